From an optimization exercise on the open Yosys and OpenROAD flow, aimed at small area; shortcuts taken in it are not production practice. Only simulation tests tie the RTL to the original design; equivalence was not proved. Runs are listed by start time; runs that overlapped did not see each other's results, and the first one shown may already differ from the original design. Not every run is shown, and edits may drop behaviour that the tests do not exercise. Power figures rest on the tool's default switching activity, not on a simulated workload.

[design/flow/run.sh]
#!/bin/bash
# synth_recipe.tcl (not shown) runs the flow's synth.tcl, then flattens the netlist and writes it again
# the make line also repeats each setting of config.mk as NAME=value (left out here)
make -C /OpenROAD-flow-scripts/flow DESIGN_CONFIG=/design/flow/config.mk WORK_HOME=/design/flow/orfs CLKGATE_MAP_FILE= SYNTH_SCRIPT=/design/flow/synth_recipe.tcl finish
[design/flow/config.mk]
export PLATFORM = sky130hd
export DESIGN_NAME = game
export DESIGN_NICKNAME = game
export VERILOG_FILES = /design/flow/design.v
export SDC_FILE = /design/flow/constraint.sdc
export NUM_CORES = 4
export LEC_CHECK = 0
export CAP_MARGIN = 40
export CORE_MARGIN = 2
export CORE_UTILIZATION = 35
export SLEW_MARGIN = 20
[design/flow/constraint.sdc]
create_clock -name core_clock -period 10.0 [get_ports {clk}]
set_input_delay 2.0000 -clock core_clock [delete_from_list [all_inputs] [get_ports {clk}]]
set_output_delay 2.0000 -clock core_clock [all_outputs]
set_load 0.01 [all_outputs]
[design/flow/design.v]
`timescale 1ns / 1ps
module game(
	input clk,
	input move_en,  
	input load,  
	input [3:0] load_stage,  
	input [9:0] load_x, load_y,
	input load_grav, load_ckpt,
	input bright,
	input rst,
	input up, input down, input left, input right,
	input [9:0] hCount, vCount,
	output reg [11:0] rgb,
	output [9:0] char_x, char_y,  
	output [3:0] level  
	);
	wire main_charac;
	reg checkpointFlag;
	reg[11:0] background;
	reg gravity;
	parameter DOWN = 0;
	parameter UP   = 1;
	reg[8:0] stage;
	parameter LVL1 = 9'b000000001; 
	parameter LVL2 = 9'b000000010; 
	parameter LVL3 = 9'b000000100; 
	parameter LVL4 = 9'b000001000; 
	parameter LVL5 = 9'b000010000; 
	parameter LVL6 = 9'b000100000; 
	parameter LVL7 = 9'b001000000; 
	parameter LVL8 = 9'b010000000; 
	parameter WIN  = 9'b100000000;
	reg [9:0] xPos, yPos;
	assign char_x = xPos;
	assign char_y = yPos;
	assign level = {stage[8], stage[7] | stage[6] | stage[5] | stage[4],
	                stage[7] | stage[6] | stage[3] | stage[2],
	                stage[7] | stage[5] | stage[3] | stage[1]};
	wire [9:0] pos_bottom_left_x, pos_bottom_right_x;
	wire [9:0] pos_bottom_y;
	wire [9:0] pos_top_left_x, pos_top_right_x;
	wire [9:0] pos_top_y;
	wire [9:0] pos_right_x;
	wire [9:0] pos_right_bottom_y, pos_right_top_y;
	wire [9:0] pos_left_x;
	wire [9:0] pos_left_bottom_y, pos_left_top_y;
	assign main_charac = (vCount>=(yPos-5) && vCount<=(yPos+5) && hCount>=(xPos-5) && hCount<=(xPos+5)) ? 1 : 0;
	assign pos_bottom_left_x = xPos - 5;
	assign pos_bottom_right_x = xPos + 5;
	assign pos_bottom_y = yPos + 7;
	assign pos_top_left_x = xPos - 5;
	assign pos_top_right_x = xPos + 5;
	assign pos_top_y = yPos - 7;
	assign pos_right_x = xPos + 7;
	assign pos_right_bottom_y = yPos + 5;
	assign pos_right_top_y = yPos - 5;
	assign pos_left_x = xPos - 7;
	assign pos_left_bottom_y = yPos + 5;
	assign pos_left_top_y = yPos - 5;
	wire lvl1Block1;  
	wire lvl1Block2;  
	wire lvl1Block3;  
	wire lvl1Block4;  
	wire lvl1Block5;  
	wire lvl1Block6;  
	wire safelevel1;  
	wire lvl1Lava;
	wire lvl1_To_lvl2;
	assign lvl1Block1 = ((hCount >= 10'd144) && (hCount <= 10'd400)) && ((vCount >= 10'd259) && (vCount <= 10'd515)) ? 1 : 0;
	assign lvl1Block2 = ((hCount >= 10'd144) && (hCount <= 10'd208)) && ((vCount >= 10'd35) && (vCount <= 10'd258)) ? 1 : 0;
	assign lvl1Block3 = ((hCount >= 10'd209) && (hCount <= 10'd784)) && ((vCount >= 10'd35) && (vCount <= 10'd115)) ? 1 : 0;
	assign lvl1Block4 = ((hCount >= 10'd639) && (hCount <= 10'd784)) && ((vCount >= 10'd116) && (vCount <= 10'd163)) ? 1 : 0;
	assign lvl1Block5 = ((hCount >= 10'd703) && (hCount <= 10'd784)) && ((vCount >= 10'd227) && (vCount <= 10'd427)) ? 1 : 0;
	assign lvl1Block6 = ((hCount >= 10'd561) && (hCount <= 10'd784)) && ((vCount >= 10'd387) && (vCount <= 10'd515)) ? 1 : 0;
	assign lvl1Lava = ((hCount >= 10'd401) && (hCount <= 10'd560)) && ((vCount >= 10'd387) && (vCount <= 10'd515)) ? 1 : 0;
	assign lvl1_To_lvl2 = ((hCount >= 10'd767) && (hCount <= 10'd784)) && ((vCount >= 10'd164) && (vCount <= 10'd226)) ? 1 : 0;
	assign safelevel1 = lvl1Block1 || lvl1Block2 || lvl1Block3 || lvl1Block4 || lvl1Block5 || lvl1Block6;
	assign lvl1Block1_col_down1 = ((pos_bottom_left_x >= 10'd144) && (pos_bottom_left_x <= 10'd400)) && ((pos_bottom_y >= 10'd259) && (pos_bottom_y <= 10'd515)) ? 1 : 0;
	assign lvl1Block1_col_down2 = ((pos_bottom_right_x >= 10'd144) && (pos_bottom_right_x <= 10'd400)) && ((pos_bottom_y >= 10'd259) && (pos_bottom_y <= 10'd515)) ? 1 : 0;
	assign lvl1Block5_col_down1 = ((pos_bottom_left_x >= 10'd703) && (pos_bottom_left_x <= 10'd784)) && ((pos_bottom_y >= 10'd227) && (pos_bottom_y <= 10'd427)) ? 1 : 0;
	assign lvl1Block5_col_down2 = ((pos_bottom_right_x >= 10'd703) && (pos_bottom_right_x <= 10'd784)) && ((pos_bottom_y >= 10'd227) && (pos_bottom_y <= 10'd427)) ? 1 : 0;
	assign lvl1Block6_col_down1 = ((pos_bottom_left_x >= 10'd561) && (pos_bottom_left_x <= 10'd784)) && ((pos_bottom_y >= 10'd387) && (pos_bottom_y <= 10'd515)) ? 1 : 0;
	assign lvl1Block6_col_down2 = ((pos_bottom_right_x >= 10'd561) && (pos_bottom_right_x <= 10'd784)) && ((pos_bottom_y >= 10'd387) && (pos_bottom_y <= 10'd515)) ? 1 : 0;
	assign lvl1_col_down = lvl1Block1_col_down1 || lvl1Block1_col_down2 || lvl1Block5_col_down1 || lvl1Block5_col_down2 || lvl1Block6_col_down1 || lvl1Block6_col_down2;
	assign lvl1Block1_col_left1 = ((pos_left_x >= 10'd144) && (pos_left_x <= 10'd400)) && ((pos_left_bottom_y >= 10'd259) && (pos_left_bottom_y <= 10'd515)) ? 1 : 0;
	assign lvl1Block1_col_left2 = ((pos_left_x >= 10'd144) && (pos_left_x <= 10'd400)) && ((pos_left_top_y >= 10'd259) && (pos_left_top_y <= 10'd515)) ? 1 : 0;
	assign lvl1Block2_col_left1 = ((pos_left_x >= 10'd144) && (pos_left_x <= 10'd208)) && ((pos_left_bottom_y >= 10'd35) && (pos_left_bottom_y <= 10'd258)) ? 1 : 0;
	assign lvl1Block2_col_left2 = ((pos_left_x >= 10'd144) && (pos_left_x <= 10'd208)) && ((pos_left_top_y >= 10'd35) && (pos_left_top_y <= 10'd258)) ? 1 : 0;
	assign lvl1_col_left = lvl1Block1_col_left1 || lvl1Block1_col_left2 || lvl1Block2_col_left1 || lvl1Block2_col_left2;
	assign lvl1Block3_col_up1 = ((pos_top_left_x >= 10'd209) && (pos_top_left_x <= 10'd784)) && ((pos_top_y >= 10'd35) && (pos_top_y <= 10'd115)) ? 1 : 0;
	assign lvl1Block3_col_up2 = ((pos_top_right_x >= 10'd209) && (pos_top_right_x <= 10'd784)) && ((pos_top_y >= 10'd35) && (pos_top_y <= 10'd115)) ? 1 : 0;
	assign lvl1Block4_col_up1 = ((pos_top_left_x >= 10'd639) && (pos_top_left_x <= 10'd784)) && ((pos_top_y >= 10'd116) && (pos_top_y <= 10'd163)) ? 1 : 0;
	assign lvl1Block4_col_up2 = ((pos_top_right_x >= 10'd639) && (pos_top_right_x <= 10'd784)) && ((pos_top_y >= 10'd116) && (pos_top_y <= 10'd163)) ? 1 : 0;
	assign lvl1_col_up = lvl1Block3_col_up1 || lvl1Block3_col_up2 || lvl1Block4_col_up1 || lvl1Block4_col_up2;
	assign lvl1Block4_col_right1 = ((pos_right_x >= 10'd639) && (pos_right_x <= 10'd784)) && ((pos_right_bottom_y >= 10'd116) && (pos_right_bottom_y <= 10'd163)) ? 1 : 0;
	assign lvl1Block4_col_right2 = ((pos_right_x >= 10'd639) && (pos_right_x <= 10'd784)) && ((pos_right_top_y >= 10'd116) && (pos_right_top_y <= 10'd163)) ? 1 : 0;
	assign lvl1Block5_col_right1 = ((pos_right_x >= 10'd703) && (pos_right_x <= 10'd784)) && ((pos_right_bottom_y >= 10'd227) && (pos_right_bottom_y <= 10'd427)) ? 1 : 0;
	assign lvl1Block5_col_right2 = ((pos_right_x >= 10'd703) && (pos_right_x <= 10'd784)) && ((pos_right_top_y >= 10'd227) && (pos_right_top_y <= 10'd427)) ? 1 : 0;
	assign lvl1_col_right = lvl1Block4_col_right1 || lvl1Block4_col_right2 || lvl1Block5_col_right1 || lvl1Block5_col_right2;
	assign lvl1Lava_col = ((xPos >= 10'd401) && (xPos <= 10'd560)) && ((yPos >= 10'd387) && (yPos <= 10'd515)) ? 1 : 0;
	assign lvl1_To_lvl2_col = ((xPos >= 10'd767) && (xPos <= 10'd784)) && ((yPos >= 10'd164) && (yPos <= 10'd226)) ? 1 : 0;
    wire lvl2Block1;  
    wire lvl2Block2;  
    wire lvl2Block3;  
    wire lvl2Block4;  
    wire lvl2Block5;  
    wire lvl2Block6;  
	wire safelvl2;
    wire lvl2Lava;
    wire lvl2_To_lvl1;
    wire lvl2_To_lvl3;
    wire lvl2_To_lvl7;
    wire lvl2_To_lvl8;
    assign lvl2Block1 = ((hCount >= 10'd144) && (hCount <= 10'd400)) && ((vCount >= 10'd227) && (vCount <= 10'd515));
    assign lvl2Block2 = ((hCount >= 10'd144) && (hCount <= 10'd336)) && ((vCount >= 10'd35) && (vCount <= 10'd163)) ? 1 : 0;
    assign lvl2Block3 = ((hCount >= 10'd593) && (hCount <= 10'd656)) && ((vCount >= 10'd35) && (vCount <= 10'd163)) ? 1 : 0;
    assign lvl2Block4 = ((hCount >= 10'd529) && (hCount <= 10'd656)) && ((vCount >= 10'd227) && (vCount <= 10'd515)) ? 1 : 0;
    assign lvl2Block5 = ((hCount >= 10'd655) && (hCount <= 10'd784)) && ((vCount >= 10'd386) && (vCount <= 10'd515)) ? 1 : 0;
    assign lvl2Block6 = ((hCount >= 10'd719) && (hCount <= 10'd784)) && ((vCount >= 10'd35) && (vCount <= 10'd323)) ? 1 : 0;
	assign safelevel2 = lvl2Block1 || lvl2Block2 || lvl2Block3 || lvl2Block4 || lvl2Block5 || lvl2Block6;
    assign lvl2Lava = ((hCount >= 10'd337) && (hCount <= 10'd592)) && ((vCount >= 10'd35) && (vCount <= 10'd67)) ? 1 : 0;
    assign lvl2_To_lvl1 = ((hCount >= 10'd144) && (hCount <= 10'd160)) && ((vCount >= 10'd164) && (vCount <= 10'd226)) ? 1 : 0;
    assign lvl2_To_lvl3 = ((hCount >= 10'd401) && (hCount <= 10'd528)) && ((vCount >= 10'd499) && (vCount <= 10'd515)) ? 1 : 0;
    assign lvl2_To_lvl7 = ((hCount >= 10'd767) && (hCount <= 10'd784)) && ((vCount >= 10'd324) && (vCount <= 10'd387)) ? 1 : 0;
    assign lvl2_To_lvl8 = ((hCount >= 10'd657) && (hCount <= 10'd720)) && ((vCount >= 10'd35) && (vCount <= 10'd51)) ? 1 : 0;
	assign lvl2Block1_col_down1 = ((pos_bottom_left_x >= 10'd144) && (pos_bottom_left_x <= 10'd400)) && ((pos_bottom_y >= 10'd227) && (pos_bottom_y <= 10'd515)) ? 1 : 0;
	assign lvl2Block1_col_down2 = ((pos_bottom_right_x >= 10'd144) && (pos_bottom_right_x <= 10'd400)) && ((pos_bottom_y >= 10'd227) && (pos_bottom_y <= 10'd515)) ? 1 : 0;
	assign lvl2Block4_col_down1 = ((pos_bottom_left_x >= 10'd529) && (pos_bottom_left_x <= 10'd656)) && ((pos_bottom_y >= 10'd227) && (pos_bottom_y <= 10'd515)) ? 1 : 0;
	assign lvl2Block4_col_down2 = ((pos_bottom_right_x >= 10'd529) && (pos_bottom_right_x <= 10'd656)) && ((pos_bottom_y >= 10'd227) && (pos_bottom_y <= 10'd515)) ? 1 : 0;
	assign lvl2Block5_col_down1 = ((pos_bottom_left_x >= 10'd655) && (pos_bottom_left_x <= 10'd784)) && ((pos_bottom_y >= 10'd386) && (pos_bottom_y <= 10'd515)) ? 1 : 0;
	assign lvl2Block5_col_down2 = ((pos_bottom_right_x >= 10'd655) && (pos_bottom_right_x <= 10'd784)) && ((pos_bottom_y >= 10'd386) && (pos_bottom_y <= 10'd515)) ? 1 : 0;
	assign lvl2_col_down = lvl2Block1_col_down1 || lvl2Block1_col_down2 || lvl2Block4_col_down1 || lvl2Block4_col_down2 || lvl2Block5_col_down1 || lvl2Block5_col_down2;
	assign lvl2Block1_col_left1 = ((pos_left_x >= 10'd144) && (pos_left_x <= 10'd400)) && ((pos_left_bottom_y >= 10'd227) && (pos_left_bottom_y <= 10'd515)) ? 1 : 0;
	assign lvl2Block1_col_left2 = ((pos_left_x >= 10'd144) && (pos_left_x <= 10'd400)) && ((pos_left_top_y >= 10'd227) && (pos_left_top_y <= 10'd515)) ? 1 : 0;
	assign lvl2Block2_col_left1 = ((pos_left_x >= 10'd144) && (pos_left_x <= 10'd336)) && ((pos_left_bottom_y >= 10'd35) && (pos_left_bottom_y <= 10'd163)) ? 1 : 0;
	assign lvl2Block2_col_left2 = ((pos_left_x >= 10'd144) && (pos_left_x <= 10'd336)) && ((pos_left_top_y >= 10'd35) && (pos_left_top_y <= 10'd163)) ? 1 : 0;
	assign lvl2Block3_col_left1 = ((pos_left_x >= 10'd593) && (pos_left_x <= 10'd656)) && ((pos_left_bottom_y >= 10'd35) && (pos_left_bottom_y <= 10'd163)) ? 1 : 0;
	assign lvl2Block3_col_left2 = ((pos_left_x >= 10'd593) && (pos_left_x <= 10'd656)) && ((pos_left_top_y >= 10'd35) && (pos_left_top_y <= 10'd163)) ? 1 : 0;
	assign lvl2Block4_col_left1 = ((pos_left_x >= 10'd529) && (pos_left_x <= 10'd656)) && ((pos_left_bottom_y >= 10'd227) && (pos_left_bottom_y <= 10'd515)) ? 1 : 0;
	assign lvl2Block4_col_left2 = ((pos_left_x >= 10'd529) && (pos_left_x <= 10'd656)) && ((pos_left_top_y >= 10'd227) && (pos_left_top_y <= 10'd515)) ? 1 : 0;
	assign lvl2_col_left = lvl2Block1_col_left1 || lvl2Block1_col_left2 || lvl2Block2_col_left1 || lvl2Block2_col_left2 || lvl2Block3_col_left1 || lvl2Block3_col_left2 || lvl2Block4_col_left1 || lvl2Block4_col_left2;
	assign lvl2Block2_col_up1 = ((pos_top_left_x >= 10'd144) && (pos_top_left_x <= 10'd336)) && ((pos_top_y >= 10'd35) && (pos_top_y <= 10'd163)) ? 1 : 0;
	assign lvl2Block2_col_up2 = ((pos_top_right_x >= 10'd144) && (pos_top_right_x <= 10'd336)) && ((pos_top_y >= 10'd35) && (pos_top_y <= 10'd163)) ? 1 : 0;
	assign lvl2Block3_col_up1 = ((pos_top_left_x >= 10'd593) && (pos_top_left_x <= 10'd656)) && ((pos_top_y >= 10'd35) && (pos_top_y <= 10'd163)) ? 1 : 0;
	assign lvl2Block3_col_up2 = ((pos_top_right_x >= 10'd593) && (pos_top_right_x <= 10'd656)) && ((pos_top_y >= 10'd35) && (pos_top_y <= 10'd163)) ? 1 : 0;
	assign lvl2Block6_col_up1 = ((pos_top_left_x >= 10'd719) && (pos_top_left_x <= 10'd784)) && ((pos_top_y >= 10'd35) && (pos_top_y <= 10'd323)) ? 1 : 0;
	assign lvl2Block6_col_up2 = ((pos_top_right_x >= 10'd719) && (pos_top_right_x <= 10'd784)) && ((pos_top_y >= 10'd35) && (pos_top_y <= 10'd323)) ? 1 : 0;
	assign lvl2_col_up = lvl2Block2_col_up1 || lvl2Block2_col_up2 || lvl2Block3_col_up1 || lvl2Block3_col_up2 || lvl2Block6_col_up1 || lvl2Block6_col_up2;
	assign lvl2Block3_col_right1 = ((pos_right_x >= 10'd593) && (pos_right_x <= 10'd656)) && ((pos_right_bottom_y >= 10'd35) && (pos_right_bottom_y <= 10'd163)) ? 1 : 0;
	assign lvl2Block3_col_right2 = ((pos_right_x >= 10'd593) && (pos_right_x <= 10'd656)) && ((pos_right_top_y >= 10'd35) && (pos_right_top_y <= 10'd163)) ? 1 : 0;
	assign lvl2Block4_col_right1 = ((pos_right_x >= 10'd529) && (pos_right_x <= 10'd656)) && ((pos_right_bottom_y >= 10'd227) && (pos_right_bottom_y <= 10'd515)) ? 1 : 0;
	assign lvl2Block4_col_right2 = ((pos_right_x >= 10'd529) && (pos_right_x <= 10'd656)) && ((pos_right_top_y >= 10'd227) && (pos_right_top_y <= 10'd515)) ? 1 : 0;
	assign lvl2Block6_col_right1 = ((pos_right_x >= 10'd719) && (pos_right_x <= 10'd784)) && ((pos_right_bottom_y >= 10'd35) && (pos_right_bottom_y <= 10'd323)) ? 1 : 0;
	assign lvl2Block6_col_right2 = ((pos_right_x >= 10'd719) && (pos_right_x <= 10'd784)) && ((pos_right_top_y >= 10'd35) && (pos_right_top_y <= 10'd323)) ? 1 : 0;
	assign lvl2_col_right = lvl2Block3_col_right1 || lvl2Block3_col_right2 || lvl2Block4_col_right1 || lvl2Block4_col_right2 || lvl2Block6_col_right1 || lvl2Block6_col_right2;
	assign lvl2Lava_col = ((xPos >= 10'd337) && (xPos <= 10'd592)) && ((yPos >= 10'd35) && (yPos <= 10'd67)) ? 1 : 0;
	assign lvl2_To_lvl1_col = ((xPos >= 10'd144) && (xPos <= 10'd160)) && ((yPos >= 10'd164) && (yPos <= 10'd226)) ? 1 : 0;
	assign lvl2_To_lvl3_col = ((xPos >= 10'd401) && (xPos <= 10'd528)) && ((yPos >= 10'd499) && (yPos <= 10'd515)) ? 1 : 0;
	assign lvl2_To_lvl7_col = ((xPos >= 10'd767) && (xPos <= 10'd784)) && ((yPos >= 10'd324) && (yPos <= 10'd387)) ? 1 : 0;
	assign lvl2_To_lvl8_col = ((xPos >= 10'd657) && (xPos <= 10'd720)) && ((yPos >= 10'd35) && (yPos <= 10'd51)) ? 1 : 0;
    wire lvl3Block1;  
    wire lvl3Block2;  
	wire safelevel3;
    wire lvl3Lava;
    wire lvl3_To_lvl2;
    wire lvl3_To_lvl4;
    assign lvl3Block1 = ((hCount >= 10'd144) && (hCount <= 10'd400)) && ((vCount >= 10'd35) && (vCount <= 10'd515)) ? 1 : 0;
    assign lvl3Block2 = ((hCount >= 10'd529) && (hCount <= 10'd784)) && ((vCount >= 10'd35) && (vCount <= 10'd515)) ? 1 : 0;
	assign safelevel3 = lvl3Block1 || lvl3Block2;
    assign lvl3Lava = ((hCount >= 10'd448) && (hCount <= 10'd480)) && ((vCount >= 10'd355) && (vCount <= 10'd467)) ? 1 : 0;
    assign lvl3_To_lvl2 = ((hCount >= 10'd401) && (hCount <= 10'd528)) && ((vCount >= 10'd35) && (vCount <= 10'd51)) ? 1 : 0;
    assign lvl3_To_lvl4 = ((hCount >= 10'd401) && (hCount <= 10'd528)) && ((vCount >= 10'd499) && (vCount <= 10'd515)) ? 1 : 0;
	assign lvl3Block1_col_left1 = ((pos_left_x >= 10'd144) && (pos_left_x <= 10'd400)) && ((pos_left_bottom_y >= 10'd35) && (pos_left_bottom_y <= 10'd515)) ? 1 : 0;
	assign lvl3Block1_col_left2 = ((pos_left_x >= 10'd144) && (pos_left_x <= 10'd400)) && ((pos_left_top_y >= 10'd35) && (pos_left_top_y <= 10'd515)) ? 1 : 0;
	assign lvl3_col_left = lvl3Block1_col_left1 || lvl3Block1_col_left2;
	assign lvl3Block2_col_right1 = ((pos_right_x >= 10'd529) && (pos_right_x <= 10'd784)) && ((pos_right_bottom_y >= 10'd35) && (pos_right_bottom_y <= 10'd515)) ? 1 : 0;
	assign lvl3Block2_col_right2 = ((pos_right_x >= 10'd529) && (pos_right_x <= 10'd784)) && ((pos_right_top_y >= 10'd35) && (pos_right_top_y <= 10'd515)) ? 1 : 0;
	assign lvl3_col_right = lvl3Block2_col_right1 || lvl3Block2_col_right2;
	assign lvl3Lava_col = ((xPos >= 10'd448) && (xPos <= 10'd480)) && ((yPos >= 10'd355) && (yPos <= 10'd467)) ? 1 : 0;
	assign lvl3_To_lvl2_col = ((xPos >= 10'd401) && (xPos <= 10'd528)) && ((yPos >= 10'd35) && (yPos <= 10'd51)) ? 1 : 0;
	assign lvl3_To_lvl4_col = ((xPos >= 10'd401) && (xPos <= 10'd528)) && ((yPos >= 10'd499) && (yPos <= 10'd515)) ? 1 : 0;
    wire lvl4Block1;  
    wire lvl4Block2;  
    wire lvl4Block3;  
    wire lvl4Block4;  
    wire lvl4Block5;  
    wire lvl4Block6;  
	wire safelevel4;
    wire lvl4Lava1;
    wire lvl4Lava2;
    wire lvl4Lava3;
    wire lvl4Lava4;
	wire lvl4Lava;
    wire lvl4_To_lvl3;
    wire lvl4_To_lvl5;
    assign lvl4Block1 = ((hCount >= 10'd272) && (hCount <= 10'd784)) && ((vCount >= 10'd164) && (vCount <= 10'd275)) ? 1 : 0;
    assign lvl4Block2 = ((hCount >= 10'd144) && (hCount <= 10'd400)) && ((vCount >= 10'd35) && (vCount <= 10'd99)) ? 1 : 0;
    assign lvl4Block3 = ((hCount >= 10'd144) && (hCount <= 10'd208)) && ((vCount >= 10'd100) && (vCount <= 10'd515)) ? 1 : 0;
    assign lvl4Block4 = ((hCount >= 10'd209) && (hCount <= 10'd784)) && ((vCount >= 10'd451) && (vCount <= 10'd515)) ? 1 : 0;
    assign lvl4Block5 = ((hCount >= 10'd529) && (hCount <= 10'd784)) && ((vCount >= 10'd35) && (vCount <= 10'd163)) ? 1 : 0;
    assign lvl4Block6 = ((hCount >= 10'd719) && (hCount <= 10'd784)) && ((vCount >= 10'd276) && (vCount <= 10'd387)) ? 1 : 0;
	assign safelevel4 = lvl4Block1 || lvl4Block2 || lvl4Block3 || lvl4Block4 || lvl4Block5 || lvl4Block6;
    assign lvl4Lava1 = ((hCount >= 10'd288) && (hCount <= 10'd384)) && ((vCount >= 10'd434) && (vCount <= 10'd450)) ? 1 : 0;
    assign lvl4Lava2 = ((hCount >= 10'd400) && (hCount <= 10'd496)) && ((vCount >= 10'd276) && (vCount <= 10'd291)) ? 1 : 0;
    assign lvl4Lava3 = ((hCount >= 10'd512) && (hCount <= 10'd608)) && ((vCount >= 10'd434) && (vCount <= 10'd450)) ? 1 : 0;
    assign lvl4Lava4 = ((hCount >= 10'd624) && (hCount <= 10'd718)) && ((vCount >= 10'd276) && (vCount <= 10'd291)) ? 1 : 0;
	assign lvl4Lava = lvl4Lava1 || lvl4Lava2 || lvl4Lava3 || lvl4Lava4;
    assign lvl4_To_lvl3 = ((hCount >= 10'd401) && (hCount <= 10'd528)) && ((vCount >= 10'd35) && (vCount <= 10'd51)) ? 1 : 0;
    assign lvl4_To_lvl5 = ((hCount >= 10'd768) && (hCount <= 10'd784)) && ((vCount >= 10'd388) && (vCount <= 10'd450)) ? 1 : 0;
	assign lvl4Block1_col_down1 = ((pos_bottom_left_x >= 10'd272) && (pos_bottom_left_x <= 10'd784)) && ((pos_bottom_y >= 10'd164) && (pos_bottom_y <= 10'd275)) ? 1 : 0;
	assign lvl4Block1_col_down2 = ((pos_bottom_right_x >= 10'd272) && (pos_bottom_right_x <= 10'd784)) && ((pos_bottom_y >= 10'd164) && (pos_bottom_y <= 10'd275)) ? 1 : 0;
	assign lvl4Block4_col_down1 = ((pos_bottom_left_x >= 10'd209) && (pos_bottom_left_x <= 10'd784)) && ((pos_bottom_y >= 10'd451) && (pos_bottom_y <= 10'd515)) ? 1 : 0;
	assign lvl4Block4_col_down2 = ((pos_bottom_right_x >= 10'd209) && (pos_bottom_right_x <= 10'd784)) && ((pos_bottom_y >= 10'd451) && (pos_bottom_y <= 10'd515)) ? 1 : 0;
	assign lvl4_col_down = lvl4Block1_col_down1 || lvl4Block1_col_down2 || lvl4Block4_col_down1 || lvl4Block4_col_down2;
	assign lvl4Block2_col_left1 = ((pos_left_x >= 10'd144) && (pos_left_x <= 10'd400)) && ((pos_left_bottom_y >= 10'd35) && (pos_left_bottom_y <= 10'd99)) ? 1 : 0;
	assign lvl4Block2_col_left2 = ((pos_left_x >= 10'd144) && (pos_left_x <= 10'd400)) && ((pos_left_top_y >= 10'd35) && (pos_left_top_y <= 10'd99)) ? 1 : 0;
	assign lvl4Block3_col_left1 = ((pos_left_x >= 10'd144) && (pos_left_x <= 10'd208)) && ((pos_left_bottom_y >= 10'd100) && (pos_left_bottom_y <= 10'd515)) ? 1 : 0;
	assign lvl4Block3_col_left2 = ((pos_left_x >= 10'd144) && (pos_left_x <= 10'd208)) && ((pos_left_top_y >= 10'd100) && (pos_left_top_y <= 10'd515)) ? 1 : 0;
	assign lvl4_col_left = lvl4Block2_col_left1 || lvl4Block2_col_left2 || lvl4Block3_col_left1 || lvl4Block3_col_left2;
    assign lvl4Block1_col_up1 = ((pos_top_left_x >= 10'd272) && (pos_top_left_x <= 10'd784)) && ((pos_top_y >= 10'd164) && (pos_top_y <= 10'd275)) ? 1 : 0;
    assign lvl4Block1_col_up2 = ((pos_top_right_x >= 10'd272) && (pos_top_right_x <= 10'd784)) && ((pos_top_y >= 10'd164) && (pos_top_y <= 10'd275)) ? 1 : 0;
	assign lvl4Block2_col_up1 = ((pos_top_left_x >= 10'd144) && (pos_top_left_x <= 10'd400)) && ((pos_top_y >= 10'd35) && (pos_top_y <= 10'd99)) ? 1 : 0;
	assign lvl4Block2_col_up2 = ((pos_top_right_x >= 10'd144) && (pos_top_right_x <= 10'd400)) && ((pos_top_y >= 10'd35) && (pos_top_y <= 10'd99)) ? 1 : 0;
	assign lvl4Block6_col_up1 = ((pos_top_left_x >= 10'd719) && (pos_top_left_x <= 10'd784)) && ((pos_top_y >= 10'd276) && (pos_top_y <= 10'd387)) ? 1 : 0;
	assign lvl4Block6_col_up2 = ((pos_top_right_x >= 10'd719) && (pos_top_right_x <= 10'd784)) && ((pos_top_y >= 10'd276) && (pos_top_y <= 10'd387)) ? 1 : 0;
	assign lvl4_col_up = lvl4Block1_col_up1 || lvl4Block1_col_up2 || lvl4Block2_col_up1 || lvl4Block2_col_up2 || lvl4Block6_col_up1 || lvl4Block6_col_up2;
	assign lvl4Block1_col_right1 = ((pos_right_x >= 10'd272) && (pos_right_x <= 10'd784)) && ((pos_right_bottom_y >= 10'd164) && (pos_right_bottom_y <= 10'd275)) ? 1 : 0;
	assign lvl4Block1_col_right2 = ((pos_right_x >= 10'd272) && (pos_right_x <= 10'd784)) && ((pos_right_top_y >= 10'd164) && (pos_right_top_y <= 10'd275)) ? 1 : 0;
	assign lvl4Block5_col_right1 = ((pos_right_x >= 10'd529) && (pos_right_x <= 10'd784)) && ((pos_right_bottom_y >= 10'd35) && (pos_right_bottom_y <= 10'd163)) ? 1 : 0;
	assign lvl4Block5_col_right2 = ((pos_right_x >= 10'd529) && (pos_right_x <= 10'd784)) && ((pos_right_top_y >= 10'd35) && (pos_right_top_y <= 10'd163)) ? 1 : 0;
	assign lvl4Block6_col_right1 = ((pos_right_x >= 10'd719) && (pos_right_x <= 10'd784)) && ((pos_right_bottom_y >= 10'd276) && (pos_right_bottom_y <= 10'd387)) ? 1 : 0;
	assign lvl4Block6_col_right2 = ((pos_right_x >= 10'd719) && (pos_right_x <= 10'd784)) && ((pos_right_top_y >= 10'd276) && (pos_right_top_y <= 10'd387)) ? 1 : 0;
	assign lvl4_col_right = lvl4Block1_col_right1 || lvl4Block1_col_right2 || lvl4Block5_col_right1 || lvl4Block5_col_right2 || lvl4Block6_col_right1 || lvl4Block6_col_right2;
	assign lvl4Lava1_col = ((xPos >= 10'd288) && (xPos <= 10'd384)) && ((yPos >= 10'd434) && (yPos <= 10'd450)) ? 1 : 0;
    assign lvl4Lava2_col = ((xPos >= 10'd400) && (xPos <= 10'd496)) && ((yPos >= 10'd276) && (yPos <= 10'd291)) ? 1 : 0;
    assign lvl4Lava3_col = ((xPos >= 10'd512) && (xPos <= 10'd608)) && ((yPos >= 10'd434) && (yPos <= 10'd450)) ? 1 : 0;
    assign lvl4Lava4_col = ((xPos >= 10'd624) && (xPos <= 10'd718)) && ((yPos >= 10'd276) && (yPos <= 10'd291)) ? 1 : 0;
	assign lvl4Lava_col = lvl4Lava1_col || lvl4Lava2_col || lvl4Lava3_col || lvl4Lava4_col;
	assign lvl4_To_lvl3_col = ((xPos >= 10'd401) && (xPos <= 10'd528)) && ((yPos >= 10'd35) && (yPos <= 10'd51)) ? 1 : 0;
    assign lvl4_To_lvl5_col = ((xPos >= 10'd768) && (xPos <= 10'd784)) && ((yPos >= 10'd388) && (yPos <= 10'd450)) ? 1 : 0;
    wire lvl5Block1;  
    wire lvl5Block2;  
    wire lvl5Block3;  
    wire lvl5Block4;  
    wire lvl5Block5;  
    wire lvl5Block6;  
    wire lvl5Block7;  
    wire lvl5Block8;  
	wire safelevel5;
    wire lvl5Lava1;
    wire lvl5Lava2;
    wire lvl5Lava3;
    wire lvl5Lava4;
	wire lvl5Lava;
    wire lvl5_To_lvl4;
    wire lvl5_To_lvl6;
    wire checkpointLoc;
    assign lvl5Block1 = ((hCount >= 10'd144) && (hCount <= 10'd336)) && ((vCount >= 10'd35) && (vCount <= 10'd386)) ? 1 : 0;
    assign lvl5Block2 = ((hCount >= 10'd337) && (hCount <= 10'd400)) && ((vCount >= 10'd35) && (vCount <= 10'd354)) ? 1 : 0;
    assign lvl5Block3 = ((hCount >= 10'd401) && (hCount <= 10'd464)) && ((vCount >= 10'd35) && (vCount <= 10'd322)) ? 1 : 0;
    assign lvl5Block4 = ((hCount >= 10'd465) && (hCount <= 10'd528)) && ((vCount >= 10'd35) && (vCount <= 10'd290)) ? 1 : 0;
    assign lvl5Block5 = ((hCount >= 10'd529) && (hCount <= 10'd656)) && ((vCount >= 10'd35) && (vCount <= 10'd258)) ? 1 : 0;
    assign lvl5Block6 = ((hCount >= 10'd721) && (hCount <= 10'd784)) && ((vCount >= 10'd35) && (vCount <= 10'd450)) ? 1 : 0;
    assign lvl5Block7 = ((hCount >= 10'd592) && (hCount <= 10'd720)) && ((vCount >= 10'd323) && (vCount <= 10'd450)) ? 1 : 0;
    assign lvl5Block8 = ((hCount >= 10'd144) && (hCount <= 10'd784)) && ((vCount >= 10'd451) && (vCount <= 10'd515)) ? 1 : 0;
	assign safelevel5 = lvl5Block1 || lvl5Block2 || lvl5Block3 || lvl5Block4 || lvl5Block5 || lvl5Block6 || lvl5Block7 || lvl5Block8;
    assign lvl5Lava1 = ((hCount >= 10'd337) && (hCount <= 10'd400)) && ((vCount >= 10'd434) && (vCount <= 10'd450)) ? 1 : 0;
    assign lvl5Lava2 = ((hCount >= 10'd401) && (hCount <= 10'd464)) && ((vCount >= 10'd418) && (vCount <= 10'd450)) ? 1 : 0;
    assign lvl5Lava3 = ((hCount >= 10'd465) && (hCount <= 10'd528)) && ((vCount >= 10'd402) && (vCount <= 10'd450)) ? 1 : 0;
    assign lvl5Lava4 = ((hCount >= 10'd529) && (hCount <= 10'd591)) && ((vCount >= 10'd386) && (vCount <= 10'd450)) ? 1 : 0;
	assign lvl5Lava = lvl5Lava1 || lvl5Lava2 || lvl5Lava3 || lvl5Lava4;
    assign lvl5_To_lvl4 = ((hCount >= 10'd144) && (hCount <= 10'd160)) && ((vCount >= 10'd387) && (vCount <= 10'd450)) ? 1 : 0;
    assign lvl5_To_lvl6 = ((hCount >= 10'd657) && (hCount <= 10'd720)) && ((vCount >= 10'd35) && (vCount <= 10'd51)) ? 1 : 0;
    assign checkpointLoc = ((hCount >= 10'd687) && (hCount <= 10'd703)) && ((vCount >= 10'd307) && (vCount <= 10'd322)) ? 1 : 0;
	assign lvl5Block7_col_down1 = ((pos_bottom_left_x >= 10'd592) && (pos_bottom_left_x <= 10'd720)) && ((pos_bottom_y >= 10'd323) && (pos_bottom_y <= 10'd450)) ? 1 : 0;
	assign lvl5Block7_col_down2 = ((pos_bottom_right_x >= 10'd592) && (pos_bottom_right_x <= 10'd720)) && ((pos_bottom_y >= 10'd323) && (pos_bottom_y <= 10'd450)) ? 1 : 0;
	assign lvl5Block8_col_down1 = ((pos_bottom_left_x >= 10'd144) && (pos_bottom_left_x <= 10'd784)) && ((pos_bottom_y >= 10'd451) && (pos_bottom_y <= 10'd515)) ? 1 : 0;
	assign lvl5Block8_col_down2 = ((pos_bottom_right_x >= 10'd144) && (pos_bottom_right_x <= 10'd784)) && ((pos_bottom_y >= 10'd451) && (pos_bottom_y <= 10'd515)) ? 1 : 0;
	assign lvl5_col_down = lvl5Block7_col_down1 || lvl5Block7_col_down2 || lvl5Block8_col_down1 || lvl5Block8_col_down2;
	assign lvl5Block1_col_left1 = ((pos_left_x >= 10'd144) && (pos_left_x <= 10'd336)) && ((pos_left_bottom_y >= 10'd35) && (pos_left_bottom_y <= 10'd386)) ? 1 : 0;
	assign lvl5Block1_col_left2 = ((pos_left_x >= 10'd144) && (pos_left_x <= 10'd336)) && ((pos_left_top_y >= 10'd35) && (pos_left_top_y <= 10'd386)) ? 1 : 0;
    assign lvl5Block2_col_left1 = ((pos_left_x >= 10'd337) && (pos_left_x <= 10'd400)) && ((pos_left_bottom_y >= 10'd35) && (pos_left_bottom_y <= 10'd354)) ? 1 : 0;
    assign lvl5Block2_col_left2 = ((pos_left_x >= 10'd337) && (pos_left_x <= 10'd400)) && ((pos_left_top_y >= 10'd35) && (pos_left_top_y <= 10'd354)) ? 1 : 0;
	assign lvl5Block3_col_left1 = ((pos_left_x >= 10'd401) && (pos_left_x <= 10'd464)) && ((pos_left_bottom_y >= 10'd35) && (pos_left_bottom_y <= 10'd322)) ? 1 : 0;
	assign lvl5Block3_col_left2 = ((pos_left_x >= 10'd401) && (pos_left_x <= 10'd464)) && ((pos_left_top_y >= 10'd35) && (pos_left_top_y <= 10'd322)) ? 1 : 0;
	assign lvl5Block4_col_left1 = ((pos_left_x >= 10'd465) && (pos_left_x <= 10'd528)) && ((pos_left_bottom_y >= 10'd35) && (pos_left_bottom_y <= 10'd290)) ? 1 : 0;
	assign lvl5Block4_col_left2 = ((pos_left_x >= 10'd465) && (pos_left_x <= 10'd528)) && ((pos_left_top_y >= 10'd35) && (pos_left_top_y <= 10'd290)) ? 1 : 0;
	assign lvl5Block5_col_left1 = ((pos_left_x >= 10'd529) && (pos_left_x <= 10'd656)) && ((pos_left_bottom_y >= 10'd35) && (pos_left_bottom_y <= 10'd258)) ? 1 : 0;
	assign lvl5Block5_col_left2 = ((pos_left_x >= 10'd529) && (pos_left_x <= 10'd656)) && ((pos_left_top_y >= 10'd35) && (pos_left_top_y <= 10'd258)) ? 1 : 0;
	assign lvl5_col_left = lvl5Block1_col_left1 || lvl5Block1_col_left2 || lvl5Block2_col_left1 || lvl5Block2_col_left2 || lvl5Block3_col_left1 || lvl5Block3_col_left2 || lvl5Block4_col_left1 || lvl5Block4_col_left2 || lvl5Block5_col_left1 || lvl5Block5_col_left2;
    assign lvl5Block1_col_up1 = ((pos_top_left_x >= 10'd144) && (pos_top_left_x <= 10'd336)) && ((pos_top_y >= 10'd35) && (pos_top_y <= 10'd386)) ? 1 : 0;
	assign lvl5Block1_col_up2 = ((pos_top_right_x >= 10'd144) && (pos_top_right_x <= 10'd336)) && ((pos_top_y >= 10'd35) && (pos_top_y <= 10'd386)) ? 1 : 0;
    assign lvl5Block2_col_up1 = ((pos_top_left_x >= 10'd337) && (pos_top_left_x <= 10'd400)) && ((pos_top_y >= 10'd35) && (pos_top_y <= 10'd354)) ? 1 : 0;
    assign lvl5Block2_col_up2 = ((pos_top_right_x >= 10'd337) && (pos_top_right_x <= 10'd400)) && ((pos_top_y >= 10'd35) && (pos_top_y <= 10'd354)) ? 1 : 0;
	assign lvl5Block3_col_up1 = ((pos_top_left_x >= 10'd401) && (pos_top_left_x <= 10'd464)) && ((pos_top_y >= 10'd35) && (pos_top_y <= 10'd322)) ? 1 : 0;
	assign lvl5Block3_col_up2 = ((pos_top_right_x >= 10'd401) && (pos_top_right_x <= 10'd464)) && ((pos_top_y >= 10'd35) && (pos_top_y <= 10'd322)) ? 1 : 0;
	assign lvl5Block4_col_up1 = ((pos_top_left_x >= 10'd465) && (pos_top_left_x <= 10'd528)) && ((pos_top_y >= 10'd35) && (pos_top_y <= 10'd290)) ? 1 : 0;
	assign lvl5Block4_col_up2 = ((pos_top_right_x >= 10'd465) && (pos_top_right_x <= 10'd528)) && ((pos_top_y >= 10'd35) && (pos_top_y <= 10'd290)) ? 1 : 0;
	assign lvl5Block5_col_up1 = ((pos_top_left_x >= 10'd529) && (pos_top_left_x <= 10'd656)) && ((pos_top_y >= 10'd35) && (pos_top_y <= 10'd258)) ? 1 : 0;
	assign lvl5Block5_col_up2 = ((pos_top_right_x >= 10'd529) && (pos_top_right_x <= 10'd656)) && ((pos_top_y >= 10'd35) && (pos_top_y <= 10'd258)) ? 1 : 0;
	assign lvl5_col_up = lvl5Block1_col_up1 || lvl5Block1_col_up2 || lvl5Block2_col_up1 || lvl5Block2_col_up2 || lvl5Block3_col_up1 || lvl5Block3_col_up2 || lvl5Block4_col_up1 || lvl5Block4_col_up2 || lvl5Block5_col_up1 || lvl5Block5_col_up1;
	assign lvl5Block6_col_right1 = ((pos_right_x >= 10'd721) && (pos_right_x <= 10'd784)) && ((pos_right_bottom_y >= 10'd35) && (pos_right_bottom_y <= 10'd450)) ? 1 : 0;
	assign lvl5Block6_col_right2 = ((pos_right_x >= 10'd721) && (pos_right_x <= 10'd784)) && ((pos_right_top_y >= 10'd35) && (pos_right_top_y <= 10'd450)) ? 1 : 0;
	assign lvl5Block7_col_right1 = ((pos_right_x >= 10'd592) && (pos_right_x <= 10'd720)) && ((pos_right_bottom_y >= 10'd323) && (pos_right_bottom_y <= 10'd450)) ? 1 : 0;
	assign lvl5Block7_col_right2 = ((pos_right_x >= 10'd592) && (pos_right_x <= 10'd720)) && ((pos_right_top_y >= 10'd323) && (pos_right_top_y <= 10'd450)) ? 1 : 0;
	assign lvl5_col_right = lvl5Block6_col_right1 || lvl5Block6_col_right2 || lvl5Block7_col_right1 || lvl5Block7_col_right2;
    assign lvl5Lava1_col = ((xPos >= 10'd337) && (xPos <= 10'd400)) && ((yPos >= 10'd434) && (yPos <= 10'd450)) ? 1 : 0;
    assign lvl5Lava2_col = ((xPos >= 10'd401) && (xPos <= 10'd464)) && ((yPos >= 10'd418) && (yPos <= 10'd450)) ? 1 : 0;
    assign lvl5Lava3_col = ((xPos >= 10'd465) && (xPos <= 10'd528)) && ((yPos >= 10'd402) && (yPos <= 10'd450)) ? 1 : 0;
    assign lvl5Lava4_col = ((xPos >= 10'd529) && (xPos <= 10'd591)) && ((yPos >= 10'd386) && (yPos <= 10'd450)) ? 1 : 0;
	assign lvl5Lava_col = lvl5Lava1_col || lvl5Lava2_col || lvl5Lava3_col || lvl5Lava4_col;
	assign lvl5_To_lvl4_col = ((xPos >= 10'd144) && (xPos <= 10'd160)) && ((yPos >= 10'd387) && (yPos <= 10'd450)) ? 1 : 0;
    assign lvl5_To_lvl6_col = ((xPos >= 10'd657) && (xPos <= 10'd720)) && ((yPos >= 10'd35) && (yPos <= 10'd51)) ? 1 : 0;
	assign checkpointLoc_col = ((xPos >= 10'd687) && (xPos <= 10'd703)) && ((yPos >= 10'd307) && (yPos <= 10'd322)) ? 1 : 0;
    wire lvl6Block1;  
    wire lvl6Block2;  
    wire lvl6Block3;  
    wire lvl6Block4;  
    wire lvl6Block5;  
    wire lvl6Block6;  
    wire lvl6Block7;  
    wire lvl6Block8;  
	wire safelevel6;
    wire lvl6Lava1;
    wire lvl6Lava2;
    wire lvl6Lava3;
    wire lvl6Lava4;
	wire lvl6Lava;
    wire lvl6_To_lvl5;
    wire lvl6_To_lvl7;
    assign lvl6Block1 = ((hCount >= 10'd384) && (hCount <= 10'd576)) && ((vCount >= 10'd147) && (vCount <= 10'd163)) ? 1 : 0;
    assign lvl6Block2 = ((hCount >= 10'd272) && (hCount <= 10'd400)) && ((vCount >= 10'd324) && (vCount <= 10'd355)) ? 1 : 0;
    assign lvl6Block3 = ((hCount >= 10'd528) && (hCount <= 10'd656)) && ((vCount >= 10'd419) && (vCount <= 10'd450)) ? 1 : 0;
    assign lvl6Block4 = ((hCount >= 10'd209) && (hCount <= 10'd656)) && ((vCount >= 10'd451) && (vCount <= 10'd515)) ? 1 : 0;
    assign lvl6Block5 = ((hCount >= 10'd144) && (hCount <= 10'd208)) && ((vCount >= 10'd35) && (vCount <= 10'd515)) ? 1 : 0;
    assign lvl6Block6 = ((hCount >= 10'd209) && (hCount <= 10'd656)) && ((vCount >= 10'd35) && (vCount <= 10'd99)) ? 1 : 0;
    assign lvl6Block7 = ((hCount >= 10'd719) && (hCount <= 10'd784)) && ((vCount >= 10'd35) && (vCount <= 10'd515)) ? 1 : 0;
    assign lvl6Block8 = ((hCount >= 10'd272) && (hCount <= 10'd718)) && ((vCount >= 10'd227) && (vCount <= 10'd323)) ? 1 : 0;
	assign safelevel6 = lvl6Block1 || lvl6Block2 || lvl6Block3 || lvl6Block4 || lvl6Block5 || lvl6Block6 || lvl6Block7 || lvl6Block8;
    assign lvl6Lava1 = ((hCount >= 10'd528) && (hCount <= 10'd656)) && ((vCount >= 10'd402) && (vCount <= 10'd418)) ? 1 : 0;
    assign lvl6Lava2 = ((hCount >= 10'd272) && (hCount <= 10'd400)) && ((vCount >= 10'd356) && (vCount <= 10'd371)) ? 1 : 0;
    assign lvl6Lava3 = ((hCount >= 10'd432) && (hCount <= 10'd528)) && ((vCount >= 10'd211) && (vCount <= 10'd226)) ? 1 : 0;
    assign lvl6Lava4 = ((hCount >= 10'd336) && (hCount <= 10'd624)) && ((vCount >= 10'd100) && (vCount <= 10'd115)) ? 1 : 0;
	assign lvl6Lava = lvl6Lava1 || lvl6Lava2 || lvl6Lava3 || lvl6Lava4;
    assign lvl6_To_lvl5 = ((hCount >= 10'd657) && (hCount <= 10'd718)) && ((vCount >= 10'd499) && (vCount <= 10'd515)) ? 1 : 0;
    assign lvl6_To_lvl7 = ((hCount >= 10'd657) && (hCount <= 10'd718)) && ((vCount >= 10'd35) && (vCount <= 10'd51)) ? 1 : 0;
	assign lvl6Block1_col_down1 = ((pos_bottom_left_x >= 10'd384) && (pos_bottom_left_x <= 10'd576)) && ((pos_bottom_y >= 10'd147) && (pos_bottom_y <= 10'd163)) ? 1 : 0;
	assign lvl6Block1_col_down2 = ((pos_bottom_right_x >= 10'd384) && (pos_bottom_right_x <= 10'd576)) && ((pos_bottom_y >= 10'd147) && (pos_bottom_y <= 10'd163)) ? 1 : 0;
	assign lvl6Block4_col_down1 = ((pos_bottom_left_x >= 10'd209) && (pos_bottom_left_x <= 10'd656)) && ((pos_bottom_y >= 10'd451) && (pos_bottom_y <= 10'd515)) ? 1 : 0;
	assign lvl6Block4_col_down2 = ((pos_bottom_right_x >= 10'd209) && (pos_bottom_right_x <= 10'd656)) && ((pos_bottom_y >= 10'd451) && (pos_bottom_y <= 10'd515)) ? 1 : 0;
	assign lvl6Block8_col_down1 = ((pos_bottom_left_x >= 10'd272) && (pos_bottom_left_x <= 10'd718)) && ((pos_bottom_y >= 10'd227) && (pos_bottom_y <= 10'd323)) ? 1 : 0;
	assign lvl6Block8_col_down2 = ((pos_bottom_right_x >= 10'd272) && (pos_bottom_right_x <= 10'd718)) && ((pos_bottom_y >= 10'd227) && (pos_bottom_y <= 10'd323)) ? 1 : 0;
	assign lvl6_col_down = lvl6Block1_col_down1 || lvl6Block1_col_down2 || lvl6Block4_col_down1 || lvl6Block4_col_down2 || lvl6Block8_col_down1 || lvl6Block8_col_down2;
	assign lvl6Block1_col_left1 = ((pos_left_x >= 10'd384) && (pos_left_x <= 10'd576)) && ((pos_left_bottom_y >= 10'd147) && (pos_left_bottom_y <= 10'd163)) ? 1 : 0;
	assign lvl6Block1_col_left2 = ((pos_left_x >= 10'd384) && (pos_left_x <= 10'd576)) && ((pos_left_top_y >= 10'd147) && (pos_left_top_y <= 10'd163)) ? 1 : 0;
	assign lvl6Block2_col_left1 = ((pos_left_x >= 10'd272) && (pos_left_x <= 10'd400)) && ((pos_left_bottom_y >= 10'd324) && (pos_left_bottom_y <= 10'd355)) ? 1 : 0;
	assign lvl6Block2_col_left2 = ((pos_left_x >= 10'd272) && (pos_left_x <= 10'd400)) && ((pos_left_top_y >= 10'd324) && (pos_left_top_y <= 10'd355)) ? 1 : 0;
	assign lvl6Block3_col_left1 = ((pos_left_x >= 10'd528) && (pos_left_x <= 10'd656)) && ((pos_left_bottom_y >= 10'd419) && (pos_left_bottom_y <= 10'd450)) ? 1 : 0;
	assign lvl6Block3_col_left2 = ((pos_left_x >= 10'd528) && (pos_left_x <= 10'd656)) && ((pos_left_top_y >= 10'd419) && (pos_left_top_y <= 10'd450)) ? 1 : 0;
	assign lvl6Block4_col_left1 = ((pos_left_x >= 10'd209) && (pos_left_x <= 10'd656)) && ((pos_left_bottom_y >= 10'd451) && (pos_left_bottom_y <= 10'd515)) ? 1 : 0;
	assign lvl6Block4_col_left2 = ((pos_left_x >= 10'd209) && (pos_left_x <= 10'd656)) && ((pos_left_top_y >= 10'd451) && (pos_left_top_y <= 10'd515)) ? 1 : 0;
	assign lvl6Block5_col_left1 = ((pos_left_x >= 10'd144) && (pos_left_x <= 10'd208)) && ((pos_left_bottom_y >= 10'd35) && (pos_left_bottom_y <= 10'd515)) ? 1 : 0;
	assign lvl6Block5_col_left2 = ((pos_left_x >= 10'd144) && (pos_left_x <= 10'd208)) && ((pos_left_top_y >= 10'd35) && (pos_left_top_y <= 10'd515)) ? 1 : 0;
	assign lvl6Block6_col_left1 = ((pos_left_x >= 10'd209) && (pos_left_x <= 10'd656)) && ((pos_left_bottom_y >= 10'd35) && (pos_left_bottom_y <= 10'd99)) ? 1 : 0;
	assign lvl6Block6_col_left2 = ((pos_left_x >= 10'd209) && (pos_left_x <= 10'd656)) && ((pos_left_top_y >= 10'd35) && (pos_left_top_y <= 10'd99)) ? 1 : 0;
	assign lvl6_col_left = lvl6Block1_col_left1 || lvl6Block1_col_left2 || lvl6Block2_col_left1 || lvl6Block2_col_left2 || lvl6Block3_col_left1 || lvl6Block3_col_left2 || lvl6Block4_col_left1 || lvl6Block4_col_left2 || lvl6Block5_col_left1 || lvl6Block5_col_left2 || lvl6Block6_col_left1 || lvl6Block6_col_left2;
	assign lvl6Block1_col_up1 = ((pos_top_left_x >= 10'd384) && (pos_top_left_x <= 10'd576)) && ((pos_top_y >= 10'd147) && (pos_top_y <= 10'd163)) ? 1 : 0;
	assign lvl6Block1_col_up2 = ((pos_top_right_x >= 10'd384) && (pos_top_right_x <= 10'd576)) && ((pos_top_y >= 10'd147) && (pos_top_y <= 10'd163)) ? 1 : 0;
	assign lvl6Block6_col_up1 = ((pos_top_left_x >= 10'd209) && (pos_top_left_x <= 10'd656)) && ((pos_top_y >= 10'd35) && (pos_top_y <= 10'd99)) ? 1 : 0;
	assign lvl6Block6_col_up2 = ((pos_top_right_x >= 10'd209) && (pos_top_right_x <= 10'd656)) && ((pos_top_y >= 10'd35) && (pos_top_y <= 10'd99)) ? 1 : 0;
	assign lvl6Block8_col_up1 = ((pos_top_left_x >= 10'd272) && (pos_top_left_x <= 10'd718)) && ((pos_top_y >= 10'd227) && (pos_top_y <= 10'd323)) ? 1 : 0;
	assign lvl6Block8_col_up2 = ((pos_top_right_x >= 10'd272) && (pos_top_right_x <= 10'd718)) && ((pos_top_y >= 10'd227) && (pos_top_y <= 10'd323)) ? 1 : 0;
	assign lvl6_col_up = lvl6Block1_col_up1 || lvl6Block1_col_up2 || lvl6Block6_col_up1 || lvl6Block6_col_up2 || lvl6Block8_col_up1 || lvl6Block8_col_up2;
	assign lvl6Block1_col_right1 = ((pos_right_x >= 10'd384) && (pos_right_x <= 10'd576)) && ((pos_right_bottom_y >= 10'd147) && (pos_right_bottom_y <= 10'd163)) ? 1 : 0;
	assign lvl6Block1_col_right2 = ((pos_right_x >= 10'd384) && (pos_right_x <= 10'd576)) && ((pos_right_top_y >= 10'd147) && (pos_right_top_y <= 10'd163)) ? 1 : 0;
	assign lvl6Block2_col_right1 = ((pos_right_x >= 10'd272) && (pos_right_x <= 10'd400)) && ((pos_right_bottom_y >= 10'd324) && (pos_right_bottom_y <= 10'd355)) ? 1 : 0;
	assign lvl6Block2_col_right2 = ((pos_right_x >= 10'd272) && (pos_right_x <= 10'd400)) && ((pos_right_top_y >= 10'd324) && (pos_right_top_y <= 10'd355)) ? 1 : 0;
	assign lvl6Block3_col_right1 = ((pos_right_x >= 10'd528) && (pos_right_x <= 10'd656)) && ((pos_right_bottom_y >= 10'd419) && (pos_right_bottom_y <= 10'd450)) ? 1 : 0;
	assign lvl6Block3_col_right2 = ((pos_right_x >= 10'd528) && (pos_right_x <= 10'd656)) && ((pos_right_top_y >= 10'd419) && (pos_right_top_y <= 10'd450)) ? 1 : 0;
	assign lvl6Block7_col_right1 = ((pos_right_x >= 10'd719) && (pos_right_x <= 10'd784)) && ((pos_right_bottom_y >= 10'd35) && (pos_right_bottom_y <= 10'd515)) ? 1 : 0;
	assign lvl6Block7_col_right2 = ((pos_right_x >= 10'd719) && (pos_right_x <= 10'd784)) && ((pos_right_top_y >= 10'd35) && (pos_right_top_y <= 10'd515)) ? 1 : 0;
	assign lvl6Block8_col_right1 = ((pos_right_x >= 10'd272) && (pos_right_x <= 10'd718)) && ((pos_right_bottom_y >= 10'd227) && (pos_right_bottom_y <= 10'd323)) ? 1 : 0;
	assign lvl6Block8_col_right2 = ((pos_right_x >= 10'd272) && (pos_right_x <= 10'd718)) && ((pos_right_top_y >= 10'd227) && (pos_right_top_y <= 10'd323)) ? 1 : 0;
	assign lvl6_col_right = lvl6Block1_col_right1 || lvl6Block1_col_right2 || lvl6Block2_col_right1 || lvl6Block2_col_right2 || lvl6Block3_col_right1 || lvl6Block3_col_right2 || lvl6Block7_col_right1 || lvl6Block7_col_right2 || lvl6Block8_col_right1 || lvl6Block8_col_right2;
	assign lvl6Lava1_col = ((xPos >= 10'd528) && (xPos <= 10'd656)) && ((yPos >= 10'd402) && (yPos <= 10'd418)) ? 1 : 0;
    assign lvl6Lava2_col = ((xPos >= 10'd272) && (xPos <= 10'd400)) && ((yPos >= 10'd356) && (yPos <= 10'd371)) ? 1 : 0;
    assign lvl6Lava3_col = ((xPos >= 10'd432) && (xPos <= 10'd528)) && ((yPos >= 10'd211) && (yPos <= 10'd226)) ? 1 : 0;
    assign lvl6Lava4_col = ((xPos >= 10'd336) && (xPos <= 10'd624)) && ((yPos >= 10'd100) && (yPos <= 10'd115)) ? 1 : 0;
	assign lvl6Lava_col = lvl6Lava1_col || lvl6Lava2_col || lvl6Lava3_col || lvl6Lava4_col;
	assign lvl6_To_lvl5_col = ((xPos >= 10'd657) && (xPos <= 10'd718)) && ((yPos >= 10'd499) && (yPos <= 10'd515)) ? 1 : 0;
	assign lvl6_To_lvl7_col = ((xPos >= 10'd657) && (xPos <= 10'd718)) && ((yPos >= 10'd35) && (yPos <= 10'd51)) ? 1 : 0;
    wire lvl7Block1;  
    wire lvl7Block2;  
    wire lvl7Block3;  
    wire lvl7Block4;  
    wire lvl7Block5;  
    wire lvl7Block6;  
    wire lvl7Block7;  
    wire lvl7Block8;  
    wire lvl7Block9;  
	wire safelevel7;
    wire lvl7Lava1;
    wire lvl7Lava2;
    wire lvl7Lava3;
    wire lvl7Lava4;
	wire lvl7Lava;
    wire lvl7_To_lvl6;
    wire lvl7_To_lvl2;
    assign lvl7Block1 = ((hCount >= 10'd608) && (hCount <= 10'd720)) && ((vCount >= 10'd275) && (vCount <= 10'd339)) ? 1 : 0;
    assign lvl7Block2 = ((hCount >= 10'd432) && (hCount <= 10'd544)) && ((vCount >= 10'd244) && (vCount <= 10'd259)) ? 1 : 0;
    assign lvl7Block3 = ((hCount >= 10'd481) && (hCount <= 10'd496)) && ((vCount >= 10'd100) && (vCount <= 10'd243)) ? 1 : 0;
    assign lvl7Block4 = ((hCount >= 10'd144) && (hCount <= 10'd208)) && ((vCount >= 10'd386) && (vCount <= 10'd450)) ? 1 : 0;
    assign lvl7Block5 = ((hCount >= 10'd241) && (hCount <= 10'd368)) && ((vCount >= 10'd100) && (vCount <= 10'd163)) ? 1 : 0;
    assign lvl7Block6 = ((hCount >= 10'd144) && (hCount <= 10'd176)) && ((vCount >= 10'd100) && (vCount <= 10'd323)) ? 1 : 0;
    assign lvl7Block7 = ((hCount >= 10'd144) && (hCount <= 10'd720)) && ((vCount >= 10'd35) && (vCount <= 10'd99)) ? 1 : 0;
    assign lvl7Block8 = ((hCount >= 10'd721) && (hCount <= 10'd784)) && ((vCount >= 10'd35) && (vCount <= 10'd515)) ? 1 : 0;
    assign lvl7Block9 = ((hCount >= 10'd144) && (hCount <= 10'd656)) && ((vCount >= 10'd451) && (vCount <= 10'd515)) ? 1 : 0;
	assign safelevel7 = lvl7Block1 || lvl7Block2 || lvl7Block3 || lvl7Block4 || lvl7Block5 || lvl7Block6 || lvl7Block7 || lvl7Block8 || lvl7Block9;
    assign lvl7Lava1 = ((hCount >= 10'd209) && (hCount <= 10'd656)) && ((vCount >= 10'd418) && (vCount <= 10'd450)) ? 1 : 0;
    assign lvl7Lava2 = ((hCount >= 10'd177) && (hCount <= 10'd240)) && ((vCount >= 10'd100) && (vCount <= 10'd131)) ? 1 : 0;
    assign lvl7Lava3 = ((hCount >= 10'd369) && (hCount <= 10'd480)) && ((vCount >= 10'd100) && (vCount <= 10'd131)) ? 1 : 0;
    assign lvl7Lava4 = ((hCount >= 10'd497) && (hCount <= 10'd720)) && ((vCount >= 10'd100) && (vCount <= 10'd131)) ? 1 : 0;
	assign lvl7Lava = lvl7Lava1 || lvl7Lava2 || lvl7Lava3 || lvl7Lava4;
    assign lvl7_To_lvl6 = ((hCount >= 10'd657) && (hCount <= 10'd720)) && ((vCount >= 10'd499) && (vCount <= 10'd515)) ? 1 : 0;
    assign lvl7_To_lvl2 = ((hCount >= 10'd144) && (hCount <= 10'd160)) && ((vCount >= 10'd323) && (vCount <= 10'd385)) ? 1 : 0;
	assign lvl7Block1_col_down1 = ((pos_bottom_left_x >= 10'd608) && (pos_bottom_left_x <= 10'd720)) && ((pos_bottom_y >= 10'd275) && (pos_bottom_y <= 10'd339)) ? 1 : 0;
	assign lvl7Block1_col_down2 = ((pos_bottom_right_x >= 10'd608) && (pos_bottom_right_x <= 10'd720)) && ((pos_bottom_y >= 10'd275) && (pos_bottom_y <= 10'd339)) ? 1 : 0;
	assign lvl7Block2_col_down1 = ((pos_bottom_left_x >= 10'd432) && (pos_bottom_left_x <= 10'd544)) && ((pos_bottom_y >= 10'd244) && (pos_bottom_y <= 10'd259)) ? 1 : 0;
	assign lvl7Block2_col_down2 = ((pos_bottom_right_x >= 10'd432) && (pos_bottom_right_x <= 10'd544)) && ((pos_bottom_y >= 10'd244) && (pos_bottom_y <= 10'd259)) ? 1 : 0;
	assign lvl7Block4_col_down1 = ((pos_bottom_left_x >= 10'd144) && (pos_bottom_left_x <= 10'd208)) && ((pos_bottom_y >= 10'd386) && (pos_bottom_y <= 10'd450)) ? 1 : 0;
	assign lvl7Block4_col_down2 = ((pos_bottom_right_x >= 10'd144) && (pos_bottom_right_x <= 10'd208)) && ((pos_bottom_y >= 10'd386) && (pos_bottom_y <= 10'd450)) ? 1 : 0;
	assign lvl7Block9_col_down1 = ((pos_bottom_left_x >= 10'd144) && (pos_bottom_left_x <= 10'd656)) && ((pos_bottom_y >= 10'd451) && (pos_bottom_y <= 10'd515)) ? 1 : 0;
	assign lvl7Block9_col_down2 = ((pos_bottom_right_x >= 10'd144) && (pos_bottom_right_x <= 10'd656)) && ((pos_bottom_y >= 10'd451) && (pos_bottom_y <= 10'd515)) ? 1 : 0;
	assign lvl7_col_down = lvl7Block1_col_down1 || lvl7Block1_col_down2 || lvl7Block2_col_down1 || lvl7Block2_col_down2 ||lvl7Block4_col_down1 || lvl7Block4_col_down2 || lvl7Block9_col_down1 || lvl7Block9_col_down2;
	assign lvl7Block2_col_left1 = ((pos_left_x >= 10'd432) && (pos_left_x <= 10'd544)) && ((pos_left_bottom_y >= 10'd244) && (pos_left_bottom_y <= 10'd259)) ? 1 : 0;
	assign lvl7Block2_col_left2 = ((pos_left_x >= 10'd432) && (pos_left_x <= 10'd544)) && ((pos_left_top_y >= 10'd244) && (pos_left_top_y <= 10'd259)) ? 1 : 0;
	assign lvl7Block3_col_left1 = ((pos_left_x >= 10'd481) && (pos_left_x <= 10'd496)) && ((pos_left_bottom_y >= 10'd100) && (pos_left_bottom_y <= 10'd243)) ? 1 : 0;
	assign lvl7Block3_col_left2 = ((pos_left_x >= 10'd481) && (pos_left_x <= 10'd496)) && ((pos_left_top_y >= 10'd100) && (pos_left_top_y <= 10'd243)) ? 1 : 0;
	assign lvl7Block4_col_left1 = ((pos_left_x >= 10'd481) && (pos_left_x <= 10'd496)) && ((pos_left_bottom_y >= 10'd100) && (pos_left_bottom_y <= 10'd243)) ? 1 : 0;
	assign lvl7Block4_col_left2 = ((pos_left_x >= 10'd481) && (pos_left_x <= 10'd496)) && ((pos_left_top_y >= 10'd100) && (pos_left_top_y <= 10'd243)) ? 1 : 0;
	assign lvl7Block5_col_left1 = ((pos_left_x >= 10'd144) && (pos_left_x <= 10'd208)) && ((pos_left_bottom_y >= 10'd386) && (pos_left_bottom_y <= 10'd450)) ? 1 : 0;
	assign lvl7Block5_col_left2 = ((pos_left_x >= 10'd144) && (pos_left_x <= 10'd208)) && ((pos_left_top_y >= 10'd386) && (pos_left_top_y <= 10'd450)) ? 1 : 0;
	assign lvl7Block6_col_left1 = ((pos_left_x >= 10'd144) && (pos_left_x <= 10'd176)) && ((pos_left_bottom_y >= 10'd100) && (pos_left_bottom_y <= 10'd323)) ? 1 : 0;
	assign lvl7Block6_col_left2 = ((pos_left_x >= 10'd144) && (pos_left_x <= 10'd176)) && ((pos_left_top_y >= 10'd100) && (pos_left_top_y <= 10'd323)) ? 1 : 0;
	assign lvl7Block9_col_left1 = ((pos_left_x >= 10'd241) && (pos_left_x <= 10'd368)) && ((pos_left_bottom_y >= 10'd100) && (pos_left_bottom_y <= 10'd163)) ? 1 : 0;
	assign lvl7Block9_col_left2 = ((pos_left_x >= 10'd241) && (pos_left_x <= 10'd368)) && ((pos_left_top_y >= 10'd100) && (pos_left_top_y <= 10'd163)) ? 1 : 0;
	assign lvl7_col_left = lvl7Block2_col_left1 || lvl7Block2_col_left2 || lvl7Block3_col_left1 || lvl7Block3_col_left2|| lvl7Block4_col_left1 || lvl7Block6_col_left1 || lvl7Block6_col_left2 || lvl7Block4_col_left2 || lvl7Block5_col_left1 || lvl7Block5_col_left2|| lvl7Block9_col_left1 || lvl7Block9_col_left2;
    assign lvl7Block1_col_up1 = ((pos_top_left_x >= 10'd608) && (pos_top_left_x <= 10'd720)) && ((pos_top_y >= 10'd275) && (pos_top_y <= 10'd339)) ? 1 : 0;
    assign lvl7Block1_col_up2 = ((pos_top_right_x >= 10'd608) && (pos_top_right_x <= 10'd720)) && ((pos_top_y >= 10'd275) && (pos_top_y <= 10'd339)) ? 1 : 0;
	assign lvl7Block2_col_up1 = ((pos_top_left_x >= 10'd432) && (pos_top_left_x <= 10'd544)) && ((pos_top_y >= 10'd244) && (pos_top_y <= 10'd259)) ? 1 : 0;
	assign lvl7Block2_col_up2 = ((pos_top_right_x >= 10'd432) && (pos_top_right_x <= 10'd544)) && ((pos_top_y >= 10'd244) && (pos_top_y <= 10'd259)) ? 1 : 0;
	assign lvl7Block5_col_up1 = ((pos_top_left_x >= 10'd241) && (pos_top_left_x <= 10'd368)) && ((pos_top_y >= 10'd100) && (pos_top_y <= 10'd163)) ? 1 : 0;
	assign lvl7Block5_col_up2 = ((pos_top_right_x >= 10'd241) && (pos_top_right_x <= 10'd368)) && ((pos_top_y >= 10'd100) && (pos_top_y <= 10'd163)) ? 1 : 0;
	assign lvl7Block6_col_up1 = ((pos_top_left_x >= 10'd144) && (pos_top_left_x <= 10'd176)) && ((pos_top_y >= 10'd100) && (pos_top_y <= 10'd323)) ? 1 : 0;
	assign lvl7Block6_col_up2 = ((pos_top_right_x >= 10'd144) && (pos_top_right_x <= 10'd176)) && ((pos_top_y >= 10'd100) && (pos_top_y <= 10'd323)) ? 1 : 0;
	assign lvl7Block7_col_up1 = ((pos_top_left_x >= 10'd144) && (pos_top_left_x <= 10'd720)) && ((pos_top_y >= 10'd35) && (pos_top_y <= 10'd99)) ? 1 : 0;
	assign lvl7Block7_col_up2 = ((pos_top_right_x >= 10'd144) && (pos_top_right_x <= 10'd720)) && ((pos_top_y >= 10'd35) && (pos_top_y <= 10'd99)) ? 1 : 0;
	assign lvl7_col_up = lvl7Block1_col_up1 || lvl7Block1_col_up2 || lvl7Block2_col_up1 || lvl7Block2_col_up2 || lvl7Block5_col_up1 || lvl7Block5_col_up2 || lvl7Block6_col_up1 || lvl7Block6_col_up2 || lvl7Block7_col_up1 || lvl7Block7_col_up2;
	assign lvl7Block1_col_right1 = ((pos_right_x >= 10'd608) && (pos_right_x <= 10'd720)) && ((pos_right_bottom_y >= 10'd275) && (pos_right_bottom_y <= 10'd339)) ? 1 : 0;
	assign lvl7Block1_col_right2 = ((pos_right_x >= 10'd608) && (pos_right_x <= 10'd720)) && ((pos_right_top_y >= 10'd275) && (pos_right_top_y <= 10'd339)) ? 1 : 0;
	assign lvl7Block2_col_right1 = ((pos_right_x >= 10'd432) && (pos_right_x <= 10'd544)) && ((pos_right_bottom_y >= 10'd244) && (pos_right_bottom_y <= 10'd259)) ? 1 : 0;
	assign lvl7Block2_col_right2 = ((pos_right_x >= 10'd432) && (pos_right_x <= 10'd544)) && ((pos_right_top_y >= 10'd244) && (pos_right_top_y <= 10'd259)) ? 1 : 0;
	assign lvl7Block3_col_right1 = ((pos_right_x >= 10'd481) && (pos_right_x <= 10'd496)) && ((pos_right_bottom_y >= 10'd100) && (pos_right_bottom_y <= 10'd243)) ? 1 : 0;
	assign lvl7Block3_col_right2 = ((pos_right_x >= 10'd481) && (pos_right_x <= 10'd496)) && ((pos_right_top_y >= 10'd100) && (pos_right_top_y <= 10'd243)) ? 1 : 0;
	assign lvl7Block5_col_right1 = ((pos_right_x >= 10'd241) && (pos_right_x <= 10'd368)) && ((pos_right_bottom_y >= 10'd100) && (pos_right_bottom_y <= 10'd163)) ? 1 : 0;
	assign lvl7Block5_col_right2 = ((pos_right_x >= 10'd241) && (pos_right_x <= 10'd368)) && ((pos_right_top_y >= 10'd100) && (pos_right_top_y <= 10'd163)) ? 1 : 0;
	assign lvl7Block8_col_right1 = ((pos_right_x >= 10'd721) && (pos_right_x <= 10'd784)) && ((pos_right_bottom_y >= 10'd35) && (pos_right_bottom_y <= 10'd515)) ? 1 : 0;
	assign lvl7Block8_col_right2 = ((pos_right_x >= 10'd721) && (pos_right_x <= 10'd784)) && ((pos_right_top_y >= 10'd35) && (pos_right_top_y <= 10'd515)) ? 1 : 0;
	assign lvl7_col_right = lvl7Block1_col_right1 || lvl7Block1_col_right2 || lvl7Block2_col_right1 || lvl7Block2_col_right2 || lvl7Block3_col_right1 || lvl7Block3_col_right2|| lvl7Block5_col_right1 || lvl7Block5_col_right2 || lvl7Block8_col_right1 || lvl7Block8_col_right2; 
    assign lvl7Lava1_col = ((xPos >= 10'd209) && (xPos <= 10'd656)) && ((yPos >= 10'd418) && (yPos <= 10'd450)) ? 1 : 0;
    assign lvl7Lava2_col = ((xPos >= 10'd177) && (xPos <= 10'd240)) && ((yPos >= 10'd100) && (yPos <= 10'd131)) ? 1 : 0;
    assign lvl7Lava3_col = ((xPos >= 10'd369) && (xPos <= 10'd480)) && ((yPos >= 10'd100) && (yPos <= 10'd131)) ? 1 : 0;
    assign lvl7Lava4_col = ((xPos >= 10'd497) && (xPos <= 10'd720)) && ((yPos >= 10'd100) && (yPos <= 10'd131)) ? 1 : 0;
	assign lvl7Lava_col = lvl7Lava1_col || lvl7Lava2_col || lvl7Lava3_col || lvl7Lava4_col;
	assign lvl7_To_lvl6_col = ((xPos >= 10'd657) && (xPos <= 10'd720)) && ((yPos >= 10'd499) && (yPos <= 10'd515)) ? 1 : 0;
	assign lvl7_To_lvl2_col = ((xPos >= 10'd144) && (xPos <= 10'd160)) && ((yPos >= 10'd323) && (yPos <= 10'd385)) ? 1 : 0;
    wire lvl8Block1;  
    wire lvl8Block2;  
    wire lvl8Block3;  
    wire lvl8Block4;  
    wire lvl8Block5;  
    wire lvl8Block6;  
    wire lvl8Block7;  
    wire lvl8Block8;
    wire lvl8Block9;
    wire lvl8Block10;
    wire lvl8Block11;
    wire lvl8Block12;
    wire lvl8Block13;  
    wire lvl8Block14;
    wire lvl8Block15;
    wire lvl8Block16;
    wire lvl8Block17;
    wire lvl8Block18;
    wire lvl8Block19;  
    wire lvl8Block20;
    wire lvl8Block21;
    wire lvl8Block22;
    wire lvl8Block23;
    wire lvl8Block24;
    wire lvl8Block25;
    wire lvl8Block26;
    wire lvl8Block27;
    wire lvl8Block28;
    wire lvl8Block29;
    wire lvl8Block30;
    wire lvl8Block31;
    wire lvl8Block32;
    wire lvl8Block33;
	wire safelvl8;
    wire lvl8Lava1;  
    wire lvl8Lava2;
    wire lvl8Lava3;
    wire lvl8Lava4;
    wire lvl8Lava5;
    wire lvl8Lava6;
    wire lvl8Lava7;
    wire lvl8Lava8;  
    wire lvl8Lava9;
    wire lvl8Lava10;
    wire lvl8Lava11;
    wire lvl8Lava12;
    wire lvl8Lava13;
    wire lvl8Lava14;
    wire lvl8Lava15;  
    wire lvl8Lava16;
    wire lvl8Lava17;
    wire lvl8Lava18;
    wire lvl8Lava19;
    wire lvl8Lava20;
    wire lvl8Lava21;
    wire lvl8Lava22;
    wire lvl8Lava23;
    wire lvl8Lava24;
    wire lvl8Lava25;
    wire lvl8Lava26;
    wire lvl8Lava27;
    wire lvl8Lava28;
    wire lvl8Lava29;
    wire lvl8Lava30;
    wire lvl8Lava31;
	wire lvl8Lava;
    wire lvl8_To_lvl2;
    wire victoryZone;
	wire winText;
    assign lvl8Block1 = ((hCount >= 10'd209) && (hCount <= 10'd272)) && ((vCount >= 10'd35) && (vCount <= 10'd323)) ? 1 : 0;
    assign lvl8Block2 = ((hCount >= 10'd144) && (hCount <= 10'd208)) && ((vCount >= 10'd35) && (vCount <= 10'd387)) ? 1 : 0;
    assign lvl8Block3 = ((hCount >= 10'd273) && (hCount <= 10'd624)) && ((vCount >= 10'd35) && (vCount <= 10'd179)) ? 1 : 0;
    assign lvl8Block4 = ((hCount >= 10'd625) && (hCount <= 10'd720)) && ((vCount >= 10'd35) && (vCount <= 10'd323)) ? 1 : 0;
    assign lvl8Block5 = ((hCount >= 10'd721) && (hCount <= 10'd784)) && ((vCount >= 10'd35) && (vCount <= 10'd515)) ? 1 : 0;
    assign lvl8Block6 = ((hCount >= 10'd144) && (hCount <= 10'd656)) && ((vCount >= 10'd387) && (vCount <= 10'd515)) ? 1 : 0;
    assign lvl8Block7 = ((hCount >= 10'd273) && (hCount <= 10'd288)) && ((vCount >= 10'd180) && (vCount <= 10'd275)) ? 1 : 0;  
    assign lvl8Block8 = ((hCount >= 10'd289) && (hCount <= 10'd304)) && ((vCount >= 10'd180) && (vCount <= 10'd259)) ? 1 : 0;
    assign lvl8Block9 = ((hCount >= 10'd305) && (hCount <= 10'd320)) && ((vCount >= 10'd180) && (vCount <= 10'd243)) ? 1 : 0;
    assign lvl8Block10 = ((hCount >= 10'd321) && (hCount <= 10'd336)) && ((vCount >= 10'd180) && (vCount <= 10'd227)) ? 1 : 0;
    assign lvl8Block11 = ((hCount >= 10'd337) && (hCount <= 10'd352)) && ((vCount >= 10'd180) && (vCount <= 10'd211)) ? 1 : 0;
    assign lvl8Block12 = ((hCount >= 10'd353) && (hCount <= 10'd368)) && ((vCount >= 10'd180) && (vCount <= 10'd195)) ? 1 : 0;
    assign lvl8Block13 = ((hCount >= 10'd529) && (hCount <= 10'd544)) && ((vCount >= 10'd180) && (vCount <= 10'd195)) ? 1 : 0;  
    assign lvl8Block14 = ((hCount >= 10'd545) && (hCount <= 10'd560)) && ((vCount >= 10'd180) && (vCount <= 10'd211)) ? 1 : 0;
    assign lvl8Block15 = ((hCount >= 10'd561) && (hCount <= 10'd576)) && ((vCount >= 10'd180) && (vCount <= 10'd227)) ? 1 : 0;
    assign lvl8Block16 = ((hCount >= 10'd577) && (hCount <= 10'd592)) && ((vCount >= 10'd180) && (vCount <= 10'd243)) ? 1 : 0;
    assign lvl8Block17 = ((hCount >= 10'd593) && (hCount <= 10'd608)) && ((vCount >= 10'd180) && (vCount <= 10'd259)) ? 1 : 0;
    assign lvl8Block18 = ((hCount >= 10'd609) && (hCount <= 10'd719)) && ((vCount >= 10'd180) && (vCount <= 10'd275)) ? 1 : 0;
    assign lvl8Block19 = ((hCount >= 10'd321) && (hCount <= 10'd336)) && ((vCount >= 10'd370) && (vCount <= 10'd386)) ? 1 : 0;  
    assign lvl8Block20 = ((hCount >= 10'd337) && (hCount <= 10'd352)) && ((vCount >= 10'd354) && (vCount <= 10'd386)) ? 1 : 0;
    assign lvl8Block21 = ((hCount >= 10'd353) && (hCount <= 10'd368)) && ((vCount >= 10'd338) && (vCount <= 10'd386)) ? 1 : 0;
    assign lvl8Block22 = ((hCount >= 10'd369) && (hCount <= 10'd384)) && ((vCount >= 10'd322) && (vCount <= 10'd386)) ? 1 : 0;
    assign lvl8Block23 = ((hCount >= 10'd385) && (hCount <= 10'd400)) && ((vCount >= 10'd306) && (vCount <= 10'd386)) ? 1 : 0;
    assign lvl8Block24 = ((hCount >= 10'd401) && (hCount <= 10'd416)) && ((vCount >= 10'd290) && (vCount <= 10'd386)) ? 1 : 0;
    assign lvl8Block25 = ((hCount >= 10'd417) && (hCount <= 10'd432)) && ((vCount >= 10'd274) && (vCount <= 10'd386)) ? 1 : 0;
    assign lvl8Block26 = ((hCount >= 10'd433) && (hCount <= 10'd464)) && ((vCount >= 10'd258) && (vCount <= 10'd386)) ? 1 : 0;  
    assign lvl8Block27 = ((hCount >= 10'd465) && (hCount <= 10'd480)) && ((vCount >= 10'd274) && (vCount <= 10'd386)) ? 1 : 0;
    assign lvl8Block28 = ((hCount >= 10'd481) && (hCount <= 10'd496)) && ((vCount >= 10'd290) && (vCount <= 10'd386)) ? 1 : 0;
    assign lvl8Block29 = ((hCount >= 10'd497) && (hCount <= 10'd512)) && ((vCount >= 10'd306) && (vCount <= 10'd386)) ? 1 : 0;
    assign lvl8Block30 = ((hCount >= 10'd513) && (hCount <= 10'd528)) && ((vCount >= 10'd322) && (vCount <= 10'd386)) ? 1 : 0;
    assign lvl8Block31 = ((hCount >= 10'd529) && (hCount <= 10'd544)) && ((vCount >= 10'd338) && (vCount <= 10'd386)) ? 1 : 0;
    assign lvl8Block32 = ((hCount >= 10'd545) && (hCount <= 10'd560)) && ((vCount >= 10'd354) && (vCount <= 10'd386)) ? 1 : 0;
    assign lvl8Block33 = ((hCount >= 10'd561) && (hCount <= 10'd576)) && ((vCount >= 10'd370) && (vCount <= 10'd386)) ? 1 : 0;
	assign safelevel8 = lvl8Block1 || lvl8Block2 || lvl8Block3 || lvl8Block4 || lvl8Block5 || lvl8Block6 || lvl8Block7 || lvl8Block8 || lvl8Block9 || lvl8Block10 || lvl8Block11 || lvl8Block12 || lvl8Block13 || lvl8Block14 || lvl8Block15 || lvl8Block16 || lvl8Block17 || lvl8Block18 || lvl8Block19 || lvl8Block20 || lvl8Block21 || lvl8Block22 || lvl8Block23 || lvl8Block24 || lvl8Block25 || lvl8Block26 || lvl8Block27 || lvl8Block28 || lvl8Block29 || lvl8Block30 || lvl8Block31 || lvl8Block32 || lvl8Block33;
    assign lvl8Lava1 = ((hCount >= 10'd273) && (hCount <= 10'd288)) && ((vCount >= 10'd276) && (vCount <= 10'd291)) ? 1 : 0;  
    assign lvl8Lava2 = ((hCount >= 10'd289) && (hCount <= 10'd304)) && ((vCount >= 10'd260) && (vCount <= 10'd275)) ? 1 : 0;
    assign lvl8Lava3 = ((hCount >= 10'd305) && (hCount <= 10'd320)) && ((vCount >= 10'd244) && (vCount <= 10'd259)) ? 1 : 0;
    assign lvl8Lava4 = ((hCount >= 10'd321) && (hCount <= 10'd336)) && ((vCount >= 10'd228) && (vCount <= 10'd243)) ? 1 : 0;
    assign lvl8Lava5 = ((hCount >= 10'd337) && (hCount <= 10'd352)) && ((vCount >= 10'd212) && (vCount <= 10'd227)) ? 1 : 0;
    assign lvl8Lava6 = ((hCount >= 10'd353) && (hCount <= 10'd368)) && ((vCount >= 10'd196) && (vCount <= 10'd211)) ? 1 : 0;
    assign lvl8Lava7 = ((hCount >= 10'd369) && (hCount <= 10'd384)) && ((vCount >= 10'd180) && (vCount <= 10'd195)) ? 1 : 0;
    assign lvl8Lava8 = ((hCount >= 10'd513) && (hCount <= 10'd528)) && ((vCount >= 10'd180) && (vCount <= 10'd195)) ? 1 : 0;  
    assign lvl8Lava9 = ((hCount >= 10'd529) && (hCount <= 10'd544)) && ((vCount >= 10'd196) && (vCount <= 10'd211)) ? 1 : 0;
    assign lvl8Lava10 = ((hCount >= 10'd545) && (hCount <= 10'd560)) && ((vCount >= 10'd212) && (vCount <= 10'd227)) ? 1 : 0;
    assign lvl8Lava11 = ((hCount >= 10'd561) && (hCount <= 10'd576)) && ((vCount >= 10'd228) && (vCount <= 10'd243)) ? 1 : 0;
    assign lvl8Lava12 = ((hCount >= 10'd577) && (hCount <= 10'd592)) && ((vCount >= 10'd244) && (vCount <= 10'd259)) ? 1 : 0;
    assign lvl8Lava13 = ((hCount >= 10'd593) && (hCount <= 10'd608)) && ((vCount >= 10'd260) && (vCount <= 10'd275)) ? 1 : 0;
    assign lvl8Lava14 = ((hCount >= 10'd609) && (hCount <= 10'd719)) && ((vCount >= 10'd276) && (vCount <= 10'd291)) ? 1 : 0;
    assign lvl8Lava15 = ((hCount >= 10'd305) && (hCount <= 10'd320)) && ((vCount >= 10'd370) && (vCount <= 10'd386)) ? 1 : 0;  
    assign lvl8Lava16 = ((hCount >= 10'd321) && (hCount <= 10'd336)) && ((vCount >= 10'd354) && (vCount <= 10'd369)) ? 1 : 0;
    assign lvl8Lava17 = ((hCount >= 10'd337) && (hCount <= 10'd352)) && ((vCount >= 10'd338) && (vCount <= 10'd353)) ? 1 : 0;
    assign lvl8Lava18 = ((hCount >= 10'd353) && (hCount <= 10'd368)) && ((vCount >= 10'd322) && (vCount <= 10'd337)) ? 1 : 0;
    assign lvl8Lava19 = ((hCount >= 10'd369) && (hCount <= 10'd384)) && ((vCount >= 10'd306) && (vCount <= 10'd321)) ? 1 : 0;
    assign lvl8Lava20 = ((hCount >= 10'd385) && (hCount <= 10'd400)) && ((vCount >= 10'd290) && (vCount <= 10'd305)) ? 1 : 0;
    assign lvl8Lava21 = ((hCount >= 10'd401) && (hCount <= 10'd416)) && ((vCount >= 10'd274) && (vCount <= 10'd289)) ? 1 : 0;
    assign lvl8Lava22 = ((hCount >= 10'd417) && (hCount <= 10'd432)) && ((vCount >= 10'd258) && (vCount <= 10'd273)) ? 1 : 0;
    assign lvl8Lava23 = ((hCount >= 10'd433) && (hCount <= 10'd464)) && ((vCount >= 10'd242) && (vCount <= 10'd257)) ? 1 : 0;  
    assign lvl8Lava24 = ((hCount >= 10'd465) && (hCount <= 10'd480)) && ((vCount >= 10'd258) && (vCount <= 10'd273)) ? 1 : 0;
    assign lvl8Lava25 = ((hCount >= 10'd481) && (hCount <= 10'd496)) && ((vCount >= 10'd274) && (vCount <= 10'd289)) ? 1 : 0;
    assign lvl8Lava26 = ((hCount >= 10'd497) && (hCount <= 10'd512)) && ((vCount >= 10'd290) && (vCount <= 10'd305)) ? 1 : 0;
    assign lvl8Lava27 = ((hCount >= 10'd513) && (hCount <= 10'd528)) && ((vCount >= 10'd306) && (vCount <= 10'd321)) ? 1 : 0;
    assign lvl8Lava28 = ((hCount >= 10'd529) && (hCount <= 10'd544)) && ((vCount >= 10'd322) && (vCount <= 10'd337)) ? 1 : 0;
    assign lvl8Lava29 = ((hCount >= 10'd545) && (hCount <= 10'd560)) && ((vCount >= 10'd338) && (vCount <= 10'd353)) ? 1 : 0;
    assign lvl8Lava30 = ((hCount >= 10'd561) && (hCount <= 10'd576)) && ((vCount >= 10'd354) && (vCount <= 10'd369)) ? 1 : 0;
    assign lvl8Lava31 = ((hCount >= 10'd577) && (hCount <= 10'd592)) && ((vCount >= 10'd370) && (vCount <= 10'd386)) ? 1 : 0;
	assign lvl8Lava = lvl8Lava1 || lvl8Lava2 || lvl8Lava3 || lvl8Lava4 || lvl8Lava5 || lvl8Lava6 || lvl8Lava7 || lvl8Lava8 || lvl8Lava9 || lvl8Lava10 || lvl8Lava11 || lvl8Lava12 || lvl8Lava13 || lvl8Lava14 || lvl8Lava15 || lvl8Lava16 || lvl8Lava17 || lvl8Lava18 || lvl8Lava19 || lvl8Lava20 || lvl8Lava21 || lvl8Lava22 || lvl8Lava23 || lvl8Lava24 || lvl8Lava25 || lvl8Lava26 || lvl8Lava27 || lvl8Lava28 || lvl8Lava29 || lvl8Lava30 || lvl8Lava31;
    assign lvl8_To_lvl2 = ((hCount >= 10'd657) && (hCount <= 10'd720)) && ((vCount >= 10'd499) && (vCount <= 10'd515)) ? 1 : 0;
    assign victoryZone = ((hCount >= 10'd224) && (hCount <= 10'd239)) && ((vCount >= 10'd371) && (vCount <= 10'd386)) ? 1 : 0;
	assign winTextBlock1 = ((hCount >= 10'd144) && (hCount <= 10'd208)) && ((vCount >= 10'd259) && (vCount <= 10'd291)) ? 1 : 0;  
	assign winTextBlock2 = ((hCount >= 10'd704) && (hCount <= 10'd784)) && ((vCount >= 10'd259) && (vCount <= 10'd291)) ? 1 : 0;
	assign winTextBlock3 = ((hCount >= 10'd304) && (hCount <= 10'd608)) && ((vCount >= 10'd115) && (vCount <= 10'd131)) ? 1 : 0;
	assign winTextBlock4 = ((hCount >= 10'd304) && (hCount <= 10'd608)) && ((vCount >= 10'd419) && (vCount <= 10'd435)) ? 1 : 0;
	assign winTextBlock5 = ((hCount >= 10'd208) && (hCount <= 10'd224)) && ((vCount >= 10'd195) && (vCount <= 10'd355)) ? 1 : 0;  
	assign winTextBlock6 = ((hCount >= 10'd225) && (hCount <= 10'd240)) && ((vCount >= 10'd179) && (vCount <= 10'd371)) ? 1 : 0;
	assign winTextBlock7 = ((hCount >= 10'd241) && (hCount <= 10'd256)) && ((vCount >= 10'd163) && (vCount <= 10'd387)) ? 1 : 0;
	assign winTextBlock8 = ((hCount >= 10'd257) && (hCount <= 10'd272)) && ((vCount >= 10'd147) && (vCount <= 10'd403)) ? 1 : 0;
	assign winTextBlock9 = ((hCount >= 10'd273) && (hCount <= 10'd288)) && ((vCount >= 10'd131) && (vCount <= 10'd419)) ? 1 : 0;
	assign winTextBlock10 = ((hCount >= 10'd289) && (hCount <= 10'd303)) && ((vCount >= 10'd115) && (vCount <= 10'd435)) ? 1 : 0;
	assign winTextBlock11 = ((hCount >= 10'd609) && (hCount <= 10'd624)) && ((vCount >= 10'd115) && (vCount <= 10'd435)) ? 1 : 0;  
	assign winTextBlock12 = ((hCount >= 10'd625) && (hCount <= 10'd640)) && ((vCount >= 10'd131) && (vCount <= 10'd419)) ? 1 : 0;
	assign winTextBlock13 = ((hCount >= 10'd641) && (hCount <= 10'd656)) && ((vCount >= 10'd147) && (vCount <= 10'd403)) ? 1 : 0;
	assign winTextBlock14 = ((hCount >= 10'd657) && (hCount <= 10'd672)) && ((vCount >= 10'd163) && (vCount <= 10'd387)) ? 1 : 0;
	assign winTextBlock15 = ((hCount >= 10'd673) && (hCount <= 10'd688)) && ((vCount >= 10'd179) && (vCount <= 10'd371)) ? 1 : 0;
	assign winTextBlock16 = ((hCount >= 10'd689) && (hCount <= 10'd703)) && ((vCount >= 10'd195) && (vCount <= 10'd355)) ? 1 : 0;
	assign winText_Y_block1 = ((hCount >= 10'd320) && (hCount <= 10'd336)) && ((vCount >= 10'd147) && (vCount <= 10'd211)) ? 1 : 0;
	assign winText_Y_block2 = ((hCount >= 10'd337) && (hCount <= 10'd384)) && ((vCount >= 10'd195) && (vCount <= 10'd211)) ? 1 : 0;
	assign winText_Y_block3 = ((hCount >= 10'd385) && (hCount <= 10'd400)) && ((vCount >= 10'd147) && (vCount <= 10'd211)) ? 1 : 0;
	assign winText_Y_block4 = ((hCount >= 10'd352) && (hCount <= 10'd368)) && ((vCount >= 10'd212) && (vCount <= 10'd259)) ? 1 : 0;
	assign winText_O_block1 = ((hCount >= 10'd416) && (hCount <= 10'd432)) && ((vCount >= 10'd147) && (vCount <= 10'd259)) ? 1 : 0;
	assign winText_O_block2 = ((hCount >= 10'd433) && (hCount <= 10'd480)) && ((vCount >= 10'd147) && (vCount <= 10'd162)) ? 1 : 0;
	assign winText_O_block3 = ((hCount >= 10'd433) && (hCount <= 10'd480)) && ((vCount >= 10'd243) && (vCount <= 10'd259)) ? 1 : 0;
	assign winText_O_block4 = ((hCount >= 10'd481) && (hCount <= 10'd496)) && ((vCount >= 10'd147) && (vCount <= 10'd259)) ? 1 : 0;
	assign winText_U_block1 = ((hCount >= 10'd512) && (hCount <= 10'd528)) && ((vCount >= 10'd147) && (vCount <= 10'd259)) ? 1 : 0;
	assign winText_U_block2 = ((hCount >= 10'd529) && (hCount <= 10'd576)) && ((vCount >= 10'd243) && (vCount <= 10'd259)) ? 1 : 0;
	assign winText_U_block3 = ((hCount >= 10'd577) && (hCount <= 10'd592)) && ((vCount >= 10'd147) && (vCount <= 10'd259)) ? 1 : 0;
	assign winText_W_block1 = ((hCount >= 10'd320) && (hCount <= 10'd336)) && ((vCount >= 10'd291) && (vCount <= 10'd403)) ? 1 : 0;
	assign winText_W_block2 = ((hCount >= 10'd337) && (hCount <= 10'd352)) && ((vCount >= 10'd371) && (vCount <= 10'd403)) ? 1 : 0;
	assign winText_W_block3 = ((hCount >= 10'd353) && (hCount <= 10'd368)) && ((vCount >= 10'd355) && (vCount <= 10'd387)) ? 1 : 0;
	assign winText_W_block4 = ((hCount >= 10'd369) && (hCount <= 10'd384)) && ((vCount >= 10'd371) && (vCount <= 10'd403)) ? 1 : 0;
	assign winText_W_block5 = ((hCount >= 10'd385) && (hCount <= 10'd400)) && ((vCount >= 10'd291) && (vCount <= 10'd403)) ? 1 : 0;
	assign winText_I_block1 = ((hCount >= 10'd416) && (hCount <= 10'd496)) && ((vCount >= 10'd291) && (vCount <= 10'd306)) ? 1 : 0;
	assign winText_I_block2 = ((hCount >= 10'd448) && (hCount <= 10'd464)) && ((vCount >= 10'd307) && (vCount <= 10'd386)) ? 1 : 0;
	assign winText_I_block3 = ((hCount >= 10'd416) && (hCount <= 10'd496)) && ((vCount >= 10'd387) && (vCount <= 10'd403)) ? 1 : 0;
	assign winText_N_block1 = ((hCount >= 10'd512) && (hCount <= 10'd528)) && ((vCount >= 10'd291) && (vCount <= 10'd403)) ? 1 : 0;
	assign winText_N_block2 = ((hCount >= 10'd529) && (hCount <= 10'd544)) && ((vCount >= 10'd307) && (vCount <= 10'd323)) ? 1 : 0;
	assign winText_N_block3 = ((hCount >= 10'd545) && (hCount <= 10'd560)) && ((vCount >= 10'd324) && (vCount <= 10'd371)) ? 1 : 0;
	assign winText_N_block4 = ((hCount >= 10'd561) && (hCount <= 10'd576)) && ((vCount >= 10'd372) && (vCount <= 10'd387)) ? 1 : 0;
	assign winText_N_block5 = ((hCount >= 10'd577) && (hCount <= 10'd592)) && ((vCount >= 10'd291) && (vCount <= 10'd403)) ? 1 : 0;
	assign winText = winTextBlock1 || winTextBlock2 || winTextBlock3 || winTextBlock4 || winTextBlock5 || winTextBlock6 || winTextBlock7 || winTextBlock8 || winTextBlock9 || winTextBlock10 || winTextBlock11 || winTextBlock12 || winTextBlock13 || winTextBlock14 || winTextBlock15 || winTextBlock16 || winText_Y_block1 || winText_Y_block2 || winText_Y_block3 || winText_Y_block4 || winText_O_block1 || winText_O_block2 || winText_O_block3 || winText_O_block4 || winText_U_block1 || winText_U_block2 || winText_U_block3 || winText_W_block1 || winText_W_block2 || winText_W_block3 || winText_W_block4 || winText_W_block5 || winText_I_block1 || winText_I_block2 || winText_I_block3 || winText_N_block1 || winText_N_block2 || winText_N_block3 || winText_N_block4 || winText_N_block5;
	assign lvl8Block6_col_down1 = ((pos_bottom_left_x >= 10'd144) && (pos_bottom_left_x <= 10'd656)) && ((pos_bottom_y >= 10'd387) && (pos_bottom_y <= 10'd515)) ? 1 : 0;
	assign lvl8Block6_col_down2 = ((pos_bottom_right_x >= 10'd144) && (pos_bottom_right_x <= 10'd656)) && ((pos_bottom_y >= 10'd387) && (pos_bottom_y <= 10'd515)) ? 1 : 0;
	assign lvl8_col_down = lvl8Block6_col_down1 || lvl8Block6_col_down2;
	assign lvl8Block1_col_left1 = ((pos_left_x >= 10'd209) && (pos_left_x <= 10'd272)) && ((pos_left_bottom_y >= 10'd35) && (pos_left_bottom_y <= 10'd323)) ? 1 : 0;
	assign lvl8Block1_col_left2 = ((pos_left_x >= 10'd209) && (pos_left_x <= 10'd272)) && ((pos_left_top_y >= 10'd35) && (pos_left_top_y <= 10'd323)) ? 1 : 0;
	assign lvl8Block2_col_left1 = ((pos_left_x >= 10'd144) && (pos_left_x <= 10'd208)) && ((pos_left_bottom_y >= 10'd35) && (pos_left_bottom_y <= 10'd387)) ? 1 : 0;
	assign lvl8Block2_col_left2 = ((pos_left_x >= 10'd144) && (pos_left_x <= 10'd208)) && ((pos_left_top_y >= 10'd35) && (pos_left_top_y <= 10'd387)) ? 1 : 0;
	assign lvl8Block6_col_left1 = ((pos_left_x >= 10'd144) && (pos_left_x <= 10'd656)) && ((pos_left_bottom_y >= 10'd387) && (pos_left_bottom_y <= 10'd515)) ? 1 : 0;
	assign lvl8Block6_col_left2 = ((pos_left_x >= 10'd144) && (pos_left_x <= 10'd656)) && ((pos_left_top_y >= 10'd387) && (pos_left_top_y <= 10'd515)) ? 1 : 0;
	assign lvl8_col_left = lvl8Block1_col_left1 || lvl8Block1_col_left2 || lvl8Block2_col_left1 || lvl8Block2_col_left2 || lvl8Block6_col_left1 || lvl8Block6_col_left2;
    assign lvl8Block1_col_up1 = ((pos_top_left_x >= 10'd209) && (pos_top_left_x <= 10'd272)) && ((pos_top_y >= 10'd35) && (pos_top_y <= 10'd323)) ? 1 : 0;
    assign lvl8Block1_col_up2 = ((pos_top_right_x >= 10'd209) && (pos_top_right_x <= 10'd272)) && ((pos_top_y >= 10'd35) && (pos_top_y <= 10'd323)) ? 1 : 0;
	assign lvl8Block3_col_up1 = ((pos_top_left_x >= 10'd273) && (pos_top_left_x <= 10'd624)) && ((pos_top_y >= 10'd35) && (pos_top_y <= 10'd179)) ? 1 : 0;
	assign lvl8Block3_col_up2 = ((pos_top_right_x >= 10'd273) && (pos_top_right_x <= 10'd624)) && ((pos_top_y >= 10'd35) && (pos_top_y <= 10'd179)) ? 1 : 0;
	assign lvl8Block4_col_up1 = ((pos_top_left_x >= 10'd625) && (pos_top_left_x <= 10'd720)) && ((pos_top_y >= 10'd35) && (pos_top_y <= 10'd323)) ? 1 : 0;
	assign lvl8Block4_col_up2 = ((pos_top_right_x >= 10'd625) && (pos_top_right_x <= 10'd720)) && ((pos_top_y >= 10'd35) && (pos_top_y <= 10'd323)) ? 1 : 0;
	assign lvl8_col_up = lvl8Block1_col_up1 || lvl8Block1_col_up2 || lvl8Block3_col_up1 || lvl8Block3_col_up2 || lvl8Block4_col_up1 || lvl8Block4_col_up2;
	assign lvl8Block4_col_right1 = ((pos_right_x >= 10'd625) && (pos_right_x <= 10'd720)) && ((pos_right_bottom_y >= 10'd35) && (pos_right_bottom_y <= 10'd323)) ? 1 : 0;
	assign lvl8Block4_col_right2 = ((pos_right_x >= 10'd625) && (pos_right_x <= 10'd720)) && ((pos_right_top_y >= 10'd35) && (pos_right_top_y <= 10'd323)) ? 1 : 0;
	assign lvl8Block5_col_right1 = ((pos_right_x >= 10'd721) && (pos_right_x <= 10'd784)) && ((pos_right_bottom_y >= 10'd35) && (pos_right_bottom_y <= 10'd515)) ? 1 : 0;
	assign lvl8Block5_col_right2 = ((pos_right_x >= 10'd721) && (pos_right_x <= 10'd784)) && ((pos_right_top_y >= 10'd35) && (pos_right_top_y <= 10'd515)) ? 1 : 0;
	assign lvl8_col_right = lvl8Block4_col_right1 || lvl8Block4_col_right2 || lvl8Block5_col_right1 || lvl8Block5_col_right2; 
	assign lvl8Lava1_col = ((xPos >= 10'd273) && (xPos <= 10'd288)) && ((yPos >= 10'd276) && (yPos <= 10'd291)) ? 1 : 0;  
	assign lvl8Lava2_col = ((xPos >= 10'd289) && (xPos <= 10'd304)) && ((yPos >= 10'd260) && (yPos <= 10'd275)) ? 1 : 0;
	assign lvl8Lava3_col = ((xPos >= 10'd305) && (xPos <= 10'd320)) && ((yPos >= 10'd244) && (yPos <= 10'd259)) ? 1 : 0;
	assign lvl8Lava4_col = ((xPos >= 10'd321) && (xPos <= 10'd336)) && ((yPos >= 10'd228) && (yPos <= 10'd243)) ? 1 : 0;
	assign lvl8Lava5_col = ((xPos >= 10'd337) && (xPos <= 10'd352)) && ((yPos >= 10'd212) && (yPos <= 10'd227)) ? 1 : 0;
	assign lvl8Lava6_col = ((xPos >= 10'd353) && (xPos <= 10'd368)) && ((yPos >= 10'd196) && (yPos <= 10'd211)) ? 1 : 0;
	assign lvl8Lava7_col = ((xPos >= 10'd369) && (xPos <= 10'd384)) && ((yPos >= 10'd180) && (yPos <= 10'd195)) ? 1 : 0;
	assign lvl8Lava8_col = ((xPos >= 10'd513) && (xPos <= 10'd528)) && ((yPos >= 10'd180) && (yPos <= 10'd195)) ? 1 : 0;  
	assign lvl8Lava9_col = ((xPos >= 10'd529) && (xPos <= 10'd544)) && ((yPos >= 10'd196) && (yPos <= 10'd211)) ? 1 : 0;
	assign lvl8Lava10_col = ((xPos >= 10'd545) && (xPos <= 10'd560)) && ((yPos >= 10'd212) && (yPos <= 10'd227)) ? 1 : 0;
	assign lvl8Lava11_col = ((xPos >= 10'd561) && (xPos <= 10'd576)) && ((yPos >= 10'd228) && (yPos <= 10'd243)) ? 1 : 0;
	assign lvl8Lava12_col = ((xPos >= 10'd577) && (xPos <= 10'd592)) && ((yPos >= 10'd244) && (yPos <= 10'd259)) ? 1 : 0;
	assign lvl8Lava13_col = ((xPos >= 10'd593) && (xPos <= 10'd608)) && ((yPos >= 10'd260) && (yPos <= 10'd275)) ? 1 : 0;
	assign lvl8Lava14_col = ((xPos >= 10'd609) && (xPos <= 10'd719)) && ((yPos >= 10'd276) && (yPos <= 10'd291)) ? 1 : 0;
	assign lvl8Lava15_col = ((xPos >= 10'd305) && (xPos <= 10'd320)) && ((yPos >= 10'd370) && (yPos <= 10'd386)) ? 1 : 0;  
	assign lvl8Lava16_col = ((xPos >= 10'd321) && (xPos <= 10'd336)) && ((yPos >= 10'd354) && (yPos <= 10'd369)) ? 1 : 0;
	assign lvl8Lava17_col = ((xPos >= 10'd337) && (xPos <= 10'd352)) && ((yPos >= 10'd338) && (yPos <= 10'd353)) ? 1 : 0;
	assign lvl8Lava18_col = ((xPos >= 10'd353) && (xPos <= 10'd368)) && ((yPos >= 10'd322) && (yPos <= 10'd337)) ? 1 : 0;
	assign lvl8Lava19_col = ((xPos >= 10'd369) && (xPos <= 10'd384)) && ((yPos >= 10'd306) && (yPos <= 10'd321)) ? 1 : 0;
	assign lvl8Lava20_col = ((xPos >= 10'd385) && (xPos <= 10'd400)) && ((yPos >= 10'd290) && (yPos <= 10'd305)) ? 1 : 0;
	assign lvl8Lava21_col = ((xPos >= 10'd401) && (xPos <= 10'd416)) && ((yPos >= 10'd274) && (yPos <= 10'd289)) ? 1 : 0;
	assign lvl8Lava22_col = ((xPos >= 10'd417) && (xPos <= 10'd432)) && ((yPos >= 10'd258) && (yPos <= 10'd273)) ? 1 : 0;
	assign lvl8Lava23_col = ((xPos >= 10'd433) && (xPos <= 10'd464)) && ((yPos >= 10'd242) && (yPos <= 10'd257)) ? 1 : 0;  
	assign lvl8Lava24_col = ((xPos >= 10'd465) && (xPos <= 10'd480)) && ((yPos >= 10'd258) && (yPos <= 10'd273)) ? 1 : 0;
	assign lvl8Lava25_col = ((xPos >= 10'd481) && (xPos <= 10'd496)) && ((yPos >= 10'd274) && (yPos <= 10'd289)) ? 1 : 0;
	assign lvl8Lava26_col = ((xPos >= 10'd497) && (xPos <= 10'd512)) && ((yPos >= 10'd290) && (yPos <= 10'd305)) ? 1 : 0;
	assign lvl8Lava27_col = ((xPos >= 10'd513) && (xPos <= 10'd528)) && ((yPos >= 10'd306) && (yPos <= 10'd321)) ? 1 : 0;
	assign lvl8Lava28_col = ((xPos >= 10'd529) && (xPos <= 10'd544)) && ((yPos >= 10'd322) && (yPos <= 10'd337)) ? 1 : 0;
	assign lvl8Lava29_col = ((xPos >= 10'd545) && (xPos <= 10'd560)) && ((yPos >= 10'd338) && (yPos <= 10'd353)) ? 1 : 0;
	assign lvl8Lava30_col = ((xPos >= 10'd561) && (xPos <= 10'd576)) && ((yPos >= 10'd354) && (yPos <= 10'd369)) ? 1 : 0;
	assign lvl8Lava31_col = ((xPos >= 10'd577) && (xPos <= 10'd592)) && ((yPos >= 10'd370) && (yPos <= 10'd386)) ? 1 : 0;
	assign lvl8Lava_col = lvl8Lava1_col || lvl8Lava2_col || lvl8Lava3_col || lvl8Lava4_col || lvl8Lava5_col || lvl8Lava6_col || lvl8Lava7_col || lvl8Lava8_col || lvl8Lava9_col || lvl8Lava10_col || lvl8Lava11_col || lvl8Lava12_col || lvl8Lava13_col || lvl8Lava14_col || lvl8Lava15_col || lvl8Lava16_col || lvl8Lava17_col || lvl8Lava18_col || lvl8Lava19_col || lvl8Lava20_col || lvl8Lava21_col || lvl8Lava22_col || lvl8Lava23_col || lvl8Lava24_col || lvl8Lava25_col || lvl8Lava26_col || lvl8Lava27_col || lvl8Lava28_col || lvl8Lava29_col || lvl8Lava30_col || lvl8Lava31_col;
	assign lvl8_To_lvl2_col = ((xPos >= 10'd657) && (xPos <= 10'd720)) && ((yPos >= 10'd499) && (yPos <= 10'd515)) ? 1 : 0;
	assign victoryZone_col = ((xPos >= 10'd224) && (xPos <= 10'd239)) && ((yPos >= 10'd371) && (yPos <= 10'd386)) ? 1 : 0;
	parameter RED     = 12'b1111_0000_0000;  
	parameter BLACK   = 12'b0000_0000_0000;  
	parameter GREEN   = 12'b0000_1111_0000;  
	parameter YELLOW  = 12'b1111_1111_0000;  
	parameter ORANGE  = 12'b1111_0111_0000;  
	parameter PURPLE  = 12'b1010_0000_1111;  
	parameter BLUE    = 12'b0000_0000_1111;  
	always@ (*) begin
    	if(~bright)	 
			rgb = BLACK;
		else begin
			rgb = background;  
			if (stage == LVL1) begin
				if (safelevel1 == 1)
					rgb = BLUE;
				else if (lvl1Lava == 1)
					rgb = RED;
				else if (lvl1_To_lvl2 == 1)
					rgb = GREEN;
				else
					rgb = background;
			end
			else if (stage == LVL2) begin
				if (safelevel2 == 1)
					rgb = BLUE;
				else if (lvl2Lava == 1)
					rgb = RED;
				else if (lvl2_To_lvl3 || lvl2_To_lvl7 || lvl2_To_lvl8 || lvl2_To_lvl1)
					rgb = GREEN;
				else
					rgb = background;
			end
			else if (stage == LVL3) begin
				if (safelevel3 == 1)
					rgb = BLUE;
				else if (lvl3Lava == 1)
					rgb = RED;
				else if (lvl3_To_lvl2 || lvl3_To_lvl4)
					rgb = GREEN;
				else
					rgb = background;
			end
			else if (stage == LVL4) begin
				if (safelevel4 == 1)
					rgb = BLUE;
				else if (lvl4Lava == 1)
					rgb = RED;
				else if (lvl4_To_lvl3 || lvl4_To_lvl5)
					rgb = GREEN;
				else
					rgb = background;
			end
			else if (stage == LVL5) begin
				if (safelevel5 == 1)
					rgb = BLUE;
				else if (lvl5Lava == 1)
					rgb = RED;
				else if (lvl5_To_lvl4 || lvl5_To_lvl6)
					rgb = GREEN;
				else if (checkpointLoc)
					rgb = PURPLE;
				else
					rgb = background;
			end
			else if (stage == LVL6) begin
				if (safelevel6 == 1)
					rgb = BLUE;
				else if (lvl6Lava == 1)
					rgb = RED;
				else if (lvl6_To_lvl5 || lvl6_To_lvl7)
					rgb = GREEN;
				else
					rgb = background;
			end
			else if (stage == LVL7) begin
				if (safelevel7 == 1)
					rgb = BLUE;
				else if (lvl7Lava == 1)
					rgb = RED;
				else if (lvl7_To_lvl6 || lvl7_To_lvl2)
					rgb = GREEN;
				else
					rgb = background;
			end
			else if (stage == LVL8) begin
				if (safelevel8 == 1)
					rgb = BLUE;
				else if (lvl8Lava == 1)
					rgb = RED;
				else if (lvl8_To_lvl2 == 1)
					rgb = GREEN;
				else if (victoryZone)
					rgb = YELLOW;
				else
					rgb = background;
			end
			else if (stage == WIN)  begin
				if (winText == 1)
					rgb = YELLOW;
				else
					rgb = background;
			end
			if (main_charac == 1)  
				rgb = ORANGE;
		end
	end
	always@(posedge clk, posedge rst) 
     begin
		if(rst) begin
			xPos <= 304;
			yPos <= 220;
			stage <= LVL1;
			gravity <= DOWN;
			background <= BLACK;
			checkpointFlag <= 0;
		end
		else if (load) begin
			xPos <= load_x;
			yPos <= load_y;
			stage <= (load_stage <= 4'd8) ? (9'b1 << load_stage) : LVL1;
			gravity <= load_grav;
			checkpointFlag <= load_ckpt;
		end
		else if (move_en) begin
			if (stage == LVL1) begin
				if(gravity == DOWN && ~lvl1_col_down) begin
					yPos <= yPos + 2;  
				end
				else if (gravity == DOWN && up) begin
					gravity <= UP;
				end
				if (gravity == UP && ~lvl1_col_up) begin
					yPos <= yPos - 2;  
				end
				else if (gravity == UP && up) begin
					gravity <= DOWN;
				end
				if (right && left) begin
					xPos <= xPos;
				end
				else if (right && ~lvl1_col_right) begin
					xPos <= xPos + 2;  
				end
				else if (left && ~lvl1_col_left) begin
					xPos <= xPos - 2;  
				end
				if (lvl1Lava_col) begin
					if (~checkpointFlag) begin  
						xPos <= 304;
						yPos <= 220;
					end
					else begin  
						stage <= LVL5;
						xPos <= 695;
						yPos <= 307;
					end
					gravity <= DOWN;
				end
				if (lvl1_To_lvl2_col) begin
					stage <= LVL2;
					xPos <= 176;
					yPos <= yPos;
				end
			end
			else if (stage == LVL2) begin
				if(gravity == DOWN && ~lvl2_col_down) begin
					yPos <= yPos + 2;  
				end
				else if (gravity == DOWN && up) begin
					gravity <= UP;
				end
				if (gravity == UP && ~lvl2_col_up) begin
					yPos <= yPos - 2;  
				end
				else if (gravity == UP && up) begin
					gravity <= DOWN;
				end
				if (right && left) begin
					xPos <= xPos;
				end
				else if (right && ~lvl2_col_right) begin
					xPos <= xPos + 2;  
				end
				else if (left && ~lvl2_col_left) begin
					xPos <= xPos - 2;  
				end
				if (lvl2Lava_col) begin
					if (~checkpointFlag) begin  
						stage <= LVL1;
						xPos <= 304;
						yPos <= 220;
					end
					else begin  
						stage <= LVL5;
						xPos <= 695;
						yPos <= 307;
					end
					gravity <= DOWN;
				end
				if (lvl2_To_lvl3_col) begin
					stage <= LVL3;
					xPos <= xPos;
					yPos <= 61;
					gravity <= DOWN;
				end
				else if (lvl2_To_lvl8_col) begin
					stage <= LVL8;
					xPos <= xPos;
					yPos <= 489;
					gravity <= UP;
				end
				else if (lvl2_To_lvl1_col) begin
					stage <= LVL1;
					xPos <= 758;
					yPos <= yPos;
				end
				else if (lvl2_To_lvl7_col) begin
					stage <= LVL7;
					xPos <= 170;
					yPos <= yPos;
				end
			end
			else if (stage == LVL3) begin
				if (gravity == DOWN)
					yPos <= yPos + 2;
				else
					yPos <= yPos - 2;
				if (right && left) begin
					xPos <= xPos;
				end
				else if (right && ~lvl3_col_right) begin
					xPos <= xPos + 2;  
				end
				else if (left && ~lvl3_col_left) begin
					xPos <= xPos - 2;  
				end
				if (lvl3Lava_col) begin
					if (~checkpointFlag) begin  
						stage <= LVL1;
						xPos <= 304;
						yPos <= 220;
					end
					else begin  
						stage <= LVL5;
						xPos <= 695;
						yPos <= 307;
					end
					gravity <= DOWN;
				end
				if (lvl3_To_lvl4_col) begin
					stage <= LVL4;
					xPos <= xPos;
					yPos <= 61;
					gravity <= DOWN;
				end
				else if (lvl3_To_lvl2_col) begin
					stage <= LVL2;
					xPos <= xPos;
					yPos <= 489;
					gravity <= UP;
				end
			end
			else if (stage == LVL4) begin
				if(gravity == DOWN && ~lvl4_col_down) begin
					yPos <= yPos + 2;  
				end
				else if (gravity == DOWN && up) begin
					gravity <= UP;
				end
				if (gravity == UP && ~lvl4_col_up) begin
					yPos <= yPos - 2;  
				end
				else if (gravity == UP && up) begin
					gravity <= DOWN;
				end
				if (right && left) begin
					xPos <= xPos;
				end
				else if (right && ~lvl4_col_right) begin
					xPos <= xPos + 2;  
				end
				else if (left && ~lvl4_col_left) begin
					xPos <= xPos - 2;  
				end
				if (lvl4Lava_col) begin
					if (~checkpointFlag) begin  
						stage <= LVL1;
						xPos <= 304;
						yPos <= 220;
					end
					else begin  
						stage <= LVL5;
						xPos <= 695;
						yPos <= 307;
					end
					gravity <= DOWN;
				end
				if (lvl4_To_lvl5_col) begin
					stage <= LVL5;
					xPos <= 170;
					yPos <= yPos;
				end
				else if (lvl4_To_lvl3_col) begin
					stage <= LVL3;
					xPos <= xPos;
					yPos <= 489;
					gravity <= UP;
				end
			end
			else if (stage == LVL5) begin
				if(gravity == DOWN && ~lvl5_col_down) begin
					yPos <= yPos + 2;  
				end
				else if (gravity == DOWN && up) begin
					gravity <= UP;
				end
				if (gravity == UP && ~lvl5_col_up) begin
					yPos <= yPos - 2;  
				end
				else if (gravity == UP && up) begin
					gravity <= DOWN;
				end
				if (right && left) begin
					xPos <= xPos;
				end
				else if (right && ~lvl5_col_right) begin
					xPos <= xPos + 2;  
				end
				else if (left && ~lvl5_col_left) begin
					xPos <= xPos - 2;  
				end
				if (lvl5Lava_col) begin
					if (~checkpointFlag) begin  
						stage <= LVL1;
						xPos <= 304;
						yPos <= 220;
					end
					else begin  
						stage <= LVL5;
						xPos <= 695;
						yPos <= 307;
					end
					gravity <= DOWN;
				end
				if (lvl5_To_lvl6_col) begin
					stage <= LVL6;
					xPos <= xPos;
					yPos <= 489;
					gravity <= UP;
				end
				else if (lvl5_To_lvl4_col) begin
					stage <= LVL4;
					xPos <= 758;
					yPos <= yPos;
				end
				else if (checkpointLoc_col) begin
					checkpointFlag <= 1;
				end
			end
			else if (stage == LVL6) begin
				if(gravity == DOWN && ~lvl6_col_down) begin
					yPos <= yPos + 2;  
				end
				else if (gravity == DOWN && up) begin
					gravity <= UP;
				end
				if (gravity == UP && ~lvl6_col_up) begin
					yPos <= yPos - 2;  
				end
				else if (gravity == UP && up) begin
					gravity <= DOWN;
				end
				if (right && left) begin
					xPos <= xPos;
				end
				else if (right && ~lvl6_col_right) begin
					xPos <= xPos + 2;  
				end
				else if (left && ~lvl6_col_left) begin
					xPos <= xPos - 2;  
				end
				if (lvl6Lava_col) begin
					if (~checkpointFlag) begin  
						stage <= LVL1;
						xPos <= 304;
						yPos <= 220;
					end
					else begin  
						stage <= LVL5;
						xPos <= 695;
						yPos <= 307;
					end
					gravity <= DOWN;
				end
				if (lvl6_To_lvl7_col) begin
					stage <= LVL7;
					xPos <= xPos;
					yPos <= 489;
					gravity <= UP;
				end
				else if (lvl6_To_lvl5_col) begin
					stage <= LVL5;
					xPos <= xPos;
					yPos <= 61;
					gravity <= DOWN;
				end
			end
			else if (stage == LVL7) begin
				if(gravity == DOWN && ~lvl7_col_down) begin
					yPos <= yPos + 2;  
				end
				else if (gravity == DOWN && up) begin
					gravity <= UP;
				end
				if (gravity == UP && ~lvl7_col_up) begin
					yPos <= yPos - 2;  
				end
				else if (gravity == UP && up) begin
					gravity <= DOWN;
				end
				if (right && left) begin
					xPos <= xPos;
				end
				else if (right && ~lvl7_col_right) begin
					xPos <= xPos + 2;  
				end
				else if (left && ~lvl7_col_left) begin
					xPos <= xPos - 2;  
				end
				if (lvl7Lava_col) begin
					if (~checkpointFlag) begin  
						stage <= LVL1;
						xPos <= 304;
						yPos <= 220;
					end
					else begin  
						stage <= LVL5;
						xPos <= 695;
						yPos <= 307;
					end
					gravity <= DOWN;
				end
				if (lvl7_To_lvl2_col) begin
					stage <= LVL2;
					xPos <= 758;
					yPos <= yPos;
				end
				else if (lvl7_To_lvl6_col) begin
					stage <= LVL6;
					xPos <= xPos;
					yPos <= 61;
					gravity <= DOWN;
				end
			end
			else if (stage == LVL8) begin
				if(gravity == DOWN && ~lvl8_col_down) begin
					yPos <= yPos + 2;  
				end
				else if (gravity == DOWN && up) begin
					gravity <= UP;
				end
				if (gravity == UP && ~lvl8_col_up) begin
					yPos <= yPos - 2;  
				end
				else if (gravity == UP && up) begin
					gravity <= DOWN;
				end
				if (right && left) begin
					xPos <= xPos;
				end
				else if (right && ~lvl8_col_right) begin
					xPos <= xPos + 2;  
				end
				else if (left && ~lvl8_col_left) begin
					xPos <= xPos - 2;  
				end
				if (lvl8Lava_col) begin
					if (~checkpointFlag) begin  
						stage <= LVL1;
						xPos <= 304;
						yPos <= 220;
					end
					else begin  
						stage <= LVL5;
						xPos <= 695;
						yPos <= 307;
					end
					gravity <= DOWN;
				end
				if (lvl8_To_lvl2_col) begin
					stage <= LVL2;
					xPos <= xPos;
					yPos <= 61;
				end
				else if (victoryZone_col) begin
					stage <= WIN;
					xPos <= 464;
					yPos <= 275;
				end
			end
			else if (stage == WIN) begin
				if (up && down) 
					yPos <= yPos;
				else if (up && yPos >= 41) 
					yPos <= yPos - 2;
				else if (down && yPos <= 509)
					yPos <= yPos + 2;
				if (right && left)
					xPos <= xPos;
				else if (right && xPos <= 778)
					xPos <= xPos + 2;
				else if (left && xPos >= 150)
					xPos <= xPos - 2;
			end
		end
	end
endmodule
==> results_tabular.tex, run 1 <==
\begin{tabular}{lr}
\hline
Metric & Value \\
\hline
\multicolumn{2}{l}{\textbf{Run status}} \\
\quad Outcome & finished clean \\
\multicolumn{2}{l}{\textbf{Clock network}} \\
\quad Clock-pin transition on the worst setup and hold timing paths & 0.06 ns \\
\quad Clock sink count & 31 \\
\quad Count of H-tree levels built during CTS & 2 \\
\quad Clock tree from TritonCTS & done \\
\quad Number of buffers created by CTS & 5 \\
\quad Buffer count from post-CTS setup fixing & 0 \\
\quad Quantity of hold-fixing buffers added after cts & 0 \\
\quad Clk Tree Root Cell & sky130\_fd\_sc\_hd\_\_clkbuf\_16 \\
\quad Clock Latency Late Sink & 0.32 ns \\
\quad Post-cts sizing count & 0 \\
\quad Maximum clock insertion buffer count & 2 \\
\multicolumn{2}{l}{\textbf{Critical path}} \\
\quad Crit path capture type & output pin \\
\quad Data required time at the worst endpoint & 8.00 ns \\
\quad Worst Path Class, Setup & in2out \\
\quad Delay contributed by the slowest stage of the critical path & 0.81 ns \\
\quad Critical path's top delay family & compound AO/OA/AOI/OAI gates \\
\quad Critical path startpoint category & primary input \\
\quad Number of buffers and inverters on the critical path & 2 \\
\quad Worst r2r path cells & 15 \\
\quad Highest-delay cell along the critical path & sky130\_fd\_sc\_hd\_\_or4\_1 \\
\quad Worst Path Max Fanout & 15 \\
\quad Crit path depth & 14 \\
\quad CP arrival & 6.95 ns \\
\quad Worst path cell trace & clkdlybuf4s50\_1, or4\_1, a21oi\_1, nand2\_1, and3\_1, o21ai\_0, a311oi\_1, nand4\_1, nor4\_1, a21oi\_1, nor3\_1, o41ai\_1, o21a\_1, clkdlybuf4s50\_1 \\
\multicolumn{2}{l}{\textbf{Layout}} \\
\quad Number of filler cells placed in the layout & 6703 \\
\quad Synthesis-to-finish area growth & 9.04\% \\
\quad Area of the multi-input gates & 19000 um2 \\
\quad Most common cell after layout, fill and taps aside & sky130\_fd\_sc\_hd\_\_nand2\_1 \\
\quad Total area of sequential cells & 792 um2 \\
\quad Share of cells above drive strength 1 & 9.11\% \\
\quad Commonest cells after routing, fill and taps aside & sky130\_fd\_sc\_hd\_\_nand2\_1 (352), sky130\_fd\_sc\_hd\_\_nor2\_1 (346), sky130\_fd\_sc\_hd\_\_a21oi\_1 (273) \\
\quad Net count reported at finish & 3494 \\
\multicolumn{2}{l}{\textbf{Placed design}} \\
\quad Global placer's final weighted congestion & 1.10 \\
\quad Port bufs & 90 \\
\quad Detail Placement HPWL & 109000 um \\
\multicolumn{2}{l}{\textbf{Job}} \\
\quad Max-cap check violation count & 0 \\
\multicolumn{2}{l}{\textbf{Synthesis}} \\
\quad Area of the mapped netlist & 21300 um2 \\
\quad Number of distinct library cells after synthesis & 111 \\
\quad Post-Syn Area per Cell & 6.24 um2 \\
\quad Most common flop cell mapped by yosys & sky130\_fd\_sc\_hd\_\_dfrtp\_1 \\
\quad Synth Register Bits & 31 \\
\quad Simple-gate share of the synthesized area & 33.8\% \\
\quad Adder and majority gate portion of the synthesized area & 3.52\% \\
\quad Ys Warns & 334 \\
\quad Fraction of the mapped netlist area in compound gates & 42.4\% \\
\quad Dominant combinational cell family by area after synthesis & compound AO/OA/AOI/OAI gates \\
\quad Fraction of the yosys area taken by sequential cells & 3.69\% \\
\quad Post-synthesis cell count & 3417 \\
\quad Share of synthesized registers carrying an async set or reset & 100\% \\
\quad Xor and xnor area share after synthesis & 4.41\% \\
\quad Post-Syn Nets & 3532 \\
\quad Fraction of synthesized area in multiplexers & 4.72\% \\
\quad EDFF count, synth & 0 \\
\multicolumn{2}{l}{\textbf{Worst hold path}} \\
\quad Cell depth of the worst hold path & 2 \\
\quad Type of the most critical hold path & reg2reg \\
\multicolumn{2}{l}{\textbf{STA}} \\
\quad Count of pins over their slew limit & 0 \\
\quad Max frequency & 112 MHz \\
\quad Hold Vio Cnt, Final & 0 \\
\quad Shortest clock period the worst path allows after layout & 8.95 ns \\
\quad Worst slew slack as a fraction of its limit & 19.1\% \\
\quad Tightest Pin Transition & 1.18 ns \\
\quad Fraction of the cycle the final worst path needs & 89.5\% \\
\quad Fin Clk Skew & 0.0153 ns \\
\quad Sum of negative setup slack & 0 ns \\
\quad Final setup violation count & 0 \\
\quad Worst hold margin & 0.646 ns \\
\quad Unrepaired setup endpoints after global routing & no \\
\multicolumn{2}{l}{\textbf{Route}} \\
\quad Post-DR vias/cell & 7.45 \\
\quad Total Wirelength & 139000 um \\
\quad DRC & 0 \\
\quad Detailed Routing Iterations Pass 1 & 9 \\
\quad DR WL/cell & 33.5 um \\
\quad Via count & 31100 \\
\quad DRC violation total after the first TritonRoute iteration & 5584 \\
\quad Post-DRT Antenna Nets & 0 \\
\multicolumn{2}{l}{\textbf{Global routing}} \\
\quad Wire length of the first global-routing pass & 199000 um \\
\quad Overflow left after global routing & 0 \\
\quad Aggregate global-route resource usage & 42.2\% \\
\quad Vias in the first global route & 28000 \\
\quad Pin count of the biggest net entering global routing & 62 \\
\quad Initial antenna violation count & 2 \\
\multicolumn{2}{l}{\textbf{Floorplanning}} \\
\quad Standard-cell rows & 90 \\
\quad Horizontal extent of the die & 251 um \\
\quad \# IOs & 91 \\
\quad Die Span Y & 251 um \\
\quad Effective utilization at floorplan & 35.3\% \\
\quad Die Outline Area & 62900 um2 \\
\quad Placeable core area & 60400 um2 \\
\multicolumn{2}{l}{\textbf{Pwr}} \\
\quad Leakage dissipation & 7.98 nW \\
\quad Ratio of total power to cell area & 390 nW/um2 \\
\quad Worst VDD drop & 319 uV \\
\hline
\end{tabular}
[through the flow]
| step | setup WS (ns) | area, um2 | std cells | total power (W) | util, % |
|---|---|---|---|---|---|
| 2_1_floorplan | 3.07 | 21300 | 3417 | 0.00559 | - |
| 3_3_place_gp | 1.30 | 22900 | 4123 | 0.00835 | 37.9 |
| 3_5_place_dp | 1.23 | 23000 | 4145 | 0.00835 | 38.1 |
| 4_1_cts | 1.20 | 23200 | 4153 | 0.00858 | 38.4 |
| 5_1_grt | 0.841 | 23200 | 4162 | 0.00941 | 38.5 |
| 6_report | 1.05 | 23300 | 4167 | 0.00907 | 38.5 |
[registers in the layout, summed over array words and instances, names as in the netlist]
signal	flops
gravity	1
yPos	10
checkpointFlag	1
xPos	10
stage	9
[cell families after synthesis]
| kind of cell | after synthesis |
|---|---|
| flops | 31 |
| simple gates | 1436 |
| fa+ha+maj | 60 |
| compound gates | 1324 |
| mux | 97 |
| xor+xnor | 103 |
| buf+inv | 366 |
[worst reg2reg max path: stages, from the launching register on]
cell and delay, ns:
sky130_fd_sc_hd__dfrtp_1 0.38, sky130_fd_sc_hd__inv_1 0.45, sky130_fd_sc_hd__ha_1 0.77, sky130_fd_sc_hd__nand2b_1 0.55, sky130_fd_sc_hd__nand3_1 0.24, sky130_fd_sc_hd__xnor2_2 0.45, sky130_fd_sc_hd__clkinv_1 0.45, sky130_fd_sc_hd__nand3_1 0.26
sky130_fd_sc_hd__nor3_1 0.10, sky130_fd_sc_hd__a22oi_1 0.53, sky130_fd_sc_hd__o2111a_1 0.38, sky130_fd_sc_hd__nand3_1 0.59, sky130_fd_sc_hd__a311oi_1 0.46, sky130_fd_sc_hd__and3_1 0.18, sky130_fd_sc_hd__and3_1 0.54, sky130_fd_sc_hd__mux2i_1 0.41
[cells in the mapped netlist, types with 27 or more instances]
cell                       count  area (um2)
sky130_fd_sc_hd__a32oi_1      29         254
sky130_fd_sc_hd__mux2i_1      69         691
sky130_fd_sc_hd__a22oi_1      27         203
sky130_fd_sc_hd__nand2b_1     53         332
sky130_fd_sc_hd__a21o_1       42         315
sky130_fd_sc_hd__o211ai_1     54         405
sky130_fd_sc_hd__nand2_1     352        1320
sky130_fd_sc_hd__nor4_1       57         357
sky130_fd_sc_hd__nand3_1     160         801
sky130_fd_sc_hd__and3_1       28         175
sky130_fd_sc_hd__a221oi_1     36         315
sky130_fd_sc_hd__xnor2_1      80         701
sky130_fd_sc_hd__o21ai_0     269        1350
sky130_fd_sc_hd__buf_2        71         355
sky130_fd_sc_hd__or2_2        27         169
sky130_fd_sc_hd__inv_1        59         221
sky130_fd_sc_hd__a21oi_1     273        1370
sky130_fd_sc_hd__nor3_1      111         556
sky130_fd_sc_hd__o31ai_1      30         225
sky130_fd_sc_hd__nor2b_1      39         244
sky130_fd_sc_hd__clkbuf_1    155         582
sky130_fd_sc_hd__buf_1        31         116
sky130_fd_sc_hd__buf_4        28         210
sky130_fd_sc_hd__nand4_1      58         363
sky130_fd_sc_hd__o21a_1       33         248
sky130_fd_sc_hd__o22ai_1      45         282
sky130_fd_sc_hd__or3_1        45         282
sky130_fd_sc_hd__nor2_1      346        1300
sky130_fd_sc_hd__a211oi_1     53         398
sky130_fd_sc_hd__and2_1       48         300
sky130_fd_sc_hd__a31oi_1      70         438
sky130_fd_sc_hd__ha_1         60         751
[per-layer routing]
metal  vias to the layer above  routed length (um)  GRT usage [%]
li1                      13100                   -              -
met1                     14600               54600           55.5
met2                      2715               54400           59.8
met5                         -                   0              0
met4                         0               11900           27.2
met3                       619               18600           12.1
[power by group]
part	total, W	leakage (nW)	switching, W	internal [W]
sequential	0.000391	0.351	0.000193	0.000199
clock	0.000202	0.0869	0.0000779	0.000124
combinational	0.00848	7.54	0.00593	0.00254
total	0.00907	7.98	0.00620	0.00287
[area by class of cell]
| class | count | share of cell area, % |
|---|---|---|
| antenna | 5 | 0.0538 |
| multi-input combinational | 3020 | 81.6 |
| clock buffer | 6 | 0.597 |
| clock inverter | 2 | 0.151 |
| tap | 782 | 4.21 |
| inverter | 78 | 1.26 |
| timing repair buffer | 243 | 8.69 |
| sequential | 31 | 3.41 |
[worst paths after layout]
path                                            from                    to  slack [ns]
min in group asynchronous                        rst   xPos[0]$_DFFE_PP0P_        2.11
max in group asynchronous                        rst   yPos[8]$_DFFE_PP0P_        7.50
worst min register to register  stage[8]$_DFFE_PP0P_  stage[8]$_DFFE_PP0P_        0.65
worst max register to register   yPos[0]$_DFFE_PP0P_   xPos[9]$_DFFE_PP0P_        3.12
worst max-delay path                       hCount[2]                rgb[6]        1.05
worst min-delay path            stage[8]$_DFFE_PP0P_  stage[8]$_DFFE_PP0P_        0.65
==> run 2, diff against run 1 <==
==> design/flow/design.v (replaced) <==
`timescale 1ns / 1ps
module game(
	input clk,
	input move_en,
	input load,
	input [3:0] load_stage,
	input [9:0] load_x, load_y,
	input load_grav, load_ckpt,
	input bright,
	input rst,
	input up, input down, input left, input right,
	input [9:0] hCount, vCount,
	output reg [11:0] rgb,
	output [9:0] char_x, char_y,
	output [3:0] level
	);
	reg [9:0] xPos, yPos;
	reg [3:0] stage;  
	reg gravity, checkpointFlag;
	assign char_x = xPos;
	assign char_y = yPos;
	assign level = stage;
	wire s8 = stage[3];
	wire s0 = ~stage[3] & (stage[2:0] == 3'd0);
	wire s1 = stage[2:0] == 3'd1;
	wire s2 = stage[2:0] == 3'd2;
	wire s3 = stage[2:0] == 3'd3;
	wire s4 = stage[2:0] == 3'd4;
	wire s5 = stage[2:0] == 3'd5;
	wire s6 = stage[2:0] == 3'd6;
	wire s7 = stage[2:0] == 3'd7;
	wire ge_h_144 = hCount >= 10'd144;
	wire ge_h_161 = hCount >= 10'd161;
	wire ge_h_177 = hCount >= 10'd177;
	wire ge_h_208 = hCount >= 10'd208;
	wire ge_h_209 = hCount >= 10'd209;
	wire ge_h_224 = hCount >= 10'd224;
	wire ge_h_225 = hCount >= 10'd225;
	wire ge_h_240 = hCount >= 10'd240;
	wire ge_h_241 = hCount >= 10'd241;
	wire ge_h_257 = hCount >= 10'd257;
	wire ge_h_272 = hCount >= 10'd272;
	wire ge_h_273 = hCount >= 10'd273;
	wire ge_h_288 = hCount >= 10'd288;
	wire ge_h_289 = hCount >= 10'd289;
	wire ge_h_304 = hCount >= 10'd304;
	wire ge_h_305 = hCount >= 10'd305;
	wire ge_h_320 = hCount >= 10'd320;
	wire ge_h_321 = hCount >= 10'd321;
	wire ge_h_336 = hCount >= 10'd336;
	wire ge_h_337 = hCount >= 10'd337;
	wire ge_h_352 = hCount >= 10'd352;
	wire ge_h_353 = hCount >= 10'd353;
	wire ge_h_369 = hCount >= 10'd369;
	wire ge_h_384 = hCount >= 10'd384;
	wire ge_h_385 = hCount >= 10'd385;
	wire ge_h_400 = hCount >= 10'd400;
	wire ge_h_401 = hCount >= 10'd401;
	wire ge_h_416 = hCount >= 10'd416;
	wire ge_h_417 = hCount >= 10'd417;
	wire ge_h_432 = hCount >= 10'd432;
	wire ge_h_433 = hCount >= 10'd433;
	wire ge_h_448 = hCount >= 10'd448;
	wire ge_h_465 = hCount >= 10'd465;
	wire ge_h_481 = hCount >= 10'd481;
	wire ge_h_497 = hCount >= 10'd497;
	wire ge_h_512 = hCount >= 10'd512;
	wire ge_h_513 = hCount >= 10'd513;
	wire ge_h_528 = hCount >= 10'd528;
	wire ge_h_529 = hCount >= 10'd529;
	wire ge_h_545 = hCount >= 10'd545;
	wire ge_h_561 = hCount >= 10'd561;
	wire ge_h_577 = hCount >= 10'd577;
	wire ge_h_592 = hCount >= 10'd592;
	wire ge_h_593 = hCount >= 10'd593;
	wire ge_h_608 = hCount >= 10'd608;
	wire ge_h_609 = hCount >= 10'd609;
	wire ge_h_624 = hCount >= 10'd624;
	wire ge_h_625 = hCount >= 10'd625;
	wire ge_h_639 = hCount >= 10'd639;
	wire ge_h_641 = hCount >= 10'd641;
	wire ge_h_657 = hCount >= 10'd657;
	wire ge_h_673 = hCount >= 10'd673;
	wire ge_h_687 = hCount >= 10'd687;
	wire ge_h_689 = hCount >= 10'd689;
	wire ge_h_703 = hCount >= 10'd703;
	wire ge_h_704 = hCount >= 10'd704;
	wire ge_h_719 = hCount >= 10'd719;
	wire ge_h_721 = hCount >= 10'd721;
	wire ge_h_767 = hCount >= 10'd767;
	wire ge_h_768 = hCount >= 10'd768;
	wire ge_h_785 = hCount >= 10'd785;
	wire ge_v_35 = vCount >= 10'd35;
	wire ge_v_52 = vCount >= 10'd52;
	wire ge_v_68 = vCount >= 10'd68;
	wire ge_v_100 = vCount >= 10'd100;
	wire ge_v_115 = vCount >= 10'd115;
	wire ge_v_116 = vCount >= 10'd116;
	wire ge_v_131 = vCount >= 10'd131;
	wire ge_v_132 = vCount >= 10'd132;
	wire ge_v_147 = vCount >= 10'd147;
	wire ge_v_163 = vCount >= 10'd163;
	wire ge_v_164 = vCount >= 10'd164;
	wire ge_v_179 = vCount >= 10'd179;
	wire ge_v_180 = vCount >= 10'd180;
	wire ge_v_195 = vCount >= 10'd195;
	wire ge_v_196 = vCount >= 10'd196;
	wire ge_v_211 = vCount >= 10'd211;
	wire ge_v_212 = vCount >= 10'd212;
	wire ge_v_227 = vCount >= 10'd227;
	wire ge_v_228 = vCount >= 10'd228;
	wire ge_v_242 = vCount >= 10'd242;
	wire ge_v_243 = vCount >= 10'd243;
	wire ge_v_244 = vCount >= 10'd244;
	wire ge_v_258 = vCount >= 10'd258;
	wire ge_v_259 = vCount >= 10'd259;
	wire ge_v_260 = vCount >= 10'd260;
	wire ge_v_274 = vCount >= 10'd274;
	wire ge_v_275 = vCount >= 10'd275;
	wire ge_v_276 = vCount >= 10'd276;
	wire ge_v_290 = vCount >= 10'd290;
	wire ge_v_291 = vCount >= 10'd291;
	wire ge_v_292 = vCount >= 10'd292;
	wire ge_v_306 = vCount >= 10'd306;
	wire ge_v_307 = vCount >= 10'd307;
	wire ge_v_322 = vCount >= 10'd322;
	wire ge_v_323 = vCount >= 10'd323;
	wire ge_v_324 = vCount >= 10'd324;
	wire ge_v_338 = vCount >= 10'd338;
	wire ge_v_340 = vCount >= 10'd340;
	wire ge_v_354 = vCount >= 10'd354;
	wire ge_v_355 = vCount >= 10'd355;
	wire ge_v_356 = vCount >= 10'd356;
	wire ge_v_370 = vCount >= 10'd370;
	wire ge_v_371 = vCount >= 10'd371;
	wire ge_v_372 = vCount >= 10'd372;
	wire ge_v_386 = vCount >= 10'd386;
	wire ge_v_387 = vCount >= 10'd387;
	wire ge_v_388 = vCount >= 10'd388;
	wire ge_v_402 = vCount >= 10'd402;
	wire ge_v_404 = vCount >= 10'd404;
	wire ge_v_418 = vCount >= 10'd418;
	wire ge_v_419 = vCount >= 10'd419;
	wire ge_v_420 = vCount >= 10'd420;
	wire ge_v_434 = vCount >= 10'd434;
	wire ge_v_436 = vCount >= 10'd436;
	wire ge_v_451 = vCount >= 10'd451;
	wire ge_v_468 = vCount >= 10'd468;
	wire ge_v_499 = vCount >= 10'd499;
	wire ge_v_516 = vCount >= 10'd516;
	wire ge_x_139 = xPos >= 10'd139;
	wire ge_x_144 = xPos >= 10'd144;
	wire ge_x_150 = xPos >= 10'd150;
	wire ge_x_151 = xPos >= 10'd151;
	wire ge_x_161 = xPos >= 10'd161;
	wire ge_x_177 = xPos >= 10'd177;
	wire ge_x_182 = xPos >= 10'd182;
	wire ge_x_184 = xPos >= 10'd184;
	wire ge_x_204 = xPos >= 10'd204;
	wire ge_x_209 = xPos >= 10'd209;
	wire ge_x_214 = xPos >= 10'd214;
	wire ge_x_216 = xPos >= 10'd216;
	wire ge_x_224 = xPos >= 10'd224;
	wire ge_x_234 = xPos >= 10'd234;
	wire ge_x_236 = xPos >= 10'd236;
	wire ge_x_240 = xPos >= 10'd240;
	wire ge_x_241 = xPos >= 10'd241;
	wire ge_x_248 = xPos >= 10'd248;
	wire ge_x_265 = xPos >= 10'd265;
	wire ge_x_267 = xPos >= 10'd267;
	wire ge_x_272 = xPos >= 10'd272;
	wire ge_x_273 = xPos >= 10'd273;
	wire ge_x_278 = xPos >= 10'd278;
	wire ge_x_279 = xPos >= 10'd279;
	wire ge_x_280 = xPos >= 10'd280;
	wire ge_x_288 = xPos >= 10'd288;
	wire ge_x_289 = xPos >= 10'd289;
	wire ge_x_305 = xPos >= 10'd305;
	wire ge_x_321 = xPos >= 10'd321;
	wire ge_x_336 = xPos >= 10'd336;
	wire ge_x_337 = xPos >= 10'd337;
	wire ge_x_342 = xPos >= 10'd342;
	wire ge_x_344 = xPos >= 10'd344;
	wire ge_x_353 = xPos >= 10'd353;
	wire ge_x_362 = xPos >= 10'd362;
	wire ge_x_369 = xPos >= 10'd369;
	wire ge_x_374 = xPos >= 10'd374;
	wire ge_x_376 = xPos >= 10'd376;
	wire ge_x_377 = xPos >= 10'd377;
	wire ge_x_379 = xPos >= 10'd379;
	wire ge_x_385 = xPos >= 10'd385;
	wire ge_x_391 = xPos >= 10'd391;
	wire ge_x_394 = xPos >= 10'd394;
	wire ge_x_400 = xPos >= 10'd400;
	wire ge_x_401 = xPos >= 10'd401;
	wire ge_x_406 = xPos >= 10'd406;
	wire ge_x_408 = xPos >= 10'd408;
	wire ge_x_417 = xPos >= 10'd417;
	wire ge_x_425 = xPos >= 10'd425;
	wire ge_x_427 = xPos >= 10'd427;
	wire ge_x_432 = xPos >= 10'd432;
	wire ge_x_433 = xPos >= 10'd433;
	wire ge_x_439 = xPos >= 10'd439;
	wire ge_x_448 = xPos >= 10'd448;
	wire ge_x_465 = xPos >= 10'd465;
	wire ge_x_470 = xPos >= 10'd470;
	wire ge_x_472 = xPos >= 10'd472;
	wire ge_x_474 = xPos >= 10'd474;
	wire ge_x_481 = xPos >= 10'd481;
	wire ge_x_488 = xPos >= 10'd488;
	wire ge_x_490 = xPos >= 10'd490;
	wire ge_x_497 = xPos >= 10'd497;
	wire ge_x_504 = xPos >= 10'd504;
	wire ge_x_512 = xPos >= 10'd512;
	wire ge_x_513 = xPos >= 10'd513;
	wire ge_x_521 = xPos >= 10'd521;
	wire ge_x_522 = xPos >= 10'd522;
	wire ge_x_524 = xPos >= 10'd524;
	wire ge_x_528 = xPos >= 10'd528;
	wire ge_x_529 = xPos >= 10'd529;
	wire ge_x_534 = xPos >= 10'd534;
	wire ge_x_535 = xPos >= 10'd535;
	wire ge_x_536 = xPos >= 10'd536;
	wire ge_x_538 = xPos >= 10'd538;
	wire ge_x_545 = xPos >= 10'd545;
	wire ge_x_550 = xPos >= 10'd550;
	wire ge_x_552 = xPos >= 10'd552;
	wire ge_x_556 = xPos >= 10'd556;
	wire ge_x_561 = xPos >= 10'd561;
	wire ge_x_570 = xPos >= 10'd570;
	wire ge_x_577 = xPos >= 10'd577;
	wire ge_x_582 = xPos >= 10'd582;
	wire ge_x_584 = xPos >= 10'd584;
	wire ge_x_585 = xPos >= 10'd585;
	wire ge_x_586 = xPos >= 10'd586;
	wire ge_x_587 = xPos >= 10'd587;
	wire ge_x_588 = xPos >= 10'd588;
	wire ge_x_592 = xPos >= 10'd592;
	wire ge_x_593 = xPos >= 10'd593;
	wire ge_x_600 = xPos >= 10'd600;
	wire ge_x_601 = xPos >= 10'd601;
	wire ge_x_603 = xPos >= 10'd603;
	wire ge_x_609 = xPos >= 10'd609;
	wire ge_x_618 = xPos >= 10'd618;
	wire ge_x_620 = xPos >= 10'd620;
	wire ge_x_624 = xPos >= 10'd624;
	wire ge_x_625 = xPos >= 10'd625;
	wire ge_x_632 = xPos >= 10'd632;
	wire ge_x_634 = xPos >= 10'd634;
	wire ge_x_650 = xPos >= 10'd650;
	wire ge_x_657 = xPos >= 10'd657;
	wire ge_x_662 = xPos >= 10'd662;
	wire ge_x_664 = xPos >= 10'd664;
	wire ge_x_687 = xPos >= 10'd687;
	wire ge_x_696 = xPos >= 10'd696;
	wire ge_x_698 = xPos >= 10'd698;
	wire ge_x_704 = xPos >= 10'd704;
	wire ge_x_712 = xPos >= 10'd712;
	wire ge_x_714 = xPos >= 10'd714;
	wire ge_x_719 = xPos >= 10'd719;
	wire ge_x_720 = xPos >= 10'd720;
	wire ge_x_721 = xPos >= 10'd721;
	wire ge_x_724 = xPos >= 10'd724;
	wire ge_x_726 = xPos >= 10'd726;
	wire ge_x_767 = xPos >= 10'd767;
	wire ge_x_768 = xPos >= 10'd768;
	wire ge_x_778 = xPos >= 10'd778;
	wire ge_x_779 = xPos >= 10'd779;
	wire ge_x_785 = xPos >= 10'd785;
	wire ge_x_790 = xPos >= 10'd790;
	wire ge_y_30 = yPos >= 10'd30;
	wire ge_y_35 = yPos >= 10'd35;
	wire ge_y_41 = yPos >= 10'd41;
	wire ge_y_42 = yPos >= 10'd42;
	wire ge_y_52 = yPos >= 10'd52;
	wire ge_y_68 = yPos >= 10'd68;
	wire ge_y_95 = yPos >= 10'd95;
	wire ge_y_100 = yPos >= 10'd100;
	wire ge_y_105 = yPos >= 10'd105;
	wire ge_y_107 = yPos >= 10'd107;
	wire ge_y_111 = yPos >= 10'd111;
	wire ge_y_116 = yPos >= 10'd116;
	wire ge_y_123 = yPos >= 10'd123;
	wire ge_y_132 = yPos >= 10'd132;
	wire ge_y_140 = yPos >= 10'd140;
	wire ge_y_142 = yPos >= 10'd142;
	wire ge_y_154 = yPos >= 10'd154;
	wire ge_y_157 = yPos >= 10'd157;
	wire ge_y_159 = yPos >= 10'd159;
	wire ge_y_164 = yPos >= 10'd164;
	wire ge_y_169 = yPos >= 10'd169;
	wire ge_y_171 = yPos >= 10'd171;
	wire ge_y_180 = yPos >= 10'd180;
	wire ge_y_187 = yPos >= 10'd187;
	wire ge_y_196 = yPos >= 10'd196;
	wire ge_y_211 = yPos >= 10'd211;
	wire ge_y_212 = yPos >= 10'd212;
	wire ge_y_220 = yPos >= 10'd220;
	wire ge_y_222 = yPos >= 10'd222;
	wire ge_y_227 = yPos >= 10'd227;
	wire ge_y_228 = yPos >= 10'd228;
	wire ge_y_234 = yPos >= 10'd234;
	wire ge_y_237 = yPos >= 10'd237;
	wire ge_y_239 = yPos >= 10'd239;
	wire ge_y_242 = yPos >= 10'd242;
	wire ge_y_244 = yPos >= 10'd244;
	wire ge_y_251 = yPos >= 10'd251;
	wire ge_y_252 = yPos >= 10'd252;
	wire ge_y_253 = yPos >= 10'd253;
	wire ge_y_254 = yPos >= 10'd254;
	wire ge_y_258 = yPos >= 10'd258;
	wire ge_y_260 = yPos >= 10'd260;
	wire ge_y_264 = yPos >= 10'd264;
	wire ge_y_265 = yPos >= 10'd265;
	wire ge_y_266 = yPos >= 10'd266;
	wire ge_y_267 = yPos >= 10'd267;
	wire ge_y_268 = yPos >= 10'd268;
	wire ge_y_269 = yPos >= 10'd269;
	wire ge_y_270 = yPos >= 10'd270;
	wire ge_y_274 = yPos >= 10'd274;
	wire ge_y_276 = yPos >= 10'd276;
	wire ge_y_281 = yPos >= 10'd281;
	wire ge_y_282 = yPos >= 10'd282;
	wire ge_y_283 = yPos >= 10'd283;
	wire ge_y_290 = yPos >= 10'd290;
	wire ge_y_292 = yPos >= 10'd292;
	wire ge_y_296 = yPos >= 10'd296;
	wire ge_y_298 = yPos >= 10'd298;
	wire ge_y_306 = yPos >= 10'd306;
	wire ge_y_307 = yPos >= 10'd307;
	wire ge_y_316 = yPos >= 10'd316;
	wire ge_y_317 = yPos >= 10'd317;
	wire ge_y_318 = yPos >= 10'd318;
	wire ge_y_319 = yPos >= 10'd319;
	wire ge_y_322 = yPos >= 10'd322;
	wire ge_y_323 = yPos >= 10'd323;
	wire ge_y_324 = yPos >= 10'd324;
	wire ge_y_328 = yPos >= 10'd328;
	wire ge_y_329 = yPos >= 10'd329;
	wire ge_y_330 = yPos >= 10'd330;
	wire ge_y_331 = yPos >= 10'd331;
	wire ge_y_333 = yPos >= 10'd333;
	wire ge_y_338 = yPos >= 10'd338;
	wire ge_y_345 = yPos >= 10'd345;
	wire ge_y_347 = yPos >= 10'd347;
	wire ge_y_354 = yPos >= 10'd354;
	wire ge_y_355 = yPos >= 10'd355;
	wire ge_y_356 = yPos >= 10'd356;
	wire ge_y_360 = yPos >= 10'd360;
	wire ge_y_361 = yPos >= 10'd361;
	wire ge_y_362 = yPos >= 10'd362;
	wire ge_y_370 = yPos >= 10'd370;
	wire ge_y_371 = yPos >= 10'd371;
	wire ge_y_372 = yPos >= 10'd372;
	wire ge_y_379 = yPos >= 10'd379;
	wire ge_y_380 = yPos >= 10'd380;
	wire ge_y_381 = yPos >= 10'd381;
	wire ge_y_382 = yPos >= 10'd382;
	wire ge_y_386 = yPos >= 10'd386;
	wire ge_y_387 = yPos >= 10'd387;
	wire ge_y_388 = yPos >= 10'd388;
	wire ge_y_392 = yPos >= 10'd392;
	wire ge_y_393 = yPos >= 10'd393;
	wire ge_y_394 = yPos >= 10'd394;
	wire ge_y_395 = yPos >= 10'd395;
	wire ge_y_402 = yPos >= 10'd402;
	wire ge_y_414 = yPos >= 10'd414;
	wire ge_y_418 = yPos >= 10'd418;
	wire ge_y_419 = yPos >= 10'd419;
	wire ge_y_433 = yPos >= 10'd433;
	wire ge_y_434 = yPos >= 10'd434;
	wire ge_y_444 = yPos >= 10'd444;
	wire ge_y_446 = yPos >= 10'd446;
	wire ge_y_451 = yPos >= 10'd451;
	wire ge_y_456 = yPos >= 10'd456;
	wire ge_y_468 = yPos >= 10'd468;
	wire ge_y_499 = yPos >= 10'd499;
	wire ge_y_509 = yPos >= 10'd509;
	wire ge_y_510 = yPos >= 10'd510;
	wire ge_y_516 = yPos >= 10'd516;
	wire ge_y_521 = yPos >= 10'd521;
	wire r0 = ge_h_144 & ~ge_h_209 & ge_v_35 & ~ge_v_516;
	wire r1 = ge_h_144 & ~ge_h_785 & ge_v_35 & ~ge_v_116;
	wire r2 = ge_h_144 & ~ge_h_401 & ge_v_259 & ~ge_v_516;
	wire r3 = ge_h_561 & ~ge_h_785 & ge_v_387 & ~ge_v_516;
	wire r4 = ge_h_639 & ~ge_h_785 & ge_v_35 & ~ge_v_164;
	wire r5 = ge_h_703 & ~ge_h_785 & ge_v_227 & ~ge_v_516;
	wire r6 = ge_h_144 & ~ge_h_337 & ge_v_35 & ~ge_v_164;
	wire r7 = ge_h_144 & ~ge_h_401 & ge_v_227 & ~ge_v_516;
	wire r8 = ge_h_529 & ~ge_h_657 & ge_v_227 & ~ge_v_516;
	wire r9 = ge_h_593 & ~ge_h_657 & ge_v_35 & ~ge_v_164;
	wire r10 = ge_h_529 & ~ge_h_785 & ge_v_386 & ~ge_v_516;
	wire r11 = ge_h_719 & ~ge_h_785 & ge_v_35 & ~ge_v_324;
	wire r12 = ge_h_144 & ~ge_h_401 & ge_v_35 & ~ge_v_516;
	wire r13 = ge_h_529 & ~ge_h_785 & ge_v_35 & ~ge_v_516;
	wire r14 = ge_h_144 & ~ge_h_401 & ge_v_35 & ~ge_v_100;
	wire r15 = ge_h_144 & ~ge_h_785 & ge_v_451 & ~ge_v_516;
	wire r16 = ge_h_272 & ~ge_h_785 & ge_v_164 & ~ge_v_276;
	wire r17 = ge_h_529 & ~ge_h_785 & ge_v_35 & ~ge_v_276;
	wire r18 = ge_h_719 & ~ge_h_785 & ge_v_35 & ~ge_v_388;
	wire r19 = ge_h_144 & ~ge_h_465 & ge_v_35 & ~ge_v_323;
	wire r20 = ge_h_144 & ~ge_h_337 & ge_v_35 & ~ge_v_387;
	wire r21 = ge_h_144 & ~ge_h_401 & ge_v_35 & ~ge_v_355;
	wire r22 = ge_h_144 & ~ge_h_657 & ge_v_35 & ~ge_v_259;
	wire r23 = ge_h_144 & ~ge_h_529 & ge_v_35 & ~ge_v_291;
	wire r24 = ge_h_592 & ~ge_h_785 & ge_v_323 & ~ge_v_516;
	wire r25 = ge_h_687 & ~ge_h_704 & ge_v_307 & ~ge_v_516;
	wire r26 = ge_h_721 & ~ge_h_785 & ge_v_35 & ~ge_v_516;
	wire r27 = ge_h_144 & ~ge_h_657 & ge_v_35 & ~ge_v_100;
	wire r28 = ge_h_144 & ~ge_h_657 & ge_v_451 & ~ge_v_516;
	wire r29 = ge_h_272 & ~ge_h_785 & ge_v_227 & ~ge_v_324;
	wire r30 = ge_h_272 & ~ge_h_401 & ge_v_227 & ~ge_v_356;
	wire r31 = ge_h_384 & ~ge_h_577 & ge_v_147 & ~ge_v_164;
	wire r32 = ge_h_528 & ~ge_h_657 & ge_v_419 & ~ge_v_516;
	wire r33 = ge_h_719 & ~ge_h_785 & ge_v_35 & ~ge_v_516;
	wire r34 = ge_h_144 & ~ge_h_785 & ge_v_35 & ~ge_v_100;
	wire r35 = ge_h_144 & ~ge_h_177 & ge_v_35 & ~ge_v_324;
	wire r36 = ge_h_144 & ~ge_h_209 & ge_v_386 & ~ge_v_516;
	wire r37 = ge_h_241 & ~ge_h_369 & ge_v_35 & ~ge_v_164;
	wire r38 = ge_h_432 & ~ge_h_545 & ge_v_244 & ~ge_v_260;
	wire r39 = ge_h_481 & ~ge_h_497 & ge_v_35 & ~ge_v_260;
	wire r40 = ge_h_608 & ~ge_h_785 & ge_v_275 & ~ge_v_340;
	wire r41 = ge_h_144 & ~ge_h_305 & ge_v_35 & ~ge_v_260;
	wire r42 = ge_h_144 & ~ge_h_273 & ge_v_35 & ~ge_v_324;
	wire r43 = ge_h_144 & ~ge_h_657 & ge_v_387 & ~ge_v_516;
	wire r44 = ge_h_144 & ~ge_h_289 & ge_v_35 & ~ge_v_276;
	wire r45 = ge_h_144 & ~ge_h_785 & ge_v_35 & ~ge_v_180;
	wire r46 = ge_h_144 & ~ge_h_337 & ge_v_35 & ~ge_v_228;
	wire r47 = ge_h_144 & ~ge_h_321 & ge_v_35 & ~ge_v_244;
	wire r48 = ge_h_321 & ~ge_h_577 & ge_v_370 & ~ge_v_516;
	wire r49 = ge_h_144 & ~ge_h_353 & ge_v_35 & ~ge_v_212;
	wire r50 = ge_h_337 & ~ge_h_561 & ge_v_354 & ~ge_v_516;
	wire r51 = ge_h_144 & ~ge_h_369 & ge_v_35 & ~ge_v_196;
	wire r52 = ge_h_353 & ~ge_h_545 & ge_v_338 & ~ge_v_516;
	wire r53 = ge_h_369 & ~ge_h_529 & ge_v_322 & ~ge_v_516;
	wire r54 = ge_h_385 & ~ge_h_513 & ge_v_306 & ~ge_v_516;
	wire r55 = ge_h_401 & ~ge_h_497 & ge_v_290 & ~ge_v_516;
	wire r56 = ge_h_417 & ~ge_h_481 & ge_v_274 & ~ge_v_516;
	wire r57 = ge_h_433 & ~ge_h_465 & ge_v_258 & ~ge_v_516;
	wire r58 = ge_h_529 & ~ge_h_785 & ge_v_35 & ~ge_v_196;
	wire r59 = ge_h_545 & ~ge_h_785 & ge_v_35 & ~ge_v_212;
	wire r60 = ge_h_561 & ~ge_h_785 & ge_v_35 & ~ge_v_228;
	wire r61 = ge_h_577 & ~ge_h_785 & ge_v_35 & ~ge_v_244;
	wire r62 = ge_h_593 & ~ge_h_785 & ge_v_35 & ~ge_v_260;
	wire r63 = ge_h_609 & ~ge_h_785 & ge_v_35 & ~ge_v_276;
	wire r64 = ge_h_625 & ~ge_h_785 & ge_v_35 & ~ge_v_324;
	wire r65 = ge_h_401 & ~ge_h_561 & ge_v_387 & ~ge_v_516;
	wire r66 = ge_h_337 & ~ge_h_593 & ge_v_35 & ~ge_v_68;
	wire r67 = ge_h_448 & ~ge_h_481 & ge_v_355 & ~ge_v_468;
	wire r68 = ge_h_288 & ~ge_h_385 & ge_v_434 & ~ge_v_451;
	wire r69 = ge_h_400 & ~ge_h_497 & ge_v_276 & ~ge_v_292;
	wire r70 = ge_h_512 & ~ge_h_609 & ge_v_434 & ~ge_v_451;
	wire r71 = ge_h_624 & ~ge_h_719 & ge_v_276 & ~ge_v_292;
	wire r72 = ge_h_337 & ~ge_h_592 & ge_v_434 & ~ge_v_451;
	wire r73 = ge_h_401 & ~ge_h_592 & ge_v_418 & ~ge_v_451;
	wire r74 = ge_h_465 & ~ge_h_592 & ge_v_402 & ~ge_v_451;
	wire r75 = ge_h_529 & ~ge_h_592 & ge_v_386 & ~ge_v_451;
	wire r76 = ge_h_687 & ~ge_h_704 & ge_v_307 & ~ge_v_323;
	wire r77 = ge_h_272 & ~ge_h_401 & ge_v_356 & ~ge_v_372;
	wire r78 = ge_h_336 & ~ge_h_625 & ge_v_100 & ~ge_v_116;
	wire r79 = ge_h_432 & ~ge_h_529 & ge_v_211 & ~ge_v_227;
	wire r80 = ge_h_528 & ~ge_h_657 & ge_v_402 & ~ge_v_419;
	wire r81 = ge_h_177 & ~ge_h_241 & ge_v_100 & ~ge_v_132;
	wire r82 = ge_h_209 & ~ge_h_657 & ge_v_418 & ~ge_v_451;
	wire r83 = ge_h_369 & ~ge_h_481 & ge_v_100 & ~ge_v_132;
	wire r84 = ge_h_497 & ~ge_h_721 & ge_v_100 & ~ge_v_132;
	wire r85 = ge_h_224 & ~ge_h_240 & ge_v_371 & ~ge_v_387;
	wire r86 = ge_h_273 & ~ge_h_289 & ge_v_276 & ~ge_v_292;
	wire r87 = ge_h_289 & ~ge_h_305 & ge_v_260 & ~ge_v_276;
	wire r88 = ge_h_305 & ~ge_h_321 & ge_v_244 & ~ge_v_260;
	wire r89 = ge_h_305 & ~ge_h_321 & ge_v_370 & ~ge_v_387;
	wire r90 = ge_h_321 & ~ge_h_337 & ge_v_228 & ~ge_v_244;
	wire r91 = ge_h_321 & ~ge_h_337 & ge_v_354 & ~ge_v_370;
	wire r92 = ge_h_337 & ~ge_h_353 & ge_v_212 & ~ge_v_228;
	wire r93 = ge_h_337 & ~ge_h_353 & ge_v_338 & ~ge_v_354;
	wire r94 = ge_h_353 & ~ge_h_369 & ge_v_196 & ~ge_v_212;
	wire r95 = ge_h_353 & ~ge_h_369 & ge_v_322 & ~ge_v_338;
	wire r96 = ge_h_369 & ~ge_h_385 & ge_v_180 & ~ge_v_196;
	wire r97 = ge_h_369 & ~ge_h_385 & ge_v_306 & ~ge_v_322;
	wire r98 = ge_h_385 & ~ge_h_401 & ge_v_290 & ~ge_v_306;
	wire r99 = ge_h_401 & ~ge_h_417 & ge_v_274 & ~ge_v_290;
	wire r100 = ge_h_417 & ~ge_h_433 & ge_v_258 & ~ge_v_274;
	wire r101 = ge_h_433 & ~ge_h_465 & ge_v_242 & ~ge_v_258;
	wire r102 = ge_h_465 & ~ge_h_481 & ge_v_258 & ~ge_v_274;
	wire r103 = ge_h_481 & ~ge_h_497 & ge_v_274 & ~ge_v_290;
	wire r104 = ge_h_497 & ~ge_h_513 & ge_v_290 & ~ge_v_306;
	wire r105 = ge_h_513 & ~ge_h_529 & ge_v_180 & ~ge_v_196;
	wire r106 = ge_h_513 & ~ge_h_529 & ge_v_306 & ~ge_v_322;
	wire r107 = ge_h_529 & ~ge_h_545 & ge_v_196 & ~ge_v_212;
	wire r108 = ge_h_529 & ~ge_h_545 & ge_v_322 & ~ge_v_338;
	wire r109 = ge_h_545 & ~ge_h_561 & ge_v_212 & ~ge_v_228;
	wire r110 = ge_h_545 & ~ge_h_561 & ge_v_338 & ~ge_v_354;
	wire r111 = ge_h_561 & ~ge_h_577 & ge_v_228 & ~ge_v_244;
	wire r112 = ge_h_561 & ~ge_h_577 & ge_v_354 & ~ge_v_370;
	wire r113 = ge_h_577 & ~ge_h_593 & ge_v_244 & ~ge_v_260;
	wire r114 = ge_h_577 & ~ge_h_593 & ge_v_370 & ~ge_v_387;
	wire r115 = ge_h_593 & ~ge_h_609 & ge_v_260 & ~ge_v_276;
	wire r116 = ge_h_609 & ~ge_h_625 & ge_v_276 & ~ge_v_292;
	wire r117 = ge_h_144 & ~ge_h_304 & ge_v_259 & ~ge_v_292;
	wire r118 = ge_h_208 & ~ge_h_304 & ge_v_195 & ~ge_v_356;
	wire r119 = ge_h_225 & ~ge_h_304 & ge_v_179 & ~ge_v_372;
	wire r120 = ge_h_241 & ~ge_h_304 & ge_v_163 & ~ge_v_388;
	wire r121 = ge_h_257 & ~ge_h_304 & ge_v_147 & ~ge_v_404;
	wire r122 = ge_h_273 & ~ge_h_641 & ge_v_131 & ~ge_v_132;
	wire r123 = ge_h_273 & ~ge_h_304 & ge_v_131 & ~ge_v_420;
	wire r124 = ge_h_289 & ~ge_h_625 & ge_v_115 & ~ge_v_132;
	wire r125 = ge_h_289 & ~ge_h_625 & ge_v_419 & ~ge_v_436;
	wire r126 = ge_h_320 & ~ge_h_337 & ge_v_147 & ~ge_v_212;
	wire r127 = ge_h_320 & ~ge_h_337 & ge_v_291 & ~ge_v_404;
	wire r128 = ge_h_320 & ~ge_h_401 & ge_v_195 & ~ge_v_212;
	wire r129 = ge_h_320 & ~ge_h_401 & ge_v_371 & ~ge_v_388;
	wire r130 = ge_h_320 & ~ge_h_353 & ge_v_371 & ~ge_v_404;
	wire r131 = ge_h_352 & ~ge_h_369 & ge_v_195 & ~ge_v_260;
	wire r132 = ge_h_353 & ~ge_h_369 & ge_v_355 & ~ge_v_388;
	wire r133 = ge_h_369 & ~ge_h_401 & ge_v_371 & ~ge_v_404;
	wire r134 = ge_h_385 & ~ge_h_401 & ge_v_147 & ~ge_v_212;
	wire r135 = ge_h_385 & ~ge_h_401 & ge_v_291 & ~ge_v_404;
	wire r136 = ge_h_416 & ~ge_h_433 & ge_v_147 & ~ge_v_260;
	wire r137 = ge_h_416 & ~ge_h_497 & ge_v_291 & ~ge_v_307;
	wire r138 = ge_h_416 & ~ge_h_497 & ge_v_387 & ~ge_v_404;
	wire r139 = ge_h_416 & ~ge_h_497 & ge_v_147 & ~ge_v_163;
	wire r140 = ge_h_416 & ~ge_h_497 & ge_v_243 & ~ge_v_260;
	wire r141 = ge_h_448 & ~ge_h_465 & ge_v_291 & ~ge_v_404;
	wire r142 = ge_h_481 & ~ge_h_497 & ge_v_147 & ~ge_v_260;
	wire r143 = ge_h_512 & ~ge_h_529 & ge_v_147 & ~ge_v_260;
	wire r144 = ge_h_512 & ~ge_h_529 & ge_v_291 & ~ge_v_404;
	wire r145 = ge_h_512 & ~ge_h_593 & ge_v_243 & ~ge_v_260;
	wire r146 = ge_h_512 & ~ge_h_545 & ge_v_307 & ~ge_v_324;
	wire r147 = ge_h_545 & ~ge_h_561 & ge_v_324 & ~ge_v_372;
	wire r148 = ge_h_561 & ~ge_h_593 & ge_v_372 & ~ge_v_388;
	wire r149 = ge_h_577 & ~ge_h_593 & ge_v_147 & ~ge_v_260;
	wire r150 = ge_h_577 & ~ge_h_593 & ge_v_291 & ~ge_v_404;
	wire r151 = ge_h_609 & ~ge_h_641 & ge_v_131 & ~ge_v_420;
	wire r152 = ge_h_609 & ~ge_h_657 & ge_v_147 & ~ge_v_404;
	wire r153 = ge_h_609 & ~ge_h_673 & ge_v_163 & ~ge_v_388;
	wire r154 = ge_h_609 & ~ge_h_689 & ge_v_179 & ~ge_v_372;
	wire r155 = ge_h_609 & ~ge_h_704 & ge_v_195 & ~ge_v_356;
	wire r156 = ge_h_609 & ~ge_h_785 & ge_v_259 & ~ge_v_292;
	wire r157 = ge_h_767 & ~ge_h_785 & ge_v_164 & ~ge_v_227;
	wire r158 = ge_h_144 & ~ge_h_161 & ge_v_164 & ~ge_v_227;
	wire r159 = ge_h_401 & ~ge_h_529 & ge_v_499 & ~ge_v_516;
	wire r160 = ge_h_657 & ~ge_h_719 & ge_v_35 & ~ge_v_52;
	wire r161 = ge_h_767 & ~ge_h_785 & ge_v_324 & ~ge_v_386;
	wire r162 = ge_h_401 & ~ge_h_529 & ge_v_35 & ~ge_v_52;
	wire r163 = ge_h_768 & ~ge_h_785 & ge_v_388 & ~ge_v_451;
	wire r164 = ge_h_144 & ~ge_h_161 & ge_v_387 & ~ge_v_451;
	wire r165 = ge_h_657 & ~ge_h_721 & ge_v_35 & ~ge_v_52;
	wire r166 = ge_h_657 & ~ge_h_719 & ge_v_499 & ~ge_v_516;
	wire r167 = ge_h_144 & ~ge_h_161 & ge_v_324 & ~ge_v_386;
	wire r168 = ge_h_657 & ~ge_h_721 & ge_v_499 & ~ge_v_516;
	wire r169 = ge_x_139 & ~ge_x_406 & ge_y_252 & ~ge_y_509;
	wire r170 = ge_x_556 & ~ge_x_790 & ge_y_380 & ~ge_y_509;
	wire r171 = ge_x_698 & ~ge_x_790 & ge_y_220 & ~ge_y_509;
	wire r172 = ge_x_139 & ~ge_x_406 & ge_y_220 & ~ge_y_509;
	wire r173 = ge_x_524 & ~ge_x_662 & ge_y_220 & ~ge_y_509;
	wire r174 = ge_x_524 & ~ge_x_790 & ge_y_379 & ~ge_y_509;
	wire r175 = ge_x_204 & ~ge_x_790 & ge_y_444 & ~ge_y_509;
	wire r176 = ge_x_267 & ~ge_x_790 & ge_y_157 & ~ge_y_269;
	wire r177 = ge_x_139 & ~ge_x_790 & ge_y_444 & ~ge_y_509;
	wire r178 = ge_x_587 & ~ge_x_726 & ge_y_316 & ~ge_y_509;
	wire r179 = ge_x_204 & ~ge_x_662 & ge_y_444 & ~ge_y_509;
	wire r180 = ge_x_267 & ~ge_x_724 & ge_y_220 & ~ge_y_317;
	wire r181 = ge_x_379 & ~ge_x_582 & ge_y_140 & ~ge_y_157;
	wire r182 = ge_x_139 & ~ge_x_214 & ge_y_379 & ~ge_y_509;
	wire r183 = ge_x_139 & ~ge_x_662 & ge_y_444 & ~ge_y_509;
	wire r184 = ge_x_427 & ~ge_x_550 & ge_y_237 & ~ge_y_253;
	wire r185 = ge_x_603 & ~ge_x_726 & ge_y_268 & ~ge_y_333;
	wire r186 = ge_x_139 & ~ge_x_662 & ge_y_380 & ~ge_y_509;
	wire r187 = ge_y_510;
	wire r188 = ge_x_204 & ~ge_x_790 & ge_y_42 & ~ge_y_123;
	wire r189 = ge_x_634 & ~ge_x_790 & ge_y_42 & ~ge_y_171;
	wire r190 = ge_x_139 & ~ge_x_342 & ge_y_42 & ~ge_y_171;
	wire r191 = ge_x_588 & ~ge_x_662 & ge_y_42 & ~ge_y_171;
	wire r192 = ge_x_714 & ~ge_x_790 & ge_y_42 & ~ge_y_331;
	wire r193 = ge_x_139 & ~ge_x_406 & ge_y_42 & ~ge_y_107;
	wire r194 = ge_x_267 & ~ge_x_790 & ge_y_171 & ~ge_y_283;
	wire r195 = ge_x_714 & ~ge_x_790 & ge_y_171 & ~ge_y_395;
	wire r196 = ge_x_139 & ~ge_x_470 & ge_y_42 & ~ge_y_330;
	wire r197 = ge_x_139 & ~ge_x_342 & ge_y_42 & ~ge_y_394;
	wire r198 = ge_x_139 & ~ge_x_406 & ge_y_42 & ~ge_y_362;
	wire r199 = ge_x_139 & ~ge_x_534 & ge_y_42 & ~ge_y_298;
	wire r200 = ge_x_139 & ~ge_x_662 & ge_y_42 & ~ge_y_266;
	wire r201 = ge_x_204 & ~ge_x_662 & ge_y_42 & ~ge_y_107;
	wire r202 = ge_x_267 & ~ge_x_724 & ge_y_234 & ~ge_y_331;
	wire r203 = ge_x_379 & ~ge_x_582 & ge_y_154 & ~ge_y_171;
	wire r204 = ge_x_139 & ~ge_x_726 & ge_y_42 & ~ge_y_107;
	wire r205 = ge_x_139 & ~ge_x_182 & ge_y_42 & ~ge_y_331;
	wire r206 = ge_x_236 & ~ge_x_374 & ge_y_42 & ~ge_y_171;
	wire r207 = ge_x_427 & ~ge_x_550 & ge_y_251 & ~ge_y_267;
	wire r208 = ge_x_603 & ~ge_x_726 & ge_y_282 & ~ge_y_347;
	wire r209 = ge_x_204 & ~ge_x_726 & ge_y_42 & ~ge_y_187;
	wire r210 = ge_x_204 & ~ge_x_278 & ge_y_42 & ~ge_y_331;
	wire r211 = ge_x_620 & ~ge_x_726 & ge_y_42 & ~ge_y_331;
	wire r212 = ~ge_y_41;
	wire r213 = ge_x_151 & ~ge_x_216 & ge_y_30 & ~ge_y_521;
	wire r214 = ge_x_151 & ~ge_x_408 & ge_y_254 & ~ge_y_521;
	wire r215 = ge_x_151 & ~ge_x_344 & ge_y_30 & ~ge_y_169;
	wire r216 = ge_x_151 & ~ge_x_408 & ge_y_222 & ~ge_y_521;
	wire r217 = ge_x_536 & ~ge_x_664 & ge_y_222 & ~ge_y_521;
	wire r218 = ge_x_600 & ~ge_x_664 & ge_y_30 & ~ge_y_169;
	wire r219 = ge_x_151 & ~ge_x_408 & ge_y_30 & ~ge_y_521;
	wire r220 = ge_x_151 & ~ge_x_408 & ge_y_30 & ~ge_y_105;
	wire r221 = ge_x_151 & ~ge_x_472 & ge_y_30 & ~ge_y_328;
	wire r222 = ge_x_151 & ~ge_x_344 & ge_y_30 & ~ge_y_392;
	wire r223 = ge_x_151 & ~ge_x_408 & ge_y_30 & ~ge_y_360;
	wire r224 = ge_x_151 & ~ge_x_536 & ge_y_30 & ~ge_y_296;
	wire r225 = ge_x_151 & ~ge_x_664 & ge_y_30 & ~ge_y_264;
	wire r226 = ge_x_151 & ~ge_x_664 & ge_y_30 & ~ge_y_105;
	wire r227 = ge_x_151 & ~ge_x_664 & ge_y_446 & ~ge_y_521;
	wire r228 = ge_x_279 & ~ge_x_408 & ge_y_319 & ~ge_y_361;
	wire r229 = ge_x_391 & ~ge_x_584 & ge_y_142 & ~ge_y_169;
	wire r230 = ge_x_535 & ~ge_x_664 & ge_y_414 & ~ge_y_521;
	wire r231 = ge_x_151 & ~ge_x_184 & ge_y_95 & ~ge_y_329;
	wire r232 = ge_x_151 & ~ge_x_216 & ge_y_381 & ~ge_y_456;
	wire r233 = ge_x_248 & ~ge_x_376 & ge_y_95 & ~ge_y_169;
	wire r234 = ge_x_439 & ~ge_x_552 & ge_y_239 & ~ge_y_265;
	wire r235 = ge_x_488 & ~ge_x_504 & ge_y_95 & ~ge_y_265;
	wire r236 = ge_x_151 & ~ge_x_280 & ge_y_30 & ~ge_y_329;
	wire r237 = ge_x_151 & ~ge_x_664 & ge_y_382 & ~ge_y_521;
	wire r238 = ~ge_x_150;
	wire r239 = ge_x_632 & ~ge_x_778 & ge_y_111 & ~ge_y_169;
	wire r240 = ge_x_696 & ~ge_x_778 & ge_y_222 & ~ge_y_433;
	wire r241 = ge_x_522 & ~ge_x_650 & ge_y_222 & ~ge_y_521;
	wire r242 = ge_x_586 & ~ge_x_650 & ge_y_30 & ~ge_y_169;
	wire r243 = ge_x_712 & ~ge_x_778 & ge_y_30 & ~ge_y_329;
	wire r244 = ge_x_522 & ~ge_x_778 & ge_y_30 & ~ge_y_521;
	wire r245 = ge_x_265 & ~ge_x_778 & ge_y_159 & ~ge_y_281;
	wire r246 = ge_x_522 & ~ge_x_778 & ge_y_30 & ~ge_y_281;
	wire r247 = ge_x_712 & ~ge_x_778 & ge_y_30 & ~ge_y_393;
	wire r248 = ge_x_585 & ~ge_x_778 & ge_y_318 & ~ge_y_456;
	wire r249 = ge_x_714 & ~ge_x_778 & ge_y_30 & ~ge_y_456;
	wire r250 = ge_x_265 & ~ge_x_778 & ge_y_222 & ~ge_y_329;
	wire r251 = ge_x_265 & ~ge_x_394 & ge_y_222 & ~ge_y_361;
	wire r252 = ge_x_377 & ~ge_x_570 & ge_y_142 & ~ge_y_169;
	wire r253 = ge_x_521 & ~ge_x_650 & ge_y_414 & ~ge_y_456;
	wire r254 = ge_x_712 & ~ge_x_778 & ge_y_30 & ~ge_y_521;
	wire r255 = ge_x_234 & ~ge_x_362 & ge_y_95 & ~ge_y_169;
	wire r256 = ge_x_425 & ~ge_x_538 & ge_y_239 & ~ge_y_265;
	wire r257 = ge_x_474 & ~ge_x_490 & ge_y_95 & ~ge_y_265;
	wire r258 = ge_x_601 & ~ge_x_778 & ge_y_270 & ~ge_y_345;
	wire r259 = ge_x_714 & ~ge_x_778 & ge_y_30 & ~ge_y_521;
	wire r260 = ge_x_618 & ~ge_x_778 & ge_y_30 & ~ge_y_329;
	wire r261 = ge_x_779;
	wire r262 = ge_x_401 & ~ge_x_561 & ge_y_387 & ~ge_y_516;
	wire r263 = ge_x_337 & ~ge_x_593 & ge_y_35 & ~ge_y_68;
	wire r264 = ge_x_448 & ~ge_x_481 & ge_y_355 & ~ge_y_468;
	wire r265 = ge_x_288 & ~ge_x_385 & ge_y_434 & ~ge_y_451;
	wire r266 = ge_x_400 & ~ge_x_497 & ge_y_276 & ~ge_y_292;
	wire r267 = ge_x_512 & ~ge_x_609 & ge_y_434 & ~ge_y_451;
	wire r268 = ge_x_624 & ~ge_x_719 & ge_y_276 & ~ge_y_292;
	wire r269 = ge_x_337 & ~ge_x_592 & ge_y_434 & ~ge_y_451;
	wire r270 = ge_x_401 & ~ge_x_592 & ge_y_418 & ~ge_y_451;
	wire r271 = ge_x_465 & ~ge_x_592 & ge_y_402 & ~ge_y_451;
	wire r272 = ge_x_529 & ~ge_x_592 & ge_y_386 & ~ge_y_451;
	wire r273 = ge_x_272 & ~ge_x_401 & ge_y_356 & ~ge_y_372;
	wire r274 = ge_x_336 & ~ge_x_625 & ge_y_100 & ~ge_y_116;
	wire r275 = ge_x_432 & ~ge_x_529 & ge_y_211 & ~ge_y_227;
	wire r276 = ge_x_528 & ~ge_x_657 & ge_y_402 & ~ge_y_419;
	wire r277 = ge_x_177 & ~ge_x_241 & ge_y_100 & ~ge_y_132;
	wire r278 = ge_x_209 & ~ge_x_657 & ge_y_418 & ~ge_y_451;
	wire r279 = ge_x_369 & ~ge_x_481 & ge_y_100 & ~ge_y_132;
	wire r280 = ge_x_497 & ~ge_x_721 & ge_y_100 & ~ge_y_132;
	wire r281 = ge_x_273 & ~ge_x_289 & ge_y_276 & ~ge_y_292;
	wire r282 = ge_x_289 & ~ge_x_305 & ge_y_260 & ~ge_y_276;
	wire r283 = ge_x_305 & ~ge_x_321 & ge_y_244 & ~ge_y_260;
	wire r284 = ge_x_305 & ~ge_x_321 & ge_y_370 & ~ge_y_387;
	wire r285 = ge_x_321 & ~ge_x_337 & ge_y_228 & ~ge_y_244;
	wire r286 = ge_x_321 & ~ge_x_337 & ge_y_354 & ~ge_y_370;
	wire r287 = ge_x_337 & ~ge_x_353 & ge_y_212 & ~ge_y_228;
	wire r288 = ge_x_337 & ~ge_x_353 & ge_y_338 & ~ge_y_354;
	wire r289 = ge_x_353 & ~ge_x_369 & ge_y_196 & ~ge_y_212;
	wire r290 = ge_x_353 & ~ge_x_369 & ge_y_322 & ~ge_y_338;
	wire r291 = ge_x_369 & ~ge_x_385 & ge_y_180 & ~ge_y_196;
	wire r292 = ge_x_369 & ~ge_x_385 & ge_y_306 & ~ge_y_322;
	wire r293 = ge_x_385 & ~ge_x_401 & ge_y_290 & ~ge_y_306;
	wire r294 = ge_x_401 & ~ge_x_417 & ge_y_274 & ~ge_y_290;
	wire r295 = ge_x_417 & ~ge_x_433 & ge_y_258 & ~ge_y_274;
	wire r296 = ge_x_433 & ~ge_x_465 & ge_y_242 & ~ge_y_258;
	wire r297 = ge_x_465 & ~ge_x_481 & ge_y_258 & ~ge_y_274;
	wire r298 = ge_x_481 & ~ge_x_497 & ge_y_274 & ~ge_y_290;
	wire r299 = ge_x_497 & ~ge_x_513 & ge_y_290 & ~ge_y_306;
	wire r300 = ge_x_513 & ~ge_x_529 & ge_y_180 & ~ge_y_196;
	wire r301 = ge_x_513 & ~ge_x_529 & ge_y_306 & ~ge_y_322;
	wire r302 = ge_x_529 & ~ge_x_545 & ge_y_196 & ~ge_y_212;
	wire r303 = ge_x_529 & ~ge_x_545 & ge_y_322 & ~ge_y_338;
	wire r304 = ge_x_545 & ~ge_x_561 & ge_y_212 & ~ge_y_228;
	wire r305 = ge_x_545 & ~ge_x_561 & ge_y_338 & ~ge_y_354;
	wire r306 = ge_x_561 & ~ge_x_577 & ge_y_228 & ~ge_y_244;
	wire r307 = ge_x_561 & ~ge_x_577 & ge_y_354 & ~ge_y_370;
	wire r308 = ge_x_577 & ~ge_x_593 & ge_y_244 & ~ge_y_260;
	wire r309 = ge_x_577 & ~ge_x_593 & ge_y_370 & ~ge_y_387;
	wire r310 = ge_x_593 & ~ge_x_609 & ge_y_260 & ~ge_y_276;
	wire r311 = ge_x_609 & ~ge_x_720 & ge_y_276 & ~ge_y_292;
	wire r312 = ge_x_767 & ~ge_x_785 & ge_y_164 & ~ge_y_227;
	wire r313 = ge_x_401 & ~ge_x_529 & ge_y_499 & ~ge_y_516;
	wire r314 = ge_x_657 & ~ge_x_721 & ge_y_35 & ~ge_y_52;
	wire r315 = ge_x_144 & ~ge_x_161 & ge_y_164 & ~ge_y_227;
	wire r316 = ge_x_767 & ~ge_x_785 & ge_y_324 & ~ge_y_388;
	wire r317 = ge_x_401 & ~ge_x_529 & ge_y_35 & ~ge_y_52;
	wire r318 = ge_x_768 & ~ge_x_785 & ge_y_388 & ~ge_y_451;
	wire r319 = ge_x_144 & ~ge_x_161 & ge_y_387 & ~ge_y_451;
	wire r320 = ge_x_687 & ~ge_x_704 & ge_y_307 & ~ge_y_323;
	wire r321 = ge_x_657 & ~ge_x_719 & ge_y_35 & ~ge_y_52;
	wire r322 = ge_x_657 & ~ge_x_719 & ge_y_499 & ~ge_y_516;
	wire r323 = ge_x_144 & ~ge_x_161 & ge_y_323 & ~ge_y_386;
	wire r324 = ge_x_657 & ~ge_x_721 & ge_y_499 & ~ge_y_516;
	wire r325 = ge_x_224 & ~ge_x_240 & ge_y_371 & ~ge_y_387;
	wire mB = ((s0 | s3 | s5 | s7) & r0) | ((s0) & r1) | ((s0) & r2) | ((s0) & r3) | ((s0) & r4) | ((s0) & r5) | ((s1) & r6) | ((s1) & r7) | ((s1) & r8) | ((s1) & r9) | ((s1) & r10) | ((s1) & r11) | ((s2) & r12) | ((s2) & r13) | ((s3) & r14) | ((s3 | s4) & r15) | ((s3) & r16) | ((s3) & r17) | ((s3) & r18) | ((s4) & r19) | ((s4) & r20) | ((s4) & r21) | ((s4) & r22) | ((s4) & r23) | ((s4) & r24) | ((s4) & r25) | ((s4 | s6 | s7) & r26) | ((s5) & r27) | ((s5 | s6) & r28) | ((s5) & r29) | ((s5) & r30) | ((s5) & r31) | ((s5) & r32) | ((s5) & r33) | ((s6) & r34) | ((s6) & r35) | ((s6) & r36) | ((s6) & r37) | ((s6) & r38) | ((s6) & r39) | ((s6) & r40) | ((s7) & r41) | ((s7) & r42) | ((s7) & r43) | ((s7) & r44) | ((s7) & r45) | ((s7) & r46) | ((s7) & r47) | ((s7) & r48) | ((s7) & r49) | ((s7) & r50) | ((s7) & r51) | ((s7) & r52) | ((s7) & r53) | ((s7) & r54) | ((s7) & r55) | ((s7) & r56) | ((s7) & r57) | ((s7) & r58) | ((s7) & r59) | ((s7) & r60) | ((s7) & r61) | ((s7) & r62) | ((s7) & r63) | ((s7) & r64);
	wire mRH = ((s0) & r65) | ((s1) & r66) | ((s2) & r67) | ((s3) & r68) | ((s3) & r69) | ((s3) & r70) | ((s3) & r71) | ((s4) & r72) | ((s4) & r73) | ((s4) & r74) | ((s4) & r75) | ((s4) & r76) | ((s5) & r77) | ((s5) & r78) | ((s5) & r79) | ((s5) & r80) | ((s6) & r81) | ((s6) & r82) | ((s6) & r83) | ((s6) & r84) | ((s7) & r85) | ((s7) & r86) | ((s7) & r87) | ((s7) & r88) | ((s7) & r89) | ((s7) & r90) | ((s7) & r91) | ((s7) & r92) | ((s7) & r93) | ((s7) & r94) | ((s7) & r95) | ((s7) & r96) | ((s7) & r97) | ((s7) & r98) | ((s7) & r99) | ((s7) & r100) | ((s7) & r101) | ((s7) & r102) | ((s7) & r103) | ((s7) & r104) | ((s7) & r105) | ((s7) & r106) | ((s7) & r107) | ((s7) & r108) | ((s7) & r109) | ((s7) & r110) | ((s7) & r111) | ((s7) & r112) | ((s7) & r113) | ((s7) & r114) | ((s7) & r115) | ((s7) & r116) | ((s8) & r117) | ((s8) & r118) | ((s8) & r119) | ((s8) & r120) | ((s8) & r121) | ((s8) & r122) | ((s8) & r123) | ((s8) & r124) | ((s8) & r125) | ((s8) & r126) | ((s8) & r127) | ((s8) & r128) | ((s8) & r129) | ((s8) & r130) | ((s8) & r131) | ((s8) & r132) | ((s8) & r133) | ((s8) & r134) | ((s8) & r135) | ((s8) & r136) | ((s8) & r137) | ((s8) & r138) | ((s8) & r139) | ((s8) & r140) | ((s8) & r141) | ((s8) & r142) | ((s8) & r143) | ((s8) & r144) | ((s8) & r145) | ((s8) & r146) | ((s8) & r147) | ((s8) & r148) | ((s8) & r149) | ((s8) & r150) | ((s8) & r151) | ((s8) & r152) | ((s8) & r153) | ((s8) & r154) | ((s8) & r155) | ((s8) & r156);
	wire mRL = ((s0) & r65) | ((s1) & r66) | ((s2) & r67) | ((s3) & r68) | ((s3) & r69) | ((s3) & r70) | ((s3) & r71) | ((s4) & r72) | ((s4) & r73) | ((s4) & r74) | ((s4) & r75) | ((s5) & r77) | ((s5) & r78) | ((s5) & r79) | ((s5) & r80) | ((s6) & r81) | ((s6) & r82) | ((s6) & r83) | ((s6) & r84) | ((s7) & r85) | ((s7) & r86) | ((s7) & r87) | ((s7) & r88) | ((s7) & r89) | ((s7) & r90) | ((s7) & r91) | ((s7) & r92) | ((s7) & r93) | ((s7) & r94) | ((s7) & r95) | ((s7) & r96) | ((s7) & r97) | ((s7) & r98) | ((s7) & r99) | ((s7) & r100) | ((s7) & r101) | ((s7) & r102) | ((s7) & r103) | ((s7) & r104) | ((s7) & r105) | ((s7) & r106) | ((s7) & r107) | ((s7) & r108) | ((s7) & r109) | ((s7) & r110) | ((s7) & r111) | ((s7) & r112) | ((s7) & r113) | ((s7) & r114) | ((s7) & r115) | ((s7) & r116) | ((s8) & r117) | ((s8) & r118) | ((s8) & r119) | ((s8) & r120) | ((s8) & r121) | ((s8) & r122) | ((s8) & r123) | ((s8) & r124) | ((s8) & r125) | ((s8) & r126) | ((s8) & r127) | ((s8) & r128) | ((s8) & r129) | ((s8) & r130) | ((s8) & r131) | ((s8) & r132) | ((s8) & r133) | ((s8) & r134) | ((s8) & r135) | ((s8) & r136) | ((s8) & r137) | ((s8) & r138) | ((s8) & r139) | ((s8) & r140) | ((s8) & r141) | ((s8) & r142) | ((s8) & r143) | ((s8) & r144) | ((s8) & r145) | ((s8) & r146) | ((s8) & r147) | ((s8) & r148) | ((s8) & r149) | ((s8) & r150) | ((s8) & r151) | ((s8) & r152) | ((s8) & r153) | ((s8) & r154) | ((s8) & r155) | ((s8) & r156);
	wire mG = ((s0) & r157) | ((s1) & r158) | ((s1 | s2) & r159) | ((s1 | s5) & r160) | ((s1) & r161) | ((s2 | s3) & r162) | ((s3) & r163) | ((s4) & r164) | ((s4) & r165) | ((s5) & r166) | ((s6) & r167) | ((s6 | s7) & r168) | ((s7) & r85) | ((s8) & r117) | ((s8) & r118) | ((s8) & r119) | ((s8) & r120) | ((s8) & r121) | ((s8) & r122) | ((s8) & r123) | ((s8) & r124) | ((s8) & r125) | ((s8) & r126) | ((s8) & r127) | ((s8) & r128) | ((s8) & r129) | ((s8) & r130) | ((s8) & r131) | ((s8) & r132) | ((s8) & r133) | ((s8) & r134) | ((s8) & r135) | ((s8) & r136) | ((s8) & r137) | ((s8) & r138) | ((s8) & r139) | ((s8) & r140) | ((s8) & r141) | ((s8) & r142) | ((s8) & r143) | ((s8) & r144) | ((s8) & r145) | ((s8) & r146) | ((s8) & r147) | ((s8) & r148) | ((s8) & r149) | ((s8) & r150) | ((s8) & r151) | ((s8) & r152) | ((s8) & r153) | ((s8) & r154) | ((s8) & r155) | ((s8) & r156);
	wire cD = ((s0) & r169) | ((s0) & r170) | ((s0) & r171) | ((s1) & r172) | ((s1) & r173) | ((s1) & r174) | ((s3) & r175) | ((s3) & r176) | ((s4) & r177) | ((s4) & r178) | ((s5) & r179) | ((s5) & r180) | ((s5) & r181) | ((s6) & r182) | ((s6) & r183) | ((s6) & r184) | ((s6) & r185) | ((s7) & r186) | ((s8) & r187);
	wire cU = ((s0) & r188) | ((s0) & r189) | ((s1) & r190) | ((s1) & r191) | ((s1) & r192) | ((s3) & r193) | ((s3) & r194) | ((s3) & r195) | ((s4) & r196) | ((s4) & r197) | ((s4) & r198) | ((s4) & r199) | ((s4) & r200) | ((s5) & r201) | ((s5) & r202) | ((s5) & r203) | ((s6) & r204) | ((s6) & r205) | ((s6) & r206) | ((s6) & r207) | ((s6) & r208) | ((s7) & r209) | ((s7) & r210) | ((s7) & r211) | ((s8) & r212);
	wire cL = ((s0 | s3 | s5 | s7) & r213) | ((s0) & r214) | ((s1) & r215) | ((s1) & r216) | ((s1) & r217) | ((s1) & r218) | ((s2) & r219) | ((s3) & r220) | ((s4) & r221) | ((s4) & r222) | ((s4) & r223) | ((s4) & r224) | ((s4) & r225) | ((s5) & r226) | ((s5) & r227) | ((s5) & r228) | ((s5) & r229) | ((s5) & r230) | ((s6) & r231) | ((s6) & r232) | ((s6) & r233) | ((s6) & r234) | ((s6) & r235) | ((s7) & r236) | ((s7) & r237) | ((s8) & r238);
	wire cR = ((s0) & r239) | ((s0) & r240) | ((s1) & r241) | ((s1) & r242) | ((s1) & r243) | ((s2) & r244) | ((s3) & r245) | ((s3) & r246) | ((s3) & r247) | ((s4) & r248) | ((s4) & r249) | ((s5) & r250) | ((s5) & r251) | ((s5) & r252) | ((s5) & r253) | ((s5) & r254) | ((s6) & r255) | ((s6) & r256) | ((s6) & r257) | ((s6) & r258) | ((s6 | s7) & r259) | ((s7) & r260) | ((s8) & r261);
	wire lava = ((s0) & r262) | ((s1) & r263) | ((s2) & r264) | ((s3) & r265) | ((s3) & r266) | ((s3) & r267) | ((s3) & r268) | ((s4) & r269) | ((s4) & r270) | ((s4) & r271) | ((s4) & r272) | ((s5) & r273) | ((s5) & r274) | ((s5) & r275) | ((s5) & r276) | ((s6) & r277) | ((s6) & r278) | ((s6) & r279) | ((s6) & r280) | ((s7) & r281) | ((s7) & r282) | ((s7) & r283) | ((s7) & r284) | ((s7) & r285) | ((s7) & r286) | ((s7) & r287) | ((s7) & r288) | ((s7) & r289) | ((s7) & r290) | ((s7) & r291) | ((s7) & r292) | ((s7) & r293) | ((s7) & r294) | ((s7) & r295) | ((s7) & r296) | ((s7) & r297) | ((s7) & r298) | ((s7) & r299) | ((s7) & r300) | ((s7) & r301) | ((s7) & r302) | ((s7) & r303) | ((s7) & r304) | ((s7) & r305) | ((s7) & r306) | ((s7) & r307) | ((s7) & r308) | ((s7) & r309) | ((s7) & r310) | ((s7) & r311);
	wire t12 = ((s0) & r312);
	wire t23 = ((s1) & r313);
	wire t28 = ((s1) & r314);
	wire t21 = ((s1) & r315);
	wire t27 = ((s1) & r316);
	wire t34 = ((s2) & r313);
	wire t32 = ((s2) & r317);
	wire t45 = ((s3) & r318);
	wire t43 = ((s3) & r317);
	wire t56 = ((s4) & r314);
	wire t54 = ((s4) & r319);
	wire ck = ((s4) & r320);
	wire t67 = ((s5) & r321);
	wire t65 = ((s5) & r322);
	wire t72 = ((s6) & r323);
	wire t76 = ((s6) & r324);
	wire t82 = ((s7) & r324);
	wire vic = ((s7) & r325);
	wire [10:0] dh = {1'b0, hCount} - {1'b0, xPos};
	wire [10:0] dv = {1'b0, vCount} - {1'b0, yPos};
	wire inh = xPos >= 10'd5 && (dh[10] ? dh[9:0] >= 10'd1019 : dh[9:0] <= 10'd5);
	wire inv = yPos >= 10'd5 && (dv[10] ? dv[9:0] >= 10'd1019 : dv[9:0] <= 10'd5);
	wire main_charac = inh & inv;
	always @(*) begin
		if (~bright) rgb = 12'h000;
		else if (main_charac) rgb = 12'hF70;
		else rgb = {mRH, mRL, mRH, mRL, mG, mG, mG, mG, mB, mB, mB, mB};
	end
	reg [9:0] nx, ny;
	reg [3:0] nst;
	reg ng, nc;
	wire incY = s8 ? (down & ~up & ~cD) : (~gravity & ~cD);
	wire decY = s8 ? (up & ~down & ~cU) : (gravity & ~cU);
	wire incX = right & ~left & ~cR;
	wire decX = left & ~right & ~cL;
	wire flip = ~s8 & up & (gravity ? cU : cD);
	always @(*) begin
		nx = incX ? xPos + 10'd2 : decX ? xPos - 10'd2 : xPos;
		ny = incY ? yPos + 10'd2 : decY ? yPos - 10'd2 : yPos;
		ng = gravity ^ flip;
		nst = stage;
		nc = checkpointFlag;
		if (lava) begin
			nst = checkpointFlag ? 4'd4 : 4'd0;
			nx = checkpointFlag ? 10'd695 : 10'd304;
			ny = checkpointFlag ? 10'd307 : 10'd220;
			ng = 1'b0;
		end
		if (t12) begin nst = 4'd1; nx = 10'd176; ny = yPos; end
		if (t23) begin nst = 4'd2; nx = xPos; ny = 10'd61; ng = 1'b0; end
		else if (t28) begin nst = 4'd7; nx = xPos; ny = 10'd489; ng = 1'b1; end
		else if (t21) begin nst = 4'd0; nx = 10'd758; ny = yPos; end
		else if (t27) begin nst = 4'd6; nx = 10'd170; ny = yPos; end
		if (t34) begin nst = 4'd3; nx = xPos; ny = 10'd61; ng = 1'b0; end
		else if (t32) begin nst = 4'd1; nx = xPos; ny = 10'd489; ng = 1'b1; end
		if (t45) begin nst = 4'd4; nx = 10'd170; ny = yPos; end
		else if (t43) begin nst = 4'd2; nx = xPos; ny = 10'd489; ng = 1'b1; end
		if (t56) begin nst = 4'd5; nx = xPos; ny = 10'd489; ng = 1'b1; end
		else if (t54) begin nst = 4'd3; nx = 10'd758; ny = yPos; end
		else if (ck) nc = 1'b1;
		if (t67) begin nst = 4'd6; nx = xPos; ny = 10'd489; ng = 1'b1; end
		else if (t65) begin nst = 4'd4; nx = xPos; ny = 10'd61; ng = 1'b0; end
		if (t72) begin nst = 4'd1; nx = 10'd758; ny = yPos; end
		else if (t76) begin nst = 4'd5; nx = xPos; ny = 10'd61; ng = 1'b0; end
		if (t82) begin nst = 4'd1; nx = xPos; ny = 10'd61; end
		else if (vic) begin nst = 4'd8; nx = 10'd464; ny = 10'd275; end
	end
	always @(posedge clk or posedge rst) begin
		if (rst) begin
			xPos <= 10'd304;
			yPos <= 10'd220;
			stage <= 4'd0;
			gravity <= 1'b0;
			checkpointFlag <= 1'b0;
		end else if (load) begin
			xPos <= load_x;
			yPos <= load_y;
			stage <= (load_stage <= 4'd8) ? load_stage : 4'd0;
			gravity <= load_grav;
			checkpointFlag <= load_ckpt;
		end else if (move_en) begin
			xPos <= nx;
			yPos <= ny;
			stage <= nst;
			gravity <= ng;
			checkpointFlag <= nc;
		end
	end
endmodule
==> run 2 against run 1 <==
Effect of this change: total power fell by 51%; cell count fell by 43%; worst setup slack better by 0.23 ns; sequential power down 19%; via count fell by 43%; hold slack lost 0.070 ns; clock power fell by about 40%; combinational power down 53%; global-route usage is 0.57 points lower; register-to-register slack improved by 0.19 ns; synthesized cell count fell by 44%; critical endpoint is now rgb[1]; highest routed layer unchanged.
==> results_tabular.tex, run 2 <==
\begin{tabular}{lr}
\hline
Metric & Value \\
\hline
\multicolumn{2}{l}{\textbf{Layout}} \\
\quad Number of filler cells placed in the layout & 3775 (-44\%) \\
\quad Commonest cells after routing, fill and taps aside & sky130\_fd\_sc\_hd\_\_nand2\_1 (192), sky130\_fd\_sc\_hd\_\_a21oi\_1 (179), sky130\_fd\_sc\_hd\_\_nor2\_1 (159) \\
\quad Filler-free cell count of the finished design & 2360 (-43\%) \\
\quad Inserted Diodes & 0 (-5) \\
\quad Share of cells above drive strength 1 & 9.50\% (+0.39 points) \\
\quad Synthesis-to-finish area growth & 10.5\% \\
\quad Largest registers & xPos: 10 flops, yPos: 10 flops, stage: 4 flops \\
\quad Net count reported at finish & 1999 (-43\%) \\
\quad Area of the multi-input gates & 10500 um2 (-44\%) \\
\quad Layout Cell Area excl Fill & 13500 um2 (-42\%) \\
\quad Most common cell after layout, fill and taps aside & sky130\_fd\_sc\_hd\_\_nand2\_1 \\
\quad Total area of sequential cells & 661 um2 (-17\%) \\
\multicolumn{2}{l}{\textbf{Clock network}} \\
\quad Clock tree from TritonCTS & done \\
\quad Clk Tree Root Cell & sky130\_fd\_sc\_hd\_\_clkbuf\_16 \\
\quad Number of buffers created by CTS & 3 (-2) \\
\quad Quantity of hold-fixing buffers added after cts & 0 (unchanged) \\
\quad Maximum clock insertion buffer count & 2 (unchanged) \\
\quad Post-cts sizing count & 0 (unchanged) \\
\quad Clock sink count & 26 (-16\%) \\
\quad Clock Latency Late Sink & 0.27 ns (-0.05 ns) \\
\quad Buffer count from post-CTS setup fixing & 0 (unchanged) \\
\quad Clock-pin transition on the worst setup and hold timing paths & 0.07 ns (about the same) \\
\quad Count of H-tree levels built during CTS & 1 (-1) \\
\multicolumn{2}{l}{\textbf{Route}} \\
\quad Via count & 17800 (-43\%) \\
\quad DRC violation total after the first TritonRoute iteration & 3529 (-37\%) \\
\quad Total Wirelength & 78800 um (-44\%) \\
\quad Detailed Routing Iterations Pass 1 & 9 (unchanged) \\
\quad DRC & 0 (unchanged) \\
\quad DR WL/cell & 33.4 um (-0.25\%) \\
\quad Post-DR vias/cell & 7.56 (+1.4\%) \\
\quad Post-DRT Antenna Nets & 0 (unchanged) \\
\multicolumn{2}{l}{\textbf{STA}} \\
\quad Max frequency & 115 MHz (+2.7\%) \\
\quad Count of pins over their slew limit & 0 (unchanged) \\
\quad Worst slew slack as a fraction of its limit & 33.2\% (+14 points) \\
\quad Fin Clk Skew & 0.00896 ns (-0.00639 ns) \\
\quad Hold Vio Cnt, Final & 0 (unchanged) \\
\quad Unrepaired setup endpoints after global routing & no \\
\quad Sum of negative setup slack & 0 ns (unchanged) \\
\quad Shortest clock period the worst path allows after layout & 8.72 ns (-0.232 ns) \\
\quad Fraction of the cycle the final worst path needs & 87.2\% (-2.3 points) \\
\quad Worst hold margin & 0.576 ns (-0.0698 ns) \\
\quad Final setup violation count & 0 (unchanged) \\
\quad Tightest Pin Transition & 1.00 ns (-0.182 ns) \\
\multicolumn{2}{l}{\textbf{Placed design}} \\
\quad Detail Placement HPWL & 60700 um (-44\%) \\
\quad Instance area at placement & 13400 um2 (-42\%) \\
\quad Instance count after placement with tap cells included & 2351 (-43\%) \\
\quad Global placer's final weighted congestion & 1.09 (-0.27\%) \\
\quad Port bufs & 90 (unchanged) \\
\multicolumn{2}{l}{\textbf{Global routing}} \\
\quad Aggregate global-route resource usage & 41.6\% (-0.57 points) \\
\quad Vias in the first global route & 16200 (-42\%) \\
\quad Wire length of the first global-routing pass & 113000 um (-43\%) \\
\quad Overflow left after global routing & 0 (unchanged) \\
\quad Pin count of the biggest net entering global routing & 49 (-21\%) \\
\quad Initial antenna violation count & 0 (-2) \\
\multicolumn{2}{l}{\textbf{Run status}} \\
\quad Outcome & finished clean \\
\multicolumn{2}{l}{\textbf{Critical path}} \\
\quad Worst setup path endpoint & rgb[1] \\
\quad Worst r2r path cells & 19 (+4) \\
\quad Data required time at the worst endpoint & 8.00 ns (about the same) \\
\quad Worst setup slack for register-to-register paths & 3.31 ns (+0.19 ns) \\
\quad Crit path capture type & output pin \\
\quad Worst Path Max Fanout & 15 (unchanged) \\
\quad Critical path startpoint category & primary input \\
\quad Endpoint of the lowest-slack register-to-register path & yPos[9]\$\_DFFE\_PP0P\_ \\
\quad CP arrival & 6.72 ns (-0.23 ns) \\
\quad Origin of the worst setup path & vCount[1] \\
\quad Worst Path Class, Setup & in2out \\
\quad Reg-to-reg startpoint & yPos[8]\$\_DFFE\_PP0P\_ \\
\multicolumn{2}{l}{\textbf{Floorplanning}} \\
\quad Die Span Y & 191 um (-24\%) \\
\quad Horizontal extent of the die & 191 um (-24\%) \\
\quad Standard-cell rows & 68 (-24\%) \\
\quad \# IOs & 91 (unchanged) \\
\quad Effective utilization at floorplan & 35.5\% (+0.20 points) \\
\quad Die Outline Area & 36500 um2 (-42\%) \\
\quad Placeable core area & 34500 um2 (-43\%) \\
\multicolumn{2}{l}{\textbf{Synthesis}} \\
\quad Cell taking the most area after synthesis & sky130\_fd\_sc\_hd\_\_a21oi\_1 \\
\quad Area of the mapped netlist & 12200 um2 (-43\%) \\
\quad Fraction of the yosys area taken by sequential cells & 5.40\% (+1.7 points) \\
\quad Post-Syn Area per Cell & 6.44 um2 (+3.1\%) \\
\quad EDFF count, synth & 0 (unchanged) \\
\quad Number of distinct library cells after synthesis & 122 (+9.9\%) \\
\quad Share of synthesized registers carrying an async set or reset & 100\% (unchanged) \\
\quad Most common flop cell mapped by yosys & sky130\_fd\_sc\_hd\_\_dfrtp\_1 \\
\quad Top cells by count, synth & sky130\_fd\_sc\_hd\_\_nand2\_1 (192), sky130\_fd\_sc\_hd\_\_a21oi\_1 (179), sky130\_fd\_sc\_hd\_\_nor2\_1 (159) \\
\quad Synth Register Bits & 26 (-16\%) \\
\quad Ranking of synthesized cells by area & sky130\_fd\_sc\_hd\_\_a21oi\_1 (7.3\%), sky130\_fd\_sc\_hd\_\_o21ai\_0 (6.5\%), sky130\_fd\_sc\_hd\_\_nand2\_1 (5.9\%) \\
\quad Fraction of post-synthesis cell area in the top cell type by area & 7.32\% (+0.91 points) \\
\quad Most common cell in the synthesized netlist & sky130\_fd\_sc\_hd\_\_nand2\_1 \\
\quad Post-Syn Nets & 1995 (-44\%) \\
\quad Post-synthesis cell count & 1902 (-44\%) \\
\quad Ys Warns & 1 (-99.7\%) \\
\multicolumn{2}{l}{\textbf{Pwr}} \\
\quad Total power draw & 0.00445 W (-51\%) \\
\quad Leakage dissipation & 4.55 nW (-43\%) \\
\quad Ratio of total power to cell area & 329 nW/um2 (-16\%) \\
\quad Worst VDD drop & 307 uV (-3.6\%) \\
\multicolumn{2}{l}{\textbf{Worst hold path}} \\
\quad Type of the most critical hold path & reg2reg \\
\multicolumn{2}{l}{\textbf{Job}} \\
\quad Max-cap check violation count & 0 (unchanged) \\
\hline
\end{tabular}
## run 2: changes by cell type after synthesis, moves of 60 or more
cell                       previous run  this run
sky130_fd_sc_hd__a21oi_1            273       179
sky130_fd_sc_hd__clkbuf_1           155        69
sky130_fd_sc_hd__mux2i_1             69         8
sky130_fd_sc_hd__nand2_1            352       192
sky130_fd_sc_hd__nand3_1            160        82
sky130_fd_sc_hd__nor2_1             346       159
sky130_fd_sc_hd__o21ai_0            269       158
sky130_fd_sc_hd__xnor2_1             80        20
## run 2: per-stage QoR
| stage | worst slack (ns) | utilization [%] |
|---|---|---|
| finish | 1.28 | 39.3 |
| global route | 1.10 | 39.3 |
| CTS | 1.47 | 39.1 |
| detailed placement | 1.48 | 38.8 |
| global placement | 1.47 | 38.7 |
| floorplan | 3.31 | - |
## run 2: worst min-delay path by stage
stage	from	to	slack (ns)	cells past startpoint
CTS	checkpointFlag$_DFFE_PP0P_	checkpointFlag$_DFFE_PP0P_	0.60	2
finish	stage[0]$_DFFE_PP0P_	stage[0]$_DFFE_PP0P_	0.58	1
global placement	checkpointFlag$_DFFE_PP0P_	checkpointFlag$_DFFE_PP0P_	0.57	2
detailed placement	yPos[9]$_DFFE_PP0P_	yPos[9]$_DFFE_PP0P_	0.58	2
global route	stage[0]$_DFFE_PP0P_	stage[0]$_DFFE_PP0P_	0.58	1
floorplan	checkpointFlag$_DFFE_PP0P_	checkpointFlag$_DFFE_PP0P_	0.54	2
## run 2: critical path, cell delays in order
cell and delay [ns]:
sky130_fd_sc_hd__clkdlybuf4s50_1 0.75, sky130_fd_sc_hd__a2111oi_0 0.71, sky130_fd_sc_hd__nor2_1 0.29, sky130_fd_sc_hd__nor2_1 0.63, sky130_fd_sc_hd__nor2_1 0.23, sky130_fd_sc_hd__nand3_1 0.19, sky130_fd_sc_hd__o21ai_0 0.15, sky130_fd_sc_hd__a221oi_1 0.31
sky130_fd_sc_hd__o21ai_0 0.13, sky130_fd_sc_hd__a2111oi_0 0.45, sky130_fd_sc_hd__a31oi_1 0.32, sky130_fd_sc_hd__clkdlybuf4s50_1 0.56
## run 2: layout make-up
type	count	area share, %
well taps	455	4.21
clock inverters	1	0.222
repair buffers	162	10.7
flip-flops and latches	26	4.88
multi-input cells	1660	78.0
clock buffers	3	0.555
inverters	53	1.47
## run 2: logic make-up after synthesis
kind of cell / synth area share (%)
mux: 2.19
xor+xnor: 2.15
buf+inv: 8.57
fa+ha+maj: 4.37
simple gates: 35.1
flops: 5.40
compound gates: 42.2
## run 2: power breakdown
part / internal, W / leakage, nW / switching [W] / total [W]
clock network: 0.0000799 / 0.0511 / 0.0000415 / 0.000121
logic: 0.00130 / 4.20 / 0.00271 / 0.00401
registers: 0.000169 / 0.301 / 0.000147 / 0.000316
total: 0.00155 / 4.55 / 0.00290 / 0.00445
## run 2: routing by layer
| layer | global-route usage [%] | vias up | part of all wire, % |
|---|---|---|---|
| li1 | - | 7413 | - |
| met1 | 57.8 | 8528 | 41 |
| met2 | 57.7 | 1618 | 39 |
| met3 | 15.2 | 289 | 16 |
| met4 | 15.7 | 0 | 4.9 |
| met5 | 0 | - | 0 |
==> run 3, diff against run 2 <==
==> design/flow/design.v (replaced) <==
`timescale 1ns / 1ps
module game(
	input clk,
	input move_en,
	input load,
	input [3:0] load_stage,
	input [9:0] load_x, load_y,
	input load_grav, load_ckpt,
	input bright,
	input rst,
	input up, input down, input left, input right,
	input [9:0] hCount, vCount,
	output reg [11:0] rgb,
	output [9:0] char_x, char_y,
	output [3:0] level
	);
	reg [9:0] xPos, yPos;
	reg [3:0] stage;  
	reg gravity, checkpointFlag;
	assign char_x = xPos;
	assign char_y = yPos;
	assign level = stage;
	wire s8 = stage[3];
	wire s0 = ~stage[3] & (stage[2:0] == 3'd0);
	wire s1 = stage[2:0] == 3'd1;
	wire s2 = stage[2:0] == 3'd2;
	wire s3 = stage[2:0] == 3'd3;
	wire s4 = stage[2:0] == 3'd4;
	wire s5 = stage[2:0] == 3'd5;
	wire s6 = stage[2:0] == 3'd6;
	wire s7 = stage[2:0] == 3'd7;
	wire vs = s8 ? up : gravity;
	wire ge_h_144 = hCount >= 10'd144;
	wire ge_h_161 = hCount >= 10'd161;
	wire ge_h_177 = hCount >= 10'd177;
	wire ge_h_208 = hCount >= 10'd208;
	wire ge_h_209 = hCount >= 10'd209;
	wire ge_h_224 = hCount >= 10'd224;
	wire ge_h_225 = hCount >= 10'd225;
	wire ge_h_240 = hCount >= 10'd240;
	wire ge_h_241 = hCount >= 10'd241;
	wire ge_h_257 = hCount >= 10'd257;
	wire ge_h_272 = hCount >= 10'd272;
	wire ge_h_273 = hCount >= 10'd273;
	wire ge_h_288 = hCount >= 10'd288;
	wire ge_h_289 = hCount >= 10'd289;
	wire ge_h_304 = hCount >= 10'd304;
	wire ge_h_305 = hCount >= 10'd305;
	wire ge_h_320 = hCount >= 10'd320;
	wire ge_h_321 = hCount >= 10'd321;
	wire ge_h_336 = hCount >= 10'd336;
	wire ge_h_337 = hCount >= 10'd337;
	wire ge_h_352 = hCount >= 10'd352;
	wire ge_h_353 = hCount >= 10'd353;
	wire ge_h_369 = hCount >= 10'd369;
	wire ge_h_384 = hCount >= 10'd384;
	wire ge_h_385 = hCount >= 10'd385;
	wire ge_h_400 = hCount >= 10'd400;
	wire ge_h_401 = hCount >= 10'd401;
	wire ge_h_416 = hCount >= 10'd416;
	wire ge_h_417 = hCount >= 10'd417;
	wire ge_h_432 = hCount >= 10'd432;
	wire ge_h_433 = hCount >= 10'd433;
	wire ge_h_448 = hCount >= 10'd448;
	wire ge_h_465 = hCount >= 10'd465;
	wire ge_h_481 = hCount >= 10'd481;
	wire ge_h_497 = hCount >= 10'd497;
	wire ge_h_512 = hCount >= 10'd512;
	wire ge_h_513 = hCount >= 10'd513;
	wire ge_h_528 = hCount >= 10'd528;
	wire ge_h_529 = hCount >= 10'd529;
	wire ge_h_545 = hCount >= 10'd545;
	wire ge_h_561 = hCount >= 10'd561;
	wire ge_h_577 = hCount >= 10'd577;
	wire ge_h_592 = hCount >= 10'd592;
	wire ge_h_593 = hCount >= 10'd593;
	wire ge_h_608 = hCount >= 10'd608;
	wire ge_h_609 = hCount >= 10'd609;
	wire ge_h_624 = hCount >= 10'd624;
	wire ge_h_625 = hCount >= 10'd625;
	wire ge_h_639 = hCount >= 10'd639;
	wire ge_h_641 = hCount >= 10'd641;
	wire ge_h_657 = hCount >= 10'd657;
	wire ge_h_673 = hCount >= 10'd673;
	wire ge_h_687 = hCount >= 10'd687;
	wire ge_h_689 = hCount >= 10'd689;
	wire ge_h_703 = hCount >= 10'd703;
	wire ge_h_704 = hCount >= 10'd704;
	wire ge_h_719 = hCount >= 10'd719;
	wire ge_h_721 = hCount >= 10'd721;
	wire ge_h_767 = hCount >= 10'd767;
	wire ge_h_768 = hCount >= 10'd768;
	wire ge_h_785 = hCount >= 10'd785;
	wire ge_v_35 = vCount >= 10'd35;
	wire ge_v_52 = vCount >= 10'd52;
	wire ge_v_68 = vCount >= 10'd68;
	wire ge_v_100 = vCount >= 10'd100;
	wire ge_v_115 = vCount >= 10'd115;
	wire ge_v_116 = vCount >= 10'd116;
	wire ge_v_131 = vCount >= 10'd131;
	wire ge_v_132 = vCount >= 10'd132;
	wire ge_v_147 = vCount >= 10'd147;
	wire ge_v_163 = vCount >= 10'd163;
	wire ge_v_164 = vCount >= 10'd164;
	wire ge_v_179 = vCount >= 10'd179;
	wire ge_v_180 = vCount >= 10'd180;
	wire ge_v_195 = vCount >= 10'd195;
	wire ge_v_196 = vCount >= 10'd196;
	wire ge_v_211 = vCount >= 10'd211;
	wire ge_v_212 = vCount >= 10'd212;
	wire ge_v_227 = vCount >= 10'd227;
	wire ge_v_228 = vCount >= 10'd228;
	wire ge_v_242 = vCount >= 10'd242;
	wire ge_v_243 = vCount >= 10'd243;
	wire ge_v_244 = vCount >= 10'd244;
	wire ge_v_258 = vCount >= 10'd258;
	wire ge_v_259 = vCount >= 10'd259;
	wire ge_v_260 = vCount >= 10'd260;
	wire ge_v_274 = vCount >= 10'd274;
	wire ge_v_275 = vCount >= 10'd275;
	wire ge_v_276 = vCount >= 10'd276;
	wire ge_v_290 = vCount >= 10'd290;
	wire ge_v_291 = vCount >= 10'd291;
	wire ge_v_292 = vCount >= 10'd292;
	wire ge_v_306 = vCount >= 10'd306;
	wire ge_v_307 = vCount >= 10'd307;
	wire ge_v_322 = vCount >= 10'd322;
	wire ge_v_323 = vCount >= 10'd323;
	wire ge_v_324 = vCount >= 10'd324;
	wire ge_v_338 = vCount >= 10'd338;
	wire ge_v_340 = vCount >= 10'd340;
	wire ge_v_354 = vCount >= 10'd354;
	wire ge_v_355 = vCount >= 10'd355;
	wire ge_v_356 = vCount >= 10'd356;
	wire ge_v_370 = vCount >= 10'd370;
	wire ge_v_371 = vCount >= 10'd371;
	wire ge_v_372 = vCount >= 10'd372;
	wire ge_v_386 = vCount >= 10'd386;
	wire ge_v_387 = vCount >= 10'd387;
	wire ge_v_388 = vCount >= 10'd388;
	wire ge_v_402 = vCount >= 10'd402;
	wire ge_v_404 = vCount >= 10'd404;
	wire ge_v_418 = vCount >= 10'd418;
	wire ge_v_419 = vCount >= 10'd419;
	wire ge_v_420 = vCount >= 10'd420;
	wire ge_v_434 = vCount >= 10'd434;
	wire ge_v_436 = vCount >= 10'd436;
	wire ge_v_451 = vCount >= 10'd451;
	wire ge_v_468 = vCount >= 10'd468;
	wire ge_v_499 = vCount >= 10'd499;
	wire ge_v_516 = vCount >= 10'd516;
	wire ge_x_139 = xPos >= 10'd139;
	wire ge_x_144 = xPos >= 10'd144;
	wire ge_x_150 = xPos >= 10'd150;
	wire ge_x_151 = xPos >= 10'd151;
	wire ge_x_161 = xPos >= 10'd161;
	wire ge_x_177 = xPos >= 10'd177;
	wire ge_x_182 = xPos >= 10'd182;
	wire ge_x_184 = xPos >= 10'd184;
	wire ge_x_204 = xPos >= 10'd204;
	wire ge_x_209 = xPos >= 10'd209;
	wire ge_x_214 = xPos >= 10'd214;
	wire ge_x_216 = xPos >= 10'd216;
	wire ge_x_224 = xPos >= 10'd224;
	wire ge_x_234 = xPos >= 10'd234;
	wire ge_x_236 = xPos >= 10'd236;
	wire ge_x_240 = xPos >= 10'd240;
	wire ge_x_241 = xPos >= 10'd241;
	wire ge_x_248 = xPos >= 10'd248;
	wire ge_x_265 = xPos >= 10'd265;
	wire ge_x_267 = xPos >= 10'd267;
	wire ge_x_272 = xPos >= 10'd272;
	wire ge_x_273 = xPos >= 10'd273;
	wire ge_x_278 = xPos >= 10'd278;
	wire ge_x_279 = xPos >= 10'd279;
	wire ge_x_280 = xPos >= 10'd280;
	wire ge_x_288 = xPos >= 10'd288;
	wire ge_x_289 = xPos >= 10'd289;
	wire ge_x_305 = xPos >= 10'd305;
	wire ge_x_321 = xPos >= 10'd321;
	wire ge_x_336 = xPos >= 10'd336;
	wire ge_x_337 = xPos >= 10'd337;
	wire ge_x_342 = xPos >= 10'd342;
	wire ge_x_344 = xPos >= 10'd344;
	wire ge_x_353 = xPos >= 10'd353;
	wire ge_x_362 = xPos >= 10'd362;
	wire ge_x_369 = xPos >= 10'd369;
	wire ge_x_374 = xPos >= 10'd374;
	wire ge_x_376 = xPos >= 10'd376;
	wire ge_x_377 = xPos >= 10'd377;
	wire ge_x_379 = xPos >= 10'd379;
	wire ge_x_385 = xPos >= 10'd385;
	wire ge_x_391 = xPos >= 10'd391;
	wire ge_x_394 = xPos >= 10'd394;
	wire ge_x_400 = xPos >= 10'd400;
	wire ge_x_401 = xPos >= 10'd401;
	wire ge_x_406 = xPos >= 10'd406;
	wire ge_x_408 = xPos >= 10'd408;
	wire ge_x_417 = xPos >= 10'd417;
	wire ge_x_425 = xPos >= 10'd425;
	wire ge_x_427 = xPos >= 10'd427;
	wire ge_x_432 = xPos >= 10'd432;
	wire ge_x_433 = xPos >= 10'd433;
	wire ge_x_439 = xPos >= 10'd439;
	wire ge_x_448 = xPos >= 10'd448;
	wire ge_x_465 = xPos >= 10'd465;
	wire ge_x_470 = xPos >= 10'd470;
	wire ge_x_472 = xPos >= 10'd472;
	wire ge_x_474 = xPos >= 10'd474;
	wire ge_x_481 = xPos >= 10'd481;
	wire ge_x_488 = xPos >= 10'd488;
	wire ge_x_490 = xPos >= 10'd490;
	wire ge_x_497 = xPos >= 10'd497;
	wire ge_x_504 = xPos >= 10'd504;
	wire ge_x_512 = xPos >= 10'd512;
	wire ge_x_513 = xPos >= 10'd513;
	wire ge_x_521 = xPos >= 10'd521;
	wire ge_x_522 = xPos >= 10'd522;
	wire ge_x_524 = xPos >= 10'd524;
	wire ge_x_528 = xPos >= 10'd528;
	wire ge_x_529 = xPos >= 10'd529;
	wire ge_x_534 = xPos >= 10'd534;
	wire ge_x_535 = xPos >= 10'd535;
	wire ge_x_536 = xPos >= 10'd536;
	wire ge_x_538 = xPos >= 10'd538;
	wire ge_x_545 = xPos >= 10'd545;
	wire ge_x_550 = xPos >= 10'd550;
	wire ge_x_552 = xPos >= 10'd552;
	wire ge_x_556 = xPos >= 10'd556;
	wire ge_x_561 = xPos >= 10'd561;
	wire ge_x_570 = xPos >= 10'd570;
	wire ge_x_577 = xPos >= 10'd577;
	wire ge_x_582 = xPos >= 10'd582;
	wire ge_x_584 = xPos >= 10'd584;
	wire ge_x_585 = xPos >= 10'd585;
	wire ge_x_586 = xPos >= 10'd586;
	wire ge_x_587 = xPos >= 10'd587;
	wire ge_x_588 = xPos >= 10'd588;
	wire ge_x_592 = xPos >= 10'd592;
	wire ge_x_593 = xPos >= 10'd593;
	wire ge_x_600 = xPos >= 10'd600;
	wire ge_x_601 = xPos >= 10'd601;
	wire ge_x_603 = xPos >= 10'd603;
	wire ge_x_609 = xPos >= 10'd609;
	wire ge_x_618 = xPos >= 10'd618;
	wire ge_x_620 = xPos >= 10'd620;
	wire ge_x_624 = xPos >= 10'd624;
	wire ge_x_625 = xPos >= 10'd625;
	wire ge_x_632 = xPos >= 10'd632;
	wire ge_x_634 = xPos >= 10'd634;
	wire ge_x_650 = xPos >= 10'd650;
	wire ge_x_657 = xPos >= 10'd657;
	wire ge_x_662 = xPos >= 10'd662;
	wire ge_x_664 = xPos >= 10'd664;
	wire ge_x_687 = xPos >= 10'd687;
	wire ge_x_696 = xPos >= 10'd696;
	wire ge_x_698 = xPos >= 10'd698;
	wire ge_x_704 = xPos >= 10'd704;
	wire ge_x_712 = xPos >= 10'd712;
	wire ge_x_714 = xPos >= 10'd714;
	wire ge_x_719 = xPos >= 10'd719;
	wire ge_x_720 = xPos >= 10'd720;
	wire ge_x_721 = xPos >= 10'd721;
	wire ge_x_724 = xPos >= 10'd724;
	wire ge_x_726 = xPos >= 10'd726;
	wire ge_x_767 = xPos >= 10'd767;
	wire ge_x_768 = xPos >= 10'd768;
	wire ge_x_778 = xPos >= 10'd778;
	wire ge_x_779 = xPos >= 10'd779;
	wire ge_x_785 = xPos >= 10'd785;
	wire ge_x_790 = xPos >= 10'd790;
	wire ge_y_30 = yPos >= 10'd30;
	wire ge_y_35 = yPos >= 10'd35;
	wire ge_y_41 = yPos >= 10'd41;
	wire ge_y_42 = yPos >= 10'd42;
	wire ge_y_52 = yPos >= 10'd52;
	wire ge_y_68 = yPos >= 10'd68;
	wire ge_y_95 = yPos >= 10'd95;
	wire ge_y_100 = yPos >= 10'd100;
	wire ge_y_105 = yPos >= 10'd105;
	wire ge_y_107 = yPos >= 10'd107;
	wire ge_y_111 = yPos >= 10'd111;
	wire ge_y_116 = yPos >= 10'd116;
	wire ge_y_123 = yPos >= 10'd123;
	wire ge_y_132 = yPos >= 10'd132;
	wire ge_y_140 = yPos >= 10'd140;
	wire ge_y_142 = yPos >= 10'd142;
	wire ge_y_154 = yPos >= 10'd154;
	wire ge_y_157 = yPos >= 10'd157;
	wire ge_y_159 = yPos >= 10'd159;
	wire ge_y_164 = yPos >= 10'd164;
	wire ge_y_169 = yPos >= 10'd169;
	wire ge_y_171 = yPos >= 10'd171;
	wire ge_y_180 = yPos >= 10'd180;
	wire ge_y_187 = yPos >= 10'd187;
	wire ge_y_196 = yPos >= 10'd196;
	wire ge_y_211 = yPos >= 10'd211;
	wire ge_y_212 = yPos >= 10'd212;
	wire ge_y_220 = yPos >= 10'd220;
	wire ge_y_222 = yPos >= 10'd222;
	wire ge_y_227 = yPos >= 10'd227;
	wire ge_y_228 = yPos >= 10'd228;
	wire ge_y_234 = yPos >= 10'd234;
	wire ge_y_237 = yPos >= 10'd237;
	wire ge_y_239 = yPos >= 10'd239;
	wire ge_y_242 = yPos >= 10'd242;
	wire ge_y_244 = yPos >= 10'd244;
	wire ge_y_251 = yPos >= 10'd251;
	wire ge_y_252 = yPos >= 10'd252;
	wire ge_y_253 = yPos >= 10'd253;
	wire ge_y_254 = yPos >= 10'd254;
	wire ge_y_258 = yPos >= 10'd258;
	wire ge_y_260 = yPos >= 10'd260;
	wire ge_y_264 = yPos >= 10'd264;
	wire ge_y_265 = yPos >= 10'd265;
	wire ge_y_266 = yPos >= 10'd266;
	wire ge_y_267 = yPos >= 10'd267;
	wire ge_y_268 = yPos >= 10'd268;
	wire ge_y_269 = yPos >= 10'd269;
	wire ge_y_270 = yPos >= 10'd270;
	wire ge_y_274 = yPos >= 10'd274;
	wire ge_y_276 = yPos >= 10'd276;
	wire ge_y_281 = yPos >= 10'd281;
	wire ge_y_282 = yPos >= 10'd282;
	wire ge_y_283 = yPos >= 10'd283;
	wire ge_y_290 = yPos >= 10'd290;
	wire ge_y_292 = yPos >= 10'd292;
	wire ge_y_296 = yPos >= 10'd296;
	wire ge_y_298 = yPos >= 10'd298;
	wire ge_y_306 = yPos >= 10'd306;
	wire ge_y_307 = yPos >= 10'd307;
	wire ge_y_316 = yPos >= 10'd316;
	wire ge_y_317 = yPos >= 10'd317;
	wire ge_y_318 = yPos >= 10'd318;
	wire ge_y_319 = yPos >= 10'd319;
	wire ge_y_322 = yPos >= 10'd322;
	wire ge_y_323 = yPos >= 10'd323;
	wire ge_y_324 = yPos >= 10'd324;
	wire ge_y_328 = yPos >= 10'd328;
	wire ge_y_329 = yPos >= 10'd329;
	wire ge_y_330 = yPos >= 10'd330;
	wire ge_y_331 = yPos >= 10'd331;
	wire ge_y_333 = yPos >= 10'd333;
	wire ge_y_338 = yPos >= 10'd338;
	wire ge_y_345 = yPos >= 10'd345;
	wire ge_y_347 = yPos >= 10'd347;
	wire ge_y_354 = yPos >= 10'd354;
	wire ge_y_355 = yPos >= 10'd355;
	wire ge_y_356 = yPos >= 10'd356;
	wire ge_y_360 = yPos >= 10'd360;
	wire ge_y_361 = yPos >= 10'd361;
	wire ge_y_362 = yPos >= 10'd362;
	wire ge_y_370 = yPos >= 10'd370;
	wire ge_y_371 = yPos >= 10'd371;
	wire ge_y_372 = yPos >= 10'd372;
	wire ge_y_379 = yPos >= 10'd379;
	wire ge_y_380 = yPos >= 10'd380;
	wire ge_y_381 = yPos >= 10'd381;
	wire ge_y_382 = yPos >= 10'd382;
	wire ge_y_386 = yPos >= 10'd386;
	wire ge_y_387 = yPos >= 10'd387;
	wire ge_y_388 = yPos >= 10'd388;
	wire ge_y_392 = yPos >= 10'd392;
	wire ge_y_393 = yPos >= 10'd393;
	wire ge_y_394 = yPos >= 10'd394;
	wire ge_y_395 = yPos >= 10'd395;
	wire ge_y_402 = yPos >= 10'd402;
	wire ge_y_414 = yPos >= 10'd414;
	wire ge_y_418 = yPos >= 10'd418;
	wire ge_y_419 = yPos >= 10'd419;
	wire ge_y_433 = yPos >= 10'd433;
	wire ge_y_434 = yPos >= 10'd434;
	wire ge_y_444 = yPos >= 10'd444;
	wire ge_y_446 = yPos >= 10'd446;
	wire ge_y_451 = yPos >= 10'd451;
	wire ge_y_456 = yPos >= 10'd456;
	wire ge_y_468 = yPos >= 10'd468;
	wire ge_y_499 = yPos >= 10'd499;
	wire ge_y_509 = yPos >= 10'd509;
	wire ge_y_510 = yPos >= 10'd510;
	wire ge_y_516 = yPos >= 10'd516;
	wire ge_y_521 = yPos >= 10'd521;
	wire r0 = ge_h_144 & ~ge_h_209 & ge_v_35 & ~ge_v_516;
	wire r1 = ge_h_144 & ~ge_h_785 & ge_v_35 & ~ge_v_116;
	wire r2 = ge_h_144 & ~ge_h_401 & ge_v_259 & ~ge_v_516;
	wire r3 = ge_h_561 & ~ge_h_785 & ge_v_387 & ~ge_v_516;
	wire r4 = ge_h_639 & ~ge_h_785 & ge_v_35 & ~ge_v_164;
	wire r5 = ge_h_703 & ~ge_h_785 & ge_v_227 & ~ge_v_516;
	wire r6 = ge_h_144 & ~ge_h_337 & ge_v_35 & ~ge_v_164;
	wire r7 = ge_h_144 & ~ge_h_401 & ge_v_227 & ~ge_v_516;
	wire r8 = ge_h_529 & ~ge_h_657 & ge_v_227 & ~ge_v_516;
	wire r9 = ge_h_593 & ~ge_h_657 & ge_v_35 & ~ge_v_164;
	wire r10 = ge_h_529 & ~ge_h_785 & ge_v_386 & ~ge_v_516;
	wire r11 = ge_h_719 & ~ge_h_785 & ge_v_35 & ~ge_v_324;
	wire r12 = ge_h_144 & ~ge_h_401 & ge_v_35 & ~ge_v_516;
	wire r13 = ge_h_529 & ~ge_h_785 & ge_v_35 & ~ge_v_516;
	wire r14 = ge_h_144 & ~ge_h_401 & ge_v_35 & ~ge_v_100;
	wire r15 = ge_h_144 & ~ge_h_785 & ge_v_451 & ~ge_v_516;
	wire r16 = ge_h_272 & ~ge_h_785 & ge_v_164 & ~ge_v_276;
	wire r17 = ge_h_529 & ~ge_h_785 & ge_v_35 & ~ge_v_276;
	wire r18 = ge_h_719 & ~ge_h_785 & ge_v_35 & ~ge_v_388;
	wire r19 = ge_h_144 & ~ge_h_465 & ge_v_35 & ~ge_v_323;
	wire r20 = ge_h_144 & ~ge_h_337 & ge_v_35 & ~ge_v_387;
	wire r21 = ge_h_144 & ~ge_h_401 & ge_v_35 & ~ge_v_355;
	wire r22 = ge_h_144 & ~ge_h_657 & ge_v_35 & ~ge_v_259;
	wire r23 = ge_h_144 & ~ge_h_529 & ge_v_35 & ~ge_v_291;
	wire r24 = ge_h_592 & ~ge_h_785 & ge_v_323 & ~ge_v_516;
	wire r25 = ge_h_721 & ~ge_h_785 & ge_v_35 & ~ge_v_516;
	wire r26 = ge_h_144 & ~ge_h_657 & ge_v_35 & ~ge_v_100;
	wire r27 = ge_h_144 & ~ge_h_657 & ge_v_451 & ~ge_v_516;
	wire r28 = ge_h_272 & ~ge_h_785 & ge_v_227 & ~ge_v_324;
	wire r29 = ge_h_272 & ~ge_h_401 & ge_v_227 & ~ge_v_356;
	wire r30 = ge_h_384 & ~ge_h_577 & ge_v_147 & ~ge_v_164;
	wire r31 = ge_h_528 & ~ge_h_657 & ge_v_419 & ~ge_v_516;
	wire r32 = ge_h_719 & ~ge_h_785 & ge_v_35 & ~ge_v_516;
	wire r33 = ge_h_144 & ~ge_h_785 & ge_v_35 & ~ge_v_100;
	wire r34 = ge_h_144 & ~ge_h_177 & ge_v_35 & ~ge_v_324;
	wire r35 = ge_h_144 & ~ge_h_209 & ge_v_386 & ~ge_v_516;
	wire r36 = ge_h_241 & ~ge_h_369 & ge_v_35 & ~ge_v_164;
	wire r37 = ge_h_432 & ~ge_h_545 & ge_v_244 & ~ge_v_260;
	wire r38 = ge_h_481 & ~ge_h_497 & ge_v_35 & ~ge_v_260;
	wire r39 = ge_h_608 & ~ge_h_785 & ge_v_275 & ~ge_v_340;
	wire r40 = ge_h_144 & ~ge_h_305 & ge_v_35 & ~ge_v_260;
	wire r41 = ge_h_144 & ~ge_h_273 & ge_v_35 & ~ge_v_324;
	wire r42 = ge_h_144 & ~ge_h_657 & ge_v_387 & ~ge_v_516;
	wire r43 = ge_h_144 & ~ge_h_289 & ge_v_35 & ~ge_v_276;
	wire r44 = ge_h_144 & ~ge_h_785 & ge_v_35 & ~ge_v_180;
	wire r45 = ge_h_144 & ~ge_h_337 & ge_v_35 & ~ge_v_228;
	wire r46 = ge_h_144 & ~ge_h_321 & ge_v_35 & ~ge_v_244;
	wire r47 = ge_h_321 & ~ge_h_577 & ge_v_370 & ~ge_v_516;
	wire r48 = ge_h_144 & ~ge_h_353 & ge_v_35 & ~ge_v_212;
	wire r49 = ge_h_337 & ~ge_h_561 & ge_v_354 & ~ge_v_516;
	wire r50 = ge_h_144 & ~ge_h_369 & ge_v_35 & ~ge_v_196;
	wire r51 = ge_h_353 & ~ge_h_545 & ge_v_338 & ~ge_v_516;
	wire r52 = ge_h_369 & ~ge_h_529 & ge_v_322 & ~ge_v_516;
	wire r53 = ge_h_385 & ~ge_h_513 & ge_v_306 & ~ge_v_516;
	wire r54 = ge_h_401 & ~ge_h_497 & ge_v_290 & ~ge_v_516;
	wire r55 = ge_h_417 & ~ge_h_481 & ge_v_274 & ~ge_v_516;
	wire r56 = ge_h_433 & ~ge_h_465 & ge_v_258 & ~ge_v_516;
	wire r57 = ge_h_529 & ~ge_h_785 & ge_v_35 & ~ge_v_196;
	wire r58 = ge_h_545 & ~ge_h_785 & ge_v_35 & ~ge_v_212;
	wire r59 = ge_h_561 & ~ge_h_785 & ge_v_35 & ~ge_v_228;
	wire r60 = ge_h_577 & ~ge_h_785 & ge_v_35 & ~ge_v_244;
	wire r61 = ge_h_593 & ~ge_h_785 & ge_v_35 & ~ge_v_260;
	wire r62 = ge_h_609 & ~ge_h_785 & ge_v_35 & ~ge_v_276;
	wire r63 = ge_h_625 & ~ge_h_785 & ge_v_35 & ~ge_v_324;
	wire r64 = ge_h_144 & ~ge_h_561 & ge_v_387 & ~ge_v_516;
	wire r65 = ge_h_144 & ~ge_h_593 & ge_v_35 & ~ge_v_68;
	wire r66 = ge_h_448 & ~ge_h_481 & ge_v_355 & ~ge_v_468;
	wire r67 = ge_h_288 & ~ge_h_385 & ge_v_434 & ~ge_v_516;
	wire r68 = ge_h_400 & ~ge_h_497 & ge_v_164 & ~ge_v_292;
	wire r69 = ge_h_512 & ~ge_h_609 & ge_v_434 & ~ge_v_516;
	wire r70 = ge_h_624 & ~ge_h_719 & ge_v_35 & ~ge_v_292;
	wire r71 = ge_h_337 & ~ge_h_592 & ge_v_434 & ~ge_v_516;
	wire r72 = ge_h_401 & ~ge_h_592 & ge_v_418 & ~ge_v_516;
	wire r73 = ge_h_465 & ~ge_h_592 & ge_v_402 & ~ge_v_516;
	wire r74 = ge_h_529 & ~ge_h_592 & ge_v_386 & ~ge_v_516;
	wire r75 = ge_h_272 & ~ge_h_401 & ge_v_227 & ~ge_v_372;
	wire r76 = ge_h_336 & ~ge_h_625 & ge_v_35 & ~ge_v_116;
	wire r77 = ge_h_432 & ~ge_h_529 & ge_v_211 & ~ge_v_324;
	wire r78 = ge_h_528 & ~ge_h_657 & ge_v_402 & ~ge_v_516;
	wire r79 = ge_h_144 & ~ge_h_721 & ge_v_35 & ~ge_v_132;
	wire r80 = ge_h_144 & ~ge_h_657 & ge_v_418 & ~ge_v_516;
	wire r81 = ge_h_144 & ~ge_h_289 & ge_v_35 & ~ge_v_292;
	wire r82 = ge_h_144 & ~ge_h_305 & ge_v_35 & ~ge_v_276;
	wire r83 = ge_h_144 & ~ge_h_321 & ge_v_35 & ~ge_v_260;
	wire r84 = ge_h_305 & ~ge_h_593 & ge_v_370 & ~ge_v_516;
	wire r85 = ge_h_144 & ~ge_h_337 & ge_v_35 & ~ge_v_244;
	wire r86 = ge_h_321 & ~ge_h_577 & ge_v_354 & ~ge_v_516;
	wire r87 = ge_h_144 & ~ge_h_353 & ge_v_35 & ~ge_v_228;
	wire r88 = ge_h_337 & ~ge_h_561 & ge_v_338 & ~ge_v_516;
	wire r89 = ge_h_144 & ~ge_h_369 & ge_v_35 & ~ge_v_212;
	wire r90 = ge_h_353 & ~ge_h_545 & ge_v_322 & ~ge_v_516;
	wire r91 = ge_h_144 & ~ge_h_385 & ge_v_35 & ~ge_v_196;
	wire r92 = ge_h_369 & ~ge_h_529 & ge_v_306 & ~ge_v_516;
	wire r93 = ge_h_385 & ~ge_h_513 & ge_v_290 & ~ge_v_516;
	wire r94 = ge_h_401 & ~ge_h_497 & ge_v_274 & ~ge_v_516;
	wire r95 = ge_h_417 & ~ge_h_481 & ge_v_258 & ~ge_v_516;
	wire r96 = ge_h_433 & ~ge_h_465 & ge_v_242 & ~ge_v_516;
	wire r97 = ge_h_513 & ~ge_h_529 & ge_v_35 & ~ge_v_196;
	wire r98 = ge_h_529 & ~ge_h_545 & ge_v_35 & ~ge_v_212;
	wire r99 = ge_h_545 & ~ge_h_561 & ge_v_35 & ~ge_v_228;
	wire r100 = ge_h_561 & ~ge_h_577 & ge_v_35 & ~ge_v_244;
	wire r101 = ge_h_577 & ~ge_h_593 & ge_v_35 & ~ge_v_260;
	wire r102 = ge_h_593 & ~ge_h_609 & ge_v_35 & ~ge_v_276;
	wire r103 = ge_h_609 & ~ge_h_625 & ge_v_35 & ~ge_v_292;
	wire r104 = ge_h_767 & ~ge_h_785 & ge_v_35 & ~ge_v_516;
	wire r105 = ge_h_144 & ~ge_h_161 & ge_v_35 & ~ge_v_516;
	wire r106 = ge_h_144 & ~ge_h_529 & ge_v_499 & ~ge_v_516;
	wire r107 = ge_h_144 & ~ge_h_719 & ge_v_35 & ~ge_v_52;
	wire r108 = ge_h_144 & ~ge_h_529 & ge_v_35 & ~ge_v_52;
	wire r109 = ge_h_768 & ~ge_h_785 & ge_v_35 & ~ge_v_516;
	wire r110 = ge_h_144 & ~ge_h_721 & ge_v_35 & ~ge_v_52;
	wire r111 = ge_h_144 & ~ge_h_719 & ge_v_499 & ~ge_v_516;
	wire r112 = ge_h_144 & ~ge_h_721 & ge_v_499 & ~ge_v_516;
	wire r113 = ge_h_687 & ~ge_h_704 & ge_v_307 & ~ge_v_516;
	wire r114 = ge_h_224 & ~ge_h_240 & ge_v_371 & ~ge_v_516;
	wire r115 = ge_h_144 & ~ge_h_304 & ge_v_259 & ~ge_v_292;
	wire r116 = ge_h_208 & ~ge_h_304 & ge_v_195 & ~ge_v_356;
	wire r117 = ge_h_225 & ~ge_h_304 & ge_v_179 & ~ge_v_372;
	wire r118 = ge_h_241 & ~ge_h_304 & ge_v_163 & ~ge_v_388;
	wire r119 = ge_h_257 & ~ge_h_304 & ge_v_147 & ~ge_v_404;
	wire r120 = ge_h_273 & ~ge_h_641 & ge_v_131 & ~ge_v_132;
	wire r121 = ge_h_273 & ~ge_h_304 & ge_v_131 & ~ge_v_420;
	wire r122 = ge_h_289 & ~ge_h_625 & ge_v_115 & ~ge_v_132;
	wire r123 = ge_h_289 & ~ge_h_625 & ge_v_419 & ~ge_v_436;
	wire r124 = ge_h_320 & ~ge_h_337 & ge_v_147 & ~ge_v_212;
	wire r125 = ge_h_320 & ~ge_h_337 & ge_v_291 & ~ge_v_404;
	wire r126 = ge_h_320 & ~ge_h_401 & ge_v_195 & ~ge_v_212;
	wire r127 = ge_h_320 & ~ge_h_401 & ge_v_371 & ~ge_v_388;
	wire r128 = ge_h_320 & ~ge_h_353 & ge_v_371 & ~ge_v_404;
	wire r129 = ge_h_352 & ~ge_h_369 & ge_v_195 & ~ge_v_260;
	wire r130 = ge_h_353 & ~ge_h_369 & ge_v_355 & ~ge_v_388;
	wire r131 = ge_h_369 & ~ge_h_401 & ge_v_371 & ~ge_v_404;
	wire r132 = ge_h_385 & ~ge_h_401 & ge_v_147 & ~ge_v_212;
	wire r133 = ge_h_385 & ~ge_h_401 & ge_v_291 & ~ge_v_404;
	wire r134 = ge_h_416 & ~ge_h_433 & ge_v_147 & ~ge_v_260;
	wire r135 = ge_h_416 & ~ge_h_497 & ge_v_291 & ~ge_v_307;
	wire r136 = ge_h_416 & ~ge_h_497 & ge_v_387 & ~ge_v_404;
	wire r137 = ge_h_416 & ~ge_h_497 & ge_v_147 & ~ge_v_163;
	wire r138 = ge_h_416 & ~ge_h_497 & ge_v_243 & ~ge_v_260;
	wire r139 = ge_h_448 & ~ge_h_465 & ge_v_291 & ~ge_v_404;
	wire r140 = ge_h_481 & ~ge_h_497 & ge_v_147 & ~ge_v_260;
	wire r141 = ge_h_512 & ~ge_h_529 & ge_v_147 & ~ge_v_260;
	wire r142 = ge_h_512 & ~ge_h_529 & ge_v_291 & ~ge_v_404;
	wire r143 = ge_h_512 & ~ge_h_593 & ge_v_243 & ~ge_v_260;
	wire r144 = ge_h_512 & ~ge_h_545 & ge_v_307 & ~ge_v_324;
	wire r145 = ge_h_545 & ~ge_h_561 & ge_v_324 & ~ge_v_372;
	wire r146 = ge_h_561 & ~ge_h_593 & ge_v_372 & ~ge_v_388;
	wire r147 = ge_h_577 & ~ge_h_593 & ge_v_147 & ~ge_v_260;
	wire r148 = ge_h_577 & ~ge_h_593 & ge_v_291 & ~ge_v_404;
	wire r149 = ge_h_609 & ~ge_h_641 & ge_v_131 & ~ge_v_420;
	wire r150 = ge_h_609 & ~ge_h_657 & ge_v_147 & ~ge_v_404;
	wire r151 = ge_h_609 & ~ge_h_673 & ge_v_163 & ~ge_v_388;
	wire r152 = ge_h_609 & ~ge_h_689 & ge_v_179 & ~ge_v_372;
	wire r153 = ge_h_609 & ~ge_h_704 & ge_v_195 & ~ge_v_356;
	wire r154 = ge_h_609 & ~ge_h_785 & ge_v_259 & ~ge_v_292;
	wire r155 = ge_x_139 & ~ge_x_406 & ge_y_252 & ~ge_y_509;
	wire r156 = ge_x_556 & ~ge_x_790 & ge_y_380 & ~ge_y_509;
	wire r157 = ge_x_698 & ~ge_x_790 & ge_y_220 & ~ge_y_509;
	wire r158 = ge_x_139 & ~ge_x_406 & ge_y_220 & ~ge_y_509;
	wire r159 = ge_x_524 & ~ge_x_662 & ge_y_220 & ~ge_y_509;
	wire r160 = ge_x_524 & ~ge_x_790 & ge_y_379 & ~ge_y_509;
	wire r161 = ge_x_204 & ~ge_x_790 & ge_y_444 & ~ge_y_509;
	wire r162 = ge_x_267 & ~ge_x_790 & ge_y_157 & ~ge_y_269;
	wire r163 = ge_x_139 & ~ge_x_790 & ge_y_444 & ~ge_y_509;
	wire r164 = ge_x_587 & ~ge_x_726 & ge_y_316 & ~ge_y_509;
	wire r165 = ge_x_204 & ~ge_x_662 & ge_y_444 & ~ge_y_509;
	wire r166 = ge_x_267 & ~ge_x_724 & ge_y_220 & ~ge_y_317;
	wire r167 = ge_x_379 & ~ge_x_582 & ge_y_140 & ~ge_y_157;
	wire r168 = ge_x_139 & ~ge_x_214 & ge_y_379 & ~ge_y_509;
	wire r169 = ge_x_139 & ~ge_x_662 & ge_y_444 & ~ge_y_509;
	wire r170 = ge_x_427 & ~ge_x_550 & ge_y_237 & ~ge_y_253;
	wire r171 = ge_x_603 & ~ge_x_726 & ge_y_268 & ~ge_y_333;
	wire r172 = ge_x_139 & ~ge_x_662 & ge_y_380 & ~ge_y_509;
	wire r173 = ge_y_510;
	wire r174 = ge_x_204 & ~ge_x_790 & ge_y_42 & ~ge_y_123;
	wire r175 = ge_x_634 & ~ge_x_790 & ge_y_42 & ~ge_y_171;
	wire r176 = ge_x_139 & ~ge_x_662 & ge_y_42 & ~ge_y_68;
	wire r177 = ge_x_139 & ~ge_x_342 & ge_y_42 & ~ge_y_171;
	wire r178 = ge_x_588 & ~ge_x_662 & ge_y_42 & ~ge_y_171;
	wire r179 = ge_x_714 & ~ge_x_790 & ge_y_42 & ~ge_y_331;
	wire r180 = ge_x_139 & ~ge_x_406 & ge_y_42 & ~ge_y_107;
	wire r181 = ge_x_267 & ~ge_x_790 & ge_y_171 & ~ge_y_283;
	wire r182 = ge_x_714 & ~ge_x_790 & ge_y_171 & ~ge_y_395;
	wire r183 = ge_x_139 & ~ge_x_470 & ge_y_42 & ~ge_y_330;
	wire r184 = ge_x_139 & ~ge_x_342 & ge_y_42 & ~ge_y_394;
	wire r185 = ge_x_139 & ~ge_x_406 & ge_y_42 & ~ge_y_362;
	wire r186 = ge_x_139 & ~ge_x_662 & ge_y_42 & ~ge_y_266;
	wire r187 = ge_x_139 & ~ge_x_534 & ge_y_42 & ~ge_y_298;
	wire r188 = ge_x_204 & ~ge_x_662 & ge_y_42 & ~ge_y_107;
	wire r189 = ge_x_267 & ~ge_x_724 & ge_y_234 & ~ge_y_331;
	wire r190 = ge_x_379 & ~ge_x_582 & ge_y_154 & ~ge_y_171;
	wire r191 = ge_x_139 & ~ge_x_726 & ge_y_42 & ~ge_y_107;
	wire r192 = ge_x_139 & ~ge_x_182 & ge_y_42 & ~ge_y_331;
	wire r193 = ge_x_236 & ~ge_x_374 & ge_y_42 & ~ge_y_171;
	wire r194 = ge_x_427 & ~ge_x_550 & ge_y_251 & ~ge_y_267;
	wire r195 = ge_x_603 & ~ge_x_726 & ge_y_282 & ~ge_y_347;
	wire r196 = ge_x_204 & ~ge_x_726 & ge_y_42 & ~ge_y_187;
	wire r197 = ge_x_204 & ~ge_x_278 & ge_y_42 & ~ge_y_331;
	wire r198 = ge_x_620 & ~ge_x_726 & ge_y_42 & ~ge_y_331;
	wire r199 = ~ge_y_41;
	wire r200 = ge_x_151 & ~ge_x_216 & ge_y_30 & ~ge_y_521;
	wire r201 = ge_x_151 & ~ge_x_408 & ge_y_254 & ~ge_y_521;
	wire r202 = ge_x_151 & ~ge_x_344 & ge_y_30 & ~ge_y_169;
	wire r203 = ge_x_151 & ~ge_x_408 & ge_y_222 & ~ge_y_521;
	wire r204 = ge_x_536 & ~ge_x_664 & ge_y_222 & ~ge_y_521;
	wire r205 = ge_x_600 & ~ge_x_664 & ge_y_30 & ~ge_y_169;
	wire r206 = ge_x_151 & ~ge_x_408 & ge_y_30 & ~ge_y_521;
	wire r207 = ge_x_151 & ~ge_x_408 & ge_y_30 & ~ge_y_105;
	wire r208 = ge_x_151 & ~ge_x_536 & ge_y_30 & ~ge_y_296;
	wire r209 = ge_x_151 & ~ge_x_344 & ge_y_30 & ~ge_y_392;
	wire r210 = ge_x_151 & ~ge_x_408 & ge_y_30 & ~ge_y_360;
	wire r211 = ge_x_151 & ~ge_x_472 & ge_y_30 & ~ge_y_328;
	wire r212 = ge_x_151 & ~ge_x_664 & ge_y_30 & ~ge_y_264;
	wire r213 = ge_x_151 & ~ge_x_664 & ge_y_30 & ~ge_y_105;
	wire r214 = ge_x_151 & ~ge_x_664 & ge_y_446 & ~ge_y_521;
	wire r215 = ge_x_279 & ~ge_x_408 & ge_y_319 & ~ge_y_361;
	wire r216 = ge_x_391 & ~ge_x_584 & ge_y_142 & ~ge_y_169;
	wire r217 = ge_x_535 & ~ge_x_664 & ge_y_414 & ~ge_y_521;
	wire r218 = ge_x_151 & ~ge_x_184 & ge_y_95 & ~ge_y_329;
	wire r219 = ge_x_151 & ~ge_x_216 & ge_y_381 & ~ge_y_456;
	wire r220 = ge_x_248 & ~ge_x_376 & ge_y_95 & ~ge_y_169;
	wire r221 = ge_x_439 & ~ge_x_552 & ge_y_239 & ~ge_y_265;
	wire r222 = ge_x_488 & ~ge_x_504 & ge_y_95 & ~ge_y_265;
	wire r223 = ge_x_151 & ~ge_x_280 & ge_y_30 & ~ge_y_329;
	wire r224 = ge_x_151 & ~ge_x_664 & ge_y_382 & ~ge_y_521;
	wire r225 = ~ge_x_150;
	wire r226 = ge_x_632 & ~ge_x_778 & ge_y_111 & ~ge_y_169;
	wire r227 = ge_x_696 & ~ge_x_778 & ge_y_222 & ~ge_y_433;
	wire r228 = ge_x_522 & ~ge_x_650 & ge_y_222 & ~ge_y_521;
	wire r229 = ge_x_586 & ~ge_x_650 & ge_y_30 & ~ge_y_169;
	wire r230 = ge_x_712 & ~ge_x_778 & ge_y_30 & ~ge_y_329;
	wire r231 = ge_x_522 & ~ge_x_778 & ge_y_30 & ~ge_y_521;
	wire r232 = ge_x_265 & ~ge_x_778 & ge_y_159 & ~ge_y_281;
	wire r233 = ge_x_522 & ~ge_x_778 & ge_y_30 & ~ge_y_281;
	wire r234 = ge_x_712 & ~ge_x_778 & ge_y_30 & ~ge_y_393;
	wire r235 = ge_x_585 & ~ge_x_778 & ge_y_318 & ~ge_y_456;
	wire r236 = ge_x_714 & ~ge_x_778 & ge_y_30 & ~ge_y_456;
	wire r237 = ge_x_265 & ~ge_x_778 & ge_y_222 & ~ge_y_329;
	wire r238 = ge_x_265 & ~ge_x_394 & ge_y_222 & ~ge_y_361;
	wire r239 = ge_x_377 & ~ge_x_570 & ge_y_142 & ~ge_y_169;
	wire r240 = ge_x_521 & ~ge_x_650 & ge_y_414 & ~ge_y_456;
	wire r241 = ge_x_712 & ~ge_x_778 & ge_y_30 & ~ge_y_521;
	wire r242 = ge_x_234 & ~ge_x_362 & ge_y_95 & ~ge_y_169;
	wire r243 = ge_x_425 & ~ge_x_538 & ge_y_239 & ~ge_y_265;
	wire r244 = ge_x_474 & ~ge_x_490 & ge_y_95 & ~ge_y_265;
	wire r245 = ge_x_601 & ~ge_x_778 & ge_y_270 & ~ge_y_345;
	wire r246 = ge_x_714 & ~ge_x_778 & ge_y_30 & ~ge_y_521;
	wire r247 = ge_x_618 & ~ge_x_778 & ge_y_30 & ~ge_y_329;
	wire r248 = ge_x_779;
	wire r249 = ge_x_401 & ~ge_x_561 & ge_y_387 & ~ge_y_516;
	wire r250 = ge_x_337 & ~ge_x_593 & ge_y_35 & ~ge_y_68;
	wire r251 = ge_x_448 & ~ge_x_481 & ge_y_355 & ~ge_y_468;
	wire r252 = ge_x_288 & ~ge_x_385 & ge_y_434 & ~ge_y_451;
	wire r253 = ge_x_400 & ~ge_x_497 & ge_y_276 & ~ge_y_292;
	wire r254 = ge_x_512 & ~ge_x_609 & ge_y_434 & ~ge_y_451;
	wire r255 = ge_x_624 & ~ge_x_719 & ge_y_276 & ~ge_y_292;
	wire r256 = ge_x_337 & ~ge_x_592 & ge_y_434 & ~ge_y_451;
	wire r257 = ge_x_401 & ~ge_x_592 & ge_y_418 & ~ge_y_451;
	wire r258 = ge_x_465 & ~ge_x_592 & ge_y_402 & ~ge_y_451;
	wire r259 = ge_x_529 & ~ge_x_592 & ge_y_386 & ~ge_y_451;
	wire r260 = ge_x_272 & ~ge_x_401 & ge_y_356 & ~ge_y_372;
	wire r261 = ge_x_336 & ~ge_x_625 & ge_y_100 & ~ge_y_116;
	wire r262 = ge_x_432 & ~ge_x_529 & ge_y_211 & ~ge_y_227;
	wire r263 = ge_x_528 & ~ge_x_657 & ge_y_402 & ~ge_y_419;
	wire r264 = ge_x_177 & ~ge_x_241 & ge_y_100 & ~ge_y_132;
	wire r265 = ge_x_209 & ~ge_x_657 & ge_y_418 & ~ge_y_451;
	wire r266 = ge_x_369 & ~ge_x_481 & ge_y_100 & ~ge_y_132;
	wire r267 = ge_x_497 & ~ge_x_721 & ge_y_100 & ~ge_y_132;
	wire r268 = ge_x_273 & ~ge_x_289 & ge_y_276 & ~ge_y_292;
	wire r269 = ge_x_289 & ~ge_x_305 & ge_y_260 & ~ge_y_276;
	wire r270 = ge_x_305 & ~ge_x_321 & ge_y_244 & ~ge_y_260;
	wire r271 = ge_x_305 & ~ge_x_321 & ge_y_370 & ~ge_y_387;
	wire r272 = ge_x_321 & ~ge_x_337 & ge_y_228 & ~ge_y_244;
	wire r273 = ge_x_321 & ~ge_x_337 & ge_y_354 & ~ge_y_370;
	wire r274 = ge_x_337 & ~ge_x_353 & ge_y_212 & ~ge_y_228;
	wire r275 = ge_x_337 & ~ge_x_353 & ge_y_338 & ~ge_y_354;
	wire r276 = ge_x_353 & ~ge_x_369 & ge_y_196 & ~ge_y_212;
	wire r277 = ge_x_353 & ~ge_x_369 & ge_y_322 & ~ge_y_338;
	wire r278 = ge_x_369 & ~ge_x_385 & ge_y_180 & ~ge_y_196;
	wire r279 = ge_x_369 & ~ge_x_385 & ge_y_306 & ~ge_y_322;
	wire r280 = ge_x_385 & ~ge_x_401 & ge_y_290 & ~ge_y_306;
	wire r281 = ge_x_401 & ~ge_x_417 & ge_y_274 & ~ge_y_290;
	wire r282 = ge_x_417 & ~ge_x_433 & ge_y_258 & ~ge_y_274;
	wire r283 = ge_x_433 & ~ge_x_465 & ge_y_242 & ~ge_y_258;
	wire r284 = ge_x_465 & ~ge_x_481 & ge_y_258 & ~ge_y_274;
	wire r285 = ge_x_481 & ~ge_x_497 & ge_y_274 & ~ge_y_290;
	wire r286 = ge_x_497 & ~ge_x_513 & ge_y_290 & ~ge_y_306;
	wire r287 = ge_x_513 & ~ge_x_529 & ge_y_180 & ~ge_y_196;
	wire r288 = ge_x_513 & ~ge_x_529 & ge_y_306 & ~ge_y_322;
	wire r289 = ge_x_529 & ~ge_x_545 & ge_y_196 & ~ge_y_212;
	wire r290 = ge_x_529 & ~ge_x_545 & ge_y_322 & ~ge_y_338;
	wire r291 = ge_x_545 & ~ge_x_561 & ge_y_212 & ~ge_y_228;
	wire r292 = ge_x_545 & ~ge_x_561 & ge_y_338 & ~ge_y_354;
	wire r293 = ge_x_561 & ~ge_x_577 & ge_y_228 & ~ge_y_244;
	wire r294 = ge_x_561 & ~ge_x_577 & ge_y_354 & ~ge_y_370;
	wire r295 = ge_x_577 & ~ge_x_593 & ge_y_244 & ~ge_y_260;
	wire r296 = ge_x_577 & ~ge_x_593 & ge_y_370 & ~ge_y_387;
	wire r297 = ge_x_593 & ~ge_x_609 & ge_y_260 & ~ge_y_276;
	wire r298 = ge_x_609 & ~ge_x_720 & ge_y_276 & ~ge_y_292;
	wire r299 = ge_x_767 & ~ge_x_785 & ge_y_164 & ~ge_y_227;
	wire r300 = ge_x_401 & ~ge_x_529 & ge_y_499 & ~ge_y_516;
	wire r301 = ge_x_657 & ~ge_x_721 & ge_y_35 & ~ge_y_52;
	wire r302 = ge_x_144 & ~ge_x_161 & ge_y_164 & ~ge_y_227;
	wire r303 = ge_x_767 & ~ge_x_785 & ge_y_324 & ~ge_y_388;
	wire r304 = ge_x_401 & ~ge_x_529 & ge_y_35 & ~ge_y_52;
	wire r305 = ge_x_768 & ~ge_x_785 & ge_y_388 & ~ge_y_451;
	wire r306 = ge_x_144 & ~ge_x_161 & ge_y_387 & ~ge_y_451;
	wire r307 = ge_x_687 & ~ge_x_704 & ge_y_307 & ~ge_y_323;
	wire r308 = ge_x_657 & ~ge_x_719 & ge_y_35 & ~ge_y_52;
	wire r309 = ge_x_657 & ~ge_x_719 & ge_y_499 & ~ge_y_516;
	wire r310 = ge_x_144 & ~ge_x_161 & ge_y_323 & ~ge_y_386;
	wire r311 = ge_x_657 & ~ge_x_721 & ge_y_499 & ~ge_y_516;
	wire r312 = ge_x_224 & ~ge_x_240 & ge_y_371 & ~ge_y_387;
	wire dB = ((s0 | s3 | s5 | s7) & r0) | (s0 & r1) | (s0 & r2) | (s0 & r3) | (s0 & r4) | (s0 & r5) | (s1 & r6) | (s1 & r7) | (s1 & r8) | (s1 & r9) | (s1 & r10) | (s1 & r11) | (s2 & r12) | (s2 & r13) | (s3 & r14) | ((s3 | s4) & r15) | (s3 & r16) | (s3 & r17) | (s3 & r18) | (s4 & r19) | (s4 & r20) | (s4 & r21) | (s4 & r22) | (s4 & r23) | (s4 & r24) | ((s4 | s6 | s7) & r25) | (s5 & r26) | ((s5 | s6) & r27) | (s5 & r28) | (s5 & r29) | (s5 & r30) | (s5 & r31) | (s5 & r32) | (s6 & r33) | (s6 & r34) | (s6 & r35) | (s6 & r36) | (s6 & r37) | (s6 & r38) | (s6 & r39) | (s7 & r40) | (s7 & r41) | (s7 & r42) | (s7 & r43) | (s7 & r44) | (s7 & r45) | (s7 & r46) | (s7 & r47) | (s7 & r48) | (s7 & r49) | (s7 & r50) | (s7 & r51) | (s7 & r52) | (s7 & r53) | (s7 & r54) | (s7 & r55) | (s7 & r56) | (s7 & r57) | (s7 & r58) | (s7 & r59) | (s7 & r60) | (s7 & r61) | (s7 & r62) | (s7 & r63);
	wire dR = (s0 & r64) | (s1 & r65) | (s2 & r66) | (s3 & r67) | (s3 & r68) | (s3 & r69) | (s3 & r70) | (s4 & r71) | (s4 & r72) | (s4 & r73) | (s4 & r74) | (s5 & r75) | (s5 & r76) | (s5 & r77) | (s5 & r78) | (s6 & r79) | (s6 & r80) | (s7 & r81) | (s7 & r82) | (s7 & r83) | (s7 & r84) | (s7 & r85) | (s7 & r86) | (s7 & r87) | (s7 & r88) | (s7 & r89) | (s7 & r90) | (s7 & r91) | (s7 & r92) | (s7 & r93) | (s7 & r94) | (s7 & r95) | (s7 & r96) | (s7 & r97) | (s7 & r98) | (s7 & r99) | (s7 & r100) | (s7 & r101) | (s7 & r102) | (s7 & r103);
	wire dG = ((s0 | s1) & r104) | ((s1 | s4 | s6) & r105) | ((s1 | s2) & r106) | ((s1 | s5) & r107) | ((s2 | s3) & r108) | (s3 & r109) | (s4 & r110) | (s5 & r111) | ((s6 | s7) & r112);
	wire dP = (s4 & r113);
	wire dY = (s7 & r114) | (s8 & r115) | (s8 & r116) | (s8 & r117) | (s8 & r118) | (s8 & r119) | (s8 & r120) | (s8 & r121) | (s8 & r122) | (s8 & r123) | (s8 & r124) | (s8 & r125) | (s8 & r126) | (s8 & r127) | (s8 & r128) | (s8 & r129) | (s8 & r130) | (s8 & r131) | (s8 & r132) | (s8 & r133) | (s8 & r134) | (s8 & r135) | (s8 & r136) | (s8 & r137) | (s8 & r138) | (s8 & r139) | (s8 & r140) | (s8 & r141) | (s8 & r142) | (s8 & r143) | (s8 & r144) | (s8 & r145) | (s8 & r146) | (s8 & r147) | (s8 & r148) | (s8 & r149) | (s8 & r150) | (s8 & r151) | (s8 & r152) | (s8 & r153) | (s8 & r154);
	wire cD = (s0 & r155) | (s0 & r156) | (s0 & r157) | (s1 & r158) | (s1 & r159) | (s1 & r160) | (s3 & r161) | (s3 & r162) | (s4 & r163) | (s4 & r164) | (s5 & r165) | (s5 & r166) | (s5 & r167) | (s6 & r168) | (s6 & r169) | (s6 & r170) | (s6 & r171) | (s7 & r172) | (s8 & r173);
	wire cU = (s0 & r174) | (s0 & r175) | (s1 & r176) | (s1 & r177) | (s1 & r178) | (s1 & r179) | (s3 & r180) | (s3 & r181) | (s3 & r182) | (s4 & r183) | (s4 & r184) | (s4 & r185) | (s4 & r186) | (s4 & r187) | (s5 & r188) | (s5 & r189) | (s5 & r190) | (s6 & r191) | (s6 & r192) | (s6 & r193) | (s6 & r194) | (s6 & r195) | (s7 & r196) | (s7 & r197) | (s7 & r198) | (s8 & r199);
	wire cL = ((s0 | s3 | s5 | s7) & r200) | (s0 & r201) | (s1 & r202) | (s1 & r203) | (s1 & r204) | (s1 & r205) | (s2 & r206) | (s3 & r207) | (s4 & r208) | (s4 & r209) | (s4 & r210) | (s4 & r211) | (s4 & r212) | (s5 & r213) | (s5 & r214) | (s5 & r215) | (s5 & r216) | (s5 & r217) | (s6 & r218) | (s6 & r219) | (s6 & r220) | (s6 & r221) | (s6 & r222) | (s7 & r223) | (s7 & r224) | (s8 & r225);
	wire cR = (s0 & r226) | (s0 & r227) | (s1 & r228) | (s1 & r229) | (s1 & r230) | (s2 & r231) | (s3 & r232) | (s3 & r233) | (s3 & r234) | (s4 & r235) | (s4 & r236) | (s5 & r237) | (s5 & r238) | (s5 & r239) | (s5 & r240) | (s5 & r241) | (s6 & r242) | (s6 & r243) | (s6 & r244) | (s6 & r245) | ((s6 | s7) & r246) | (s7 & r247) | (s8 & r248);
	wire lava = (s0 & r249) | (s1 & r250) | (s2 & r251) | (s3 & r252) | (s3 & r253) | (s3 & r254) | (s3 & r255) | (s4 & r256) | (s4 & r257) | (s4 & r258) | (s4 & r259) | (s5 & r260) | (s5 & r261) | (s5 & r262) | (s5 & r263) | (s6 & r264) | (s6 & r265) | (s6 & r266) | (s6 & r267) | (s7 & r268) | (s7 & r269) | (s7 & r270) | (s7 & r271) | (s7 & r272) | (s7 & r273) | (s7 & r274) | (s7 & r275) | (s7 & r276) | (s7 & r277) | (s7 & r278) | (s7 & r279) | (s7 & r280) | (s7 & r281) | (s7 & r282) | (s7 & r283) | (s7 & r284) | (s7 & r285) | (s7 & r286) | (s7 & r287) | (s7 & r288) | (s7 & r289) | (s7 & r290) | (s7 & r291) | (s7 & r292) | (s7 & r293) | (s7 & r294) | (s7 & r295) | (s7 & r296) | (s7 & r297) | (s7 & r298);
	wire t12 = (s0 & r299);
	wire t23 = (s1 & r300);
	wire t28 = (s1 & r301);
	wire t21 = (s1 & r302);
	wire t27 = (s1 & r303);
	wire t34 = (s2 & r300);
	wire t32 = (s2 & r304);
	wire t45 = (s3 & r305);
	wire t43 = (s3 & r304);
	wire t56 = (s4 & r301);
	wire t54 = (s4 & r306);
	wire ck = (s4 & r307);
	wire t67 = (s5 & r308);
	wire t65 = (s5 & r309);
	wire t72 = (s6 & r310);
	wire t76 = (s6 & r311);
	wire t82 = (s7 & r311);
	wire vic = (s7 & r312);
	wire cRd = dR & ~dB;
	wire cGr = dG & ~dB & ~dR;
	wire cPu = dP & ~dB & ~dR & ~dG;
	wire cYe = dY & ~dB & ~dR & ~dG;
	wire mB = dB | cPu;
	wire mRL = cRd | cYe;
	wire mRH = mRL | cPu;
	wire mG = cGr | cYe;
	wire [10:0] chb, cvb;
	wire [9:0] dh, dv;
	assign chb[0] = 1'b1;
	assign cvb[0] = 1'b1;
	genvar j;
	generate for (j = 0; j < 10; j = j + 1) begin : sub
		assign dh[j] = hCount[j] ^ ~xPos[j] ^ chb[j];
		assign chb[j + 1] = (hCount[j] & ~xPos[j]) | (hCount[j] & chb[j]) | (~xPos[j] & chb[j]);
		assign dv[j] = vCount[j] ^ ~yPos[j] ^ cvb[j];
		assign cvb[j + 1] = (vCount[j] & ~yPos[j]) | (vCount[j] & cvb[j]) | (~yPos[j] & cvb[j]);
	end endgenerate
	wire inh = (xPos >= 10'd5) & ((chb[10] & ~|dh[9:3] & (dh[2:0] <= 3'd5)) | (~chb[10] & &dh[9:3] & (dh[2:0] >= 3'd3)));
	wire inv = (yPos >= 10'd5) & ((cvb[10] & ~|dv[9:3] & (dv[2:0] <= 3'd5)) | (~cvb[10] & &dv[9:3] & (dv[2:0] >= 3'd3)));
	wire main_charac = inh & inv;
	always @(*) begin
		if (~bright) rgb = 12'h000;
		else if (main_charac) rgb = 12'hF70;
		else rgb = {mRH, mRL, mRH, mRL, mG, mG, mG, mG, mB, mB, mB, mB};
	end
	wire cV = vs ? cU : cD;
	wire cH = right ? cR : cL;
	wire mvV = ~cV & (~s8 | (up ^ down));
	wire mvH = (right ^ left) & ~cH;
	wire flip = ~s8 & up & cV;
	wire e28 = t28 & ~t23;
	wire e21 = t21 & ~t23 & ~t28;
	wire e27 = t27 & ~t23 & ~t28 & ~t21;
	wire e32 = t32 & ~t34;
	wire e43 = t43 & ~t45;
	wire e54 = t54 & ~t56;
	wire eck = ck & ~t56 & ~t54;
	wire e65 = t65 & ~t67;
	wire e76 = t76 & ~t72;
	wire evic = vic & ~t82;
	wire lv = lava & ~(t12 | t23 | t28 | t21 | t27 | t34 | t32 | t45 | t43 | t56 | t54 | t67 | t65 | t72 | t76 | t82 | vic);
	wire lv0 = lv & ~checkpointFlag, lv1 = lv & checkpointFlag;
	wire x176 = t12;
	wire x758 = e21 | e54 | t72;
	wire x170 = e27 | t45;
	wire x464 = evic;
	wire xhold = t23 | e28 | t34 | e32 | e43 | t56 | t67 | e65 | e76 | t82;
	wire xconst = lv | x176 | x758 | x170 | x464;
	wire [9:0] xc = ({10{lv0}} & 10'd304) | ({10{lv1}} & 10'd695) | ({10{x176}} & 10'd176) |
		({10{x758}} & 10'd758) | ({10{x170}} & 10'd170) | ({10{x464}} & 10'd464);
	wire xstep = mvH & ~xconst & ~xhold;
	wire y61 = t23 | t34 | e65 | e76 | t82;
	wire y489 = e28 | e32 | e43 | t56 | t67;
	wire y275 = evic;
	wire yhold = t12 | e21 | e27 | t45 | e54 | t72;
	wire yconst = lv | y61 | y489 | y275;
	wire [9:0] yc = ({10{lv0}} & 10'd220) | ({10{lv1}} & 10'd307) | ({10{y61}} & 10'd61) |
		({10{y489}} & 10'd489) | ({10{y275}} & 10'd275);
	wire ystep = mvV & ~yconst & ~yhold;
	wire [9:0] xs, ys;
	wire [10:0] xcy, ycy;
	assign xcy[1] = xstep; assign ycy[1] = ystep;
	assign xs[0] = xPos[0]; assign ys[0] = yPos[0];
	genvar i;
	generate for (i = 1; i < 10; i = i + 1) begin : cnt
		assign xs[i] = xPos[i] ^ xcy[i];
		assign xcy[i + 1] = xcy[i] & (xPos[i] ^ ~right);
		assign ys[i] = yPos[i] ^ ycy[i];
		assign ycy[i + 1] = ycy[i] & (yPos[i] ^ vs);
	end endgenerate
	wire [9:0] nx = xconst ? xc : xs;
	wire [9:0] ny = yconst ? yc : ys;
	wire st1 = t12 | e32 | t72 | t82;
	wire st2 = t23 | e43;
	wire st3 = t34 | e54;
	wire st4 = lv1 | t45 | e65;
	wire st5 = t56 | e76;
	wire st6 = e27 | t67;
	wire st7 = e28;
	wire st8 = evic;
	wire st0 = lv0 | e21;
	wire stc = st0 | st1 | st2 | st3 | st4 | st5 | st6 | st7 | st8;
	wire [3:0] nst = stc ? {st8, st4 | st5 | st6 | st7, st2 | st3 | st6 | st7, st1 | st3 | st5 | st7} : stage;
	wire g0 = t23 | t34 | e65 | e76;
	wire g1 = e28 | e32 | e43 | t56 | t67;
	wire ng = g1 | (~g0 & ~lava & (gravity ^ flip));
	wire nc = checkpointFlag | eck;
	always @(posedge clk or posedge rst) begin
		if (rst) begin
			xPos <= 10'd304;
			yPos <= 10'd220;
			stage <= 4'd0;
			gravity <= 1'b0;
			checkpointFlag <= 1'b0;
		end else if (load) begin
			xPos <= load_x;
			yPos <= load_y;
			stage <= (load_stage <= 4'd8) ? load_stage : 4'd0;
			gravity <= load_grav;
			checkpointFlag <= load_ckpt;
		end else if (move_en) begin
			xPos <= nx;
			yPos <= ny;
			stage <= nst;
			gravity <= ng;
			checkpointFlag <= nc;
		end
	end
endmodule
--- a/design/flow/config.mk
+++ b/design/flow/config.mk
@@ -7,2 +7,3 @@
 export LEC_CHECK = 0
+export ABC_AREA = 1
 export CAP_MARGIN = 40
==> run 3 against run 2 <==
Effect of this change: clock skew decreased by 0.0057 ns; via count is 4.7% lower; largest cell class unchanged; hold slack worse by 0.023 ns; critical endpoint is now rgb[7]; cell area shrank 6.8%; sequential share of layout area is 0.36 points higher; non-clock buffer count fell by 33.
==> results_tabular.tex, run 3 <==
\begin{tabular}{lr}
\hline
Metric & Value \\
\hline
\multicolumn{2}{l}{\textbf{Layout}} \\
\quad Commonest cells after routing, fill and taps aside & sky130\_fd\_sc\_hd\_\_nand2\_1 (627), sky130\_fd\_sc\_hd\_\_nor2\_1 (354), sky130\_fd\_sc\_hd\_\_nand3\_1 (246) \\
\quad Number of filler cells placed in the layout & 3665 (-2.9\%) \\
\quad Largest registers & xPos: 10 flops, yPos: 10 flops, stage: 4 flops \\
\quad Most common cell after layout, fill and taps aside & sky130\_fd\_sc\_hd\_\_nand2\_1 \\
\quad Share of cells above drive strength 1 & 7.36\% (-2.1 points) \\
\quad Net count reported at finish & 2373 (+19\%) \\
\quad Inserted Diodes & 0 (unchanged) \\
\quad Final Util & 39.9\% (+0.70 points) \\
\quad Synthesis-to-finish area growth & 12.5\% \\
\multicolumn{2}{l}{\textbf{STA}} \\
\quad Final setup violation count & 0 (unchanged) \\
\quad Tightest Pin Transition & 0.957 ns (-0.0446 ns) \\
\quad Fraction of the cycle the final worst path needs & 98.1\% (+11 points) \\
\quad Count of pins over their slew limit & 0 (unchanged) \\
\quad Shortest clock period the worst path allows after layout & 9.81 ns (+1.09 ns) \\
\quad Fin Clk Skew & 0.00323 ns (-0.00572 ns) \\
\quad Worst slew slack as a fraction of its limit & 35.5\% (+2.3 points) \\
\quad Sum of negative setup slack & 0 ns (unchanged) \\
\quad Max frequency & 102 MHz (-11\%) \\
\quad Hold Vio Cnt, Final & 0 (unchanged) \\
\quad Setup ws final & 0.190 ns (-1.09 ns) \\
\multicolumn{2}{l}{\textbf{Critical path}} \\
\quad Data required time at the worst endpoint & 8.00 ns (about the same) \\
\quad Critical path startpoint category & primary input \\
\quad Most common cell type on the critical path & sky130\_fd\_sc\_hd\_\_fa\_1 \\
\quad Crit path capture type & output pin \\
\quad Highest-delay cell along the critical path & sky130\_fd\_sc\_hd\_\_fa\_1 \\
\quad Worst Path Class, Setup & in2out \\
\quad Worst path cell trace & clkdlybuf4s50\_1, inv\_2, ha\_1, inv\_1, fa\_1, fa\_1, fa\_1, fa\_1, fa\_1, fa\_2, fa\_1, fa\_1, fa\_1, nand3\_1, o41ai\_2, buf\_4, nand4\_1, nand2\_2, nor2\_1, clkdlybuf4s50\_1 \\
\quad Worst Path Max Fanout & 3 (-12) \\
\quad Number of buffers and inverters on the critical path & 5 (+3) \\
\quad Delay contributed by the slowest stage of the critical path & 0.53 ns (-0.22 ns) \\
\quad Critical path's top delay family & adder cells \\
\quad CP arrival & 7.81 ns (+1.09 ns) \\
\multicolumn{2}{l}{\textbf{Clock network}} \\
\quad Clock tree from TritonCTS & done \\
\quad Number of buffers created by CTS & 3 (unchanged) \\
\quad Clock-pin transition on the worst setup and hold timing paths & 0.07 ns (about the same) \\
\quad Buffer count from post-CTS setup fixing & 0 (unchanged) \\
\quad Count of H-tree levels built during CTS & 1 (unchanged) \\
\quad Clk Tree Root Cell & sky130\_fd\_sc\_hd\_\_clkbuf\_16 \\
\quad Maximum clock insertion buffer count & 2 (unchanged) \\
\quad Clock Latency Late Sink & 0.28 ns (about the same) \\
\quad Clock sink count & 26 (unchanged) \\
\multicolumn{2}{l}{\textbf{Placed design}} \\
\quad Worst-case setup slack after placement & -0.129 ns (-1.61 ns) \\
\quad Detail Placement HPWL & 56800 um (-6.5\%) \\
\quad Port bufs & 90 (unchanged) \\
\quad Global placer's final weighted congestion & 1.12 (+2.2\%) \\
\multicolumn{2}{l}{\textbf{Synthesis}} \\
\quad Synth Register Bits & 26 (unchanged) \\
\quad Fraction of post-synthesis cell area in the top cell type by area & 21.0\% (+14 points) \\
\quad Post-Syn Nets & 2310 (+16\%) \\
\quad Most common flop cell mapped by yosys & sky130\_fd\_sc\_hd\_\_dfrtp\_1 \\
\quad Cell taking the most area after synthesis & sky130\_fd\_sc\_hd\_\_nand2\_1 \\
\quad Post-synthesis cell count & 2235 (+18\%) \\
\quad Most common cell in the synthesized netlist & sky130\_fd\_sc\_hd\_\_nand2\_1 \\
\quad EDFF count, synth & 0 (unchanged) \\
\quad Ys Warns & 1 (unchanged) \\
\quad Area of the mapped netlist & 11200 um2 (-8.5\%) \\
\quad Ranking of synthesized cells by area & sky130\_fd\_sc\_hd\_\_nand2\_1 (21\%), sky130\_fd\_sc\_hd\_\_nor2\_1 (12\%), sky130\_fd\_sc\_hd\_\_nand3\_1 (11\%) \\
\quad Fraction of the yosys area taken by sequential cells & 5.90\% (+0.50 points) \\
\quad Number of distinct library cells after synthesis & 62 (-49\%) \\
\quad Post-Syn Area per Cell & 5.01 um2 (-22\%) \\
\quad Top cells by count, synth & sky130\_fd\_sc\_hd\_\_nand2\_1 (628), sky130\_fd\_sc\_hd\_\_nor2\_1 (355), sky130\_fd\_sc\_hd\_\_nand3\_1 (246) \\
\quad Share of synthesized registers carrying an async set or reset & 100\% (unchanged) \\
\multicolumn{2}{l}{\textbf{Pwr}} \\
\quad Clock network fraction of design power & 3.3\% (+0.6 points) \\
\quad Worst VDD drop & 206 uV (-33\%) \\
\quad Ratio of total power to cell area & 251 nW/um2 (-24\%) \\
\quad Leakage dissipation & 6.12 nW (+34\%) \\
\quad Net switching power figure & 0.00221 W (-24\%) \\
\quad Sw Share & 69.8\% (+4.6 points) \\
\quad Seq pwr share & 9.7\% (+2.6 points) \\
\quad Int Pwr & 0.000954 W (-38\%) \\
\quad Combinational Power Share & 87.0\% (-3.2 points) \\
\multicolumn{2}{l}{\textbf{Global routing}} \\
\quad Vias in the first global route & 16300 (+0.25\%) \\
\quad Wire length of the first global-routing pass & 103000 um (-8.6\%) \\
\quad Aggregate global-route resource usage & 41.5\% (-0.11 points) \\
\quad Initial antenna violation count & 0 (unchanged) \\
\quad Overflow left after global routing & 0 (unchanged) \\
\quad Pin count of the biggest net entering global routing & 31 (-37\%) \\
\multicolumn{2}{l}{\textbf{Route}} \\
\quad DRC & 0 (unchanged) \\
\quad DRC violation total after the first TritonRoute iteration & 2617 (-26\%) \\
\quad DR WL/cell & 26.4 um (-21\%) \\
\quad Via count & 17000 (-4.7\%) \\
\quad Detailed Routing Iterations Pass 1 & 6 (-3) \\
\quad Post-DR vias/cell & 6.30 (-17\%) \\
\quad Total Wirelength & 71100 um (-9.7\%) \\
\quad Post-DRT Antenna Nets & 0 (unchanged) \\
\multicolumn{2}{l}{\textbf{Floorplanning}} \\
\quad Horizontal extent of the die & 183 um (-4.3\%) \\
\quad Die Outline Area & 33500 um2 (-8.3\%) \\
\quad Effective utilization at floorplan & 35.5\% (about the same) \\
\quad \# IOs & 91 (unchanged) \\
\quad Standard-cell rows & 65 (-4.4\%) \\
\quad Placeable core area & 31600 um2 (-8.4\%) \\
\quad Die Span Y & 183 um (-4.3\%) \\
\multicolumn{2}{l}{\textbf{Job}} \\
\quad Max-cap check violation count & 0 (unchanged) \\
\multicolumn{2}{l}{\textbf{Worst hold path}} \\
\quad Type of the most critical hold path & reg2reg \\
\multicolumn{2}{l}{\textbf{Run status}} \\
\quad Outcome & finished clean \\
\hline
\end{tabular}
[run 3: power by group through the flow]
| stage | clock network [W] | logic [W] | registers, W |
|---|---|---|---|
| final | 0.000104 | 0.00275 | 0.000308 |
| after floorplan | 0 | 0.00174 | 0.000213 |
| after global placement | 0 | 0.00262 | 0.000298 |
| after global routing | 0.000106 | 0.00292 | 0.000310 |
| after detailed placement | 0 | 0.00262 | 0.000298 |
| after CTS | 0.000105 | 0.00263 | 0.000297 |
[run 3: logic make-up after synthesis]
family / synth area share (%)
adders and majority gates: 3.44
DFF: 5.90
buffers and inverters: 12.6
xor gates and xnor gates: 0.547
and+or+nand+nor: 56.1
AOI/OAI and AO/OA: 21.4
[run 3: repair_timing]
| action | CTS | global route |
|---|---|---|
| resized for setup | 6 | 12 |
| hold buffers | 0 | 0 |
| endpoints found under the setup margin | 11 | 10 |
| cloned | 0 | 0 |
| pin swaps | 1 | 2 |
[run 3: final cells by class]
type	instances	area, um2	area share (%)
clock buffers	4	88.8	0.705
inverters	263	996	7.90
multi-input cells	1875	9160	72.7
flip-flops and latches	26	661	5.24
well taps	402	503	3.99
repair buffers	129	1200	9.50
[run 3: stage by stage]
| stage | instance area [um2] | instances | hold slack [ns] | total power, W |
|---|---|---|---|---|
| 2_1_floorplan | 11200 | 2235 | 0.485 | 0.00195 |
| 3_3_place_gp | 12400 | 2682 | 0.518 | 0.00292 |
| 3_5_place_dp | 12400 | 2687 | 0.531 | 0.00291 |
| 4_1_cts | 12500 | 2691 | 0.550 | 0.00303 |
| 5_1_grt | 12600 | 2699 | 0.561 | 0.00334 |
| 6_report | 12600 | 2699 | 0.553 | 0.00316 |
[run 3: path summary, 6_finish.rpt]
check | start | end | slack [ns] | depth (start not counted)
setup / recovery | vCount[0] | rgb[7] | 0.19 | 20
hold / removal | gravity$_DFFE_PP0P_ | gravity$_DFFE_PP0P_ | 0.55 | 2
setup reg to reg | yPos[9]$_DFFE_PP0P_ | xPos[5]$_DFFE_PP1P_ | 5.15 | 22
hold reg to reg | gravity$_DFFE_PP0P_ | gravity$_DFFE_PP0P_ | 0.55 | 2
max in group asynchronous | rst | yPos[6]$_DFFE_PP1P_ | 7.43 | 3
min in group asynchronous | rst | xPos[2]$_DFFE_PP0P_ | 2.01 | 2
[run 3: per-layer routing]
layer | global-route usage [%] | share of wire [%] | vias to the layer above
li1 | - | - | 7541
met1 | 45.0 | 34 | 7810
met2 | 69.8 | 45 | 1268
met3 | 7.76 | 9.5 | 394
met4 | 36.2 | 11 | 0
met5 | 0 | 0 | -
[run 3: tightest hold or removal path, delay by kind of cell, from the launching register on]
kind / cells / cell delay [ns]
DFF: 1 / 0.39
and+or+nand+nor: 2 / 0.13
==> run 4, diff against run 3 <==
==> design/flow/flow/run.sh (new file) <==
#!/bin/bash
# Standard layout, with the smallest buffer cell used for the port buffers.
set -euo pipefail
bash standard.sh BUFFER_PORTS_ARGS="-buffer_cell sky130_fd_sc_hd__buf_1" finish > standard.log 2>&1
==> design/flow/standard.sh (new file) <==
#!/bin/bash
# synth_recipe.tcl (not shown) runs the flow's synth.tcl, then flattens the netlist and writes it again
# the make line also repeats each setting of config.mk as NAME=value (left out here)
make -C /OpenROAD-flow-scripts/flow DESIGN_CONFIG=/design/flow/config.mk WORK_HOME=/design/flow/orfs CLKGATE_MAP_FILE= SYNTH_SCRIPT=/design/flow/synth_recipe.tcl "${@:-finish}"
removed: design/flow/run.sh
==> run 4 against run 3 <==
Effect of this change: still clean; synthesized cell count is the same; combinational power shrank 2%; die area is the same; routed wire length grew 1.2%; clock skew is essentially flat; sequential cell count is the same; cell count is essentially flat; sequential share of layout area grew 0.27 points; via count grew 0.14%; sequential power is essentially flat; synthesized area is the same; largest power group unchanged.
==> results_tabular.tex, run 4 <==
\begin{tabular}{lr}
\hline
Metric & Value \\
\hline
\multicolumn{2}{l}{\textbf{STA}} \\
\quad Max frequency & 104 MHz (+1.7\%) \\
\quad Unrepaired setup endpoints after global routing & no \\
\quad Worst slew slack as a fraction of its limit & 38.6\% (+3.0 points) \\
\quad Hold Vio Cnt, Final & 0 (unchanged) \\
\quad Fin Clk Skew & 0.00273 ns (-0.000497 ns) \\
\quad Count of pins over their slew limit & 0 (unchanged) \\
\quad Worst hold margin & 0.537 ns (-0.0153 ns) \\
\quad Shortest clock period the worst path allows after layout & 9.65 ns (-0.159 ns) \\
\quad Sum of negative setup slack & 0 ns (unchanged) \\
\quad Tightest Pin Transition & 0.914 ns (-0.0424 ns) \\
\quad Fraction of the cycle the final worst path needs & 96.5\% (-1.6 points) \\
\quad Final setup violation count & 0 (unchanged) \\
\multicolumn{2}{l}{\textbf{Pwr}} \\
\quad Total power draw & 0.00311 W (-1.6\%) \\
\quad Leakage dissipation & 5.71 nW (-6.7\%) \\
\quad Ratio of total power to cell area & 259 nW/um2 (+3.4\%) \\
\quad Worst VDD drop & 209 uV (+1.2\%) \\
\multicolumn{2}{l}{\textbf{Clock network}} \\
\quad Clock Latency Late Sink & 0.27 ns (about the same) \\
\quad Post-cts sizing count & 0 (-6) \\
\quad Buffer count from post-CTS setup fixing & 0 (unchanged) \\
\quad Maximum clock insertion buffer count & 2 (unchanged) \\
\quad Clk Tree Root Cell & sky130\_fd\_sc\_hd\_\_clkbuf\_16 \\
\quad Number of buffers created by CTS & 3 (unchanged) \\
\quad Clock tree from TritonCTS & done \\
\quad Clock sink count & 26 (unchanged) \\
\quad Quantity of hold-fixing buffers added after cts & 0 (unchanged) \\
\quad Count of H-tree levels built during CTS & 1 (unchanged) \\
\quad Clock-pin transition on the worst setup and hold timing paths & 0.07 ns (about the same) \\
\multicolumn{2}{l}{\textbf{Synthesis}} \\
\quad Post-Syn Nets & 2310 (unchanged) \\
\quad EDFF count, synth & 0 (unchanged) \\
\quad Post-synthesis cell count & 2235 (unchanged) \\
\quad Fraction of the yosys area taken by sequential cells & 5.90\% (unchanged) \\
\quad Xor and xnor area share after synthesis & 0.547\% (unchanged) \\
\quad Simple-gate share of the synthesized area & 56.1\% (unchanged) \\
\quad Area of the mapped netlist & 11200 um2 (unchanged) \\
\quad Synth Register Bits & 26 (unchanged) \\
\quad Top cells by count, synth & sky130\_fd\_sc\_hd\_\_nand2\_1 (628), sky130\_fd\_sc\_hd\_\_nor2\_1 (355), sky130\_fd\_sc\_hd\_\_nand3\_1 (246) \\
\quad Ys Warns & 1 (unchanged) \\
\quad Ranking of synthesized cells by area & sky130\_fd\_sc\_hd\_\_nand2\_1 (21\%), sky130\_fd\_sc\_hd\_\_nor2\_1 (12\%), sky130\_fd\_sc\_hd\_\_nand3\_1 (11\%) \\
\quad Fraction of the mapped netlist area in compound gates & 21.4\% (unchanged) \\
\quad Cell taking the most area after synthesis & sky130\_fd\_sc\_hd\_\_nand2\_1 \\
\quad Number of distinct library cells after synthesis & 62 (unchanged) \\
\quad Adder and majority gate portion of the synthesized area & 3.44\% (unchanged) \\
\quad Most common flop cell mapped by yosys & sky130\_fd\_sc\_hd\_\_dfrtp\_1 \\
\quad Fraction of post-synthesis cell area in the top cell type by area & 21.0\% (unchanged) \\
\quad Most common cell in the synthesized netlist & sky130\_fd\_sc\_hd\_\_nand2\_1 \\
\quad Dominant combinational cell family by area after synthesis & simple AND/OR/NAND/NOR gates \\
\quad Post-Syn Area per Cell & 5.01 um2 (unchanged) \\
\quad Fraction of synthesized area in multiplexers & 0\% (unchanged) \\
\quad Share of synthesized registers carrying an async set or reset & 100\% (unchanged) \\
\multicolumn{2}{l}{\textbf{Job}} \\
\quad Max-cap check violation count & 0 (unchanged) \\
\multicolumn{2}{l}{\textbf{Run status}} \\
\quad Outcome & finished clean \\
\multicolumn{2}{l}{\textbf{Critical path}} \\
\quad Data required time at the worst endpoint & 8.00 ns (about the same) \\
\quad Critical path's top delay family & adder cells \\
\quad Highest-delay cell along the critical path & sky130\_fd\_sc\_hd\_\_fa\_1 \\
\quad Crit path capture type & output pin \\
\quad Worst Path Class, Setup & in2out \\
\quad Most common cell type on the critical path & sky130\_fd\_sc\_hd\_\_fa\_1 \\
\quad Worst Path Max Fanout & 4 (+1) \\
\quad CP arrival & 7.65 ns (-0.16 ns) \\
\quad Delay contributed by the slowest stage of the critical path & 0.51 ns (-0.02 ns) \\
\quad Critical path startpoint category & primary input \\
\quad Number of buffers and inverters on the critical path & 5 (unchanged) \\
\quad Worst path cell trace & buf\_1, inv\_1, ha\_1, inv\_1, fa\_1, fa\_1, fa\_1, fa\_1, fa\_1, fa\_1, fa\_1, fa\_1, fa\_1, nand3\_1, o41ai\_1, buf\_4, nand4\_1, a21boi\_0, buf\_1 \\
\multicolumn{2}{l}{\textbf{Global routing}} \\
\quad Wire length of the first global-routing pass & 105000 um (+1.9\%) \\
\quad Vias in the first global route & 16100 (-1.1\%) \\
\quad Overflow left after global routing & 0 (unchanged) \\
\quad Pin count of the biggest net entering global routing & 31 (unchanged) \\
\quad Aggregate global-route resource usage & 42.4\% (+0.89 points) \\
\quad Initial antenna violation count & 1 (+1) \\
\multicolumn{2}{l}{\textbf{Floorplanning}} \\
\quad Die Span Y & 183 um (unchanged) \\
\quad Horizontal extent of the die & 183 um (unchanged) \\
\quad Die Outline Area & 33500 um2 (unchanged) \\
\quad Placeable core area & 31600 um2 (unchanged) \\
\quad Standard-cell rows & 65 (unchanged) \\
\quad \# IOs & 91 (unchanged) \\
\quad Effective utilization at floorplan & 35.5\% (unchanged) \\
\multicolumn{2}{l}{\textbf{Layout}} \\
\quad Layout Cell Area excl Fill & 12000 um2 (-4.8\%) \\
\quad Share of cells above drive strength 1 & 7.02\% (-0.34 points) \\
\quad Net count reported at finish & 2371 (-0.084\%) \\
\quad Number of filler cells placed in the layout & 3799 (+3.7\%) \\
\quad Largest registers & xPos: 10 flops, yPos: 10 flops, stage: 4 flops \\
\quad Commonest cells after routing, fill and taps aside & sky130\_fd\_sc\_hd\_\_nand2\_1 (628), sky130\_fd\_sc\_hd\_\_nor2\_1 (354), sky130\_fd\_sc\_hd\_\_nand3\_1 (246) \\
\quad Inserted Diodes & 0 (unchanged) \\
\quad Most common cell after layout, fill and taps aside & sky130\_fd\_sc\_hd\_\_nand2\_1 \\
\quad Synthesis-to-finish area growth & 7.10\% \\
\multicolumn{2}{l}{\textbf{Route}} \\
\quad DRC & 0 (unchanged) \\
\quad Post-DR vias/cell & 6.32 (+0.21\%) \\
\quad Via count & 17000 (+0.14\%) \\
\quad Detailed Routing Iterations Pass 1 & 8 (+2) \\
\quad DRC violation total after the first TritonRoute iteration & 2427 (-7.3\%) \\
\quad DR WL/cell & 26.7 um (+1.3\%) \\
\quad Total Wirelength & 72000 um (+1.2\%) \\
\quad Post-DRT Antenna Nets & 0 (unchanged) \\
\multicolumn{2}{l}{\textbf{Worst hold path}} \\
\quad Type of the most critical hold path & reg2reg \\
\multicolumn{2}{l}{\textbf{Placed design}} \\
\quad Detail Placement HPWL & 58500 um (+3.0\%) \\
\quad Instance area at placement & 11900 um2 (-4.6\%) \\
\quad Port bufs & 90 (unchanged) \\
\quad Global placer's final weighted congestion & 1.12 (about the same) \\
\hline
\end{tabular}
[run 4: cell counts after synthesis]
No cell type changed its count.
[run 4: cell type report]
cell class | count | area, um2 | area share, %
multi-input combinational | 1875 | 9140 | 76.2
tap | 402 | 503 | 4.19
timing repair buffer | 127 | 612 | 5.10
clock buffer | 4 | 88.8 | 0.740
sequential | 26 | 661 | 5.51
inverter | 263 | 996 | 8.30
[run 4: power breakdown]
| part | switching, W | internal (W) |
|---|---|---|
| Clock | 0.0000402 | 0.0000615 |
| Sequential | 0.000155 | 0.000156 |
| Combinational | 0.00204 | 0.000660 |
[run 4: layer usage]
metal | vias up | global-route usage (%) | routed length (um)
li1 | 7551 | - | -
met5 | - | 0 | 18
met3 | 376 | 7.05 | 6630
met1 | 7848 | 46.8 | 24700
met4 | 2 | 36.7 | 7680
met2 | 1259 | 71.0 | 32900
[run 4: worst min-delay path, delay by kind of cell, from the launching register on]
| kind | cells | cell delay [ns] |
|---|---|---|
| simple gates | 2 | 0.12 |
| flops | 1 | 0.38 |
[run 4: path summary, 6_finish.rpt]
| kind | from | end | slack (ns) | cells past startpoint |
|---|---|---|---|---|
| max | vCount[0] | rgb[4] | 0.35 | 19 |
| min | gravity$_DFFE_PP0P_ | gravity$_DFFE_PP0P_ | 0.54 | 2 |
| max reg2reg | yPos[9]$_DFFE_PP0P_ | xPos[5]$_DFFE_PP1P_ | 4.93 | 22 |
| min reg2reg | gravity$_DFFE_PP0P_ | gravity$_DFFE_PP0P_ | 0.54 | 2 |
| max in group asynchronous | rst | yPos[6]$_DFFE_PP1P_ | 7.80 | 3 |
| min in group asynchronous | rst | xPos[7]$_DFFE_PP0P_ | 1.66 | 2 |
[run 4: kinds of logic (layout without fill, tap and decap cells)]
| family | count (synthesis) | in the layout |
|---|---|---|
| AND/OR/NAND/NOR | 1426 | 1426 |
| XOR/XNOR | 7 | 7 |
| flip-flops | 26 | 26 |
| buffers and inverters | 334 | 394 |
| AO/OA/AOI/OAI | 422 | 422 |
| adder cells (fa/ha/maj) | 20 | 20 |
[run 4: stage by stage]
| step | cells | setup slack [ns] | util (%) |
|---|---|---|---|
| 4_1_cts | 2690 | 0.285 | 37.9 |
| 3_5_place_dp | 2686 | 0.322 | 37.6 |
| 6_report | 2697 | 0.349 | 38.0 |
| 2_1_floorplan | 2235 | 0.977 | - |
| 3_3_place_gp | 2678 | 0.377 | 37.4 |
| 5_1_grt | 2697 | 0.00411 | 38.0 |
==> run 5, diff against run 4 <==
==> design/flow/flow/run.sh (replaced) <==
#!/bin/bash
# Standard synthesis, then an area-oriented re-mapping of the combinational logic only
# (registers, their names and cell types untouched), then the standard layout with the
# smallest buffer cell for the port buffers.
set -euo pipefail
R=orfs/results/${FLOW_PLATFORM}/game/base
L=orfs/logs/${FLOW_PLATFORM}/game/base
LIB=${FLOW_HOME}/platforms/${FLOW_PLATFORM}/lib/sky130_fd_sc_hd__tt_025C_1v80.lib
bash standard.sh synth > standard_synth.log 2>&1
cp $R/1_2_yosys.v standard_1_2_yosys.v
python3 flow/mkcells.py cells_comb.v > mkcells.log 2>&1
DU=$(grep -o -- "-dont_use [^ ]*" $L/1_2_yosys.log | sort -u | tr '\n' ' ')
cat > remap.abc <<'EOA'
strash
dc2
dch -f
map -a
strash
dch -f
amap
EOA
yosys -l remap_yosys.log -p "read_liberty -lib $LIB; \
  read_verilog standard_1_2_yosys.v; hierarchy -top ${FLOW_TOP}; techmap -map cells_comb.v; opt -purge; techmap; opt -fast -purge; \
  abc -liberty $LIB $DU -script remap.abc; opt_clean -purge; \
  hilomap -singleton -hicell sky130_fd_sc_hd__conb_1 HI -locell sky130_fd_sc_hd__conb_1 LO; \
  splitnets; opt_clean -purge; check -assert; stat -liberty $LIB; \
  write_verilog -noattr -noexpr -nohex -nodec remapped.v" > /dev/null 2>&1
cp remapped.v $R/1_2_yosys.v
bash standard.sh BUFFER_PORTS_ARGS="-buffer_cell sky130_fd_sc_hd__buf_1" finish > standard_finish.log 2>&1
==> design/flow/flow/mkcells.py (new file) <==
# Write Verilog models (assign from the liberty 'function') of the combinational sky130hd cells.
import re, sys
lib = open('/OpenROAD-flow-scripts/flow/platforms/sky130hd/lib/sky130_fd_sc_hd__tt_025C_1v80.lib').read()
out = []
for m in re.finditer(r'\n\s*cell\s*\(\s*"?(sky130_fd_sc_hd__\w+)"?\s*\)\s*\{', lib):
    name = m.group(1)
    start = m.end()
    # find the cell body by brace matching
    depth = 1; i = start
    while depth:
        c = lib[i]
        if c == '{': depth += 1
        elif c == '}': depth -= 1
        i += 1
    body = lib[start:i]
    if re.search(r'\b(ff|latch|statetable)\s*\(', body): continue
    pins = []
    for pm in re.finditer(r'\n\s*pin\s*\(\s*"?(\w+)"?\s*\)\s*\{', body):
        s = pm.end(); d = 1; j = s
        while d:
            if body[j] == '{': d += 1
            elif body[j] == '}': d -= 1
            j += 1
        pb = body[s:j]
        dirm = re.search(r'direction\s*:\s*"?(\w+)"?', pb)
        fm = re.search(r'function\s*:\s*"([^"]*)"', pb)
        pins.append((pm.group(1), dirm.group(1) if dirm else None, fm.group(1) if fm else None))
    outs = [p for p in pins if p[1] == 'output']
    ins = [p for p in pins if p[1] == 'input']
    if not outs or any(o[2] is None for o in outs): continue
    def conv(f):
        f = f.replace('!', '~').replace('+', '|').replace('*', '&').replace('^', '^')
        # implicit AND by space between operands
        f = re.sub(r'(\w|\))\s+(?=[\w(~])', r'\1 & ', f)
        return f
    ports = ', '.join(['input ' + p[0] for p in ins] + ['output ' + o[0] for o in outs])
    lines = ['module %s(%s);' % (name, ports)]
    for o in outs: lines.append('  assign %s = %s;' % (o[0], conv(o[2])))
    lines.append('endmodule')
    out.append('\n'.join(lines))
open(sys.argv[1], 'w').write('\n'.join(out) + '\n')
print(len(out), 'cells')
==> run 5 against run 4 <==
Effect of this change: die area fell by 22%; still clean on timing, DRC and antenna; first-iteration DRC count rose by 10%; non-clock buffer count up 1.
==> results_tabular.tex, run 5 <==
\begin{tabular}{lr}
\hline
Metric & Value \\
\hline
\multicolumn{2}{l}{\textbf{Floorplanning}} \\
\quad Horizontal extent of the die & 162 um (-12\%) \\
\quad Standard-cell rows & 57 (-12\%) \\
\quad Die Outline Area & 26100 um2 (-22\%) \\
\quad Placeable core area & 24300 um2 (-23\%) \\
\quad Die Span Y & 162 um (-12\%) \\
\quad Effective utilization at floorplan & 35.7\% (+0.23 points) \\
\quad \# IOs & 91 (unchanged) \\
\multicolumn{2}{l}{\textbf{Pwr}} \\
\quad Combinational Power Share & 85.9\% (-0.8 points) \\
\quad Ratio of total power to cell area & 294 nW/um2 (+13\%) \\
\quad Clock network fraction of design power & 3.2\% (about the same) \\
\quad Seq pwr share & 10.9\% (+0.9 points) \\
\quad Int Pwr & 0.000866 W (-1.3\%) \\
\quad Sw Share & 70.0\% (-1.8 points) \\
\quad Leakage dissipation & 3.03 nW (-47\%) \\
\quad Worst VDD drop & 180 uV (-14\%) \\
\quad Net switching power figure & 0.00202 W (-9.7\%) \\
\multicolumn{2}{l}{\textbf{Clock network}} \\
\quad Clock sink count & 26 (unchanged) \\
\quad Number of buffers created by CTS & 3 (unchanged) \\
\quad Count of H-tree levels built during CTS & 1 (unchanged) \\
\quad Clock-pin transition on the worst setup and hold timing paths & 0.06 ns (about the same) \\
\quad Clock tree from TritonCTS & done \\
\quad Maximum clock insertion buffer count & 2 (unchanged) \\
\quad Quantity of hold-fixing buffers added after cts & 0 (unchanged) \\
\quad Clock Latency Late Sink & 0.27 ns (about the same) \\
\quad Post-cts sizing count & 0 (unchanged) \\
\quad Buffer count from post-CTS setup fixing & 0 (unchanged) \\
\quad Clk Tree Root Cell & sky130\_fd\_sc\_hd\_\_clkbuf\_16 \\
\multicolumn{2}{l}{\textbf{Placed design}} \\
\quad Port bufs & 90 (unchanged) \\
\quad Detail Placement HPWL & 45000 um (-23\%) \\
\quad Global placer's final weighted congestion & 1.16 (+3.8\%) \\
\multicolumn{2}{l}{\textbf{Worst hold path}} \\
\quad Type of the most critical hold path & reg2reg \\
\multicolumn{2}{l}{\textbf{Global routing}} \\
\quad Pin count of the biggest net entering global routing & 25 (-19\%) \\
\quad Wire length of the first global-routing pass & 86400 um (-18\%) \\
\quad Vias in the first global route & 13900 (-14\%) \\
\quad Initial antenna violation count & 1 (unchanged) \\
\quad Aggregate global-route resource usage & 43.5\% (+1.1 points) \\
\quad Overflow left after global routing & 0 (unchanged) \\
\multicolumn{2}{l}{\textbf{Synthesis}} \\
\quad Post-synthesis cell count & 1605 (-28\%) \\
\quad Ys Warns & 1 (unchanged) \\
\quad Area of the mapped netlist & 8690 um2 (-22\%) \\
\quad Post-Syn Nets & 1660 (-28\%) \\
\quad Post-Syn Area per Cell & 5.41 um2 (+8.0\%) \\
\multicolumn{2}{l}{\textbf{Layout}} \\
\quad Final Util & 40.3\% (+2.3 points) \\
\quad Share of cells above drive strength 1 & 2.76\% (-4.3 points) \\
\quad Commonest cells after routing, fill and taps aside & sky130\_fd\_sc\_hd\_\_nor2\_1 (417), sky130\_fd\_sc\_hd\_\_clkinv\_1 (202), sky130\_fd\_sc\_hd\_\_o21ai\_0 (167) \\
\quad Most common cell after layout, fill and taps aside & sky130\_fd\_sc\_hd\_\_nor2\_1 \\
\quad Total area of sequential cells & 661 um2 (unchanged) \\
\quad Area of the multi-input gates & 7270 um2 (-20\%) \\
\quad Net count reported at finish & 1793 (-24\%) \\
\quad Number of filler cells placed in the layout & 2734 (-28\%) \\
\quad Largest registers & xPos: 10 flops, yPos: 10 flops, stage: 4 flops \\
\quad Synthesis-to-finish area growth & 12.9\% \\
\multicolumn{2}{l}{\textbf{Job}} \\
\quad Max-cap check violation count & 0 (unchanged) \\
\multicolumn{2}{l}{\textbf{Critical path}} \\
\quad Critical path startpoint category & primary input \\
\quad Crit path capture type & output pin \\
\quad CP arrival & 6.86 ns (-0.79 ns) \\
\quad Worst Path Max Fanout & 10 (+6) \\
\quad Worst Path Class, Setup & in2out \\
\quad Data required time at the worst endpoint & 8.00 ns (about the same) \\
\multicolumn{2}{l}{\textbf{Route}} \\
\quad Detailed Routing Iterations Pass 1 & 9 (+1) \\
\quad Total Wirelength & 58400 um (-19\%) \\
\quad Via count & 14900 (-13\%) \\
\quad DR WL/cell & 28.3 um (+6.0\%) \\
\quad DRC violation total after the first TritonRoute iteration & 2676 (+10\%) \\
\quad DRC & 0 (unchanged) \\
\quad Post-DR vias/cell & 7.21 (+14\%) \\
\quad Post-DRT Antenna Nets & 0 (unchanged) \\
\multicolumn{2}{l}{\textbf{STA}} \\
\quad Worst hold margin & 0.584 ns (+0.0467 ns) \\
\quad Max frequency & 113 MHz (+8.9\%) \\
\quad Final setup violation count & 0 (unchanged) \\
\quad Worst slew slack as a fraction of its limit & 37.1\% (-1.5 points) \\
\quad Shortest clock period the worst path allows after layout & 8.86 ns (-0.792 ns) \\
\quad Tightest Pin Transition & 0.920 ns (+0.00531 ns) \\
\quad Unrepaired setup endpoints after global routing & no \\
\quad Count of pins over their slew limit & 0 (unchanged) \\
\quad Fraction of the cycle the final worst path needs & 88.6\% (-7.9 points) \\
\quad Fin Clk Skew & 0.00361 ns (+0.000871 ns) \\
\quad Hold Vio Cnt, Final & 0 (unchanged) \\
\quad Sum of negative setup slack & 0 ns (unchanged) \\
\multicolumn{2}{l}{\textbf{Run status}} \\
\quad Outcome & finished clean \\
\hline
\end{tabular}
-- run 5: cell count changes in the layout (fill, tap and decap cells not counted), moves of 34 or more --
| cell | change |
|---|---|
| sky130_fd_sc_hd__nand3_1 | -219 |
| sky130_fd_sc_hd__nand2_1 | -516 |
| sky130_fd_sc_hd__o21ai_1 | -36 |
| sky130_fd_sc_hd__inv_1 | -228 |
| sky130_fd_sc_hd__nor2_1 | +63 |
| sky130_fd_sc_hd__a31oi_1 | +34 |
| sky130_fd_sc_hd__nor3_1 | +37 |
| sky130_fd_sc_hd__clkinv_1 | +197 |
-- run 5: layout make-up --
type                       instances  share of cell area [%]
multi-input combinational       1377                    74.1
inverter                         202                    7.73
sequential                        26                    6.74
timing repair buffer             128                    6.43
tap                              324                    4.13
clock buffer                       4                   0.804
antenna                            1                  0.0255
-- run 5: power by group through the flow --
stage / clock (W) / sequential (W) / combinational [W]
finish: 0.0000911 / 0.000315 / 0.00248
global placement: 0 / 0.000303 / 0.00229
detailed placement: 0 / 0.000305 / 0.00227
global route: 0.0000982 / 0.000318 / 0.00256
floorplan: 0 / 0.000265 / 0.00140
CTS: 0.0000936 / 0.000303 / 0.00228
-- run 5: final timing paths --
check	slack [ns]	cells past startpoint	end	start
worst max-delay path	1.14	22	rgb[11]	vCount[2]
worst min-delay path	0.58	2	gravity$_DFFE_PP0P_	gravity$_DFFE_PP0P_
worst max register to register	1.92	29	yPos[9]$_DFFE_PP0P_	xPos[6]$_DFFE_PP0P_
worst min register to register	0.58	2	gravity$_DFFE_PP0P_	gravity$_DFFE_PP0P_
max in group asynchronous	7.89	3	xPos[8]$_DFFE_PP1P_	rst
min in group asynchronous	1.64	2	yPos[8]$_DFFE_PP0P_	rst
-- run 5: critical path, stage by stage --
cell	delay, ns
sky130_fd_sc_hd__buf_1	0.11
sky130_fd_sc_hd__nor2_1	0.33
sky130_fd_sc_hd__clkinv_1	0.18
sky130_fd_sc_hd__o21ai_0	0.68
sky130_fd_sc_hd__clkinv_1	0.21
sky130_fd_sc_hd__nor3_1	0.39
sky130_fd_sc_hd__nand2_1	0.29
sky130_fd_sc_hd__clkinv_1	0.30
sky130_fd_sc_hd__nor2_1	0.14
sky130_fd_sc_hd__clkinv_1	0.09
sky130_fd_sc_hd__nor2_1	0.05
sky130_fd_sc_hd__o21ai_0	0.18
sky130_fd_sc_hd__o221ai_1	0.14
sky130_fd_sc_hd__nand2_1	0.10
sky130_fd_sc_hd__o31ai_1	0.08
sky130_fd_sc_hd__nor4_1	0.57
sky130_fd_sc_hd__nand2_1	0.15
sky130_fd_sc_hd__a21oi_1	0.16
sky130_fd_sc_hd__nor2_1	0.05
sky130_fd_sc_hd__nor2_1	0.26
sky130_fd_sc_hd__a21o_1	0.21
sky130_fd_sc_hd__buf_1	0.17
-- run 5: stage by stage --
| stage | instance area, um2 | instances | power (W) | worst slack [ns] |
|---|---|---|---|---|
| 5_1_grt | 9800 | 2061 | 0.00298 | 0.786 |
| 3_3_place_gp | 9640 | 2046 | 0.00259 | 0.960 |
| 3_5_place_dp | 9680 | 2050 | 0.00257 | 1.43 |
| 4_1_cts | 9760 | 2054 | 0.00268 | 1.42 |
| 6_report | 9810 | 2062 | 0.00288 | 1.14 |
| 2_1_floorplan | 8690 | 1605 | 0.00167 | 2.81 |
-- run 5: routing by layer --
metal | up-vias | share of wire, % | track usage [%]
met4 | 0 | 12 | 37.1
met3 | 531 | 13 | 12.0
met2 | 1554 | 42 | 68.5
met5 | - | 0 | 0
met1 | 6551 | 33 | 48.7
li1 | 6241 | - | -
==> run 6, diff against run 5 <==
==> design/flow/flow/run.sh (replaced) <==
#!/bin/bash
# Standard synthesis; then the combinational logic alone is re-synthesised for area with ABC
# (&deepsyn from several seeds in parallel, area mapping, smallest result kept). Registers, their
# names and cell types are left exactly as the standard synthesis made them. Then the standard
# layout, with the smallest buffer cell for the port buffers.
set -euo pipefail
R=orfs/results/${FLOW_PLATFORM}/game/base
L=orfs/logs/${FLOW_PLATFORM}/game/base
LIB=${FLOW_HOME}/platforms/${FLOW_PLATFORM}/lib/sky130_fd_sc_hd__tt_025C_1v80.lib
DST=${DEEPSYN_T:-720}
bash standard.sh synth > standard_synth.log 2>&1
cp $R/1_2_yosys.v standard_1_2_yosys.v
python3 flow/mkcells.py cells_comb.v > mkcells.log 2>&1
DU=$(grep -o -- "-dont_use [^ ]*" $L/1_2_yosys.log | sort -u | tr '\n' ' ')
remap() { # $1 = tag, $2 = abc script
  printf '%s\n' "$2" | tr ';' '\n' > remap_$1.abc
  yosys -l remap_$1_yosys.log -p "read_liberty -lib $LIB; \
    read_verilog standard_1_2_yosys.v; hierarchy -top ${FLOW_TOP}; techmap -map cells_comb.v; \
    opt -purge; techmap; opt -fast -purge; \
    abc -liberty $LIB $DU -script remap_$1.abc; opt_clean -purge; \
    hilomap -singleton -hicell sky130_fd_sc_hd__conb_1 HI -locell sky130_fd_sc_hd__conb_1 LO; \
    splitnets; opt_clean -purge; check -assert; tee -o remap_$1.stat stat -liberty $LIB; \
    write_verilog -noattr -noexpr -nohex -nodec remapped_$1.v" > /dev/null 2>&1 || true
}
remap a "strash; dc2; dch -f; map -a; strash; dch -f; amap" &
for S in 1 2 3; do
  remap s$S "strash; &get -n; &deepsyn -T $DST -S $S; &put; dch -f; amap" &
done
wait
best=""; besta=""
for t in a s1 s2 s3; do
  [[ -s remapped_$t.v && -s remap_$t.stat ]] || continue
  a=$(grep -i "chip area" remap_$t.stat | awk '{print $NF}')
  echo "$t $a" >> remap_areas.log
  if [[ -z "$best" ]] || python3 -c "import sys; sys.exit(0 if $a < $besta else 1)"; then best=$t; besta=$a; fi
done
echo "best $best $besta" >> remap_areas.log
cp remapped_$best.v $R/1_2_yosys.v
bash standard.sh BUFFER_PORTS_ARGS="-buffer_cell sky130_fd_sc_hd__buf_1" finish > standard_finish.log 2>&1
--- a/design/flow/config.mk
+++ b/design/flow/config.mk
@@ -8,5 +8,6 @@
 export ABC_AREA = 1
-export CAP_MARGIN = 40
+export CAP_MARGIN = 10
 export CORE_MARGIN = 2
 export CORE_UTILIZATION = 35
-export SLEW_MARGIN = 20
+export CTS_BUF_LIST = sky130_fd_sc_hd__clkbuf_4 sky130_fd_sc_hd__clkbuf_8
+export SLEW_MARGIN = 10
==> run 6 against run 5 <==
Effect of this change: synthesized cell count fell by 12%; fmax fell by 6.0%; critical endpoint is now rgb[6]; cell area fell by 12%; highest routed layer unchanged; worst setup slack got worse by 0.57 ns; sequential power fell by 41%; total power fell by 60%; sequential share of layout area rose by 0.96 points; global-route usage rose by 7.3 points; synthesized area fell by 13%; critical path type unchanged; via count fell by 11%.
==> results_tabular.tex, run 6 <==
\begin{tabular}{lr}
\hline
Metric & Value \\
\hline
\multicolumn{2}{l}{\textbf{Clock network}} \\
\quad Post-cts sizing count & 0 (unchanged) \\
\quad Buffer count from post-CTS setup fixing & 0 (unchanged) \\
\quad Clock Latency Late Sink & 0.30 ns (+0.03 ns) \\
\quad Clock sink count & 26 (unchanged) \\
\quad Number of buffers created by CTS & 3 (unchanged) \\
\quad Clock-pin transition on the worst setup and hold timing paths & 0.11 ns (+0.05 ns) \\
\quad Count of H-tree levels built during CTS & 1 (unchanged) \\
\quad Clk Tree Root Cell & sky130\_fd\_sc\_hd\_\_clkbuf\_8 \\
\quad Quantity of hold-fixing buffers added after cts & 0 (unchanged) \\
\quad Clock tree from TritonCTS & done \\
\quad Maximum clock insertion buffer count & 2 (unchanged) \\
\multicolumn{2}{l}{\textbf{STA}} \\
\quad Sum of negative setup slack & 0 ns (unchanged) \\
\quad Fin Clk Skew & 0.0107 ns (+0.00706 ns) \\
\quad Max frequency & 106 MHz (-6.0\%) \\
\quad Unrepaired setup endpoints after global routing & no \\
\quad Tightest Pin Transition & 1.29 ns (+0.367 ns) \\
\quad Final setup violation count & 0 (unchanged) \\
\quad Count of pins over their slew limit & 0 (unchanged) \\
\quad Fraction of the cycle the final worst path needs & 94.3\% (+5.7 points) \\
\quad Shortest clock period the worst path allows after layout & 9.43 ns (+0.570 ns) \\
\quad Worst slew slack as a fraction of its limit & 12.0\% (-25 points) \\
\quad Hold Vio Cnt, Final & 0 (unchanged) \\
\multicolumn{2}{l}{\textbf{Critical path}} \\
\quad CP arrival & 7.43 ns (+0.57 ns) \\
\quad Critical path startpoint category & primary input \\
\quad Worst r2r path cells & 35 (+21\%) \\
\quad Worst setup slack for register-to-register paths & 2.10 ns (+0.18 ns) \\
\quad Origin of the worst setup path & hCount[3] \\
\quad Data required time at the worst endpoint & 8.00 ns (about the same) \\
\quad Crit path capture type & output pin \\
\quad Worst setup path endpoint & rgb[6] \\
\quad Endpoint of the lowest-slack register-to-register path & xPos[9]\$\_DFFE\_PP0P\_ \\
\quad Reg-to-reg startpoint & yPos[3]\$\_DFFE\_PP1P\_ \\
\quad Worst Path Max Fanout & 6 (-4) \\
\quad Worst Path Class, Setup & in2out \\
\multicolumn{2}{l}{\textbf{Pwr}} \\
\quad Ratio of total power to cell area & 134 nW/um2 (-55\%) \\
\quad Worst VDD drop & 117 uV (-35\%) \\
\quad Total power draw & 0.00115 W (-60\%) \\
\quad Leakage dissipation & 2.72 nW (-10\%) \\
\multicolumn{2}{l}{\textbf{Synthesis}} \\
\quad Post-Syn Nets & 1461 (-12\%) \\
\quad Post-synthesis cell count & 1406 (-12\%) \\
\quad Post-Syn Area per Cell & 5.38 um2 (-0.64\%) \\
\quad Ys Warns & 1 (unchanged) \\
\quad Area of the mapped netlist & 7560 um2 (-13\%) \\
\multicolumn{2}{l}{\textbf{Route}} \\
\quad DR WL/cell & 31.4 um (+11\%) \\
\quad Detailed Routing Iterations Pass 1 & 10 (+1) \\
\quad DRC & 0 (unchanged) \\
\quad Via count & 13300 (-11\%) \\
\quad DRC violation total after the first TritonRoute iteration & 2268 (-15\%) \\
\quad Post-DR vias/cell & 7.34 (+1.7\%) \\
\quad Post-DRT Antenna Nets & 0 (unchanged) \\
\quad Total Wirelength & 56900 um (-2.6\%) \\
\multicolumn{2}{l}{\textbf{Global routing}} \\
\quad Wire length of the first global-routing pass & 84500 um (-2.2\%) \\
\quad Vias in the first global route & 12600 (-9.3\%) \\
\quad Initial antenna violation count & 1 (unchanged) \\
\quad Pin count of the biggest net entering global routing & 27 (+8.0\%) \\
\quad Overflow left after global routing & 0 (unchanged) \\
\quad Aggregate global-route resource usage & 50.8\% (+7.3 points) \\
\multicolumn{2}{l}{\textbf{Placed design}} \\
\quad Detail Placement HPWL & 43300 um (-3.9\%) \\
\quad Global placer's final weighted congestion & 1.23 (+6.0\%) \\
\quad Port bufs & 90 (unchanged) \\
\multicolumn{2}{l}{\textbf{Layout}} \\
\quad Net count reported at finish & 1593 (-11\%) \\
\quad Number of filler cells placed in the layout & 2432 (-11\%) \\
\quad Most common cell after layout, fill and taps aside & sky130\_fd\_sc\_hd\_\_nor2\_1 \\
\quad Largest registers & xPos: 10 flops, yPos: 10 flops, stage: 4 flops \\
\quad Synthesis-to-finish area growth & 13.5\% \\
\quad Share of cells above drive strength 1 & 3.25\% (+0.49 points) \\
\quad Commonest cells after routing, fill and taps aside & sky130\_fd\_sc\_hd\_\_nor2\_1 (399), sky130\_fd\_sc\_hd\_\_clkinv\_1 (194), sky130\_fd\_sc\_hd\_\_o21ai\_0 (134) \\
\multicolumn{2}{l}{\textbf{Run status}} \\
\quad Outcome & finished clean \\
\multicolumn{2}{l}{\textbf{Job}} \\
\quad Max-cap check violation count & 0 (unchanged) \\
\multicolumn{2}{l}{\textbf{Floorplanning}} \\
\quad \# IOs & 91 (unchanged) \\
\quad Placeable core area & 21100 um2 (-13\%) \\
\quad Die Outline Area & 22800 um2 (-13\%) \\
\quad Horizontal extent of the die & 151 um (-6.5\%) \\
\quad Effective utilization at floorplan & 35.9\% (+0.14 points) \\
\quad Standard-cell rows & 53 (-7.0\%) \\
\quad Die Span Y & 151 um (-6.5\%) \\
\multicolumn{2}{l}{\textbf{Worst hold path}} \\
\quad Type of the most critical hold path & reg2reg \\
\hline
\end{tabular}
[run 6: cell count changes in the layout (fill, tap and decap cells not counted), sizes merged, moves of 7 or more]
cell	change
a31oi	-7
o22ai	-21
or3	-20
a211oi	+10
or4	-9
o21ai	-34
nand4	-11
clkinv	-8
or2	-11
a21oi	-41
nor2	-18
nand2	-9
[run 6: cell type report]
class	count	area, um2	area share [%]
multi-input cells	1186	6180	72.0
inverters	194	728	8.48
diodes	1	2.50	0.0291
repair buffers	127	616	7.17
flip-flops and latches	26	661	7.69
well taps	275	344	4.01
clock buffers	4	55.1	0.641
[run 6: worst min path at each step]
stage                                from                         end  slack [ns]  cells past startpoint
3_3_place_gp          gravity$_DFFE_PP0P_         gravity$_DFFE_PP0P_        0.64                      2
3_5_place_dp          yPos[7]$_DFFE_PP1P_         yPos[7]$_DFFE_PP1P_        0.65                      2
6_report              yPos[7]$_DFFE_PP1P_         yPos[7]$_DFFE_PP1P_        0.67                      2
4_1_cts               yPos[7]$_DFFE_PP1P_         yPos[7]$_DFFE_PP1P_        0.67                      2
5_1_grt               yPos[2]$_DFFE_PP1P_         yPos[2]$_DFFE_PP1P_        0.72                      2
2_1_floorplan  checkpointFlag$_DFFE_PP0P_  checkpointFlag$_DFFE_PP0P_        0.55                      2
[run 6: critical path, cell delays in order]
cell,delay [ns]
sky130_fd_sc_hd__buf_1,0.12
sky130_fd_sc_hd__nor4_1,0.53
sky130_fd_sc_hd__nor2_1,0.20
sky130_fd_sc_hd__nor2_1,0.50
sky130_fd_sc_hd__clkinv_1,0.45
sky130_fd_sc_hd__nor2_1,0.40
sky130_fd_sc_hd__o21ai_0,0.15
sky130_fd_sc_hd__or2_0,0.46
sky130_fd_sc_hd__nor2_1,0.19
sky130_fd_sc_hd__nor2_1,0.07
sky130_fd_sc_hd__a211oi_1,1.00
sky130_fd_sc_hd__a31oi_1,0.08
sky130_fd_sc_hd__o22ai_1,0.25
sky130_fd_sc_hd__nor2_1,0.08
sky130_fd_sc_hd__a21oi_1,0.15
sky130_fd_sc_hd__a41o_1,0.14
sky130_fd_sc_hd__a221oi_1,0.06
sky130_fd_sc_hd__nor3_1,0.24
sky130_fd_sc_hd__o21a_1,0.18
sky130_fd_sc_hd__buf_1,0.16
[run 6: through the flow]
| step | cell area [um2] | cells | utilization, % | setup slack (ns) | hold slack, ns |
|---|---|---|---|---|---|
| 2_1_floorplan | 7560 | 1406 | - | 2.83 | 0.545 |
| 6_report | 8590 | 1813 | 40.7 | 0.571 | 0.665 |
| 5_1_grt | 8590 | 1813 | 40.7 | 0.371 | 0.720 |
| 3_5_place_dp | 8520 | 1808 | 40.4 | 0.980 | 0.652 |
| 4_1_cts | 8580 | 1812 | 40.7 | 0.954 | 0.668 |
| 3_3_place_gp | 8520 | 1808 | 40.4 | 0.795 | 0.644 |
[run 6: where the power goes]
| group | leakage (nW) | internal, W | switching (W) | total (W) |
|---|---|---|---|---|
| Combinational | 2.39 | 0.000218 | 0.000665 | 0.000883 |
| Clock | 0.0288 | 0.0000356 | 0.0000414 | 0.0000769 |
| Sequential | 0.294 | 0.000126 | 0.0000610 | 0.000187 |
| Total | 2.72 | 0.000380 | 0.000767 | 0.00115 |
[run 6: metal layers]
layer	wire [um]	up-vias	track usage, %
met2	24300	1407	78.8
li1	-	5403	-
met5	0	-	2.05
met4	7220	0	45.6
met3	7680	515	19.1
met1	17700	5977	53.6
==> run 7, diff against run 6 <==
--- a/design/flow/flow/run.sh
+++ b/design/flow/flow/run.sh
@@ -9,3 +9,3 @@
 LIB=${FLOW_HOME}/platforms/${FLOW_PLATFORM}/lib/sky130_fd_sc_hd__tt_025C_1v80.lib
-DST=${DEEPSYN_T:-720}
+DST=${DEEPSYN_T:-30}
 bash standard.sh synth > standard_synth.log 2>&1
--- a/design/flow/config.mk
+++ b/design/flow/config.mk
@@ -12,2 +12,3 @@
 export CTS_BUF_LIST = sky130_fd_sc_hd__clkbuf_4 sky130_fd_sc_hd__clkbuf_8
+export GPL_TIMING_DRIVEN = 0
 export SLEW_MARGIN = 10
==> run 7 against run 6 <==
Effect of this change: cell area grew 2.7%; critical endpoint is now rgb[2]; sequential cell count unchanged; still clean; register-to-register slack got worse by 0.93 ns; clock-buffer cell count fell by 1; combinational power rose by 33%; largest cell class unchanged; clock power grew 16%.
==> results_tabular.tex, run 7 <==
\begin{tabular}{lr}
\hline
Metric & Value \\
\hline
\multicolumn{2}{l}{\textbf{Run status}} \\
\quad Outcome & finished clean \\
\multicolumn{2}{l}{\textbf{Global routing}} \\
\quad Wire length of the first global-routing pass & 81100 um (-4.0\%) \\
\quad Vias in the first global route & 12300 (-2.3\%) \\
\quad Overflow left after global routing & 0 (unchanged) \\
\quad Pin count of the biggest net entering global routing & 29 (+7.4\%) \\
\quad Initial antenna violation count & 2 (+1) \\
\quad Aggregate global-route resource usage & 45.0\% (-5.8 points) \\
\multicolumn{2}{l}{\textbf{STA}} \\
\quad Shortest clock period the worst path allows after layout & 9.75 ns (+0.323 ns) \\
\quad Tightest Pin Transition & 1.28 ns (-0.00702 ns) \\
\quad Worst slew slack as a fraction of its limit & 14.7\% (+2.7 points) \\
\quad Fraction of the cycle the final worst path needs & 97.5\% (+3.2 points) \\
\quad Sum of negative setup slack & 0 ns (unchanged) \\
\quad Final setup violation count & 0 (unchanged) \\
\quad Setup ws final & 0.248 ns (-0.323 ns) \\
\quad Max frequency & 103 MHz (-3.3\%) \\
\quad Count of pins over their slew limit & 0 (unchanged) \\
\quad Unrepaired setup endpoints after global routing & no \\
\quad Fin Clk Skew & 0.00312 ns (-0.00755 ns) \\
\quad Hold Vio Cnt, Final & 0 (unchanged) \\
\multicolumn{2}{l}{\textbf{Critical path}} \\
\quad Crit path capture type & output pin \\
\quad Critical path startpoint category & primary input \\
\quad CP arrival & 7.75 ns (+0.32 ns) \\
\quad Worst Path Class, Setup & in2out \\
\quad Data required time at the worst endpoint & 8.00 ns (about the same) \\
\quad Origin of the worst setup path & hCount[5] \\
\quad Worst Path Max Fanout & 9 (+3) \\
\quad Worst path cell trace & buf\_1, nor2\_1, clkinv\_1, nor2\_1, clkinv\_1, a21oi\_1, nor2\_1, clkinv\_1, nor2\_1, o21ai\_0, clkinv\_1, o21ai\_0, o221ai\_1, a21oi\_1, o221ai\_1, nor3\_1, o21ai\_0, o21bai\_1, or2\_0, nor4\_1, o21a\_1, buf\_1 \\
\quad Highest-delay cell along the critical path & sky130\_fd\_sc\_hd\_\_a21oi\_1 \\
\quad Reg-to-reg startpoint & xPos[6]\$\_DFFE\_PP0P\_ \\
\quad Critical path's top delay family & compound AO/OA/AOI/OAI gates \\
\quad Number of buffers and inverters on the critical path & 6 (+3) \\
\quad Delay contributed by the slowest stage of the critical path & 1.02 ns (+0.02 ns) \\
\multicolumn{2}{l}{\textbf{Clock network}} \\
\quad Clock-pin transition on the worst setup and hold timing paths & 0.09 ns (-0.02 ns) \\
\quad Clock sink count & 26 (unchanged) \\
\quad Clock Latency Late Sink & 0.28 ns (-0.02 ns) \\
\quad Number of buffers created by CTS & 3 (unchanged) \\
\quad Clk Tree Root Cell & sky130\_fd\_sc\_hd\_\_clkbuf\_8 \\
\quad Quantity of hold-fixing buffers added after cts & 0 (unchanged) \\
\quad Count of H-tree levels built during CTS & 1 (unchanged) \\
\quad Post-cts sizing count & 0 (unchanged) \\
\quad Buffer count from post-CTS setup fixing & 0 (unchanged) \\
\quad Maximum clock insertion buffer count & 2 (unchanged) \\
\quad Clock tree from TritonCTS & done \\
\multicolumn{2}{l}{\textbf{Route}} \\
\quad DR WL/cell & 30.4 um (-3.0\%) \\
\quad DRC violation total after the first TritonRoute iteration & 2337 (+3.0\%) \\
\quad Detailed Routing Iterations Pass 1 & 8 (-2) \\
\quad Post-DRT Antenna Nets & 0 (unchanged) \\
\quad Via count & 13500 (+1.5\%) \\
\quad Post-DR vias/cell & 7.24 (-1.4\%) \\
\quad Total Wirelength & 56800 um (-0.12\%) \\
\quad DRC & 0 (unchanged) \\
\multicolumn{2}{l}{\textbf{Floorplanning}} \\
\quad Placeable core area & 22600 um2 (+7.0\%) \\
\quad Standard-cell rows & 55 (+3.8\%) \\
\quad Effective utilization at floorplan & 35.6\% (-0.25 points) \\
\quad Die Outline Area & 24200 um2 (+6.1\%) \\
\quad \# IOs & 91 (unchanged) \\
\quad Horizontal extent of the die & 156 um (+3.0\%) \\
\quad Die Span Y & 156 um (+3.0\%) \\
\multicolumn{2}{l}{\textbf{Pwr}} \\
\quad Leakage dissipation & 2.73 nW (+0.49\%) \\
\quad Sw Share & 68.2\% (+1.4 points) \\
\quad Net switching power figure & 0.00102 W (+33\%) \\
\quad Total power draw & 0.00150 W (+30\%) \\
\quad Int Pwr & 0.000475 W (+25\%) \\
\quad Clock network fraction of design power & 6.0\% (-0.7 points) \\
\quad Combinational Power Share & 78.0\% (+1.0 points) \\
\quad Seq pwr share & 16.0\% (-0.3 points) \\
\quad Ratio of total power to cell area & 170 nW/um2 (+27\%) \\
\quad Worst VDD drop & 128 uV (+9.8\%) \\
\multicolumn{2}{l}{\textbf{Placed design}} \\
\quad Global placer's final weighted congestion & 1.05 (-15\%) \\
\quad Detail Placement HPWL & 45000 um (+4.0\%) \\
\quad Worst-case setup slack after placement & 0.585 ns (-0.394 ns) \\
\quad Port bufs & 90 (unchanged) \\
\multicolumn{2}{l}{\textbf{Synthesis}} \\
\quad Post-Syn Nets & 1540 (+5.4\%) \\
\quad Post-Syn Area per Cell & 5.41 um2 (+0.63\%) \\
\quad Post-synthesis cell count & 1485 (+5.6\%) \\
\quad Area of the mapped netlist & 8040 um2 (+6.3\%) \\
\quad Ys Warns & 1 (unchanged) \\
\multicolumn{2}{l}{\textbf{Worst hold path}} \\
\quad Type of the most critical hold path & reg2reg \\
\quad Beginning of the worst hold path & checkpointFlag\$\_DFFE\_PP0P\_ \\
\multicolumn{2}{l}{\textbf{Job}} \\
\quad Max-cap check violation count & 0 (unchanged) \\
\multicolumn{2}{l}{\textbf{Layout}} \\
\quad Commonest cells after routing, fill and taps aside & sky130\_fd\_sc\_hd\_\_nor2\_1 (413), sky130\_fd\_sc\_hd\_\_clkinv\_1 (195), sky130\_fd\_sc\_hd\_\_o21ai\_0 (127) \\
\quad Most common cell after layout, fill and taps aside & sky130\_fd\_sc\_hd\_\_nor2\_1 \\
\quad Number of filler cells placed in the layout & 2632 (+8.2\%) \\
\quad Synthesis-to-finish area growth & 9.73\% \\
\quad Share of cells above drive strength 1 & 0.886\% (-2.4 points) \\
\quad Net count reported at finish & 1636 (+2.7\%) \\
\quad Largest registers & xPos: 10 flops, yPos: 10 flops, stage: 4 flops \\
\hline
\end{tabular}
## run 7: metal layers
metal,share of wire [%],global-route usage [%]
met2,40,66.1
met3,15,12.4
met5,0.16,2.48
met4,6.0,20.3
met1,39,61.0
## run 7: layout make-up
type	instances	area, um2	area share [%]
multi-input combinational	1264	6650	75.4
clock buffer	3	41.3	0.468
timing repair buffer	91	345	3.91
clock inverter	1	30.0	0.340
sequential	26	661	7.49
inverter	195	732	8.30
tap	285	357	4.04
antenna	1	2.50	0.0284
## run 7: worst paths after layout
path | end | slack (ns) | depth (start not counted)
setup reg to reg | yPos[9]$_DFFE_PP0P_ | 1.17 | 26
min in group asynchronous | xPos[2]$_DFFE_PP0P_ | 1.77 | 2
max in group asynchronous | stage[0]$_DFFE_PP0P_ | 7.79 | 2
hold reg to reg | checkpointFlag$_DFFE_PP0P_ | 0.58 | 1
setup / recovery | rgb[2] | 0.25 | 22
hold / removal | checkpointFlag$_DFFE_PP0P_ | 0.58 | 1
## run 7: power groups by stage
stage	clock network [W]	registers (W)	logic, W
floorplan	0	0.000189	0.000667
global route	0.0000927	0.000239	0.00121
CTS	0.0000911	0.000232	0.00109
finish	0.0000893	0.000240	0.00117
detailed placement	0	0.000234	0.00108
global placement	0	0.000234	0.00110
## run 7: worst reg2reg max path, cell delays in order (launching register included)
cell and delay [ns]:
sky130_fd_sc_hd__dfrtp_1 0.90, sky130_fd_sc_hd__clkinv_1 0.96, sky130_fd_sc_hd__nand2_1 0.48, sky130_fd_sc_hd__nor2_1 0.26, sky130_fd_sc_hd__nor2_1 0.59, sky130_fd_sc_hd__clkinv_1 0.48, sky130_fd_sc_hd__a21oi_1 0.57, sky130_fd_sc_hd__nor3_1 0.15
sky130_fd_sc_hd__o22ai_1 0.52, sky130_fd_sc_hd__nor2_1 0.10, sky130_fd_sc_hd__a31oi_1 0.20, sky130_fd_sc_hd__nor2_1 0.06, sky130_fd_sc_hd__o41ai_1 0.82, sky130_fd_sc_hd__o211a_1 0.32, sky130_fd_sc_hd__o21a_1 0.15, sky130_fd_sc_hd__o21a_1 0.13
sky130_fd_sc_hd__o221ai_1 0.15, sky130_fd_sc_hd__nor2_1 0.23, sky130_fd_sc_hd__o221ai_1 0.20, sky130_fd_sc_hd__a21oi_1 0.27, sky130_fd_sc_hd__o221ai_1 0.18, sky130_fd_sc_hd__clkinv_1 0.09, sky130_fd_sc_hd__o21ai_0 0.10, sky130_fd_sc_hd__nand2_1 0.10
sky130_fd_sc_hd__o21ai_0 0.15, sky130_fd_sc_hd__a222oi_1 0.42, sky130_fd_sc_hd__clkinv_1 0.11
## run 7: per-stage QoR
stage	util [%]	area (um2)	instances	hold WS, ns
after global placement	38.7	8730	1860	0.537
after floorplan	-	8040	1485	0.522
final	39.1	8820	1866	0.577
after global routing	39.1	8820	1865	0.605
after detailed placement	38.7	8740	1861	0.550
after CTS	39.0	8810	1865	0.572
==> run 8, diff against run 7 <==
--- a/design/flow/config.mk
+++ b/design/flow/config.mk
@@ -8,3 +8,3 @@
 export ABC_AREA = 1
-export CAP_MARGIN = 10
+export CAP_MARGIN = 0
 export CORE_MARGIN = 2
@@ -12,3 +12,2 @@
 export CTS_BUF_LIST = sky130_fd_sc_hd__clkbuf_4 sky130_fd_sc_hd__clkbuf_8
-export GPL_TIMING_DRIVEN = 0
-export SLEW_MARGIN = 10
+export SLEW_MARGIN = 0
==> run 8 against run 7 <==
Effect of this change: global-route usage grew 2.2 points; sequential share of layout area decreased by 0.17 points; combinational power rose by 3%; first-iteration DRC count fell by 14%; highest routed layer unchanged.
==> results_tabular.tex, run 8 <==
\begin{tabular}{lr}
\hline
Metric & Value \\
\hline
\multicolumn{2}{l}{\textbf{STA}} \\
\quad Tightest Pin Transition & 1.33 ns (+0.0542 ns) \\
\quad Sum of negative setup slack & 0 ns (unchanged) \\
\quad Worst slew slack as a fraction of its limit & 10.2\% (-4.6 points) \\
\quad Shortest clock period the worst path allows after layout & 9.23 ns (-0.521 ns) \\
\quad Max frequency & 108 MHz (+5.6\%) \\
\quad Unrepaired setup endpoints after global routing & no \\
\quad Fraction of the cycle the final worst path needs & 92.3\% (-5.2 points) \\
\quad Fin Clk Skew & 0.00690 ns (+0.00377 ns) \\
\quad Hold Vio Cnt, Final & 0 (unchanged) \\
\quad Worst hold margin & 0.571 ns (-0.00583 ns) \\
\quad Final setup violation count & 0 (unchanged) \\
\quad Count of pins over their slew limit & 0 (unchanged) \\
\multicolumn{2}{l}{\textbf{Layout}} \\
\quad Share of cells above drive strength 1 & 2.49\% (+1.6 points) \\
\quad Synthesis-to-finish area growth & 12.2\% \\
\quad Most common cell after layout, fill and taps aside & sky130\_fd\_sc\_hd\_\_nor2\_1 \\
\quad Largest registers & xPos: 10 flops, yPos: 10 flops, stage: 4 flops \\
\quad Layout Cell Area excl Fill & 9020 um2 (+2.3\%) \\
\quad Net count reported at finish & 1663 (+1.7\%) \\
\quad Final Util & 40.0\% (+0.89 points) \\
\quad Commonest cells after routing, fill and taps aside & sky130\_fd\_sc\_hd\_\_nor2\_1 (413), sky130\_fd\_sc\_hd\_\_clkinv\_1 (195), sky130\_fd\_sc\_hd\_\_o21ai\_0 (130) \\
\multicolumn{2}{l}{\textbf{Clock network}} \\
\quad Number of buffers created by CTS & 3 (unchanged) \\
\quad Clk Tree Root Cell & sky130\_fd\_sc\_hd\_\_clkbuf\_8 \\
\quad Quantity of hold-fixing buffers added after cts & 0 (unchanged) \\
\quad Count of H-tree levels built during CTS & 1 (unchanged) \\
\quad Clock-pin transition on the worst setup and hold timing paths & 0.10 ns (about the same) \\
\quad Maximum clock insertion buffer count & 2 (unchanged) \\
\quad Clock Latency Late Sink & 0.30 ns (+0.02 ns) \\
\quad Post-cts sizing count & 0 (unchanged) \\
\quad Clock sink count & 26 (unchanged) \\
\quad Buffer count from post-CTS setup fixing & 0 (unchanged) \\
\quad Clock tree from TritonCTS & done \\
\multicolumn{2}{l}{\textbf{Floorplanning}} \\
\quad Placeable core area & 22600 um2 (unchanged) \\
\quad Die Outline Area & 24200 um2 (unchanged) \\
\quad Horizontal extent of the die & 156 um (unchanged) \\
\quad Effective utilization at floorplan & 35.6\% (unchanged) \\
\quad \# IOs & 91 (unchanged) \\
\quad Die Span Y & 156 um (unchanged) \\
\quad Standard-cell rows & 55 (unchanged) \\
\multicolumn{2}{l}{\textbf{Global routing}} \\
\quad Aggregate global-route resource usage & 47.2\% (+2.2 points) \\
\quad Overflow left after global routing & 0 (unchanged) \\
\quad Initial antenna violation count & 5 (+3) \\
\quad GR Layer Usage met3 & 13.3\% (+0.92 points) \\
\quad Pin count of the biggest net entering global routing & 29 (unchanged) \\
\quad Vias in the first global route & 12900 (+4.5\%) \\
\quad GR Layer Usage met1 & 51.0\% (-10 points) \\
\quad Met2 Track Usage GR & 76.5\% (+10 points) \\
\quad Wire length of the first global-routing pass & 84500 um (+4.1\%) \\
\quad Layer with the highest usage after global routing & met2 \\
\multicolumn{2}{l}{\textbf{Route}} \\
\quad DRC & 0 (unchanged) \\
\quad Post-DRT Antenna Nets & 0 (unchanged) \\
\quad Post-DR vias/cell & 7.25 (+0.21\%) \\
\quad Via count & 13700 (+1.8\%) \\
\quad DRC violation total after the first TritonRoute iteration & 2007 (-14\%) \\
\quad DR WL/cell & 30.9 um (+1.7\%) \\
\quad Detailed Routing Iterations Pass 1 & 8 (unchanged) \\
\quad Total Wirelength & 58600 um (+3.3\%) \\
\multicolumn{2}{l}{\textbf{Job}} \\
\quad Max-cap check violation count & 0 (unchanged) \\
\multicolumn{2}{l}{\textbf{Pwr}} \\
\quad Ratio of total power to cell area & 168 nW/um2 (-0.87\%) \\
\quad Leakage dissipation & 2.86 nW (+4.7\%) \\
\quad Worst VDD drop & 133 uV (+3.6\%) \\
\multicolumn{2}{l}{\textbf{Synthesis}} \\
\quad Area of the mapped netlist & 8040 um2 (unchanged) \\
\quad Post-synthesis cell count & 1485 (unchanged) \\
\quad Ys Warns & 1 (unchanged) \\
\quad Post-Syn Area per Cell & 5.41 um2 (unchanged) \\
\quad Post-Syn Nets & 1540 (unchanged) \\
\multicolumn{2}{l}{\textbf{Placed design}} \\
\quad Instance area at placement & 8940 um2 (+2.3\%) \\
\quad Detail Placement HPWL & 45500 um (+1.2\%) \\
\quad Global placer's final weighted congestion & 1.15 (+9.5\%) \\
\quad Port bufs & 90 (unchanged) \\
\multicolumn{2}{l}{\textbf{Critical path}} \\
\quad Critical path's top delay family & compound AO/OA/AOI/OAI gates \\
\quad Worst path cell trace & buf\_1, clkinv\_1, nor2\_1, nor2\_1, clkinv\_1, o21ai\_0, nand2\_1, clkinv\_1, nand2\_1, o21ai\_0, nor2\_1, a2111oi\_0, o22a\_1, o221a\_1, o21bai\_1, or2\_0, nor4\_1, o21a\_1, buf\_1 \\
\quad Crit path capture type & output pin \\
\quad Delay contributed by the slowest stage of the critical path & 0.56 ns (-0.46 ns) \\
\quad CP arrival & 7.23 ns (-0.52 ns) \\
\quad Worst Path Class, Setup & in2out \\
\quad Data required time at the worst endpoint & 8.00 ns (about the same) \\
\quad Number of buffers and inverters on the critical path & 5 (-1) \\
\quad Highest-delay cell along the critical path & sky130\_fd\_sc\_hd\_\_nor2\_1 \\
\quad Worst Path Max Fanout & 9 (unchanged) \\
\quad Critical path startpoint category & primary input \\
\multicolumn{2}{l}{\textbf{Worst hold path}} \\
\quad Type of the most critical hold path & reg2reg \\
\multicolumn{2}{l}{\textbf{Run status}} \\
\quad Outcome & finished clean \\
\hline
\end{tabular}
==> run 8: cell count changes in the layout (fill, tap and decap cells not counted), sizes merged <==
cell	delta
buf	+27
diode	+2
==> run 8: per-layer routing <==
metal | vias up | wire length (um)
met3 | 441 | 7500
met5 | - | 11
met2 | 1352 | 25600
met1 | 6201 | 18800
met4 | 2 | 6720
li1 | 5743 | -
==> run 8: final timing paths <==
| kind | depth (start not counted) | end | from | slack [ns] |
|---|---|---|---|---|
| worst min-delay path | 1 | checkpointFlag$_DFFE_PP0P_ | checkpointFlag$_DFFE_PP0P_ | 0.57 |
| min in group asynchronous | 2 | xPos[1]$_DFFE_PP0P_ | rst | 1.78 |
| worst max-delay path | 19 | rgb[1] | hCount[8] | 0.77 |
| max in group asynchronous | 2 | checkpointFlag$_DFFE_PP0P_ | rst | 7.76 |
| worst min register to register | 1 | checkpointFlag$_DFFE_PP0P_ | checkpointFlag$_DFFE_PP0P_ | 0.57 |
| worst max register to register | 27 | yPos[9]$_DFFE_PP0P_ | yPos[8]$_DFFE_PP0P_ | 2.28 |
==> run 8: stage by stage <==
stage	setup WS (ns)	total power [W]	std cells
detailed placement	1.14	0.00133	1888
CTS	1.13	0.00142	1892
global route	0.500	0.00157	1892
finish	0.769	0.00152	1895
floorplan	2.52	0.000857	1485
global placement	1.04	0.00134	1888
==> run 8: power breakdown <==
group	internal [W]	total, W	leakage (nW)	switching [W]
Clock	0.0000538	0.0000942	0.0357	0.0000403
Combinational	0.000310	0.00121	2.53	0.000904
Sequential	0.000131	0.000209	0.296	0.0000782
==> run 8: area by class of cell <==
class / count / area, um2
Fill cell: 2609 / 13500
Multi-Input combinational cell: 1264 / 6650
Inverter: 195 / 732
Sequential cell: 26 / 661
Timing Repair Buffer: 118 / 548
Tap cell: 285 / 357
Clock buffer: 3 / 41.3
Clock inverter: 1 / 30.0
Antenna cell: 3 / 7.51
==> run 8: worst reg2reg max path, stage by stage (launching register included) <==
cell,delay [ns]
sky130_fd_sc_hd__dfrtp_1,0.66
sky130_fd_sc_hd__clkinv_1,0.39
sky130_fd_sc_hd__nor2_1,0.26
sky130_fd_sc_hd__nor2_1,0.21
sky130_fd_sc_hd__clkinv_1,0.28
sky130_fd_sc_hd__nor2_1,0.59
sky130_fd_sc_hd__clkinv_1,0.49
sky130_fd_sc_hd__o21ai_0,0.73
sky130_fd_sc_hd__a211oi_1,0.20
sky130_fd_sc_hd__a21oi_1,0.17
sky130_fd_sc_hd__o221ai_1,0.15
sky130_fd_sc_hd__nor2_1,0.25
sky130_fd_sc_hd__nor2_1,0.07
sky130_fd_sc_hd__o41ai_1,0.69
sky130_fd_sc_hd__o211a_1,0.33
sky130_fd_sc_hd__o21a_1,0.17
sky130_fd_sc_hd__o21a_1,0.15
sky130_fd_sc_hd__o221ai_1,0.16
sky130_fd_sc_hd__nor2_1,0.23
sky130_fd_sc_hd__o221ai_1,0.21
sky130_fd_sc_hd__a21oi_1,0.24
sky130_fd_sc_hd__o221ai_1,0.19
sky130_fd_sc_hd__clkinv_1,0.09
sky130_fd_sc_hd__o21ai_0,0.10
sky130_fd_sc_hd__nand2_1,0.11
sky130_fd_sc_hd__o21ai_0,0.10
sky130_fd_sc_hd__a222oi_1,0.29
sky130_fd_sc_hd__clkinv_1,0.12
==> run 9, diff against run 8 <==
--- a/design/flow/flow/run.sh
+++ b/design/flow/flow/run.sh
@@ -9,3 +9,3 @@
 LIB=${FLOW_HOME}/platforms/${FLOW_PLATFORM}/lib/sky130_fd_sc_hd__tt_025C_1v80.lib
-DST=${DEEPSYN_T:-30}
+DST=${DEEPSYN_T:-900}
 bash standard.sh synth > standard_synth.log 2>&1
@@ -25,3 +25,3 @@
 remap a "strash; dc2; dch -f; map -a; strash; dch -f; amap" &
-for S in 1 2 3; do
+for S in 1 2 3 4; do
   remap s$S "strash; &get -n; &deepsyn -T $DST -S $S; &put; dch -f; amap" &
@@ -30,3 +30,3 @@
 best=""; besta=""
-for t in a s1 s2 s3; do
+for t in a s1 s2 s3 s4; do
   [[ -s remapped_$t.v && -s remap_$t.stat ]] || continue
--- a/design/flow/config.mk
+++ b/design/flow/config.mk
@@ -8,3 +8,3 @@
 export ABC_AREA = 1
-export CAP_MARGIN = 0
+export CAP_MARGIN = 10
 export CORE_MARGIN = 2
@@ -12,2 +12,4 @@
 export CTS_BUF_LIST = sky130_fd_sc_hd__clkbuf_4 sky130_fd_sc_hd__clkbuf_8
-export SLEW_MARGIN = 0
+export GPL_TIMING_DRIVEN = 0
+export SETUP_SLACK_MARGIN = 0.1
+export SLEW_MARGIN = 10
==> run 9 against run 8 <==
Effect of this change: sequential share of layout area is 0.59 points higher; clock skew rose by 0.0022 ns; via count decreased by 8.0%; critical path type unchanged; largest cell class unchanged.
==> results_tabular.tex, run 9 <==
\begin{tabular}{lr}
\hline
Metric & Value \\
\hline
\multicolumn{2}{l}{\textbf{Clock network}} \\
\quad Count of H-tree levels built during CTS & 1 (unchanged) \\
\quad Maximum clock insertion buffer count & 2 (unchanged) \\
\quad Clk Tree Root Cell & sky130\_fd\_sc\_hd\_\_clkbuf\_8 \\
\quad Clock sink count & 26 (unchanged) \\
\quad Quantity of hold-fixing buffers added after cts & 0 (unchanged) \\
\quad Number of buffers created by CTS & 3 (unchanged) \\
\quad Clock tree from TritonCTS & done \\
\quad Clock-pin transition on the worst setup and hold timing paths & 0.09 ns (about the same) \\
\quad Clock Latency Late Sink & 0.29 ns (about the same) \\
\multicolumn{2}{l}{\textbf{Floorplanning}} \\
\quad Standard-cell rows & 53 (-3.6\%) \\
\quad Die Span Y & 151 um (-2.9\%) \\
\quad Die Outline Area & 22800 um2 (-5.8\%) \\
\quad Effective utilization at floorplan & 35.9\% (+0.24 points) \\
\quad \# IOs & 91 (unchanged) \\
\quad Placeable core area & 21100 um2 (-6.6\%) \\
\quad Horizontal extent of the die & 151 um (-2.9\%) \\
\multicolumn{2}{l}{\textbf{STA}} \\
\quad Final setup violation count & 0 (unchanged) \\
\quad Fraction of the cycle the final worst path needs & 95.8\% (+3.5 points) \\
\quad Max frequency & 104 MHz (-3.6\%) \\
\quad Fin Clk Skew & 0.00910 ns (+0.00221 ns) \\
\quad Shortest clock period the worst path allows after layout & 9.58 ns (+0.348 ns) \\
\quad Unrepaired setup endpoints after global routing & no \\
\quad Tightest Pin Transition & 1.30 ns (-0.0372 ns) \\
\quad Sum of negative setup slack & 0 ns (unchanged) \\
\quad Count of pins over their slew limit & 0 (unchanged) \\
\quad Worst slew slack as a fraction of its limit & 13.0\% (+2.8 points) \\
\quad Hold Vio Cnt, Final & 0 (unchanged) \\
\multicolumn{2}{l}{\textbf{Synthesis}} \\
\quad Post-Syn Nets & 1463 (-5.0\%) \\
\quad Ys Warns & 1 (unchanged) \\
\quad Area of the mapped netlist & 7560 um2 (-5.9\%) \\
\quad Post-Syn Area per Cell & 5.37 um2 (-0.80\%) \\
\quad Post-synthesis cell count & 1408 (-5.2\%) \\
\multicolumn{2}{l}{\textbf{Global routing}} \\
\quad Initial antenna violation count & 5 (unchanged) \\
\quad Pin count of the biggest net entering global routing & 27 (-6.9\%) \\
\quad Wire length of the first global-routing pass & 78600 um (-7.0\%) \\
\quad Aggregate global-route resource usage & 47.5\% (+0.27 points) \\
\quad Overflow left after global routing & 0 (unchanged) \\
\quad Vias in the first global route & 11900 (-7.5\%) \\
\multicolumn{2}{l}{\textbf{Route}} \\
\quad Post-DRT Antenna Nets & 0 (unchanged) \\
\quad Via count & 12600 (-8.0\%) \\
\quad DR WL/cell & 30.3 um (-2.0\%) \\
\quad Total Wirelength & 54000 um (-7.9\%) \\
\quad DRC violation total after the first TritonRoute iteration & 1986 (-1.0\%) \\
\quad Post-DR vias/cell & 7.09 (-2.2\%) \\
\quad Detailed Routing Iterations Pass 1 & 8 (unchanged) \\
\quad DRC & 0 (unchanged) \\
\multicolumn{2}{l}{\textbf{Layout}} \\
\quad Share of cells above drive strength 1 & 1.40\% (-1.1 points) \\
\quad Commonest cells after routing, fill and taps aside & sky130\_fd\_sc\_hd\_\_nor2\_1 (390), sky130\_fd\_sc\_hd\_\_clkinv\_1 (182), sky130\_fd\_sc\_hd\_\_o21ai\_0 (133) \\
\quad Largest registers & xPos: 10 flops, yPos: 10 flops, stage: 4 flops \\
\quad Net count reported at finish & 1561 (-6.1\%) \\
\quad Synthesis-to-finish area growth & 10.5\% \\
\quad Most common cell after layout, fill and taps aside & sky130\_fd\_sc\_hd\_\_nor2\_1 \\
\quad Final Util & 39.6\% (-0.37 points) \\
\multicolumn{2}{l}{\textbf{Pwr}} \\
\quad Leakage dissipation & 2.53 nW (-12\%) \\
\quad Worst VDD drop & 99.2 uV (-25\%) \\
\quad Ratio of total power to cell area & 125 nW/um2 (-26\%) \\
\quad Net switching power figure & 0.000696 W (-32\%) \\
\quad Int Pwr & 0.000344 W (-30\%) \\
\quad Sw Share & 66.9\% (-0.45 points) \\
\quad Clock network fraction of design power & 6.6\% (+0.4 points) \\
\quad Seq pwr share & 19.6\% (+5.8 points) \\
\quad Combinational Power Share & 73.8\% (-6.2 points) \\
\multicolumn{2}{l}{\textbf{Critical path}} \\
\quad Highest-delay cell along the critical path & sky130\_fd\_sc\_hd\_\_clkinv\_1 \\
\quad Critical path startpoint category & primary input \\
\quad Worst Path Class, Setup & in2out \\
\quad Critical path's top delay family & simple AND/OR/NAND/NOR gates \\
\quad Number of buffers and inverters on the critical path & 5 (unchanged) \\
\quad CP arrival & 7.58 ns (+0.35 ns) \\
\quad Data required time at the worst endpoint & 8.00 ns (about the same) \\
\quad Crit path capture type & output pin \\
\quad Worst Path Max Fanout & 15 (+6) \\
\quad Delay contributed by the slowest stage of the critical path & 0.62 ns (+0.06 ns) \\
\quad Most common cell type on the critical path & sky130\_fd\_sc\_hd\_\_nor3\_1 \\
\quad Worst path cell trace & buf\_1, clkinv\_1, nor2\_1, o21ai\_0, clkinv\_1, o21ai\_0, clkinv\_1, o32ai\_1, a221oi\_1, nor3\_1, nor3\_1, o221a\_1, a21oi\_1, nor3\_1, nor2b\_1, nor3b\_2, nor2\_1, nor3\_1, buf\_1 \\
\multicolumn{2}{l}{\textbf{Worst hold path}} \\
\quad Type of the most critical hold path & reg2reg \\
\multicolumn{2}{l}{\textbf{Job}} \\
\quad Max-cap check violation count & 0 (unchanged) \\
\multicolumn{2}{l}{\textbf{Placed design}} \\
\quad Port bufs & 90 (unchanged) \\
\quad Detail Placement HPWL & 42000 um (-7.8\%) \\
\quad Global placer's final weighted congestion & 1.08 (-6.0\%) \\
\multicolumn{2}{l}{\textbf{Run status}} \\
\quad Outcome & finished clean \\
\hline
\end{tabular}
[run 9: cell count changes in the layout (fill, tap and decap cells not counted), sizes merged, moves of 8 or more]
cell	previous run	this run
nor2	413	390
clkinv	195	182
nand2	107	118
nor3	85	99
or2	18	9
buf	118	92
a21oi	118	94
o22ai	38	25
a2111oi	9	17
[run 9: power groups by stage]
stage          Sequential [W]  Combinational [W]  Clock [W]
2_1_floorplan        0.000171           0.000439          0
3_3_place_gp         0.000200           0.000719          0
3_5_place_dp         0.000200           0.000711          0
4_1_cts              0.000198           0.000715  0.0000699
5_1_grt              0.000204           0.000802  0.0000730
6_report             0.000204           0.000768  0.0000686
[run 9: path summary, 6_finish.rpt]
kind,start,to,slack (ns),cells past startpoint
max,vCount[6],rgb[2],0.42,19
min,checkpointFlag$_DFFE_PP0P_,checkpointFlag$_DFFE_PP0P_,0.56,1
max reg2reg,xPos[9]$_DFFE_PP0P_,yPos[9]$_DFFE_PP0P_,2.21,23
min reg2reg,checkpointFlag$_DFFE_PP0P_,checkpointFlag$_DFFE_PP0P_,0.56,1
max in group asynchronous,rst,yPos[1]$_DFFE_PP0P_,7.75,2
min in group asynchronous,rst,xPos[6]$_DFFE_PP0P_,1.78,2
[run 9: repair_timing]
action                     in CTS  in global routing
hold endpoints to repair        0                  0
gates resized for setup         0                  2
buffers inserted                0                  0
setup endpoints to repair       0                  4
[run 9: metal layers]
layer  routed length (um)  track usage [%]
met1                17600             51.7
met2                23900             76.0
met3                 6310             13.0
met4                 6250             41.0
met5                   11                0
[run 9: area by class of cell]
cell class / instances / area [um2]
diodes: 2 / 5.00
clock buffers: 4 / 48.8
fillers: 2443 / 12700
inverters: 182 / 683
multi-input cells: 1200 / 6250
flip-flops and latches: 26 / 661
well taps: 275 / 344
repair buffers: 93 / 358
[run 9: stage by stage]
step	std cells	setup WS (ns)	total power, W	area [um2]	hold slack, ns
2_1_floorplan	1408	2.12	0.000610	7560	0.517
3_3_place_gp	1773	0.240	0.000919	8240	0.532
3_5_place_dp	1773	0.538	0.000911	8250	0.539
4_1_cts	1777	0.525	0.000982	8300	0.557
5_1_grt	1781	0.226	0.00108	8350	0.575
6_report	1782	0.421	0.00104	8350	0.558
==> run 10, diff against run 9 <==
--- a/design/flow/flow/run.sh
+++ b/design/flow/flow/run.sh
@@ -25,3 +25,3 @@
 remap a "strash; dc2; dch -f; map -a; strash; dch -f; amap" &
-for S in 1 2 3 4; do
+for S in 5 6 7 8; do
   remap s$S "strash; &get -n; &deepsyn -T $DST -S $S; &put; dch -f; amap" &
@@ -30,3 +30,3 @@
 best=""; besta=""
-for t in a s1 s2 s3 s4; do
+for t in a s5 s6 s7 s8; do
   [[ -s remapped_$t.v && -s remap_$t.stat ]] || continue
--- a/design/flow/config.mk
+++ b/design/flow/config.mk
@@ -8,3 +8,3 @@
 export ABC_AREA = 1
-export CAP_MARGIN = 10
+export CAP_MARGIN = 0
 export CORE_MARGIN = 2
@@ -13,3 +13,2 @@
 export GPL_TIMING_DRIVEN = 0
-export SETUP_SLACK_MARGIN = 0.1
-export SLEW_MARGIN = 10
+export SLEW_MARGIN = 0
==> run 10 against run 9 <==
Effect of this change: cell area increased by 1.1%; hold slack better by 0.047 ns; via count fell by 0.70%; non-clock buffer count fell by 1; clock skew decreased by 0.0050 ns; clock-buffer cell count did not move; total power fell by 0.22%; largest cell class unchanged; highest routed layer unchanged.
==> results_tabular.tex, run 10 <==
\begin{tabular}{lr}
\hline
Metric & Value \\
\hline
\multicolumn{2}{l}{\textbf{Run status}} \\
\quad Outcome & finished clean \\
\multicolumn{2}{l}{\textbf{Synthesis}} \\
\quad Post-Syn Nets & 1494 (+2.1\%) \\
\quad Post-synthesis cell count & 1439 (+2.2\%) \\
\quad Post-Syn Area per Cell & 5.31 um2 (-1.1\%) \\
\quad Ys Warns & 1 (unchanged) \\
\quad Area of the mapped netlist & 7640 um2 (+1.1\%) \\
\multicolumn{2}{l}{\textbf{Route}} \\
\quad Post-DR vias/cell & 6.91 (-2.5\%) \\
\quad Via count & 12600 (-0.70\%) \\
\quad Post-DRT Antenna Nets & 0 (unchanged) \\
\quad Total Wirelength & 54000 um (about the same) \\
\quad DR WL/cell & 29.8 um (-1.9\%) \\
\quad DRC & 0 (unchanged) \\
\quad DRC violation total after the first TritonRoute iteration & 1787 (-10\%) \\
\quad Detailed Routing Iterations Pass 1 & 6 (-2) \\
\multicolumn{2}{l}{\textbf{Layout}} \\
\quad Most common cell after layout, fill and taps aside & sky130\_fd\_sc\_hd\_\_nor2\_1 \\
\quad Final Util & 39.1\% (-0.55 points) \\
\quad Commonest cells after routing, fill and taps aside & sky130\_fd\_sc\_hd\_\_nor2\_1 (413), sky130\_fd\_sc\_hd\_\_clkinv\_1 (194), sky130\_fd\_sc\_hd\_\_nand2\_1 (128) \\
\quad Largest registers & xPos: 10 flops, yPos: 10 flops, stage: 4 flops \\
\quad Net count reported at finish & 1591 (+1.9\%) \\
\quad Layout Cell Area excl Fill & 8440 um2 (+1.1\%) \\
\quad Synthesis-to-finish area growth & 10.5\% (about the same) \\
\quad Share of cells above drive strength 1 & 1.50\% (+0.10 points) \\
\quad Inserted Diodes & 0 (-2) \\
\multicolumn{2}{l}{\textbf{Critical path}} \\
\quad Worst Path Max Fanout & 10 (-5) \\
\quad Data required time at the worst endpoint & 8.00 ns (about the same) \\
\quad Worst Path Class, Setup & in2out \\
\quad CP arrival & 7.68 ns (+0.10 ns) \\
\quad Crit path capture type & output pin \\
\quad Highest-delay cell along the critical path & sky130\_fd\_sc\_hd\_\_a22oi\_2 \\
\quad Critical path startpoint category & primary input \\
\quad Delay contributed by the slowest stage of the critical path & 0.50 ns (-0.12 ns) \\
\quad Most common cell type on the critical path & sky130\_fd\_sc\_hd\_\_nor2\_1 \\
\quad Worst path cell trace & buf\_1, clkinv\_1, nor2\_1, clkinv\_1, nor2\_1, nor2\_1, a22oi\_2, o21ai\_1, clkinv\_1, a21oi\_1, a311oi\_4, or2\_0, a31oi\_1, o21bai\_1, o2111a\_1, o21a\_1, o221a\_1, nor2\_1, nor4\_1, o31ai\_1, nor4\_1, nor2\_1, nor3\_1, buf\_1 \\
\multicolumn{2}{l}{\textbf{STA}} \\
\quad Tightest Pin Transition & 1.22 ns (-0.0771 ns) \\
\quad Max frequency & 103 MHz (-1.1\%) \\
\quad Hold Vio Cnt, Final & 0 (unchanged) \\
\quad Count of pins over their slew limit & 0 (unchanged) \\
\quad Worst hold margin & 0.604 ns (+0.0468 ns) \\
\quad Fraction of the cycle the final worst path needs & 96.8\% (+1.0 points) \\
\quad Shortest clock period the worst path allows after layout & 9.68 ns (+0.105 ns) \\
\quad Fin Clk Skew & 0.00405 ns (-0.00505 ns) \\
\quad Final setup violation count & 0 (unchanged) \\
\quad Worst slew slack as a fraction of its limit & 17.9\% (+4.9 points) \\
\multicolumn{2}{l}{\textbf{Floorplanning}} \\
\quad Die Outline Area & 23000 um2 (+1.0\%) \\
\quad Effective utilization at floorplan & 35.3\% (-0.51 points) \\
\quad Placeable core area & 21600 um2 (+2.5\%) \\
\quad Horizontal extent of the die & 152 um (+0.51\%) \\
\quad \# IOs & 91 (unchanged) \\
\quad Die Span Y & 152 um (+0.51\%) \\
\quad Standard-cell rows & 54 (+1.9\%) \\
\multicolumn{2}{l}{\textbf{Clock network}} \\
\quad Clock-pin transition on the worst setup and hold timing paths & 0.10 ns (about the same) \\
\quad Clk Tree Root Cell & sky130\_fd\_sc\_hd\_\_clkbuf\_8 \\
\quad Clock tree from TritonCTS & done \\
\quad Number of buffers created by CTS & 3 (unchanged) \\
\quad Clock sink count & 26 (unchanged) \\
\quad Buffer count from post-CTS setup fixing & 0 (unchanged) \\
\quad Count of H-tree levels built during CTS & 1 (unchanged) \\
\quad Quantity of hold-fixing buffers added after cts & 0 (unchanged) \\
\quad Clock Latency Late Sink & 0.28 ns (about the same) \\
\quad Maximum clock insertion buffer count & 2 (unchanged) \\
\multicolumn{2}{l}{\textbf{Pwr}} \\
\quad Total power draw & 0.00104 W (-0.22\%) \\
\quad Net switching power figure & 0.000684 W (-1.7\%) \\
\quad Seq pwr share & 18.9\% (-0.7 points) \\
\quad Leakage dissipation & 2.66 nW (+5.3\%) \\
\quad Worst VDD drop & 116 uV (+17\%) \\
\quad Sw Share & 65.9\% (-1.0 points) \\
\quad Combinational Power Share & 74.1\% (+0.3 points) \\
\quad Int Pwr & 0.000354 W (+2.8\%) \\
\quad Clock network fraction of design power & 7.0\% (+0.4 points) \\
\quad Ratio of total power to cell area & 123 nW/um2 (-1.3\%) \\
\multicolumn{2}{l}{\textbf{Global routing}} \\
\quad Aggregate global-route resource usage & 46.6\% (-0.83 points) \\
\quad Vias in the first global route & 11800 (-0.45\%) \\
\quad Overflow left after global routing & 0 (unchanged) \\
\quad Initial antenna violation count & 1 (-4) \\
\quad Wire length of the first global-routing pass & 77700 um (-1.1\%) \\
\quad Pin count of the biggest net entering global routing & 27 (unchanged) \\
\multicolumn{2}{l}{\textbf{Job}} \\
\quad Max-cap check violation count & 0 (unchanged) \\
\multicolumn{2}{l}{\textbf{Placed design}} \\
\quad Detail Placement HPWL & 41700 um (-0.66\%) \\
\quad Port bufs & 90 (unchanged) \\
\quad Global placer's final weighted congestion & 1.14 (+5.2\%) \\
\quad Instance area at placement & 8340 um2 (+1.0\%) \\
\multicolumn{2}{l}{\textbf{Worst hold path}} \\
\quad Type of the most critical hold path & reg2reg \\
\hline
\end{tabular}
[run 10: what timing repair did]
action	in CTS	in global routing
setup endpoints to repair	12	12
gates cloned	0	0
resized for setup	3	7
pin swaps	0	1
[run 10: critical path: cells and delay by family]
kind                   cells  cell delay (ns)
AO/OA/AOI/OAI             10             2.40
AND/OR/NAND/NOR            9             2.07
buffers and inverters      5             1.21
[run 10: through the flow]
stage | setup TNS [ns] | cells | worst slack [ns]
final | 0 | 1815 | 0.316
after global routing | -0.0611 | 1815 | -0.0180
after CTS | 0 | 1814 | 0.131
after detailed placement | -6.03 | 1810 | -0.583
after global placement | -9.02 | 1809 | -0.819
after floorplan | 0 | 1439 | 1.95
[run 10: cell type report]
class | count | area, um2
Clock buffer | 4 | 55.1
Fill cell | 2586 | 13200
Inverter | 196 | 741
Multi-Input combinational cell | 1217 | 6280
Sequential cell | 26 | 661
Tap cell | 280 | 350
Timing Repair Buffer | 92 | 357
[run 10: power by group through the flow]
stage / sequential [W] / combinational [W] / clock (W)
6_report: 0.000197 / 0.000769 / 0.0000723
5_1_grt: 0.000197 / 0.000808 / 0.0000775
4_1_cts: 0.000191 / 0.000716 / 0.0000764
3_5_place_dp: 0.000193 / 0.000712 / 0
3_3_place_gp: 0.000193 / 0.000721 / 0
2_1_floorplan: 0.000167 / 0.000445 / 0
[run 10: routing by layer]
layer	track usage (%)	up-vias	share of wire, %
met3	12.9	382	12
met4	41.9	2	11
met2	74.4	1063	44
met5	0	-	0.019
li1	-	5415	-
met1	50.3	5688	33
[run 10: worst paths after layout]
kind / end / start / slack, ns / cells after the start
setup / recovery: rgb[2] / hCount[5] / 0.32 / 24
hold / removal: checkpointFlag$_DFFE_PP0P_ / checkpointFlag$_DFFE_PP0P_ / 0.60 / 2
setup reg to reg: yPos[9]$_DFFE_PP0P_ / xPos[9]$_DFFE_PP0P_ / 2.62 / 28
hold reg to reg: checkpointFlag$_DFFE_PP0P_ / checkpointFlag$_DFFE_PP0P_ / 0.60 / 2
max in group asynchronous: xPos[2]$_DFFE_PP0P_ / rst / 7.75 / 2
min in group asynchronous: yPos[0]$_DFFE_PP0P_ / rst / 1.79 / 2
==> run 11, diff against run 10 <==
--- a/design/flow/flow/run.sh
+++ b/design/flow/flow/run.sh
@@ -9,3 +9,3 @@
 LIB=${FLOW_HOME}/platforms/${FLOW_PLATFORM}/lib/sky130_fd_sc_hd__tt_025C_1v80.lib
-DST=${DEEPSYN_T:-900}
+DST=${DEEPSYN_T:-1200}
 bash standard.sh synth > standard_synth.log 2>&1
@@ -24,4 +24,4 @@
 }
-remap a "strash; dc2; dch -f; map -a; strash; dch -f; amap" &
-for S in 5 6 7 8; do
+
+for S in 11 12 13 14; do
   remap s$S "strash; &get -n; &deepsyn -T $DST -S $S; &put; dch -f; amap" &
@@ -30,3 +30,3 @@
 best=""; besta=""
-for t in a s5 s6 s7 s8; do
+for t in s11 s12 s13 s14; do
   [[ -s remapped_$t.v && -s remap_$t.stat ]] || continue
--- a/design/flow/config.mk
+++ b/design/flow/config.mk
@@ -8,3 +8,3 @@
 export ABC_AREA = 1
-export CAP_MARGIN = 0
+export CAP_MARGIN = 10
 export CORE_MARGIN = 2
@@ -13,2 +13,3 @@
 export GPL_TIMING_DRIVEN = 0
-export SLEW_MARGIN = 0
+export SETUP_SLACK_MARGIN = 0.1
+export SLEW_MARGIN = 10
==> run 11 against run 10 <==
Effect of this change: still clean on timing, DRC and antenna; utilization increased by 0.46 points; cell area down 1.3%; sequential power about the same; fmax is essentially flat; critical endpoint is now rgb[9].
==> results_tabular.tex, run 11 <==
\begin{tabular}{lr}
\hline
Metric & Value \\
\hline
\multicolumn{2}{l}{\textbf{Critical path}} \\
\quad Number of buffers and inverters on the critical path & 5 (unchanged) \\
\quad Worst Path Class, Setup & in2out \\
\quad Critical path startpoint category & primary input \\
\quad Most common cell type on the critical path & sky130\_fd\_sc\_hd\_\_clkinv\_1 \\
\quad CP arrival & 7.68 ns (about the same) \\
\quad Data required time at the worst endpoint & 8.00 ns (about the same) \\
\quad Worst Path Max Fanout & 17 (+7) \\
\quad Critical path's top delay family & buffers and inverters \\
\quad Crit path capture type & output pin \\
\quad Highest-delay cell along the critical path & sky130\_fd\_sc\_hd\_\_clkinv\_1 \\
\quad Reg-to-reg startpoint & xPos[7]\$\_DFFE\_PP0P\_ \\
\quad Origin of the worst setup path & vCount[7] \\
\quad Delay contributed by the slowest stage of the critical path & 0.74 ns (+0.24 ns) \\
\quad Worst path cell trace & buf\_1, clkinv\_1, nand2\_1, o21ai\_0, clkinv\_1, o21ai\_0, nor2\_1, nor3\_1, a2111oi\_0, nor2\_1, o22ai\_1, a31oi\_1, a211o\_1, or3\_1, or2\_0, nor3\_1, clkinv\_1, a21oi\_1, buf\_1 \\
\multicolumn{2}{l}{\textbf{Clock network}} \\
\quad Buffer count from post-CTS setup fixing & 0 (unchanged) \\
\quad Clock-pin transition on the worst setup and hold timing paths & 0.09 ns (about the same) \\
\quad Quantity of hold-fixing buffers added after cts & 0 (unchanged) \\
\quad Clock tree from TritonCTS & done \\
\quad Number of buffers created by CTS & 3 (unchanged) \\
\quad Clk Tree Root Cell & sky130\_fd\_sc\_hd\_\_clkbuf\_8 \\
\quad Post-cts sizing count & 0 (-3) \\
\quad Clock Latency Late Sink & 0.28 ns (about the same) \\
\quad Clock sink count & 26 (unchanged) \\
\quad Maximum clock insertion buffer count & 2 (unchanged) \\
\quad Count of H-tree levels built during CTS & 1 (unchanged) \\
\multicolumn{2}{l}{\textbf{Route}} \\
\quad Post-DRT Antenna Nets & 0 (unchanged) \\
\quad DR WL/cell & 29.6 um (-0.55\%) \\
\quad Detailed route wirelength on metal3 & 6120 um (-2.4\%) \\
\quad Top routing layer used & met5 \\
\quad Detailed-route wire length on metal 1 & 17700 um (-1.2\%) \\
\quad Total Wirelength & 52600 um (-2.6\%) \\
\quad DRC & 0 (unchanged) \\
\quad Met2 layer wire length in the routed design & 23000 um (-2.5\%) \\
\quad Post-DR vias/cell & 7.04 (+1.8\%) \\
\quad Detailed Routing Iterations Pass 1 & 6 (unchanged) \\
\quad DRC violation total after the first TritonRoute iteration & 1679 (-6.0\%) \\
\quad Via count & 12500 (-0.33\%) \\
\multicolumn{2}{l}{\textbf{STA}} \\
\quad Unrepaired setup endpoints after global routing & no \\
\quad Tightest Pin Transition & 1.33 ns (+0.113 ns) \\
\quad Count of pins over their slew limit & 0 (unchanged) \\
\quad Max frequency & 103 MHz (about the same) \\
\quad Sum of negative setup slack & 0 ns (unchanged) \\
\quad Fraction of the cycle the final worst path needs & 96.8\% (about the same) \\
\quad Worst hold margin & 0.561 ns (-0.0435 ns) \\
\quad Final setup violation count & 0 (unchanged) \\
\quad Fin Clk Skew & 0.00893 ns (+0.00487 ns) \\
\quad Shortest clock period the worst path allows after layout & 9.68 ns (-0.00680 ns) \\
\quad Hold Vio Cnt, Final & 0 (unchanged) \\
\quad Worst slew slack as a fraction of its limit & 10.2\% (-7.6 points) \\
\quad Setup ws final & 0.323 ns (+0.00680 ns) \\
\multicolumn{2}{l}{\textbf{Pwr}} \\
\quad Clock network fraction of design power & 6.5\% (-0.5 points) \\
\quad Int Pwr & 0.000348 W (-1.8\%) \\
\quad Worst VDD drop & 97.3 uV (-16\%) \\
\quad Ratio of total power to cell area & 124 nW/um2 (+0.91\%) \\
\quad Sw Share & 66.4\% (+0.47 points) \\
\quad Combinational Power Share & 74.8\% (+0.7 points) \\
\quad Leakage dissipation & 2.54 nW (-4.8\%) \\
\quad Seq pwr share & 18.8\% (about the same) \\
\quad Net switching power figure & 0.000686 W (+0.30\%) \\
\multicolumn{2}{l}{\textbf{Worst hold path}} \\
\quad Type of the most critical hold path & reg2reg \\
\quad Beginning of the worst hold path & checkpointFlag\$\_DFFE\_PP0P\_ \\
\multicolumn{2}{l}{\textbf{Synthesis}} \\
\quad Post-Syn Nets & 1457 (-2.5\%) \\
\quad Ys Warns & 1 (unchanged) \\
\quad Post-Syn Area per Cell & 5.39 um2 (+1.6\%) \\
\quad Post-synthesis cell count & 1402 (-2.6\%) \\
\quad Area of the mapped netlist & 7560 um2 (-1.0\%) \\
\multicolumn{2}{l}{\textbf{Layout}} \\
\quad Largest registers & xPos: 10 flops, yPos: 10 flops, stage: 4 flops \\
\quad Most common cell after layout, fill and taps aside & sky130\_fd\_sc\_hd\_\_nor2\_1 \\
\quad Filler-free cell count of the finished design & 1777 (-2.1\%) \\
\quad Number of filler cells placed in the layout & 2471 (-4.4\%) \\
\quad Area of the multi-input gates & 6200 um2 (-1.3\%) \\
\quad Net count reported at finish & 1553 (-2.4\%) \\
\quad Share of cells above drive strength 1 & 1.14\% (-0.36 points) \\
\quad Total area of sequential cells & 661 um2 (unchanged) \\
\quad Synthesis-to-finish area growth & 10.2\% \\
\quad Final Util & 39.5\% (+0.46 points) \\
\quad Commonest cells after routing, fill and taps aside & sky130\_fd\_sc\_hd\_\_nor2\_1 (396), sky130\_fd\_sc\_hd\_\_clkinv\_1 (190), sky130\_fd\_sc\_hd\_\_o21ai\_0 (119) \\
\multicolumn{2}{l}{\textbf{Floorplanning}} \\
\quad Die Outline Area & 22800 um2 (-1.0\%) \\
\quad Effective utilization at floorplan & 35.9\% (+0.52 points) \\
\quad Placeable core area & 21100 um2 (-2.5\%) \\
\quad Horizontal extent of the die & 151 um (-0.50\%) \\
\quad Standard-cell rows & 53 (-1.9\%) \\
\quad \# IOs & 91 (unchanged) \\
\quad Die Span Y & 151 um (-0.50\%) \\
\multicolumn{2}{l}{\textbf{Placed design}} \\
\quad Instance count after placement with tap cells included & 1767 (-2.4\%) \\
\quad Worst-case setup slack after placement & 0.352 ns (+0.935 ns) \\
\quad Detail Placement HPWL & 40200 um (-3.6\%) \\
\quad Port bufs & 90 (unchanged) \\
\quad Global placer's final weighted congestion & 1.15 (+1.2\%) \\
\multicolumn{2}{l}{\textbf{Global routing}} \\
\quad Pin count of the biggest net entering global routing & 27 (unchanged) \\
\quad Initial antenna violation count & 8 (+7) \\
\quad Wire length of the first global-routing pass & 77200 um (-0.73\%) \\
\quad Vias in the first global route & 11700 (-1.5\%) \\
\quad Aggregate global-route resource usage & 46.6\% (-0.071 points) \\
\quad Overflow left after global routing & 0 (unchanged) \\
\multicolumn{2}{l}{\textbf{Job}} \\
\quad Max-cap check violation count & 0 (unchanged) \\
\multicolumn{2}{l}{\textbf{Run status}} \\
\quad Outcome & finished clean \\
\hline
\end{tabular}
run 11: per-stage QoR:
stage,total power [W],area (um2)
after floorplan,0.000606,7560
after global placement,0.000913,8240
after detailed placement,0.000902,8240
after CTS,0.000974,8290
after global routing,0.00108,8320
final,0.00103,8330
run 11: path summary, 6_finish.rpt:
path,endpoint,slack (ns),depth (start not counted)
worst max register to register,yPos[9]$_DFFE_PP0P_,1.59,20
min in group asynchronous,xPos[9]$_DFFE_PP0P_,1.78,2
worst min register to register,checkpointFlag$_DFFE_PP0P_,0.56,2
worst min-delay path,checkpointFlag$_DFFE_PP0P_,0.56,2
worst max-delay path,rgb[9],0.32,19
max in group asynchronous,yPos[0]$_DFFE_PP0P_,7.75,2
run 11: worst register-to-register path: cells and delay by family (launching register included):
kind                   cells  cell delay (ns)
AND/OR/NAND/NOR            2             0.93
flip-flops                 1             1.05
AO/OA/AOI/OAI             13             4.62
buffers and inverters      5             1.68
run 11: power groups by stage:
stage	clock network [W]	registers (W)	logic (W)
after global routing	0.0000730	0.000195	0.000810
after floorplan	0	0.000167	0.000440
after global placement	0	0.000191	0.000722
final	0.0000667	0.000194	0.000773
after CTS	0.0000696	0.000189	0.000715
after detailed placement	0	0.000191	0.000711
run 11: metal layers:
| layer | GRT usage [%] | vias to the layer above |
|---|---|---|
| li1 | - | 5337 |
| met1 | 50.3 | 5721 |
| met2 | 73.0 | 1080 |
| met3 | 16.2 | 365 |
| met4 | 39.3 | 6 |
| met5 | 0 | - |
run 11: area by class of cell:
type	count	area share, %
Antenna cell	5	0.150
Clock buffer	4	0.586
Inverter	191	8.65
Multi-Input combinational cell	1185	74.4
Sequential cell	26	7.93
Tap cell	275	4.13
Timing Repair Buffer	91	4.14
==> run 12, diff against run 11 <==
--- a/design/flow/design.v
+++ b/design/flow/design.v
@@ -32,2 +32,4 @@
 	wire vs = s8 ? up : gravity;
+	wire [9:0] yv = yPos + (vs ? 10'd1017 : 10'd7);
+	wire [9:0] xh = xPos + (right ? 10'd7 : 10'd1017);
 	wire ge_h_144 = hCount >= 10'd144;
@@ -153,4 +155,2 @@
 	wire ge_x_144 = xPos >= 10'd144;
-	wire ge_x_150 = xPos >= 10'd150;
-	wire ge_x_151 = xPos >= 10'd151;
 	wire ge_x_161 = xPos >= 10'd161;
@@ -158,3 +158,2 @@
 	wire ge_x_182 = xPos >= 10'd182;
-	wire ge_x_184 = xPos >= 10'd184;
 	wire ge_x_204 = xPos >= 10'd204;
@@ -162,5 +161,3 @@
 	wire ge_x_214 = xPos >= 10'd214;
-	wire ge_x_216 = xPos >= 10'd216;
 	wire ge_x_224 = xPos >= 10'd224;
-	wire ge_x_234 = xPos >= 10'd234;
 	wire ge_x_236 = xPos >= 10'd236;
@@ -168,4 +165,2 @@
 	wire ge_x_241 = xPos >= 10'd241;
-	wire ge_x_248 = xPos >= 10'd248;
-	wire ge_x_265 = xPos >= 10'd265;
 	wire ge_x_267 = xPos >= 10'd267;
@@ -174,4 +169,2 @@
 	wire ge_x_278 = xPos >= 10'd278;
-	wire ge_x_279 = xPos >= 10'd279;
-	wire ge_x_280 = xPos >= 10'd280;
 	wire ge_x_288 = xPos >= 10'd288;
@@ -183,13 +176,7 @@
 	wire ge_x_342 = xPos >= 10'd342;
-	wire ge_x_344 = xPos >= 10'd344;
 	wire ge_x_353 = xPos >= 10'd353;
-	wire ge_x_362 = xPos >= 10'd362;
 	wire ge_x_369 = xPos >= 10'd369;
 	wire ge_x_374 = xPos >= 10'd374;
-	wire ge_x_376 = xPos >= 10'd376;
-	wire ge_x_377 = xPos >= 10'd377;
 	wire ge_x_379 = xPos >= 10'd379;
 	wire ge_x_385 = xPos >= 10'd385;
-	wire ge_x_391 = xPos >= 10'd391;
-	wire ge_x_394 = xPos >= 10'd394;
 	wire ge_x_400 = xPos >= 10'd400;
@@ -197,5 +184,3 @@
 	wire ge_x_406 = xPos >= 10'd406;
-	wire ge_x_408 = xPos >= 10'd408;
 	wire ge_x_417 = xPos >= 10'd417;
-	wire ge_x_425 = xPos >= 10'd425;
 	wire ge_x_427 = xPos >= 10'd427;
@@ -203,3 +188,2 @@
 	wire ge_x_433 = xPos >= 10'd433;
-	wire ge_x_439 = xPos >= 10'd439;
 	wire ge_x_448 = xPos >= 10'd448;
@@ -207,13 +191,6 @@
 	wire ge_x_470 = xPos >= 10'd470;
-	wire ge_x_472 = xPos >= 10'd472;
-	wire ge_x_474 = xPos >= 10'd474;
 	wire ge_x_481 = xPos >= 10'd481;
-	wire ge_x_488 = xPos >= 10'd488;
-	wire ge_x_490 = xPos >= 10'd490;
 	wire ge_x_497 = xPos >= 10'd497;
-	wire ge_x_504 = xPos >= 10'd504;
 	wire ge_x_512 = xPos >= 10'd512;
 	wire ge_x_513 = xPos >= 10'd513;
-	wire ge_x_521 = xPos >= 10'd521;
-	wire ge_x_522 = xPos >= 10'd522;
 	wire ge_x_524 = xPos >= 10'd524;
@@ -222,16 +199,8 @@
 	wire ge_x_534 = xPos >= 10'd534;
-	wire ge_x_535 = xPos >= 10'd535;
-	wire ge_x_536 = xPos >= 10'd536;
-	wire ge_x_538 = xPos >= 10'd538;
 	wire ge_x_545 = xPos >= 10'd545;
 	wire ge_x_550 = xPos >= 10'd550;
-	wire ge_x_552 = xPos >= 10'd552;
 	wire ge_x_556 = xPos >= 10'd556;
 	wire ge_x_561 = xPos >= 10'd561;
-	wire ge_x_570 = xPos >= 10'd570;
 	wire ge_x_577 = xPos >= 10'd577;
 	wire ge_x_582 = xPos >= 10'd582;
-	wire ge_x_584 = xPos >= 10'd584;
-	wire ge_x_585 = xPos >= 10'd585;
-	wire ge_x_586 = xPos >= 10'd586;
 	wire ge_x_587 = xPos >= 10'd587;
@@ -240,7 +209,4 @@
 	wire ge_x_593 = xPos >= 10'd593;
-	wire ge_x_600 = xPos >= 10'd600;
-	wire ge_x_601 = xPos >= 10'd601;
 	wire ge_x_603 = xPos >= 10'd603;
 	wire ge_x_609 = xPos >= 10'd609;
-	wire ge_x_618 = xPos >= 10'd618;
 	wire ge_x_620 = xPos >= 10'd620;
@@ -248,13 +214,8 @@
 	wire ge_x_625 = xPos >= 10'd625;
-	wire ge_x_632 = xPos >= 10'd632;
 	wire ge_x_634 = xPos >= 10'd634;
-	wire ge_x_650 = xPos >= 10'd650;
 	wire ge_x_657 = xPos >= 10'd657;
 	wire ge_x_662 = xPos >= 10'd662;
-	wire ge_x_664 = xPos >= 10'd664;
 	wire ge_x_687 = xPos >= 10'd687;
-	wire ge_x_696 = xPos >= 10'd696;
 	wire ge_x_698 = xPos >= 10'd698;
 	wire ge_x_704 = xPos >= 10'd704;
-	wire ge_x_712 = xPos >= 10'd712;
 	wire ge_x_714 = xPos >= 10'd714;
@@ -267,10 +228,66 @@
 	wire ge_x_768 = xPos >= 10'd768;
-	wire ge_x_778 = xPos >= 10'd778;
-	wire ge_x_779 = xPos >= 10'd779;
 	wire ge_x_785 = xPos >= 10'd785;
 	wire ge_x_790 = xPos >= 10'd790;
+	wire ge_yv_7 = yv >= 10'd7;
+	wire ge_yv_34 = yv >= 10'd34;
+	wire ge_yv_35 = yv >= 10'd35;
+	wire ge_yv_61 = yv >= 10'd61;
+	wire ge_yv_100 = yv >= 10'd100;
+	wire ge_yv_116 = yv >= 10'd116;
+	wire ge_yv_147 = yv >= 10'd147;
+	wire ge_yv_164 = yv >= 10'd164;
+	wire ge_yv_180 = yv >= 10'd180;
+	wire ge_yv_227 = yv >= 10'd227;
+	wire ge_yv_244 = yv >= 10'd244;
+	wire ge_yv_259 = yv >= 10'd259;
+	wire ge_yv_260 = yv >= 10'd260;
+	wire ge_yv_275 = yv >= 10'd275;
+	wire ge_yv_276 = yv >= 10'd276;
+	wire ge_yv_291 = yv >= 10'd291;
+	wire ge_yv_323 = yv >= 10'd323;
+	wire ge_yv_324 = yv >= 10'd324;
+	wire ge_yv_340 = yv >= 10'd340;
+	wire ge_yv_355 = yv >= 10'd355;
+	wire ge_yv_386 = yv >= 10'd386;
+	wire ge_yv_387 = yv >= 10'd387;
+	wire ge_yv_388 = yv >= 10'd388;
+	wire ge_yv_451 = yv >= 10'd451;
+	wire ge_yv_516 = yv >= 10'd516;
+	wire ge_yv_517 = yv >= 10'd517;
+	wire ge_yv_1017 = yv >= 10'd1017;
+	wire ge_xh_7 = xh >= 10'd7;
+	wire ge_xh_143 = xh >= 10'd143;
+	wire ge_xh_144 = xh >= 10'd144;
+	wire ge_xh_154 = xh >= 10'd154;
+	wire ge_xh_177 = xh >= 10'd177;
+	wire ge_xh_209 = xh >= 10'd209;
+	wire ge_xh_241 = xh >= 10'd241;
+	wire ge_xh_272 = xh >= 10'd272;
+	wire ge_xh_273 = xh >= 10'd273;
+	wire ge_xh_337 = xh >= 10'd337;
+	wire ge_xh_369 = xh >= 10'd369;
+	wire ge_xh_384 = xh >= 10'd384;
+	wire ge_xh_401 = xh >= 10'd401;
+	wire ge_xh_432 = xh >= 10'd432;
+	wire ge_xh_465 = xh >= 10'd465;
+	wire ge_xh_481 = xh >= 10'd481;
+	wire ge_xh_497 = xh >= 10'd497;
+	wire ge_xh_528 = xh >= 10'd528;
+	wire ge_xh_529 = xh >= 10'd529;
+	wire ge_xh_545 = xh >= 10'd545;
+	wire ge_xh_577 = xh >= 10'd577;
+	wire ge_xh_592 = xh >= 10'd592;
+	wire ge_xh_593 = xh >= 10'd593;
+	wire ge_xh_608 = xh >= 10'd608;
+	wire ge_xh_625 = xh >= 10'd625;
+	wire ge_xh_639 = xh >= 10'd639;
+	wire ge_xh_657 = xh >= 10'd657;
+	wire ge_xh_703 = xh >= 10'd703;
+	wire ge_xh_719 = xh >= 10'd719;
+	wire ge_xh_721 = xh >= 10'd721;
+	wire ge_xh_785 = xh >= 10'd785;
+	wire ge_xh_786 = xh >= 10'd786;
+	wire ge_xh_1017 = xh >= 10'd1017;
 	wire ge_y_30 = yPos >= 10'd30;
 	wire ge_y_35 = yPos >= 10'd35;
-	wire ge_y_41 = yPos >= 10'd41;
-	wire ge_y_42 = yPos >= 10'd42;
 	wire ge_y_52 = yPos >= 10'd52;
@@ -280,11 +297,6 @@
 	wire ge_y_105 = yPos >= 10'd105;
-	wire ge_y_107 = yPos >= 10'd107;
 	wire ge_y_111 = yPos >= 10'd111;
 	wire ge_y_116 = yPos >= 10'd116;
-	wire ge_y_123 = yPos >= 10'd123;
 	wire ge_y_132 = yPos >= 10'd132;
-	wire ge_y_140 = yPos >= 10'd140;
 	wire ge_y_142 = yPos >= 10'd142;
-	wire ge_y_154 = yPos >= 10'd154;
-	wire ge_y_157 = yPos >= 10'd157;
 	wire ge_y_159 = yPos >= 10'd159;
@@ -292,5 +304,3 @@
 	wire ge_y_169 = yPos >= 10'd169;
-	wire ge_y_171 = yPos >= 10'd171;
 	wire ge_y_180 = yPos >= 10'd180;
-	wire ge_y_187 = yPos >= 10'd187;
 	wire ge_y_196 = yPos >= 10'd196;
@@ -298,3 +308,2 @@
 	wire ge_y_212 = yPos >= 10'd212;
-	wire ge_y_220 = yPos >= 10'd220;
 	wire ge_y_222 = yPos >= 10'd222;
@@ -302,4 +311,2 @@
 	wire ge_y_228 = yPos >= 10'd228;
-	wire ge_y_234 = yPos >= 10'd234;
-	wire ge_y_237 = yPos >= 10'd237;
 	wire ge_y_239 = yPos >= 10'd239;
@@ -307,5 +314,2 @@
 	wire ge_y_244 = yPos >= 10'd244;
-	wire ge_y_251 = yPos >= 10'd251;
-	wire ge_y_252 = yPos >= 10'd252;
-	wire ge_y_253 = yPos >= 10'd253;
 	wire ge_y_254 = yPos >= 10'd254;
@@ -315,6 +319,2 @@
 	wire ge_y_265 = yPos >= 10'd265;
-	wire ge_y_266 = yPos >= 10'd266;
-	wire ge_y_267 = yPos >= 10'd267;
-	wire ge_y_268 = yPos >= 10'd268;
-	wire ge_y_269 = yPos >= 10'd269;
 	wire ge_y_270 = yPos >= 10'd270;
@@ -323,4 +323,2 @@
 	wire ge_y_281 = yPos >= 10'd281;
-	wire ge_y_282 = yPos >= 10'd282;
-	wire ge_y_283 = yPos >= 10'd283;
 	wire ge_y_290 = yPos >= 10'd290;
@@ -328,7 +326,4 @@
 	wire ge_y_296 = yPos >= 10'd296;
-	wire ge_y_298 = yPos >= 10'd298;
 	wire ge_y_306 = yPos >= 10'd306;
 	wire ge_y_307 = yPos >= 10'd307;
-	wire ge_y_316 = yPos >= 10'd316;
-	wire ge_y_317 = yPos >= 10'd317;
 	wire ge_y_318 = yPos >= 10'd318;
@@ -340,8 +335,4 @@
 	wire ge_y_329 = yPos >= 10'd329;
-	wire ge_y_330 = yPos >= 10'd330;
-	wire ge_y_331 = yPos >= 10'd331;
-	wire ge_y_333 = yPos >= 10'd333;
 	wire ge_y_338 = yPos >= 10'd338;
 	wire ge_y_345 = yPos >= 10'd345;
-	wire ge_y_347 = yPos >= 10'd347;
 	wire ge_y_354 = yPos >= 10'd354;
@@ -351,3 +342,2 @@
 	wire ge_y_361 = yPos >= 10'd361;
-	wire ge_y_362 = yPos >= 10'd362;
 	wire ge_y_370 = yPos >= 10'd370;
@@ -355,4 +345,2 @@
 	wire ge_y_372 = yPos >= 10'd372;
-	wire ge_y_379 = yPos >= 10'd379;
-	wire ge_y_380 = yPos >= 10'd380;
 	wire ge_y_381 = yPos >= 10'd381;
@@ -364,4 +352,2 @@
 	wire ge_y_393 = yPos >= 10'd393;
-	wire ge_y_394 = yPos >= 10'd394;
-	wire ge_y_395 = yPos >= 10'd395;
 	wire ge_y_402 = yPos >= 10'd402;
@@ -372,3 +358,2 @@
 	wire ge_y_434 = yPos >= 10'd434;
-	wire ge_y_444 = yPos >= 10'd444;
 	wire ge_y_446 = yPos >= 10'd446;
@@ -378,4 +363,2 @@
 	wire ge_y_499 = yPos >= 10'd499;
-	wire ge_y_509 = yPos >= 10'd509;
-	wire ge_y_510 = yPos >= 10'd510;
 	wire ge_y_516 = yPos >= 10'd516;
@@ -537,160 +520,152 @@
 	wire r154 = ge_h_609 & ~ge_h_785 & ge_v_259 & ~ge_v_292;
-	wire r155 = ge_x_139 & ~ge_x_406 & ge_y_252 & ~ge_y_509;
-	wire r156 = ge_x_556 & ~ge_x_790 & ge_y_380 & ~ge_y_509;
-	wire r157 = ge_x_698 & ~ge_x_790 & ge_y_220 & ~ge_y_509;
-	wire r158 = ge_x_139 & ~ge_x_406 & ge_y_220 & ~ge_y_509;
-	wire r159 = ge_x_524 & ~ge_x_662 & ge_y_220 & ~ge_y_509;
-	wire r160 = ge_x_524 & ~ge_x_790 & ge_y_379 & ~ge_y_509;
-	wire r161 = ge_x_204 & ~ge_x_790 & ge_y_444 & ~ge_y_509;
-	wire r162 = ge_x_267 & ~ge_x_790 & ge_y_157 & ~ge_y_269;
-	wire r163 = ge_x_139 & ~ge_x_790 & ge_y_444 & ~ge_y_509;
-	wire r164 = ge_x_587 & ~ge_x_726 & ge_y_316 & ~ge_y_509;
-	wire r165 = ge_x_204 & ~ge_x_662 & ge_y_444 & ~ge_y_509;
-	wire r166 = ge_x_267 & ~ge_x_724 & ge_y_220 & ~ge_y_317;
-	wire r167 = ge_x_379 & ~ge_x_582 & ge_y_140 & ~ge_y_157;
-	wire r168 = ge_x_139 & ~ge_x_214 & ge_y_379 & ~ge_y_509;
-	wire r169 = ge_x_139 & ~ge_x_662 & ge_y_444 & ~ge_y_509;
-	wire r170 = ge_x_427 & ~ge_x_550 & ge_y_237 & ~ge_y_253;
-	wire r171 = ge_x_603 & ~ge_x_726 & ge_y_268 & ~ge_y_333;
-	wire r172 = ge_x_139 & ~ge_x_662 & ge_y_380 & ~ge_y_509;
-	wire r173 = ge_y_510;
-	wire r174 = ge_x_204 & ~ge_x_790 & ge_y_42 & ~ge_y_123;
-	wire r175 = ge_x_634 & ~ge_x_790 & ge_y_42 & ~ge_y_171;
-	wire r176 = ge_x_139 & ~ge_x_662 & ge_y_42 & ~ge_y_68;
-	wire r177 = ge_x_139 & ~ge_x_342 & ge_y_42 & ~ge_y_171;
-	wire r178 = ge_x_588 & ~ge_x_662 & ge_y_42 & ~ge_y_171;
-	wire r179 = ge_x_714 & ~ge_x_790 & ge_y_42 & ~ge_y_331;
-	wire r180 = ge_x_139 & ~ge_x_406 & ge_y_42 & ~ge_y_107;
-	wire r181 = ge_x_267 & ~ge_x_790 & ge_y_171 & ~ge_y_283;
-	wire r182 = ge_x_714 & ~ge_x_790 & ge_y_171 & ~ge_y_395;
-	wire r183 = ge_x_139 & ~ge_x_470 & ge_y_42 & ~ge_y_330;
-	wire r184 = ge_x_139 & ~ge_x_342 & ge_y_42 & ~ge_y_394;
-	wire r185 = ge_x_139 & ~ge_x_406 & ge_y_42 & ~ge_y_362;
-	wire r186 = ge_x_139 & ~ge_x_662 & ge_y_42 & ~ge_y_266;
-	wire r187 = ge_x_139 & ~ge_x_534 & ge_y_42 & ~ge_y_298;
-	wire r188 = ge_x_204 & ~ge_x_662 & ge_y_42 & ~ge_y_107;
-	wire r189 = ge_x_267 & ~ge_x_724 & ge_y_234 & ~ge_y_331;
-	wire r190 = ge_x_379 & ~ge_x_582 & ge_y_154 & ~ge_y_171;
-	wire r191 = ge_x_139 & ~ge_x_726 & ge_y_42 & ~ge_y_107;
-	wire r192 = ge_x_139 & ~ge_x_182 & ge_y_42 & ~ge_y_331;
-	wire r193 = ge_x_236 & ~ge_x_374 & ge_y_42 & ~ge_y_171;
-	wire r194 = ge_x_427 & ~ge_x_550 & ge_y_251 & ~ge_y_267;
-	wire r195 = ge_x_603 & ~ge_x_726 & ge_y_282 & ~ge_y_347;
-	wire r196 = ge_x_204 & ~ge_x_726 & ge_y_42 & ~ge_y_187;
-	wire r197 = ge_x_204 & ~ge_x_278 & ge_y_42 & ~ge_y_331;
-	wire r198 = ge_x_620 & ~ge_x_726 & ge_y_42 & ~ge_y_331;
-	wire r199 = ~ge_y_41;
-	wire r200 = ge_x_151 & ~ge_x_216 & ge_y_30 & ~ge_y_521;
-	wire r201 = ge_x_151 & ~ge_x_408 & ge_y_254 & ~ge_y_521;
-	wire r202 = ge_x_151 & ~ge_x_344 & ge_y_30 & ~ge_y_169;
-	wire r203 = ge_x_151 & ~ge_x_408 & ge_y_222 & ~ge_y_521;
-	wire r204 = ge_x_536 & ~ge_x_664 & ge_y_222 & ~ge_y_521;
-	wire r205 = ge_x_600 & ~ge_x_664 & ge_y_30 & ~ge_y_169;
-	wire r206 = ge_x_151 & ~ge_x_408 & ge_y_30 & ~ge_y_521;
-	wire r207 = ge_x_151 & ~ge_x_408 & ge_y_30 & ~ge_y_105;
-	wire r208 = ge_x_151 & ~ge_x_536 & ge_y_30 & ~ge_y_296;
-	wire r209 = ge_x_151 & ~ge_x_344 & ge_y_30 & ~ge_y_392;
-	wire r210 = ge_x_151 & ~ge_x_408 & ge_y_30 & ~ge_y_360;
-	wire r211 = ge_x_151 & ~ge_x_472 & ge_y_30 & ~ge_y_328;
-	wire r212 = ge_x_151 & ~ge_x_664 & ge_y_30 & ~ge_y_264;
-	wire r213 = ge_x_151 & ~ge_x_664 & ge_y_30 & ~ge_y_105;
-	wire r214 = ge_x_151 & ~ge_x_664 & ge_y_446 & ~ge_y_521;
-	wire r215 = ge_x_279 & ~ge_x_408 & ge_y_319 & ~ge_y_361;
-	wire r216 = ge_x_391 & ~ge_x_584 & ge_y_142 & ~ge_y_169;
-	wire r217 = ge_x_535 & ~ge_x_664 & ge_y_414 & ~ge_y_521;
-	wire r218 = ge_x_151 & ~ge_x_184 & ge_y_95 & ~ge_y_329;
-	wire r219 = ge_x_151 & ~ge_x_216 & ge_y_381 & ~ge_y_456;
-	wire r220 = ge_x_248 & ~ge_x_376 & ge_y_95 & ~ge_y_169;
-	wire r221 = ge_x_439 & ~ge_x_552 & ge_y_239 & ~ge_y_265;
-	wire r222 = ge_x_488 & ~ge_x_504 & ge_y_95 & ~ge_y_265;
-	wire r223 = ge_x_151 & ~ge_x_280 & ge_y_30 & ~ge_y_329;
-	wire r224 = ge_x_151 & ~ge_x_664 & ge_y_382 & ~ge_y_521;
-	wire r225 = ~ge_x_150;
-	wire r226 = ge_x_632 & ~ge_x_778 & ge_y_111 & ~ge_y_169;
-	wire r227 = ge_x_696 & ~ge_x_778 & ge_y_222 & ~ge_y_433;
-	wire r228 = ge_x_522 & ~ge_x_650 & ge_y_222 & ~ge_y_521;
-	wire r229 = ge_x_586 & ~ge_x_650 & ge_y_30 & ~ge_y_169;
-	wire r230 = ge_x_712 & ~ge_x_778 & ge_y_30 & ~ge_y_329;
-	wire r231 = ge_x_522 & ~ge_x_778 & ge_y_30 & ~ge_y_521;
-	wire r232 = ge_x_265 & ~ge_x_778 & ge_y_159 & ~ge_y_281;
-	wire r233 = ge_x_522 & ~ge_x_778 & ge_y_30 & ~ge_y_281;
-	wire r234 = ge_x_712 & ~ge_x_778 & ge_y_30 & ~ge_y_393;
-	wire r235 = ge_x_585 & ~ge_x_778 & ge_y_318 & ~ge_y_456;
-	wire r236 = ge_x_714 & ~ge_x_778 & ge_y_30 & ~ge_y_456;
-	wire r237 = ge_x_265 & ~ge_x_778 & ge_y_222 & ~ge_y_329;
-	wire r238 = ge_x_265 & ~ge_x_394 & ge_y_222 & ~ge_y_361;
-	wire r239 = ge_x_377 & ~ge_x_570 & ge_y_142 & ~ge_y_169;
-	wire r240 = ge_x_521 & ~ge_x_650 & ge_y_414 & ~ge_y_456;
-	wire r241 = ge_x_712 & ~ge_x_778 & ge_y_30 & ~ge_y_521;
-	wire r242 = ge_x_234 & ~ge_x_362 & ge_y_95 & ~ge_y_169;
-	wire r243 = ge_x_425 & ~ge_x_538 & ge_y_239 & ~ge_y_265;
-	wire r244 = ge_x_474 & ~ge_x_490 & ge_y_95 & ~ge_y_265;
-	wire r245 = ge_x_601 & ~ge_x_778 & ge_y_270 & ~ge_y_345;
-	wire r246 = ge_x_714 & ~ge_x_778 & ge_y_30 & ~ge_y_521;
-	wire r247 = ge_x_618 & ~ge_x_778 & ge_y_30 & ~ge_y_329;
-	wire r248 = ge_x_779;
-	wire r249 = ge_x_401 & ~ge_x_561 & ge_y_387 & ~ge_y_516;
-	wire r250 = ge_x_337 & ~ge_x_593 & ge_y_35 & ~ge_y_68;
-	wire r251 = ge_x_448 & ~ge_x_481 & ge_y_355 & ~ge_y_468;
-	wire r252 = ge_x_288 & ~ge_x_385 & ge_y_434 & ~ge_y_451;
-	wire r253 = ge_x_400 & ~ge_x_497 & ge_y_276 & ~ge_y_292;
-	wire r254 = ge_x_512 & ~ge_x_609 & ge_y_434 & ~ge_y_451;
-	wire r255 = ge_x_624 & ~ge_x_719 & ge_y_276 & ~ge_y_292;
-	wire r256 = ge_x_337 & ~ge_x_592 & ge_y_434 & ~ge_y_451;
-	wire r257 = ge_x_401 & ~ge_x_592 & ge_y_418 & ~ge_y_451;
-	wire r258 = ge_x_465 & ~ge_x_592 & ge_y_402 & ~ge_y_451;
-	wire r259 = ge_x_529 & ~ge_x_592 & ge_y_386 & ~ge_y_451;
-	wire r260 = ge_x_272 & ~ge_x_401 & ge_y_356 & ~ge_y_372;
-	wire r261 = ge_x_336 & ~ge_x_625 & ge_y_100 & ~ge_y_116;
-	wire r262 = ge_x_432 & ~ge_x_529 & ge_y_211 & ~ge_y_227;
-	wire r263 = ge_x_528 & ~ge_x_657 & ge_y_402 & ~ge_y_419;
-	wire r264 = ge_x_177 & ~ge_x_241 & ge_y_100 & ~ge_y_132;
-	wire r265 = ge_x_209 & ~ge_x_657 & ge_y_418 & ~ge_y_451;
-	wire r266 = ge_x_369 & ~ge_x_481 & ge_y_100 & ~ge_y_132;
-	wire r267 = ge_x_497 & ~ge_x_721 & ge_y_100 & ~ge_y_132;
-	wire r268 = ge_x_273 & ~ge_x_289 & ge_y_276 & ~ge_y_292;
-	wire r269 = ge_x_289 & ~ge_x_305 & ge_y_260 & ~ge_y_276;
-	wire r270 = ge_x_305 & ~ge_x_321 & ge_y_244 & ~ge_y_260;
-	wire r271 = ge_x_305 & ~ge_x_321 & ge_y_370 & ~ge_y_387;
-	wire r272 = ge_x_321 & ~ge_x_337 & ge_y_228 & ~ge_y_244;
-	wire r273 = ge_x_321 & ~ge_x_337 & ge_y_354 & ~ge_y_370;
-	wire r274 = ge_x_337 & ~ge_x_353 & ge_y_212 & ~ge_y_228;
-	wire r275 = ge_x_337 & ~ge_x_353 & ge_y_338 & ~ge_y_354;
-	wire r276 = ge_x_353 & ~ge_x_369 & ge_y_196 & ~ge_y_212;
-	wire r277 = ge_x_353 & ~ge_x_369 & ge_y_322 & ~ge_y_338;
-	wire r278 = ge_x_369 & ~ge_x_385 & ge_y_180 & ~ge_y_196;
-	wire r279 = ge_x_369 & ~ge_x_385 & ge_y_306 & ~ge_y_322;
-	wire r280 = ge_x_385 & ~ge_x_401 & ge_y_290 & ~ge_y_306;
-	wire r281 = ge_x_401 & ~ge_x_417 & ge_y_274 & ~ge_y_290;
-	wire r282 = ge_x_417 & ~ge_x_433 & ge_y_258 & ~ge_y_274;
-	wire r283 = ge_x_433 & ~ge_x_465 & ge_y_242 & ~ge_y_258;
-	wire r284 = ge_x_465 & ~ge_x_481 & ge_y_258 & ~ge_y_274;
-	wire r285 = ge_x_481 & ~ge_x_497 & ge_y_274 & ~ge_y_290;
-	wire r286 = ge_x_497 & ~ge_x_513 & ge_y_290 & ~ge_y_306;
-	wire r287 = ge_x_513 & ~ge_x_529 & ge_y_180 & ~ge_y_196;
-	wire r288 = ge_x_513 & ~ge_x_529 & ge_y_306 & ~ge_y_322;
-	wire r289 = ge_x_529 & ~ge_x_545 & ge_y_196 & ~ge_y_212;
-	wire r290 = ge_x_529 & ~ge_x_545 & ge_y_322 & ~ge_y_338;
-	wire r291 = ge_x_545 & ~ge_x_561 & ge_y_212 & ~ge_y_228;
-	wire r292 = ge_x_545 & ~ge_x_561 & ge_y_338 & ~ge_y_354;
-	wire r293 = ge_x_561 & ~ge_x_577 & ge_y_228 & ~ge_y_244;
-	wire r294 = ge_x_561 & ~ge_x_577 & ge_y_354 & ~ge_y_370;
-	wire r295 = ge_x_577 & ~ge_x_593 & ge_y_244 & ~ge_y_260;
-	wire r296 = ge_x_577 & ~ge_x_593 & ge_y_370 & ~ge_y_387;
-	wire r297 = ge_x_593 & ~ge_x_609 & ge_y_260 & ~ge_y_276;
-	wire r298 = ge_x_609 & ~ge_x_720 & ge_y_276 & ~ge_y_292;
-	wire r299 = ge_x_767 & ~ge_x_785 & ge_y_164 & ~ge_y_227;
-	wire r300 = ge_x_401 & ~ge_x_529 & ge_y_499 & ~ge_y_516;
-	wire r301 = ge_x_657 & ~ge_x_721 & ge_y_35 & ~ge_y_52;
-	wire r302 = ge_x_144 & ~ge_x_161 & ge_y_164 & ~ge_y_227;
-	wire r303 = ge_x_767 & ~ge_x_785 & ge_y_324 & ~ge_y_388;
-	wire r304 = ge_x_401 & ~ge_x_529 & ge_y_35 & ~ge_y_52;
-	wire r305 = ge_x_768 & ~ge_x_785 & ge_y_388 & ~ge_y_451;
-	wire r306 = ge_x_144 & ~ge_x_161 & ge_y_387 & ~ge_y_451;
-	wire r307 = ge_x_687 & ~ge_x_704 & ge_y_307 & ~ge_y_323;
-	wire r308 = ge_x_657 & ~ge_x_719 & ge_y_35 & ~ge_y_52;
-	wire r309 = ge_x_657 & ~ge_x_719 & ge_y_499 & ~ge_y_516;
-	wire r310 = ge_x_144 & ~ge_x_161 & ge_y_323 & ~ge_y_386;
-	wire r311 = ge_x_657 & ~ge_x_721 & ge_y_499 & ~ge_y_516;
-	wire r312 = ge_x_224 & ~ge_x_240 & ge_y_371 & ~ge_y_387;
+	wire r155 = ge_x_139 & ~ge_x_406 & ge_yv_259 & ~ge_yv_516;
+	wire r156 = ge_x_556 & ~ge_x_790 & ge_yv_387 & ~ge_yv_516;
+	wire r157 = ge_x_698 & ~ge_x_790 & ge_yv_227 & ~ge_yv_516;
+	wire r158 = ge_x_204 & ~ge_x_790 & ge_yv_35 & ~ge_yv_116;
+	wire r159 = ge_x_634 & ~ge_x_790 & ge_yv_35 & ~ge_yv_164;
+	wire r160 = ge_x_139 & ~ge_x_406 & ge_yv_227 & ~ge_yv_516;
+	wire r161 = ge_x_524 & ~ge_x_662 & ge_yv_227 & ~ge_yv_516;
+	wire r162 = ge_x_524 & ~ge_x_790 & ge_yv_386 & ~ge_yv_516;
+	wire r163 = ge_x_139 & ~ge_x_662 & ge_yv_35 & ~ge_yv_61;
+	wire r164 = ge_x_139 & ~ge_x_342 & ge_yv_35 & ~ge_yv_164;
+	wire r165 = ge_x_588 & ~ge_x_662 & ge_yv_35 & ~ge_yv_164;
+	wire r166 = ge_x_714 & ~ge_x_790 & ge_yv_35 & ~ge_yv_324;
+	wire r167 = ge_x_267 & ~ge_x_790 & ge_yv_164 & ~ge_yv_276;
+	wire r168 = ge_x_204 & ~ge_x_790 & ge_yv_451 & ~ge_yv_516;
+	wire r169 = ge_x_139 & ~ge_x_406 & ge_yv_35 & ~ge_yv_100;
+	wire r170 = ge_x_714 & ~ge_x_790 & ge_yv_164 & ~ge_yv_388;
+	wire r171 = ge_x_139 & ~ge_x_790 & ge_yv_451 & ~ge_yv_516;
+	wire r172 = ge_x_587 & ~ge_x_726 & ge_yv_323 & ~ge_yv_516;
+	wire r173 = ge_x_139 & ~ge_x_470 & ge_yv_35 & ~ge_yv_323;
+	wire r174 = ge_x_139 & ~ge_x_342 & ge_yv_35 & ~ge_yv_387;
+	wire r175 = ge_x_139 & ~ge_x_406 & ge_yv_35 & ~ge_yv_355;
+	wire r176 = ge_x_139 & ~ge_x_662 & ge_yv_35 & ~ge_yv_259;
+	wire r177 = ge_x_139 & ~ge_x_534 & ge_yv_35 & ~ge_yv_291;
+	wire r178 = ge_x_267 & ~ge_x_724 & ge_yv_227 & ~ge_yv_324;
+	wire r179 = ge_x_379 & ~ge_x_582 & ge_yv_147 & ~ge_yv_164;
+	wire r180 = ge_x_204 & ~ge_x_662 & ge_yv_451 & ~ge_yv_516;
+	wire r181 = ge_x_204 & ~ge_x_662 & ge_yv_35 & ~ge_yv_100;
+	wire r182 = ge_x_427 & ~ge_x_550 & ge_yv_244 & ~ge_yv_260;
+	wire r183 = ge_x_603 & ~ge_x_726 & ge_yv_275 & ~ge_yv_340;
+	wire r184 = ge_x_139 & ~ge_x_214 & ge_yv_386 & ~ge_yv_516;
+	wire r185 = ge_x_139 & ~ge_x_662 & ge_yv_451 & ~ge_yv_516;
+	wire r186 = ge_x_139 & ~ge_x_726 & ge_yv_35 & ~ge_yv_100;
+	wire r187 = ge_x_139 & ~ge_x_182 & ge_yv_35 & ~ge_yv_324;
+	wire r188 = ge_x_236 & ~ge_x_374 & ge_yv_35 & ~ge_yv_164;
+	wire r189 = ge_x_139 & ~ge_x_662 & ge_yv_387 & ~ge_yv_516;
+	wire r190 = ge_x_204 & ~ge_x_726 & ge_yv_35 & ~ge_yv_180;
+	wire r191 = ge_x_204 & ~ge_x_278 & ge_yv_35 & ~ge_yv_324;
+	wire r192 = ge_x_620 & ~ge_x_726 & ge_yv_35 & ~ge_yv_324;
+	wire r193 = ~ge_yv_7;
+	wire r194 = ge_yv_1017;
+	wire r195 = ge_yv_517;
+	wire r196 = ~ge_yv_34;
+	wire r197 = ge_xh_144 & ~ge_xh_209 & ge_y_30 & ~ge_y_521;
+	wire r198 = ge_xh_144 & ~ge_xh_401 & ge_y_254 & ~ge_y_521;
+	wire r199 = ge_xh_639 & ~ge_xh_785 & ge_y_111 & ~ge_y_169;
+	wire r200 = ge_xh_703 & ~ge_xh_785 & ge_y_222 & ~ge_y_433;
+	wire r201 = ge_xh_529 & ~ge_xh_657 & ge_y_222 & ~ge_y_521;
+	wire r202 = ge_xh_593 & ~ge_xh_657 & ge_y_30 & ~ge_y_169;
+	wire r203 = ge_xh_144 & ~ge_xh_154 & ge_y_30 & ~ge_y_521;
+	wire r204 = ge_xh_144 & ~ge_xh_337 & ge_y_30 & ~ge_y_169;
+	wire r205 = ge_xh_144 & ~ge_xh_401 & ge_y_222 & ~ge_y_521;
+	wire r206 = ge_xh_719 & ~ge_xh_785 & ge_y_30 & ~ge_y_329;
+	wire r207 = ge_xh_144 & ~ge_xh_401 & ge_y_30 & ~ge_y_521;
+	wire r208 = ge_xh_529 & ~ge_xh_785 & ge_y_30 & ~ge_y_521;
+	wire r209 = ge_xh_144 & ~ge_xh_401 & ge_y_30 & ~ge_y_105;
+	wire r210 = ge_xh_272 & ~ge_xh_785 & ge_y_159 & ~ge_y_281;
+	wire r211 = ge_xh_529 & ~ge_xh_785 & ge_y_30 & ~ge_y_281;
+	wire r212 = ge_xh_719 & ~ge_xh_785 & ge_y_30 & ~ge_y_393;
+	wire r213 = ge_xh_144 & ~ge_xh_529 & ge_y_30 & ~ge_y_296;
+	wire r214 = ge_xh_144 & ~ge_xh_337 & ge_y_30 & ~ge_y_392;
+	wire r215 = ge_xh_144 & ~ge_xh_401 & ge_y_30 & ~ge_y_360;
+	wire r216 = ge_xh_144 & ~ge_xh_465 & ge_y_30 & ~ge_y_328;
+	wire r217 = ge_xh_144 & ~ge_xh_657 & ge_y_30 & ~ge_y_264;
+	wire r218 = ge_xh_592 & ~ge_xh_785 & ge_y_318 & ~ge_y_456;
+	wire r219 = ge_xh_721 & ~ge_xh_785 & ge_y_30 & ~ge_y_456;
+	wire r220 = ge_xh_272 & ~ge_xh_401 & ge_y_319 & ~ge_y_361;
+	wire r221 = ge_xh_384 & ~ge_xh_577 & ge_y_142 & ~ge_y_169;
+	wire r222 = ge_xh_528 & ~ge_xh_657 & ge_y_414 & ~ge_y_456;
+	wire r223 = ge_xh_144 & ~ge_xh_657 & ge_y_30 & ~ge_y_105;
+	wire r224 = ge_xh_144 & ~ge_xh_657 & ge_y_446 & ~ge_y_521;
+	wire r225 = ge_xh_272 & ~ge_xh_785 & ge_y_222 & ~ge_y_329;
+	wire r226 = ge_xh_719 & ~ge_xh_785 & ge_y_30 & ~ge_y_521;
+	wire r227 = ge_xh_241 & ~ge_xh_369 & ge_y_95 & ~ge_y_169;
+	wire r228 = ge_xh_432 & ~ge_xh_545 & ge_y_239 & ~ge_y_265;
+	wire r229 = ge_xh_481 & ~ge_xh_497 & ge_y_95 & ~ge_y_265;
+	wire r230 = ge_xh_144 & ~ge_xh_177 & ge_y_95 & ~ge_y_329;
+	wire r231 = ge_xh_144 & ~ge_xh_209 & ge_y_381 & ~ge_y_456;
+	wire r232 = ge_xh_608 & ~ge_xh_785 & ge_y_270 & ~ge_y_345;
+	wire r233 = ge_xh_721 & ~ge_xh_785 & ge_y_30 & ~ge_y_521;
+	wire r234 = ge_xh_144 & ~ge_xh_273 & ge_y_30 & ~ge_y_329;
+	wire r235 = ge_xh_144 & ~ge_xh_657 & ge_y_382 & ~ge_y_521;
+	wire r236 = ge_xh_625 & ~ge_xh_785 & ge_y_30 & ~ge_y_329;
+	wire r237 = ~ge_xh_7;
+	wire r238 = ge_xh_1017;
+	wire r239 = ~ge_xh_143;
+	wire r240 = ge_xh_786 & ~ge_xh_1017;
+	wire r241 = ge_x_401 & ~ge_x_561 & ge_y_387 & ~ge_y_516;
+	wire r242 = ge_x_337 & ~ge_x_593 & ge_y_35 & ~ge_y_68;
+	wire r243 = ge_x_448 & ~ge_x_481 & ge_y_355 & ~ge_y_468;
+	wire r244 = ge_x_288 & ~ge_x_385 & ge_y_434 & ~ge_y_451;
+	wire r245 = ge_x_400 & ~ge_x_497 & ge_y_276 & ~ge_y_292;
+	wire r246 = ge_x_512 & ~ge_x_609 & ge_y_434 & ~ge_y_451;
+	wire r247 = ge_x_624 & ~ge_x_719 & ge_y_276 & ~ge_y_292;
+	wire r248 = ge_x_337 & ~ge_x_592 & ge_y_434 & ~ge_y_451;
+	wire r249 = ge_x_401 & ~ge_x_592 & ge_y_418 & ~ge_y_451;
+	wire r250 = ge_x_465 & ~ge_x_592 & ge_y_402 & ~ge_y_451;
+	wire r251 = ge_x_529 & ~ge_x_592 & ge_y_386 & ~ge_y_451;
+	wire r252 = ge_x_272 & ~ge_x_401 & ge_y_356 & ~ge_y_372;
+	wire r253 = ge_x_336 & ~ge_x_625 & ge_y_100 & ~ge_y_116;
+	wire r254 = ge_x_432 & ~ge_x_529 & ge_y_211 & ~ge_y_227;
+	wire r255 = ge_x_528 & ~ge_x_657 & ge_y_402 & ~ge_y_419;
+	wire r256 = ge_x_177 & ~ge_x_241 & ge_y_100 & ~ge_y_132;
+	wire r257 = ge_x_209 & ~ge_x_657 & ge_y_418 & ~ge_y_451;
+	wire r258 = ge_x_369 & ~ge_x_481 & ge_y_100 & ~ge_y_132;
+	wire r259 = ge_x_497 & ~ge_x_721 & ge_y_100 & ~ge_y_132;
+	wire r260 = ge_x_273 & ~ge_x_289 & ge_y_276 & ~ge_y_292;
+	wire r261 = ge_x_289 & ~ge_x_305 & ge_y_260 & ~ge_y_276;
+	wire r262 = ge_x_305 & ~ge_x_321 & ge_y_244 & ~ge_y_260;
+	wire r263 = ge_x_305 & ~ge_x_321 & ge_y_370 & ~ge_y_387;
+	wire r264 = ge_x_321 & ~ge_x_337 & ge_y_228 & ~ge_y_244;
+	wire r265 = ge_x_321 & ~ge_x_337 & ge_y_354 & ~ge_y_370;
+	wire r266 = ge_x_337 & ~ge_x_353 & ge_y_212 & ~ge_y_228;
+	wire r267 = ge_x_337 & ~ge_x_353 & ge_y_338 & ~ge_y_354;
+	wire r268 = ge_x_353 & ~ge_x_369 & ge_y_196 & ~ge_y_212;
+	wire r269 = ge_x_353 & ~ge_x_369 & ge_y_322 & ~ge_y_338;
+	wire r270 = ge_x_369 & ~ge_x_385 & ge_y_180 & ~ge_y_196;
+	wire r271 = ge_x_369 & ~ge_x_385 & ge_y_306 & ~ge_y_322;
+	wire r272 = ge_x_385 & ~ge_x_401 & ge_y_290 & ~ge_y_306;
+	wire r273 = ge_x_401 & ~ge_x_417 & ge_y_274 & ~ge_y_290;
+	wire r274 = ge_x_417 & ~ge_x_433 & ge_y_258 & ~ge_y_274;
+	wire r275 = ge_x_433 & ~ge_x_465 & ge_y_242 & ~ge_y_258;
+	wire r276 = ge_x_465 & ~ge_x_481 & ge_y_258 & ~ge_y_274;
+	wire r277 = ge_x_481 & ~ge_x_497 & ge_y_274 & ~ge_y_290;
+	wire r278 = ge_x_497 & ~ge_x_513 & ge_y_290 & ~ge_y_306;
+	wire r279 = ge_x_513 & ~ge_x_529 & ge_y_180 & ~ge_y_196;
+	wire r280 = ge_x_513 & ~ge_x_529 & ge_y_306 & ~ge_y_322;
+	wire r281 = ge_x_529 & ~ge_x_545 & ge_y_196 & ~ge_y_212;
+	wire r282 = ge_x_529 & ~ge_x_545 & ge_y_322 & ~ge_y_338;
+	wire r283 = ge_x_545 & ~ge_x_561 & ge_y_212 & ~ge_y_228;
+	wire r284 = ge_x_545 & ~ge_x_561 & ge_y_338 & ~ge_y_354;
+	wire r285 = ge_x_561 & ~ge_x_577 & ge_y_228 & ~ge_y_244;
+	wire r286 = ge_x_561 & ~ge_x_577 & ge_y_354 & ~ge_y_370;
+	wire r287 = ge_x_577 & ~ge_x_593 & ge_y_244 & ~ge_y_260;
+	wire r288 = ge_x_577 & ~ge_x_593 & ge_y_370 & ~ge_y_387;
+	wire r289 = ge_x_593 & ~ge_x_609 & ge_y_260 & ~ge_y_276;
+	wire r290 = ge_x_609 & ~ge_x_720 & ge_y_276 & ~ge_y_292;
+	wire r291 = ge_x_767 & ~ge_x_785 & ge_y_164 & ~ge_y_227;
+	wire r292 = ge_x_401 & ~ge_x_529 & ge_y_499 & ~ge_y_516;
+	wire r293 = ge_x_657 & ~ge_x_721 & ge_y_35 & ~ge_y_52;
+	wire r294 = ge_x_144 & ~ge_x_161 & ge_y_164 & ~ge_y_227;
+	wire r295 = ge_x_767 & ~ge_x_785 & ge_y_324 & ~ge_y_388;
+	wire r296 = ge_x_401 & ~ge_x_529 & ge_y_35 & ~ge_y_52;
+	wire r297 = ge_x_768 & ~ge_x_785 & ge_y_388 & ~ge_y_451;
+	wire r298 = ge_x_144 & ~ge_x_161 & ge_y_387 & ~ge_y_451;
+	wire r299 = ge_x_687 & ~ge_x_704 & ge_y_307 & ~ge_y_323;
+	wire r300 = ge_x_657 & ~ge_x_719 & ge_y_35 & ~ge_y_52;
+	wire r301 = ge_x_657 & ~ge_x_719 & ge_y_499 & ~ge_y_516;
+	wire r302 = ge_x_144 & ~ge_x_161 & ge_y_323 & ~ge_y_386;
+	wire r303 = ge_x_657 & ~ge_x_721 & ge_y_499 & ~ge_y_516;
+	wire r304 = ge_x_224 & ~ge_x_240 & ge_y_371 & ~ge_y_387;
 	wire dB = ((s0 | s3 | s5 | s7) & r0) | (s0 & r1) | (s0 & r2) | (s0 & r3) | (s0 & r4) | (s0 & r5) | (s1 & r6) | (s1 & r7) | (s1 & r8) | (s1 & r9) | (s1 & r10) | (s1 & r11) | (s2 & r12) | (s2 & r13) | (s3 & r14) | ((s3 | s4) & r15) | (s3 & r16) | (s3 & r17) | (s3 & r18) | (s4 & r19) | (s4 & r20) | (s4 & r21) | (s4 & r22) | (s4 & r23) | (s4 & r24) | ((s4 | s6 | s7) & r25) | (s5 & r26) | ((s5 | s6) & r27) | (s5 & r28) | (s5 & r29) | (s5 & r30) | (s5 & r31) | (s5 & r32) | (s6 & r33) | (s6 & r34) | (s6 & r35) | (s6 & r36) | (s6 & r37) | (s6 & r38) | (s6 & r39) | (s7 & r40) | (s7 & r41) | (s7 & r42) | (s7 & r43) | (s7 & r44) | (s7 & r45) | (s7 & r46) | (s7 & r47) | (s7 & r48) | (s7 & r49) | (s7 & r50) | (s7 & r51) | (s7 & r52) | (s7 & r53) | (s7 & r54) | (s7 & r55) | (s7 & r56) | (s7 & r57) | (s7 & r58) | (s7 & r59) | (s7 & r60) | (s7 & r61) | (s7 & r62) | (s7 & r63);
@@ -700,25 +675,23 @@
 	wire dY = (s7 & r114) | (s8 & r115) | (s8 & r116) | (s8 & r117) | (s8 & r118) | (s8 & r119) | (s8 & r120) | (s8 & r121) | (s8 & r122) | (s8 & r123) | (s8 & r124) | (s8 & r125) | (s8 & r126) | (s8 & r127) | (s8 & r128) | (s8 & r129) | (s8 & r130) | (s8 & r131) | (s8 & r132) | (s8 & r133) | (s8 & r134) | (s8 & r135) | (s8 & r136) | (s8 & r137) | (s8 & r138) | (s8 & r139) | (s8 & r140) | (s8 & r141) | (s8 & r142) | (s8 & r143) | (s8 & r144) | (s8 & r145) | (s8 & r146) | (s8 & r147) | (s8 & r148) | (s8 & r149) | (s8 & r150) | (s8 & r151) | (s8 & r152) | (s8 & r153) | (s8 & r154);
-	wire cD = (s0 & r155) | (s0 & r156) | (s0 & r157) | (s1 & r158) | (s1 & r159) | (s1 & r160) | (s3 & r161) | (s3 & r162) | (s4 & r163) | (s4 & r164) | (s5 & r165) | (s5 & r166) | (s5 & r167) | (s6 & r168) | (s6 & r169) | (s6 & r170) | (s6 & r171) | (s7 & r172) | (s8 & r173);
-	wire cU = (s0 & r174) | (s0 & r175) | (s1 & r176) | (s1 & r177) | (s1 & r178) | (s1 & r179) | (s3 & r180) | (s3 & r181) | (s3 & r182) | (s4 & r183) | (s4 & r184) | (s4 & r185) | (s4 & r186) | (s4 & r187) | (s5 & r188) | (s5 & r189) | (s5 & r190) | (s6 & r191) | (s6 & r192) | (s6 & r193) | (s6 & r194) | (s6 & r195) | (s7 & r196) | (s7 & r197) | (s7 & r198) | (s8 & r199);
-	wire cL = ((s0 | s3 | s5 | s7) & r200) | (s0 & r201) | (s1 & r202) | (s1 & r203) | (s1 & r204) | (s1 & r205) | (s2 & r206) | (s3 & r207) | (s4 & r208) | (s4 & r209) | (s4 & r210) | (s4 & r211) | (s4 & r212) | (s5 & r213) | (s5 & r214) | (s5 & r215) | (s5 & r216) | (s5 & r217) | (s6 & r218) | (s6 & r219) | (s6 & r220) | (s6 & r221) | (s6 & r222) | (s7 & r223) | (s7 & r224) | (s8 & r225);
-	wire cR = (s0 & r226) | (s0 & r227) | (s1 & r228) | (s1 & r229) | (s1 & r230) | (s2 & r231) | (s3 & r232) | (s3 & r233) | (s3 & r234) | (s4 & r235) | (s4 & r236) | (s5 & r237) | (s5 & r238) | (s5 & r239) | (s5 & r240) | (s5 & r241) | (s6 & r242) | (s6 & r243) | (s6 & r244) | (s6 & r245) | ((s6 | s7) & r246) | (s7 & r247) | (s8 & r248);
-	wire lava = (s0 & r249) | (s1 & r250) | (s2 & r251) | (s3 & r252) | (s3 & r253) | (s3 & r254) | (s3 & r255) | (s4 & r256) | (s4 & r257) | (s4 & r258) | (s4 & r259) | (s5 & r260) | (s5 & r261) | (s5 & r262) | (s5 & r263) | (s6 & r264) | (s6 & r265) | (s6 & r266) | (s6 & r267) | (s7 & r268) | (s7 & r269) | (s7 & r270) | (s7 & r271) | (s7 & r272) | (s7 & r273) | (s7 & r274) | (s7 & r275) | (s7 & r276) | (s7 & r277) | (s7 & r278) | (s7 & r279) | (s7 & r280) | (s7 & r281) | (s7 & r282) | (s7 & r283) | (s7 & r284) | (s7 & r285) | (s7 & r286) | (s7 & r287) | (s7 & r288) | (s7 & r289) | (s7 & r290) | (s7 & r291) | (s7 & r292) | (s7 & r293) | (s7 & r294) | (s7 & r295) | (s7 & r296) | (s7 & r297) | (s7 & r298);
-	wire t12 = (s0 & r299);
-	wire t23 = (s1 & r300);
-	wire t28 = (s1 & r301);
-	wire t21 = (s1 & r302);
-	wire t27 = (s1 & r303);
-	wire t34 = (s2 & r300);
-	wire t32 = (s2 & r304);
-	wire t45 = (s3 & r305);
-	wire t43 = (s3 & r304);
-	wire t56 = (s4 & r301);
-	wire t54 = (s4 & r306);
-	wire ck = (s4 & r307);
-	wire t67 = (s5 & r308);
-	wire t65 = (s5 & r309);
-	wire t72 = (s6 & r310);
-	wire t76 = (s6 & r311);
-	wire t82 = (s7 & r311);
-	wire vic = (s7 & r312);
+	wire cV = ((~vs & s0) & r155) | ((~vs & s0) & r156) | ((~vs & s0) & r157) | ((vs & s0) & r158) | ((vs & s0) & r159) | ((~vs & s1) & r160) | ((~vs & s1) & r161) | ((~vs & s1) & r162) | ((vs & s1) & r163) | ((vs & s1) & r164) | ((vs & s1) & r165) | ((vs & s1) & r166) | (s3 & r167) | ((~vs & s3) & r168) | ((vs & s3) & r169) | ((vs & s3) & r170) | ((~vs & s4) & r171) | ((~vs & s4) & r172) | ((vs & s4) & r173) | ((vs & s4) & r174) | ((vs & s4) & r175) | ((vs & s4) & r176) | ((vs & s4) & r177) | (s5 & r178) | (s5 & r179) | ((~vs & s5) & r180) | ((vs & s5) & r181) | (s6 & r182) | (s6 & r183) | ((~vs & s6) & r184) | ((~vs & s6) & r185) | ((vs & s6) & r186) | ((vs & s6) & r187) | ((vs & s6) & r188) | ((~vs & s7) & r189) | ((vs & s7) & r190) | ((vs & s7) & r191) | ((vs & s7) & r192) | (s8 & r193) | (s8 & r194) | ((~vs & s8) & r195) | ((vs & s8) & r196);
+	wire cH = ((~right & (s0 | s3 | s5 | s7)) & r197) | ((~right & s0) & r198) | ((right & s0) & r199) | ((right & s0) & r200) | (s1 & r201) | (s1 & r202) | ((~right & s1) & r203) | ((~right & s1) & r204) | ((~right & s1) & r205) | ((right & s1) & r206) | ((~right & s2) & r207) | ((right & s2) & r208) | ((~right & s3) & r209) | ((right & s3) & r210) | ((right & s3) & r211) | ((right & s3) & r212) | ((~right & s4) & r213) | ((~right & s4) & r214) | ((~right & s4) & r215) | ((~right & s4) & r216) | ((~right & s4) & r217) | ((right & s4) & r218) | ((right & s4) & r219) | (s5 & r220) | (s5 & r221) | (s5 & r222) | ((~right & s5) & r223) | ((~right & s5) & r224) | ((right & s5) & r225) | ((right & s5) & r226) | (s6 & r227) | (s6 & r228) | (s6 & r229) | ((~right & s6) & r230) | ((~right & s6) & r231) | ((right & s6) & r232) | ((right & (s6 | s7)) & r233) | ((~right & s7) & r234) | ((~right & s7) & r235) | ((right & s7) & r236) | (s8 & r237) | (s8 & r238) | ((~right & s8) & r239) | ((right & s8) & r240);
+	wire lava = (s0 & r241) | (s1 & r242) | (s2 & r243) | (s3 & r244) | (s3 & r245) | (s3 & r246) | (s3 & r247) | (s4 & r248) | (s4 & r249) | (s4 & r250) | (s4 & r251) | (s5 & r252) | (s5 & r253) | (s5 & r254) | (s5 & r255) | (s6 & r256) | (s6 & r257) | (s6 & r258) | (s6 & r259) | (s7 & r260) | (s7 & r261) | (s7 & r262) | (s7 & r263) | (s7 & r264) | (s7 & r265) | (s7 & r266) | (s7 & r267) | (s7 & r268) | (s7 & r269) | (s7 & r270) | (s7 & r271) | (s7 & r272) | (s7 & r273) | (s7 & r274) | (s7 & r275) | (s7 & r276) | (s7 & r277) | (s7 & r278) | (s7 & r279) | (s7 & r280) | (s7 & r281) | (s7 & r282) | (s7 & r283) | (s7 & r284) | (s7 & r285) | (s7 & r286) | (s7 & r287) | (s7 & r288) | (s7 & r289) | (s7 & r290);
+	wire t12 = (s0 & r291);
+	wire t23 = (s1 & r292);
+	wire t28 = (s1 & r293);
+	wire t21 = (s1 & r294);
+	wire t27 = (s1 & r295);
+	wire t34 = (s2 & r292);
+	wire t32 = (s2 & r296);
+	wire t45 = (s3 & r297);
+	wire t43 = (s3 & r296);
+	wire t56 = (s4 & r293);
+	wire t54 = (s4 & r298);
+	wire ck = (s4 & r299);
+	wire t67 = (s5 & r300);
+	wire t65 = (s5 & r301);
+	wire t72 = (s6 & r302);
+	wire t76 = (s6 & r303);
+	wire t82 = (s7 & r303);
+	wire vic = (s7 & r304);
 	wire cRd = dR & ~dB;
@@ -750,4 +723,2 @@
 	end
-	wire cV = vs ? cU : cD;
-	wire cH = right ? cR : cL;
 	wire mvV = ~cV & (~s8 | (up ^ down));
--- a/design/flow/flow/run.sh
+++ b/design/flow/flow/run.sh
@@ -9,3 +9,3 @@
 LIB=${FLOW_HOME}/platforms/${FLOW_PLATFORM}/lib/sky130_fd_sc_hd__tt_025C_1v80.lib
-DST=${DEEPSYN_T:-1200}
+DST=${DEEPSYN_T:-900}
 bash standard.sh synth > standard_synth.log 2>&1
@@ -25,3 +25,3 @@
 
-for S in 11 12 13 14; do
+for S in 21 22 23 24 25 26 27; do
   remap s$S "strash; &get -n; &deepsyn -T $DST -S $S; &put; dch -f; amap" &
@@ -30,3 +30,3 @@
 best=""; besta=""
-for t in s11 s12 s13 s14; do
+for t in s21 s22 s23 s24 s25 s26 s27; do
   [[ -s remapped_$t.v && -s remap_$t.stat ]] || continue
--- a/design/flow/config.mk
+++ b/design/flow/config.mk
@@ -11,5 +11,5 @@
 export CORE_UTILIZATION = 35
-export CTS_BUF_LIST = sky130_fd_sc_hd__clkbuf_4 sky130_fd_sc_hd__clkbuf_8
+export CTS_BUF_LIST = sky130_fd_sc_hd__clkbuf_8
 export GPL_TIMING_DRIVEN = 0
-export SETUP_SLACK_MARGIN = 0.1
+export SETUP_SLACK_MARGIN = 0.3
 export SLEW_MARGIN = 10
==> run 12 against run 11 <==
Effect of this change: still clean on timing, DRC and antenna; fmax up 3.4%; routed wire length fell by 5.6%; worst setup slack better by 0.32 ns.
==> results_tabular.tex, run 12 <==
\begin{tabular}{lr}
\hline
Metric & Value \\
\hline
\multicolumn{2}{l}{\textbf{Clock network}} \\
\quad Clock Latency Late Sink & 0.30 ns (+0.02 ns) \\
\quad Clock tree from TritonCTS & done \\
\quad Maximum clock insertion buffer count & 2 (unchanged) \\
\quad Clock-pin transition on the worst setup and hold timing paths & 0.10 ns (about the same) \\
\quad Quantity of hold-fixing buffers added after cts & 0 (unchanged) \\
\quad Post-cts sizing count & 4 (+4) \\
\quad Clk Tree Root Cell & sky130\_fd\_sc\_hd\_\_clkbuf\_8 \\
\quad Number of buffers created by CTS & 3 (unchanged) \\
\quad Count of H-tree levels built during CTS & 1 (unchanged) \\
\quad Clock sink count & 26 (unchanged) \\
\quad Buffer count from post-CTS setup fixing & 0 (unchanged) \\
\multicolumn{2}{l}{\textbf{Pwr}} \\
\quad Total power draw & 0.00130 W (+25\%) \\
\quad Ratio of total power to cell area & 155 nW/um2 (+25\%) \\
\quad Worst VDD drop & 104 uV (+6.6\%) \\
\quad Leakage dissipation & 2.57 nW (+1.3\%) \\
\multicolumn{2}{l}{\textbf{Floorplanning}} \\
\quad Die Span Y & 151 um (-0.15\%) \\
\quad Placeable core area & 21100 um2 (unchanged) \\
\quad Horizontal extent of the die & 151 um (-0.15\%) \\
\quad \# IOs & 91 (unchanged) \\
\quad Die Outline Area & 22700 um2 (-0.30\%) \\
\quad Effective utilization at floorplan & 35.7\% (-0.11 points) \\
\quad Standard-cell rows & 53 (unchanged) \\
\multicolumn{2}{l}{\textbf{Global routing}} \\
\quad Vias in the first global route & 11000 (-5.8\%) \\
\quad Overflow left after global routing & 0 (unchanged) \\
\quad Initial antenna violation count & 1 (-7) \\
\quad Wire length of the first global-routing pass & 71700 um (-7.1\%) \\
\quad Aggregate global-route resource usage & 42.7\% (-3.8 points) \\
\quad Pin count of the biggest net entering global routing & 27 (unchanged) \\
\multicolumn{2}{l}{\textbf{Critical path}} \\
\quad Worst Path Max Fanout & 10 (-7) \\
\quad Critical path startpoint category & primary input \\
\quad Delay contributed by the slowest stage of the critical path & 0.57 ns (-0.17 ns) \\
\quad CP arrival & 7.36 ns (-0.32 ns) \\
\quad Worst Path Class, Setup & in2out \\
\quad Crit path capture type & output pin \\
\quad Most common cell type on the critical path & sky130\_fd\_sc\_hd\_\_nor2\_1 \\
\quad Data required time at the worst endpoint & 8.00 ns (about the same) \\
\quad Worst path cell trace & buf\_1, clkinv\_1, nor2\_1, clkinv\_1, nor2\_1, nor2\_1, clkinv\_1, nor2\_1, o21ai\_0, nor2\_1, a2111oi\_0, o221ai\_1, nor2\_1, o21ai\_0, nor2\_1, clkinv\_1, or2\_0, nor2\_1, nand2\_1, a211oi\_2, buf\_1 \\
\quad Highest-delay cell along the critical path & sky130\_fd\_sc\_hd\_\_a2111oi\_0 \\
\multicolumn{2}{l}{\textbf{Synthesis}} \\
\quad Post-Syn Area per Cell & 5.35 um2 (-0.81\%) \\
\quad Ys Warns & 1 (unchanged) \\
\quad Post-Syn Nets & 1464 (+0.48\%) \\
\quad Area of the mapped netlist & 7540 um2 (-0.31\%) \\
\quad Post-synthesis cell count & 1409 (+0.50\%) \\
\multicolumn{2}{l}{\textbf{Placed design}} \\
\quad Detail Placement HPWL & 40300 um (+0.26\%) \\
\quad Instance area at placement & 8230 um2 (-0.14\%) \\
\quad Port bufs & 90 (unchanged) \\
\quad Global placer's final weighted congestion & 1.08 (-6.1\%) \\
\multicolumn{2}{l}{\textbf{Layout}} \\
\quad Largest registers & xPos: 10 flops, yPos: 10 flops, stage: 4 flops \\
\quad Layout Cell Area excl Fill & 8360 um2 (+0.32\%) \\
\quad Commonest cells after routing, fill and taps aside & sky130\_fd\_sc\_hd\_\_nor2\_1 (386), sky130\_fd\_sc\_hd\_\_clkinv\_1 (191), sky130\_fd\_sc\_hd\_\_o21ai\_0 (130) \\
\quad Net count reported at finish & 1560 (+0.45\%) \\
\quad Inserted Diodes & 0 (-5) \\
\quad Most common cell after layout, fill and taps aside & sky130\_fd\_sc\_hd\_\_nor2\_1 \\
\quad Number of filler cells placed in the layout & 2480 (+0.36\%) \\
\quad Share of cells above drive strength 1 & 1.93\% (+0.79 points) \\
\quad Synthesis-to-finish area growth & 10.9\% \\
\multicolumn{2}{l}{\textbf{STA}} \\
\quad Hold Vio Cnt, Final & 0 (unchanged) \\
\quad Worst slew slack as a fraction of its limit & 11.2\% (+0.99 points) \\
\quad Unrepaired setup endpoints after global routing & no \\
\quad Final setup violation count & 0 (unchanged) \\
\quad Count of pins over their slew limit & 0 (unchanged) \\
\quad Fraction of the cycle the final worst path needs & 93.6\% (-3.2 points) \\
\quad Shortest clock period the worst path allows after layout & 9.36 ns (-0.316 ns) \\
\quad Max frequency & 107 MHz (+3.4\%) \\
\quad Fin Clk Skew & 0.0102 ns (+0.00132 ns) \\
\quad Tightest Pin Transition & 1.32 ns (-0.0109 ns) \\
\multicolumn{2}{l}{\textbf{Job}} \\
\quad Max-cap check violation count & 0 (unchanged) \\
\multicolumn{2}{l}{\textbf{Run status}} \\
\quad Outcome & finished clean \\
\multicolumn{2}{l}{\textbf{Route}} \\
\quad Total Wirelength & 49600 um (-5.6\%) \\
\quad DRC violation total after the first TritonRoute iteration & 1990 (+19\%) \\
\quad Post-DRT Antenna Nets & 0 (unchanged) \\
\quad DR WL/cell & 27.9 um (-5.7\%) \\
\quad DRC & 0 (unchanged) \\
\quad Post-DR vias/cell & 6.93 (-1.5\%) \\
\quad Via count & 12300 (-1.4\%) \\
\quad Detailed Routing Iterations Pass 1 & 6 (unchanged) \\
\multicolumn{2}{l}{\textbf{Worst hold path}} \\
\quad Type of the most critical hold path & reg2reg \\
\hline
\end{tabular}
## run 12: area by class of cell
class                           instances  area, um2  area share (%)
Tap cell                              275        344            4.12
Clock buffer                            3       41.3           0.494
Inverter                              193        729            8.73
Timing Repair Buffer                   91        348            4.16
Multi-Input combinational cell       1190       6210            74.2
Clock inverter                          1       30.0           0.359
Sequential cell                        26        661            7.90
## run 12: worst paths after layout
check	start	end	slack, ns	depth (start not counted)
max	vCount[6]	rgb[3]	0.64	21
min	gravity$_DFFE_PP0P_	gravity$_DFFE_PP0P_	0.56	2
max reg2reg	yPos[8]$_DFFE_PP0P_	xPos[9]$_DFFE_PP0P_	1.64	24
min reg2reg	gravity$_DFFE_PP0P_	gravity$_DFFE_PP0P_	0.56	2
max in group asynchronous	rst	stage[3]$_DFFE_PP0P_	7.74	2
min in group asynchronous	rst	yPos[1]$_DFFE_PP0P_	1.79	2
## run 12: layer usage
| layer | share of wire (%) | vias to the layer above | global-route usage, % |
|---|---|---|---|
| met2 | 37 | 1114 | 57.2 |
| met1 | 42 | 5709 | 61.9 |
| li1 | - | 5330 | - |
| met4 | 3.8 | 0 | 10.7 |
| met5 | 0 | - | 0 |
| met3 | 17 | 177 | 18.5 |
## run 12: critical path, delay by kind of cell
| family | cells | cell delay (ns) |
|---|---|---|
| AND/OR/NAND/NOR | 10 | 2.13 |
| AO/OA/AOI/OAI | 5 | 1.55 |
| buffers and inverters | 6 | 1.68 |
## run 12: where the power goes
part	internal, W	leakage [nW]	switching, W	total, W
sequential	0.000128	0.292	0.0000795	0.000208
clock	0.0000538	0.0357	0.0000417	0.0000956
combinational	0.000253	2.24	0.000739	0.000993
total	0.000435	2.57	0.000861	0.00130
## run 12: stage by stage
step / util, % / hold WS (ns) / setup WS [ns] / TNS [ns] / cells
2_1_floorplan: - / 0.514 / 1.97 / 0 / 1409
3_3_place_gp: 39.0 / 0.541 / -0.126 / -0.502 / 1774
3_5_place_dp: 39.0 / 0.546 / 0.112 / 0 / 1775
4_1_cts: 39.5 / 0.561 / 0.504 / 0 / 1779
5_1_grt: 39.6 / 0.599 / 0.333 / 0 / 1779
6_report: 39.6 / 0.563 / 0.639 / 0 / 1779

-- separate check: timing with driven ports --
Ports are ideal in the flow. The routed layouts listed here were re-timed in OpenROAD.
Step 1: set_driving_cell puts a clkbuf_16 on clk and a buf_2 on each other input, an assumption about the parent block.
Step 2, shift: input delay + t, output delay - t, t = (earliest + latest rising clock arrival at the registers) / 2. This alone moves slack from input paths to output paths.
Slacks: ideal / step 1 / step 2; pairs: ideal / step 1.
run | t (ns) | setup WS [ns] | latest minus earliest clock arrival (ns)
run 1 | 0.362 | 1.051 / 1.023 / 1.023 | 0.016 / 0.015
run 2 | 0.307 | 1.282 / 1.255 / 1.255 | 0.009 / 0.008
run 3 | 0.309 | 0.190 / 0.161 / 0.161 | 0.003 / 0.004
run 4 | 0.305 | 0.349 / 0.326 / 0.326 | 0.003 / 0.002
run 5 | 0.299 | 1.141 / 1.118 / 1.118 | 0.003 / 0.003
run 6 | 0.331 | 0.571 / 0.548 / 0.548 | 0.011 / 0.011
run 7 | 0.306 | 0.248 / 0.227 / 0.227 | 0.003 / 0.003
run 8 | 0.322 | 0.769 / 0.735 / 0.735 | 0.007 / 0.007
run 9 | 0.316 | 0.421 / 0.387 / 0.387 | 0.009 / 0.009
run 10 | 0.313 | 0.316 / 0.284 / 0.284 | 0.004 / 0.004
run 11 | 0.310 | 0.323 / 0.286 / 0.286 | 0.009 / 0.009
run 12 | 0.323 | 0.639 / 0.614 / 0.460 | 0.010 / 0.010
After both steps every run listed still meets setup and hold. For run 12, which loses most, drivers alone change the setup slack by -0.025 ns; drivers and shift together by -0.179 ns.
